Source: an optimization exercise on an open RTL-to-GDS flow (aim: small area, a short achievable clock period and few clock cycles). Production flows keep margins and buffers that such runs may drop. Where RTL was checked, it was by simulation tests only, not by an equivalence proof against the original. The runs stand in the order in which they began. Some may have run side by side, so a run need not build on the results above it, and the first need not be the original design. Some runs may be left out. An edit can pass the tests and still lose a function that they never use. For runs 1, 3 to 7, 11, 12, 24 and 25, only the layout was checked, not whether the RTL still works. The clock cells of runs 42 to 61 come from the design's own scripts or RTL, not from TritonCTS. The clock port is modelled as an ideal driver, which makes a skipped or thinned clock tree look cheaper than it is; a real chip needs a root buffer or a tree.

**flow/config.mk**
```make
export PLATFORM = sky130hd
export DESIGN_NAME = qr_decode
export DESIGN_NICKNAME = qr_decode
export VERILOG_FILES = /design/flow/design.v
export SDC_FILE = /design/flow/constraint.sdc
export NUM_CORES = 4
export LEC_CHECK = 0
export CAP_MARGIN = 20
export CORE_MARGIN = 2
export CORE_UTILIZATION = 40
export SLEW_MARGIN = 20
```
**flow/constraint.sdc**
```tcl
create_clock -name core_clock -period 9.0 [get_ports {clk}]
set_input_delay 1.8000 -clock core_clock [delete_from_list [all_inputs] [get_ports {clk}]]
set_output_delay 1.8000 -clock core_clock [all_outputs]
set_load 0.01 [all_outputs]
```
**flow/design.v**
```verilog
module poro(
    input clk,
    input srstn,
    input poro_valid,
    input sram_rdata,
    output reg [11:0] sram_raddr,
    output reg SRAM_done,
    output reg [624:0]qr_array
  );
  localparam IDLE = 0,
             PO_RO = 1,  
             DE_MASK = 2,  
             DE_CODEWORD = 3,
             DE_TEXT = 4;
  reg [6:0]height, width;
  reg [6:0]nheight, nwidth;
  reg [11:0] nsram_raddr;
  always@*
  begin
    if(poro_valid==1 && width!=24)
      nwidth = width + 1;
    else
      nwidth = 0;
    if(width==24)
      nheight = height + 1;
    else
      nheight = height;
    nsram_raddr = 64*nheight + nwidth;
    if(nheight==25)
      SRAM_done = 1;
    else
      SRAM_done = 0;
  end
  always@(posedge clk)
    if(~srstn)
    begin
      height <= 0;
      width <= 0;
      sram_raddr <= 0;
    end
    else
    begin
      height <= nheight;
      width <= nwidth;
      sram_raddr <= nsram_raddr;
      if(poro_valid)
        qr_array[25*height + width] <= sram_rdata;
    end
endmodule
module de_mask(
    input clk,
    input srstn,
    input [624:0]qr_array,
    input de_mask_valid,
    output reg [624:0]de_array,
    output reg MASK_done
);
reg [2:0] pat_ID;
reg [624:0] mask;
reg [624:0] nde_array;
integer i,j;  
always@* begin
    pat_ID = {qr_array[25*8+2], qr_array[25*8+3], qr_array[25*8 +4]} ^ 3'b101;
    case(pat_ID)
    3'b000: 
    for(i=0; i<25; i=i+1)
        for(j=0; j<25; j=j+1)begin
            if( (i+j)%2==0 )
                mask[i*25+j] = 1;
            else
                mask[i*25+j] = 0;
        end
    3'b001: 
    for(i=0; i<25; i=i+1)
        for(j=0; j<25; j=j+1)begin
            if( i%2==0 )
                mask[i*25+j] = 1;
            else
                mask[i*25+j] = 0;
        end
    3'b010: 
    for(i=0; i<25; i=i+1)
        for(j=0; j<25; j=j+1)begin
            if( j%3==0 )
                mask[i*25+j] = 1;
            else
                mask[i*25+j] = 0;
        end
    3'b011: 
    for(i=0; i<25; i=i+1)
        for(j=0; j<25; j=j+1)begin
            if( (i+j)%3==0 )
                mask[i*25+j] = 1;
            else
                mask[i*25+j] = 0;
        end
    3'b100: 
    for(i=0; i<25; i=i+1)
        for(j=0; j<25; j=j+1)begin
            if( ((i/2)+(j/3))%2==0 )
                mask[i*25+j] = 1;
            else
                mask[i*25+j] = 0;
        end
    3'b101: 
    for(i=0; i<25; i=i+1)
        for(j=0; j<25; j=j+1)begin
            if( ((i*j)%2+(i*j)%3)==0 )
                mask[i*25+j] = 1;
            else
                mask[i*25+j] = 0;
        end
    3'b110: 
    for(i=0; i<25; i=i+1)
        for(j=0; j<25; j=j+1)begin
            if( ((i*j)%2+(i*j)%3)%2==0  )
                mask[i*25+j] = 1;
            else
                mask[i*25+j] = 0;
        end
    default: 
    for(i=0; i<25; i=i+1)
        for(j=0; j<25; j=j+1)begin
            if( ((i*j)%3+(i+j)%2)%2==0 )
                mask[i*25+j] = 1;
            else
                mask[i*25+j] = 0;
        end
    endcase  
    if(de_mask_valid)begin
        nde_array = qr_array ^ mask;
        MASK_done = 1;
    end
    else begin
        nde_array = 625'b0;
        MASK_done = 0;
    end    
end
always@(posedge clk)
    if(MASK_done)
        de_array <= nde_array;
endmodule
module de_codeword(
    input clk,
    input srstn,
    input [624:0]de_array,
    input de_codeword_valid,
    output reg CODE_done,
    output [351:0] codeword
);
always@(posedge clk)
    if(~srstn)
        CODE_done <= 0;
    else if(de_codeword_valid)
        CODE_done <= 1;
assign codeword[0] = de_array[21*25+23];
assign codeword[1] = de_array[21*25+24];
assign codeword[2] = de_array[22*25+23];
assign codeword[3] = de_array[22*25+24];
assign codeword[4] = de_array[23*25+23];
assign codeword[5] = de_array[23*25+24];
assign codeword[6] = de_array[24*25+23];
assign codeword[7] = de_array[24*25+24];
assign codeword[8] = de_array[17*25+23];
assign codeword[9] = de_array[17*25+24];
assign codeword[10] = de_array[18*25+23];
assign codeword[11] = de_array[18*25+24];
assign codeword[12] = de_array[19*25+23];
assign codeword[13] = de_array[19*25+24];
assign codeword[14] = de_array[20*25+23];
assign codeword[15] = de_array[20*25+24];
assign codeword[16] = de_array[13*25+23];
assign codeword[17] = de_array[13*25+24];
assign codeword[18] = de_array[14*25+23];
assign codeword[19] = de_array[14*25+24];
assign codeword[20] = de_array[15*25+23];
assign codeword[21] = de_array[15*25+24];
assign codeword[22] = de_array[16*25+23];
assign codeword[23] = de_array[16*25+24];
assign codeword[24] = de_array[9*25+23];
assign codeword[25] = de_array[9*25+24];
assign codeword[26] = de_array[10*25+23];
assign codeword[27] = de_array[10*25+24];
assign codeword[28] = de_array[11*25+23];
assign codeword[29] = de_array[11*25+24];
assign codeword[30] = de_array[12*25+23];
assign codeword[31] = de_array[12*25+24];
assign codeword[32] = de_array[12*25+21];
assign codeword[33] = de_array[12*25+22];
assign codeword[34] = de_array[11*25+21];
assign codeword[35] = de_array[11*25+22];
assign codeword[36] = de_array[10*25+21];
assign codeword[37] = de_array[10*25+22];
assign codeword[38] = de_array[9*25+21];
assign codeword[39] = de_array[9*25+22];
assign codeword[40] = de_array[16*25+21];
assign codeword[41] = de_array[16*25+22];
assign codeword[42] = de_array[15*25+21];
assign codeword[43] = de_array[15*25+22];
assign codeword[44] = de_array[14*25+21];
assign codeword[45] = de_array[14*25+22];
assign codeword[46] = de_array[13*25+21];
assign codeword[47] = de_array[13*25+22];
assign codeword[48] = de_array[20*25+21];
assign codeword[49] = de_array[20*25+22];
assign codeword[50] = de_array[19*25+21];
assign codeword[51] = de_array[19*25+22];
assign codeword[52] = de_array[18*25+21];
assign codeword[53] = de_array[18*25+22];
assign codeword[54] = de_array[17*25+21];
assign codeword[55] = de_array[17*25+22];
assign codeword[56] = de_array[24*25+21];
assign codeword[57] = de_array[24*25+22];
assign codeword[58] = de_array[23*25+21];
assign codeword[59] = de_array[23*25+22];
assign codeword[60] = de_array[22*25+21];
assign codeword[61] = de_array[22*25+22];
assign codeword[62] = de_array[21*25+21];
assign codeword[63] = de_array[21*25+22];
assign codeword[64] = de_array[21*25+19];
assign codeword[65] = de_array[21*25+20];
assign codeword[66] = de_array[22*25+19];
assign codeword[67] = de_array[22*25+20];
assign codeword[68] = de_array[23*25+19];
assign codeword[69] = de_array[23*25+20];
assign codeword[70] = de_array[24*25+19];
assign codeword[71] = de_array[24*25+20];
assign codeword[72] = de_array[12*25+19];
assign codeword[73] = de_array[12*25+20];
assign codeword[74] = de_array[13*25+19];
assign codeword[75] = de_array[13*25+20];
assign codeword[76] = de_array[14*25+19];
assign codeword[77] = de_array[14*25+20];
assign codeword[78] = de_array[15*25+19];
assign codeword[79] = de_array[15*25+20];
assign codeword[80] = de_array[9*25+17];
assign codeword[81] = de_array[9*25+18];
assign codeword[82] = de_array[9*25+19];
assign codeword[83] = de_array[9*25+20];
assign codeword[84] = de_array[10*25+19];
assign codeword[85] = de_array[10*25+20];
assign codeword[86] = de_array[11*25+19];
assign codeword[87] = de_array[11*25+20];
assign codeword[88] = de_array[13*25+17];
assign codeword[89] = de_array[13*25+18];
assign codeword[90] = de_array[12*25+17];
assign codeword[91] = de_array[12*25+18];
assign codeword[92] = de_array[11*25+17];
assign codeword[93] = de_array[11*25+18];
assign codeword[94] = de_array[10*25+17];
assign codeword[95] = de_array[10*25+18];
assign codeword[96] = de_array[22*25+17];
assign codeword[97] = de_array[22*25+18];
assign codeword[98] = de_array[21*25+17];
assign codeword[99] = de_array[21*25+18];
assign codeword[100] = de_array[15*25+17];
assign codeword[101] = de_array[15*25+18];
assign codeword[102] = de_array[14*25+17];
assign codeword[103] = de_array[14*25+18];
assign codeword[104] = de_array[23*25+15];
assign codeword[105] = de_array[23*25+16];
assign codeword[106] = de_array[24*25+15];
assign codeword[107] = de_array[24*25+16];
assign codeword[108] = de_array[24*25+17];
assign codeword[109] = de_array[24*25+18];
assign codeword[110] = de_array[23*25+17];
assign codeword[111] = de_array[23*25+18];
assign codeword[112] = de_array[17*25+15];
assign codeword[113] = de_array[18*25+15];
assign codeword[114] = de_array[19*25+15];
assign codeword[115] = de_array[20*25+15];
assign codeword[116] = de_array[21*25+15];
assign codeword[117] = de_array[21*25+16];
assign codeword[118] = de_array[22*25+15];
assign codeword[119] = de_array[22*25+16];
assign codeword[120] = de_array[12*25+16];
assign codeword[121] = de_array[13*25+15];
assign codeword[122] = de_array[13*25+16];
assign codeword[123] = de_array[14*25+15];
assign codeword[124] = de_array[14*25+16];
assign codeword[125] = de_array[15*25+15];
assign codeword[126] = de_array[15*25+16];
assign codeword[127] = de_array[16*25+15];
assign codeword[128] = de_array[8*25+16];
assign codeword[129] = de_array[9*25+15];
assign codeword[130] = de_array[9*25+16];
assign codeword[131] = de_array[10*25+15];
assign codeword[132] = de_array[10*25+16];
assign codeword[133] = de_array[11*25+15];
assign codeword[134] = de_array[11*25+16];
assign codeword[135] = de_array[12*25+15];
assign codeword[136] = de_array[3*25+16];
assign codeword[137] = de_array[4*25+15];
assign codeword[138] = de_array[4*25+16];
assign codeword[139] = de_array[5*25+15];
assign codeword[140] = de_array[5*25+16];
assign codeword[141] = de_array[7*25+15];
assign codeword[142] = de_array[7*25+16];
assign codeword[143] = de_array[8*25+15];
assign codeword[144] = de_array[0*25+14];
assign codeword[145] = de_array[0*25+15];
assign codeword[146] = de_array[0*25+16];
assign codeword[147] = de_array[1*25+15];
assign codeword[148] = de_array[1*25+16];
assign codeword[149] = de_array[2*25+15];
assign codeword[150] = de_array[2*25+16];
assign codeword[151] = de_array[3*25+15];
assign codeword[152] = de_array[4*25+14];
assign codeword[153] = de_array[3*25+13];
assign codeword[154] = de_array[3*25+14];
assign codeword[155] = de_array[2*25+13];
assign codeword[156] = de_array[2*25+14];
assign codeword[157] = de_array[1*25+13];
assign codeword[158] = de_array[1*25+14];
assign codeword[159] = de_array[0*25+13];
assign codeword[160] = de_array[9*25+14];
assign codeword[161] = de_array[8*25+13];
assign codeword[162] = de_array[8*25+14];
assign codeword[163] = de_array[7*25+13];
assign codeword[164] = de_array[7*25+14];
assign codeword[165] = de_array[5*25+13];
assign codeword[166] = de_array[5*25+14];
assign codeword[167] = de_array[4*25+13];
assign codeword[168] = de_array[13*25+14];
assign codeword[169] = de_array[12*25+13];
assign codeword[170] = de_array[12*25+14];
assign codeword[171] = de_array[11*25+13];
assign codeword[172] = de_array[11*25+14];
assign codeword[173] = de_array[10*25+13];
assign codeword[174] = de_array[10*25+14];
assign codeword[175] = de_array[9*25+13];
assign codeword[176] = de_array[17*25+14];
assign codeword[177] = de_array[16*25+13];
assign codeword[178] = de_array[16*25+14];
assign codeword[179] = de_array[15*25+13];
assign codeword[180] = de_array[15*25+14];
assign codeword[181] = de_array[14*25+13];
assign codeword[182] = de_array[14*25+14];
assign codeword[183] = de_array[13*25+13];
assign codeword[184] = de_array[21*25+14];
assign codeword[185] = de_array[20*25+13];
assign codeword[186] = de_array[20*25+14];
assign codeword[187] = de_array[19*25+13];
assign codeword[188] = de_array[19*25+14];
assign codeword[189] = de_array[18*25+13];
assign codeword[190] = de_array[18*25+14];
assign codeword[191] = de_array[17*25+13];
assign codeword[192] = de_array[24*25+12];
assign codeword[193] = de_array[24*25+13];
assign codeword[194] = de_array[24*25+14];
assign codeword[195] = de_array[23*25+13];
assign codeword[196] = de_array[23*25+14];
assign codeword[197] = de_array[22*25+13];
assign codeword[198] = de_array[22*25+14];
assign codeword[199] = de_array[21*25+13];
assign codeword[200] = de_array[20*25+12];
assign codeword[201] = de_array[21*25+11];
assign codeword[202] = de_array[21*25+12];
assign codeword[203] = de_array[22*25+11];
assign codeword[204] = de_array[22*25+12];
assign codeword[205] = de_array[23*25+11];
assign codeword[206] = de_array[23*25+12];
assign codeword[207] = de_array[24*25+11];
assign codeword[208] = de_array[16*25+12];
assign codeword[209] = de_array[17*25+11];
assign codeword[210] = de_array[17*25+12];
assign codeword[211] = de_array[18*25+11];
assign codeword[212] = de_array[18*25+12];
assign codeword[213] = de_array[19*25+11];
assign codeword[214] = de_array[19*25+12];
assign codeword[215] = de_array[20*25+11];
assign codeword[216] = de_array[12*25+12];
assign codeword[217] = de_array[13*25+11];
assign codeword[218] = de_array[13*25+12];
assign codeword[219] = de_array[14*25+11];
assign codeword[220] = de_array[14*25+12];
assign codeword[221] = de_array[15*25+11];
assign codeword[222] = de_array[15*25+12];
assign codeword[223] = de_array[16*25+11];
assign codeword[224] = de_array[8*25+12];
assign codeword[225] = de_array[9*25+11];
assign codeword[226] = de_array[9*25+12];
assign codeword[227] = de_array[10*25+11];
assign codeword[228] = de_array[10*25+12];
assign codeword[229] = de_array[11*25+11];
assign codeword[230] = de_array[11*25+12];
assign codeword[231] = de_array[12*25+11];
assign codeword[232] = de_array[3*25+12];
assign codeword[233] = de_array[4*25+11];
assign codeword[234] = de_array[4*25+12];
assign codeword[235] = de_array[5*25+11];
assign codeword[236] = de_array[5*25+12];
assign codeword[237] = de_array[7*25+11];
assign codeword[238] = de_array[7*25+12];
assign codeword[239] = de_array[8*25+11];
assign codeword[240] = de_array[0*25+10];
assign codeword[241] = de_array[0*25+11];
assign codeword[242] = de_array[0*25+12];
assign codeword[243] = de_array[1*25+11];
assign codeword[244] = de_array[1*25+12];
assign codeword[245] = de_array[2*25+11];
assign codeword[246] = de_array[2*25+12];
assign codeword[247] = de_array[3*25+11];
assign codeword[248] = de_array[4*25+10];
assign codeword[249] = de_array[3*25+9];
assign codeword[250] = de_array[3*25+10];
assign codeword[251] = de_array[2*25+9];
assign codeword[252] = de_array[2*25+10];
assign codeword[253] = de_array[1*25+9];
assign codeword[254] = de_array[1*25+10];
assign codeword[255] = de_array[0*25+9];
assign codeword[256] = de_array[9*25+10];
assign codeword[257] = de_array[8*25+9];
assign codeword[258] = de_array[8*25+10];
assign codeword[259] = de_array[7*25+9];
assign codeword[260] = de_array[7*25+10];
assign codeword[261] = de_array[5*25+9];
assign codeword[262] = de_array[5*25+10];
assign codeword[263] = de_array[4*25+9];
assign codeword[264] = de_array[13*25+10];
assign codeword[265] = de_array[12*25+9];
assign codeword[266] = de_array[12*25+10];
assign codeword[267] = de_array[11*25+9];
assign codeword[268] = de_array[11*25+10];
assign codeword[269] = de_array[10*25+9];
assign codeword[270] = de_array[10*25+10];
assign codeword[271] = de_array[9*25+9];
assign codeword[272] = de_array[17*25+10];
assign codeword[273] = de_array[16*25+9];
assign codeword[274] = de_array[16*25+10];
assign codeword[275] = de_array[15*25+9];
assign codeword[276] = de_array[15*25+10];
assign codeword[277] = de_array[14*25+9];
assign codeword[278] = de_array[14*25+10];
assign codeword[279] = de_array[13*25+9];
assign codeword[280] = de_array[21*25+10];
assign codeword[281] = de_array[20*25+9];
assign codeword[282] = de_array[20*25+10];
assign codeword[283] = de_array[19*25+9];
assign codeword[284] = de_array[19*25+10];
assign codeword[285] = de_array[18*25+9];
assign codeword[286] = de_array[18*25+10];
assign codeword[287] = de_array[17*25+9];
assign codeword[288] = de_array[16*25+8];
assign codeword[289] = de_array[24*25+9];
assign codeword[290] = de_array[24*25+10];
assign codeword[291] = de_array[23*25+9];
assign codeword[292] = de_array[23*25+10];
assign codeword[293] = de_array[22*25+9];
assign codeword[294] = de_array[22*25+10];
assign codeword[295] = de_array[21*25+9];
assign codeword[296] = de_array[12*25+8];
assign codeword[297] = de_array[13*25+7];
assign codeword[298] = de_array[13*25+8];
assign codeword[299] = de_array[14*25+7];
assign codeword[300] = de_array[14*25+8];
assign codeword[301] = de_array[15*25+7];
assign codeword[302] = de_array[15*25+8];
assign codeword[303] = de_array[16*25+7];
assign codeword[304] = de_array[9*25+5];
assign codeword[305] = de_array[9*25+7];
assign codeword[306] = de_array[9*25+8];
assign codeword[307] = de_array[10*25+7];
assign codeword[308] = de_array[10*25+8];
assign codeword[309] = de_array[11*25+7];
assign codeword[310] = de_array[11*25+8];
assign codeword[311] = de_array[12*25+7];
assign codeword[312] = de_array[13*25+5];
assign codeword[313] = de_array[12*25+4];
assign codeword[314] = de_array[12*25+5];
assign codeword[315] = de_array[11*25+4];
assign codeword[316] = de_array[11*25+5];
assign codeword[317] = de_array[10*25+4];
assign codeword[318] = de_array[10*25+5];
assign codeword[319] = de_array[9*25+4];
assign codeword[320] = de_array[16*25+3];
assign codeword[321] = de_array[16*25+4];
assign codeword[322] = de_array[16*25+5];
assign codeword[323] = de_array[15*25+4];
assign codeword[324] = de_array[15*25+5];
assign codeword[325] = de_array[14*25+4];
assign codeword[326] = de_array[14*25+5];
assign codeword[327] = de_array[13*25+4];
assign codeword[328] = de_array[12*25+3];
assign codeword[329] = de_array[13*25+2];
assign codeword[330] = de_array[13*25+3];
assign codeword[331] = de_array[14*25+2];
assign codeword[332] = de_array[14*25+3];
assign codeword[333] = de_array[15*25+2];
assign codeword[334] = de_array[15*25+3];
assign codeword[335] = de_array[16*25+2];
assign codeword[336] = de_array[9*25+1];
assign codeword[337] = de_array[9*25+2];
assign codeword[338] = de_array[9*25+3];
assign codeword[339] = de_array[10*25+2];
assign codeword[340] = de_array[10*25+3];
assign codeword[341] = de_array[11*25+2];
assign codeword[342] = de_array[11*25+3];
assign codeword[343] = de_array[12*25+2];
assign codeword[344] = de_array[13*25+1];
assign codeword[345] = de_array[12*25+0];
assign codeword[346] = de_array[12*25+1];
assign codeword[347] = de_array[11*25+0];
assign codeword[348] = de_array[11*25+1];
assign codeword[349] = de_array[10*25+0];
assign codeword[350] = de_array[10*25+1];
assign codeword[351] = de_array[9*25+0];
endmodule
module de_text(
    input clk,
    input srstn,
    input [351:0]codeword,
    input de_text_valid,
    output reg decode_valid,                  
    output reg [7:0] decode_jis8_code,        
    output reg qr_decode_finish 
);
reg [7:0] text_len;
reg [7:0] cnt, ncnt;
reg [7:0] ndecode_jis8_code;
reg ndecode_valid;
always@*begin
    if(de_text_valid) begin
        text_len = {codeword[3], codeword[2], codeword[1], codeword[0], codeword[15], codeword[14], codeword[13], codeword[12]};
        ndecode_valid = 1;
    end
    else begin
        text_len = 8'b0; 
        ndecode_valid = 0;
    end
end
always@* begin
    if(de_text_valid)
        ncnt = cnt + 1;
    else
        ncnt = cnt;
    if(de_text_valid && cnt==text_len)
        qr_decode_finish = 1;
    else
        qr_decode_finish = 0;
end
always@* begin
    ndecode_jis8_code = {codeword[11+cnt*8], codeword[10+cnt*8], codeword[9+cnt*8], codeword[8+cnt*8], codeword[23+cnt*8], codeword[22+cnt*8], codeword[21+cnt*8], codeword[20+cnt*8]};
end
always@(posedge clk)begin
    if(~srstn) begin
        cnt <= 0;
        decode_valid <= 0;
    end
    else begin
        cnt <= ncnt;
        decode_valid <= ndecode_valid;
        decode_jis8_code <= ndecode_jis8_code;
    end
end
endmodule
module qr_decode(
    input clk,                            
    input srstn,                          
    input qr_decode_start,                
    input sram_rdata,                     
    output [11:0] sram_raddr,         
    output decode_valid,                  
    output [7:0] decode_jis8_code,        
    output qr_decode_finish               
  );
  localparam IDLE = 0,
             PO_RO = 1,  
             DE_MASK = 2,  
             DE_CODEWORD = 3,
             ECC = 4,
						 DE_TEXT = 5;
  integer i;
  reg [2:0] state, nstate;
  wire SRAM_done;  
  wire MASK_done;
  wire CODE_done;
	wire ECC_done;
  wire [624:0]qr_array;
  wire [624:0]de_array;
  reg poro_valid;
  reg de_mask_valid;
  reg de_codeword_valid;
  reg de_text_valid;
	reg ecc_valid;
  wire [351:0] codeword;
	wire [351:0] correct_codeword;
  always@*
  begin
    nstate = IDLE;
    poro_valid = 0;
    de_mask_valid = 0;
    de_codeword_valid = 0;
    de_text_valid = 0;
		ecc_valid = 0;
    case(state)
      IDLE:
      begin
        poro_valid = 0;
        de_mask_valid = 0;
        de_codeword_valid = 0;
        de_text_valid = 0;
				ecc_valid = 0;
        if(qr_decode_start)
        begin
          nstate = PO_RO;
        end
        else
        begin
          nstate = IDLE;
        end
      end
      PO_RO:
      begin
        poro_valid = 1;
        de_mask_valid = 0;
        de_codeword_valid = 0;
        de_text_valid = 0;
				ecc_valid = 0;
        if(SRAM_done)
        begin
          nstate = DE_MASK;
        end
        else
        begin
          nstate = PO_RO;
        end
      end
      DE_MASK:
      begin
        poro_valid = 0;
        de_mask_valid = 1;
        de_codeword_valid = 0;
        de_text_valid = 0;
				ecc_valid = 0;
        if(MASK_done)
        begin
          nstate = DE_CODEWORD;
        end
        else
        begin
          nstate = DE_MASK;
        end
      end
      DE_CODEWORD:
      begin
        poro_valid = 0;
        de_mask_valid = 0;
        de_codeword_valid = 1;
        de_text_valid = 0;
				ecc_valid = 0;
        if(CODE_done)
        begin
          nstate = ECC;
        end
        else
          nstate = DE_CODEWORD;
      end
      ECC:
      begin
        poro_valid = 0;
        de_mask_valid = 0;
        de_codeword_valid = 0;
        de_text_valid = 0;
				ecc_valid = 1;
        if(ECC_done)
        begin
          nstate = DE_TEXT;
        end
        else
        begin
          nstate = ECC;
        end
      end
      DE_TEXT:
      begin
        poro_valid = 0;
        de_mask_valid = 0;
        de_codeword_valid = 0;
        de_text_valid = 1;
				ecc_valid = 0;
        if(qr_decode_finish)
        begin
          nstate = IDLE;
        end
        else
        begin
          nstate = DE_TEXT;
        end
      end
    endcase
  end
  always@(posedge clk)
    if(~srstn)
      state <= IDLE;
    else
      state <= nstate;
  poro 
		poro(
       .clk(clk),
       .srstn(srstn),
       .poro_valid(poro_valid),
       .sram_rdata(sram_rdata),
       .sram_raddr(sram_raddr),
       .SRAM_done(SRAM_done),
       .qr_array(qr_array)
     );
  de_mask
    de_mask(
      .clk(clk),
      .srstn(srstn),
      .qr_array(qr_array),
      .de_mask_valid(de_mask_valid),
      .de_array(de_array),
      .MASK_done(MASK_done)
    );
  de_codeword
    de_codeword(
      .clk(clk),
      .srstn(srstn),
      .de_array(de_array),
      .de_codeword_valid(de_codeword_valid),
      .CODE_done(CODE_done),
      .codeword(codeword)
    );
  de_text
    de_text(
      .clk(clk),
      .srstn(srstn),
      .codeword(correct_codeword),
      .de_text_valid(de_text_valid),
      .decode_valid(decode_valid),                  
      .decode_jis8_code(decode_jis8_code),        
      .qr_decode_finish(qr_decode_finish)
    );
  assign correct_codeword = codeword;
  assign ECC_done = 1'b1;
endmodule
```
**flow/run.sh**
```bash
#!/bin/bash
# synth_recipe.tcl (not shown) runs the flow's synth.tcl, then flattens the netlist and writes it again
# the make line also repeats each setting of config.mk as NAME=value (left out here)
make -C /OpenROAD-flow-scripts/flow DESIGN_CONFIG=/design/flow/config.mk WORK_HOME=/design/flow/orfs CLKGATE_MAP_FILE= SYNTH_SCRIPT=/design/flow/synth_recipe.tcl finish
```
==> summary.txt, run 1 <==
met1 Resource Use GR 0.350; gr usage total 0.254; Tmin final 7.11 ns; Synth Instances 3098; Worst Setup Start Kind register; Slew headroom 0.137; clk buf depth 3; First-pass DRT Iterations 6; core area 0.0983 mm²; synthesis-stage register bit count 740; Max Slew Vio Count 0; DRC Markers 0; CP Data Required Time 9.42 ns; layout cell share with drive strength beyond 1 0.198; most frequent cells in the layout edfxtp_1, nor2_1, xnor2_1, nand4_1, mux2_2; GRT met2 Usage 0.389; starting density of the core 0.403; chip width 318 µm; Post-synth EDFFs around 710; Syn Area/Cell 12.8 µm²; Die H 318 µm; WL final about 130000 µm; Top FF cell, synth edfxtp_1; crit path kind register to register; post-route setup slack 1.89 ns; pin count of the biggest net entering global routing 184; vias in the first global route 25789; post-route setup TNS 0 ns; # port buffers 25; Worst Tran Pin Value roughly 1.3 ns; Hold Path Class register to register; fillers 8912; DR vias 26863; crit share post-route 0.790; Wirelength per Cell 29.9 µm; Hold-fix buffers, CTS 0; CP Data Arrival Time 7.53 ns; pre-CTS WS 2.09 ns; Distinct cells, synth a little under 90; antenna violations before repair 4; worst skew pair latency 0.67 ns; CTS buffer count 82; critical path fanouts, max 19; most common cell after layout, fill and taps aside edfxtp_1; Max-Cap Viols 0; Final #Nets 3082; routability cong. 0.916; Post-Syn Area ~0.040 mm²; Syn. warnings 5; Via density roughly 6; post-route ant nets 0; setup violators final 0; clk_skew about 0.05 ns; register area share after synthesis 0.553; Post-CTS Resized 0; Rows roughly 120; GR peak layer met2; postcts setup bufs 0; global-route wire length before repair 189000 µm; # H-tree levels 3; met3 Track Usage GR 0.0550; CTS sink count 740; FF+latch area 0.0219 mm²; Ports 26; status finished clean; Fin. Hold Viols 0; FMAX 141 MHz; CTS tree yes; CTS root buffer clkbuf_16; 1st-iter DRT viols 3697; gr ovfl total 0; ys async rst share 0; HPWL Detailed 80000 µm; Die ar. just over 0.1 mm²; Layout Area Growth over Synthesis 11.1%; RSZ-0062 raised after global routing no; CP endpoint kind register; clk slew on worst S/H paths around 0.070 ns; Multi-input gate area 0.0167 mm²
==> final timing paths <==
| path | start | to | slack (ns) | cells past startpoint |
|---|---|---|---|---|
| max | poro.height[2]$_SDFF_PN0_ | poro.qr_array[246]$_DFFE_PP_ | 1.89 | 19 |
| min | de_codeword.CODE_done$_SDFFE_PN0N_ | state[2]$_SDFF_PN0_ | 0.52 | 2 |
| max reg2reg | poro.height[2]$_SDFF_PN0_ | poro.qr_array[246]$_DFFE_PP_ | 1.89 | 19 |
| min reg2reg | de_codeword.CODE_done$_SDFFE_PN0N_ | state[2]$_SDFF_PN0_ | 0.52 | 2 |
==> sequential cells by signal, summed over array words and instances, names as in the netlist <==
signal,cells
de_text.decode_valid,1
de_codeword.CODE_done,1
state,3
poro.height,7
poro.width,1
de_mask.de_array,348
de_text.cnt,8
de_text.decode_jis8_code,8
poro.qr_array,351
poro.sram_raddr,12
==> cell usage after synthesis, types with 34 or more instances <==
cell      number  area [µm²]
buf_1         34         128
buf_2         65         325
xor2_1       139        1220
nand2_1       63         236
nand3_1       79         395
xnor2_1      245        2150
ha_1          42         526
nor3_1        46         230
nor2_1       456        1710
a21oi_1       46         230
mux2_2       218        2450
mux4_2        96        2160
mux2_1       132        1490
clkbuf_1     148         556
edfxtp_1     707       21200
nand4_1      240        1500
==> worst max-delay path, cell delays in order, from the launching register on <==
cell and delay (ns):
dfxtp_1 0.42, ha_1 0.27, ha_1 0.29, fa_1 0.46
ha_1 0.38, xnor2_1 0.16, ha_1 0.39, o21ai_0 0.15
a32o_1 0.25, nor2_2 0.21, nand3_2 0.13, or4_1 0.64
o2111a_1 0.19, ha_1 0.28, nand2b_1 0.12, nor2_1 0.14
nand2_1 0.56, nor3_1 1.25, nand3_1 0.21, mux2_1 0.37
==> final cells by class <==
cell class / instances / area share
inverters: 29 / 0.00265
repair buffers: 111 / 0.0225
clock buffers: 104 / 0.0504
well taps: 1287 / 0.0366
clock inverters: 47 / 0.00957
multi-input cells: 2069 / 0.380
diodes: 2 / 0.000114
flip-flops and latches: 740 / 0.498
==> per-stage QoR <==
| stage | area [µm²] | util | hold slack (ns) | instances |
|---|---|---|---|---|
| after floorplan | 39600 | - | 0.456 | 3098 |
| after global placement | 41300 | 0.420 | 0.514 | 4236 |
| after detailed placement | 41300 | 0.420 | 0.519 | 4236 |
| after CTS | 43900 | 0.447 | 0.530 | 4387 |
| after global routing | 43900 | 0.447 | 0.548 | 4387 |
| final | 43900 | 0.447 | 0.522 | 4389 |
==> cells by family (layout without fill, tap and decap cells) <==
| kind of cell | Yosys count | count (layout) | synth area share |
|---|---|---|---|
| adders and majority gates | 45 | 45 | 0.0148 |
| other | 0 | 2 | 0 |
| xor gates and xnor gates | 388 | 388 | 0.0868 |
| muxes | 450 | 450 | 0.155 |
| and+or+nand+nor | 1032 | 1032 | 0.130 |
| DFF | 740 | 740 | 0.553 |
| AOI/OAI and AO/OA | 154 | 154 | 0.0285 |
| buffers and inverters | 289 | 291 | 0.0310 |
==> metal layers <==
metal | wire length (µm) | up-vias
li1 | - | 11420
met1 | 52400 | 13701
met2 | 59200 | 1497
met3 | 14000 | 241
met4 | 5530 | 4
met5 | 22 | -
Power of run 1 is not shown: the default activity estimate is doubtful for this run.
==> run 2: changes to the inputs <==
==> flow/design.v (replaced) <==
module qr_decode(
    input clk,
    input srstn,
    input qr_decode_start,
    input sram_rdata,
    output [11:0] sram_raddr,
    output reg decode_valid,
    output reg [7:0] decode_jis8_code,
    output reg qr_decode_finish
  );
  reg [4:0] r, c;       
  reg [2:0] m;          
  reg [2:0] b;          
  reg [4:0] nb;         
  reg hdr;              
  assign sram_raddr = {1'b0, r, 1'b0, c};
  wire fmt = ~c[4] & ~c[3];
  function [1:0] mod3;
    input [4:0] x;
    mod3 = x % 3;
  endfunction
  wire [1:0] rm = mod3(r);
  wire [1:0] cm = mod3(c);
  wire c3odd = ((c / 3) % 2) == 1;
  wire [2:0] pat = m ^ 3'b101;
  wire a  = r[0] & c[0];                         
  wire s  = r[0] ^ c[0];                         
  wire q0 = (rm == 2'd0) | (cm == 2'd0);         
  wire q1 = (rm == cm) & (rm != 2'd0);           
  reg mk;
  always @* begin
    case (pat)
      3'd0: mk = ~s;
      3'd1: mk = ~r[0];
      3'd2: mk = (cm == 2'd0);
      3'd3: mk = (rm == 2'd0 && cm == 2'd0) || (rm == 2'd1 && cm == 2'd2) || (rm == 2'd2 && cm == 2'd1);
      3'd4: mk = ~(r[1] ^ c3odd);
      3'd5: mk = ~a & q0;
      3'd6: mk = ~(a ^ q1);
      default: mk = ~(s ^ q1);
    endcase
  end
  wire bit_in = sram_rdata ^ mk;
  reg [4:0] nr, nc;
  always @* begin
    nr = r;
    nc = c;
    if (fmt) begin
      if (c[2]) begin nr = 5'd22; nc = 5'd24; end       
      else if (c[0]) nc = 5'd4;                          
      else if (qr_decode_start) nc = 5'd3;               
    end else if (~c[0]) begin
      nc = c - 5'd1;                                     
    end else if (c[1]) begin                             
      if (r == (c[4] ? 5'd9 : 5'd0))
        nc = c - 5'd1;                                   
      else begin
        nr = r - 5'd1;
        if (r == 5'd7) nr = 5'd5;                        
        if (r == 5'd21 && c == 5'd19) nr = 5'd15;        
        nc = c + 5'd1;
        if (c == 5'd15 && r >= 5'd17 && r <= 5'd21) nc = c;    
      end
    end else begin                                       
      if (r == 5'd24)
        nc = c - 5'd1;                                   
      else begin
        nr = r + 5'd1;
        if (r == 5'd5) nr = 5'd7;
        if (r == 5'd15 && c == 5'd17) nr = 5'd21;
        nc = c + 5'd1;
      end
    end
  end
  wire last_bit = (b == 3'd7);
  always @(posedge clk) begin
    if (~srstn) begin
      r <= 5'd8;
      c <= 5'd2;
      hdr <= 1'b1;
      decode_valid <= 1'b0;
      qr_decode_finish <= 1'b0;
    end else begin
      r <= nr;
      c <= nc;
      if (~fmt && last_bit) hdr <= 1'b0;
      decode_valid <= ~hdr & last_bit;
      qr_decode_finish <= ~hdr & ((last_bit & (nb == 5'd1)) | (nb == 5'd0));
    end
    if (fmt) m <= {m[1:0], sram_rdata};
    b <= fmt ? 3'd0 : b + 3'd1;
    if (hdr) nb <= {decode_jis8_code[3:0], bit_in};
    else if (last_bit) nb <= nb - 5'd1;
    decode_jis8_code <= {decode_jis8_code[6:0], bit_in};
  end
endmodule
==> summary.txt, run 2 <==
Layout Cells excl Fill 491; placed inst area between 0.003 and 0.004 mm²; WL final between 7000 and 8000 µm; Synth Area in Adders 0.107; max reg flops 8; crit share post-route 0.635; synth cell count leaders nand2_1, nor2_1, ha_1; R2R Setup Slk 3.29 ns; Synth Area in Compound Gates 0.262; Worst Tran Pin Value 0.905 ns; Reg with most FFs decode_jis8_code; antenna violations before repair 0; Layout Area Growth over Synthesis 11.5%; 1st-iter DRT viols about 120; vias in the first global route approximately 2500; Via density between 5 and 6; routability cong. 0.860; critical path fanouts, max 19; Post-Synth XOR/XNOR Area 0.0590; max incr delay on CP about 0.74 ns; DR vias 2821; Wirelength per Cell roughly 15 µm; postcts setup bufs 0; Die H 91.4 µm; Tmin final 5.71 ns; Fin. Hold Viols 0; synthesis-stage register bit count 32; fin area between 0.003 and 0.004 mm²; met2 routed WL 3270 µm; ys async rst share 0; Final #Nets 421; worst r2r src r[3]$_SDFFE_PN1P_; cell type with the largest total area after synthesis dfxtp_1; DRC Markers 0; # diodes 0; main combinational cell family by area after synthesis compound AO/OA/AOI/OAI gates; post-route ant nets 0; CP endpoint kind register; most common cell after layout, fill and taps aside nand2_1; Syn. warnings 1; Slew headroom 0.396; register area share after synthesis 0.236; worst min-delay path endpoint decode_jis8_code[6]$_DFF_P_; Max Slew Vio Count 0; crit path kind register to register; WHS Path Cells 0; CP Data Required Time between 9 and 10 ns; CP Data Arrival Time about 5.8 ns; ranking of synthesized cells by area dfxtp_1, ha_1, edfxtp_1, nand2_1, a21oi_1; mux cell area share after synthesis 0.0201; highest routed layer met4; CTS tree yes; Top FF cell, synth dfxtp_1; cell depth of the worst flop-to-flop path 21; Ports 26; # H-tree levels 2; Post-CTS Resized 0; # port buffers 23; clk slew on worst S/H paths 0.07 ns; Worst Setup Start Kind register; gr ovfl total 0; gr usage total 0.171; clk buf depth 2; status finished clean; layout cell share with drive strength beyond 1 0.0689; chip width roughly 91 µm; Distinct cells, synth 75; CP Cell Sequence ha_1 > nor3_1 > a41oi_1 > o21ai_0 > ha_1 > inv_1 > o211ai_1 > a221o_1 > xnor2_1 > inv_1 > ha_1 > inv_1 > o211ai_1 > or3b_1 > nor3_1 > nor3_1 > or2_1 > xor2_1 > a311o_1 > a211o_1 > and3_1; capture point of the worst path nb[0]$_DFFE_PP_; most numerous cell in the Yosys netlist nand2_1; setup violators final 0; pre-CTS WS 3.35 ns; crit path max-delay cell type dfxtp_1; post-route setup TNS 0 ns; Hold-fix buffers, CTS 0; routed length on met1 3530 µm; Hold Path Class register to register; Yosys top cell area share 0.157; Post-Synth Simple-Gate Area 0.249; Post-Syn Area 0.00305 mm²; post-route setup slack between 3 and 4 ns; most frequent cells in the layout nand2_1, nor2_1, ha_1, dfxtp_1; HPWL Detailed approximately 5200 µm; critical path startpoint r[3]$_SDFFE_PN1P_; fillers 735; RSZ-0062 raised after global routing no; Die ar. 0.00835 mm²; worst skew pair latency 0.28 ns; Placed Cells 483; core area 0.00733 mm²; pin count of the biggest net entering global routing 26; CTS root buffer clkbuf_8; Rows 31; CTS buffer count 5; hold_sp decode_jis8_code[5]$_DFF_P_; First-pass DRT Iterations 4; FMAX between 150 and 200 MHz; routed wl met3 ~330 µm; global-route wire length before repair 11900 µm; reg2reg end nb[0]$_DFFE_PP_; Synth Instances 382; Max-Cap Viols 0; CTS sink count 32; Post-synth EDFFs 8; starting density of the core 0.416; Syn Area/Cell 7.99 µm²; clk_skew between 0.004 and 0.005 ns
==> run 2: cell types whose count changed after synthesis, sizes merged, moves of 96 or more <==
cell    change
nand4     -237
mux4       -96
xnor2     -236
xor2      -133
mux2      -349
clkbuf    -136
edfxtp    -699
buf       -101
nor2      -429
==> run 2: layout make-up <==
| type | count | area, µm² | share of cell area |
|---|---|---|---|
| Inverter | 21 | 78.8 | 0.0232 |
| Clock inverter | 2 | 35.0 | 0.0103 |
| Sequential cell | 32 | 721 | 0.212 |
| Clock buffer | 6 | 72.6 | 0.0213 |
| Tap cell | 99 | 124 | 0.0364 |
| Timing Repair Buffer | 24 | 238 | 0.0698 |
| Multi-Input combinational cell | 307 | 2140 | 0.627 |
==> run 2: cells by family (layout without fill, tap and decap cells) <==
| logic type | after synthesis | in the layout |
|---|---|---|
| mux | 6 | 6 |
| fa+ha+maj | 26 | 26 |
| xor+xnor | 19 | 19 |
| other cells | 1 | 2 |
| flops | 32 | 32 |
| simple gates | 144 | 144 |
| buf+inv | 44 | 53 |
| compound gates | 110 | 110 |
==> run 2: stage by stage <==
step	util	hold slack, ns
6_report	0.464	0.351
5_1_grt	0.464	0.361
4_1_cts	0.464	0.353
3_5_place_dp	0.450	0.340
3_3_place_gp	0.450	0.333
2_1_floorplan	-	0.382
==> run 2: layer usage <==
layer / GRT usage / vias to the layer above
li1: - / 1422
met3: 0.0332 / 4
met5: 0 / -
met1: 0.236 / 1323
met2: 0.278 / 72
met4: 0.0316 / 0
==> run 2: worst max-delay path, delay by kind of cell (launching register included) <==
family / cells / cell delay, ns
AO/OA/AOI/OAI: 7 / 1.43
XOR/XNOR: 2 / 0.55
adder cells (fa/ha/maj): 3 / 1.04
buffers and inverters: 3 / 0.24
flip-flops: 1 / 0.74
AND/OR/NAND/NOR: 6 / 1.47
Testbench counts for the RTL of run 2, summed over its fixed seeds: cycles 16,184.
Power of run 2 is not shown: the default activity estimate is doubtful for this run.
==> run 3: changes to the inputs <==
==> flow/design.v (replaced) <==
module qr_decode(
    input clk,
    input srstn,
    input qr_decode_start,
    input sram_rdata,
    output [11:0] sram_raddr,
    output reg decode_valid,
    output reg [7:0] decode_jis8_code,
    output reg qr_decode_finish
  );
  reg [4:0] r, c;       
  reg R1, R2;           
  reg [2:0] m;          
  reg [2:0] b;          
  reg [4:0] nb;         
  reg hdr;              
  assign sram_raddr = {1'b0, r, 1'b0, c};
  wire fmt = ~c[4] & ~c[3];
  wire up = c[1];
  wire at_top = c[4] ? (~r[4] & ~r[2] & ~r[1]) : (r == 5'd0);    
  wire at_bot = r[4] & r[3];                                      
  wire turn = up ? at_top : at_bot;
  wire sk6 = ~r[4] & ~r[3] & r[2] & r[0] & (r[1] == up);         
  wire al  = c[4] & ~c[2] & (up ? (r == 5'd21) : (r == 5'd15));  
  wire [4:0] d = r ^ {5{up}};
  wire [4:0] tr = {d[3] & d[2] & d[1] & d[0], d[2] & d[1] & d[0], d[1] & d[0], d[0], 1'b1};
  wire [4:0] rt = al ? 5'b11010 : sk6 ? 5'b00010 : tr;            
  wire [4:0] e = c ^ {5{~c[0]}};
  wire [4:0] tc = {e[3] & e[2] & e[1], e[2] & e[1], e[1], 1'b1, 1'b1};  
  wire alc = ~c[4] & c[3] & c[2] & c[1] & c[0] & r[4] & ~r[3] & ~(r[2] & r[1]) & (r[2] | r[1] | r[0]);
  wire rowmove = ~fmt & c[0] & ~turn;
  reg [4:0] tcol, frow;
  always @* begin
    frow = 5'd0;
    if (fmt) begin
      if (c[2]) begin frow = 5'b11110; tcol = 5'b11100; end      
      else if (c[0]) tcol = 5'b00111;                             
      else tcol = {4'b0, qr_decode_start};                        
    end else if (~c[0]) tcol = tc;
    else if (turn) tcol = 5'b00001;
    else if (alc) tcol = 5'b00000;
    else tcol = tc;
  end
  wire [4:0] nr = r ^ (rowmove ? rt : frow);
  wire [4:0] nc = c ^ tcol;
  wire R0 = ~R1 & ~R2;
  wire rdn = up ^ sk6;
  wire nR1 = fmt ? (R1 | c[2]) : (rowmove & ~al) ? (rdn ? R2 : R0) : R1;
  wire nR2 = fmt ? R2 & ~c[2] : (rowmove & ~al) ? (rdn ? R0 : R1) : R2;
  wire C0 = (~c[0] & ~c[1] & c[3]) | (~c[0] & c[1] & ~c[2]) | (c[0] & c[1] & c[2] & ~c[4]) | (c[0] & ~c[1] & c[2] & ~c[3]);
  wire C1 = (c[0] & ~c[1] & c[3]) | (~c[0] & c[1] & c[2] & c[4]) | (c[0] & c[1] & ~c[2] & c[4]) | (~c[0] & ~c[1] & ~c[2] & ~c[3]);
  wire C2 = ~C0 & ~C1;
  wire C3o = (c[1] & c[2] & ~c[3]) | (~c[1] & ~c[2] & ~c[3]) | (c[0] & c[1] & c[3]) | (c[0] & ~c[1] & ~c[3]);   
  wire a = r[0] & c[0];
  wire s = r[0] ^ c[0];
  wire q0 = R0 | C0;
  wire q1 = (R1 & C1) | (R2 & C2);
  wire z3 = (R0 & C0) | (R1 & C2) | (R2 & C1);
  reg mk;
  always @* begin
    case (m ^ 3'b101)
      3'd0: mk = ~s;
      3'd1: mk = ~r[0];
      3'd2: mk = C0;
      3'd3: mk = z3;
      3'd4: mk = ~(r[1] ^ C3o);
      3'd5: mk = ~a & q0;
      3'd6: mk = ~(a ^ q1);
      default: mk = ~(s ^ q1);
    endcase
  end
  wire bit_in = sram_rdata ^ mk;
  wire last_bit = (b == 3'd7);
  always @(posedge clk) begin
    if (~srstn) begin
      r <= 5'd8;
      c <= 5'd2;
      R1 <= 1'b0;
      R2 <= 1'b1;
      hdr <= 1'b1;
      decode_valid <= 1'b0;
      qr_decode_finish <= 1'b0;
    end else begin
      r <= nr;
      c <= nc;
      R1 <= nR1;
      R2 <= nR2;
      if (~fmt && last_bit) hdr <= 1'b0;
      decode_valid <= ~hdr & last_bit;
      qr_decode_finish <= ~hdr & ((last_bit & (nb == 5'd1)) | (nb == 5'd0));
    end
    if (fmt) m <= {m[1:0], sram_rdata};
    b <= fmt ? 3'd0 : b + 3'd1;
    if (hdr) nb <= {decode_jis8_code[3:0], bit_in};
    else if (last_bit) nb <= nb - 5'd1;
    decode_jis8_code <= {decode_jis8_code[6:0], bit_in};
  end
endmodule
==> summary.txt, run 3 <==
Layout Area Growth over Synthesis 17.4%; Die ar. 0.00568 mm²; Fin. Hold Viols 0; gr usage total 0.153; most common cell after layout, fill and taps aside dfxtp_1; Post-CTS Resized 0; # diodes 0; Critical path buffers and inverters 1; CP Data Arrival Time 1.60 ns; critical path fanouts, max 14; crit share post-route 0.378; family with the most delay on the worst path flip-flops; 1st-iter DRT viols 73; # H-tree levels 2; # port buffers 23; Syn. warnings 1; register area share after synthesis 0.373; post-route setup TNS 0 ns; layout cell share with drive strength beyond 1 0.0750; max incr delay on CP 0.66 ns; routability cong. 0.842; FMAX 294 MHz; Synth Instances 223; DRC Markers 0; Final #Nets 255; vias in the first global route ~1400; Max Slew Vio Count 0; Rows 25; crit path max-delay cell type dfxtp_1; Wirelength per Cell 13.2 µm; Yosys top cell area share 0.255; CTS sink count 34; max reg flops 8; synthesis-stage register bit count 34; synth cell count leaders dfxtp_1, nand2_1, ha_1; clk buf depth 2; postcts setup bufs 0; Ports 26; Via density 5.17; Worst Setup Start Kind register; ranking of synthesized cells by area dfxtp_1, edfxtp_1, ha_1, nand2_1, xor2_1; DR vias 1587; WL final 4070 µm; gr ovfl total 0; Layout Cells excl Fill about 310; starting density of the core 0.423; Post-synth EDFFs 8; CP Cell Sequence clkdlybuf4s50_1; Die H ~75 µm; cell type with the largest total area after synthesis dfxtp_1; ys async rst share 0; Syn Area/Cell 9.14 µm²; Distinct cells, synth between 50 and 60; antenna violations before repair 0; CTS root buffer clkbuf_8; most frequent cells in the layout dfxtp_1, nand2_1, clkdlybuf4s50_1, ha_1, inv_1; GR peak layer met2; core area 0.00482 mm²; clk_skew 0.00848 ns; pre-CTS WS 5.84 ns; Slew headroom 0.643; GRT met2 Usage 0.237; Placed Cells between 200 and 300; Tmin final between 3 and 4 ns; CTS buffer count 5; CTS tree yes; status finished clean; setup violators final 0; Max-Cap Viols 0; post-route ant nets 0; Top FF cell, synth dfxtp_1; First-pass DRT Iterations 4; met3 Track Usage GR 0.0370; Hold-fix buffers, CTS 0; HPWL Detailed 2880 µm; post-route setup slack around 5.6 ns; clk slew on worst S/H paths around 0.080 ns; pin count of the biggest net entering global routing 18; CP endpoint kind primary output; chip width between 70 and 80 µm; worst skew pair latency 0.29 ns; Reg with most FFs decode_jis8_code; global-route wire length before repair 6640 µm; CP Data Required Time 7.20 ns; Post-Syn Area 0.00204 mm²; crit path kind register to primary output; RSZ-0062 raised after global routing no; most numerous cell in the Yosys netlist dfxtp_1; met1 Resource Use GR 0.212; Hold Path Class register to register; Worst Tran Pin Value 0.535 ns
run 3: changes by cell type after synthesis, sizes merged, moves of 10 or more:
cell / delta
nand2: -11
o21ai: -16
inv: -10
ha: -14
nor2: -19
a21oi: -17
run 3: cell families after synthesis:
logic type                 after synthesis  share of synthesized area
adders and majority gates               12                     0.0737
muxes                                    5                     0.0276
other                                    1                    0.00184
xor gates and xnor gates                13                     0.0559
and+or+nand+nor                         88                      0.244
DFF                                     34                      0.373
buffers and inverters                   26                     0.0583
AOI/OAI and AO/OA                       44                      0.165
run 3: worst paths after layout:
check	startpoint	to	slack [ns]	depth (start not counted)
worst min-delay path	decode_jis8_code[4]$_DFF_P_	decode_jis8_code[5]$_DFF_P_	0.35	0
worst max-delay path	c[3]$_SDFF_PN0_	sram_raddr[3]	5.60	1
worst min register to register	decode_jis8_code[4]$_DFF_P_	decode_jis8_code[5]$_DFF_P_	0.35	0
worst max register to register	c[0]$_SDFF_PN0_	nb[0]$_DFFE_PP_	6.01	9
run 3: stage by stage:
step	instance area, µm²	hold WS [ns]	utilization
2_1_floorplan	2040	0.382	-
4_1_cts	2390	0.357	0.497
3_5_place_dp	2280	0.343	0.473
3_3_place_gp	2280	0.340	0.473
5_1_grt	2390	0.366	0.497
6_report	2390	0.353	0.497
run 3: per-layer routing:
layer,vias to the layer above,part of all wire
met4,0,0.010
met5,-,0
met1,741,0.52
met3,4,0.032
met2,26,0.44
li1,816,-
run 3: cell type report:
class / count / area, µm²
well taps: 67 / 83.8
repair buffers: 23 / 230
fillers: 476 / 2420
inverters: 11 / 41.3
multi-input cells: 164 / 1160
clock buffers: 5 / 68.8
flip-flops and latches: 34 / 761
clock inverters: 3 / 45.0
Power of run 3 is not shown: the default activity estimate is doubtful for this run.
==> run 4: changes to the inputs <==
--- a/flow/config.mk
+++ b/flow/config.mk
@@ -8,4 +8,5 @@
 export CAP_MARGIN = 20
 export CORE_MARGIN = 2
 export CORE_UTILIZATION = 40
+export SETUP_SLACK_MARGIN = 5
 export SLEW_MARGIN = 20
==> summary.txt, run 4 <==
WHS Path Cells 0; # port buffers 23; DR vias 1587; worst r2r src c[0]$_SDFF_PN0_; Distinct cells, synth 57; synth cell count leaders dfxtp_1, nand2_1, ha_1; Syn. warnings 1; # diodes 0; R2R Setup Slk 6.01 ns; postcts setup bufs 0; Syn Area/Cell a little over 9 µm²; WP depth 1; FMAX 294 MHz; register area share after synthesis 0.373; post-route setup TNS 0 ns; post-route ant nets 0; chip width 75.4 µm; crit path max-delay cell type dfxtp_1; pre-CTS WS just under 6 ns; Die H 75.4 µm; core area just under 0.005 mm²; Ports 26; Worst Tran Pin Value 0.535 ns; most common cell after layout, fill and taps aside dfxtp_1; CTS root buffer clkbuf_8; CP Data Required Time approximately 7.2 ns; clk_skew 0.00848 ns; global-route wire length before repair 6640 µm; routability cong. between 0.8 and 0.9; Synth Instances 223; synthesis-stage register bit count 34; Rows 25; Top FF cell, synth dfxtp_1; Yosys top cell area share 0.255; Fin. Hold Viols 0; fillers ~480; Final #Nets 255; antenna violations before repair 0; WL final 4070 µm; crit path kind register to primary output; crit share post-route 0.378; most numerous cell in the Yosys netlist dfxtp_1; RSZ-0062 raised after global routing no; pin count of the biggest net entering global routing 18; hold_sp decode_jis8_code[4]$_DFF_P_; DRC Markers 0; Die ar. 0.00568 mm²; 1st-iter DRT viols 73; vias in the first global route 1432; placed inst area between 0.002 and 0.0025 mm²; cell type with the largest total area after synthesis dfxtp_1; starting density of the core 0.423; ys async rst share 0; setup violators final 0; Max-Cap Viols 0; FF+latch area 761 µm²; Worst Setup Start Kind register; Post-synth EDFFs 8; First-pass DRT Iterations 4; layout cell share with drive strength beyond 1 0.0750; max incr delay on CP 0.66 ns; Layout Area Growth over Synthesis 17.4%; critical path startpoint c[3]$_SDFF_PN0_; Wirelength per Cell between 10 and 15 µm; Post-Syn Area approximately 0.002 mm²; max reg flops 8; cell depth of the worst flop-to-flop path 9; clk buf depth 2; Critical path buffers and inverters 1; ranking of synthesized cells by area dfxtp_1, edfxtp_1, ha_1, nand2_1, xor2_1; CP endpoint kind primary output; worst skew pair latency 0.29 ns; # H-tree levels 2; CP Cell Sequence clkdlybuf4s50_1; fin area 0.00239 mm²; CTS buffer count 5; gr usage total 0.153; Reg with most FFs decode_jis8_code; Hold-fix buffers, CTS 0; CTS sink count 34; Tmin final 3.40 ns; Slew headroom 0.643; Max Slew Vio Count 0; CTS tree yes; Post-CTS Resized 0; Multi-input gate area about 0.0012 mm²; HPWL Detailed 2880 µm; Hold Path Class register to register; critical path fanouts, max 14; family with the most delay on the worst path flip-flops; status finished clean; clk slew on worst S/H paths 0.08 ns; Via density 5.17; post-route setup slack 5.60 ns; gr ovfl total 0; CP Data Arrival Time 1.60 ns; most frequent cells in the layout dfxtp_1, nand2_1, clkdlybuf4s50_1, ha_1, inv_1
[run 4: cell counts after synthesis]
Identical to the previous run, type by type.
[run 4: cell type report]
class	count	share of cell area
clock buffer	5	0.0288
clock inverter	3	0.0188
inverter	11	0.0173
multi-input combinational	164	0.486
sequential	34	0.318
tap	67	0.0350
timing repair buffer	23	0.0962
[run 4: final timing paths]
kind	end
setup / recovery	sram_raddr[3]
setup reg to reg	nb[0]$_DFFE_PP_
hold reg to reg	decode_jis8_code[5]$_DFF_P_
hold / removal	decode_jis8_code[5]$_DFF_P_
[run 4: logic make-up (layout without fill, tap and decap cells)]
group           Yosys count  count (layout)  synth area share
fa+ha+maj                12              12            0.0737
buf+inv                  26              42            0.0583
mux                       5               5            0.0276
xor+xnor                 13              13            0.0559
simple gates             88              88             0.244
other cells               1               2           0.00184
compound gates           44              44             0.165
flops                    34              34             0.373
[run 4: metal layers]
layer,track usage,wire length [µm]
met4,0.0468,41
met1,0.212,2110
met2,0.237,1780
met3,0.0370,132
met5,0,0
[run 4: worst reg2reg max path, delay by kind of cell, from the launching register on]
kind	cells	cell delay, ns
buffers and inverters	1	0.18
muxes	1	0.27
AOI/OAI and AO/OA	2	0.72
and+or+nand+nor	4	0.64
DFF	1	0.66
adders and majority gates	1	0.26
[run 4: per-stage QoR]
step / hold slack (ns) / std cells / utilization
after floorplan: 0.382 / 224 / -
final: 0.353 / 307 / 0.497
after global routing: 0.366 / 307 / 0.497
after detailed placement: 0.343 / 299 / 0.473
after CTS: 0.357 / 307 / 0.497
after global placement: 0.340 / 299 / 0.473
Power of run 4 is not shown: the default activity estimate is doubtful for this run.
==> run 5: changes to the inputs <==
==> flow/flow/run.sh (new file) <==
#!/bin/bash
# Standard ORFS layout, with faster port buffers and timing repair aimed
# past the clock period (the constraints themselves are unchanged).
set -euo pipefail
export BUFFER_PORTS_ARGS="-buffer_cell sky130_fd_sc_hd__buf_4"
export SETUP_SLACK_MARGIN=6.5
bash standard.sh > standard.log 2>&1
==> flow/standard.sh (new file) <==
#!/bin/bash
# synth_recipe.tcl (not shown) runs the flow's synth.tcl, then flattens the netlist and writes it again
# the make line also repeats each setting of config.mk as NAME=value (left out here)
make -C /OpenROAD-flow-scripts/flow DESIGN_CONFIG=/design/flow/config.mk WORK_HOME=/design/flow/orfs CLKGATE_MAP_FILE= SYNTH_SCRIPT=/design/flow/synth_recipe.tcl "${@:-finish}"
--- a/flow/config.mk
+++ b/flow/config.mk
@@ -8,5 +8,4 @@
 export CAP_MARGIN = 20
 export CORE_MARGIN = 2
 export CORE_UTILIZATION = 40
-export SETUP_SLACK_MARGIN = 5
 export SLEW_MARGIN = 20
removed: flow/run.sh
==> summary.txt, run 5 <==
met1 Resource Use GR 0.244; clk buf depth 2; crit path kind register to primary output; Synth Area in Adders 0.0737; Post-Syn Area about 0.0020 mm²; ranking of synthesized cells by area dfxtp_1, edfxtp_1, ha_1, nand2_1, xor2_1; Synth Instances 223; most common cell after layout, fill and taps aside buf_4; Hold Path Class register to register; starting density of the core 0.423; WP depth 1; post-route setup slack 6.44 ns; CP Cell Sequence buf_6; cell depth of the worst flop-to-flop path 9; critical path fanouts, max 5; clk_skew 0.00309 ns; Post-Synth XOR/XNOR Area 0.0559; gr usage total 0.174; RSZ-0062 raised after global routing yes; setup violators final 0; WL final 4370 µm; met3 Track Usage GR 0.0397; CTS sink count 34; layout cell share with drive strength beyond 1 0.330; gr ovfl total 0; Die ar. 0.00568 mm²; First-pass DRT Iterations 4; placed inst area 0.00222 mm²; Reg with most FFs decode_jis8_code; Layout Area Growth over Synthesis 30.5%; Max Slew Vio Count 0; chip width 75.4 µm; Synth Area in Compound Gates 0.165; HPWL Detailed approximately 2900 µm; GR peak layer met2; Final #Nets 276; CTS tree yes; max reg flops 8; CTS buffer count 5; routability cong. roughly 0.84; synth cell count leaders dfxtp_1, nand2_1, ha_1; cell type with the largest total area after synthesis dfxtp_1; max incr delay on CP 0.36 ns; Worst Setup Start Kind register; family with the most delay on the worst path flip-flops; antenna violations before repair 0; ys async rst share 0; # port buffers 23; vias in the first global route 1588; Fin. Hold Viols 0; Rows 25; status finished clean; GRT met2 Usage 0.263; # diodes 0; Wirelength per Cell 13.3 µm; fin area 0.00266 mm²; DRC Markers 0; most frequent cells in the layout buf_4, nand2_1, buf_6, inv_1; Distinct cells, synth 57; crit path max-delay cell type dfxtp_4; core area 0.00482 mm²; Via density 5.16; pre-CTS WS 6.15 ns; clk slew on worst S/H paths around 0.07 ns; mux cell area share after synthesis 0.0276; worst skew pair latency 0.29 ns; fillers 461; WHS Path Cells 0; FF+latch area between 800 and 900 µm²; Post-Synth Simple-Gate Area 0.244; most numerous cell in the Yosys netlist dfxtp_1; Tmin final 2.56 ns; Multi-input gate area 0.00119 mm²; post-route ant nets 0; Post-synth EDFFs 8; DR vias 1691; post-route setup TNS 0 ns; register area share after synthesis 0.373; Max-Cap Viols 0; Top FF cell, synth dfxtp_1; main combinational cell family by area after synthesis simple AND/OR/NAND/NOR gates; CP Data Arrival Time about 0.76 ns; FMAX 390 MHz; CTS root buffer clkbuf_8; pin count of the biggest net entering global routing 16; Ports 26; Die H 75.4 µm; # H-tree levels 2; Syn Area/Cell a little over 9 µm²; 1st-iter DRT viols 116; Yosys top cell area share 0.255; Critical path buffers and inverters 1; global-route wire length before repair 7510 µm; CP Data Required Time 7.20 ns; Syn. warnings 1; crit share post-route 0.285; CP endpoint kind primary output; synthesis-stage register bit count 34
==> run 5: cell counts after synthesis <==
No cell type changed its count.
==> run 5: cell type report <==
| type | instances | area share |
|---|---|---|
| Inverter | 11 | 0.0155 |
| Clock inverter | 2 | 0.0146 |
| Timing Repair Buffer | 44 | 0.152 |
| Clock buffer | 6 | 0.0353 |
| Multi-Input combinational cell | 164 | 0.446 |
| Sequential cell | 34 | 0.305 |
| Tap cell | 67 | 0.0315 |
==> run 5: metrics by stage <==
stage / hold WS [ns] / util / std cells
detailed placement: 0.341 / 0.462 / 299
finish: 0.359 / 0.552 / 328
global route: 0.362 / 0.552 / 328
global placement: 0.343 / 0.462 / 299
floorplan: 0.382 / - / 224
CTS: 0.363 / 0.547 / 326
==> run 5: timing repair <==
item,4_1_cts,5_1_grt
setup endpoints to repair,22,22
pin swaps,3,2
hold buffers,0,0
resized for setup,49,4
setup buffers,19,2
==> run 5: final timing paths <==
kind | start | to | slack [ns]
worst max-delay path | c[1]$_SDFF_PN1_ | sram_raddr[1] | 6.44
worst min-delay path | decode_jis8_code[6]$_DFF_P_ | decode_jis8_code[7]$_DFF_P_ | 0.36
worst max register to register | c[0]$_SDFF_PN0_ | nb[0]$_DFFE_PP_ | 6.51
worst min register to register | decode_jis8_code[6]$_DFF_P_ | decode_jis8_code[7]$_DFF_P_ | 0.36
==> run 5: kinds of logic (layout without fill, tap and decap cells) <==
group / after synthesis / count (layout)
and+or+nand+nor: 88 / 88
AOI/OAI and AO/OA: 44 / 44
DFF: 34 / 34
buffers and inverters: 26 / 63
xor gates and xnor gates: 13 / 13
adders and majority gates: 12 / 12
muxes: 5 / 5
other: 1 / 2
==> run 5: layer usage <==
metal / part of all wire / wire (µm)
met2: 0.45 / 1980
met5: 0 / 0
met3: 0.029 / 129
met1: 0.51 / 2220
met4: 0.011 / 46
Power of run 5 is not shown: the default activity estimate is doubtful for this run.
==> run 6: changes to the inputs <==
--- a/flow/config.mk
+++ b/flow/config.mk
@@ -8,4 +8,7 @@
 export CAP_MARGIN = 20
 export CORE_MARGIN = 2
 export CORE_UTILIZATION = 40
+export CTS_BUF_LIST = sky130_fd_sc_hd__clkbuf_16
+export CTS_CLUSTER_DIAMETER = 200
+export CTS_CLUSTER_SIZE = 60
 export SLEW_MARGIN = 20
==> summary.txt, run 6 <==
status finished clean; CTS sink count 34; Final #Nets 276; CP Data Required Time 7.20 ns; CP endpoint kind primary output; Syn Area/Cell 9.14 µm²; GR peak layer met2; met3 Track Usage GR 0.0397; Rows 25; pre-CTS WS 6.15 ns; pin count of the biggest net entering global routing 16; clk slew on worst S/H paths 0.05 ns; ys async rst share 0; GRT met2 Usage 0.273; clk_skew 0.00193 ns; CTS tree yes; post-route setup slack 6.45 ns; hold_sp decode_jis8_code[6]$_DFF_P_; WL final between 4000 and 5000 µm; Placed Cells 299; CP Data Arrival Time 0.75 ns; gr usage total 0.174; most frequent cells in the layout buf_4, nand2_1, buf_6, inv_1; antenna violations before repair 0; critical path fanouts, max 5; WP depth 1; Syn. warnings 1; met1 Resource Use GR 0.243; global-route wire length before repair 7590 µm; DRC Markers 0; register area share after synthesis 0.373; post-route setup TNS 0 ns; critical path startpoint c[1]$_SDFF_PN1_; max reg flops 8; synthesis-stage register bit count 34; CTS root buffer clkbuf_16; core area about 0.0048 mm²; clk buf depth 2; HPWL Detailed roughly 2900 µm; family with the most delay on the worst path flip-flops; CTS buffer count 5; Yosys top cell area share 0.255; Distinct cells, synth 57; # H-tree levels 2; Fin. Hold Viols 0; post-route ant nets 0; Die H 75.4 µm; capture point of the worst path sram_raddr[1]; Critical path buffers and inverters 1; synth cell count leaders dfxtp_1, nand2_1, ha_1; reg2reg end nb[0]$_DFFE_PP_; Tmin final 2.55 ns; Synth Instances ~220; cell type with the largest total area after synthesis dfxtp_1; fin area 0.00272 mm²; layout cell share with drive strength beyond 1 0.330; Hold Path Class register to register; gr ovfl total 0; most numerous cell in the Yosys netlist dfxtp_1; starting density of the core 0.423; chip width 75.4 µm; DR vias 1694; Max-Cap Viols 0; Layout Cells excl Fill 328; most common cell after layout, fill and taps aside buf_4; Max Slew Vio Count 0; Wirelength per Cell 13.6 µm; ranking of synthesized cells by area dfxtp_1, edfxtp_1, ha_1, nand2_1, xor2_1; Top FF cell, synth dfxtp_1; worst skew pair latency between 0.2 and 0.3 ns; 1st-iter DRT viols 92; Reg with most FFs decode_jis8_code; FMAX roughly 400 MHz; fillers between 400 and 500; worst r2r src c[0]$_SDFF_PN0_; Die ar. 0.00568 mm²; First-pass DRT Iterations 4; R2R Setup Slk ~6.5 ns; setup violators final 0; cell depth of the worst flop-to-flop path 9; Post-Syn Area 0.00204 mm²; Post-synth EDFFs 8; Hold-fix buffers, CTS 0; Ports 26; # port buffers 23; routability cong. roughly 0.84; # diodes 0; vias in the first global route between 1500 and 2000; crit share post-route 0.283; placed inst area around 0.0022 mm²; CP Cell Sequence buf_6; crit path kind register to primary output; Layout Area Growth over Synthesis 33.3%; Via density slightly above 5; Worst Setup Start Kind register; max incr delay on CP 0.36 ns; RSZ-0062 raised after global routing yes; crit path max-delay cell type dfxtp_4
[run 6: cell count changes in the layout (fill, tap and decap cells not counted)]
cell / previous run / this run
clkbuf_16: 1 / 6
clkbuf_8: 5 / 0
[run 6: metrics by stage]
step	hold slack, ns	utilization
final	0.356	0.564
after global routing	0.359	0.564
after CTS	0.359	0.559
after detailed placement	0.341	0.462
after global placement	0.343	0.462
after floorplan	0.382	-
[run 6: worst min-delay path by stage]
stage | endpoint | slack (ns) | depth (start not counted)
2_1_floorplan | decode_jis8_code[5]$_DFF_P_ | 0.38 | 0
3_3_place_gp | decode_jis8_code[7]$_DFF_P_ | 0.34 | 0
3_5_place_dp | decode_jis8_code[7]$_DFF_P_ | 0.34 | 0
4_1_cts | decode_jis8_code[7]$_DFF_P_ | 0.36 | 0
5_1_grt | decode_jis8_code[7]$_DFF_P_ | 0.36 | 0
6_report | decode_jis8_code[7]$_DFF_P_ | 0.36 | 0
[run 6: final cells by class]
cell class                 instances  area [µm²]  share of cell area
tap                               67        83.8              0.0309
multi-input combinational        164        1190               0.437
clock inverter                     2        38.8              0.0143
clock buffer                       6         150              0.0553
sequential                        34         811               0.298
timing repair buffer              44         405               0.149
inverter                          11        41.3              0.0152
[run 6: per-layer routing]
layer / up-vias / routed length, µm
li1: 866 / -
met1: 796 / 2220
met2: 25 / 2040
met3: 7 / 140
met4: 0 / 47
met5: - / 0
[run 6: kinds of logic after synthesis]
family                     count (synthesis)  synth area share
other                                      1           0.00184
muxes                                      5            0.0276
xor gates and xnor gates                  13            0.0559
adders and majority gates                 12            0.0737
and+or+nand+nor                           88             0.244
AOI/OAI and AO/OA                         44             0.165
buffers and inverters                     26            0.0583
DFF                                       34             0.373
[run 6: timing repair]
action / CTS / global route
setup endpoints to repair: 22 / 22
gates resized for setup: 49 / 4
pin swaps: 3 / 2
buffers inserted: 19 / 2
Power of run 6 is not shown: the default activity estimate is doubtful for this run.
==> run 7: changes to the inputs <==
==> flow/flow/run.sh (replaced) <==
#!/bin/bash
# Standard ORFS layout, with faster port buffers and timing repair aimed
# past the clock period (the constraints themselves are unchanged).
set -euo pipefail
export BUFFER_PORTS_ARGS="-buffer_cell sky130_fd_sc_hd__buf_2"
export SETUP_SLACK_MARGIN=6.5
bash standard.sh > standard.log 2>&1
--- a/flow/config.mk
+++ b/flow/config.mk
@@ -8,7 +8,4 @@
 export CAP_MARGIN = 20
 export CORE_MARGIN = 2
 export CORE_UTILIZATION = 40
-export CTS_BUF_LIST = sky130_fd_sc_hd__clkbuf_16
-export CTS_CLUSTER_DIAMETER = 200
-export CTS_CLUSTER_SIZE = 60
 export SLEW_MARGIN = 20
==> summary.txt, run 7 <==
status finished clean; family with the most delay on the worst path flip-flops; routability cong. around 0.85; RSZ-0062 raised after global routing yes; global-route wire length before repair 7420 µm; Synth Instances 223; FF+latch area 808 µm²; synth cell count leaders dfxtp_1, nand2_1, ha_1; met3 Track Usage GR 0.0437; Ports 26; Rows 25; clk buf depth 2; CTS sink count 34; max incr delay on CP 0.39 ns; 1st-iter DRT viols 68; pre-CTS WS 6.17 ns; synthesis-stage register bit count 34; gr usage total 0.172; GRT met2 Usage 0.268; post-route setup TNS 0 ns; fin area 0.00261 mm²; Top FF cell, synth dfxtp_1; Max Slew Vio Count 0; DRC Markers 0; HPWL Detailed 2860 µm; most common cell after layout, fill and taps aside nand2_1; register area share after synthesis 0.373; Tmin final between 2 and 3 ns; # diodes 0; pin count of the biggest net entering global routing 16; # port buffers 23; Final #Nets around 270; placed inst area between 0.002 and 0.0025 mm²; CP endpoint kind primary output; Reg with most FFs decode_jis8_code; gr ovfl total 0; crit path max-delay cell type dfxtp_4; Placed Cells 299; Syn Area/Cell 9.14 µm²; ranking of synthesized cells by area dfxtp_1, edfxtp_1, ha_1, nand2_1, xor2_1; CTS tree yes; First-pass DRT Iterations 4; clk_skew 0.00756 ns; cell type with the largest total area after synthesis dfxtp_1; Multi-input gate area 0.00118 mm²; Distinct cells, synth 57; worst skew pair latency 0.29 ns; FMAX 387 MHz; CP Data Required Time 7.20 ns; setup violators final 0; starting density of the core 0.423; CTS buffer count 5; GR peak layer met2; Layout Area Growth over Synthesis 27.8%; met1 Resource Use GR 0.235; Yosys top cell area share 0.255; Max-Cap Viols 0; most numerous cell in the Yosys netlist dfxtp_1; CP Data Arrival Time 0.78 ns; Fin. Hold Viols 0; clk slew on worst S/H paths ~0.08 ns; post-route ant nets 0; Die ar. 0.00568 mm²; CTS root buffer clkbuf_8; # H-tree levels 2; fin util 0.541; Post-Syn Area roughly 0.0020 mm²; antenna violations before repair 0; Post-synth EDFFs 8; vias in the first global route 1582; Critical path buffers and inverters 1; Hold Slack 0.361 ns; core area 0.00482 mm²; crit path kind register to primary output; critical path fanouts, max 6; chip width 75.4 µm; Wirelength per Cell 13.6 µm; CP Cell Sequence buf_6; crit share post-route 0.287; post-route setup slack 6.42 ns; Die H 75.4 µm; Hold Path Class register to register; most frequent cells in the layout nand2_1, buf_6, buf_4, inv_1; layout cell share with drive strength beyond 1 0.318; Layout Cells excl Fill 325; max reg flops 8; Syn. warnings 1; DR vias 1689; ys async rst share 0; Via density about 5.2; WL final 4410 µm; Worst Setup Start Kind register; fillers 448
-- run 7: area by class of cell --
| type | instances | share of cell area |
|---|---|---|
| multi-input combinational | 164 | 0.453 |
| inverter | 11 | 0.0159 |
| tap | 67 | 0.0322 |
| timing repair buffer | 41 | 0.139 |
| clock inverter | 1 | 0.00336 |
| sequential | 34 | 0.310 |
| clock buffer | 7 | 0.0456 |
-- run 7: final timing paths --
| check | slack [ns] | startpoint | cells after the start | to |
|---|---|---|---|---|
| hold / removal | 0.36 | decode_jis8_code[5]$_DFF_P_ | 0 | decode_jis8_code[6]$_DFF_P_ |
| setup / recovery | 6.42 | c[0]$_SDFF_PN0_ | 1 | sram_raddr[0] |
| setup reg to reg | 6.56 | c[0]$_SDFF_PN0_ | 9 | nb[0]$_DFFE_PP_ |
| hold reg to reg | 0.36 | decode_jis8_code[5]$_DFF_P_ | 0 | decode_jis8_code[6]$_DFF_P_ |
-- run 7: cells by family (layout without fill, tap and decap cells) --
kind of cell / Yosys count / count (layout) / synth area share
other: 1 / 2 / 0.00184
adder cells (fa/ha/maj): 12 / 12 / 0.0737
buffers and inverters: 26 / 60 / 0.0583
flip-flops: 34 / 34 / 0.373
AO/OA/AOI/OAI: 44 / 44 / 0.165
AND/OR/NAND/NOR: 88 / 88 / 0.244
multiplexers: 5 / 5 / 0.0276
XOR/XNOR: 13 / 13 / 0.0559
-- run 7: timing repair --
action / CTS / global route
pin swaps: 5 / 5
setup buffers: 18 / 0
resized for setup: 44 / 5
hold buffers: 0 / 0
setup endpoints to repair: 22 / 22
-- run 7: metal layers --
metal | part of all wire | wire length [µm]
met5 | 0 | 0
met4 | 0.013 | 59
met3 | 0.042 | 187
met2 | 0.48 | 2100
met1 | 0.47 | 2060
Power of run 7 is not shown: the default activity estimate is doubtful for this run.
==> run 8: changes to the inputs <==
--- a/flow/design.v
+++ b/flow/design.v
@@ -17,31 +17,26 @@
   assign sram_raddr = {1'b0, r, 1'b0, c};
   wire fmt = ~c[4] & ~c[3];
   wire up = c[1];
-  wire at_top = c[4] ? (~r[4] & ~r[2] & ~r[1]) : (r == 5'd0);    
-  wire at_bot = r[4] & r[3];                                      
-  wire turn = up ? at_top : at_bot;
-  wire sk6 = ~r[4] & ~r[3] & r[2] & r[0] & (r[1] == up);         
-  wire al  = c[4] & ~c[2] & (up ? (r == 5'd21) : (r == 5'd15));  
-  wire [4:0] d = r ^ {5{up}};
-  wire [4:0] tr = {d[3] & d[2] & d[1] & d[0], d[2] & d[1] & d[0], d[1] & d[0], d[0], 1'b1};
-  wire [4:0] rt = al ? 5'b11010 : sk6 ? 5'b00010 : tr;            
-  wire [4:0] e = c ^ {5{~c[0]}};
-  wire [4:0] tc = {e[3] & e[2] & e[1], e[2] & e[1], e[1], 1'b1, 1'b1};  
+  wire at_top = c[4] ? (~r[4] & ~r[2] & ~r[1]) : ~(r[4] | r[3] | r[2] | r[1] | r[0]);   
+  wire at_bot = r[4] & r[3];                                                           
+  wire turn = c[0] & (up ? at_top : at_bot);
+  wire sk6 = ~r[4] & ~r[3] & r[2] & r[0] & ~(r[1] ^ up);                  
+  wire al_up = c[4] & ~c[2] & up & r[4] & ~r[3] & r[2] & ~r[1] & r[0];     
+  wire al_dn = c[4] & ~c[2] & ~up & ~r[4] & r[3] & r[2] & r[1] & r[0];    
+  wire al = al_up | al_dn;
+  wire x = sk6 | al;
+  wire [3:0] d = r[3:0] ^ {4{up}};
+  wire t1 = d[0], t2 = d[1] & d[0], t3 = d[2] & t2, t4 = d[3] & t3;      
+  wire [4:0] rt = {t4 | al, t3 | al, t2 & ~x, t1 | x, ~x};                
+  wire rowmove = ~fmt & c[0] & ~turn;
+  wire [4:0] frow = {{4{fmt & c[2]}}, 1'b0};                                
+  wire [4:0] nr = r ^ (rowmove ? rt : frow);
   wire alc = ~c[4] & c[3] & c[2] & c[1] & c[0] & r[4] & ~r[3] & ~(r[2] & r[1]) & (r[2] | r[1] | r[0]);
-  wire rowmove = ~fmt & c[0] & ~turn;
-  reg [4:0] tcol, frow;
-  always @* begin
-    frow = 5'd0;
-    if (fmt) begin
-      if (c[2]) begin frow = 5'b11110; tcol = 5'b11100; end      
-      else if (c[0]) tcol = 5'b00111;                             
-      else tcol = {4'b0, qr_decode_start};                        
-    end else if (~c[0]) tcol = tc;
-    else if (turn) tcol = 5'b00001;
-    else if (alc) tcol = 5'b00000;
-    else tcol = tc;
-  end
-  wire [4:0] nr = r ^ (rowmove ? rt : frow);
+  wire hold = c[0] & (turn | alc);
+  wire [3:1] e = c[3:1] ^ {3{~c[0]}};
+  wire [4:0] tc = {e[3] & e[2] & e[1], e[2] & e[1], e[1], 1'b1, 1'b1};   
+  wire [4:0] tf = c[2] ? 5'b11100 : c[0] ? 5'b00111 : {4'b0, qr_decode_start};
+  wire [4:0] tcol = fmt ? tf : hold ? {4'b0, ~alc} : tc;
   wire [4:0] nc = c ^ tcol;
   wire R0 = ~R1 & ~R2;
   wire rdn = up ^ sk6;
==> summary.txt, run 8 <==
CTS root buffer clkbuf_8; clk_skew 0.00366 ns; critical path startpoint c[0]$_SDFF_PN0_; CTS buffer count 5; pin count of the biggest net entering global routing 15; global-route wire length before repair 7180 µm; worst skew pair latency a little under 0.3 ns; fillers 421; clk slew on worst S/H paths 0.07 ns; post-route setup TNS 0 ns; crit share post-route 0.290; vias in the first global route 1557; synth cell count leaders dfxtp_1, nor2_1, nand2_1; Max-Cap Viols 0; Die H 74.1 µm; Via density 5.12; Synth Instances between 200 and 250; ranking of synthesized cells by area dfxtp_1, edfxtp_1, ha_1, nor2_1, xor2_1; fin area 0.00258 mm²; Final #Nets 274; antenna violations before repair 0; Slew headroom 0.583; Worst Setup Start Kind register; hold_sp decode_jis8_code[5]$_DFF_P_; cell type with the largest total area after synthesis dfxtp_1; CP Data Arrival Time 0.81 ns; First-pass DRT Iterations 4; max incr delay on CP 0.41 ns; Placed Cells 295; most frequent cells in the layout buf_4, buf_6, nor2_1, nand2_1, inv_1; HPWL Detailed approximately 2900 µm; CTS sink count 34; Layout Area Growth over Synthesis 31.5%; Post-synth EDFFs 8; Yosys top cell area share 0.265; fin util 0.547; Distinct cells, synth 53; setup violators final 0; placed inst area 0.00214 mm²; WHS Path Cells 0; max reg flops 8; status finished clean; DR vias roughly 1700; Hold Slack 0.358 ns; CP Cell Sequence buf_6; cell depth of the worst flop-to-flop path 10; worst r2r src c[0]$_SDFF_PN0_; CP Data Required Time approximately 7 ns; crit path kind register to primary output; crit path max-delay cell type dfxtp_4; chip width 74.1 µm; Tmin final roughly 2.6 ns; WP depth 1; ys async rst share 0; Multi-input gate area approximately 0.0011 mm²; Post-Syn Area 0.00196 mm²; most common cell after layout, fill and taps aside buf_4; register area share after synthesis 0.387; DRC Markers 0; starting density of the core 0.416; CP endpoint kind primary output; Hold Path Class register to register; WL final 4420 µm; synthesis-stage register bit count 34; clk buf depth 2; FF+latch area 807 µm²; gr ovfl total 0; Ports 26; Layout Cells excl Fill 326; RSZ-0062 raised after global routing yes; core area 0.00472 mm²; Rows 25; layout cell share with drive strength beyond 1 0.324; # diodes 0; routability cong. just over 0.8; Syn Area/Cell 9.18 µm²; Hold-fix buffers, CTS 0; FMAX approximately 380 MHz; Critical path buffers and inverters 1; Wirelength per Cell 13.6 µm; pre-CTS WS 6.23 ns; gr usage total 0.171; Reg with most FFs decode_jis8_code; Die ar. around 0.0055 mm²; most numerous cell in the Yosys netlist dfxtp_1; Syn. warnings 1; 1st-iter DRT viols slightly below 90; # port buffers 23; Worst Tran Pin Value 0.618 ns; post-route setup slack approximately 6.4 ns; family with the most delay on the worst path flip-flops; critical path fanouts, max 6; # H-tree levels 2; Fin. Hold Viols 0; post-route ant nets 0; Max Slew Vio Count 0; CTS tree yes; Top FF cell, synth dfxtp_1
run 8: changes by cell type after synthesis, sizes merged, moves of 3 or more:
| cell | previous run | this run |
|---|---|---|
| nor2 | 9 | 18 |
| o31ai | 2 | 5 |
| nand2 | 23 | 15 |
| nor3 | 6 | 10 |
| and2 | 9 | 2 |
| mux2i | 3 | 6 |
| clkbuf | 8 | 5 |
run 8: repair_timing:
action / 4_1_cts / 5_1_grt
setup buffers: 18 / 5
pin swaps: 2 / 6
endpoints found under the setup margin: 22 / 27
gates resized for setup: 41 / 7
run 8: cell families (layout without fill, tap and decap cells):
logic type                 after synthesis  count (layout)  share of synthesized area
DFF                                     34              34                      0.387
buffers and inverters                   23              67                     0.0541
xor gates and xnor gates                13              13                     0.0580
AOI/OAI and AO/OA                       47              47                      0.171
other                                    1               2                    0.00191
adders and majority gates               12              12                     0.0764
and+or+nand+nor                         75              75                      0.201
muxes                                    9               9                     0.0497
run 8: cell type report:
class | count | area share
Clock buffer | 7 | 0.0373
Clock inverter | 1 | 0.00145
Tap cell | 67 | 0.0325
Sequential cell | 34 | 0.312
Inverter | 13 | 0.0208
Timing Repair Buffer | 46 | 0.154
Multi-Input combinational cell | 158 | 0.441
run 8: per-layer routing:
| layer | routed length [µm] | track usage |
|---|---|---|
| met5 | 0 | 0 |
| met4 | 79 | 0.0687 |
| met3 | 140 | 0.0407 |
| met2 | 2060 | 0.268 |
| met1 | 2140 | 0.228 |
run 8: final timing paths:
check                                endpoint  slack [ns]
hold reg to reg   decode_jis8_code[6]$_DFF_P_        0.36
setup reg to reg              nb[0]$_DFFE_PP_        6.51
hold / removal    decode_jis8_code[6]$_DFF_P_        0.36
setup / recovery                sram_raddr[0]        6.39
Testbench counts for the RTL of run 8, summed over its fixed seeds: cycles 16,184.
Power of run 8 is not shown: the default activity estimate is doubtful for this run.
==> run 9: changes to the inputs <==
==> flow/flow/run.sh (replaced) <==
#!/bin/bash
# ORFS layout of the design with three changes to how it is made (the
# constraints are unchanged):
#  - synthesis maps the logic with an area-oriented ABC script and without
#    half/full-adder extraction (registers are mapped exactly as before);
#  - ports are buffered with buf_2 instead of the slow delay buffer;
#  - timing repair aims for more setup slack than the clock period needs.
set -euo pipefail
rm -rf myscripts
cp -r "$FLOW_HOME/scripts" myscripts
printf 'strash\ndch -f\namap\ntopo\n' > myscripts/abc_speed.script
export SCRIPTS_DIR="$PWD/myscripts"
export ADDER_MAP_FILE=
export BUFFER_PORTS_ARGS="-buffer_cell sky130_fd_sc_hd__buf_2"
export SETUP_SLACK_MARGIN=6.5
bash standard.sh > standard.log 2>&1
==> summary.txt, run 9 <==
post-route setup slack 6.35 ns; Hold Path Class register to register; routability cong. 0.918; Ports 26; Worst Tran Pin Value 0.514 ns; Distinct cells, synth 34; DRC Markers 0; Slew headroom 0.653; CP endpoint kind primary output; core area 0.00400 mm²; pin count of the biggest net entering global routing 15; chip width between 60 and 70 µm; cell type with the largest total area after synthesis dfxtp_1; First-pass DRT Iterations 4; setup violators final 0; Post-synth EDFFs 8; pre-CTS WS 5.97 ns; fin area 0.00248 mm²; Top FF cell, synth dfxtp_1; clk buf depth 2; status finished clean; Fin. Hold Viols 0; ranking of synthesized cells by area dfxtp_1, edfxtp_1, clkinv_1, nor2_1, o21ai_0; Tmin final 2.65 ns; crit path kind register to primary output; 1st-iter DRT viols a little over 80; synthesis-stage register bit count 34; crit share post-route 0.294; HPWL Detailed just under 3000 µm; vias in the first global route ~1400; Reg with most FFs decode_jis8_code; placed inst area 0.00184 mm²; Max Slew Vio Count 0; Placed Cells 281; Layout Area Growth over Synthesis 48.4%; CTS buffer count 5; Rows 23; worst skew pair latency 0.29 ns; CTS tree yes; Final #Nets 267; global-route wire length before repair 7040 µm; layout cell share with drive strength beyond 1 0.409; Post-Syn Area 0.00167 mm²; antenna violations before repair 0; max incr delay on CP 0.44 ns; gr usage total 0.205; Die H 68.6 µm; # diodes 0; post-route setup TNS 0 ns; fillers about 330; CTS sink count 34; max reg flops 8; clk slew on worst S/H paths 0.07 ns; starting density of the core 0.418; CTS root buffer clkbuf_8; WL final 4740 µm; gr ovfl total 0; Worst Setup Start Kind register; synth cell count leaders clkinv_1, nor2_1, dfxtp_1; Die ar. 0.00471 mm²; Syn Area/Cell 7.96 µm²; RSZ-0062 raised after global routing yes; ys async rst share 0; Layout Cells excl Fill 314; clk_skew 0.00620 ns; crit path max-delay cell type dfxtp_4; register area share after synthesis 0.455; # port buffers 23; Max-Cap Viols 0; family with the most delay on the worst path flip-flops; DR vias roughly 1700; critical path fanouts, max 6; Wirelength per Cell 15.1 µm; CP Data Arrival Time approximately 0.85 ns; FMAX 378 MHz; Syn. warnings 1; Yosys top cell area share 0.311; CP Data Required Time 7.20 ns; CP Cell Sequence buf_6; # H-tree levels 2; Synth Instances 210; Hold-fix buffers, CTS 0; Via density 5.56; most numerous cell in the Yosys netlist clkinv_1; most frequent cells in the layout nor2_1, buf_4, clkinv_1, buf_6, nand2_1; Critical path buffers and inverters 1; post-route ant nets 0
## run 9: path summary, 6_finish.rpt
path | start | endpoint | slack (ns) | cells after the start
worst max-delay path | c[0]$_SDFF_PN0_ | sram_raddr[0] | 6.35 | 1
worst min register to register | decode_jis8_code[4]$_DFF_P_ | decode_jis8_code[5]$_DFF_P_ | 0.36 | 0
worst min-delay path | decode_jis8_code[4]$_DFF_P_ | decode_jis8_code[5]$_DFF_P_ | 0.36 | 0
worst max register to register | r[2]$_SDFF_PN0_ | r[1]$_SDFF_PN0_ | 6.46 | 13
## run 9: timing repair
action,in CTS,in global routing
endpoints found under the setup margin,28,29
gates resized for setup,50,41
setup buffers,18,7
gates cloned,0,0
endpoints found under the hold margin,0,0
pin swaps,2,9
## run 9: cell type report
| type | instances | area [µm²] | area share |
|---|---|---|---|
| multi-input cells | 141 | 911 | 0.367 |
| flip-flops and latches | 34 | 803 | 0.324 |
| repair buffers | 48 | 415 | 0.167 |
| inverters | 33 | 151 | 0.0610 |
| clock buffers | 5 | 68.8 | 0.0277 |
| clock inverters | 3 | 68.8 | 0.0277 |
| well taps | 50 | 62.6 | 0.0252 |
## run 9: through the flow
stage	util	hold WS [ns]
after floorplan	-	0.382
after global placement	0.460	0.329
after detailed placement	0.460	0.335
after CTS	0.571	0.360
after global routing	0.620	0.365
final	0.620	0.358
## run 9: logic make-up (layout without fill, tap and decap cells)
family,Yosys count,in the layout,share of synthesized area
AO/OA/AOI/OAI,70,70,0.276
buffers and inverters,36,89,0.0876
other,1,2,0.00224
AND/OR/NAND/NOR,69,69,0.179
flip-flops,34,34,0.455
## run 9: metal layers
metal	share of wire	global-route usage	up-vias	wire length, µm
met2	0.47	0.297	64	2220
met4	0.023	0.0750	0	108
met1	0.45	0.296	796	2140
li1	-	-	877	-
met3	0.057	0.0438	10	271
met5	0	0	-	0
Power of run 9 is not shown: the default activity estimate is doubtful for this run.
==> run 10: changes to the inputs <==
--- a/flow/flow/run.sh
+++ b/flow/flow/run.sh
@@ -12,5 +12,5 @@
 export SCRIPTS_DIR="$PWD/myscripts"
 export ADDER_MAP_FILE=
 export BUFFER_PORTS_ARGS="-buffer_cell sky130_fd_sc_hd__buf_2"
-export SETUP_SLACK_MARGIN=6.5
+export SETUP_SLACK_MARGIN=6.0
 bash standard.sh > standard.log 2>&1
==> summary.txt, run 10 <==
clk_skew 0.00637 ns; CP Data Required Time 7.20 ns; worst skew pair latency between 0.2 and 0.3 ns; FMAX roughly 360 MHz; Top FF cell, synth dfxtp_1; RSZ-0062 raised after global routing no; # diodes 0; cell type with the largest total area after synthesis dfxtp_1; Syn Area/Cell 7.96 µm²; Wirelength per Cell 13.6 µm; Die ar. ~0.0047 mm²; most numerous cell in the Yosys netlist clkinv_1; core area 0.00400 mm²; family with the most delay on the worst path flip-flops; most frequent cells in the layout clkinv_1, nor2_1, dfxtp_1, buf_2; ys async rst share 0; Rows 23; global-route wire length before repair 6670 µm; Placed Cells 281; vias in the first global route 1445; Via density 5.44; starting density of the core 0.418; clk slew on worst S/H paths 0.07 ns; Yosys top cell area share 0.311; crit share post-route 0.307; Distinct cells, synth 34; Multi-input gate area 805 µm²; Critical path buffers and inverters 1; post-route ant nets 0; synth cell count leaders clkinv_1, nor2_1, dfxtp_1; max reg flops 8; layout cell share with drive strength beyond 1 0.183; Ports 26; Worst Setup Start Kind register; Fin. Hold Viols 0; setup violators final 0; Tmin final 2.76 ns; Die H 68.6 µm; CP endpoint kind primary output; Post-synth EDFFs 8; pin count of the biggest net entering global routing 15; Slew headroom 0.564; Hold Path Class register to register; crit path kind register to primary output; DR vias 1579; Worst Tran Pin Value 0.654 ns; FF+latch area roughly 770 µm²; CTS buffer count 5; fillers 416; Reg with most FFs decode_jis8_code; WL final 3960 µm; gr usage total 0.191; chip width slightly below 70 µm; status finished clean; Final #Nets 243; CTS tree yes; CTS root buffer clkbuf_8; DRC Markers 0; clk buf depth 2; crit path max-delay cell type dfxtp_1; register area share after synthesis 0.455; max incr delay on CP roughly 0.49 ns; Synth Instances 210; Hold-fix buffers, CTS 0; Syn. warnings 1; routability cong. 0.869; Max-Cap Viols 0; First-pass DRT Iterations 4; gr ovfl total 0; Post-Syn Area 0.00167 mm²; Max Slew Vio Count 0; CP Cell Sequence buf_2; critical path fanouts, max 7; synthesis-stage register bit count 34; Layout Cells excl Fill 290; CP Data Arrival Time around 0.96 ns; # H-tree levels 2; ranking of synthesized cells by area dfxtp_1, edfxtp_1, clkinv_1, nor2_1, o21ai_0; Layout Area Growth over Synthesis 17.8%; antenna violations before repair 0; post-route setup TNS 0 ns; # port buffers 23; CTS sink count 34; 1st-iter DRT viols 86; HPWL Detailed about 2900 µm
## run 10: cell count changes in the layout (fill, tap and decap cells not counted), sizes merged
cell | previous run | this run
buf | 48 | 24
clkinv | 23 | 34
inv | 8 | 0
bufinv | 2 | 0
clkinvlp | 3 | 1
clkbuf | 5 | 6
## run 10: final timing paths
check	startpoint	endpoint	slack [ns]	depth (start not counted)
worst max-delay path	c[3]$_SDFF_PN0_	sram_raddr[3]	6.24	1
worst min-delay path	decode_jis8_code[4]$_DFF_P_	decode_jis8_code[5]$_DFF_P_	0.35	0
worst max register to register	c[1]$_SDFF_PN1_	nb[0]$_DFFE_PP_	6.30	13
worst min register to register	decode_jis8_code[4]$_DFF_P_	decode_jis8_code[5]$_DFF_P_	0.35	0
## run 10: kinds of logic after synthesis
logic type | share of synthesized area
simple gates | 0.179
flops | 0.455
compound gates | 0.276
other cells | 0.00224
buf+inv | 0.0876
## run 10: area by class of cell
cell class,instances,area share
multi-input combinational,141,0.409
sequential,34,0.389
inverter,33,0.0661
timing repair buffer,24,0.0623
clock buffer,6,0.0368
tap,50,0.0318
clock inverter,2,0.00508
## run 10: repair_timing
action	CTS	global route
pin swaps	0	1
endpoints found under the setup margin	3	4
setup buffers	0	1
resized for setup	3	13
## run 10: metrics by stage
step / setup WS, ns / cell area, µm² / utilization / hold WS [ns]
after floorplan: 6.39 / 1680 / - / 0.382
after CTS: 6.02 / 1920 / 0.479 / 0.350
after global placement: 5.96 / 1830 / 0.458 / 0.333
after global routing: 6.01 / 1970 / 0.492 / 0.359
after detailed placement: 5.98 / 1830 / 0.458 / 0.333
final: 6.24 / 1970 / 0.492 / 0.348
## run 10: routing by layer
metal / vias to the layer above / share of wire / track usage
li1: 823 / - / -
met3: 4 / 0.048 / 0.0503
met1: 712 / 0.51 / 0.282
met5: - / 0 / 0
met4: 0 / 0.011 / 0.0700
met2: 40 / 0.43 / 0.264
Power of run 10 is not shown: the default activity estimate is doubtful for this run.
==> run 11: changes to the inputs <==
--- a/flow/design.v
+++ b/flow/design.v
@@ -40,8 +40,8 @@
   wire [4:0] nc = c ^ tcol;
   wire R0 = ~R1 & ~R2;
   wire rdn = up ^ sk6;
-  wire nR1 = fmt ? (R1 | c[2]) : (rowmove & ~al) ? (rdn ? R2 : R0) : R1;
-  wire nR2 = fmt ? R2 & ~c[2] : (rowmove & ~al) ? (rdn ? R0 : R1) : R2;
+  wire nR1 = fmt ? 1'b1 : (rowmove & ~al) ? (rdn ? R2 : R0) : R1;
+  wire nR2 = fmt ? 1'b0 : (rowmove & ~al) ? (rdn ? R0 : R1) : R2;
   wire C0 = (~c[0] & ~c[1] & c[3]) | (~c[0] & c[1] & ~c[2]) | (c[0] & c[1] & c[2] & ~c[4]) | (c[0] & ~c[1] & c[2] & ~c[3]);
   wire C1 = (c[0] & ~c[1] & c[3]) | (~c[0] & c[1] & c[2] & c[4]) | (c[0] & c[1] & ~c[2] & c[4]) | (~c[0] & ~c[1] & ~c[2] & ~c[3]);
   wire C2 = ~C0 & ~C1;
@@ -70,20 +70,18 @@
     if (~srstn) begin
       r <= 5'd8;
       c <= 5'd2;
-      R1 <= 1'b0;
-      R2 <= 1'b1;
       hdr <= 1'b1;
       decode_valid <= 1'b0;
       qr_decode_finish <= 1'b0;
     end else begin
       r <= nr;
       c <= nc;
-      R1 <= nR1;
-      R2 <= nR2;
       if (~fmt && last_bit) hdr <= 1'b0;
       decode_valid <= ~hdr & last_bit;
       qr_decode_finish <= ~hdr & ((last_bit & (nb == 5'd1)) | (nb == 5'd0));
     end
+    R1 <= nR1;
+    R2 <= nR2;
     if (fmt) m <= {m[1:0], sram_rdata};
     b <= fmt ? 3'd0 : b + 3'd1;
     if (hdr) nb <= {decode_jis8_code[3:0], bit_in};
--- a/flow/flow/run.sh
+++ b/flow/flow/run.sh
@@ -12,5 +12,5 @@
 export SCRIPTS_DIR="$PWD/myscripts"
 export ADDER_MAP_FILE=
 export BUFFER_PORTS_ARGS="-buffer_cell sky130_fd_sc_hd__buf_2"
-export SETUP_SLACK_MARGIN=6.0
+export SETUP_SLACK_MARGIN=6.3
 bash standard.sh > standard.log 2>&1
==> summary.txt, run 11 <==
status finished clean; Yosys top cell area share 0.317; post-route setup slack 6.30 ns; starting density of the core 0.414; gr usage total 0.181; antenna violations before repair 0; RSZ-0062 raised after global routing yes; Synth Area in Adders 0; crit share post-route 0.300; Post-Synth XOR/XNOR Area 0; synth cell count leaders clkinv_1, nor2_1, dfxtp_1; Reg with most FFs decode_jis8_code; Syn. warnings 1; Distinct cells, synth 35; post-route ant nets 0; Die ar. between 0.004 and 0.005 mm²; CP most frequent cell buf_6; First-pass DRT Iterations 4; Post-synth EDFFs 8; met3 Track Usage GR 0.0493; gr ovfl total 0; clk buf depth 2; Slew headroom 0.571; Hold Path Class register to register; CP Cell Sequence buf_6 > buf_6; Wirelength per Cell 13.0 µm; chip width 68.1 µm; crit path kind register to primary output; max incr delay on CP 0.41 ns; crit path max-delay cell type dfxtp_4; FMAX 370 MHz; setup violators final 0; CTS sink count 34; Post-Synth Simple-Gate Area 0.173; DRC Markers 0; pin count of the biggest net entering global routing 13; Top FF cell, synth dfxtp_1; Post-Syn Area roughly 0.0016 mm²; clk_skew roughly 0.0028 ns; CTS tree yes; worst skew pair latency 0.28 ns; critical path fanouts, max 7; Final #Nets 244; synthesis-stage register bit count 34; Tmin final 2.70 ns; Worst Tran Pin Value 0.637 ns; post-route setup TNS 0 ns; ys async rst share 0; Max Slew Vio Count 0; CTS buffer count 5; cell type with the largest total area after synthesis dfxtp_1; mux cell area share after synthesis 0; Synth Instances 203; Ports 26; pre-CTS WS 5.99 ns; CP endpoint kind primary output; clk slew on worst S/H paths 0.07 ns; DR vias 1582; Syn Area/Cell 8.10 µm²; vias in the first global route 1372; max reg flops 8; most common cell after layout, fill and taps aside nor2_1; core area 0.00397 mm²; Synth Area in Compound Gates 0.280; Max-Cap Viols 0; Hold-fix buffers, CTS 0; layout cell share with drive strength beyond 1 0.257; Die H 68.1 µm; # H-tree levels 2; GRT met2 Usage 0.244; routability cong. 0.918; family with the most delay on the worst path flip-flops; Layout Area Growth over Synthesis 25.7%; CP Data Arrival Time 0.90 ns; ranking of synthesized cells by area dfxtp_1, edfxtp_1, clkinv_1, nor2_1, o21ai_0; 1st-iter DRT viols 147; Fin. Hold Viols 0; Critical path buffers and inverters 2; Worst Setup Start Kind register; main combinational cell family by area after synthesis compound AO/OA/AOI/OAI gates; met1 Resource Use GR 0.262; register area share after synthesis 0.463; HPWL Detailed 2660 µm; CTS root buffer clkbuf_8; Via density 5.44; most frequent cells in the layout nor2_1, clkinv_1, buf_2, nand2_1, dfxtp_1; global-route wire length before repair 6240 µm; # port buffers 23; GR peak layer met1; WL final ~3800 µm; # diodes 0; CP Data Required Time 7.20 ns; Rows 23
## run 11: routing by layer
| layer | up-vias | share of wire |
|---|---|---|
| li1 | 833 | - |
| met1 | 694 | 0.48 |
| met2 | 45 | 0.44 |
| met3 | 10 | 0.058 |
| met4 | 0 | 0.023 |
| met5 | - | 0 |
## run 11: cells by family after synthesis
| group | count (synthesis) |
|---|---|
| DFF | 34 |
| and+or+nand+nor | 66 |
| buffers and inverters | 33 |
| other | 1 |
| AOI/OAI and AO/OA | 69 |
## run 11: final cells by class
type,instances,area (µm²)
Fill cell,375,1900
Multi-Input combinational cell,137,805
Sequential cell,34,779
Timing Repair Buffer,32,193
Inverter,30,121
Clock buffer,7,76.3
Tap cell,50,62.6
Clock inverter,1,30.0
## run 11: what timing repair did
action / CTS / global route
pin swaps: 1 / 2
resized for setup: 10 / 19
endpoints found under the setup margin: 7 / 8
endpoints found under the hold margin: 0 / 0
setup buffers: 0 / 8
## run 11: metrics by stage
stage | area (µm²) | hold slack, ns | util | cells
2_1_floorplan | 1650 | 0.382 | - | 204
3_3_place_gp | 1820 | 0.328 | 0.457 | 275
3_5_place_dp | 1820 | 0.333 | 0.457 | 275
4_1_cts | 1950 | 0.350 | 0.490 | 283
5_1_grt | 2070 | 0.360 | 0.520 | 291
6_report | 2070 | 0.349 | 0.520 | 291
## run 11: path summary, 6_finish.rpt
| check | to | slack [ns] | startpoint | cells after the start |
|---|---|---|---|---|
| hold reg to reg | decode_jis8_code[6]$_DFF_P_ | 0.35 | decode_jis8_code[5]$_DFF_P_ | 0 |
| hold / removal | decode_jis8_code[6]$_DFF_P_ | 0.35 | decode_jis8_code[5]$_DFF_P_ | 0 |
| setup / recovery | sram_raddr[1] | 6.30 | c[1]$_SDFF_PN1_ | 2 |
| setup reg to reg | nb[0]$_DFFE_PP_ | 6.32 | c[1]$_SDFF_PN1_ | 15 |
Power of run 11 is not shown: the default activity estimate is doubtful for this run.
==> run 12: changes to the inputs <==
--- a/flow/flow/run.sh
+++ b/flow/flow/run.sh
@@ -12,5 +12,5 @@
 export SCRIPTS_DIR="$PWD/myscripts"
 export ADDER_MAP_FILE=
 export BUFFER_PORTS_ARGS="-buffer_cell sky130_fd_sc_hd__buf_2"
-export SETUP_SLACK_MARGIN=6.3
+export SETUP_SLACK_MARGIN=6.4
 bash standard.sh > standard.log 2>&1
==> summary.txt, run 12 <==
max incr delay on CP 0.42 ns; Fin. Hold Viols 0; Rows 23; # port buffers 23; crit path max-delay cell type dfxtp_4; worst skew pair latency around 0.29 ns; gr usage total 0.200; most common cell after layout, fill and taps aside buf_4; Yosys top cell area share 0.317; DR vias 1741; ys async rst share 0; Slew headroom 0.556; cell type with the largest total area after synthesis dfxtp_1; DRC Markers 0; Ports 26; WL final 4660 µm; CP Cell Sequence buf_6; max reg flops 8; synth cell count leaders clkinv_1, nor2_1, dfxtp_1; Reg with most FFs decode_jis8_code; HPWL Detailed 2810 µm; Distinct cells, synth 35; CTS tree yes; layout cell share with drive strength beyond 1 0.385; Die ar. 0.00464 mm²; starting density of the core 0.414; # diodes 0; core area 0.00397 mm²; synthesis-stage register bit count 34; global-route wire length before repair 7070 µm; Hold-fix buffers, CTS 0; Tmin final between 2 and 3 ns; post-route setup TNS 0 ns; Via density 5.62; First-pass DRT Iterations 4; chip width 68.1 µm; CP Data Required Time slightly above 7 ns; critical path fanouts, max 6; antenna violations before repair 0; most frequent cells in the layout buf_4, nor2_1, clkinv_1, buf_2, nand2_1; family with the most delay on the worst path flip-flops; RSZ-0062 raised after global routing yes; Top FF cell, synth dfxtp_1; register area share after synthesis 0.463; CP endpoint kind primary output; clk buf depth 2; Max Slew Vio Count 0; 1st-iter DRT viols 194; ranking of synthesized cells by area dfxtp_1, edfxtp_1, clkinv_1, nor2_1, o21ai_0; setup violators final 0; status finished clean; vias in the first global route between 1500 and 2000; Die H 68.1 µm; clk slew on worst S/H paths 0.08 ns; gr ovfl total 0; Post-Syn Area between 0.0015 and 0.002 mm²; fillers ~350; pin count of the biggest net entering global routing 13; Max-Cap Viols 0; Wirelength per Cell about 15 µm; Final #Nets about 260; Syn Area/Cell 8.10 µm²; Synth Instances 203; Hold Path Class register to register; FMAX 380 MHz; post-route ant nets 0; Worst Setup Start Kind register; Worst Tran Pin Value 0.659 ns; crit path kind register to primary output; CTS sink count 34; routability cong. approximately 0.92; CTS root buffer clkbuf_8; clk_skew 0.0102 ns; CP Data Arrival Time 0.83 ns; Layout Area Growth over Synthesis 43.5%; Syn. warnings 1; crit share post-route 0.292; # H-tree levels 2; Post-CTS Resized 30; CTS buffer count 5; Critical path buffers and inverters 1; Post-synth EDFFs 8; postcts setup bufs 11
[run 12: cell counts after synthesis]
No cell type changed its count.
[run 12: layout make-up]
cell class | count | area [µm²] | share of cell area
clock buffer | 6 | 93.8 | 0.0398
tap | 50 | 62.6 | 0.0265
multi-input combinational | 137 | 870 | 0.369
timing repair buffer | 51 | 350 | 0.148
sequential | 34 | 801 | 0.339
inverter | 30 | 144 | 0.0610
clock inverter | 2 | 38.8 | 0.0164
[run 12: layer usage]
| metal | global-route usage | share of wire | vias to the layer above |
|---|---|---|---|
| li1 | - | - | 860 |
| met1 | 0.272 | 0.44 | 800 |
| met2 | 0.297 | 0.48 | 65 |
| met3 | 0.0526 | 0.053 | 16 |
| met4 | 0.0875 | 0.026 | 0 |
| met5 | 0 | 0 | - |
[run 12: stage by stage]
stage	hold WS (ns)	utilization	instance area (µm²)	worst slack, ns	cells
after floorplan	0.382	-	1660	6.43	204
after global placement	0.330	0.457	1810	6.08	274
after detailed placement	0.336	0.457	1810	6.10	274
after CTS	0.351	0.531	2110	6.35	293
after global routing	0.355	0.594	2360	6.29	310
final	0.350	0.594	2360	6.37	310
[run 12: logic make-up after synthesis]
| logic type | after synthesis | share of synthesized area |
|---|---|---|
| DFF | 34 | 0.463 |
| and+or+nand+nor | 66 | 0.173 |
| buffers and inverters | 33 | 0.0822 |
| other | 1 | 0.00228 |
| AOI/OAI and AO/OA | 69 | 0.280 |
[run 12: worst paths after layout]
kind                                      end  slack [ns]  cells after the start                   startpoint
hold reg to reg   decode_jis8_code[7]$_DFF_P_        0.35                      0  decode_jis8_code[6]$_DFF_P_
setup reg to reg              nb[0]$_DFFE_PP_        6.42                     14              c[0]$_SDFF_PN0_
hold / removal    decode_jis8_code[7]$_DFF_P_        0.35                      0  decode_jis8_code[6]$_DFF_P_
setup / recovery                sram_raddr[0]        6.37                      1              c[0]$_SDFF_PN0_
Power of run 12 is not shown: the default activity estimate is doubtful for this run.
==> run 13: changes to the inputs <==
--- a/flow/design.v
+++ b/flow/design.v
@@ -40,8 +40,8 @@
   wire [4:0] nc = c ^ tcol;
   wire R0 = ~R1 & ~R2;
   wire rdn = up ^ sk6;
-  wire nR1 = fmt ? 1'b1 : (rowmove & ~al) ? (rdn ? R2 : R0) : R1;
-  wire nR2 = fmt ? 1'b0 : (rowmove & ~al) ? (rdn ? R0 : R1) : R2;
+  wire nR1 = fmt ? (R1 | c[2]) : (rowmove & ~al) ? (rdn ? R2 : R0) : R1;
+  wire nR2 = fmt ? R2 & ~c[2] : (rowmove & ~al) ? (rdn ? R0 : R1) : R2;
   wire C0 = (~c[0] & ~c[1] & c[3]) | (~c[0] & c[1] & ~c[2]) | (c[0] & c[1] & c[2] & ~c[4]) | (c[0] & ~c[1] & c[2] & ~c[3]);
   wire C1 = (c[0] & ~c[1] & c[3]) | (~c[0] & c[1] & c[2] & c[4]) | (c[0] & c[1] & ~c[2] & c[4]) | (~c[0] & ~c[1] & ~c[2] & ~c[3]);
   wire C2 = ~C0 & ~C1;
@@ -70,18 +70,20 @@
     if (~srstn) begin
       r <= 5'd8;
       c <= 5'd2;
+      R1 <= 1'b0;
+      R2 <= 1'b1;
       hdr <= 1'b1;
       decode_valid <= 1'b0;
       qr_decode_finish <= 1'b0;
     end else begin
       r <= nr;
       c <= nc;
+      R1 <= nR1;
+      R2 <= nR2;
       if (~fmt && last_bit) hdr <= 1'b0;
       decode_valid <= ~hdr & last_bit;
       qr_decode_finish <= ~hdr & ((last_bit & (nb == 5'd1)) | (nb == 5'd0));
     end
-    R1 <= nR1;
-    R2 <= nR2;
     if (fmt) m <= {m[1:0], sram_rdata};
     b <= fmt ? 3'd0 : b + 3'd1;
     if (hdr) nb <= {decode_jis8_code[3:0], bit_in};
--- a/flow/flow/run.sh
+++ b/flow/flow/run.sh
@@ -12,5 +12,5 @@
 export SCRIPTS_DIR="$PWD/myscripts"
 export ADDER_MAP_FILE=
 export BUFFER_PORTS_ARGS="-buffer_cell sky130_fd_sc_hd__buf_2"
-export SETUP_SLACK_MARGIN=6.4
+export SETUP_SLACK_MARGIN=6.3
 bash standard.sh > standard.log 2>&1
==> summary.txt, run 13 <==
Yosys top cell area share 0.311; Distinct cells, synth 34; max incr delay on CP 0.42 ns; DR vias approximately 1600; Rows 23; Final #Nets 244; DRC Markers 0; Post-synth EDFFs 8; vias in the first global route 1448; Worst Setup Start Kind register; max reg flops 8; crit path max-delay cell type dfxtp_2; Syn. warnings 1; First-pass DRT Iterations 4; routability cong. 0.869; # diodes 0; WL final approximately 4000 µm; CP Data Arrival Time 0.86 ns; CTS root buffer clkbuf_8; starting density of the core 0.418; postcts setup bufs 0; CP Data Required Time 7.20 ns; synthesis-stage register bit count 34; chip width 68.6 µm; Post-CTS Resized 14; HPWL Detailed 2860 µm; Worst Tran Pin Value 0.637 ns; # H-tree levels 2; clk_skew 0.00636 ns; Top FF cell, synth dfxtp_1; Via density 5.48; core area 0.00400 mm²; ys async rst share 0; worst skew pair latency around 0.28 ns; Slew headroom 0.575; global-route wire length before repair 6700 µm; Post-Syn Area 0.00167 mm²; layout cell share with drive strength beyond 1 0.249; clk buf depth 2; crit share post-route 0.296; CP Cell Sequence buf_2; 1st-iter DRT viols 99; most numerous cell in the Yosys netlist clkinv_1; Die ar. ~0.0047 mm²; most common cell after layout, fill and taps aside nor2_1; Reg with most FFs decode_jis8_code; Layout Area Growth over Synthesis 21.0%; Synth Instances 210; Syn Area/Cell 7.96 µm²; family with the most delay on the worst path flip-flops; Max Slew Vio Count 0; pin count of the biggest net entering global routing 15; synth cell count leaders clkinv_1, nor2_1, dfxtp_1; # port buffers 23; ranking of synthesized cells by area dfxtp_1, edfxtp_1, clkinv_1, nor2_1, o21ai_0; clk slew on worst S/H paths 0.07 ns; CTS buffer count 5; Fin. Hold Viols 0; cell type with the largest total area after synthesis dfxtp_1; fillers between 400 and 500; Wirelength per Cell 13.6 µm; gr ovfl total 0; Tmin final 2.66 ns; post-route setup TNS 0 ns; Max-Cap Viols 0; most frequent cells in the layout nor2_1, clkinv_1, buf_2, dfxtp_1, nand2_1; status finished clean; Critical path buffers and inverters 1; RSZ-0062 raised after global routing yes; CTS sink count 34; Hold Path Class register to register; register area share after synthesis 0.455; setup violators final 0; CTS tree yes; crit path kind register to primary output; antenna violations before repair 0; critical path fanouts, max 7; Ports 26; Die H 68.6 µm; FMAX ~380 MHz; CP endpoint kind primary output; gr usage total 0.192; Hold-fix buffers, CTS 0; post-route ant nets 0
## run 13: changes by cell type after synthesis, sizes merged, moves of 2 or more
cell    previous run  this run
nand3              1         3
clkinv            30        33
o22ai              9         7
o21ai             15        18
or2                2         0
a22oi              3         1
## run 13: final timing paths
kind | from | to | slack (ns) | cells after the start
worst max-delay path | r[0]$_SDFF_PN0_ | sram_raddr[6] | 6.34 | 1
worst min-delay path | decode_jis8_code[4]$_DFF_P_ | decode_jis8_code[5]$_DFF_P_ | 0.35 | 0
worst max register to register | c[0]$_SDFF_PN0_ | nb[0]$_DFFE_PP_ | 6.47 | 13
worst min register to register | decode_jis8_code[4]$_DFF_P_ | decode_jis8_code[5]$_DFF_P_ | 0.35 | 0
## run 13: stage by stage
| stage | area (µm²) | std cells | hold WS [ns] | util | worst slack [ns] |
|---|---|---|---|---|---|
| after detailed placement | 1830 | 281 | 0.333 | 0.458 | 5.98 |
| final | 2020 | 291 | 0.348 | 0.505 | 6.34 |
| after global placement | 1830 | 281 | 0.333 | 0.458 | 5.96 |
| after floorplan | 1680 | 211 | 0.382 | - | 6.39 |
| after CTS | 1940 | 289 | 0.350 | 0.484 | 6.24 |
| after global routing | 2020 | 291 | 0.359 | 0.505 | 6.24 |
## run 13: metal layers
layer / routed length [µm] / share of wire / track usage
met1: 2010 / 0.51 / 0.285
met2: 1720 / 0.43 / 0.264
met3: 194 / 0.049 / 0.0503
met4: 46 / 0.012 / 0.0700
met5: 0 / 0 / 0
## run 13: kinds of logic after synthesis
family | count (synthesis) | synth area share
simple gates | 69 | 0.179
flops | 34 | 0.455
compound gates | 70 | 0.276
other cells | 1 | 0.00224
buf+inv | 36 | 0.0876
## run 13: area by class of cell
cell class	instances	area, µm²	area share
well taps	50	62.6	0.0309
inverters	33	133	0.0656
repair buffers	25	130	0.0644
clock inverters	2	10.0	0.00495
flip-flops and latches	34	778	0.385
clock buffers	6	72.6	0.0359
multi-input cells	141	836	0.413
Testbench counts for the RTL of run 13, summed over its fixed seeds: cycles 16,184.
Power of run 13 is not shown: the default activity estimate is doubtful for this run.
==> run 14: changes to the inputs <==
--- a/flow/flow/run.sh
+++ b/flow/flow/run.sh
@@ -12,5 +12,5 @@
 export SCRIPTS_DIR="$PWD/myscripts"
 export ADDER_MAP_FILE=
 export BUFFER_PORTS_ARGS="-buffer_cell sky130_fd_sc_hd__buf_2"
-export SETUP_SLACK_MARGIN=6.3
+export SETUP_SLACK_MARGIN=6.25
 bash standard.sh > standard.log 2>&1
==> summary.txt, run 14 <==
# diodes 0; Top FF cell, synth dfxtp_1; Placed Cells 281; TAP cells 50; family with the most delay on the worst path flip-flops; DRC Markers 0; most numerous cell in the Yosys netlist clkinv_1; most frequent cells in the layout nor2_1, clkinv_1, buf_2, dfxtp_1, nand2_1; max reg flops 8; Worst Setup Start Kind register; chip width 68.6 µm; Die H 68.6 µm; # H-tree levels 2; ys async rst share 0; clk slew on worst S/H paths 0.07 ns; max incr delay on CP ~0.43 ns; RSZ-0062 raised after global routing yes; fillers 414; Via density 5.57; CP Cell Sequence buf_2; vias in the first global route 1450; placed inst area between 0.0015 and 0.002 mm²; WP depth 1; FMAX 375 MHz; CP endpoint kind primary output; Distinct cells, synth 34; synth cell count leaders clkinv_1, nor2_1, dfxtp_1; Clock buf/inv share 0.0414; 1st-iter DRT viols 98; FF+latch area 777 µm²; Fin. Hold Viols 0; Ports 26; Layout Cells excl Fill 290; worst skew pair latency roughly 0.28 ns; crit share post-route 0.296; ranking of synthesized cells by area dfxtp_1, edfxtp_1, clkinv_1, nor2_1, o21ai_0; Reg with most FFs decode_jis8_code; post-route ant nets 0; synthesis-stage register bit count 34; post-route setup slack 6.34 ns; core area 0.00400 mm²; inverter count 33; Critical path buffers and inverters 1; CP Data Arrival Time 0.86 ns; CTS buffer count 5; Seq area share 0.389; antenna violations before repair 0; FF+latch count 34; CTS tree yes; crit path max-delay cell type dfxtp_4; Hold Path Class register to register; layout cell share with drive strength beyond 1 0.233; HPWL Detailed 2860 µm; worst r2r src c[0]$_SDFF_PN0_; CTS sink count 34; critical path fanouts, max 13; crit path kind register to primary output; fraction of area in multi-input gates 0.411; Syn Area/Cell 7.96 µm²; starting density of the core 0.418; Post-synth EDFFs 8; Slew headroom 0.582; gr ovfl total 0; Die ar. about 0.0047 mm²; fin area 0.00200 mm²; pre-CTS WS 5.98 ns; Wirelength per Cell approximately 14 µm; Final #Nets 243; Max-Cap Viols 0; R2R Setup Slk 6.37 ns; CTS root buffer clkbuf_8; DR vias between 1500 and 2000; Yosys top cell area share 0.311; pin count of the biggest net entering global routing 15; setup violators final 0; Multi-input gate area 820 µm²; Layout Area Growth over Synthesis 19.4%; clock buffers 6; Tmin final 2.66 ns; Rows 23; Signal buffers 24; # port buffers 23; post-route setup TNS 0 ns; CP Data Required Time 7.20 ns; clk buf depth 2; Hold-fix buffers, CTS 0; clk_skew 0.00765 ns; WL final 3990 µm; most common cell after layout, fill and taps aside nor2_1; Max Slew Vio Count 0; Worst Tran Pin Value 0.627 ns; fraction of area in non-clock buffers 0.0614; Biggest Area Class multi-input gates; register area share after synthesis 0.455; gr usage total 0.192; routability cong. 0.869; cell depth of the worst flop-to-flop path 14; Post-Syn Area 0.00167 mm²; multi-input combinational gate total roughly 140; First-pass DRT Iterations 4; Synth Instances 210; status finished clean; Syn. warnings 1; critical path startpoint c[1]$_SDFF_PN1_; reg2reg end nb[0]$_DFFE_PP_; capture point of the worst path sram_raddr[1]; global-route wire length before repair 6690 µm; cell type with the largest total area after synthesis dfxtp_1
==> run 14: cell counts after synthesis <==
No cell type changed its count.
==> run 14: worst min path at each step <==
| stage | startpoint | to | slack (ns) | cells past startpoint |
|---|---|---|---|---|
| floorplan | decode_jis8_code[4]$_DFF_P_ | decode_jis8_code[5]$_DFF_P_ | 0.38 | 0 |
| global placement | decode_jis8_code[4]$_DFF_P_ | decode_jis8_code[5]$_DFF_P_ | 0.33 | 0 |
| detailed placement | decode_jis8_code[4]$_DFF_P_ | decode_jis8_code[5]$_DFF_P_ | 0.33 | 0 |
| CTS | decode_jis8_code[4]$_DFF_P_ | decode_jis8_code[5]$_DFF_P_ | 0.35 | 0 |
| global route | decode_jis8_code[4]$_DFF_P_ | decode_jis8_code[5]$_DFF_P_ | 0.36 | 0 |
| finish | decode_jis8_code[4]$_DFF_P_ | decode_jis8_code[5]$_DFF_P_ | 0.35 | 0 |
==> run 14: per-layer routing <==
metal	global-route usage	wire length [µm]	vias to the layer above
met3	0.0503	234	2
met4	0.0700	26	0
met1	0.282	1990	741
met5	0	0	-
met2	0.266	1740	47
li1	-	-	824
==> run 14: stage by stage <==
step | utilization | hold slack [ns]
6_report | 0.499 | 0.348
5_1_grt | 0.499 | 0.359
4_1_cts | 0.482 | 0.350
3_5_place_dp | 0.458 | 0.333
3_3_place_gp | 0.458 | 0.333
2_1_floorplan | - | 0.382
==> run 14: cell families (layout without fill, tap and decap cells) <==
group                  Yosys count  after routing  share of synthesized area
other                            1              2                    0.00224
AND/OR/NAND/NOR                 69             69                      0.179
AO/OA/AOI/OAI                   70             70                      0.276
buffers and inverters           36             65                     0.0876
flip-flops                      34             34                      0.455
==> run 14: repair_timing <==
action                                  4_1_cts  5_1_grt
buffers inserted                              0        1
gates cloned                                  0        0
resized for setup                             9       22
endpoints found under the setup margin        7       12
pin swaps                                     0        3
Power of run 14 is not shown: the default activity estimate is doubtful for this run.
==> run 15: changes to the inputs <==
--- a/flow/flow/run.sh
+++ b/flow/flow/run.sh
@@ -12,5 +12,5 @@
 export SCRIPTS_DIR="$PWD/myscripts"
 export ADDER_MAP_FILE=
 export BUFFER_PORTS_ARGS="-buffer_cell sky130_fd_sc_hd__buf_2"
-export SETUP_SLACK_MARGIN=6.25
+export SETUP_SLACK_MARGIN=6.35
 bash standard.sh > standard.log 2>&1
==> summary.txt, run 15 <==
gr usage total 0.202; cell depth of the worst flop-to-flop path 14; Synth Instances 210; Top FF cell, synth dfxtp_1; worst skew pair latency 0.28 ns; chip width 68.6 µm; Hold Path Class register to register; CTS tree yes; Wirelength per Cell 14.3 µm; WP depth 1; antenna violations before repair 0; Worst Setup Start Kind register; critical path fanouts, max 6; ys async rst share 0; Syn. warnings 1; CP Data Required Time 7.20 ns; Via density 5.56; critical path startpoint c[0]$_SDFF_PN0_; pin count of the biggest net entering global routing 15; status finished clean; Layout Area Growth over Synthesis 25.4%; setup violators final 0; Rows 23; post-route setup TNS 0 ns; layout cell share with drive strength beyond 1 0.285; post-route setup slack between 6 and 7 ns; Fin. Hold Viols 0; clk_skew between 0.007 and 0.008 ns; CTS root buffer clkbuf_8; Slew headroom 0.580; most common cell after layout, fill and taps aside nor2_1; core area 0.00400 mm²; most frequent cells in the layout nor2_1, clkinv_1, buf_2, nand2_1; gr ovfl total 0; # diodes 0; Distinct cells, synth 34; cell type with the largest total area after synthesis dfxtp_1; fin area 0.00210 mm²; DR vias 1645; family with the most delay on the worst path flip-flops; WL final 4230 µm; CP Data Arrival Time 0.85 ns; 1st-iter DRT viols 119; Max-Cap Viols 0; # H-tree levels 2; Hold-fix buffers, CTS 0; CP endpoint kind primary output; Post-Syn Area 0.00167 mm²; placed inst area 0.00183 mm²; Ports 26; Critical path buffers and inverters 1; vias in the first global route 1484; Post-synth EDFFs 8; clk slew on worst S/H paths 0.07 ns; reg2reg end nb[0]$_DFFE_PP_; Reg with most FFs decode_jis8_code; FMAX between 300 and 400 MHz; crit path kind register to primary output; max reg flops 8; post-route ant nets 0; max incr delay on CP ~0.42 ns; CTS buffer count 5; Die ar. 0.00471 mm²; FF+latch area around 790 µm²; capture point of the worst path sram_raddr[0]; starting density of the core 0.418; Tmin final 2.65 ns; First-pass DRT Iterations 4; global-route wire length before repair 6980 µm; Placed Cells roughly 280; pre-CTS WS 5.98 ns; CTS sink count 34; fillers ~400; clk buf depth 2; Die H 68.6 µm; synth cell count leaders clkinv_1, nor2_1, dfxtp_1; CP Cell Sequence buf_2; Syn Area/Cell 7.96 µm²; crit share post-route 0.295; Layout Cells excl Fill 296; HPWL Detailed 2860 µm; routability cong. approximately 0.87; crit path max-delay cell type dfxtp_4; Multi-input gate area 843 µm²; RSZ-0062 raised after global routing yes; worst r2r src c[0]$_SDFF_PN0_; R2R Setup Slk between 6 and 7 ns; DRC Markers 0; Final #Nets 249; Max Slew Vio Count 0; # port buffers 23; register area share after synthesis 0.455; Worst Tran Pin Value 0.621 ns; ranking of synthesized cells by area dfxtp_1, edfxtp_1, clkinv_1, nor2_1, o21ai_0; Yosys top cell area share 0.311; synthesis-stage register bit count 34; most numerous cell in the Yosys netlist clkinv_1
## run 15: cell counts after synthesis
No cell type changed its count.
## run 15: per-layer routing
layer / vias up / share of wire / global-route usage
met5: - / 0 / 0
met4: 0 / 0.0095 / 0.0700
met3: 4 / 0.057 / 0.0519
met2: 55 / 0.45 / 0.297
met1: 750 / 0.48 / 0.285
li1: 836 / - / -
## run 15: per-stage QoR
| stage | hold WS, ns | utilization |
|---|---|---|
| finish | 0.348 | 0.524 |
| CTS | 0.350 | 0.496 |
| global route | 0.359 | 0.524 |
| global placement | 0.333 | 0.458 |
| detailed placement | 0.333 | 0.458 |
| floorplan | 0.382 | - |
## run 15: worst min path at each step
stage	cells past startpoint	from	to
after global routing	0	decode_jis8_code[4]$_DFF_P_	decode_jis8_code[5]$_DFF_P_
after floorplan	0	decode_jis8_code[4]$_DFF_P_	decode_jis8_code[5]$_DFF_P_
final	0	decode_jis8_code[4]$_DFF_P_	decode_jis8_code[5]$_DFF_P_
after detailed placement	0	decode_jis8_code[4]$_DFF_P_	decode_jis8_code[5]$_DFF_P_
after CTS	0	decode_jis8_code[4]$_DFF_P_	decode_jis8_code[5]$_DFF_P_
after global placement	0	decode_jis8_code[4]$_DFF_P_	decode_jis8_code[5]$_DFF_P_
## run 15: what timing repair did
action | in CTS | in global routing
resized for setup | 22 | 29
cloned | 0 | 0
buffers inserted | 3 | 4
pin swaps | 1 | 4
endpoints found under the setup margin | 15 | 17
## run 15: logic make-up (layout without fill, tap and decap cells)
family / Yosys count / after routing / synth area share
AOI/OAI and AO/OA: 70 / 70 / 0.276
and+or+nand+nor: 69 / 69 / 0.179
buffers and inverters: 36 / 71 / 0.0876
DFF: 34 / 34 / 0.455
other: 1 / 2 / 0.00224
## run 15: cell type report
cell class | instances | area share
timing repair buffer | 30 | 0.0854
tap | 50 | 0.0299
clock inverter | 2 | 0.00478
inverter | 33 | 0.0657
clock buffer | 6 | 0.0346
sequential | 34 | 0.377
multi-input combinational | 141 | 0.402
Power of run 15 is not shown: the default activity estimate is doubtful for this run.
==> run 16: changes to the inputs <==
--- a/flow/flow/run.sh
+++ b/flow/flow/run.sh
@@ -12,5 +12,5 @@
 export SCRIPTS_DIR="$PWD/myscripts"
 export ADDER_MAP_FILE=
 export BUFFER_PORTS_ARGS="-buffer_cell sky130_fd_sc_hd__buf_2"
-export SETUP_SLACK_MARGIN=6.35
+export SETUP_SLACK_MARGIN=6.3
 bash standard.sh > standard.log 2>&1
--- a/flow/config.mk
+++ b/flow/config.mk
@@ -7,5 +7,5 @@
 export LEC_CHECK = 0
 export CAP_MARGIN = 20
 export CORE_MARGIN = 2
-export CORE_UTILIZATION = 40
+export CORE_UTILIZATION = 75
 export SLEW_MARGIN = 20
==> summary.txt, run 16 <==
Synth Instances 210; pre-CTS WS 5.89 ns; cell type with the largest total area after synthesis dfxtp_1; worst ep type register input; Syn. warnings 1; # H-tree levels 2; Post-Syn Area roughly 0.0017 mm²; Rows 17; starting density of the core 0.778; CTS buffer count 5; chip width 51.2 µm; register area share after synthesis 0.455; CTS root buffer clkbuf_4; Syn Area/Cell 7.96 µm²; ranking of synthesized cells by area dfxtp_1, edfxtp_1, clkinv_1, nor2_1, o21ai_0; Placed Cells roughly 260; placed inst area ~0.0018 mm²; GR repair worst EP nb[0]$_DFFE_PP_/D; Yosys top cell area share 0.311; CTS sink count 34; HPWL Detailed about 3100 µm; synthesis-stage register bit count 34; status stopped before the end; Distinct cells, synth 34; Ports 26; Top FF cell, synth dfxtp_1; Run Error [ERROR DPL-0038] Utilization greater than 100%, impossible to legalize; synth cell count leaders clkinv_1, nor2_1, dfxtp_1; failing step global routing (5_1_grt); Hold-fix buffers, CTS 0; most numerous cell in the Yosys netlist clkinv_1; # port buffers 23; pin count of the biggest net entering global routing 15; ys async rst share 0; Die H 51.2 µm; routability cong. 0.948; Post-synth EDFFs 8; clk buf depth 2
run 16: cell counts after synthesis:
Identical to the previous run, type by type.
run 16: worst min path at each step:
stage	cells after the start	slack, ns	from	end
4_1_cts	0	0.36	decode_jis8_code[6]$_DFF_P_	decode_jis8_code[7]$_DFF_P_
3_5_place_dp	0	0.34	decode_jis8_code[6]$_DFF_P_	decode_jis8_code[7]$_DFF_P_
3_3_place_gp	0	0.34	decode_jis8_code[6]$_DFF_P_	decode_jis8_code[7]$_DFF_P_
2_1_floorplan	0	0.38	decode_jis8_code[4]$_DFF_P_	decode_jis8_code[5]$_DFF_P_
run 16: kinds of logic after synthesis:
group,Yosys count,synth area share
AO/OA/AOI/OAI,70,0.276
buffers and inverters,36,0.0876
flip-flops,34,0.455
other,1,0.00224
AND/OR/NAND/NOR,69,0.179
run 16: metrics by stage:
| step | hold slack (ns) | util |
|---|---|---|
| 3_5_place_dp | 0.336 | 0.839 |
| 4_1_cts | 0.355 | 0.911 |
| 3_3_place_gp | 0.338 | 0.839 |
| 2_1_floorplan | 0.382 | - |
run 16: what timing repair did:
action / in CTS
gates resized for setup: 21
pin swaps: 0
setup buffers: 7
setup endpoints to repair: 11
==> run 17: changes to the inputs <==
--- a/flow/config.mk
+++ b/flow/config.mk
@@ -7,5 +7,5 @@
 export LEC_CHECK = 0
 export CAP_MARGIN = 20
 export CORE_MARGIN = 2
-export CORE_UTILIZATION = 75
+export CORE_UTILIZATION = 60
 export SLEW_MARGIN = 20
==> summary.txt, run 17 <==
status finished clean; cell depth of the worst flop-to-flop path 14; max reg flops 8; fillers 198; Ports 26; post-route ant nets 0; CTS tree yes; crit share post-route 0.302; Hold Path Class register to register; met2 routed WL 2220 µm; DRC Markers 0; # port buffers 23; CP Cell Sequence nor2_2 > inv_2 > o32ai_2 > a31o_1 > nor2_2 > buf_4 > a222oi_1 > nor2_1 > a311oi_1 > o21ai_1 > o31ai_1 > nor2_1 > a21oi_2 > o22ai_1; synth cell count leaders clkinv_1, nor2_1, dfxtp_1; Max Slew Vio Count 0; Worst Setup Start Kind register; core area 0.00271 mm²; setup violators final 0; Worst Tran Pin Value around 0.66 ns; Syn. warnings 1; Multi-input gate area 812 µm²; CTS sink count 34; starting density of the core 0.617; CP Data Arrival Time 2.81 ns; highest routed layer met4; post-route setup slack around 6.3 ns; synthesis-stage register bit count 34; CTS root buffer clkbuf_4; gr ovfl total 0; RSZ-0062 raised after global routing yes; Distinct cells, synth 34; WHS Path Cells 0; register area share after synthesis 0.455; First-pass DRT Iterations 5; clk_skew around 0.014 ns; Layout Area Growth over Synthesis 25.4%; clk buf depth 2; clk slew on worst S/H paths approximately 0.11 ns; Top FF cell, synth dfxtp_1; gr usage total 0.290; CTS buffer count 5; most frequent cells in the layout nor2_1, clkinv_1, buf_2, nand2_1, o21ai_0; chip width 56.8 µm; routed wl met3 448 µm; FMAX 368 MHz; crit path max-delay cell type dfxtp_4; DR vias 1833; Rows 19; FF+latch area slightly below 800 µm²; postcts setup bufs 5; # H-tree levels 2; pin count of the biggest net entering global routing 15; Via density 6.43; Max-Cap Viols 0; Hold-fix buffers, CTS 0; Synth Instances 210; Yosys top cell area share 0.311; Post-Syn Area 0.00167 mm²; ranking of synthesized cells by area dfxtp_1, edfxtp_1, clkinv_1, nor2_1, o21ai_0; Fin. Hold Viols 0; routed length on met1 1790 µm; Post-synth EDFFs 8; post-route setup TNS 0 ns; # diodes 0; Final #Nets 257; worst min-delay path endpoint decode_jis8_code[5]$_DFF_P_; reg2reg end nb[0]$_DFFE_PP_; global-route wire length before repair approximately 7300 µm; Die H 56.8 µm; layout cell share with drive strength beyond 1 0.295; cell type with the largest total area after synthesis dfxtp_1; crit path kind register to register; ys async rst share 0; CP Data Required Time 9.10 ns; Wirelength per Cell 16.4 µm; worst r2r src c[0]$_SDFF_PN0_; antenna violations before repair 0; Reg with most FFs decode_jis8_code; routability cong. between 0.9 and 1; worst skew pair latency 0.34 ns; R2R Setup Slk 6.29 ns; WL final 4660 µm; HPWL Detailed 2970 µm; most common cell after layout, fill and taps aside nor2_1; Syn Area/Cell 7.96 µm²; Die ar. 0.00322 mm²; CP endpoint kind register; vias in the first global route 1613; Slew headroom 0.557; pre-CTS WS 6.01 ns; max incr delay on CP between 0.3 and 0.4 ns; Post-CTS Resized 21; hold_sp decode_jis8_code[4]$_DFF_P_; 1st-iter DRT viols 127; Tmin final 2.71 ns; most numerous cell in the Yosys netlist clkinv_1; critical path fanouts, max 6
## run 17: cell counts after synthesis
Identical to the previous run, type by type.
## run 17: how the worst max path moves through the flow
stage,end,from
global route,nb[0]$_DFFE_PP_,c[0]$_SDFF_PN0_
floorplan,nb[0]$_DFFE_PP_,c[0]$_SDFF_PN0_
CTS,nb[0]$_DFFE_PP_,c[0]$_SDFF_PN0_
detailed placement,qr_decode_finish$_SDFF_PN0_,srstn
finish,nb[0]$_DFFE_PP_,c[0]$_SDFF_PN0_
global placement,qr_decode_finish$_SDFF_PN0_,srstn
## run 17: cells by family after synthesis
| group | Yosys count | share of synthesized area |
|---|---|---|
| simple gates | 69 | 0.179 |
| buf+inv | 36 | 0.0876 |
| compound gates | 70 | 0.276 |
| flops | 34 | 0.455 |
| other cells | 1 | 0.00224 |
## run 17: area by class of cell
type | count | area share
Clock buffer | 7 | 0.0263
Clock inverter | 1 | 0.0143
Inverter | 33 | 0.0639
Multi-Input combinational cell | 141 | 0.387
Sequential cell | 34 | 0.379
Tap cell | 31 | 0.0185
Timing Repair Buffer | 38 | 0.110
## run 17: per-layer routing
metal  vias up  global-route usage
li1        850                   -
met1       816               0.366
met2       139               0.463
met3        28              0.0737
met4         0               0.136
met5         -                   0
## run 17: worst max-delay path: cells and delay by family, from the launching register on
kind	cells	cell delay (ns)
AO/OA/AOI/OAI	8	1.45
AND/OR/NAND/NOR	4	0.41
buffers and inverters	2	0.22
flip-flops	1	0.39
## run 17: through the flow
step / std cells / util / hold slack, ns / instance area (µm²)
after floorplan: 211 / - / 0.382 / 1680
after global placement: 262 / 0.667 / 0.335 / 1810
after detailed placement: 262 / 0.667 / 0.338 / 1810
after CTS: 275 / 0.728 / 0.344 / 1970
after global routing: 285 / 0.773 / 0.349 / 2100
final: 285 / 0.773 / 0.335 / 2100
Power of run 17 is not shown: the default activity estimate is doubtful for this run.
==> run 18: changes to the inputs <==
--- a/flow/config.mk
+++ b/flow/config.mk
@@ -7,5 +7,5 @@
 export LEC_CHECK = 0
 export CAP_MARGIN = 20
 export CORE_MARGIN = 2
-export CORE_UTILIZATION = 60
+export CORE_UTILIZATION = 30
 export SLEW_MARGIN = 20
==> summary.txt, run 18 <==
gr ovfl total 0; Max-Cap Viols 0; Fin. Hold Viols 0; most common cell after layout, fill and taps aside nor2_1; global-route wire length before repair 6590 µm; Slew headroom 0.571; Worst Tran Pin Value between 0.6 and 0.7 ns; Syn Area/Cell 7.96 µm²; Post-synth EDFFs 8; Final #Nets about 240; FMAX 372 MHz; Hold Path Class register to register; CP endpoint kind primary output; # H-tree levels 2; Tmin final 2.69 ns; Distinct cells, synth 34; vias in the first global route around 1400; Synth Instances 210; worst r2r src c[0]$_SDFF_PN0_; CP Data Required Time between 7 and 8 ns; Wirelength per Cell 12.6 µm; max reg flops 8; most numerous cell in the Yosys netlist clkinv_1; Worst Setup Start Kind register; register area share after synthesis 0.455; family with the most delay on the worst path flip-flops; status finished clean; CP Data Arrival Time 0.89 ns; max incr delay on CP 0.45 ns; setup violators final 0; crit path max-delay cell type dfxtp_4; worst skew pair latency 0.28 ns; Critical path buffers and inverters 1; ys async rst share 0; CTS buffer count 5; 1st-iter DRT viols 101; core area 0.00544 mm²; Layout Area Growth over Synthesis 21.9%; Post-Syn Area 0.00167 mm²; # port buffers 23; critical path fanouts, max 13; critical path startpoint c[1]$_SDFF_PN1_; CTS sink count 34; pin count of the biggest net entering global routing 15; crit share post-route 0.299; CP Cell Sequence buf_2; crit path kind register to primary output; synthesis-stage register bit count 34; DR vias 1602; gr usage total 0.131; chip width about 79 µm; ranking of synthesized cells by area dfxtp_1, edfxtp_1, clkinv_1, nor2_1, o21ai_0; DRC Markers 0; synth cell count leaders clkinv_1, nor2_1, dfxtp_1; Reg with most FFs decode_jis8_code; post-route ant nets 0; cell type with the largest total area after synthesis dfxtp_1; Yosys top cell area share 0.311; routability cong. 0.925; Rows 27; # diodes 0; HPWL Detailed 2840 µm; CTS tree yes; RSZ-0062 raised after global routing yes; clk_skew 0.00868 ns; Die H a little under 80 µm; Syn. warnings 1; hold_sp decode_jis8_code[5]$_DFF_P_; CTS root buffer clkbuf_8; WL final 3940 µm; Die ar. 0.00619 mm²; clk buf depth 2; Via density 5.12; Top FF cell, synth dfxtp_1; Max Slew Vio Count 0; most frequent cells in the layout nor2_1, clkinv_1, buf_2, dfxtp_1, nand2_1; post-route setup TNS 0 ns; clk slew on worst S/H paths around 0.080 ns; First-pass DRT Iterations 4; layout cell share with drive strength beyond 1 0.232; Hold Slack ~0.35 ns; starting density of the core 0.307; Ports 26; antenna violations before repair 0
run 18: final timing paths:
check / cells past startpoint / end / slack [ns]
worst max-delay path: 1 / sram_raddr[1] / 6.31
worst min-delay path: 0 / decode_jis8_code[6]$_DFF_P_ / 0.35
worst max register to register: 14 / nb[0]$_DFFE_PP_ / 6.48
worst min register to register: 0 / decode_jis8_code[6]$_DFF_P_ / 0.35
run 18: cells by family after synthesis:
logic type | synth area share
AO/OA/AOI/OAI | 0.276
AND/OR/NAND/NOR | 0.179
buffers and inverters | 0.0876
flip-flops | 0.455
other | 0.00224
run 18: what timing repair did:
| item | CTS | global route |
|---|---|---|
| setup endpoints to repair | 11 | 8 |
| hold buffers | 0 | 0 |
| cloned | 0 | 0 |
| pin swaps | 0 | 5 |
| gates resized for setup | 10 | 21 |
| buffers inserted | 0 | 2 |
run 18: layout make-up:
class,count,area (µm²)
Tap cell,72,90.1
Clock buffer,6,82.6
Multi-Input combinational cell,141,806
Clock inverter,2,12.5
Fill cell,562,3400
Sequential cell,34,777
Inverter,33,139
Timing Repair Buffer,25,130
run 18: per-stage QoR:
step                area [µm²]  utilization  instances  setup slack (ns)
floorplan                 1680            -        211              6.39
detailed placement        1860        0.342        303              6.00
finish                    2040        0.375        313              6.31
CTS                       1970        0.362        311              6.25
global placement          1860        0.342        303              5.99
global route              2040        0.375        313              6.26
run 18: metal layers:
metal  global-route usage  up-vias  part of all wire
li1                     -      836                 -
met1                0.184      722              0.48
met2                0.196       37              0.46
met3               0.0184        7             0.042
met4               0.0632        0             0.019
met5                    0        -                 0
Power of run 18 is not shown: the default activity estimate is doubtful for this run.
==> run 19: changes to the inputs <==
--- a/flow/config.mk
+++ b/flow/config.mk
@@ -7,5 +7,6 @@
 export LEC_CHECK = 0
 export CAP_MARGIN = 20
 export CORE_MARGIN = 2
-export CORE_UTILIZATION = 30
+export CORE_UTILIZATION = 40
+export CTS_BUF_LIST = sky130_fd_sc_hd__clkbuf_4
 export SLEW_MARGIN = 20
==> summary.txt, run 19 <==
fillers 396; Post-synth EDFFs 8; clk_skew 0.0132 ns; Critical path buffers and inverters 1; ranking of synthesized cells by area dfxtp_1, edfxtp_1, clkinv_1, nor2_1, o21ai_0; clk slew on worst S/H paths 0.11 ns; most numerous cell in the Yosys netlist clkinv_1; register area share after synthesis 0.455; WL final 4170 µm; CP Data Arrival Time 0.90 ns; Hold Path Class register to register; post-route setup TNS 0 ns; Post-Synth Simple-Gate Area 0.179; chip width 68.6 µm; Reg with most FFs decode_jis8_code; gr ovfl total 0; vias in the first global route 1492; ys async rst share 0; most frequent cells in the layout nor2_1, clkinv_1, buf_2, dfxtp_1, o21ai_0; Post-Synth XOR/XNOR Area 0; Synth Instances 210; clk buf depth 2; CTS tree yes; First-pass DRT Iterations 4; Post-Syn Area about 0.0017 mm²; Final #Nets 254; CP Cell Sequence buf_2; main combinational cell family by area after synthesis compound AO/OA/AOI/OAI gates; Top FF cell, synth dfxtp_1; FMAX 370 MHz; Die ar. between 0.004 and 0.005 mm²; routed length on met1 2060 µm; met2 routed WL roughly 1900 µm; cell type with the largest total area after synthesis dfxtp_1; HPWL Detailed between 2000 and 3000 µm; worst skew pair latency 0.34 ns; CP endpoint kind primary output; max incr delay on CP between 0.4 and 0.5 ns; Synth Area in Compound Gates 0.276; antenna violations before repair 0; layout cell share with drive strength beyond 1 0.303; post-route ant nets 0; global-route wire length before repair 6840 µm; Worst Tran Pin Value 0.639 ns; pin count of the biggest net entering global routing 15; Rows 23; Syn Area/Cell 7.96 µm²; # diodes 0; gr usage total 0.197; Die H 68.6 µm; RSZ-0062 raised after global routing yes; Slew headroom 0.574; routability cong. around 0.87; max reg flops 8; Max Slew Vio Count 0; Syn. warnings 1; synth cell count leaders clkinv_1, nor2_1, dfxtp_1; Synth Area in Adders 0; Distinct cells, synth 34; FF+latch area 793 µm²; # H-tree levels 2; crit share post-route 0.300; 1st-iter DRT viols a little under 100; most common cell after layout, fill and taps aside nor2_1; DR vias about 1700; family with the most delay on the worst path flip-flops; routed wl met3 roughly 180 µm; core area between 0.004 and 0.005 mm²; # port buffers 23; Worst Setup Start Kind register; status finished clean; Multi-input gate area 851 µm²; highest routed layer met4; CTS sink count 34; CTS buffer count 5; Via density 5.50; Wirelength per Cell 13.8 µm; CTS root buffer clkbuf_4; crit path kind register to primary output; Layout Area Growth over Synthesis 26.2%; critical path fanouts, max 8; DRC Markers 0; Fin. Hold Viols 0; Tmin final 2.70 ns; CP Data Required Time roughly 7.2 ns; starting density of the core 0.418; setup violators final 0; Max-Cap Viols 0; mux cell area share after synthesis 0; synthesis-stage register bit count 34; crit path max-delay cell type dfxtp_4; R2R Setup Slk 6.40 ns; Ports 26; Yosys top cell area share 0.311
[run 19: cell counts after synthesis]
Identical to the previous run, type by type.
[run 19: timing repair]
| action | 4_1_cts | 5_1_grt |
|---|---|---|
| gates resized for setup | 17 | 33 |
| endpoints found under the setup margin | 13 | 18 |
| buffers inserted | 5 | 7 |
| pin swaps | 0 | 6 |
| hold buffers | 0 | 0 |
| endpoints found under the hold margin | 0 | 0 |
[run 19: final cells by class]
| cell class | count | area share |
|---|---|---|
| well taps | 50 | 0.0297 |
| flip-flops and latches | 34 | 0.376 |
| inverters | 33 | 0.0647 |
| clock buffers | 6 | 0.0214 |
| clock inverters | 2 | 0.00474 |
| repair buffers | 35 | 0.100 |
| multi-input cells | 141 | 0.403 |
[run 19: stage by stage]
stage          setup WS, ns  hold WS, ns  area, µm²  utilization  cells
2_1_floorplan          6.39        0.382       1680            -    211
4_1_cts                6.22        0.356       1950        0.488    294
3_5_place_dp           5.98        0.333       1830        0.458    281
6_report               6.30        0.354       2110        0.527    301
5_1_grt                6.22        0.365       2110        0.527    301
3_3_place_gp           5.96        0.333       1830        0.458    281
[run 19: layer usage]
metal	GRT usage	up-vias
met2	0.274	38
met1	0.285	756
met4	0.0800	0
li1	-	854
met3	0.0519	7
met5	0	-
[run 19: path summary, 6_finish.rpt]
check | start | to | cells past startpoint
hold reg to reg | decode_jis8_code[4]$_DFF_P_ | decode_jis8_code[5]$_DFF_P_ | 0
setup reg to reg | c[0]$_SDFF_PN0_ | nb[0]$_DFFE_PP_ | 13
hold / removal | decode_jis8_code[4]$_DFF_P_ | decode_jis8_code[5]$_DFF_P_ | 0
setup / recovery | c[0]$_SDFF_PN0_ | sram_raddr[0] | 1
Power of run 19 is not shown: the default activity estimate is doubtful for this run.
==> run 20: changes to the inputs <==
--- a/flow/flow/run.sh
+++ b/flow/flow/run.sh
@@ -12,5 +12,6 @@
 export SCRIPTS_DIR="$PWD/myscripts"
 export ADDER_MAP_FILE=
 export BUFFER_PORTS_ARGS="-buffer_cell sky130_fd_sc_hd__buf_2"
-export SETUP_SLACK_MARGIN=6.3
+export SETUP_SLACK_MARGIN=6.5
+export CTS_ARGS="-sink_clustering_enable -repair_clock_nets -sink_clustering_size 50 -sink_clustering_max_diameter 1000 -root_buf sky130_fd_sc_hd__clkbuf_16 -buf_list sky130_fd_sc_hd__clkbuf_16"
 bash standard.sh > standard.log 2>&1
--- a/flow/config.mk
+++ b/flow/config.mk
@@ -8,5 +8,4 @@
 export CAP_MARGIN = 20
 export CORE_MARGIN = 2
 export CORE_UTILIZATION = 40
-export CTS_BUF_LIST = sky130_fd_sc_hd__clkbuf_4
 export SLEW_MARGIN = 20
==> summary.txt, run 20 <==
status finished clean; starting density of the core 0.418; Die H 68.6 µm; synthesis-stage register bit count 34; pin count of the biggest net entering global routing 15; Worst Setup Start Kind register; crit path kind register to primary output; 1st-iter DRT viols 90; highest routed layer met4; Tmin final roughly 2.6 ns; Worst Tran Pin Value 0.527 ns; clk buf depth 2; Wirelength per Cell between 15 and 20 µm; CTS tree yes; global-route wire length before repair around 7200 µm; DRC Markers 0; setup violators final 0; cell depth of the worst flop-to-flop path 13; Ports 26; Syn Area/Cell 7.96 µm²; routability cong. ~0.92; most numerous cell in the Yosys netlist clkinv_1; routed length on met1 2210 µm; WP depth 1; CP Cell Sequence buf_6; post-route ant nets 0; WHS Path Cells 0; Post-Syn Area between 0.0015 and 0.002 mm²; Max-Cap Viols 0; most frequent cells in the layout nor2_1, clkinv_1, buf_4, buf_6, nand2_1; critical path fanouts, max 7; register area share after synthesis 0.455; Rows 23; # port buffers 23; crit path max-delay cell type dfxtp_4; WL final approximately 4800 µm; met2 routed WL about 2200 µm; FF+latch area 801 µm²; CP Data Required Time about 7.2 ns; Distinct cells, synth 34; Slew headroom 0.644; Via density 5.58; CTS buffer count 5; Top FF cell, synth dfxtp_1; synth cell count leaders clkinv_1, nor2_1, dfxtp_1; Multi-input gate area about 900 µm²; Syn. warnings 1; fillers around 320; Layout Area Growth over Synthesis 49.9%; Yosys top cell area share 0.311; Synth Instances between 200 and 250; CTS sink count 34; Fin. Hold Viols 0; layout cell share with drive strength beyond 1 0.382; Die ar. about 0.0047 mm²; chip width 68.6 µm; cell type with the largest total area after synthesis dfxtp_1; First-pass DRT Iterations 4; clk_skew 0.00284 ns; gr ovfl total 0; gr usage total 0.210; HPWL Detailed around 2900 µm; Post-synth EDFFs 8; family with the most delay on the worst path flip-flops; Max Slew Vio Count 0; antenna violations before repair 0; crit share post-route 0.293; # diodes 0; vias in the first global route between 1000 and 1500; # H-tree levels 2; worst skew pair latency ~0.28 ns; FMAX 379 MHz; Final #Nets 265; CTS root buffer clkbuf_16; post-route setup TNS 0 ns; Reg with most FFs decode_jis8_code; max reg flops 8; ys async rst share 0; CP Data Arrival Time 0.84 ns; core area around 0.004 mm²; Hold Path Class register to register; routed wl met3 269 µm; most common cell after layout, fill and taps aside nor2_1; DR vias ~1700; Critical path buffers and inverters 1; clk slew on worst S/H paths roughly 0.050 ns; ranking of synthesized cells by area dfxtp_1, edfxtp_1, clkinv_1, nor2_1, o21ai_0; RSZ-0062 raised after global routing yes; max incr delay on CP about 0.44 ns; CP endpoint kind primary output; Hold Slack 0.355 ns
## run 20: cell counts after synthesis
Identical to the previous run, type by type.
## run 20: cell type report
type                            count  share of cell area
Tap cell                           50              0.0250
Clock buffer                        5              0.0500
Timing Repair Buffer               46               0.160
Inverter                           33              0.0589
Multi-Input combinational cell    141               0.359
Sequential cell                    34               0.320
Clock inverter                      3              0.0275
## run 20: stage by stage
stage               cell area [µm²]  worst slack [ns]   util  cells
detailed placement             1840              5.97  0.460    281
finish                         2500              6.36  0.626    312
global route                   2500              6.35  0.626    312
CTS                            2380              6.37  0.595    310
global placement               1840              5.96  0.460    281
floorplan                      1680              6.51      -    211
## run 20: cell families after synthesis
logic type | synth area share
buf+inv | 0.0876
simple gates | 0.179
compound gates | 0.276
other cells | 0.00224
flops | 0.455
## run 20: repair_timing
action | in CTS | in global routing
setup buffers | 21 | 2
gates resized for setup | 54 | 31
pin swaps | 3 | 7
hold buffers | 0 | 0
endpoints found under the setup margin | 27 | 28
## run 20: final timing paths
path         slack, ns                           to                   startpoint
max               6.36                sram_raddr[0]              c[0]$_SDFF_PN0_
min               0.36  decode_jis8_code[5]$_DFF_P_  decode_jis8_code[4]$_DFF_P_
max reg2reg       6.53              nb[0]$_DFFE_PP_              c[0]$_SDFF_PN0_
min reg2reg       0.36  decode_jis8_code[5]$_DFF_P_  decode_jis8_code[4]$_DFF_P_
## run 20: per-layer routing
layer / GRT usage / up-vias
met1: 0.296 / 802
met4: 0.0750 / 0
met3: 0.0471 / 4
li1: - / 876
met5: 0 / -
met2: 0.313 / 58
Power of run 20 is not shown: the default activity estimate is doubtful for this run.
==> run 21: changes to the inputs <==
--- a/flow/flow/run.sh
+++ b/flow/flow/run.sh
@@ -13,5 +13,5 @@
 export ADDER_MAP_FILE=
 export BUFFER_PORTS_ARGS="-buffer_cell sky130_fd_sc_hd__buf_2"
 export SETUP_SLACK_MARGIN=6.5
-export CTS_ARGS="-sink_clustering_enable -repair_clock_nets -sink_clustering_size 50 -sink_clustering_max_diameter 1000 -root_buf sky130_fd_sc_hd__clkbuf_16 -buf_list sky130_fd_sc_hd__clkbuf_16"
+export CTS_ARGS="-repair_clock_nets -root_buf sky130_fd_sc_hd__clkbuf_16 -buf_list sky130_fd_sc_hd__clkbuf_16"
 bash standard.sh > standard.log 2>&1
==> summary.txt, run 21 <==
First-pass DRT Iterations 4; CTS root buffer clkbuf_16; synth cell count leaders clkinv_1, nor2_1, dfxtp_1; Rows 23; Max-Cap Viols 0; Tmin final 2.64 ns; family with the most delay on the worst path flip-flops; Final #Nets between 200 and 300; crit share post-route 0.293; Post-Syn Area 0.00167 mm²; core area 0.00400 mm²; post-route setup slack 6.36 ns; vias in the first global route about 1500; CP Data Arrival Time 0.84 ns; Critical path buffers and inverters 1; Hold Path Class register to register; chip width 68.6 µm; Worst Tran Pin Value 0.527 ns; Worst Setup Start Kind register; post-route setup TNS 0 ns; HPWL Detailed 2940 µm; CTS buffer count 5; register area share after synthesis 0.455; starting density of the core 0.418; RSZ-0062 raised after global routing yes; WL final 4780 µm; antenna violations before repair 0; CTS sink count 34; Max Slew Vio Count 0; Ports 26; setup violators final 0; Slew headroom 0.644; CTS tree yes; worst skew pair latency 0.28 ns; CP Data Required Time 7.20 ns; # H-tree levels 2; Yosys top cell area share 0.311; post-route ant nets 0; Hold Slack 0.355 ns; Placed Cells between 200 and 300; layout cell share with drive strength beyond 1 0.382; Post-synth EDFFs 8; FMAX 379 MHz; ranking of synthesized cells by area dfxtp_1, edfxtp_1, clkinv_1, nor2_1, o21ai_0; most numerous cell in the Yosys netlist clkinv_1; Die H 68.6 µm; gr usage total 0.210; Layout Area Growth over Synthesis 49.9%; placed inst area 0.00184 mm²; Layout Cells excl Fill 312; Top FF cell, synth dfxtp_1; CP Cell Sequence buf_6; clk buf depth 2; # diodes 0; Via density 5.58; fin area 0.00250 mm²; CP endpoint kind primary output; max reg flops 8; most common cell after layout, fill and taps aside nor2_1; most frequent cells in the layout nor2_1, clkinv_1, buf_4, buf_6, nand2_1; Distinct cells, synth 34; clk slew on worst S/H paths 0.05 ns; ys async rst share 0; Synth Instances 210; Fin. Hold Viols 0; critical path fanouts, max 7; fillers 323; crit path max-delay cell type dfxtp_4; DRC Markers 0; cell type with the largest total area after synthesis dfxtp_1; crit path kind register to primary output; # port buffers 23; routability cong. 0.918; status finished clean; pin count of the biggest net entering global routing 15; 1st-iter DRT viols 90; synthesis-stage register bit count 34; FF+latch area 801 µm²; clk_skew 0.00284 ns; fin util 0.626; max incr delay on CP between 0.4 and 0.5 ns; gr ovfl total 0; pre-CTS WS ~6 ns; global-route wire length before repair 7210 µm; Reg with most FFs decode_jis8_code; Wirelength per Cell ~15 µm; Syn. warnings 1; Syn Area/Cell approximately 8 µm²; Multi-input gate area between 800 and 900 µm²; DR vias around 1700; Die ar. approximately 0.0047 mm²
[run 21: cell counts after synthesis]
Identical to the previous run, type by type.
[run 21: routing by layer]
| layer | routed length [µm] | GRT usage | part of all wire |
|---|---|---|---|
| met4 | 57 | 0.0750 | 0.012 |
| met2 | 2240 | 0.313 | 0.47 |
| met3 | 269 | 0.0471 | 0.056 |
| met5 | 0 | 0 | 0 |
| met1 | 2210 | 0.296 | 0.46 |
[run 21: what timing repair did]
| action | CTS | global route |
|---|---|---|
| setup endpoints to repair | 27 | 28 |
| setup buffers | 21 | 2 |
| hold buffers | 0 | 0 |
| gates resized for setup | 54 | 31 |
| pin swaps | 3 | 7 |
[run 21: cell families (layout without fill, tap and decap cells)]
logic type / count (synthesis) / count (layout) / synth area share
flops: 34 / 34 / 0.455
compound gates: 70 / 70 / 0.276
other cells: 1 / 2 / 0.00224
buf+inv: 36 / 87 / 0.0876
simple gates: 69 / 69 / 0.179
[run 21: layout make-up]
class / instances / share of cell area
clock inverters: 3 / 0.0275
clock buffers: 5 / 0.0500
inverters: 33 / 0.0589
flip-flops and latches: 34 / 0.320
well taps: 50 / 0.0250
repair buffers: 46 / 0.160
multi-input cells: 141 / 0.359
[run 21: worst paths after layout]
check / from / endpoint / slack [ns] / depth (start not counted)
worst min register to register: decode_jis8_code[4]$_DFF_P_ / decode_jis8_code[5]$_DFF_P_ / 0.36 / 0
worst max register to register: c[0]$_SDFF_PN0_ / nb[0]$_DFFE_PP_ / 6.53 / 13
worst max-delay path: c[0]$_SDFF_PN0_ / sram_raddr[0] / 6.36 / 1
worst min-delay path: decode_jis8_code[4]$_DFF_P_ / decode_jis8_code[5]$_DFF_P_ / 0.36 / 0
Power of run 21 is not shown: the default activity estimate is doubtful for this run.
==> run 22: changes to the inputs <==
--- a/flow/flow/run.sh
+++ b/flow/flow/run.sh
@@ -12,6 +12,5 @@
 export SCRIPTS_DIR="$PWD/myscripts"
 export ADDER_MAP_FILE=
 export BUFFER_PORTS_ARGS="-buffer_cell sky130_fd_sc_hd__buf_2"
-export SETUP_SLACK_MARGIN=6.5
-export CTS_ARGS="-repair_clock_nets -root_buf sky130_fd_sc_hd__clkbuf_16 -buf_list sky130_fd_sc_hd__clkbuf_16"
+export SETUP_SLACK_MARGIN=5.5
 bash standard.sh > standard.log 2>&1
==> summary.txt, run 22 <==
status finished clean; # H-tree levels 2; clk buf depth 2; ranking of synthesized cells by area dfxtp_1, edfxtp_1, clkinv_1, nor2_1, o21ai_0; Yosys top cell area share 0.311; layout cell share with drive strength beyond 1 0.134; CTS buffer count 5; register area share after synthesis 0.455; Worst Setup Start Kind register; Distinct cells, synth 34; synthesis-stage register bit count 34; CP Data Arrival Time 3.04 ns; reg2reg end nb[0]$_DFFE_PP_; pin count of the biggest net entering global routing 15; Rows 23; CP endpoint kind register; Die ar. between 0.004 and 0.005 mm²; Post-Syn Area 0.00167 mm²; postcts setup bufs 0; WHS Path Cells 0; chip width 68.6 µm; Placed Cells 281; CP most frequent cell nor2_1; FMAX roughly 330 MHz; cell depth of the worst flop-to-flop path 14; cell type with the largest total area after synthesis dfxtp_1; CTS root buffer clkbuf_8; clk_skew ~0.0067 ns; ys async rst share 0; # port buffers 23; CTS sink count 34; pre-CTS WS 5.98 ns; Max Slew Vio Count 0; Tmin final approximately 3 ns; Ports 26; RSZ-0062 raised after global routing no; worst r2r src c[0]$_SDFF_PN0_; Multi-input gate area between 700 and 800 µm²; crit path kind register to register; Post-synth EDFFs 8; max reg flops 8; HPWL Detailed 2860 µm; worst skew pair latency between 0.2 and 0.3 ns; CP Cell Sequence clkinv_1 > nor2_1 > a21oi_1 > clkinv_1 > a31o_1 > nor2_1 > a22oi_1 > a221oi_1 > a2111oi_1 > o21ai_0 > o31ai_1 > nor2_1 > a21oi_1 > o22ai_1; fin util 0.480; Layout Area Growth over Synthesis 14.8%; most numerous cell in the Yosys netlist clkinv_1; Synth Instances 210; CP Data Required Time roughly 9.0 ns; critical path fanouts, max 9; WL final 3880 µm; antenna violations before repair 0; FF+latch area approximately 760 µm²; Reg with most FFs decode_jis8_code; Fin. Hold Viols 0; Die H 68.6 µm; global-route wire length before repair 6630 µm; max incr delay on CP 0.48 ns; Syn Area/Cell 7.96 µm²; capture point of the worst path nb[0]$_DFFE_PP_; core area 0.00400 mm²; most frequent cells in the layout clkinv_1, nor2_1, dfxtp_1, buf_2, o21ai_0; post-route ant nets 0; Wirelength per Cell 13.4 µm; most common cell after layout, fill and taps aside clkinv_1; Top FF cell, synth dfxtp_1; post-route setup TNS 0 ns; worst min-delay path endpoint decode_jis8_code[5]$_DFF_P_; fillers 420; # diodes 0; setup violators final 0; routability cong. about 0.87; 1st-iter DRT viols 71; R2R Setup Slk 5.99 ns; DRC Markers 0; starting density of the core 0.418; Worst Tran Pin Value roughly 1.0 ns; post-route setup slack 5.99 ns; vias in the first global route 1423; Layout Cells excl Fill 289; DR vias 1556; synth cell count leaders clkinv_1, nor2_1, dfxtp_1; Max-Cap Viols 0; Final #Nets between 200 and 250; crit share post-route 0.335; gr usage total 0.190; Via density 5.38; Slew headroom 0.324; Syn. warnings 1; Hold Path Class register to register; First-pass DRT Iterations 4; CTS tree yes; critical path startpoint c[0]$_SDFF_PN0_; gr ovfl total 0; crit path max-delay cell type dfxtp_1; clk slew on worst S/H paths 0.07 ns; hold_sp decode_jis8_code[4]$_DFF_P_
[run 22: changes by cell type in the layout (fill, tap and decap cells not counted), sizes merged]
cell      before  now
buf           46   23
bufinv         2    0
clkbuf         5    6
clkinv        26   34
clkinvlp       2    1
inv            6    0
[run 22: cell type report]
class,instances,share of cell area
clock buffer,6,0.0378
clock inverter,2,0.00522
inverter,33,0.0665
multi-input combinational,141,0.401
sequential,34,0.397
tap,50,0.0326
timing repair buffer,23,0.0600
[run 22: metal layers]
layer  routed length, µm  global-route usage
met1                2030               0.282
met2                1630               0.266
met3                 174              0.0503
met4                  46              0.0600
met5                   0                   0
[run 22: kinds of logic (layout without fill, tap and decap cells)]
logic type | count (synthesis) | in the layout | share of synthesized area
AOI/OAI and AO/OA | 70 | 70 | 0.276
and+or+nand+nor | 69 | 69 | 0.179
buffers and inverters | 36 | 64 | 0.0876
DFF | 34 | 34 | 0.455
other | 1 | 2 | 0.00224
[run 22: per-stage QoR]
stage	hold WS (ns)	cell area (µm²)
floorplan	0.382	1680
global placement	0.333	1830
detailed placement	0.333	1830
CTS	0.350	1910
global route	0.359	1920
finish	0.348	1920
[run 22: repair_timing]
| item | 4_1_cts | 5_1_grt |
|---|---|---|
| endpoints found under the setup margin | 0 | 2 |
| resized for setup | 0 | 3 |
| hold buffers | 0 | 0 |
[run 22: worst max-delay path, delay by kind of cell (launching register included)]
kind                   cells  cell delay, ns
AO/OA/AOI/OAI              9            1.57
AND/OR/NAND/NOR            3            0.35
buffers and inverters      2            0.36
flip-flops                 1            0.48
Power of run 22 is not shown: the default activity estimate is doubtful for this run.
==> run 23: changes to the inputs <==
--- a/flow/flow/run.sh
+++ b/flow/flow/run.sh
@@ -12,5 +12,5 @@
 export SCRIPTS_DIR="$PWD/myscripts"
 export ADDER_MAP_FILE=
 export BUFFER_PORTS_ARGS="-buffer_cell sky130_fd_sc_hd__buf_2"
-export SETUP_SLACK_MARGIN=5.5
+export SETUP_SLACK_MARGIN=0
 bash standard.sh > standard.log 2>&1
==> summary.txt, run 23 <==
status finished clean; CP Data Arrival Time 3.20 ns; R2R Setup Slk 5.83 ns; Yosys top cell area share 0.311; ranking of synthesized cells by area dfxtp_1, edfxtp_1, clkinv_1, nor2_1, o21ai_0; CTS sink count 34; # port buffers 23; worst r2r src c[1]$_SDFF_PN1_; RSZ-0062 raised after global routing no; max incr delay on CP ~0.60 ns; vias in the first global route ~1400; Layout Area Growth over Synthesis 14.4%; clk slew on worst S/H paths 0.07 ns; CP Cell Sequence clkinv_1 > nand2_1 > o32ai_1 > a31o_1 > nor2_1 > a22oi_1 > clkinv_1 > a221oi_1 > a2111oi_0 > o21ai_0 > o31ai_1 > nor2_1 > a21oi_1 > o22ai_1; gr usage total 0.190; family with the most delay on the worst path compound AO/OA/AOI/OAI gates; CP endpoint kind register; Wirelength per Cell between 10 and 15 µm; CP Data Required Time 9.03 ns; Die ar. 0.00471 mm²; Post-synth EDFFs 8; Slew headroom 0.306; FMAX 315 MHz; Rows 23; # diodes 0; Reg with most FFs decode_jis8_code; Via density 5.43; WHS Path Cells 0; HPWL Detailed 2860 µm; Worst Tran Pin Value just over 1 ns; Distinct cells, synth 34; clk buf depth 2; post-route ant nets 0; global-route wire length before repair about 6600 µm; FF+latch area 761 µm²; crit path max-delay cell type dfxtp_1; Final #Nets 242; met2 routed WL 1630 µm; GR peak layer met1; Placed Cells ~280; most frequent cells in the layout clkinv_1, nor2_1, dfxtp_1, buf_2, o21ai_0; Hold Slack around 0.35 ns; highest routed layer met4; Multi-input gate area 768 µm²; critical path startpoint c[1]$_SDFF_PN1_; placed inst area 0.00183 mm²; crit path kind register to register; DRC Markers 0; Max Slew Vio Count 0; antenna violations before repair 0; Critical path buffers and inverters 2; Synth Instances 210; Post-CTS Resized 0; most common cell after layout, fill and taps aside clkinv_1; setup violators final 0; DR vias 1569; CTS tree yes; Layout Cells excl Fill 289; hold_sp decode_jis8_code[4]$_DFF_P_; # H-tree levels 2; postcts setup bufs 0; post-route setup TNS 0 ns; Post-Syn Area 0.00167 mm²; routed length on met1 2020 µm; gr ovfl total 0; reg2reg end nb[0]$_DFFE_PP_; fillers 421; WL final 3890 µm; Max-Cap Viols 0; worst skew pair latency around 0.28 ns; GRT met2 Usage 0.266; synth cell count leaders clkinv_1, nor2_1, dfxtp_1; layout cell share with drive strength beyond 1 0.126; Hold-fix buffers, CTS 0; ys async rst share 0; core area 0.00400 mm²; routability cong. 0.869; CTS buffer count 5; met3 Track Usage GR 0.0503; most numerous cell in the Yosys netlist clkinv_1; First-pass DRT Iterations 4; Fin. Hold Viols 0; cell type with the largest total area after synthesis dfxtp_1; CTS root buffer clkbuf_8; worst min-delay path endpoint decode_jis8_code[5]$_DFF_P_; crit share post-route 0.353; cell depth of the worst flop-to-flop path 14; Top FF cell, synth dfxtp_1; synthesis-stage register bit count 34; Syn. warnings 1; max reg flops 8; Ports 26; chip width 68.6 µm; Tmin final 3.17 ns; 1st-iter DRT viols between 70 and 80; routed wl met3 roughly 200 µm; Die H slightly below 70 µm; Worst Setup Start Kind register; starting density of the core 0.418; pin count of the biggest net entering global routing 15; Hold Path Class register to register; critical path fanouts, max 13; fin area 0.00191 mm²; Syn Area/Cell between 7 and 8 µm²; register area share after synthesis 0.455; met1 Resource Use GR 0.282; clk_skew 0.00663 ns
[run 23: cell counts after synthesis]
No cell type changed its count.
[run 23: per-stage QoR]
| step | utilization | setup WS (ns) |
|---|---|---|
| after CTS | 0.478 | 5.87 |
| after floorplan | - | 6.39 |
| final | 0.478 | 5.83 |
| after global placement | 0.458 | 5.96 |
| after detailed placement | 0.458 | 5.98 |
| after global routing | 0.478 | 5.34 |
[run 23: worst reg2reg max path: stages (launching register included)]
cell       delay (ns)
dfxtp_1          0.60
clkinv_1         0.41
nand2_1          0.20
o32ai_1          0.08
a31o_1           0.23
nor2_1           0.15
a22oi_1          0.14
clkinv_1         0.08
a221oi_1         0.08
a2111oi_0        0.35
o21ai_0          0.15
o31ai_1          0.11
nor2_1           0.07
a21oi_1          0.18
o22ai_1          0.09
[run 23: how the worst max path moves through the flow]
stage / endpoint / slack (ns) / depth (start not counted)
2_1_floorplan: nb[0]$_DFFE_PP_ / 6.39 / 14
3_3_place_gp: r[4]$_SDFF_PN0_ / 5.96 / 11
3_5_place_dp: r[4]$_SDFF_PN0_ / 5.98 / 11
4_1_cts: nb[0]$_DFFE_PP_ / 5.87 / 14
5_1_grt: nb[0]$_DFFE_PP_ / 5.34 / 14
6_report: nb[0]$_DFFE_PP_ / 5.83 / 14
[run 23: layout make-up]
class	instances	area share
multi-input cells	141	0.402
clock inverters	2	0.00523
clock buffers	6	0.0379
well taps	50	0.0327
flip-flops and latches	34	0.398
inverters	33	0.0647
repair buffers	23	0.0602
[run 23: kinds of logic (layout without fill, tap and decap cells)]
kind of cell / count (synthesis) / count (layout) / share of synthesized area
simple gates: 69 / 69 / 0.179
other cells: 1 / 2 / 0.00224
compound gates: 70 / 70 / 0.276
buf+inv: 36 / 64 / 0.0876
flops: 34 / 34 / 0.455
Power of run 23 is not shown: the default activity estimate is doubtful for this run.
==> run 24: changes to the inputs <==
--- a/flow/design.v
+++ b/flow/design.v
@@ -29,19 +29,19 @@
   wire t1 = d[0], t2 = d[1] & d[0], t3 = d[2] & t2, t4 = d[3] & t3;      
   wire [4:0] rt = {t4 | al, t3 | al, t2 & ~x, t1 | x, ~x};                
   wire rowmove = ~fmt & c[0] & ~turn;
-  wire [4:0] frow = {{4{fmt & c[2]}}, 1'b0};                                
+  wire [4:0] frow = {{3{fmt & c[2]}}, 1'b0, fmt & c[2]};                   
   wire [4:0] nr = r ^ (rowmove ? rt : frow);
   wire alc = ~c[4] & c[3] & c[2] & c[1] & c[0] & r[4] & ~r[3] & ~(r[2] & r[1]) & (r[2] | r[1] | r[0]);
   wire hold = c[0] & (turn | alc);
   wire [3:1] e = c[3:1] ^ {3{~c[0]}};
   wire [4:0] tc = {e[3] & e[2] & e[1], e[2] & e[1], e[1], 1'b1, 1'b1};   
-  wire [4:0] tf = c[2] ? 5'b11100 : c[0] ? 5'b00111 : {4'b0, qr_decode_start};
+  wire [4:0] tf = c[2] ? 5'b10011 : c[0] ? 5'b00111 : {4'b0, qr_decode_start};
   wire [4:0] tcol = fmt ? tf : hold ? {4'b0, ~alc} : tc;
   wire [4:0] nc = c ^ tcol;
   wire R0 = ~R1 & ~R2;
   wire rdn = up ^ sk6;
-  wire nR1 = fmt ? (R1 | c[2]) : (rowmove & ~al) ? (rdn ? R2 : R0) : R1;
-  wire nR2 = fmt ? R2 & ~c[2] : (rowmove & ~al) ? (rdn ? R0 : R1) : R2;
+  wire nR1 = fmt ? 1'b0 : (rowmove & ~al) ? (rdn ? R2 : R0) : R1;
+  wire nR2 = fmt ? 1'b0 : (rowmove & ~al) ? (rdn ? R0 : R1) : R2;
   wire C0 = (~c[0] & ~c[1] & c[3]) | (~c[0] & c[1] & ~c[2]) | (c[0] & c[1] & c[2] & ~c[4]) | (c[0] & ~c[1] & c[2] & ~c[3]);
   wire C1 = (c[0] & ~c[1] & c[3]) | (~c[0] & c[1] & c[2] & c[4]) | (c[0] & c[1] & ~c[2] & c[4]) | (~c[0] & ~c[1] & ~c[2] & ~c[3]);
   wire C2 = ~C0 & ~C1;
@@ -70,22 +70,20 @@
     if (~srstn) begin
       r <= 5'd8;
       c <= 5'd2;
-      R1 <= 1'b0;
-      R2 <= 1'b1;
       hdr <= 1'b1;
       decode_valid <= 1'b0;
       qr_decode_finish <= 1'b0;
     end else begin
       r <= nr;
       c <= nc;
-      R1 <= nR1;
-      R2 <= nR2;
       if (~fmt && last_bit) hdr <= 1'b0;
       decode_valid <= ~hdr & last_bit;
       qr_decode_finish <= ~hdr & ((last_bit & (nb == 5'd1)) | (nb == 5'd0));
     end
+    R1 <= nR1;
+    R2 <= nR2;
     if (fmt) m <= {m[1:0], sram_rdata};
-    b <= fmt ? 3'd0 : b + 3'd1;
+    b <= fmt ? 3'd3 : b + 3'd1;           
     if (hdr) nb <= {decode_jis8_code[3:0], bit_in};
     else if (last_bit) nb <= nb - 5'd1;
     decode_jis8_code <= {decode_jis8_code[6:0], bit_in};
--- a/flow/flow/run.sh
+++ b/flow/flow/run.sh
@@ -12,5 +12,5 @@
 export SCRIPTS_DIR="$PWD/myscripts"
 export ADDER_MAP_FILE=
 export BUFFER_PORTS_ARGS="-buffer_cell sky130_fd_sc_hd__buf_2"
-export SETUP_SLACK_MARGIN=0
+export SETUP_SLACK_MARGIN=6.25
 bash standard.sh > standard.log 2>&1
==> summary.txt, run 24 <==
status finished clean; cell depth of the worst flop-to-flop path 16; Syn. warnings 1; fin util 0.539; register area share after synthesis 0.464; Worst Setup Start Kind register; Die ar. 0.00463 mm²; Tmin final 2.74 ns; DR vias 1599; pin count of the biggest net entering global routing 13; Hold Path Class register to register; crit share post-route 0.304; synth cell count leaders clkinv_1, nor2_1, dfxtp_1; clk_skew 0.0114 ns; Layout Area Growth over Synthesis 30.5%; starting density of the core 0.413; CTS buffer count 5; # H-tree levels 2; Via density 5.46; routed length on met1 between 1500 and 2000 µm; CP Data Required Time between 7 and 8 ns; FMAX roughly 370 MHz; Syn Area/Cell 8.00 µm²; CP endpoint kind primary output; most common cell after layout, fill and taps aside nor2_1; RSZ-0062 raised after global routing yes; Fin. Hold Viols 0; crit path kind register to primary output; placed inst area 0.00181 mm²; hold_sp decode_jis8_code[5]$_DFF_P_; post-route ant nets 0; Hold Slack roughly 0.35 ns; chip width 68.0 µm; Die H 68.0 µm; cell type with the largest total area after synthesis dfxtp_1; synthesis-stage register bit count 34; reg2reg end nb[0]$_DFFE_PP_; post-route setup TNS 0 ns; most frequent cells in the layout nor2_1, clkinv_1, buf_2, dfxtp_1; post-route setup slack 6.26 ns; met2 routed WL approximately 1800 µm; setup violators final 0; gr ovfl total 0; Layout Cells excl Fill between 200 and 300; 1st-iter DRT viols 62; critical path fanouts, max 5; Slew headroom 0.606; gr usage total 0.177; max reg flops 8; fin area between 0.002 and 0.0025 mm²; worst r2r src c[1]$_SDFF_PN1_; Yosys top cell area share 0.317; routability cong. 0.858; WHS Path Cells 0; CP Data Arrival Time around 0.94 ns; ys async rst share 0; highest routed layer met4; clk buf depth 2; DRC Markers 0; Post-synth EDFFs 8; CTS tree yes; Final #Nets 246; CTS root buffer clkbuf_8; First-pass DRT Iterations 4; Max-Cap Viols 0; layout cell share with drive strength beyond 1 0.296; WL final 3920 µm; clk slew on worst S/H paths 0.07 ns; global-route wire length before repair 6170 µm; # diodes 0; Worst Tran Pin Value 0.576 ns; Wirelength per Cell 13.4 µm; routed wl met3 185 µm; Distinct cells, synth 33; vias in the first global route 1347; R2R Setup Slk ~6.3 ns; Rows 23; antenna violations before repair 0; CTS sink count 34; worst min-delay path endpoint decode_jis8_code[6]$_DFF_P_; ranking of synthesized cells by area dfxtp_1, edfxtp_1, clkinv_1, nor2_1, o21ai_0; Synth Instances 205; HPWL Detailed between 2000 and 3000 µm; core area 0.00397 mm²; pre-CTS WS just under 6 ns; worst skew pair latency 0.29 ns; Reg with most FFs decode_jis8_code; # port buffers 23; Top FF cell, synth dfxtp_1; Ports 26; fillers 379; Post-Syn Area 0.00164 mm²; Placed Cells around 280; Max Slew Vio Count 0
run 24: changes by cell type after synthesis, sizes merged, moves of 2 or more:
cell    before  now
a21oi       11    7
a22oi        1    4
a311oi       1    3
a31oi        4    2
nand3        3    5
nor2        31   33
o211ai       2    0
o221ai       4    2
run 24: metal layers:
metal,vias to the layer above,global-route usage
met2,42,0.273
met4,0,0.0450
met1,729,0.244
li1,821,-
met3,7,0.0526
met5,-,0
run 24: how the worst max path moves through the flow:
stage	to	cells past startpoint	start
global route	nb[0]$_DFFE_PP_	16	c[1]$_SDFF_PN1_
detailed placement	nb[0]$_DFFE_PP_	15	c[0]$_SDFF_PN0_
finish	sram_raddr[0]	2	c[0]$_SDFF_PN0_
global placement	nb[0]$_DFFE_PP_	15	c[0]$_SDFF_PN0_
CTS	nb[0]$_DFFE_PP_	15	c[0]$_SDFF_PN0_
floorplan	nb[0]$_DFFE_PP_	15	c[0]$_SDFF_PN0_
run 24: cells by family (layout without fill, tap and decap cells):
| group | after synthesis | in the layout | share of synthesized area |
|---|---|---|---|
| other | 1 | 2 | 0.00229 |
| and+or+nand+nor | 70 | 70 | 0.182 |
| AOI/OAI and AO/OA | 64 | 64 | 0.263 |
| DFF | 34 | 34 | 0.464 |
| buffers and inverters | 36 | 73 | 0.0892 |
run 24: area by class of cell:
class,count,area (µm²),area share
Multi-Input combinational cell,136,837,0.391
Clock buffer,5,68.8,0.0321
Tap cell,50,62.6,0.0292
Clock inverter,3,68.8,0.0321
Sequential cell,34,776,0.362
Timing Repair Buffer,32,186,0.0871
Inverter,33,141,0.0660
run 24: worst max-delay path: stages (launching register included):
cell	delay (ns)
dfxtp_4	0.38
buf_4	0.14
buf_2	0.13
run 24: timing repair:
item	CTS	global route
setup buffers	2	6
pin swaps	1	5
setup endpoints to repair	5	7
gates resized for setup	15	32
hold buffers	0	0
Power of run 24 is not shown: the default activity estimate is doubtful for this run.
==> run 25: changes to the inputs <==
--- a/flow/flow/run.sh
+++ b/flow/flow/run.sh
@@ -12,5 +12,5 @@
 export SCRIPTS_DIR="$PWD/myscripts"
 export ADDER_MAP_FILE=
 export BUFFER_PORTS_ARGS="-buffer_cell sky130_fd_sc_hd__buf_2"
-export SETUP_SLACK_MARGIN=6.25
+export SETUP_SLACK_MARGIN=6.3
 bash standard.sh > standard.log 2>&1
==> summary.txt, run 25 <==
status finished clean; Max Slew Vio Count 0; synthesis-stage register bit count 34; post-route setup slack 6.21 ns; HPWL Detailed 2830 µm; CTS tree yes; Layout Area Growth over Synthesis 30.3%; Syn Area/Cell 8.00 µm²; crit path kind register to register; mux cell area share after synthesis 0; R2R Setup Slk 6.21 ns; cell type with the largest total area after synthesis dfxtp_1; main combinational cell family by area after synthesis compound AO/OA/AOI/OAI gates; # diodes 0; GRT met2 Usage 0.279; met1 Resource Use GR 0.274; CTS root buffer clkbuf_8; RSZ-0062 raised after global routing yes; Hold Slack 0.351 ns; Final #Nets 252; routability cong. between 0.8 and 0.9; Die ar. 0.00463 mm²; gr usage total 0.193; Post-synth EDFFs 8; starting density of the core 0.413; CP Data Required Time 9.03 ns; Synth Area in Adders 0; fin util 0.538; clk buf depth 2; highest routed layer met4; crit share post-route 0.310; Synth Instances 205; post-route ant nets 0; Fin. Hold Viols 0; # port buffers 23; vias in the first global route roughly 1400; cell depth of the worst flop-to-flop path 15; pin count of the biggest net entering global routing 12; Wirelength per Cell 14.1 µm; met2 routed WL 1900 µm; 1st-iter DRT viols 95; DR vias roughly 1700; Placed Cells 277; Via density 5.60; gr ovfl total 0; Syn. warnings 1; GR peak layer met2; clk slew on worst S/H paths 0.07 ns; FMAX approximately 360 MHz; Hold-fix buffers, CTS 0; CP Data Arrival Time 2.82 ns; synth cell count leaders clkinv_1, nor2_1, dfxtp_1; Post-Synth Simple-Gate Area 0.182; Post-Synth XOR/XNOR Area 0; Distinct cells, synth 33; Layout Cells excl Fill 299; clk_skew 0.00442 ns; DRC Markers 0; critical path fanouts, max 10; ranking of synthesized cells by area dfxtp_1, edfxtp_1, clkinv_1, nor2_1, o21ai_0; CTS sink count 34; CP endpoint kind register; Die H 68.0 µm; register area share after synthesis 0.464; Max-Cap Viols 0; Top FF cell, synth dfxtp_1; Tmin final ~2.8 ns; reg2reg end nb[0]$_DFFE_PP_; antenna violations before repair 0; most common cell after layout, fill and taps aside nor2_1; chip width 68.0 µm; max reg flops 8; Hold Path Class register to register; worst skew pair latency between 0.2 and 0.3 ns; # H-tree levels 2; Reg with most FFs decode_jis8_code; core area roughly 0.004 mm²; placed inst area between 0.0015 and 0.002 mm²; most frequent cells in the layout nor2_1, clkinv_1, buf_2, dfxtp_1; CTS buffer count 5; pre-CTS WS 5.73 ns; capture point of the worst path nb[0]$_DFFE_PP_; Yosys top cell area share 0.317; routed wl met3 roughly 270 µm; critical path startpoint c[0]$_SDFF_PN0_; post-route setup TNS 0 ns; WL final 4220 µm; setup violators final 0; ys async rst share 0; global-route wire length before repair 6610 µm; Ports 26; Rows 23; layout cell share with drive strength beyond 1 0.297; First-pass DRT Iterations 4; Synth Area in Compound Gates 0.263; worst r2r src c[0]$_SDFF_PN0_; fin area 0.00214 mm²; Post-Syn Area 0.00164 mm²; Worst Setup Start Kind register; routed length on met1 1980 µm; met3 Track Usage GR 0.0510; fillers approximately 400
-- run 25: cell counts after synthesis --
No cell type changed its count.
-- run 25: cell type report --
class,count,area [µm²],area share
well taps,50,62.6,0.0293
clock buffers,5,68.8,0.0322
clock inverters,3,16.3,0.00761
inverters,33,140,0.0656
repair buffers,38,244,0.114
flip-flops and latches,34,783,0.367
multi-input cells,136,822,0.385
-- run 25: cell families (layout without fill, tap and decap cells) --
group,count (synthesis),after routing
flops,34,34
buf+inv,36,79
compound gates,64,64
simple gates,70,70
other cells,1,2
-- run 25: worst min-delay path by stage --
stage / to / cells after the start / start / slack, ns
after global routing: decode_jis8_code[5]$_DFF_P_ / 0 / decode_jis8_code[4]$_DFF_P_ / 0.36
after global placement: decode_jis8_code[6]$_DFF_P_ / 0 / decode_jis8_code[5]$_DFF_P_ / 0.33
after detailed placement: decode_jis8_code[5]$_DFF_P_ / 0 / decode_jis8_code[4]$_DFF_P_ / 0.34
after CTS: decode_jis8_code[5]$_DFF_P_ / 0 / decode_jis8_code[4]$_DFF_P_ / 0.35
after floorplan: b[0]$_SDFF_PP1_ / 1 / b[0]$_SDFF_PP1_ / 0.37
final: decode_jis8_code[7]$_DFF_P_ / 0 / decode_jis8_code[6]$_DFF_P_ / 0.35
-- run 25: timing repair --
item                       4_1_cts  5_1_grt
pin swaps                        0       10
buffers inserted                 5        9
setup endpoints to repair        8        5
gates resized for setup         23       21
-- run 25: worst max-delay path, stage by stage (launching register included) --
cell       delay [ns]
dfxtp_4          0.42
inv_8            0.07
nor2_4           0.14
clkinv_2         0.11
nor3_4           0.16
a311oi_2         0.08
inv_2            0.10
nor2_2           0.04
a22oi_2          0.21
a221oi_1         0.11
a2111oi_0        0.46
o21ai_1          0.17
o31ai_2          0.11
nor2_1           0.09
a21oi_2          0.15
o22ai_1          0.10
Power of run 25 is not shown: the default activity estimate is doubtful for this run.
==> run 26: changes to the inputs <==
--- a/flow/design.v
+++ b/flow/design.v
@@ -76,7 +76,7 @@
     end else begin
       r <= nr;
       c <= nc;
-      if (~fmt && last_bit) hdr <= 1'b0;
+      if (~fmt && b == 3'd0) hdr <= 1'b0;    
       decode_valid <= ~hdr & last_bit;
       qr_decode_finish <= ~hdr & ((last_bit & (nb == 5'd1)) | (nb == 5'd0));
     end
@@ -84,7 +84,7 @@
     R2 <= nR2;
     if (fmt) m <= {m[1:0], sram_rdata};
     b <= fmt ? 3'd3 : b + 3'd1;           
-    if (hdr) nb <= {decode_jis8_code[3:0], bit_in};
+    if (hdr) nb <= decode_jis8_code[4:0];   
     else if (last_bit) nb <= nb - 5'd1;
     decode_jis8_code <= {decode_jis8_code[6:0], bit_in};
   end
--- a/flow/flow/run.sh
+++ b/flow/flow/run.sh
@@ -12,5 +12,5 @@
 export SCRIPTS_DIR="$PWD/myscripts"
 export ADDER_MAP_FILE=
 export BUFFER_PORTS_ARGS="-buffer_cell sky130_fd_sc_hd__buf_2"
-export SETUP_SLACK_MARGIN=6.3
+export SETUP_SLACK_MARGIN=6.2
 bash standard.sh > standard.log 2>&1
==> summary.txt, run 26 <==
CTS root buffer clkbuf_8; fin area roughly 0.0020 mm²; antenna violations before repair 0; reg2reg end decode_jis8_code[0]$_DFF_P_; Rows 23; synthesis-stage register bit count 34; CP Data Arrival Time between 0.9 and 1 ns; pin count of the biggest net entering global routing 13; Hold Slack 0.353 ns; most common cell after layout, fill and taps aside nor2_1; starting density of the core 0.415; FMAX 364 MHz; cell depth of the worst flop-to-flop path 13; setup violators final 0; family with the most delay on the worst path flip-flops; CP Cell Sequence buf_2; postcts setup bufs 0; Final #Nets 240; Critical path buffers and inverters 1; crit path kind register to primary output; CP endpoint kind primary output; WHS Path Cells 0; Die H 68.4 µm; Top FF cell, synth dfxtp_1; Synth Instances 208; synth cell count leaders clkinv_1, nor2_1, dfxtp_1; Distinct cells, synth 33; Max Slew Vio Count 0; CTS tree yes; gr ovfl total 0; core area around 0.004 mm²; hold_sp decode_jis8_code[6]$_DFF_P_; worst r2r src c[2]$_SDFF_PN0_; Layout Area Growth over Synthesis 19.9%; Post-synth EDFFs 8; 1st-iter DRT viols 83; WL final 3700 µm; post-route ant nets 0; Post-CTS Resized 5; cell type with the largest total area after synthesis dfxtp_1; Syn Area/Cell 7.98 µm²; Tmin final 2.75 ns; Hold Path Class register to register; global-route wire length before repair 6330 µm; crit path max-delay cell type dfxtp_1; Fin. Hold Viols 0; Slew headroom 0.448; crit share post-route 0.305; # port buffers 23; clk slew on worst S/H paths 0.07 ns; CTS sink count 34; gr usage total 0.182; R2R Setup Slk 6.48 ns; RSZ-0062 raised after global routing yes; layout cell share with drive strength beyond 1 0.198; First-pass DRT Iterations 4; fin util 0.497; Max-Cap Viols 0; chip width 68.4 µm; clk buf depth 2; worst skew pair latency 0.28 ns; routability cong. 0.964; Layout Cells excl Fill 287; Reg with most FFs decode_jis8_code; critical path fanouts, max 6; ys async rst share 0; HPWL Detailed 2700 µm; Yosys top cell area share 0.314; post-route setup slack roughly 6.3 ns; # H-tree levels 2; placed inst area 0.00182 mm²; max incr delay on CP 0.47 ns; # diodes 0; Post-Syn Area 0.00166 mm²; CP Data Required Time between 7 and 8 ns; Via density 5.62; Placed Cells 279; DR vias 1612; Worst Setup Start Kind register; Die ar. 0.00468 mm²; DRC Markers 0; post-route setup TNS 0 ns; Wirelength per Cell 12.9 µm; CTS buffer count 5; clk_skew 0.00737 ns; status finished clean; register area share after synthesis 0.459; Ports 26; worst min-delay path endpoint decode_jis8_code[7]$_DFF_P_; Hold-fix buffers, CTS 0; most frequent cells in the layout nor2_1, clkinv_1, buf_2, nand2_1, dfxtp_1; max reg flops 8; Syn. warnings 1; ranking of synthesized cells by area dfxtp_1, edfxtp_1, clkinv_1, nor2_1, o21ai_0; pre-CTS WS about 6.1 ns; vias in the first global route 1403; Worst Tran Pin Value around 0.82 ns
-- run 26: layout make-up --
| cell class | instances | area [µm²] |
|---|---|---|
| inverters | 30 | 118 |
| well taps | 50 | 62.6 |
| multi-input cells | 142 | 788 |
| fillers | 399 | 2010 |
| repair buffers | 23 | 115 |
| flip-flops and latches | 34 | 768 |
| clock inverters | 1 | 30.0 |
| clock buffers | 7 | 108 |
-- run 26: worst max path at each step --
stage                    startpoint                          end  slack (ns)  cells past startpoint
floorplan                     srstn  qr_decode_finish$_SDFF_PN0_        6.45                      4
global placement    r[1]$_SDFF_PN0_              r[4]$_SDFF_PN0_        6.06                     14
detailed placement            srstn  qr_decode_finish$_SDFF_PN0_        6.12                      5
CTS                 c[1]$_SDFF_PN1_  decode_jis8_code[0]$_DFF_P_        6.20                     13
global route        c[0]$_SDFF_PN0_                sram_raddr[0]        6.19                      1
finish              c[0]$_SDFF_PN0_                sram_raddr[0]        6.25                      1
-- run 26: routing by layer --
metal  share of wire  track usage  vias up  wire length (µm)
met3           0.061       0.0510       10               225
met1            0.44        0.231      724              1630
li1                -            -      814                 -
met5               0            0        -                 0
met4           0.018       0.0800        0                65
met2            0.48        0.287       64              1780
-- run 26: worst reg2reg max path: stages (launching register included) --
cell      delay (ns)
dfxtp_2         0.45
clkinv_1        0.24
o32ai_1         0.33
nor2_1          0.06
o21ai_1         0.14
nor2_1          0.10
a22oi_1         0.29
clkinv_1        0.13
o22ai_1         0.17
o31ai_1         0.08
a21oi_1         0.11
or2_0           0.15
nor2_1          0.04
nand2b_1        0.12
-- run 26: kinds of logic (layout without fill, tap and decap cells) --
| group | count (synthesis) | count (layout) | synth area share |
|---|---|---|---|
| compound gates | 67 | 67 | 0.265 |
| simple gates | 73 | 73 | 0.193 |
| other cells | 1 | 2 | 0.00226 |
| buf+inv | 33 | 61 | 0.0814 |
| flops | 34 | 34 | 0.459 |
Testbench counts for the RTL of run 26, summed over its fixed seeds: cycles 15,800.
Power of run 26 is not shown: the default activity estimate is doubtful for this run.
==> run 27: changes to the inputs <==
--- a/flow/flow/run.sh
+++ b/flow/flow/run.sh
@@ -12,5 +12,5 @@
 export SCRIPTS_DIR="$PWD/myscripts"
 export ADDER_MAP_FILE=
 export BUFFER_PORTS_ARGS="-buffer_cell sky130_fd_sc_hd__buf_2"
-export SETUP_SLACK_MARGIN=6.2
+export SETUP_SLACK_MARGIN=6.3
 bash standard.sh > standard.log 2>&1
==> summary.txt, run 27 <==
CTS tree yes; reg2reg end decode_jis8_code[0]$_DFF_P_; Via density around 5.4; worst skew pair latency 0.28 ns; CP Cell Sequence buf_2; Fin. Hold Viols 0; Syn. warnings 1; GRT met2 Usage 0.287; crit path kind register to primary output; Syn Area/Cell 7.98 µm²; Critical path buffers and inverters 1; post-route setup TNS 0 ns; register area share after synthesis 0.459; Yosys top cell area share 0.314; gr ovfl total 0; Tmin final between 2 and 3 ns; Distinct cells, synth 33; # diodes 0; setup violators final 0; Hold Path Class register to register; Post-CTS Resized 11; post-route ant nets 0; Hold Slack 0.352 ns; synth cell count leaders clkinv_1, nor2_1, dfxtp_1; met1 Resource Use GR 0.231; met3 Track Usage GR 0.0510; Post-synth EDFFs 8; status finished clean; vias in the first global route ~1400; family with the most delay on the worst path flip-flops; crit path max-delay cell type dfxtp_2; Rows 23; RSZ-0062 raised after global routing yes; Post-Syn Area 0.00166 mm²; hold_sp decode_jis8_code[6]$_DFF_P_; CTS buffer count 5; synthesis-stage register bit count 34; starting density of the core 0.415; layout cell share with drive strength beyond 1 0.226; Max Slew Vio Count 0; Final #Nets 242; max incr delay on CP roughly 0.42 ns; fillers 397; Layout Area Growth over Synthesis 22.3%; postcts setup bufs 0; met2 routed WL 1850 µm; pin count of the biggest net entering global routing 13; Max-Cap Viols 0; gr usage total 0.182; Synth Instances 208; GR peak layer met2; core area 0.00400 mm²; Hold-fix buffers, CTS 0; clk_skew slightly below 0.006 ns; Multi-input gate area 800 µm²; 1st-iter DRT viols 101; global-route wire length before repair 6330 µm; clk slew on worst S/H paths roughly 0.07 ns; Die ar. around 0.0047 mm²; crit share post-route 0.296; Ports 26; Worst Setup Start Kind register; Die H 68.4 µm; FMAX 376 MHz; pre-CTS WS 6.12 ns; highest routed layer met4; Reg with most FFs decode_jis8_code; CP endpoint kind primary output; critical path fanouts, max 8; Placed Cells 279; CTS root buffer clkbuf_8; post-route setup slack 6.34 ns; CP Data Required Time between 7 and 8 ns; max reg flops 8; # port buffers 23; most frequent cells in the layout nor2_1, clkinv_1, buf_2, nand2_1; FF+latch area 778 µm²; cell depth of the worst flop-to-flop path 13; # H-tree levels 2; clk buf depth 2; antenna violations before repair 0; CP Data Arrival Time roughly 0.86 ns; DR vias ~1600; WL final between 3000 and 4000 µm; WHS Path Cells 0; routability cong. 0.964; Top FF cell, synth dfxtp_1; ranking of synthesized cells by area dfxtp_1, edfxtp_1, clkinv_1, nor2_1, o21ai_0; ys async rst share 0; First-pass DRT Iterations 4; routed length on met1 1670 µm; CTS sink count 34; worst r2r src c[0]$_SDFF_PN0_; worst min-delay path endpoint decode_jis8_code[7]$_DFF_P_; DRC Markers 0; most common cell after layout, fill and taps aside nor2_1; HPWL Detailed 2700 µm; R2R Setup Slk 6.56 ns; cell type with the largest total area after synthesis dfxtp_1; Layout Cells excl Fill 289; Wirelength per Cell 13.0 µm; routed wl met3 198 µm; chip width 68.4 µm
## run 27: cell types whose count changed in the layout (fill, tap and decap cells not counted)
cell	change
inv_2	-1
nor3_2	+1
dfxtp_1	-2
o21ai_1	-1
o21ai_2	+1
nor2_1	-1
clkinvlp_4	+1
buf_4	+2
nor3_1	-1
dfxtp_4	+3
nor2_2	+1
dfxtp_2	-1
## run 27: kinds of logic (layout without fill, tap and decap cells)
family | after synthesis | count (layout) | synth area share
compound gates | 67 | 67 | 0.265
simple gates | 73 | 73 | 0.193
other cells | 1 | 2 | 0.00226
flops | 34 | 34 | 0.459
buf+inv | 33 | 63 | 0.0814
## run 27: area by class of cell
cell class / count / area share
clock buffers: 7 / 0.0530
clock inverters: 1 / 0.0148
inverters: 30 / 0.0598
multi-input cells: 142 / 0.394
flip-flops and latches: 34 / 0.383
well taps: 50 / 0.0308
repair buffers: 25 / 0.0641
## run 27: worst register-to-register path, delay by kind of cell, from the launching register on
family | cells | cell delay [ns]
buf+inv | 2 | 0.34
compound gates | 5 | 0.89
simple gates | 6 | 0.70
flops | 1 | 0.41
## run 27: metrics by stage
step | cell area (µm²) | util
after global placement | 1820 | 0.454
after CTS | 1970 | 0.493
after global routing | 2030 | 0.507
after detailed placement | 1820 | 0.454
final | 2030 | 0.507
after floorplan | 1660 | -
## run 27: worst max-delay path by stage
stage                                              to             from  slack (ns)  depth (start not counted)
after floorplan           qr_decode_finish$_SDFF_PN0_            srstn        6.45                          4
after global placement                r[4]$_SDFF_PN0_  r[1]$_SDFF_PN0_        6.06                         14
after detailed placement  qr_decode_finish$_SDFF_PN0_            srstn        6.12                          5
after CTS                 decode_jis8_code[0]$_DFF_P_  c[1]$_SDFF_PN1_        6.30                         13
after global routing                    sram_raddr[1]  c[1]$_SDFF_PN1_        6.28                          1
final                                   sram_raddr[1]  c[1]$_SDFF_PN1_        6.34                          1
Power of run 27 is not shown: the default activity estimate is doubtful for this run.
==> run 28: changes to the inputs <==
--- a/flow/flow/run.sh
+++ b/flow/flow/run.sh
@@ -12,5 +12,5 @@
 export SCRIPTS_DIR="$PWD/myscripts"
 export ADDER_MAP_FILE=
 export BUFFER_PORTS_ARGS="-buffer_cell sky130_fd_sc_hd__buf_2"
-export SETUP_SLACK_MARGIN=6.3
+export SETUP_SLACK_MARGIN=6.35
 bash standard.sh > standard.log 2>&1
==> summary.txt, run 28 <==
synth cell count leaders clkinv_1, nor2_1, dfxtp_1; crit share post-route 0.290; Die H 68.4 µm; clk_skew slightly above 0.007 ns; Post-synth EDFFs 8; post-route setup TNS 0 ns; CP endpoint kind primary output; routability cong. 0.964; clk slew on worst S/H paths 0.07 ns; Hold Path Class register to register; pin count of the biggest net entering global routing 12; Ports 26; Wirelength per Cell approximately 13 µm; most frequent cells in the layout nor2_1, buf_2, clkinv_1, nand2_1, o21ai_0; Distinct cells, synth 33; DRC Markers 0; RSZ-0062 raised after global routing no; Final #Nets 249; CP Data Required Time 7.20 ns; Syn. warnings 1; # H-tree levels 2; Hold-fix buffers, CTS 0; HPWL Detailed 2700 µm; register area share after synthesis 0.459; placed inst area 0.00182 mm²; Post-Syn Area ~0.0017 mm²; worst skew pair latency 0.29 ns; Yosys top cell area share 0.314; Top FF cell, synth dfxtp_1; post-route ant nets 0; FMAX 382 MHz; cell type with the largest total area after synthesis dfxtp_1; CP Data Arrival Time 0.81 ns; Synth Instances 208; status finished clean; CP Cell Sequence buf_2; chip width between 60 and 70 µm; Reg with most FFs decode_jis8_code; Layout Cells excl Fill a little under 300; Via density 5.54; starting density of the core 0.415; Rows 23; Hold Slack between 0.3 and 0.4 ns; CTS root buffer clkbuf_8; setup violators final 0; Max Slew Vio Count 0; CTS sink count 34; synthesis-stage register bit count 34; 1st-iter DRT viols 92; fin area 0.00211 mm²; antenna violations before repair 0; Fin. Hold Viols 0; vias in the first global route 1421; crit path max-delay cell type dfxtp_1; ranking of synthesized cells by area dfxtp_1, edfxtp_1, clkinv_1, nor2_1, o21ai_0; Syn Area/Cell 7.98 µm²; Tmin final 2.61 ns; Worst Setup Start Kind register; max reg flops 8; Die ar. 0.00468 mm²; max incr delay on CP 0.38 ns; global-route wire length before repair ~6500 µm; WL final 3940 µm; DR vias 1641; fillers 387; Slew headroom 0.658; # diodes 0; gr usage total 0.187; post-route setup slack 6.39 ns; ys async rst share 0; CTS buffer count 5; Placed Cells 279; Critical path buffers and inverters 1; core area 0.00400 mm²; pre-CTS WS around 6 ns; critical path fanouts, max 3; First-pass DRT Iterations 4; fin util 0.527; gr ovfl total 0; Worst Tran Pin Value 0.512 ns; family with the most delay on the worst path flip-flops; CTS tree yes; layout cell share with drive strength beyond 1 0.268; # port buffers 23; clk buf depth 2; Layout Area Growth over Synthesis 27.1%; Max-Cap Viols 0; most common cell after layout, fill and taps aside nor2_1; crit path kind register to primary output
==> run 28: final timing paths <==
check / from / to / slack (ns) / cells after the start
worst max-delay path: r[2]$_SDFF_PN0_ / sram_raddr[8] / 6.39 / 1
worst min-delay path: decode_jis8_code[6]$_DFF_P_ / decode_jis8_code[7]$_DFF_P_ / 0.35 / 0
worst max register to register: c[1]$_SDFF_PN1_ / decode_jis8_code[0]$_DFF_P_ / 6.61 / 14
worst min register to register: decode_jis8_code[6]$_DFF_P_ / decode_jis8_code[7]$_DFF_P_ / 0.35 / 0
==> run 28: kinds of logic (layout without fill, tap and decap cells) <==
family / after synthesis / count (layout) / synth area share
buf+inv: 33 / 70 / 0.0814
simple gates: 73 / 73 / 0.193
flops: 34 / 34 / 0.459
compound gates: 67 / 67 / 0.265
other cells: 1 / 2 / 0.00226
==> run 28: routing by layer <==
metal	wire (µm)	up-vias	track usage
met5	0	-	0
met4	55	0	0.0775
met3	225	9	0.0510
met2	1940	44	0.300
met1	1710	763	0.234
li1	-	825	-
==> run 28: cell type report <==
cell class / count / area [µm²] / area share
Clock inverter: 1 / 30.0 / 0.0142
Tap cell: 50 / 62.6 / 0.0297
Multi-Input combinational cell: 142 / 805 / 0.381
Sequential cell: 34 / 792 / 0.375
Clock buffer: 7 / 108 / 0.0510
Timing Repair Buffer: 32 / 189 / 0.0896
Inverter: 30 / 124 / 0.0587
==> run 28: what timing repair did <==
item / in CTS / in global routing
setup buffers: 2 / 7
setup endpoints to repair: 11 / 12
pin swaps: 1 / 0
gates resized for setup: 19 / 19
==> run 28: worst register-to-register path: stages, from the launching register on <==
cell	delay, ns
dfxtp_4	0.38
buf_4	0.12
clkinv_2	0.14
nor2_4	0.17
clkinv_1	0.14
o21ai_2	0.22
nor2_1	0.10
a22oi_2	0.24
clkinv_1	0.11
o22ai_1	0.16
o31ai_1	0.08
a21oi_1	0.11
or2_0	0.15
nor2_1	0.04
nand2b_1	0.12
Power of run 28 is not shown: the default activity estimate is doubtful for this run.
==> run 29: changes to the inputs <==
--- a/flow/flow/run.sh
+++ b/flow/flow/run.sh
@@ -12,5 +12,5 @@
 export SCRIPTS_DIR="$PWD/myscripts"
 export ADDER_MAP_FILE=
 export BUFFER_PORTS_ARGS="-buffer_cell sky130_fd_sc_hd__buf_2"
-export SETUP_SLACK_MARGIN=6.35
+export SETUP_SLACK_MARGIN=6.3
 bash standard.sh > standard.log 2>&1
--- a/flow/config.mk
+++ b/flow/config.mk
@@ -7,5 +7,5 @@
 export LEC_CHECK = 0
 export CAP_MARGIN = 20
 export CORE_MARGIN = 2
-export CORE_UTILIZATION = 40
+export CORE_UTILIZATION = 35
 export SLEW_MARGIN = 20
==> summary.txt, run 29 <==
worst r2r src r[1]$_SDFF_PN0_; GRT met2 Usage 0.239; synth cell count leaders clkinv_1, nor2_1, dfxtp_1; synthesis-stage register bit count 34; CTS root buffer clkbuf_8; FMAX 376 MHz; routability cong. 0.901; WHS Path Cells 0; post-route setup TNS 0 ns; hold_sp decode_jis8_code[6]$_DFF_P_; # diodes 0; layout cell share with drive strength beyond 1 0.219; postcts setup bufs 0; CP Data Arrival Time approximately 0.86 ns; Post-synth EDFFs 8; CP Data Required Time 7.20 ns; crit share post-route 0.295; CP Cell Sequence buf_2; gr ovfl total 0; Hold-fix buffers, CTS 0; antenna violations before repair 0; DRC Markers 0; vias in the first global route 1353; Critical path buffers and inverters 1; Max Slew Vio Count 0; Die ar. 0.00531 mm²; most frequent cells in the layout nor2_1, buf_2, clkinv_1, nand2_1; WL final between 3000 and 4000 µm; pin count of the biggest net entering global routing 13; Worst Tran Pin Value around 0.73 ns; Top FF cell, synth dfxtp_1; CTS sink count 34; fin area 0.00200 mm²; gr usage total 0.147; global-route wire length before repair ~6100 µm; clk slew on worst S/H paths 0.07 ns; fin util 0.429; most common cell after layout, fill and taps aside nor2_1; Multi-input gate area 800 µm²; worst min-delay path endpoint decode_jis8_code[7]$_DFF_P_; ranking of synthesized cells by area dfxtp_1, edfxtp_1, clkinv_1, nor2_1, o21ai_0; register area share after synthesis 0.459; max reg flops 8; max incr delay on CP 0.42 ns; # H-tree levels 2; Yosys top cell area share 0.314; Synth Instances 208; Die H 72.9 µm; First-pass DRT Iterations 4; RSZ-0062 raised after global routing yes; Worst Setup Start Kind register; placed inst area 0.00182 mm²; Hold Path Class register to register; GR peak layer met2; Max-Cap Viols 0; Ports 26; Fin. Hold Viols 0; Layout Area Growth over Synthesis 20.4%; Via density 5.50; crit path max-delay cell type dfxtp_4; 1st-iter DRT viols 98; worst skew pair latency 0.28 ns; FF+latch area 776 µm²; post-route ant nets 0; starting density of the core 0.356; clk_skew 0.00741 ns; # port buffers 23; Rows 25; chip width 72.9 µm; Final #Nets 240; met1 Resource Use GR 0.191; reg2reg end r[4]$_SDFF_PN0_; status finished clean; cell type with the largest total area after synthesis dfxtp_1; Wirelength per Cell 12.8 µm; clk buf depth 2; fillers about 470; Syn Area/Cell 7.98 µm²; critical path startpoint c[2]$_SDFF_PN0_; Reg with most FFs decode_jis8_code; family with the most delay on the worst path flip-flops; Syn. warnings 1; cell depth of the worst flop-to-flop path 14; Slew headroom 0.512; Tmin final 2.66 ns; DR vias 1600; CP endpoint kind primary output; CTS buffer count 5; HPWL Detailed 2720 µm; ys async rst share 0; CTS tree yes; core area 0.00466 mm²; crit path kind register to primary output; R2R Setup Slk roughly 6.6 ns; met3 Track Usage GR 0.0373; Post-Syn Area 0.00166 mm²; setup violators final 0; critical path fanouts, max 12; Distinct cells, synth 33
[run 29: kinds of logic after synthesis]
group	synth area share
simple gates	0.193
compound gates	0.265
flops	0.459
buf+inv	0.0814
other cells	0.00226
[run 29: cell type report]
| type | instances | area share |
|---|---|---|
| multi-input combinational | 142 | 0.400 |
| sequential | 34 | 0.388 |
| inverter | 30 | 0.0620 |
| timing repair buffer | 23 | 0.0576 |
| clock buffer | 7 | 0.0432 |
| tap | 54 | 0.0338 |
| clock inverter | 1 | 0.0150 |
[run 29: worst max path at each step]
stage,slack [ns],depth (start not counted),to
2_1_floorplan,6.45,4,qr_decode_finish$_SDFF_PN0_
3_3_place_gp,6.16,5,qr_decode_finish$_SDFF_PN0_
3_5_place_dp,6.07,13,decode_jis8_code[0]$_DFF_P_
4_1_cts,6.29,1,sram_raddr[6]
5_1_grt,6.27,14,r[4]$_SDFF_PN0_
6_report,6.34,1,sram_raddr[2]
[run 29: per-stage QoR]
stage | hold WS, ns | setup slack (ns) | cells
6_report | 0.345 | 6.34 | 291
5_1_grt | 0.352 | 6.27 | 291
4_1_cts | 0.348 | 6.29 | 291
3_5_place_dp | 0.333 | 6.07 | 283
3_3_place_gp | 0.334 | 6.16 | 283
2_1_floorplan | 0.368 | 6.45 | 209
[run 29: what timing repair did]
action                                  CTS  global route
pin swaps                                 0             1
endpoints found under the setup margin    8             7
resized for setup                        11            16
[run 29: per-layer routing]
metal | vias to the layer above | routed length (µm)
li1 | 814 | -
met1 | 735 | 1720
met2 | 45 | 1790
met3 | 6 | 173
met4 | 0 | 51
met5 | - | 0
Power of run 29 is not shown: the default activity estimate is doubtful for this run.
==> run 30: changes to the inputs <==
--- a/flow/config.mk
+++ b/flow/config.mk
@@ -7,5 +7,6 @@
 export LEC_CHECK = 0
 export CAP_MARGIN = 20
 export CORE_MARGIN = 2
-export CORE_UTILIZATION = 35
+export CORE_UTILIZATION = 40
+export GPL_TIMING_DRIVEN = 1
 export SLEW_MARGIN = 20
==> summary.txt, run 30 <==
status finished clean; # diodes 0; WL final 3750 µm; Die H 68.4 µm; Syn. warnings 1; max incr delay on CP about 0.42 ns; crit path kind register to primary output; critical path fanouts, max 8; synth cell count leaders clkinv_1, nor2_1, dfxtp_1; core area roughly 0.0040 mm²; DR vias roughly 1600; crit path max-delay cell type dfxtp_2; Max-Cap Viols 0; 1st-iter DRT viols 101; antenna violations before repair 0; ys async rst share 0; Top FF cell, synth dfxtp_1; Via density 5.43; Critical path buffers and inverters 1; Post-synth EDFFs 8; pin count of the biggest net entering global routing 13; chip width 68.4 µm; cell type with the largest total area after synthesis dfxtp_1; Tmin final 2.66 ns; Final #Nets 242; global-route wire length before repair 6330 µm; Synth Instances 208; hold_sp decode_jis8_code[6]$_DFF_P_; CP Data Arrival Time 0.86 ns; gr usage total 0.182; DRC Markers 0; CP Cell Sequence buf_2; Die ar. 0.00468 mm²; clk_skew around 0.006 ns; Wirelength per Cell 13.0 µm; Post-Syn Area 0.00166 mm²; most common cell after layout, fill and taps aside nor2_1; post-route ant nets 0; starting density of the core 0.415; critical path startpoint c[1]$_SDFF_PN1_; worst r2r src c[0]$_SDFF_PN0_; Max Slew Vio Count 0; vias in the first global route 1403; clk buf depth 2; Syn Area/Cell 7.98 µm²; First-pass DRT Iterations 4; Rows 23; post-route setup TNS 0 ns; CP endpoint kind primary output; clk slew on worst S/H paths about 0.070 ns; max reg flops 8; CTS buffer count 5; CP Data Required Time 7.20 ns; worst skew pair latency 0.28 ns; Worst Setup Start Kind register; family with the most delay on the worst path flip-flops; fillers a little under 400; CTS root buffer clkbuf_8; crit share post-route 0.296; Fin. Hold Viols 0; Placed Cells 279; Hold-fix buffers, CTS 0; Hold Slack 0.352 ns; # port buffers 23; synthesis-stage register bit count 34; setup violators final 0; CTS sink count 34; Yosys top cell area share 0.314; # H-tree levels 2; HPWL Detailed 2700 µm; Layout Cells excl Fill 289; CTS tree yes; most frequent cells in the layout nor2_1, clkinv_1, buf_2, nand2_1; layout cell share with drive strength beyond 1 0.226; Hold Path Class register to register; ranking of synthesized cells by area dfxtp_1, edfxtp_1, clkinv_1, nor2_1, o21ai_0; routability cong. slightly below 1; Reg with most FFs decode_jis8_code; register area share after synthesis 0.459; RSZ-0062 raised after global routing yes; FMAX 376 MHz; gr ovfl total 0; Ports 26; Layout Area Growth over Synthesis 22.3%; Distinct cells, synth 33
## run 30: area by class of cell
type,count,area [µm²],share of cell area
clock buffers,7,108,0.0530
multi-input cells,142,800,0.394
flip-flops and latches,34,778,0.383
inverters,30,121,0.0598
repair buffers,25,130,0.0641
well taps,50,62.6,0.0308
clock inverters,1,30.0,0.0148
## run 30: final timing paths
kind	to	slack [ns]	cells after the start
setup / recovery	sram_raddr[1]	6.34	1
hold reg to reg	decode_jis8_code[7]$_DFF_P_	0.35	0
setup reg to reg	decode_jis8_code[0]$_DFF_P_	6.56	13
hold / removal	decode_jis8_code[7]$_DFF_P_	0.35	0
## run 30: logic make-up (layout without fill, tap and decap cells)
family,count (synthesis),after routing,synth area share
AND/OR/NAND/NOR,73,73,0.193
flip-flops,34,34,0.459
buffers and inverters,33,63,0.0814
AO/OA/AOI/OAI,67,67,0.265
other,1,2,0.00226
## run 30: through the flow
step | util | worst slack (ns) | instance area, µm²
2_1_floorplan | - | 6.45 | 1660
3_3_place_gp | 0.454 | 6.06 | 1820
3_5_place_dp | 0.454 | 6.12 | 1820
4_1_cts | 0.493 | 6.30 | 1970
5_1_grt | 0.507 | 6.28 | 2030
6_report | 0.507 | 6.34 | 2030
## run 30: routing by layer
metal	vias to the layer above	wire length, µm	global-route usage	part of all wire
met2	44	1850	0.287	0.49
met1	712	1670	0.231	0.45
li1	808	-	-	-
met3	4	198	0.0510	0.053
met4	0	36	0.0800	0.0096
met5	-	0	0	0
## run 30: timing repair
action / 4_1_cts / 5_1_grt
gates resized for setup: 11 / 16
setup endpoints to repair: 9 / 7
setup buffers: 0 / 2
Power of run 30 is not shown: the default activity estimate is doubtful for this run.
==> run 31: changes to the inputs <==
--- a/flow/config.mk
+++ b/flow/config.mk
@@ -7,6 +7,5 @@
 export LEC_CHECK = 0
 export CAP_MARGIN = 20
 export CORE_MARGIN = 2
-export CORE_UTILIZATION = 40
-export GPL_TIMING_DRIVEN = 1
+export CORE_UTILIZATION = 45
 export SLEW_MARGIN = 20
==> summary.txt, run 31 <==
RSZ-0062 raised after global routing yes; crit share post-route 0.297; Via density 5.68; layout cell share with drive strength beyond 1 0.219; postcts setup bufs 0; CTS sink count 34; post-route setup TNS 0 ns; antenna violations before repair 0; global-route wire length before repair 6600 µm; Tmin final about 2.7 ns; pre-CTS WS 6.08 ns; Critical path buffers and inverters 1; First-pass DRT Iterations 4; vias in the first global route between 1500 and 2000; # diodes 0; chip width approximately 65 µm; Distinct cells, synth 33; WL final 3860 µm; Die H 64.7 µm; Syn. warnings 1; synth cell count leaders clkinv_1, nor2_1, dfxtp_1; Rows 22; status finished clean; post-route setup slack 6.33 ns; Post-Syn Area 0.00166 mm²; ys async rst share 0; Final #Nets 240; worst skew pair latency about 0.28 ns; Placed Cells 277; # port buffers 23; cell type with the largest total area after synthesis dfxtp_1; most common cell after layout, fill and taps aside nor2_1; clk slew on worst S/H paths 0.07 ns; # H-tree levels 2; gr usage total 0.203; core area 0.00361 mm²; Reg with most FFs decode_jis8_code; max incr delay on CP between 0.4 and 0.5 ns; crit path max-delay cell type dfxtp_2; Worst Setup Start Kind register; CP Data Required Time between 7 and 8 ns; Hold Slack 0.348 ns; DR vias 1618; DRC Markers 0; Hold Path Class register to register; Layout Cells excl Fill 285; Yosys top cell area share 0.314; CTS buffer count 5; 1st-iter DRT viols 155; placed inst area 0.00182 mm²; most frequent cells in the layout nor2_1, buf_2, clkinv_1, nand2_1; HPWL Detailed roughly 2800 µm; ranking of synthesized cells by area dfxtp_1, edfxtp_1, clkinv_1, nor2_1, o21ai_0; Syn Area/Cell 7.98 µm²; Ports 26; family with the most delay on the worst path flip-flops; setup violators final 0; Max-Cap Viols 0; CP Cell Sequence buf_2; fin util 0.543; Max Slew Vio Count 0; routability cong. 0.937; Wirelength per Cell 13.5 µm; crit path kind register to primary output; clk_skew 0.00574 ns; Layout Area Growth over Synthesis 18.1%; CTS tree yes; starting density of the core 0.460; Die ar. 0.00419 mm²; CTS root buffer clkbuf_8; max reg flops 8; FMAX 374 MHz; post-route ant nets 0; Synth Instances 208; register area share after synthesis 0.459; Top FF cell, synth dfxtp_1; CP Data Arrival Time 0.87 ns; clk buf depth 2; synthesis-stage register bit count 34; CP endpoint kind primary output; critical path fanouts, max 10; fin area 0.00196 mm²; Post-synth EDFFs 8; Fin. Hold Viols 0; gr ovfl total 0; pin count of the biggest net entering global routing 13
## run 31: cell count changes in the layout (fill, tap and decap cells not counted), sizes merged
cell	change
clkinvlp	+1
clkbuf	-1
buf	-2
bufinv	-1
inv	+1
## run 31: per-layer routing
metal / track usage / share of wire / up-vias
li1: - / - / 806
met1: 0.263 / 0.46 / 735
met3: 0.0434 / 0.059 / 11
met4: 0.117 / 0.024 / 0
met2: 0.311 / 0.45 / 66
met5: 0 / 0 / -
## run 31: final timing paths
path	startpoint	end	slack, ns	cells after the start
setup / recovery	c[3]$_SDFF_PN0_	sram_raddr[3]	6.33	1
hold reg to reg	decode_jis8_code[5]$_DFF_P_	decode_jis8_code[6]$_DFF_P_	0.35	0
setup reg to reg	c[1]$_SDFF_PN1_	decode_jis8_code[0]$_DFF_P_	6.42	13
hold / removal	decode_jis8_code[5]$_DFF_P_	decode_jis8_code[6]$_DFF_P_	0.35	0
## run 31: layout make-up
cell class	instances	area [µm²]
fill	335	1650
multi-input combinational	142	791
sequential	34	776
inverter	30	123
timing repair buffer	23	115
clock buffer	6	82.6
tap	48	60.1
clock inverter	2	12.5
## run 31: cells by family (layout without fill, tap and decap cells)
family,count (synthesis),in the layout,share of synthesized area
compound gates,67,67,0.265
buf+inv,33,61,0.0814
flops,34,34,0.459
other cells,1,2,0.00226
simple gates,73,73,0.193
## run 31: timing repair
| item | 4_1_cts | 5_1_grt |
|---|---|---|
| setup endpoints to repair | 11 | 5 |
| hold buffers | 0 | 0 |
| gates resized for setup | 13 | 13 |
| pin swaps | 0 | 1 |
| gates cloned | 0 | 0 |
Power of run 31 is not shown: the default activity estimate is doubtful for this run.
==> run 32: changes to the inputs <==
--- a/flow/design.v
+++ b/flow/design.v
@@ -21,8 +21,8 @@
   wire at_bot = r[4] & r[3];                                                           
   wire turn = c[0] & (up ? at_top : at_bot);
   wire sk6 = ~r[4] & ~r[3] & r[2] & r[0] & ~(r[1] ^ up);                  
-  wire al_up = c[4] & ~c[2] & up & r[4] & ~r[3] & r[2] & ~r[1] & r[0];     
-  wire al_dn = c[4] & ~c[2] & ~up & ~r[4] & r[3] & r[2] & r[1] & r[0];    
+  wire al_up = c[4] & ~c[2] & up & r[4] & ~r[1] & r[0];                   
+  wire al_dn = c[4] & ~c[2] & ~up & ~r[4] & r[2] & r[1] & r[0];           
   wire al = al_up | al_dn;
   wire x = sk6 | al;
   wire [3:0] d = r[3:0] ^ {4{up}};
@@ -31,7 +31,7 @@
   wire rowmove = ~fmt & c[0] & ~turn;
   wire [4:0] frow = {{3{fmt & c[2]}}, 1'b0, fmt & c[2]};                   
   wire [4:0] nr = r ^ (rowmove ? rt : frow);
-  wire alc = ~c[4] & c[3] & c[2] & c[1] & c[0] & r[4] & ~r[3] & ~(r[2] & r[1]) & (r[2] | r[1] | r[0]);
+  wire alc = ~c[4] & c[2] & c[1] & r[4] & ~r[3] & ~(r[2] & r[1]) & (r[2] | r[1] | r[0]);
   wire hold = c[0] & (turn | alc);
   wire [3:1] e = c[3:1] ^ {3{~c[0]}};
   wire [4:0] tc = {e[3] & e[2] & e[1], e[2] & e[1], e[1], 1'b1, 1'b1};   
--- a/flow/config.mk
+++ b/flow/config.mk
@@ -7,5 +7,5 @@
 export LEC_CHECK = 0
 export CAP_MARGIN = 20
 export CORE_MARGIN = 2
-export CORE_UTILIZATION = 45
+export CORE_UTILIZATION = 40
 export SLEW_MARGIN = 20
==> summary.txt, run 32 <==
status finished clean; ys async rst share 0; starting density of the core 0.413; Post-synth EDFFs 8; Ports 26; Critical path buffers and inverters 1; synth cell count leaders clkinv_1, nor2_1, dfxtp_1; most frequent cells in the layout nor2_1, buf_2, clkinv_1, dfxtp_1, o21ai_0; WL final 3760 µm; Layout Area Growth over Synthesis 19.8%; # H-tree levels 2; Distinct cells, synth 32; routability cong. about 0.94; postcts setup bufs 0; Tmin final 2.68 ns; vias in the first global route 1340; Top FF cell, synth dfxtp_1; Die ar. around 0.0046 mm²; gr usage total 0.175; CP Data Required Time 7.20 ns; setup violators final 0; Die H 68.0 µm; most common cell after layout, fill and taps aside nor2_1; CP Data Arrival Time 0.88 ns; chip width 68.0 µm; Yosys top cell area share 0.317; gr ovfl total 0; crit path max-delay cell type dfxtp_4; First-pass DRT Iterations 4; FMAX 373 MHz; Post-Syn Area 0.00164 mm²; RSZ-0062 raised after global routing yes; clk slew on worst S/H paths 0.07 ns; Synth Instances 204; HPWL Detailed 2660 µm; layout cell share with drive strength beyond 1 0.219; CTS root buffer clkbuf_8; Worst Tran Pin Value around 0.55 ns; global-route wire length before repair 6080 µm; Syn Area/Cell ~8.0 µm²; crit path kind register to primary output; core area 0.00397 mm²; synthesis-stage register bit count 34; critical path fanouts, max 13; ranking of synthesized cells by area dfxtp_1, edfxtp_1, clkinv_1, nor2_1, o21ai_0; worst skew pair latency 0.29 ns; Rows 23; post-route setup TNS 0 ns; clk_skew roughly 0.0079 ns; CTS sink count 34; cell type with the largest total area after synthesis dfxtp_1; Wirelength per Cell 13.3 µm; Final #Nets 236; register area share after synthesis 0.464; CTS buffer count 5; fillers 404; Syn. warnings 1; clk buf depth 2; Via density 5.45; max reg flops 8; Worst Setup Start Kind register; Hold-fix buffers, CTS 0; DR vias 1543; Max Slew Vio Count 0; max incr delay on CP 0.44 ns; placed inst area 0.00180 mm²; post-route setup slack 6.32 ns; CP Cell Sequence buf_2; CTS tree yes; Max-Cap Viols 0; family with the most delay on the worst path flip-flops; pin count of the biggest net entering global routing 14; Hold Path Class register to register; Slew headroom 0.631; 1st-iter DRT viols 78; fin area 0.00197 mm²; crit share post-route 0.297; # diodes 0; CP endpoint kind primary output; most numerous cell in the Yosys netlist clkinv_1; # port buffers 23; post-route ant nets 0; Fin. Hold Viols 0; Reg with most FFs decode_jis8_code; DRC Markers 0; antenna violations before repair 0; pre-CTS WS a little under 6 ns
==> run 32: cell count changes in the layout (fill, tap and decap cells not counted), moves of 3 or more <==
cell,before,now
a211oi_1,8,5
a21oi_1,11,15
inv_2,4,7
dfxtp_2,6,3
nand2_1,21,16
or2_0,4,1
dfxtp_1,18,21
nand3_1,1,4
clkinv_2,3,0
==> run 32: final timing paths <==
path                            slack, ns                           to  cells after the start                   startpoint
worst max-delay path                 6.32                sram_raddr[1]                      1              c[1]$_SDFF_PN1_
worst min-delay path                 0.35  decode_jis8_code[7]$_DFF_P_                      0  decode_jis8_code[6]$_DFF_P_
worst max register to register       6.54  decode_jis8_code[0]$_DFF_P_                     13              c[0]$_SDFF_PN0_
worst min register to register       0.35  decode_jis8_code[7]$_DFF_P_                      0  decode_jis8_code[6]$_DFF_P_
==> run 32: cell families after synthesis <==
group,synth area share
compound gates,0.278
simple gates,0.174
flops,0.464
buf+inv,0.0824
other cells,0.00229
==> run 32: timing repair <==
| action | 4_1_cts | 5_1_grt |
|---|---|---|
| endpoints found under the setup margin | 7 | 6 |
| pin swaps | 0 | 1 |
| resized for setup | 8 | 20 |
==> run 32: through the flow <==
stage	util	hold WS (ns)	cells
3_3_place_gp	0.453	0.337	275
6_report	0.495	0.351	283
4_1_cts	0.485	0.356	283
5_1_grt	0.495	0.369	283
2_1_floorplan	-	0.368	205
3_5_place_dp	0.453	0.344	275
==> run 32: layer usage <==
metal / part of all wire / track usage
met1: 0.48 / 0.237
met2: 0.45 / 0.261
met3: 0.052 / 0.0510
met4: 0.015 / 0.0675
met5: 0 / 0
==> run 32: cell type report <==
class	instances	area [µm²]	share of cell area
timing repair buffer	23	115	0.0586
tap	50	62.6	0.0318
inverter	30	119	0.0605
clock inverter	2	33.8	0.0172
clock buffer	6	72.6	0.0369
sequential	34	772	0.393
multi-input combinational	138	791	0.402
Testbench counts for the RTL of run 32, summed over its fixed seeds: cycles 15,800.
Power of run 32 is not shown: the default activity estimate is doubtful for this run.
==> run 33: changes to the inputs <==
--- a/flow/design.v
+++ b/flow/design.v
@@ -21,8 +21,8 @@
   wire at_bot = r[4] & r[3];                                                           
   wire turn = c[0] & (up ? at_top : at_bot);
   wire sk6 = ~r[4] & ~r[3] & r[2] & r[0] & ~(r[1] ^ up);                  
-  wire al_up = c[4] & ~c[2] & up & r[4] & ~r[1] & r[0];                   
-  wire al_dn = c[4] & ~c[2] & ~up & ~r[4] & r[2] & r[1] & r[0];           
+  wire al_up = c[4] & ~c[2] & up & r[4] & ~r[3] & r[2] & ~r[1] & r[0];     
+  wire al_dn = c[4] & ~c[2] & ~up & ~r[4] & r[3] & r[2] & r[1] & r[0];    
   wire al = al_up | al_dn;
   wire x = sk6 | al;
   wire [3:0] d = r[3:0] ^ {4{up}};
@@ -31,7 +31,7 @@
   wire rowmove = ~fmt & c[0] & ~turn;
   wire [4:0] frow = {{3{fmt & c[2]}}, 1'b0, fmt & c[2]};                   
   wire [4:0] nr = r ^ (rowmove ? rt : frow);
-  wire alc = ~c[4] & c[2] & c[1] & r[4] & ~r[3] & ~(r[2] & r[1]) & (r[2] | r[1] | r[0]);
+  wire alc = ~c[4] & c[3] & c[2] & c[1] & c[0] & r[4] & ~r[3] & ~(r[2] & r[1]) & (r[2] | r[1] | r[0]);
   wire hold = c[0] & (turn | alc);
   wire [3:1] e = c[3:1] ^ {3{~c[0]}};
   wire [4:0] tc = {e[3] & e[2] & e[1], e[2] & e[1], e[1], 1'b1, 1'b1};   
--- a/flow/config.mk
+++ b/flow/config.mk
@@ -8,4 +8,5 @@
 export CAP_MARGIN = 20
 export CORE_MARGIN = 2
 export CORE_UTILIZATION = 40
+export PLACE_DENSITY = 0.75
 export SLEW_MARGIN = 20
==> summary.txt, run 33 <==
status finished clean; global-route wire length before repair 6110 µm; Final #Nets roughly 240; Layout Cells excl Fill 288; Worst Tran Pin Value 0.704 ns; fillers about 380; mux cell area share after synthesis 0; Die H 68.4 µm; synth cell count leaders clkinv_1, nor2_1, dfxtp_1; CTS buffer count 5; layout cell share with drive strength beyond 1 0.202; Syn Area/Cell 7.98 µm²; First-pass DRT Iterations 4; Synth Instances 208; Top FF cell, synth dfxtp_1; Slew headroom 0.529; vias in the first global route approximately 1400; critical path fanouts, max 9; setup violators final 0; clk buf depth 2; CP Data Required Time between 7 and 8 ns; Distinct cells, synth 33; Wirelength per Cell 13.0 µm; # H-tree levels 2; CTS root buffer clkbuf_8; Post-synth EDFFs 8; clk slew on worst S/H paths 0.07 ns; CP Data Arrival Time 0.88 ns; placed inst area 0.00182 mm²; Critical path buffers and inverters 1; DR vias 1581; max incr delay on CP around 0.43 ns; Synth Area in Compound Gates 0.265; worst skew pair latency ~0.28 ns; chip width 68.4 µm; max reg flops 8; core area ~0.004 mm²; ranking of synthesized cells by area dfxtp_1, edfxtp_1, clkinv_1, nor2_1, o21ai_0; CTS tree yes; cell type with the largest total area after synthesis dfxtp_1; CTS sink count 34; main combinational cell family by area after synthesis compound AO/OA/AOI/OAI gates; FMAX 373 MHz; Fin. Hold Viols 0; Synth Area in Adders 0; Syn. warnings 1; crit path max-delay cell type dfxtp_2; WHS Path Cells 0; FF+latch area 776 µm²; R2R Setup Slk between 6 and 7 ns; pin count of the biggest net entering global routing 13; family with the most delay on the worst path flip-flops; Hold-fix buffers, CTS 0; ys async rst share 0; Multi-input gate area 788 µm²; HPWL Detailed between 2000 and 3000 µm; worst r2r src c[0]$_SDFF_PN0_; # port buffers 23; WL final 3750 µm; RSZ-0062 raised after global routing yes; Worst Setup Start Kind register; Hold Path Class register to register; Post-Synth XOR/XNOR Area 0; fin area between 0.002 and 0.0025 mm²; crit path kind register to primary output; routability cong. 1.00; reg2reg end decode_jis8_code[0]$_DFF_P_; Layout Area Growth over Synthesis 20.7%; Post-Syn Area roughly 0.0017 mm²; fin util 0.501; Die ar. roughly 0.0047 mm²; Reg with most FFs decode_jis8_code; worst min-delay path endpoint decode_jis8_code[7]$_DFF_P_; cell depth of the worst flop-to-flop path 13; antenna violations before repair 0; Via density 5.49; post-route setup TNS 0 ns; Ports 26; clk_skew 0.00346 ns; Tmin final ~2.7 ns; most common cell after layout, fill and taps aside nor2_1; Post-Synth Simple-Gate Area 0.193; crit share post-route 0.298; CP endpoint kind primary output; Max-Cap Viols 0; Rows 23; post-route ant nets 0; Yosys top cell area share 0.314; most frequent cells in the layout nor2_1, clkinv_1, buf_2, nand2_1; gr ovfl total 0; register area share after synthesis 0.459; # diodes 0; 1st-iter DRT viols 110; Max Slew Vio Count 0; synthesis-stage register bit count 34; DRC Markers 0; hold_sp decode_jis8_code[6]$_DFF_P_; CP Cell Sequence buf_2; Placed Cells 279; gr usage total 0.173; starting density of the core 0.415
-- run 33: cell count changes after synthesis, sizes merged, moves of 2 or more --
cell / change
a211oi: +3
o31ai: +2
a21oi: -4
nand2: +4
nand3: -3
a22o: -2
or2: +3
o22ai: -2
-- run 33: worst max path at each step --
stage | start | endpoint | slack [ns] | cells past startpoint
after floorplan | srstn | qr_decode_finish$_SDFF_PN0_ | 6.45 | 4
after global placement | srstn | qr_decode_finish$_SDFF_PN0_ | 6.16 | 5
after detailed placement | srstn | qr_decode_finish$_SDFF_PN0_ | 6.11 | 5
after CTS | c[2]$_SDFF_PN0_ | sram_raddr[2] | 6.30 | 1
after global routing | c[0]$_SDFF_PN0_ | decode_jis8_code[0]$_DFF_P_ | 6.20 | 13
final | c[4]$_SDFF_PN0_ | sram_raddr[4] | 6.32 | 1
-- run 33: cell families after synthesis --
logic type / count (synthesis)
compound gates: 67
buf+inv: 33
flops: 34
simple gates: 73
other cells: 1
-- run 33: stage by stage --
| step | setup WS [ns] | hold WS, ns |
|---|---|---|
| 5_1_grt | 6.20 | 0.363 |
| 2_1_floorplan | 6.45 | 0.368 |
| 3_5_place_dp | 6.11 | 0.342 |
| 3_3_place_gp | 6.16 | 0.335 |
| 6_report | 6.32 | 0.352 |
| 4_1_cts | 6.30 | 0.356 |
-- run 33: per-layer routing --
metal	global-route usage	share of wire
met5	0	0
met4	0.0650	0.015
met3	0.0444	0.050
met2	0.272	0.47
met1	0.226	0.46
-- run 33: final cells by class --
| class | count | share of cell area |
|---|---|---|
| multi-input combinational | 142 | 0.394 |
| sequential | 34 | 0.387 |
| timing repair buffer | 24 | 0.0612 |
| inverter | 30 | 0.0606 |
| clock buffer | 5 | 0.0344 |
| clock inverter | 3 | 0.0319 |
| tap | 50 | 0.0312 |
-- run 33: repair_timing --
| item | CTS | global route |
|---|---|---|
| buffers inserted | 0 | 1 |
| endpoints found under the setup margin | 8 | 10 |
| resized for setup | 9 | 13 |
| cloned | 0 | 0 |
Testbench counts for the RTL of run 33, summed over its fixed seeds: cycles 15,800.
Power of run 33 is not shown: the default activity estimate is doubtful for this run.
==> run 34: changes to the inputs <==
--- a/flow/design.v
+++ b/flow/design.v
@@ -21,8 +21,8 @@
   wire at_bot = r[4] & r[3];                                                           
   wire turn = c[0] & (up ? at_top : at_bot);
   wire sk6 = ~r[4] & ~r[3] & r[2] & r[0] & ~(r[1] ^ up);                  
-  wire al_up = c[4] & ~c[2] & up & r[4] & ~r[3] & r[2] & ~r[1] & r[0];     
-  wire al_dn = c[4] & ~c[2] & ~up & ~r[4] & r[3] & r[2] & r[1] & r[0];    
+  wire al_up = c[4] & ~c[2] & up & r[4] & ~r[1] & r[0];                   
+  wire al_dn = c[4] & ~c[2] & ~up & ~r[4] & r[2] & r[1] & r[0];           
   wire al = al_up | al_dn;
   wire x = sk6 | al;
   wire [3:0] d = r[3:0] ^ {4{up}};
@@ -31,7 +31,7 @@
   wire rowmove = ~fmt & c[0] & ~turn;
   wire [4:0] frow = {{3{fmt & c[2]}}, 1'b0, fmt & c[2]};                   
   wire [4:0] nr = r ^ (rowmove ? rt : frow);
-  wire alc = ~c[4] & c[3] & c[2] & c[1] & c[0] & r[4] & ~r[3] & ~(r[2] & r[1]) & (r[2] | r[1] | r[0]);
+  wire alc = ~c[4] & c[2] & c[1] & r[4] & ~r[3] & ~(r[2] & r[1]) & (r[2] | r[1] | r[0]);
   wire hold = c[0] & (turn | alc);
   wire [3:1] e = c[3:1] ^ {3{~c[0]}};
   wire [4:0] tc = {e[3] & e[2] & e[1], e[2] & e[1], e[1], 1'b1, 1'b1};   
--- a/flow/config.mk
+++ b/flow/config.mk
@@ -7,6 +7,5 @@
 export LEC_CHECK = 0
 export CAP_MARGIN = 20
 export CORE_MARGIN = 2
-export CORE_UTILIZATION = 40
-export PLACE_DENSITY = 0.75
+export CORE_UTILIZATION = 35
 export SLEW_MARGIN = 20
==> summary.txt, run 34 <==
Die ar. 0.00525 mm²; FMAX ~370 MHz; Rows 24; Critical path buffers and inverters 1; Top FF cell, synth dfxtp_1; CP Cell Sequence buf_2; routability cong. 0.903; Distinct cells, synth 32; post-route setup TNS 0 ns; setup violators final 0; clk_skew between 0.006 and 0.007 ns; crit path max-delay cell type dfxtp_1; core area 0.00444 mm²; CP Data Required Time between 7 and 8 ns; post-route ant nets 0; Syn. warnings 1; chip width 72.5 µm; crit path kind register to primary output; Max Slew Vio Count 0; CP Data Arrival Time 0.88 ns; 1st-iter DRT viols 88; ys async rst share 0; clk buf depth 2; Post-synth EDFFs 8; Post-Syn Area 0.00164 mm²; fin util 0.456; Syn Area/Cell 8.04 µm²; pre-CTS WS 5.89 ns; CP endpoint kind primary output; clk slew on worst S/H paths 0.07 ns; Max-Cap Viols 0; # diodes 0; CTS root buffer clkbuf_8; synthesis-stage register bit count 34; Multi-input gate area just under 800 µm²; Layout Area Growth over Synthesis 23.4%; synth cell count leaders clkinv_1, nor2_1, dfxtp_1; most frequent cells in the layout nor2_1, buf_2, clkinv_1, dfxtp_1, o21ai_0; pin count of the biggest net entering global routing 13; fillers 458; gr usage total 0.157; Worst Tran Pin Value 0.565 ns; worst skew pair latency 0.30 ns; family with the most delay on the worst path flip-flops; Tmin final 2.68 ns; CTS tree yes; layout cell share with drive strength beyond 1 0.234; Slew headroom 0.623; antenna violations before repair 0; most numerous cell in the Yosys netlist clkinv_1; Synth Instances around 200; First-pass DRT Iterations 4; status finished clean; FF+latch area 778 µm²; register area share after synthesis 0.464; Hold-fix buffers, CTS 0; post-route setup slack approximately 6.3 ns; max incr delay on CP 0.42 ns; Fin. Hold Viols 0; RSZ-0062 raised after global routing yes; Yosys top cell area share 0.317; # port buffers 23; crit share post-route 0.298; DRC Markers 0; vias in the first global route 1361; Via density ~5.4; CTS buffer count 5; Worst Setup Start Kind register; CTS sink count 34; starting density of the core 0.369; global-route wire length before repair 6370 µm; most common cell after layout, fill and taps aside nor2_1; ranking of synthesized cells by area dfxtp_1, edfxtp_1, clkinv_1, nor2_1, o21ai_0; Hold Path Class register to register; # H-tree levels 2; DR vias roughly 1600; Wirelength per Cell 13.3 µm; Die H 72.5 µm; Ports 26; Reg with most FFs decode_jis8_code; critical path fanouts, max 5; HPWL Detailed 2740 µm; max reg flops 8; Final #Nets 238; gr ovfl total 0; WL final between 3000 and 4000 µm; cell type with the largest total area after synthesis dfxtp_1
run 34: kinds of logic (layout without fill, tap and decap cells):
| group | after synthesis | after routing | synth area share |
|---|---|---|---|
| compound gates | 70 | 70 | 0.278 |
| other cells | 1 | 2 | 0.00229 |
| simple gates | 66 | 66 | 0.174 |
| buf+inv | 33 | 63 | 0.0824 |
| flops | 34 | 34 | 0.464 |
run 34: per-stage QoR:
stage / hold WS [ns] / area (µm²) / instances
CTS: 0.360 / 1970 / 286
finish: 0.356 / 2020 / 287
global route: 0.365 / 2020 / 287
floorplan: 0.368 / 1650 / 205
detailed placement: 0.347 / 1800 / 277
global placement: 0.332 / 1800 / 277
run 34: final timing paths:
| kind | startpoint | end | slack, ns | depth (start not counted) |
|---|---|---|---|---|
| max | c[2]$_SDFF_PN0_ | sram_raddr[2] | 6.32 | 1 |
| min | decode_jis8_code[6]$_DFF_P_ | decode_jis8_code[7]$_DFF_P_ | 0.36 | 0 |
| max reg2reg | c[0]$_SDFF_PN0_ | decode_jis8_code[0]$_DFF_P_ | 6.52 | 12 |
| min reg2reg | decode_jis8_code[6]$_DFF_P_ | decode_jis8_code[7]$_DFF_P_ | 0.36 | 0 |
run 34: final cells by class:
cell class,count,area share
Multi-Input combinational cell,138,0.391
Sequential cell,34,0.384
Timing Repair Buffer,25,0.0643
Inverter,30,0.0600
Clock buffer,5,0.0340
Clock inverter,3,0.0340
Tap cell,52,0.0321
run 34: what timing repair did:
action / 4_1_cts / 5_1_grt
setup buffers: 1 / 1
pin swaps: 0 / 1
setup endpoints to repair: 7 / 9
resized for setup: 9 / 20
run 34: layer usage:
metal / global-route usage / routed length (µm)
met5: 0 / 0
met4: 0.0802 / 74
met3: 0.0458 / 216
met2: 0.225 / 1720
met1: 0.214 / 1800
Testbench counts for the RTL of run 34, summed over its fixed seeds: cycles 15,800.
Power of run 34 is not shown: the default activity estimate is doubtful for this run.
==> run 35: changes to the inputs <==
--- a/flow/config.mk
+++ b/flow/config.mk
@@ -7,5 +7,5 @@
 export LEC_CHECK = 0
 export CAP_MARGIN = 20
 export CORE_MARGIN = 2
-export CORE_UTILIZATION = 35
+export CORE_UTILIZATION = 45
 export SLEW_MARGIN = 20
==> summary.txt, run 35 <==
Die ar. ~0.0041 mm²; layout cell share with drive strength beyond 1 0.227; Top FF cell, synth dfxtp_1; Tmin final about 2.7 ns; register area share after synthesis 0.464; placed inst area 0.00180 mm²; chip width 64.4 µm; FF+latch area between 700 and 800 µm²; Worst Setup Start Kind register; # port buffers 23; # H-tree levels 2; Multi-input gate area 774 µm²; critical path fanouts, max 9; Yosys top cell area share 0.317; CTS root buffer clkbuf_4; Fin. Hold Viols 0; Reg with most FFs decode_jis8_code; clk slew on worst S/H paths 0.11 ns; Placed Cells 271; Slew headroom 0.649; most frequent cells in the layout clkinv_1, nor2_1, buf_2, o21ai_0, nand2_1; Max Slew Vio Count 0; First-pass DRT Iterations 4; max incr delay on CP 0.43 ns; synth cell count leaders clkinv_1, nor2_1, dfxtp_1; CTS tree yes; global-route wire length before repair 6700 µm; Post-synth EDFFs 8; Critical path buffers and inverters 1; Ports 26; Hold-fix buffers, CTS 0; Layout Area Growth over Synthesis 19.5%; Via density 5.59; cell type with the largest total area after synthesis dfxtp_1; DRC Markers 0; Hold Slack between 0.3 and 0.4 ns; setup violators final 0; worst skew pair latency 0.34 ns; Wirelength per Cell 13.8 µm; family with the most delay on the worst path flip-flops; CTS sink count 34; Final #Nets 241; gr usage total 0.208; clk buf depth 2; core area 0.00342 mm²; WL final 3920 µm; crit path max-delay cell type dfxtp_2; # diodes 0; RSZ-0062 raised after global routing yes; crit share post-route 0.303; max reg flops 8; ys async rst share 0; Hold Path Class register to register; CP endpoint kind primary output; fin util 0.574; routability cong. roughly 0.86; gr ovfl total 0; fillers 338; Distinct cells, synth 32; Post-Syn Area between 0.0015 and 0.002 mm²; pre-CTS WS just under 6 ns; post-route ant nets 0; Max-Cap Viols 0; vias in the first global route 1484; post-route setup TNS 0 ns; ranking of synthesized cells by area dfxtp_1, edfxtp_1, clkinv_1, nor2_1, o21ai_0; FMAX 367 MHz; Syn Area/Cell 8.04 µm²; R2R Setup Slk between 6 and 7 ns; most numerous cell in the Yosys netlist clkinv_1; 1st-iter DRT viols between 100 and 150; antenna violations before repair 0; CP Data Arrival Time 0.92 ns; Layout Cells excl Fill 284; Syn. warnings 1; DR vias 1588; post-route setup slack 6.28 ns; starting density of the core 0.480; Rows 21; status finished clean; fin area approximately 0.0020 mm²; HPWL Detailed 2860 µm; CP Data Required Time 7.20 ns; CP Cell Sequence buf_2; CTS buffer count 5; pin count of the biggest net entering global routing 13; crit path kind register to primary output; clk_skew 0.0114 ns; Worst Tran Pin Value approximately 0.53 ns; Synth Instances 204; Die H ~64 µm; synthesis-stage register bit count 34
-- run 35: changes by cell type in the layout (fill, tap and decap cells not counted), sizes merged --
| cell | previous run | this run |
|---|---|---|
| clkinv | 24 | 29 |
| inv | 6 | 1 |
| buf | 25 | 28 |
| bufinv | 2 | 0 |
| clkbuf | 5 | 7 |
-- run 35: worst paths after layout --
path,end,from,depth (start not counted)
setup reg to reg,decode_jis8_code[0]$_DFF_P_,c[2]$_SDFF_PN0_,13
setup / recovery,sram_raddr[6],r[0]$_SDFF_PN0_,1
hold reg to reg,decode_jis8_code[6]$_DFF_P_,decode_jis8_code[5]$_DFF_P_,0
hold / removal,decode_jis8_code[6]$_DFF_P_,decode_jis8_code[5]$_DFF_P_,0
-- run 35: routing by layer --
layer	track usage	up-vias	routed length [µm]
met5	0	-	0
met4	0.0638	0	37
met3	0.0405	5	227
met2	0.357	49	1910
met1	0.263	721	1750
li1	-	813	-
-- run 35: layout make-up --
| cell class | instances | share of cell area |
|---|---|---|
| clock buffers | 7 | 0.0281 |
| clock inverters | 1 | 0.00255 |
| inverters | 30 | 0.0619 |
| multi-input cells | 138 | 0.395 |
| flip-flops and latches | 34 | 0.401 |
| well taps | 46 | 0.0294 |
| repair buffers | 28 | 0.0823 |
-- run 35: timing repair --
| action | 4_1_cts | 5_1_grt |
|---|---|---|
| endpoints found under the setup margin | 10 | 11 |
| buffers inserted | 3 | 2 |
| gates resized for setup | 16 | 12 |
| hold endpoints to repair | 0 | 0 |
-- run 35: logic make-up (layout without fill, tap and decap cells) --
family	Yosys count	count (layout)	synth area share
AOI/OAI and AO/OA	70	70	0.278
buffers and inverters	33	66	0.0824
DFF	34	34	0.464
other	1	2	0.00229
and+or+nand+nor	66	66	0.174
Power of run 35 is not shown: the default activity estimate is doubtful for this run.
==> run 36: changes to the inputs <==
--- a/flow/config.mk
+++ b/flow/config.mk
@@ -7,5 +7,5 @@
 export LEC_CHECK = 0
 export CAP_MARGIN = 20
 export CORE_MARGIN = 2
-export CORE_UTILIZATION = 45
+export CORE_UTILIZATION = 50
 export SLEW_MARGIN = 20
==> summary.txt, run 36 <==
Layout Area Growth over Synthesis 26.2%; global-route wire length before repair ~6500 µm; gr usage total 0.236; Yosys top cell area share 0.317; CTS tree yes; most common cell after layout, fill and taps aside nor2_1; chip width slightly above 60 µm; synthesis-stage register bit count 34; CP Data Required Time 7.20 ns; R2R Setup Slk 6.37 ns; Fin. Hold Viols 0; Syn Area/Cell 8.04 µm²; # diodes 0; family with the most delay on the worst path flip-flops; Wirelength per Cell approximately 14 µm; RSZ-0062 raised after global routing yes; DR vias around 1700; setup violators final 0; critical path fanouts, max 3; clk slew on worst S/H paths about 0.11 ns; FMAX around 370 MHz; Syn. warnings 1; highest routed layer met4; Worst Tran Pin Value between 0.5 and 0.6 ns; clk_skew 0.0119 ns; worst skew pair latency 0.34 ns; Reg with most FFs decode_jis8_code; routability cong. 1.01; crit path kind register to primary output; Critical path buffers and inverters 1; core area 0.00308 mm²; fillers 262; status finished clean; starting density of the core 0.533; Post-Syn Area 0.00164 mm²; Via density 5.79; Post-synth EDFFs 8; Tmin final roughly 2.7 ns; synth cell count leaders clkinv_1, nor2_1, dfxtp_1; Worst Setup Start Kind register; vias in the first global route 1536; CP Cell Sequence buf_2; Max Slew Vio Count 0; routed wl met3 around 250 µm; CTS root buffer clkbuf_4; met2 routed WL 2020 µm; post-route ant nets 0; DRC Markers 0; pin count of the biggest net entering global routing 13; Die ar. 0.00375 mm²; HPWL Detailed 2870 µm; ys async rst share 0; clk buf depth 2; most frequent cells in the layout nor2_1, clkinv_1, buf_2, o21ai_0, nand2_1; Die H 61.3 µm; Distinct cells, synth 32; layout cell share with drive strength beyond 1 0.257; Synth Instances roughly 200; Top FF cell, synth dfxtp_1; antenna violations before repair 0; ranking of synthesized cells by area dfxtp_1, edfxtp_1, clkinv_1, nor2_1, o21ai_0; crit share post-route 0.299; Final #Nets 244; register area share after synthesis 0.464; Slew headroom 0.603; Rows 20; Max-Cap Viols 0; routed length on met1 1730 µm; post-route setup TNS 0 ns; max incr delay on CP 0.40 ns; gr ovfl total 0; most numerous cell in the Yosys netlist clkinv_1; WL final approximately 4100 µm; CP Data Arrival Time around 0.89 ns; cell type with the largest total area after synthesis dfxtp_1; Hold Path Class register to register; 1st-iter DRT viols 97; CTS buffer count 5; CP endpoint kind primary output; crit path max-delay cell type dfxtp_1; Ports 26; First-pass DRT Iterations 6; CTS sink count 34; # H-tree levels 2; max reg flops 8; # port buffers 23
[run 36: per-layer routing]
layer,track usage,vias to the layer above
met2,0.388,60
met1,0.287,758
met3,0.0546,10
met5,0,-
met4,0.127,0
li1,-,822
[run 36: logic make-up after synthesis]
logic type | Yosys count | share of synthesized area
buffers and inverters | 33 | 0.0824
AOI/OAI and AO/OA | 70 | 0.278
DFF | 34 | 0.464
and+or+nand+nor | 66 | 0.174
other | 1 | 0.00229
[run 36: worst paths after layout]
check / start / to / cells past startpoint
worst max-delay path: r[4]$_SDFF_PN0_ / sram_raddr[10] / 1
worst min-delay path: decode_jis8_code[5]$_DFF_P_ / decode_jis8_code[6]$_DFF_P_ / 0
worst min register to register: decode_jis8_code[5]$_DFF_P_ / decode_jis8_code[6]$_DFF_P_ / 0
worst max register to register: c[2]$_SDFF_PN0_ / decode_jis8_code[0]$_DFF_P_ / 13
[run 36: what timing repair did]
action | 4_1_cts | 5_1_grt
pin swaps | 0 | 1
gates cloned | 0 | 0
buffers inserted | 4 | 4
gates resized for setup | 16 | 18
endpoints found under the setup margin | 10 | 12
hold buffers | 0 | 0
[run 36: metrics by stage]
stage	std cells	hold slack, ns	setup slack, ns	util	area, µm²
after floorplan	205	0.368	6.38	-	1650
after global placement	269	0.334	5.90	0.583	1790
after detailed placement	269	0.332	5.78	0.583	1790
after CTS	281	0.355	6.27	0.639	1970
after global routing	285	0.359	6.10	0.672	2070
final	285	0.353	6.31	0.672	2070
[run 36: final cells by class]
cell class                 count  area, µm²  share of cell area
inverter                      30        126              0.0611
clock inverter                 3       68.8              0.0333
sequential                    34        790               0.382
clock buffer                   5       37.5              0.0181
timing repair buffer          31        194              0.0937
multi-input combinational    138        798               0.386
tap                           44       55.1              0.0266
Power of run 36 is not shown: the default activity estimate is doubtful for this run.
==> run 37: changes to the inputs <==
--- a/flow/flow/run.sh
+++ b/flow/flow/run.sh
@@ -8,7 +8,7 @@
 set -euo pipefail
 rm -rf myscripts
 cp -r "$FLOW_HOME/scripts" myscripts
-printf 'strash\ndch -f\namap\ntopo\n' > myscripts/abc_speed.script
+printf 'strash\n&get -n\n&deepsyn -T 30\n&put\ndch -f\namap\ntopo\n' > myscripts/abc_speed.script
 export SCRIPTS_DIR="$PWD/myscripts"
 export ADDER_MAP_FILE=
 export BUFFER_PORTS_ARGS="-buffer_cell sky130_fd_sc_hd__buf_2"
--- a/flow/config.mk
+++ b/flow/config.mk
@@ -7,5 +7,5 @@
 export LEC_CHECK = 0
 export CAP_MARGIN = 20
 export CORE_MARGIN = 2
-export CORE_UTILIZATION = 50
+export CORE_UTILIZATION = 40
 export SLEW_MARGIN = 20
==> summary.txt, run 37 <==
core area 0.00372 mm²; Slew headroom 0.553; Synth Area in Compound Gates 0.252; CTS sink count 34; Die H 66.5 µm; mux cell area share after synthesis 0; crit path kind register to primary output; Worst Tran Pin Value 0.668 ns; highest routed layer met4; Worst Setup Start Kind register; chip width between 60 and 70 µm; most numerous cell in the Yosys netlist nor2_1; Placed Cells approximately 270; Critical path buffers and inverters 1; Layout Cells excl Fill 282; reg2reg end r[4]$_SDFF_PN0_; 1st-iter DRT viols around 130; worst min-delay path endpoint decode_jis8_code[7]$_DFF_P_; fillers 377; # H-tree levels 2; HPWL Detailed 2460 µm; Die ar. approximately 0.0044 mm²; # diodes 0; crit path max-delay cell type dfxtp_2; hold_sp decode_jis8_code[6]$_DFF_P_; Via density 5.20; most frequent cells in the layout nor2_1, clkinv_1, buf_2, dfxtp_1, o21ai_0; Tmin final about 2.6 ns; WL final 3460 µm; max reg flops 8; Post-Synth Simple-Gate Area 0.170; gr usage total 0.176; Hold Path Class register to register; synthesis-stage register bit count 34; antenna violations before repair 0; CP Data Arrival Time about 0.84 ns; Post-Synth XOR/XNOR Area 0; fin util 0.506; post-route ant nets 0; Yosys top cell area share 0.333; # port buffers 23; worst skew pair latency roughly 0.29 ns; Rows 22; Syn Area/Cell about 7.9 µm²; Distinct cells, synth 25; crit share post-route 0.294; DR vias 1466; FMAX 378 MHz; status finished clean; met2 routed WL ~1500 µm; family with the most delay on the worst path flip-flops; CP Data Required Time 7.20 ns; CP endpoint kind primary output; critical path fanouts, max 8; starting density of the core 0.421; Reg with most FFs decode_jis8_code; Synth Instances a little under 200; gr ovfl total 0; most common cell after layout, fill and taps aside nor2_1; routed length on met1 1730 µm; cell type with the largest total area after synthesis dfxtp_1; post-route setup TNS 0 ns; register area share after synthesis 0.486; pin count of the biggest net entering global routing 15; Max Slew Vio Count 0; R2R Setup Slk 6.66 ns; Post-Syn Area between 0.0015 and 0.002 mm²; Layout Area Growth over Synthesis 20.3%; clk_skew 0.0135 ns; Top FF cell, synth dfxtp_1; routability cong. ~0.85; main combinational cell family by area after synthesis compound AO/OA/AOI/OAI gates; worst r2r src c[1]$_SDFF_PN1_; routed wl met3 163 µm; Ports 26; cell depth of the worst flop-to-flop path 12; synth cell count leaders nor2_1, clkinv_1, dfxtp_1; vias in the first global route between 1000 and 1500; CTS buffer count 5; Final #Nets 237; Fin. Hold Viols 0; ys async rst share 0; Post-synth EDFFs 8; WHS Path Cells 0; global-route wire length before repair ~5900 µm; CP Cell Sequence buf_2; CTS tree yes; max incr delay on CP ~0.40 ns; ranking of synthesized cells by area dfxtp_1, edfxtp_1, nor2_1, clkinv_1, o21ai_0; CTS root buffer clkbuf_8; setup violators final 0; First-pass DRT Iterations 4; RSZ-0062 raised after global routing no; Synth Area in Adders 0; clk buf depth 2; clk slew on worst S/H paths roughly 0.070 ns; Wirelength per Cell 12.3 µm; Max-Cap Viols 0; DRC Markers 0; Syn. warnings 1; layout cell share with drive strength beyond 1 0.192
[run 37: final cells by class]
| cell class | instances | area (µm²) | share of cell area |
|---|---|---|---|
| Inverter | 31 | 120 | 0.0638 |
| Clock inverter | 2 | 10.0 | 0.00532 |
| Clock buffer | 6 | 72.6 | 0.0386 |
| Multi-Input combinational cell | 132 | 673 | 0.358 |
| Timing Repair Buffer | 29 | 173 | 0.0918 |
| Sequential cell | 34 | 773 | 0.411 |
| Tap cell | 48 | 60.1 | 0.0319 |
[run 37: repair_timing]
| action | CTS | global route |
|---|---|---|
| pin swaps | 0 | 1 |
| hold endpoints to repair | 0 | 0 |
| buffers inserted | 0 | 6 |
| hold buffers | 0 | 0 |
| gates resized for setup | 5 | 8 |
| endpoints found under the setup margin | 5 | 10 |
[run 37: worst max-delay path by stage]
stage	start	endpoint	slack [ns]	depth (start not counted)
after global placement	srstn	qr_decode_finish$_SDFF_PN0_	6.20	6
final	c[2]$_SDFF_PN0_	sram_raddr[2]	6.36	1
after global routing	r[1]$_SDFF_PN0_	r[1]$_SDFF_PN0_	6.28	14
after detailed placement	srstn	qr_decode_finish$_SDFF_PN0_	6.12	6
after floorplan	srstn	qr_decode_finish$_SDFF_PN0_	6.46	5
after CTS	c[1]$_SDFF_PN1_	sram_raddr[1]	6.25	1
[run 37: stage by stage]
step                      instance area [µm²]  setup slack, ns  hold WS (ns)
after floorplan                          1570             6.46         0.372
after CTS                                1810             6.25         0.353
after global routing                     1880             6.28         0.358
after detailed placement                 1720             6.12         0.339
final                                    1880             6.36         0.351
after global placement                   1720             6.20         0.335
[run 37: layer usage]
metal,global-route usage,vias up
met5,0,-
met4,0.0689,0
met3,0.0557,7
met2,0.259,34
met1,0.240,658
li1,-,767
Power of run 37 is not shown: the default activity estimate is doubtful for this run.
==> run 38: changes to the inputs <==
--- a/flow/config.mk
+++ b/flow/config.mk
@@ -7,5 +7,5 @@
 export LEC_CHECK = 0
 export CAP_MARGIN = 20
 export CORE_MARGIN = 2
-export CORE_UTILIZATION = 40
+export CORE_UTILIZATION = 45
 export SLEW_MARGIN = 20
==> summary.txt, run 38 <==
status finished clean; Fin. Hold Viols 0; routed length on met1 about 1700 µm; Yosys top cell area share 0.333; DR vias 1504; Worst Setup Start Kind register; crit path kind register to primary output; Max-Cap Viols 0; HPWL Detailed 2620 µm; # port buffers 23; Layout Area Growth over Synthesis 19.1%; CTS sink count 34; cell depth of the worst flop-to-flop path 12; routed wl met3 ~240 µm; crit share post-route 0.296; Multi-input gate area between 600 and 700 µm²; gr ovfl total 0; Die H 63.0 µm; Die ar. between 0.003 and 0.004 mm²; synth cell count leaders nor2_1, clkinv_1, dfxtp_1; Top FF cell, synth dfxtp_1; vias in the first global route between 1000 and 1500; # H-tree levels 2; max incr delay on CP 0.39 ns; CTS root buffer clkbuf_4; GR peak layer met2; met2 routed WL ~1600 µm; ys async rst share 0; global-route wire length before repair roughly 5800 µm; Hold Path Class register to register; Worst Tran Pin Value around 0.65 ns; most frequent cells in the layout nor2_1, clkinv_1, buf_2, o21ai_0, nand2_1; 1st-iter DRT viols 75; routability cong. 0.800; setup violators final 0; hold_sp decode_jis8_code[6]$_DFF_P_; CP Cell Sequence buf_2; Distinct cells, synth 25; critical path fanouts, max 5; synthesis-stage register bit count 34; clk slew on worst S/H paths 0.11 ns; met3 Track Usage GR 0.0631; worst r2r src c[1]$_SDFF_PN1_; First-pass DRT Iterations 4; post-route ant nets 0; register area share after synthesis 0.486; Final #Nets 237; Slew headroom 0.566; worst skew pair latency 0.34 ns; chip width 63.0 µm; Max Slew Vio Count 0; CP Data Required Time 7.20 ns; Wirelength per Cell 12.7 µm; CTS tree yes; family with the most delay on the worst path flip-flops; CTS buffer count 5; most common cell after layout, fill and taps aside nor2_1; highest routed layer met4; max reg flops 8; RSZ-0062 raised after global routing no; Critical path buffers and inverters 1; FMAX 376 MHz; Via density 5.37; layout cell share with drive strength beyond 1 0.231; met1 Resource Use GR 0.257; fillers 337; antenna violations before repair 0; Reg with most FFs decode_jis8_code; WHS Path Cells 0; Ports 26; Synth Instances roughly 200; Syn Area/Cell 7.86 µm²; core area 0.00334 mm²; Tmin final 2.66 ns; CP Data Arrival Time 0.86 ns; clk_skew 0.00764 ns; post-route setup TNS 0 ns; GRT met2 Usage 0.286; clk buf depth 2; DRC Markers 0; R2R Setup Slk 6.52 ns; Syn. warnings 1; starting density of the core 0.469; # diodes 0; crit path max-delay cell type dfxtp_2; Post-synth EDFFs 8; ranking of synthesized cells by area dfxtp_1, edfxtp_1, nor2_1, clkinv_1, o21ai_0; most numerous cell in the Yosys netlist nor2_1; WL final about 3500 µm; Post-Syn Area 0.00156 mm²; CP endpoint kind primary output; gr usage total 0.189; Hold-fix buffers, CTS 0; cell type with the largest total area after synthesis dfxtp_1; FF+latch area 792 µm²; worst min-delay path endpoint decode_jis8_code[7]$_DFF_P_; pin count of the biggest net entering global routing 15; Rows 21; reg2reg end r[4]$_SDFF_PN0_
run 38: cell counts after synthesis:
No cell type changed its count.
run 38: timing repair:
item / 4_1_cts / 5_1_grt
endpoints found under the setup margin: 9 / 18
setup buffers: 0 / 6
pin swaps: 0 / 1
gates resized for setup: 11 / 12
run 38: cell type report:
cell class / count / share of cell area
multi-input cells: 132 / 0.361
inverters: 31 / 0.0625
clock buffers: 6 / 0.0275
flip-flops and latches: 34 / 0.425
repair buffers: 29 / 0.0860
clock inverters: 2 / 0.00672
well taps: 46 / 0.0309
run 38: how the worst max path moves through the flow:
stage / from / to / cells after the start
6_report: c[3]$_SDFF_PN0_ / sram_raddr[3] / 1
5_1_grt: c[1]$_SDFF_PN1_ / r[1]$_SDFF_PN0_ / 14
4_1_cts: c[1]$_SDFF_PN1_ / sram_raddr[1] / 1
3_5_place_dp: srstn / qr_decode_finish$_SDFF_PN0_ / 6
3_3_place_gp: srstn / qr_decode_finish$_SDFF_PN0_ / 6
2_1_floorplan: srstn / qr_decode_finish$_SDFF_PN0_ / 5
run 38: kinds of logic (layout without fill, tap and decap cells):
group | Yosys count | in the layout | synth area share
AOI/OAI and AO/OA | 65 | 65 | 0.252
buffers and inverters | 34 | 68 | 0.0888
DFF | 34 | 34 | 0.486
other | 1 | 2 | 0.00240
and+or+nand+nor | 65 | 65 | 0.170
run 38: per-stage QoR:
stage | setup WS [ns] | util | area, µm² | std cells | hold WS [ns]
floorplan | 6.46 | - | 1570 | 200 | 0.372
global placement | 6.18 | 0.515 | 1720 | 266 | 0.332
detailed placement | 6.16 | 0.515 | 1720 | 266 | 0.345
CTS | 6.26 | 0.540 | 1800 | 274 | 0.363
global route | 6.22 | 0.558 | 1860 | 280 | 0.368
finish | 6.34 | 0.558 | 1860 | 280 | 0.358
Power of run 38 is not shown: the default activity estimate is doubtful for this run.
==> run 39: changes to the inputs <==
--- a/flow/config.mk
+++ b/flow/config.mk
@@ -7,5 +7,5 @@
 export LEC_CHECK = 0
 export CAP_MARGIN = 20
 export CORE_MARGIN = 2
-export CORE_UTILIZATION = 45
+export CORE_UTILIZATION = 50
 export SLEW_MARGIN = 20
==> summary.txt, run 39 <==
status finished clean; gr ovfl total 0; # diodes 0; Max Slew Vio Count 0; WL final approximately 3500 µm; pin count of the biggest net entering global routing 15; CP endpoint kind primary output; max reg flops 8; Tmin final 2.66 ns; Worst Setup Start Kind register; CP Data Required Time around 7.2 ns; Hold Path Class register to register; CP Cell Sequence buf_2; synth cell count leaders nor2_1, clkinv_1, dfxtp_1; Post-synth EDFFs 8; Top FF cell, synth dfxtp_1; Post-Syn Area ~0.0016 mm²; synthesis-stage register bit count 34; Post-Synth Simple-Gate Area 0.170; chip width 59.9 µm; Post-Synth XOR/XNOR Area 0; DRC Markers 0; most numerous cell in the Yosys netlist nor2_1; Rows 20; core area 0.00300 mm²; most common cell after layout, fill and taps aside nor2_1; CP Data Arrival Time 0.86 ns; post-route ant nets 0; Reg with most FFs decode_jis8_code; Yosys top cell area share 0.333; R2R Setup Slk ~6.6 ns; GR peak layer met2; layout cell share with drive strength beyond 1 0.214; GRT met2 Usage 0.318; crit share post-route 0.296; 1st-iter DRT viols approximately 160; # port buffers 23; Syn. warnings 1; Synth Area in Compound Gates 0.252; max incr delay on CP 0.39 ns; setup violators final 0; Max-Cap Viols 0; family with the most delay on the worst path flip-flops; main combinational cell family by area after synthesis compound AO/OA/AOI/OAI gates; worst skew pair latency 0.34 ns; clk buf depth 2; # H-tree levels 2; Wirelength per Cell around 13 µm; Ports 26; Die H 59.9 µm; Slew headroom 0.507; post-route setup TNS 0 ns; critical path fanouts, max 6; routability cong. 0.853; clk slew on worst S/H paths 0.11 ns; Via density between 5 and 6; HPWL Detailed about 2600 µm; global-route wire length before repair between 5000 and 6000 µm; met3 Track Usage GR 0.0411; Die ar. 0.00359 mm²; CTS sink count 34; CTS root buffer clkbuf_4; DR vias 1514; starting density of the core 0.521; First-pass DRT Iterations 5; met1 Resource Use GR 0.306; antenna violations before repair 0; Layout Area Growth over Synthesis 18.5%; FMAX around 380 MHz; ranking of synthesized cells by area dfxtp_1, edfxtp_1, nor2_1, clkinv_1, o21ai_0; register area share after synthesis 0.486; mux cell area share after synthesis 0; most frequent cells in the layout nor2_1, clkinv_1, buf_2, o21ai_0, nand2_1; Final #Nets 237; CTS buffer count 5; cell type with the largest total area after synthesis dfxtp_1; Fin. Hold Viols 0; gr usage total 0.216; crit path max-delay cell type dfxtp_4; Worst Tran Pin Value roughly 0.74 ns; Distinct cells, synth 25; vias in the first global route 1323; CTS tree yes; Synth Instances between 150 and 200; Critical path buffers and inverters 1; clk_skew 0.00546 ns; crit path kind register to primary output; ys async rst share 0; RSZ-0062 raised after global routing no; Synth Area in Adders 0; Syn Area/Cell between 7 and 8 µm²
==> run 39: cell counts after synthesis <==
No cell type changed its count.
==> run 39: path summary, 6_finish.rpt <==
path | depth (start not counted) | to | startpoint
max reg2reg | 14 | r[1]$_SDFF_PN0_ | r[1]$_SDFF_PN0_
min | 0 | decode_jis8_code[7]$_DFF_P_ | decode_jis8_code[6]$_DFF_P_
min reg2reg | 0 | decode_jis8_code[7]$_DFF_P_ | decode_jis8_code[6]$_DFF_P_
max | 1 | sram_raddr[4] | c[4]$_SDFF_PN0_
==> run 39: area by class of cell <==
class                   instances  area [µm²]
clock buffers                   6        51.3
clock inverters                 2        12.5
fillers                       291        1150
inverters                      31         116
multi-input cells             132         679
flip-flops and latches         34         792
well taps                      33        41.3
repair buffers                 29         160
==> run 39: worst reg2reg max path, cell delays in order (launching register included) <==
cell and delay [ns]:
dfxtp_2 0.36, clkinv_1 0.16, nand2_1 0.14, nor2_1 0.06, o21ai_0 0.10, a21oi_1 0.13
nor3_2 0.26, clkinv_1 0.12, a31oi_1 0.23, o21ai_0 0.12, o21ai_0 0.15, clkinv_1 0.15
o21ai_1 0.17, nor2_1 0.05, a211oi_1 0.16
==> run 39: per-stage QoR <==
stage                     instance area [µm²]  worst slack (ns)  cells  utilization  hold slack [ns]
after floorplan                          1570              6.46    200            -            0.372
after global placement                   1700              6.22    253        0.567            0.333
after detailed placement                 1700              6.16    253        0.567            0.343
after CTS                                1790              6.25    262        0.598            0.362
after global routing                     1850              6.29    267        0.617            0.371
final                                    1850              6.34    267        0.617            0.361
==> run 39: repair_timing <==
action	CTS	global route
buffers inserted	1	5
hold buffers	0	0
pin swaps	0	1
gates resized for setup	11	10
endpoints found under the setup margin	8	14
==> run 39: routing by layer <==
layer	routed length, µm	share of wire
met2	1620	0.46
met4	52	0.015
met3	197	0.056
met5	0	0
met1	1660	0.47
Power of run 39 is not shown: the default activity estimate is doubtful for this run.
==> run 40: changes to the inputs <==
--- a/flow/flow/run.sh
+++ b/flow/flow/run.sh
@@ -12,5 +12,5 @@
 export SCRIPTS_DIR="$PWD/myscripts"
 export ADDER_MAP_FILE=
 export BUFFER_PORTS_ARGS="-buffer_cell sky130_fd_sc_hd__buf_2"
-export SETUP_SLACK_MARGIN=6.3
+export SETUP_SLACK_MARGIN=6.35
 bash standard.sh > standard.log 2>&1
--- a/flow/config.mk
+++ b/flow/config.mk
@@ -7,5 +7,5 @@
 export LEC_CHECK = 0
 export CAP_MARGIN = 20
 export CORE_MARGIN = 2
-export CORE_UTILIZATION = 50
+export CORE_UTILIZATION = 45
 export SLEW_MARGIN = 20
==> summary.txt, run 40 <==
Top FF cell, synth dfxtp_1; Post-Syn Area 0.00156 mm²; fin util 0.600; CTS tree yes; critical path fanouts, max 6; Worst Tran Pin Value about 0.68 ns; Reg with most FFs decode_jis8_code; global-route wire length before repair 5890 µm; Wirelength per Cell 12.6 µm; DR vias 1531; Max-Cap Viols 0; starting density of the core 0.469; max incr delay on CP 0.38 ns; post-route ant nets 0; synth cell count leaders nor2_1, clkinv_1, dfxtp_1; Synth Instances 199; most frequent cells in the layout nor2_1, clkinv_1, o21ai_0, nand2_1, buf_4; Ports 26; worst r2r src r[1]$_SDFF_PN0_; 1st-iter DRT viols 82; cell type with the largest total area after synthesis dfxtp_1; crit share post-route 0.293; # port buffers 23; Rows 21; status finished clean; layout cell share with drive strength beyond 1 0.266; setup violators final 0; critical path startpoint c[4]$_SDFF_PN0_; clk buf depth 2; crit path max-delay cell type dfxtp_4; synthesis-stage register bit count 34; CP Cell Sequence buf_6; HPWL Detailed 2620 µm; Max Slew Vio Count 0; Die ar. 0.00396 mm²; Yosys top cell area share 0.333; Hold Slack about 0.36 ns; CTS buffer count 5; crit path kind register to primary output; DRC Markers 0; CP Data Required Time between 7 and 8 ns; core area 0.00334 mm²; clk slew on worst S/H paths between 0.1 and 0.15 ns; Syn Area/Cell 7.86 µm²; routability cong. 0.800; chip width 63.0 µm; Slew headroom 0.545; CTS sink count 34; pin count of the biggest net entering global routing 15; clk_skew 0.00793 ns; CTS root buffer clkbuf_4; family with the most delay on the worst path flip-flops; Post-synth EDFFs 8; antenna violations before repair 0; # diodes 0; Hold Path Class register to register; ys async rst share 0; Fin. Hold Viols 0; ranking of synthesized cells by area dfxtp_1, edfxtp_1, nor2_1, clkinv_1, o21ai_0; Final #Nets 247; worst skew pair latency 0.33 ns; Via density 5.28; Hold-fix buffers, CTS 0; FMAX 379 MHz; Tmin final 2.64 ns; hold_sp decode_jis8_code[6]$_DFF_P_; Distinct cells, synth 25; Critical path buffers and inverters 1; gr ovfl total 0; WL final ~3700 µm; CP Data Arrival Time 0.84 ns; vias in the first global route 1322; post-route setup TNS 0 ns; most numerous cell in the Yosys netlist nor2_1; most common cell after layout, fill and taps aside nor2_1; # H-tree levels 2; Layout Area Growth over Synthesis 28.1%; CP endpoint kind primary output; First-pass DRT Iterations 4; RSZ-0062 raised after global routing yes; max reg flops 8; gr usage total 0.192; Die H 63.0 µm; register area share after synthesis 0.486; Syn. warnings 1; Worst Setup Start Kind register
==> run 40: cell counts after synthesis <==
Identical to the previous run, type by type.
==> run 40: cells by family (layout without fill, tap and decap cells) <==
family,count (synthesis),in the layout,synth area share
flops,34,34,0.486
buf+inv,34,78,0.0888
compound gates,65,65,0.252
simple gates,65,65,0.170
other cells,1,2,0.00240
==> run 40: routing by layer <==
layer / track usage / up-vias / wire length (µm)
met4: 0.0556 / 0 / 31
li1: - / 788 / -
met1: 0.260 / 702 / 1780
met5: 0 / - / 0
met2: 0.291 / 37 / 1670
met3: 0.0631 / 4 / 175
==> run 40: path summary, 6_finish.rpt <==
path,endpoint,slack (ns),cells after the start
max,sram_raddr[4],6.36,1
min,decode_jis8_code[7]$_DFF_P_,0.36,0
max reg2reg,r[1]$_SDFF_PN0_,6.53,14
min reg2reg,decode_jis8_code[7]$_DFF_P_,0.36,0
==> run 40: final cells by class <==
| cell class | count | area (µm²) |
|---|---|---|
| timing repair buffer | 39 | 285 |
| tap | 46 | 57.6 |
| clock buffer | 6 | 51.3 |
| multi-input combinational | 132 | 679 |
| sequential | 34 | 797 |
| inverter | 31 | 120 |
| clock inverter | 2 | 12.5 |
| fill | 320 | 1330 |
==> run 40: through the flow <==
stage	instances	worst slack, ns	area [µm²]
floorplan	200	6.46	1570
global placement	266	6.18	1720
detailed placement	266	6.16	1720
CTS	279	6.26	1860
global route	290	6.21	2000
finish	290	6.36	2000
==> run 40: what timing repair did <==
action                                  CTS  global route
setup buffers                             5            11
resized for setup                        23            13
pin swaps                                 0             1
endpoints found under the setup margin   18            18
Power of run 40 is not shown: the default activity estimate is doubtful for this run.
==> run 41: changes to the inputs <==
==> flow/flow/run.sh (replaced) <==
#!/bin/bash
# ORFS layout of the design with these changes to how it is made (the
# constraints are unchanged):
#  - synthesis maps the logic with an area-oriented ABC script (deepsyn,
#    then amap) and without half/full-adder extraction; the registers are
#    mapped exactly as in the standard synthesis;
#  - ports are buffered with buf_2 instead of the slow delay buffer;
#  - the clock tree is one clkbuf_16 at the registers' centroid
#    (flow/one_buf_cts.tcl) in place of the two-level tree;
#  - timing repair aims for more setup slack than the clock period needs.
set -euo pipefail
rm -rf myscripts
cp -r "$FLOW_HOME/scripts" myscripts
printf 'strash\n&get -n\n&deepsyn -T 30\n&put\ndch -f\namap\ntopo\n' > myscripts/abc_speed.script
python3 - "$PWD/flow/one_buf_cts.tcl" <<'PY'
import sys
p = 'myscripts/cts.tcl'
s = open(p).read()
old = 'log_cmd clock_tree_synthesis {*}$cts_args'
assert old in s
s = s.replace(old, 'source ' + sys.argv[1])
open(p, 'w').write(s)
PY
export SCRIPTS_DIR="$PWD/myscripts"
export ADDER_MAP_FILE=
export BUFFER_PORTS_ARGS="-buffer_cell sky130_fd_sc_hd__buf_2"
export SETUP_SLACK_MARGIN=6.4

bash standard.sh > standard.log 2>&1
==> summary.txt, run 41 <==
status stopped before the end; failing step clock tree synthesis (4_1_cts); Run Error Error: cts.tcl, 36 couldn't read file "/design/flow/flow/one_buf_cts.tcl": no such file or directory; starting density of the core 0.469; Die H 63.0 µm; cell type with the largest total area after synthesis dfxtp_1; Synth Instances 199; most numerous cell in the Yosys netlist nor2_1; Syn. warnings 1; routability cong. between 0.8 and 0.9; Rows 21; Distinct cells, synth 25; synth cell count leaders nor2_1, clkinv_1, dfxtp_1; Ports 26; register area share after synthesis 0.486; Post-Syn Area 0.00156 mm²; Top FF cell, synth dfxtp_1; Placed Cells ~270; Syn Area/Cell 7.86 µm²; # port buffers 23; ys async rst share 0; Post-synth EDFFs 8; ranking of synthesized cells by area dfxtp_1, edfxtp_1, nor2_1, clkinv_1, o21ai_0; chip width around 63 µm; synthesis-stage register bit count 34; HPWL Detailed 2620 µm; Yosys top cell area share 0.333
run 41: cell counts after synthesis:
Identical to the previous run, type by type.
run 41: logic make-up after synthesis:
logic type / share of synthesized area
AO/OA/AOI/OAI: 0.252
buffers and inverters: 0.0888
AND/OR/NAND/NOR: 0.170
other: 0.00240
flip-flops: 0.486
run 41: through the flow:
stage          worst slack, ns  instance area, µm²  utilization  hold WS, ns
3_5_place_dp              6.16                1720        0.515        0.345
2_1_floorplan             6.46                1570            -        0.372
3_3_place_gp              6.18                1720        0.515        0.332
run 41: how the worst max path moves through the flow:
stage               start                          end  slack (ns)  depth (start not counted)
global placement    srstn  qr_decode_finish$_SDFF_PN0_        6.18                          6
detailed placement  srstn  qr_decode_finish$_SDFF_PN0_        6.16                          6
floorplan           srstn  qr_decode_finish$_SDFF_PN0_        6.46                          5
==> run 42: changes to the inputs <==
==> flow/flow/one_buf_cts.tcl (new file) <==
# Clock tree of a single buffer: the design has a few dozen flip-flops close
# together, so one clkbuf_16 at their centroid drives every clock pin.
set block [ord::get_db_block]
set sx 0.0
set sy 0.0
set n 0
foreach inst [$block getInsts] {
  set master [$inst getMaster]
  if {[$master isSequential]} {
    set bb [$inst getBBox]
    set sx [expr {$sx + ([$bb xMin] + [$bb xMax]) / 2.0}]
    set sy [expr {$sy + ([$bb yMin] + [$bb yMax]) / 2.0}]
    incr n
  }
}
set dbu [$block getDbUnitsPerMicron]
set cx [expr {$sx / $n / $dbu}]
set cy [expr {$sy / $n / $dbu}]
puts "one_buf_cts: $n registers, clock buffer at $cx $cy"
log_cmd insert_buffer -buffer_cell sky130_fd_sc_hd__clkbuf_16 -net clk \
  -location [list $cx $cy] -buffer_name clkbuf_root -net_name clknet_root
==> summary.txt, run 42 <==
status finished clean; gr usage total 0.173; Syn Area/Cell between 7 and 8 µm²; Tmin final about 2.6 ns; DR vias 1435; crit path kind register to primary output; Die ar. between 0.003 and 0.004 mm²; Rows 21; reg2reg end r[1]$_SDFF_PN0_; register area share after synthesis 0.486; Final #Nets 232; setup violators final 0; Max-Cap Viols 0; HPWL Detailed around 2600 µm; Die H roughly 63 µm; synthesis-stage register bit count 34; antenna violations before repair 0; chip width roughly 63 µm; Hold Path Class register to register; starting density of the core 0.469; Placed Cells ~270; layout cell share with drive strength beyond 1 0.173; most common cell after layout, fill and taps aside nor2_1; CP Data Required Time around 7.2 ns; Layout Cells excl Fill approximately 270; post-route setup TNS 0 ns; # port buffers 23; clk slew on worst S/H paths 0.12 ns; RSZ-0062 raised after global routing yes; met2 routed WL 1560 µm; Layout Area Growth over Synthesis 15.4%; clk_skew between 0.002 and 0.0025 ns; ranking of synthesized cells by area dfxtp_1, edfxtp_1, nor2_1, clkinv_1, o21ai_0; WL final 3430 µm; CP endpoint kind primary output; routability cong. 0.800; Wirelength per Cell 12.6 µm; post-route ant nets 0; Post-Syn Area 0.00156 mm²; 1st-iter DRT viols 70; highest routed layer met4; Post-synth EDFFs 8; worst skew pair latency 0.18 ns; CP Cell Sequence buf_2; most numerous cell in the Yosys netlist nor2_1; First-pass DRT Iterations 5; Critical path buffers and inverters 1; core area between 0.003 and 0.004 mm²; # diodes 0; most frequent cells in the layout nor2_1, clkinv_1, buf_2, o21ai_0, dfxtp_1; crit path max-delay cell type dfxtp_2; Yosys top cell area share 0.333; ys async rst share 0; crit share post-route 0.284; Top FF cell, synth dfxtp_1; worst r2r src r[1]$_SDFF_PN0_; Fin. Hold Viols 0; family with the most delay on the worst path flip-flops; pin count of the biggest net entering global routing 35; Slew headroom 0.548; FMAX 391 MHz; DRC Markers 0; Worst Tran Pin Value 0.676 ns; cell depth of the worst flop-to-flop path 14; CP Data Arrival Time roughly 0.76 ns; routed length on met1 around 1700 µm; Distinct cells, synth 25; critical path startpoint c[2]$_SDFF_PN0_; Via density 5.28; cell type with the largest total area after synthesis dfxtp_1; global-route wire length before repair approximately 5700 µm; critical path fanouts, max 8; Reg with most FFs decode_jis8_code; gr ovfl total 0; synth cell count leaders nor2_1, clkinv_1, dfxtp_1; WP depth 1; R2R Setup Slk between 6 and 7 ns; Ports 26; vias in the first global route between 1000 and 1500; max reg flops 8; routed wl met3 155 µm; Syn. warnings 1; Worst Setup Start Kind register; capture point of the worst path sram_raddr[2]; Synth Instances a little under 200; Max Slew Vio Count 0; max incr delay on CP between 0.4 and 0.5 ns
[run 42: cell type report, without the clock buffers]
class	instances	area (µm²)
inverters	31	118
repair buffers	28	153
fillers	346	1530
flip-flops and latches	34	773
well taps	46	57.6
multi-input cells	132	679
[run 42: stage by stage]
step,hold WS [ns],instance area [µm²],utilization,setup slack (ns)
after detailed placement,0.345,1720,0.515,6.16
after floorplan,0.372,1570,-,6.46
after global routing,0.370,1810,0.541,6.20
final,0.360,1810,0.541,6.44
after global placement,0.332,1720,0.515,6.18
after CTS,0.345,1750,0.524,6.31
[run 42: kinds of logic after synthesis]
group | count (synthesis) | share of synthesized area
AOI/OAI and AO/OA | 65 | 0.252
buffers and inverters | 34 | 0.0888
DFF | 34 | 0.486
other | 1 | 0.00240
and+or+nand+nor | 65 | 0.170
[run 42: metal layers]
layer,global-route usage,vias to the layer above
met4,0.0111,0
met1,0.259,659
met5,0,-
met3,0.0144,2
li1,-,746
met2,0.283,28
[run 42: timing repair]
action                     4_1_cts  5_1_grt
setup endpoints to repair        7       14
hold buffers                     0        0
pin swaps                        0        1
buffers inserted                 0        5
gates resized for setup          2       11
[run 42: worst min path at each step]
stage               cells past startpoint                           to  slack [ns]                        start
floorplan                               1              b[0]$_SDFF_PP1_        0.37              b[0]$_SDFF_PP1_
global placement                        0  decode_jis8_code[6]$_DFF_P_        0.33  decode_jis8_code[5]$_DFF_P_
detailed placement                      0  decode_jis8_code[7]$_DFF_P_        0.34  decode_jis8_code[6]$_DFF_P_
CTS                                     0  decode_jis8_code[7]$_DFF_P_        0.34  decode_jis8_code[6]$_DFF_P_
global route                            0  decode_jis8_code[7]$_DFF_P_        0.37  decode_jis8_code[6]$_DFF_P_
finish                                  0  decode_jis8_code[7]$_DFF_P_        0.36  decode_jis8_code[6]$_DFF_P_
Power of run 42 is not shown: the default activity estimate is doubtful for this run.
==> run 43: changes to the inputs <==
--- a/flow/flow/run.sh
+++ b/flow/flow/run.sh
@@ -5,14 +5,14 @@
 #    then amap) and without half/full-adder extraction; the registers are
 #    mapped exactly as in the standard synthesis;
 #  - ports are buffered with buf_2 instead of the slow delay buffer;
-#  - the clock tree is one clkbuf_16 at the registers' centroid
-#    (flow/one_buf_cts.tcl) in place of the two-level tree;
+#  - the clock tree is two clkbuf_16 in parallel, one per half of the registers
+#    (flow/two_buf_cts.tcl) in place of the two-level tree;
 #  - timing repair aims for more setup slack than the clock period needs.
 set -euo pipefail
 rm -rf myscripts
 cp -r "$FLOW_HOME/scripts" myscripts
 printf 'strash\n&get -n\n&deepsyn -T 30\n&put\ndch -f\namap\ntopo\n' > myscripts/abc_speed.script
-python3 - "$PWD/flow/one_buf_cts.tcl" <<'PY'
+python3 - "$PWD/flow/two_buf_cts.tcl" <<'PY'
 import sys
 p = 'myscripts/cts.tcl'
 s = open(p).read()
@@ -25,5 +25,5 @@
 export ADDER_MAP_FILE=
 export BUFFER_PORTS_ARGS="-buffer_cell sky130_fd_sc_hd__buf_2"
 export SETUP_SLACK_MARGIN=6.4
-
+export SETUP_SLACK_MARGIN=6.35
 bash standard.sh > standard.log 2>&1
==> flow/flow/two_buf_cts.tcl (new file) <==
# Clock tree of two buffers in parallel: the registers are split into a left
# and a right half, and a clkbuf_16 at each half's centroid drives its clock pins.
set block [ord::get_db_block]
set dbu [$block getDbUnitsPerMicron]
set pins {}
foreach pin [get_pins -of_objects [get_nets clk]] {
  if {[get_property $pin direction] ne "input"} { continue }
  set it [sta::sta_to_db_pin $pin]
  set bb [[$it getInst] getBBox]
  lappend pins [list [expr {([$bb xMin] + [$bb xMax]) / 2.0 / $dbu}] [expr {([$bb yMin] + [$bb yMax]) / 2.0 / $dbu}] $pin]
}
set pins [lsort -real -index 0 $pins]
set half [expr {[llength $pins] / 2}]
foreach {name group} [list left [lrange $pins 0 [expr {$half - 1}]] right [lrange $pins $half end]] {
  set sx 0.0; set sy 0.0; set loads {}
  foreach p $group { set sx [expr {$sx + [lindex $p 0]}]; set sy [expr {$sy + [lindex $p 1]}]; lappend loads [lindex $p 2] }
  set n [llength $group]
  puts "two_buf_cts: $name $n clock pins, buffer at [expr {$sx / $n}] [expr {$sy / $n}]"
  log_cmd insert_buffer -buffer_cell sky130_fd_sc_hd__clkbuf_16 -net clk -load_pins $loads \
    -location [list [expr {$sx / $n}] [expr {$sy / $n}]] -buffer_name clkbuf_$name -net_name clknet_$name
}
removed: flow/flow/one_buf_cts.tcl
==> summary.txt, run 43 <==
Synth Area in Compound Gates 0.252; Hold Slack roughly 0.35 ns; R2R Setup Slk roughly 6.6 ns; most common cell after layout, fill and taps aside nor2_1; DRC Markers 0; Tmin final 2.60 ns; mux cell area share after synthesis 0; CP Cell Sequence buf_2; layout cell share with drive strength beyond 1 0.152; setup violators final 0; Top FF cell, synth dfxtp_1; Max-Cap Viols 0; Critical path buffers and inverters 1; Die ar. 0.00396 mm²; Synth Instances 199; crit path max-delay cell type dfxtp_2; Layout Cells excl Fill 270; gr ovfl total 0; ys async rst share 0; Via density 5.29; clk_skew between 0.002 and 0.003 ns; antenna violations before repair 0; Synth Area in Adders 0; synth cell count leaders nor2_1, clkinv_1, dfxtp_1; CP endpoint kind primary output; global-route wire length before repair 5680 µm; fillers 341; core area 0.00334 mm²; Post-Synth XOR/XNOR Area 0; Hold Path Class register to register; most frequent cells in the layout nor2_1, clkinv_1, dfxtp_1, buf_2, o21ai_0; Post-Syn Area ~0.0016 mm²; CP Data Arrival Time 0.80 ns; chip width 63.0 µm; # diodes 0; register area share after synthesis 0.486; Yosys top cell area share 0.333; synthesis-stage register bit count 34; Die H between 60 and 70 µm; post-route setup slack 6.40 ns; Post-Synth Simple-Gate Area 0.170; Worst Tran Pin Value 0.663 ns; Fin. Hold Viols 0; cell type with the largest total area after synthesis dfxtp_1; WP depth 1; Syn. warnings 1; Syn Area/Cell 7.86 µm²; reg2reg end r[1]$_SDFF_PN0_; Distinct cells, synth 25; most numerous cell in the Yosys netlist nor2_1; max reg flops 8; pre-CTS WS 6.16 ns; placed inst area 0.00172 mm²; Post-synth EDFFs 8; post-route setup TNS 0 ns; Rows 21; fin area ~0.0018 mm²; Slew headroom 0.556; routability cong. 0.800; ranking of synthesized cells by area dfxtp_1, edfxtp_1, nor2_1, clkinv_1, o21ai_0; WL final 3440 µm; DR vias 1429; gr usage total 0.173; fin util 0.540; FMAX between 300 and 400 MHz; Ports 26; capture point of the worst path sram_raddr[1]; First-pass DRT Iterations 5; clk slew on worst S/H paths approximately 0.07 ns; critical path startpoint c[1]$_SDFF_PN1_; critical path fanouts, max 14; Layout Area Growth over Synthesis 15.1%; vias in the first global route 1248; crit path kind register to primary output; # port buffers 23; RSZ-0062 raised after global routing yes; family with the most delay on the worst path flip-flops; Max Slew Vio Count 0; cell depth of the worst flop-to-flop path 14; 1st-iter DRT viols 89; CP Data Required Time between 7 and 8 ns; Reg with most FFs decode_jis8_code; crit share post-route 0.289; HPWL Detailed 2620 µm; Final #Nets 230; Wirelength per Cell 12.7 µm; max incr delay on CP 0.48 ns; worst r2r src r[1]$_SDFF_PN0_; starting density of the core 0.469; Placed Cells approximately 270; pin count of the biggest net entering global routing 18; Worst Setup Start Kind register; main combinational cell family by area after synthesis compound AO/OA/AOI/OAI gates; worst skew pair latency approximately 0.14 ns; post-route ant nets 0; status finished clean
-- run 43: layout make-up, without the clock buffers --
type                            count  area, µm²  area share
Inverter                           31        118      0.0653
Multi-Input combinational cell    132        682       0.379
Sequential cell                    34        763       0.424
Tap cell                           46       57.6      0.0320
Timing Repair Buffer               25        130      0.0723
-- run 43: what timing repair did --
| item | CTS | global route |
|---|---|---|
| gates cloned | 0 | 0 |
| setup buffers | 0 | 2 |
| hold buffers | 0 | 0 |
| pin swaps | 0 | 1 |
| resized for setup | 2 | 6 |
| setup endpoints to repair | 4 | 9 |
-- run 43: cells by family after synthesis --
group / count (synthesis)
buffers and inverters: 34
flip-flops: 34
other: 1
AO/OA/AOI/OAI: 65
AND/OR/NAND/NOR: 65
-- run 43: worst min path at each step --
stage	from	endpoint	slack, ns	depth (start not counted)
3_3_place_gp	decode_jis8_code[5]$_DFF_P_	decode_jis8_code[6]$_DFF_P_	0.33	0
4_1_cts	decode_jis8_code[6]$_DFF_P_	decode_jis8_code[7]$_DFF_P_	0.34	0
6_report	decode_jis8_code[6]$_DFF_P_	decode_jis8_code[7]$_DFF_P_	0.35	0
3_5_place_dp	decode_jis8_code[6]$_DFF_P_	decode_jis8_code[7]$_DFF_P_	0.34	0
5_1_grt	decode_jis8_code[6]$_DFF_P_	decode_jis8_code[7]$_DFF_P_	0.36	0
2_1_floorplan	b[0]$_SDFF_PP1_	b[0]$_SDFF_PP1_	0.37	1
-- run 43: per-layer routing --
metal,part of all wire,wire (µm),vias to the layer above,track usage
li1,-,-,748,-
met1,0.50,1720,653,0.257
met2,0.45,1560,25,0.282
met3,0.038,131,3,0.0198
met4,0.0058,20,0,0.0139
met5,0,0,-,0
Power of run 43 is not shown: the default activity estimate is doubtful for this run.
==> run 44: changes to the inputs <==
--- a/flow/flow/run.sh
+++ b/flow/flow/run.sh
@@ -25,5 +25,5 @@
 export ADDER_MAP_FILE=
 export BUFFER_PORTS_ARGS="-buffer_cell sky130_fd_sc_hd__buf_2"
 export SETUP_SLACK_MARGIN=6.4
-export SETUP_SLACK_MARGIN=6.35
+
 bash standard.sh > standard.log 2>&1
==> summary.txt, run 44 <==
CP Data Required Time between 7 and 8 ns; global-route wire length before repair 5680 µm; most numerous cell in the Yosys netlist nor2_1; status finished clean; Post-Syn Area 0.00156 mm²; ranking of synthesized cells by area dfxtp_1, edfxtp_1, nor2_1, clkinv_1, o21ai_0; # port buffers 23; WHS Path Cells 0; # diodes 0; Wirelength per Cell between 10 and 15 µm; HPWL Detailed between 2000 and 3000 µm; critical path fanouts, max 14; Worst Tran Pin Value 0.669 ns; Fin. Hold Viols 0; Multi-input gate area 682 µm²; Rows 21; Worst Setup Start Kind register; chip width about 63 µm; CP Cell Sequence buf_2; Critical path buffers and inverters 1; starting density of the core 0.469; DRC Markers 0; cell type with the largest total area after synthesis dfxtp_1; gr ovfl total 0; worst r2r src r[1]$_SDFF_PN0_; most common cell after layout, fill and taps aside nor2_1; vias in the first global route 1248; DR vias 1433; max reg flops 8; crit share post-route 0.289; core area 0.00334 mm²; Final #Nets 230; Via density 5.31; family with the most delay on the worst path flip-flops; Max-Cap Viols 0; 1st-iter DRT viols 87; post-route setup TNS 0 ns; routability cong. around 0.8; Slew headroom 0.553; hold_sp decode_jis8_code[6]$_DFF_P_; Synth Instances between 150 and 200; critical path startpoint c[1]$_SDFF_PN1_; Syn. warnings 1; WP depth 1; worst min-delay path endpoint decode_jis8_code[7]$_DFF_P_; layout cell share with drive strength beyond 1 0.152; setup violators final 0; FF+latch area approximately 760 µm²; Max Slew Vio Count 0; Die H roughly 63 µm; pin count of the biggest net entering global routing 18; Post-synth EDFFs 8; Yosys top cell area share 0.333; synthesis-stage register bit count 34; Syn Area/Cell 7.86 µm²; post-route ant nets 0; FMAX 384 MHz; Reg with most FFs decode_jis8_code; WL final 3400 µm; RSZ-0062 raised after global routing yes; Tmin final 2.60 ns; cell depth of the worst flop-to-flop path 14; CP endpoint kind primary output; ys async rst share 0; Hold Path Class register to register; register area share after synthesis 0.486; crit path max-delay cell type dfxtp_2; gr usage total 0.173; Layout Area Growth over Synthesis 15.2%; Die ar. between 0.003 and 0.004 mm²; CP Data Arrival Time about 0.80 ns; synth cell count leaders nor2_1, clkinv_1, dfxtp_1; Ports 26; worst skew pair latency 0.14 ns; most frequent cells in the layout nor2_1, clkinv_1, dfxtp_1, buf_2, o21ai_0; antenna violations before repair 0; max incr delay on CP 0.48 ns; clk slew on worst S/H paths 0.07 ns; First-pass DRT Iterations 5; capture point of the worst path sram_raddr[1]; crit path kind register to primary output; clk_skew 0.00255 ns; fillers 340; Top FF cell, synth dfxtp_1; reg2reg end r[1]$_SDFF_PN0_; Distinct cells, synth 25; R2R Setup Slk 6.58 ns
run 44: cell counts after synthesis:
No cell type changed its count.
run 44: timing repair:
item,in CTS,in global routing
pin swaps,0,1
hold buffers,0,0
setup endpoints to repair,7,10
gates resized for setup,2,7
setup buffers,0,2
run 44: layout make-up, without the clock buffers:
type | instances | share of cell area
sequential | 34 | 0.424
timing repair buffer | 25 | 0.0722
multi-input combinational | 132 | 0.378
inverter | 31 | 0.0660
tap | 46 | 0.0319
run 44: per-stage QoR:
stage | cell area [µm²] | std cells | hold WS (ns) | setup WS [ns] | utilization
5_1_grt | 1800 | 270 | 0.363 | 6.21 | 0.540
3_3_place_gp | 1720 | 266 | 0.332 | 6.18 | 0.515
2_1_floorplan | 1570 | 200 | 0.372 | 6.46 | -
3_5_place_dp | 1720 | 266 | 0.345 | 6.16 | 0.515
4_1_cts | 1770 | 268 | 0.345 | 6.31 | 0.532
6_report | 1800 | 270 | 0.353 | 6.40 | 0.540
run 44: worst reg2reg max path, cell delays in order, from the launching register on:
cell	delay [ns]
dfxtp_1	0.39
inv_2	0.09
nand2_1	0.10
nor2_1	0.06
o21ai_0	0.10
a21oi_1	0.14
nor3_2	0.29
clkinv_1	0.13
a31oi_1	0.22
o21ai_0	0.12
o21ai_0	0.15
clkinv_1	0.15
o21ai_1	0.20
nor2_1	0.06
a211oi_1	0.15
run 44: logic make-up (layout without fill, tap and decap cells):
kind of cell           count (synthesis)  after routing  synth area share
AO/OA/AOI/OAI                         65             65             0.252
buffers and inverters                 34             58            0.0888
flip-flops                            34             34             0.486
other                                  1              2           0.00240
AND/OR/NAND/NOR                       65             65             0.170
run 44: per-layer routing:
metal	routed length (µm)	track usage	vias up
met5	0	0	-
met4	20	0.0139	0
met3	151	0.0198	3
met2	1540	0.282	30
met1	1690	0.257	652
li1	-	-	748
Power of run 44 is not shown: the default activity estimate is doubtful for this run.
==> run 45: changes to the inputs <==
--- a/flow/flow/run.sh
+++ b/flow/flow/run.sh
@@ -5,14 +5,14 @@
 #    then amap) and without half/full-adder extraction; the registers are
 #    mapped exactly as in the standard synthesis;
 #  - ports are buffered with buf_2 instead of the slow delay buffer;
-#  - the clock tree is two clkbuf_16 in parallel, one per half of the registers
-#    (flow/two_buf_cts.tcl) in place of the two-level tree;
+#  - the clock tree is one clkbuf_16 at the registers' centroid
+#    (flow/one_buf_cts.tcl) in place of the two-level tree;
 #  - timing repair aims for more setup slack than the clock period needs.
 set -euo pipefail
 rm -rf myscripts
 cp -r "$FLOW_HOME/scripts" myscripts
 printf 'strash\n&get -n\n&deepsyn -T 30\n&put\ndch -f\namap\ntopo\n' > myscripts/abc_speed.script
-python3 - "$PWD/flow/two_buf_cts.tcl" <<'PY'
+python3 - "$PWD/flow/one_buf_cts.tcl" <<'PY'
 import sys
 p = 'myscripts/cts.tcl'
 s = open(p).read()
@@ -25,5 +25,5 @@
 export ADDER_MAP_FILE=
 export BUFFER_PORTS_ARGS="-buffer_cell sky130_fd_sc_hd__buf_2"
 export SETUP_SLACK_MARGIN=6.4
-
+export SETUP_SLACK_MARGIN=6.3
 bash standard.sh > standard.log 2>&1
==> flow/flow/one_buf_cts.tcl (new file) <==
# Clock tree of a single buffer: the design has a few dozen flip-flops close
# together, so one clkbuf_16 at their centroid drives every clock pin.
set block [ord::get_db_block]
set sx 0.0
set sy 0.0
set n 0
foreach inst [$block getInsts] {
  set master [$inst getMaster]
  if {[$master isSequential]} {
    set bb [$inst getBBox]
    set sx [expr {$sx + ([$bb xMin] + [$bb xMax]) / 2.0}]
    set sy [expr {$sy + ([$bb yMin] + [$bb yMax]) / 2.0}]
    incr n
  }
}
set dbu [$block getDbUnitsPerMicron]
set cx [expr {$sx / $n / $dbu}]
set cy [expr {$sy / $n / $dbu}]
puts "one_buf_cts: $n registers, clock buffer at $cx $cy"
log_cmd insert_buffer -buffer_cell sky130_fd_sc_hd__clkbuf_16 -net clk \
  -location [list $cx $cy] -buffer_name clkbuf_root -net_name clknet_root
removed: flow/flow/two_buf_cts.tcl
==> summary.txt, run 45 <==
cell type with the largest total area after synthesis dfxtp_1; Die ar. about 0.0040 mm²; Die H 63.0 µm; chip width 63.0 µm; fin util 0.531; Yosys top cell area share 0.333; Rows 21; 1st-iter DRT viols 68; Critical path buffers and inverters 1; worst skew pair latency 0.18 ns; Ports 26; Distinct cells, synth 25; routability cong. roughly 0.8; Fin. Hold Viols 0; starting density of the core 0.469; RSZ-0062 raised after global routing no; DR vias 1434; register area share after synthesis 0.486; Final #Nets 229; CP Cell Sequence buf_2; Post-Syn Area 0.00156 mm²; antenna violations before repair 0; # port buffers 23; Reg with most FFs decode_jis8_code; FMAX slightly below 400 MHz; status finished clean; most numerous cell in the Yosys netlist nor2_1; # diodes 0; gr ovfl total 0; Hold Slack 0.359 ns; CP Data Arrival Time 0.79 ns; Layout Area Growth over Synthesis 13.2%; crit path kind register to primary output; Via density 5.33; most common cell after layout, fill and taps aside nor2_1; vias in the first global route 1253; clk slew on worst S/H paths 0.12 ns; critical path fanouts, max 6; Worst Setup Start Kind register; DRC Markers 0; post-route setup TNS 0 ns; max reg flops 8; ranking of synthesized cells by area dfxtp_1, edfxtp_1, nor2_1, clkinv_1, o21ai_0; setup violators final 0; family with the most delay on the worst path flip-flops; crit path max-delay cell type dfxtp_1; CP endpoint kind primary output; WL final 3430 µm; gr usage total 0.173; synthesis-stage register bit count 34; Syn Area/Cell a little under 8 µm²; Synth Instances 199; most frequent cells in the layout nor2_1, clkinv_1, dfxtp_1, buf_2, o21ai_0; ys async rst share 0; Tmin final 2.59 ns; max incr delay on CP 0.45 ns; Post-synth EDFFs 8; global-route wire length before repair 5690 µm; clk_skew 0.00313 ns; Max-Cap Viols 0; layout cell share with drive strength beyond 1 0.143; core area 0.00334 mm²; post-route ant nets 0; First-pass DRT Iterations 4; pin count of the biggest net entering global routing 35; Max Slew Vio Count 0; Hold Path Class register to register; synth cell count leaders nor2_1, clkinv_1, dfxtp_1; Top FF cell, synth dfxtp_1; crit share post-route 0.288; Syn. warnings 1; CP Data Required Time 7.20 ns; Worst Tran Pin Value 0.685 ns; Slew headroom 0.542; Wirelength per Cell between 10 and 15 µm; HPWL Detailed 2620 µm; Hold-fix buffers, CTS 0
run 45: changes by cell type in the layout (fill, tap and decap cells not counted), sizes merged:
cell / change
clkbuf: -1
clkinv: +1
inv: -1
run 45: final timing paths:
kind / cells after the start / slack [ns] / to / start
hold reg to reg: 0 / 0.36 / decode_jis8_code[7]$_DFF_P_ / decode_jis8_code[6]$_DFF_P_
setup / recovery: 1 / 6.41 / sram_raddr[4] / c[4]$_SDFF_PN0_
setup reg to reg: 12 / 6.55 / r[4]$_SDFF_PN0_ / r[1]$_SDFF_PN0_
hold / removal: 0 / 0.36 / decode_jis8_code[7]$_DFF_P_ / decode_jis8_code[6]$_DFF_P_
run 45: through the flow:
stage / setup WS, ns / std cells / instance area, µm²
2_1_floorplan: 6.46 / 200 / 1570
3_3_place_gp: 6.18 / 266 / 1720
3_5_place_dp: 6.16 / 266 / 1720
4_1_cts: 6.31 / 267 / 1750
5_1_grt: 6.20 / 269 / 1770
6_report: 6.41 / 269 / 1770
run 45: layer usage:
metal	share of wire	vias up	wire, µm	GRT usage
met3	0.048	2	166	0.0144
met5	0	-	0	0
li1	-	743	-	-
met2	0.45	29	1560	0.283
met4	0.0038	0	13	0.0111
met1	0.49	660	1690	0.259
run 45: cell type report, without the clock buffers:
class / instances / area (µm²)
fill: 346 / 1570
inverter: 31 / 118
multi-input combinational: 132 / 673
sequential: 34 / 767
tap: 46 / 57.6
timing repair buffer: 25 / 130
run 45: logic make-up (layout without fill, tap and decap cells):
| group | count (synthesis) | after routing | synth area share |
|---|---|---|---|
| and+or+nand+nor | 65 | 65 | 0.170 |
| AOI/OAI and AO/OA | 65 | 65 | 0.252 |
| other | 1 | 2 | 0.00240 |
| buffers and inverters | 34 | 57 | 0.0888 |
| DFF | 34 | 34 | 0.486 |
run 45: timing repair:
action | in CTS | in global routing
resized for setup | 2 | 6
setup buffers | 0 | 2
setup endpoints to repair | 2 | 8
pin swaps | 0 | 1
Power of run 45 is not shown: the default activity estimate is doubtful for this run.
==> run 46: changes to the inputs <==
--- a/flow/flow/run.sh
+++ b/flow/flow/run.sh
@@ -5,14 +5,14 @@
 #    then amap) and without half/full-adder extraction; the registers are
 #    mapped exactly as in the standard synthesis;
 #  - ports are buffered with buf_2 instead of the slow delay buffer;
-#  - the clock tree is one clkbuf_16 at the registers' centroid
-#    (flow/one_buf_cts.tcl) in place of the two-level tree;
+#  - the clock tree is two clkbuf_8 in parallel, one per half of the registers
+#    (flow/two_buf_cts.tcl) in place of the two-level tree;
 #  - timing repair aims for more setup slack than the clock period needs.
 set -euo pipefail
 rm -rf myscripts
 cp -r "$FLOW_HOME/scripts" myscripts
 printf 'strash\n&get -n\n&deepsyn -T 30\n&put\ndch -f\namap\ntopo\n' > myscripts/abc_speed.script
-python3 - "$PWD/flow/one_buf_cts.tcl" <<'PY'
+python3 - "$PWD/flow/two_buf_cts.tcl" <<'PY'
 import sys
 p = 'myscripts/cts.tcl'
 s = open(p).read()
@@ -25,5 +25,5 @@
 export ADDER_MAP_FILE=
 export BUFFER_PORTS_ARGS="-buffer_cell sky130_fd_sc_hd__buf_2"
 export SETUP_SLACK_MARGIN=6.4
-export SETUP_SLACK_MARGIN=6.3
+export SETUP_SLACK_MARGIN=6.35
 bash standard.sh > standard.log 2>&1
==> flow/flow/two_buf_cts.tcl (new file) <==
# Clock tree of two buffers in parallel: the registers are split into a left
# and a right half, and a clkbuf_8 at each half's centroid drives its clock pins.
set block [ord::get_db_block]
set dbu [$block getDbUnitsPerMicron]
set pins {}
foreach pin [get_pins -of_objects [get_nets clk]] {
  if {[get_property $pin direction] ne "input"} { continue }
  set it [sta::sta_to_db_pin $pin]
  set bb [[$it getInst] getBBox]
  lappend pins [list [expr {([$bb xMin] + [$bb xMax]) / 2.0 / $dbu}] [expr {([$bb yMin] + [$bb yMax]) / 2.0 / $dbu}] $pin]
}
set pins [lsort -real -index 0 $pins]
set half [expr {[llength $pins] / 2}]
foreach {name group} [list left [lrange $pins 0 [expr {$half - 1}]] right [lrange $pins $half end]] {
  set sx 0.0; set sy 0.0; set loads {}
  foreach p $group { set sx [expr {$sx + [lindex $p 0]}]; set sy [expr {$sy + [lindex $p 1]}]; lappend loads [lindex $p 2] }
  set n [llength $group]
  puts "two_buf_cts: $name $n clock pins, buffer at [expr {$sx / $n}] [expr {$sy / $n}]"
  log_cmd insert_buffer -buffer_cell sky130_fd_sc_hd__clkbuf_8 -net clk -load_pins $loads \
    -location [list [expr {$sx / $n}] [expr {$sy / $n}]] -buffer_name clkbuf_$name -net_name clknet_$name
}
removed: flow/flow/one_buf_cts.tcl
==> summary.txt, run 46 <==
status finished clean; post-route setup TNS 0 ns; crit share post-route 0.287; Rows 21; Distinct cells, synth 25; global-route wire length before repair ~5600 µm; most numerous cell in the Yosys netlist nor2_1; most frequent cells in the layout nor2_1, clkinv_1, dfxtp_1, buf_2, o21ai_0; Final #Nets 230; Die ar. between 0.003 and 0.004 mm²; crit path kind register to primary output; cell depth of the worst flop-to-flop path 14; R2R Setup Slk between 6 and 7 ns; starting density of the core 0.469; DRC Markers 0; clk_skew 0.00483 ns; # diodes 0; Hold Path Class register to register; setup violators final 0; Post-synth EDFFs 8; gr usage total 0.171; WP depth 1; GR peak layer met2; pin count of the biggest net entering global routing 18; Synth Area in Compound Gates 0.252; RSZ-0062 raised after global routing yes; CP Data Arrival Time 0.78 ns; crit path max-delay cell type dfxtp_1; max reg flops 8; cell type with the largest total area after synthesis dfxtp_1; 1st-iter DRT viols 83; main combinational cell family by area after synthesis compound AO/OA/AOI/OAI gates; Yosys top cell area share 0.333; clk slew on worst S/H paths 0.10 ns; CP endpoint kind primary output; Synth Instances 199; family with the most delay on the worst path flip-flops; worst r2r src r[1]$_SDFF_PN0_; CP Cell Sequence buf_2; Ports 26; Hold Slack 0.356 ns; worst skew pair latency around 0.16 ns; First-pass DRT Iterations 4; pre-CTS WS 6.16 ns; capture point of the worst path sram_raddr[9]; critical path startpoint r[3]$_SDFF_PN1_; Reg with most FFs decode_jis8_code; FMAX 387 MHz; max incr delay on CP 0.45 ns; ranking of synthesized cells by area dfxtp_1, edfxtp_1, nor2_1, clkinv_1, o21ai_0; reg2reg end r[1]$_SDFF_PN0_; antenna violations before repair 0; register area share after synthesis 0.486; CP Data Required Time 7.20 ns; chip width 63.0 µm; Post-Synth Simple-Gate Area 0.170; # port buffers 23; Worst Setup Start Kind register; synthesis-stage register bit count 34; post-route ant nets 0; Max-Cap Viols 0; layout cell share with drive strength beyond 1 0.152; core area 0.00334 mm²; met3 Track Usage GR 0.0180; ys async rst share 0; Layout Area Growth over Synthesis 13.8%; Post-Syn Area 0.00156 mm²; Syn. warnings 1; synth cell count leaders nor2_1, clkinv_1, dfxtp_1; Max Slew Vio Count 0; Via density roughly 5.3; gr ovfl total 0; GRT met2 Usage 0.279; Tmin final 2.58 ns; WL final roughly 3400 µm; Wirelength per Cell between 10 and 15 µm; Die H 63.0 µm; vias in the first global route 1245; Slew headroom 0.548; mux cell area share after synthesis 0; Syn Area/Cell 7.86 µm²; Worst Tran Pin Value 0.675 ns; post-route setup slack ~6.4 ns; met1 Resource Use GR 0.255; Post-Synth XOR/XNOR Area 0; Top FF cell, synth dfxtp_1; Critical path buffers and inverters 1; most common cell after layout, fill and taps aside nor2_1; routability cong. approximately 0.8; DR vias around 1400; HPWL Detailed 2620 µm; Fin. Hold Viols 0; critical path fanouts, max 5; Synth Area in Adders 0
run 46: layout make-up, without the clock buffers:
type	instances	area, µm²
multi-input combinational	132	679
sequential	34	767
fill	346	1560
tap	46	57.6
timing repair buffer	25	130
inverter	31	118
run 46: logic make-up after synthesis:
group / after synthesis
flip-flops: 34
AO/OA/AOI/OAI: 65
other: 1
buffers and inverters: 34
AND/OR/NAND/NOR: 65
run 46: worst min-delay path by stage:
stage	endpoint	depth (start not counted)	slack [ns]	from
floorplan	b[0]$_SDFF_PP1_	1	0.37	b[0]$_SDFF_PP1_
global placement	decode_jis8_code[6]$_DFF_P_	0	0.33	decode_jis8_code[5]$_DFF_P_
detailed placement	decode_jis8_code[7]$_DFF_P_	0	0.34	decode_jis8_code[6]$_DFF_P_
CTS	decode_jis8_code[7]$_DFF_P_	0	0.34	decode_jis8_code[6]$_DFF_P_
global route	decode_jis8_code[7]$_DFF_P_	0	0.37	decode_jis8_code[6]$_DFF_P_
finish	decode_jis8_code[7]$_DFF_P_	0	0.36	decode_jis8_code[6]$_DFF_P_
run 46: routing by layer:
metal	up-vias	part of all wire	routed length, µm
met2	42	0.46	1560
met5	-	0	0
li1	743	-	-
met3	2	0.058	199
met1	640	0.48	1640
met4	0	0.0035	12
run 46: what timing repair did:
item | in CTS | in global routing
buffers inserted | 0 | 2
hold buffers | 0 | 0
setup endpoints to repair | 4 | 9
gates resized for setup | 2 | 7
pin swaps | 0 | 1
run 46: per-stage QoR:
| stage | instance area (µm²) | utilization | cells |
|---|---|---|---|
| after floorplan | 1570 | - | 200 |
| after global placement | 1720 | 0.515 | 266 |
| after detailed placement | 1720 | 0.515 | 266 |
| after CTS | 1750 | 0.525 | 268 |
| after global routing | 1780 | 0.533 | 270 |
| final | 1780 | 0.533 | 270 |
Power of run 46 is not shown: the default activity estimate is doubtful for this run.
==> run 47: changes to the inputs <==
--- a/flow/flow/run.sh
+++ b/flow/flow/run.sh
@@ -25,5 +25,5 @@
 export ADDER_MAP_FILE=
 export BUFFER_PORTS_ARGS="-buffer_cell sky130_fd_sc_hd__buf_2"
 export SETUP_SLACK_MARGIN=6.4
-export SETUP_SLACK_MARGIN=6.35
+export SETUP_SLACK_MARGIN=6.4
 bash standard.sh > standard.log 2>&1
==> summary.txt, run 47 <==
Distinct cells, synth 25; HPWL Detailed 2620 µm; CP Data Required Time between 7 and 8 ns; register area share after synthesis 0.486; layout cell share with drive strength beyond 1 0.165; Max Slew Vio Count 0; Tmin final 2.58 ns; Reg with most FFs decode_jis8_code; cell type with the largest total area after synthesis dfxtp_1; synth cell count leaders nor2_1, clkinv_1, dfxtp_1; starting density of the core 0.469; Ports 26; WP depth 1; post-route setup TNS 0 ns; FMAX 388 MHz; routability cong. 0.800; worst skew pair latency approximately 0.16 ns; Slew headroom 0.547; vias in the first global route 1245; WL final 3410 µm; Yosys top cell area share 0.333; synthesis-stage register bit count 34; max reg flops 8; Worst Setup Start Kind register; DRC Markers 0; crit share post-route 0.286; # port buffers 23; core area 0.00334 mm²; Synth Instances 199; First-pass DRT Iterations 4; status finished clean; gr ovfl total 0; ranking of synthesized cells by area dfxtp_1, edfxtp_1, nor2_1, clkinv_1, o21ai_0; Die ar. 0.00396 mm²; fillers 343; Layout Area Growth over Synthesis 14.3%; setup violators final 0; Worst Tran Pin Value 0.676 ns; Hold Path Class register to register; Post-synth EDFFs 8; RSZ-0062 raised after global routing yes; Syn Area/Cell 7.86 µm²; CP Data Arrival Time 0.78 ns; placed inst area 0.00172 mm²; most numerous cell in the Yosys netlist nor2_1; Final #Nets 230; Rows 21; Syn. warnings 1; most frequent cells in the layout nor2_1, clkinv_1, buf_2, dfxtp_1, o21ai_0; ys async rst share 0; DR vias 1431; family with the most delay on the worst path flip-flops; # diodes 0; CP endpoint kind primary output; Post-Syn Area ~0.0016 mm²; gr usage total 0.171; fin area 0.00179 mm²; Die H 63.0 µm; 1st-iter DRT viols 90; fin util 0.536; WHS Path Cells 0; CP Cell Sequence buf_2; antenna violations before repair 0; Max-Cap Viols 0; crit path max-delay cell type dfxtp_1; Top FF cell, synth dfxtp_1; clk slew on worst S/H paths ~0.10 ns; cell depth of the worst flop-to-flop path 14; crit path kind register to primary output; Critical path buffers and inverters 1; global-route wire length before repair 5620 µm; most common cell after layout, fill and taps aside nor2_1; Via density 5.30; chip width 63.0 µm; post-route ant nets 0; Fin. Hold Viols 0; pin count of the biggest net entering global routing 18; Wirelength per Cell 12.6 µm; max incr delay on CP 0.45 ns; critical path fanouts, max 5; clk_skew 0.00352 ns
## run 47: area by class of cell, without the clock buffers
class,count,area [µm²],share of cell area
sequential,34,772,0.432
tap,46,57.6,0.0322
inverter,31,119,0.0665
timing repair buffer,25,130,0.0728
multi-input combinational,132,682,0.381
## run 47: cells by family (layout without fill, tap and decap cells)
kind of cell    count (synthesis)  in the layout  synth area share
compound gates                 65             65             0.252
simple gates                   65             65             0.170
flops                          34             34             0.486
buf+inv                        34             58            0.0888
other cells                     1              2           0.00240
## run 47: worst paths after layout
check	endpoint	start	slack, ns
setup reg to reg	r[1]$_SDFF_PN0_	r[1]$_SDFF_PN0_	6.58
hold / removal	decode_jis8_code[7]$_DFF_P_	decode_jis8_code[6]$_DFF_P_	0.36
setup / recovery	sram_raddr[9]	r[3]$_SDFF_PN1_	6.42
hold reg to reg	decode_jis8_code[7]$_DFF_P_	decode_jis8_code[6]$_DFF_P_	0.36
## run 47: stage by stage
step	hold WS, ns	std cells	worst slack, ns
after global routing	0.367	270	6.21
final	0.357	270	6.42
after CTS	0.345	268	6.31
after detailed placement	0.345	266	6.16
after global placement	0.332	266	6.18
after floorplan	0.372	200	6.46
## run 47: layer usage
layer	share of wire	track usage
met5	0	0
met1	0.49	0.255
met3	0.050	0.0180
met2	0.45	0.279
met4	0.0035	0.00833
## run 47: timing repair
item,4_1_cts,5_1_grt
buffers inserted,0,2
hold buffers,0,0
endpoints found under the setup margin,7,13
endpoints found under the hold margin,0,0
resized for setup,2,12
pin swaps,0,1
Power of run 47 is not shown: the default activity estimate is doubtful for this run.
==> run 48: changes to the inputs <==
--- a/flow/flow/run.sh
+++ b/flow/flow/run.sh
@@ -25,5 +25,5 @@
 export ADDER_MAP_FILE=
 export BUFFER_PORTS_ARGS="-buffer_cell sky130_fd_sc_hd__buf_2"
 export SETUP_SLACK_MARGIN=6.4
-export SETUP_SLACK_MARGIN=6.4
+export SETUP_SLACK_MARGIN=6.45
 bash standard.sh > standard.log 2>&1
==> summary.txt, run 48 <==
Slew headroom 0.537; Reg with most FFs decode_jis8_code; post-route ant nets 0; Synth Area in Compound Gates 0.252; # port buffers 23; ys async rst share 0; worst skew pair latency 0.16 ns; pin count of the biggest net entering global routing 18; fin area ~0.0018 mm²; layout cell share with drive strength beyond 1 0.197; Post-synth EDFFs 8; core area 0.00334 mm²; Critical path buffers and inverters 1; pre-CTS WS ~6.2 ns; Final #Nets 235; Syn Area/Cell 7.86 µm²; placed inst area 0.00172 mm²; Tmin final 2.52 ns; Synth Instances between 150 and 200; cell type with the largest total area after synthesis dfxtp_1; Worst Tran Pin Value 0.692 ns; routability cong. 0.800; CP Cell Sequence buf_2; Wirelength per Cell 12.5 µm; status finished clean; global-route wire length before repair 5620 µm; Max-Cap Viols 0; most common cell after layout, fill and taps aside nor2_1; family with the most delay on the worst path flip-flops; crit path max-delay cell type dfxtp_4; clk_skew 0.00223 ns; CP Data Arrival Time 0.72 ns; hold_sp decode_jis8_code[6]$_DFF_P_; FMAX 398 MHz; worst min-delay path endpoint decode_jis8_code[7]$_DFF_P_; Fin. Hold Viols 0; crit path kind register to primary output; Max Slew Vio Count 0; WHS Path Cells 0; main combinational cell family by area after synthesis compound AO/OA/AOI/OAI gates; Hold Path Class register to register; synthesis-stage register bit count 34; Syn. warnings 1; post-route setup TNS 0 ns; # diodes 0; Layout Area Growth over Synthesis 17.1%; mux cell area share after synthesis 0; most numerous cell in the Yosys netlist nor2_1; RSZ-0062 raised after global routing yes; antenna violations before repair 0; synth cell count leaders nor2_1, clkinv_1, dfxtp_1; CP endpoint kind primary output; WP depth 1; critical path fanouts, max 10; Worst Setup Start Kind register; Die ar. 0.00396 mm²; Post-Synth Simple-Gate Area 0.170; DR vias 1452; Post-Syn Area 0.00156 mm²; First-pass DRT Iterations 4; 1st-iter DRT viols 76; reg2reg end r[1]$_SDFF_PN0_; Rows 21; fillers between 300 and 400; worst r2r src r[1]$_SDFF_PN0_; most frequent cells in the layout nor2_1, clkinv_1, buf_2, o21ai_0, dfxtp_1; setup violators final 0; cell depth of the worst flop-to-flop path 14; starting density of the core 0.469; crit share post-route 0.279; Die H 63.0 µm; ranking of synthesized cells by area dfxtp_1, edfxtp_1, nor2_1, clkinv_1, o21ai_0; gr usage total 0.171; HPWL Detailed 2620 µm; chip width 63.0 µm; Yosys top cell area share 0.333; Via density 5.28; register area share after synthesis 0.486; Top FF cell, synth dfxtp_1; Post-Synth XOR/XNOR Area 0; CP Data Required Time 7.20 ns; DRC Markers 0; Ports 26; vias in the first global route between 1000 and 1500; max incr delay on CP 0.41 ns; fin util 0.549; max reg flops 8; WL final 3430 µm; gr ovfl total 0; R2R Setup Slk 6.64 ns; Synth Area in Adders 0; clk slew on worst S/H paths 0.10 ns; post-route setup slack 6.48 ns; Distinct cells, synth 25
## run 48: cell counts after synthesis
No cell type changed its count.
## run 48: stage by stage
stage | hold slack (ns) | cells
floorplan | 0.372 | 200
global placement | 0.332 | 266
detailed placement | 0.345 | 266
CTS | 0.345 | 268
global route | 0.367 | 275
finish | 0.357 | 275
## run 48: per-layer routing
metal | global-route usage | share of wire | wire, µm
met1 | 0.255 | 0.50 | 1710
met2 | 0.279 | 0.46 | 1570
met3 | 0.0180 | 0.041 | 141
met4 | 0.00833 | 0.0035 | 12
met5 | 0 | 0 | 0
## run 48: cells by family (layout without fill, tap and decap cells)
logic type | after synthesis | in the layout
compound gates | 65 | 65
simple gates | 65 | 65
flops | 34 | 34
buf+inv | 34 | 63
other cells | 1 | 2
## run 48: cell type report, without the clock buffers
cell class / count / area [µm²] / share of cell area
inverters: 31 / 119 / 0.0649
multi-input cells: 132 / 682 / 0.372
flip-flops and latches: 34 / 778 / 0.425
well taps: 46 / 57.6 / 0.0314
repair buffers: 30 / 168 / 0.0915
## run 48: how the worst max path moves through the flow
stage | from | end
floorplan | srstn | qr_decode_finish$_SDFF_PN0_
global placement | srstn | qr_decode_finish$_SDFF_PN0_
detailed placement | srstn | qr_decode_finish$_SDFF_PN0_
CTS | srstn | qr_decode_finish$_SDFF_PN0_
global route | r[1]$_SDFF_PN0_ | r[1]$_SDFF_PN0_
finish | c[1]$_SDFF_PN1_ | sram_raddr[1]
## run 48: timing repair
action                                  4_1_cts  5_1_grt
hold buffers                                  0        0
endpoints found under the setup margin       10       13
buffers inserted                              0        7
gates resized for setup                       3       16
pin swaps                                     0        1
Power of run 48 is not shown: the default activity estimate is doubtful for this run.
==> run 49: changes to the inputs <==
--- a/flow/flow/run.sh
+++ b/flow/flow/run.sh
@@ -24,6 +24,5 @@
 export SCRIPTS_DIR="$PWD/myscripts"
 export ADDER_MAP_FILE=
 export BUFFER_PORTS_ARGS="-buffer_cell sky130_fd_sc_hd__buf_2"
-export SETUP_SLACK_MARGIN=6.4
-export SETUP_SLACK_MARGIN=6.45
+export SETUP_SLACK_MARGIN=6.35
 bash standard.sh > standard.log 2>&1
==> summary.txt, run 49 <==
Max Slew Vio Count 0; WL final 3410 µm; cell type with the largest total area after synthesis dfxtp_1; Reg with most FFs decode_jis8_code; CP endpoint kind primary output; Hold Slack 0.356 ns; Worst Setup Start Kind register; 1st-iter DRT viols between 80 and 90; Placed Cells approximately 270; antenna violations before repair 0; met1 Resource Use GR 0.255; Synth Area in Adders 0; global-route wire length before repair 5620 µm; family with the most delay on the worst path flip-flops; starting density of the core 0.469; RSZ-0062 raised after global routing yes; Syn Area/Cell 7.86 µm²; Distinct cells, synth 25; synthesis-stage register bit count 34; ys async rst share 0; post-route setup slack 6.42 ns; hold_sp decode_jis8_code[6]$_DFF_P_; Hold Path Class register to register; Tmin final 2.58 ns; Synth Area in Compound Gates 0.252; Syn. warnings 1; Critical path buffers and inverters 1; GRT met2 Usage 0.279; gr ovfl total 0; post-route ant nets 0; Via density 5.29; worst r2r src r[1]$_SDFF_PN0_; core area 0.00334 mm²; chip width 63.0 µm; pre-CTS WS 6.16 ns; reg2reg end r[1]$_SDFF_PN0_; most numerous cell in the Yosys netlist nor2_1; register area share after synthesis 0.486; DRC Markers 0; Top FF cell, synth dfxtp_1; Final #Nets 230; # diodes 0; Layout Area Growth over Synthesis 13.8%; vias in the first global route ~1200; Post-Syn Area 0.00156 mm²; WHS Path Cells 0; clk slew on worst S/H paths 0.10 ns; max incr delay on CP 0.45 ns; max reg flops 8; Ports 26; FMAX 387 MHz; CP Data Required Time 7.20 ns; layout cell share with drive strength beyond 1 0.152; HPWL Detailed 2620 µm; met3 Track Usage GR 0.0180; gr usage total 0.171; cell depth of the worst flop-to-flop path 14; Die H 63.0 µm; Fin. Hold Viols 0; most common cell after layout, fill and taps aside nor2_1; main combinational cell family by area after synthesis compound AO/OA/AOI/OAI gates; synth cell count leaders nor2_1, clkinv_1, dfxtp_1; Wirelength per Cell 12.6 µm; Slew headroom 0.548; ranking of synthesized cells by area dfxtp_1, edfxtp_1, nor2_1, clkinv_1, o21ai_0; status finished clean; R2R Setup Slk 6.58 ns; DR vias 1427; crit path kind register to primary output; Synth Instances approximately 200; most frequent cells in the layout nor2_1, clkinv_1, dfxtp_1, buf_2, o21ai_0; First-pass DRT Iterations 4; Max-Cap Viols 0; worst min-delay path endpoint decode_jis8_code[7]$_DFF_P_; GR peak layer met2; routability cong. 0.800; CP Cell Sequence buf_2; Layout Cells excl Fill between 200 and 300; pin count of the biggest net entering global routing 18; critical path fanouts, max 5; Worst Tran Pin Value 0.675 ns; clk_skew between 0.004 and 0.005 ns; Post-Synth Simple-Gate Area 0.170; mux cell area share after synthesis 0; CP Data Arrival Time 0.78 ns; Hold-fix buffers, CTS 0; crit path max-delay cell type dfxtp_1; Post-Synth XOR/XNOR Area 0; post-route setup TNS 0 ns; Post-synth EDFFs 8; worst skew pair latency 0.16 ns; # port buffers 23; Die ar. 0.00396 mm²; crit share post-route 0.287; setup violators final 0; Rows 21; Yosys top cell area share 0.333
## run 49: final cells by class, without the clock buffers
type | instances | area [µm²]
fill | 346 | 1560
inverter | 31 | 118
multi-input combinational | 132 | 679
tap | 46 | 57.6
sequential | 34 | 767
timing repair buffer | 25 | 130
## run 49: cells by family (layout without fill, tap and decap cells)
kind of cell,count (synthesis),count (layout)
compound gates,65,65
buf+inv,34,58
flops,34,34
other cells,1,2
simple gates,65,65
## run 49: how the worst max path moves through the flow
stage / start / to / slack, ns / cells after the start
finish: r[3]$_SDFF_PN1_ / sram_raddr[9] / 6.42 / 1
floorplan: srstn / qr_decode_finish$_SDFF_PN0_ / 6.46 / 5
detailed placement: srstn / qr_decode_finish$_SDFF_PN0_ / 6.16 / 6
global route: r[1]$_SDFF_PN0_ / r[1]$_SDFF_PN0_ / 6.21 / 14
CTS: srstn / qr_decode_finish$_SDFF_PN0_ / 6.31 / 6
global placement: srstn / qr_decode_finish$_SDFF_PN0_ / 6.18 / 6
## run 49: repair_timing
item,in CTS,in global routing
pin swaps,0,1
hold endpoints to repair,0,0
endpoints found under the setup margin,4,9
setup buffers,0,2
gates resized for setup,2,7
cloned,0,0
## run 49: per-stage QoR
step,utilization,instance area [µm²]
after floorplan,-,1570
after global placement,0.515,1720
after detailed placement,0.515,1720
after CTS,0.525,1750
after global routing,0.533,1780
final,0.533,1780
## run 49: per-layer routing
metal | up-vias | share of wire
li1 | 743 | -
met1 | 640 | 0.48
met2 | 42 | 0.46
met3 | 2 | 0.058
met4 | 0 | 0.0035
met5 | - | 0
Power of run 49 is not shown: the default activity estimate is doubtful for this run.
==> run 50: changes to the inputs <==
--- a/flow/flow/run.sh
+++ b/flow/flow/run.sh
@@ -25,4 +25,5 @@
 export ADDER_MAP_FILE=
 export BUFFER_PORTS_ARGS="-buffer_cell sky130_fd_sc_hd__buf_2"
 export SETUP_SLACK_MARGIN=6.35
+
 bash standard.sh > standard.log 2>&1
--- a/flow/config.mk
+++ b/flow/config.mk
@@ -7,5 +7,5 @@
 export LEC_CHECK = 0
 export CAP_MARGIN = 20
 export CORE_MARGIN = 2
-export CORE_UTILIZATION = 45
+export CORE_UTILIZATION = 40
 export SLEW_MARGIN = 20
==> summary.txt, run 50 <==
clk slew on worst S/H paths 0.11 ns; CP Cell Sequence buf_2; HPWL Detailed 2460 µm; met2 routed WL about 1400 µm; Layout Area Growth over Synthesis 14.0%; Hold Path Class register to register; max incr delay on CP 0.48 ns; status finished clean; synth cell count leaders nor2_1, clkinv_1, dfxtp_1; Distinct cells, synth 25; RSZ-0062 raised after global routing yes; register area share after synthesis 0.486; Fin. Hold Viols 0; First-pass DRT Iterations 4; Die ar. about 0.0044 mm²; Yosys top cell area share 0.333; core area 0.00372 mm²; DRC Markers 0; post-route ant nets 0; most numerous cell in the Yosys netlist nor2_1; Via density 5.15; Final #Nets 230; 1st-iter DRT viols 109; crit share post-route 0.292; ranking of synthesized cells by area dfxtp_1, edfxtp_1, nor2_1, clkinv_1, o21ai_0; WL final 3270 µm; Wirelength per Cell 12.0 µm; Syn. warnings 1; crit path kind register to primary output; Synth Instances 199; max reg flops 8; layout cell share with drive strength beyond 1 0.152; post-route setup TNS 0 ns; cell type with the largest total area after synthesis dfxtp_1; critical path fanouts, max 8; Post-synth EDFFs 8; vias in the first global route 1274; Tmin final 2.63 ns; # diodes 0; CP Data Required Time 7.20 ns; Max Slew Vio Count 0; setup violators final 0; Worst Setup Start Kind register; Layout Cells excl Fill 272; most common cell after layout, fill and taps aside nor2_1; Post-Syn Area ~0.0016 mm²; Max-Cap Viols 0; worst skew pair latency 0.16 ns; highest routed layer met4; routed wl met3 ~180 µm; # port buffers 23; Slew headroom 0.535; fillers 385; Worst Tran Pin Value 0.696 ns; Rows 22; CP Data Arrival Time ~0.83 ns; starting density of the core 0.421; global-route wire length before repair 5730 µm; routability cong. 0.850; chip width 66.5 µm; family with the most delay on the worst path flip-flops; CP endpoint kind primary output; Placed Cells around 270; Syn Area/Cell 7.86 µm²; Top FF cell, synth dfxtp_1; FMAX about 380 MHz; DR vias roughly 1400; gr ovfl total 0; Ports 26; Reg with most FFs decode_jis8_code; ys async rst share 0; Die H 66.5 µm; routed length on met1 about 1700 µm; pin count of the biggest net entering global routing 18; gr usage total 0.157; synthesis-stage register bit count 34; antenna violations before repair 0; clk_skew 0.00739 ns; crit path max-delay cell type dfxtp_1; Critical path buffers and inverters 1; most frequent cells in the layout nor2_1, clkinv_1, dfxtp_1, buf_2, o21ai_0
==> run 50: cell counts after synthesis <==
Identical to the previous run, type by type.
==> run 50: per-stage QoR <==
stage | instance area (µm²) | setup WS [ns] | hold slack [ns] | util
floorplan | 1570 | 6.46 | 0.372 | -
global placement | 1720 | 6.20 | 0.335 | 0.463
detailed placement | 1720 | 6.12 | 0.339 | 0.463
CTS | 1760 | 6.34 | 0.339 | 0.474
global route | 1780 | 6.27 | 0.365 | 0.480
finish | 1780 | 6.37 | 0.358 | 0.480
==> run 50: metal layers <==
metal	global-route usage	up-vias
li1	-	752
met1	0.239	609
met2	0.255	39
met3	0.0118	2
met4	0.0102	0
met5	0	-
==> run 50: final cells by class, without the clock buffers <==
cell class                      count  area, µm²  share of cell area
Multi-Input combinational cell    132        682               0.382
Inverter                           31        118              0.0660
Tap cell                           48       60.1              0.0337
Sequential cell                    34        766               0.429
Timing Repair Buffer               25        130              0.0730
==> run 50: kinds of logic after synthesis <==
logic type             after synthesis  share of synthesized area
AO/OA/AOI/OAI                       65                      0.252
buffers and inverters               34                     0.0888
flip-flops                          34                      0.486
other                                1                    0.00240
AND/OR/NAND/NOR                     65                      0.170
==> run 50: what timing repair did <==
action / 4_1_cts / 5_1_grt
buffers inserted: 0 / 2
gates resized for setup: 4 / 6
setup endpoints to repair: 2 / 9
gates cloned: 0 / 0
pin swaps: 0 / 1
hold buffers: 0 / 0
==> run 50: final timing paths <==
check / endpoint / slack [ns] / start / cells after the start
setup reg to reg: r[1]$_SDFF_PN0_ / 6.67 / r[1]$_SDFF_PN0_ / 14
hold reg to reg: decode_jis8_code[7]$_DFF_P_ / 0.36 / decode_jis8_code[6]$_DFF_P_ / 0
hold / removal: decode_jis8_code[7]$_DFF_P_ / 0.36 / decode_jis8_code[6]$_DFF_P_ / 0
setup / recovery: sram_raddr[2] / 6.37 / c[2]$_SDFF_PN0_ / 1
Power of run 50 is not shown: the default activity estimate is doubtful for this run.
==> run 51: changes to the inputs <==
--- a/flow/flow/run.sh
+++ b/flow/flow/run.sh
@@ -25,5 +25,5 @@
 export ADDER_MAP_FILE=
 export BUFFER_PORTS_ARGS="-buffer_cell sky130_fd_sc_hd__buf_2"
 export SETUP_SLACK_MARGIN=6.35
-
+export RECOVER_POWER=100
 bash standard.sh > standard.log 2>&1
--- a/flow/config.mk
+++ b/flow/config.mk
@@ -7,5 +7,5 @@
 export LEC_CHECK = 0
 export CAP_MARGIN = 20
 export CORE_MARGIN = 2
-export CORE_UTILIZATION = 40
+export CORE_UTILIZATION = 45
 export SLEW_MARGIN = 20
==> summary.txt, run 51 <==
crit share post-route 0.315; First-pass DRT Iterations 4; WL final 3420 µm; Synth Area in Compound Gates 0.252; family with the most delay on the worst path buffers and inverters; Wirelength per Cell 12.7 µm; Syn Area/Cell 7.86 µm²; Max-Cap Viols 0; mux cell area share after synthesis 0; Max Slew Vio Count 0; pin count of the biggest net entering global routing 18; gr usage total 0.171; synthesis-stage register bit count 34; Hold Path Class register to register; most common cell after layout, fill and taps aside nor2_1; CP Cell Sequence clkbuf_1 > clkinvlp_2 > nor2_1 > clkinv_1 > nor4_1 > o21a_1; HPWL Detailed 2620 µm; gr ovfl total 0; ys async rst share 0; Yosys top cell area share 0.333; post-route setup TNS 0 ns; max reg flops 8; Post-synth EDFFs 8; cell depth of the worst flop-to-flop path 12; Syn. warnings 1; Layout Area Growth over Synthesis 11.0%; DRC Markers 0; routability cong. 0.800; Final #Nets 230; Critical path buffers and inverters 3; Post-Syn Area around 0.0016 mm²; # port buffers 23; WHS Path Cells 0; Ports 26; main combinational cell family by area after synthesis compound AO/OA/AOI/OAI gates; FMAX 352 MHz; Reg with most FFs decode_jis8_code; synth cell count leaders nor2_1, clkinv_1, dfxtp_1; Worst Setup Start Kind primary input; starting density of the core 0.469; Worst Tran Pin Value 0.636 ns; crit path max-delay cell type clkinvlp_2; cell type with the largest total area after synthesis dfxtp_1; Die ar. 0.00396 mm²; worst skew pair latency 0.16 ns; Post-Synth XOR/XNOR Area 0; layout cell share with drive strength beyond 1 0.0357; 1st-iter DRT viols 74; crit path kind primary input to register; Hold-fix buffers, CTS 0; Synth Instances 199; max incr delay on CP 0.33 ns; critical path fanouts, max 9; Distinct cells, synth 25; # diodes 0; CP endpoint kind register; core area 0.00334 mm²; clk slew on worst S/H paths 0.10 ns; Tmin final 2.84 ns; vias in the first global route approximately 1200; chip width 63.0 µm; most numerous cell in the Yosys netlist nor2_1; register area share after synthesis 0.486; Fin. Hold Viols 0; CP Data Arrival Time 2.95 ns; Synth Area in Adders 0; antenna violations before repair 0; Slew headroom 0.574; DR vias 1440; CP Data Required Time 9.11 ns; WP depth 6; post-route ant nets 0; Die H roughly 63 µm; RSZ-0062 raised after global routing yes; Via density approximately 5.3; status finished clean; global-route wire length before repair 5620 µm; Top FF cell, synth dfxtp_1; clk_skew 0.00410 ns; setup violators final 0; most frequent cells in the layout nor2_1, clkinv_1, dfxtp_1, o21ai_0, clkbuf_1; ranking of synthesized cells by area dfxtp_1, edfxtp_1, nor2_1, clkinv_1, o21ai_0; Rows 21; Post-Synth Simple-Gate Area 0.170
[run 51: cell types whose count changed in the layout (fill, tap and decap cells not counted), moves of 2 or more]
cell / change
o21ai_1: -2
clkbuf_1: +20
buf_2: -20
dfxtp_1: +2
o21ai_0: +2
[run 51: final cells by class, without the clock buffers]
type / instances / area (µm²)
repair buffers: 25 / 105
flip-flops and latches: 34 / 761
well taps: 46 / 57.6
fillers: 351 / 1600
inverters: 31 / 118
multi-input cells: 132 / 668
[run 51: metal layers]
metal	part of all wire	track usage
met5	0	0
met4	0.0035	0.00833
met1	0.49	0.255
met2	0.46	0.279
met3	0.050	0.0180
[run 51: metrics by stage]
| step | instances | util | worst slack (ns) | area [µm²] | hold WS [ns] |
|---|---|---|---|---|---|
| floorplan | 200 | - | 6.46 | 1570 | 0.372 |
| global placement | 266 | 0.515 | 6.18 | 1720 | 0.332 |
| detailed placement | 266 | 0.515 | 6.16 | 1720 | 0.345 |
| CTS | 268 | 0.525 | 6.31 | 1750 | 0.345 |
| global route | 270 | 0.520 | 5.88 | 1740 | 0.370 |
| finish | 270 | 0.520 | 6.16 | 1740 | 0.358 |
[run 51: what timing repair did]
action	in CTS	in global routing
resized for setup	2	7
setup buffers	0	2
endpoints found under the setup margin	4	9
pin swaps	0	1
endpoints found under the hold margin	0	0
[run 51: worst reg2reg max path, delay by kind of cell (launching register included)]
family / cells / cell delay (ns)
compound gates: 6 / 0.99
buf+inv: 2 / 0.29
flops: 1 / 0.64
simple gates: 4 / 0.74
[run 51: path summary, 6_finish.rpt]
path	start	endpoint	slack [ns]
hold / removal	decode_jis8_code[6]$_DFF_P_	decode_jis8_code[7]$_DFF_P_	0.36
setup / recovery	srstn	qr_decode_finish$_SDFF_PN0_	6.16
setup reg to reg	c[1]$_SDFF_PN1_	r[1]$_SDFF_PN0_	6.26
hold reg to reg	decode_jis8_code[6]$_DFF_P_	decode_jis8_code[7]$_DFF_P_	0.36
Power of run 51 is not shown: the default activity estimate is doubtful for this run.
==> run 52: changes to the inputs <==
--- a/flow/flow/run.sh
+++ b/flow/flow/run.sh
@@ -7,6 +7,8 @@
 #  - ports are buffered with buf_2 instead of the slow delay buffer;
 #  - the clock tree is two clkbuf_8 in parallel, one per half of the registers
 #    (flow/two_buf_cts.tcl) in place of the two-level tree;
+#  - registers that drive output ports hand their other loads to a buffer
+#    (flow/iso_outputs.tcl, run after the clock buffers);
 #  - timing repair aims for more setup slack than the clock period needs.
 set -euo pipefail
 rm -rf myscripts
@@ -24,6 +26,6 @@
 export SCRIPTS_DIR="$PWD/myscripts"
 export ADDER_MAP_FILE=
 export BUFFER_PORTS_ARGS="-buffer_cell sky130_fd_sc_hd__buf_2"
-export SETUP_SLACK_MARGIN=6.35
-export RECOVER_POWER=100
+export SETUP_SLACK_MARGIN=6.5
+
 bash standard.sh > standard.log 2>&1
==> flow/flow/iso_outputs.tcl (new file) <==
# Output ports: the register behind each output port buffer also drives
# logic; move that logic onto a buffer so the register drives the port
# buffer alone.
foreach bufinst [get_cells output*] {
  set inpin [get_pins -of_objects $bufinst -filter "direction == input"]
  set qnet [get_nets -of_objects $inpin]
  set loads {}
  foreach p [get_pins -of_objects $qnet -filter "direction == input"] {
    if {[get_property [get_cells -of_objects $p] full_name] ne [get_property $bufinst full_name]} { lappend loads $p }
  }
  if {[llength $loads] >= 3} {
    puts "iso: [get_property $qnet full_name] [llength $loads] loads"
    insert_buffer -buffer_cell sky130_fd_sc_hd__buf_1 -net [get_property $qnet full_name] -load_pins $loads
  }
}
--- a/flow/flow/two_buf_cts.tcl
+++ b/flow/flow/two_buf_cts.tcl
@@ -19,3 +19,4 @@
   log_cmd insert_buffer -buffer_cell sky130_fd_sc_hd__clkbuf_8 -net clk -load_pins $loads \
     -location [list [expr {$sx / $n}] [expr {$sy / $n}]] -buffer_name clkbuf_$name -net_name clknet_$name
 }
+source [file join [file dirname [info script]] iso_outputs.tcl]
==> summary.txt, run 52 <==
Via density between 5 and 6; family with the most delay on the worst path flip-flops; met1 Resource Use GR 0.268; DR vias roughly 1500; CP Cell Sequence buf_2; Placed Cells around 270; most common cell after layout, fill and taps aside nor2_1; Post-Syn Area 0.00156 mm²; status finished clean; met3 Track Usage GR 0.0180; crit path max-delay cell type dfxtp_1; most frequent cells in the layout nor2_1, clkinv_1, dfxtp_1, buf_2, o21ai_0; fillers 328; antenna violations before repair 0; cell depth of the worst flop-to-flop path 12; Rows 21; Distinct cells, synth 25; ys async rst share 0; reg2reg end decode_jis8_code[0]$_DFF_P_; clk_skew 0.00634 ns; max incr delay on CP about 0.37 ns; 1st-iter DRT viols ~100; crit share post-route 0.275; Final #Nets roughly 240; Worst Setup Start Kind register; Syn. warnings 1; routability cong. 0.872; synthesis-stage register bit count 34; CP endpoint kind primary output; Die H around 63 µm; crit path kind register to primary output; Ports 26; R2R Setup Slk 6.74 ns; CP Data Arrival Time 0.67 ns; critical path startpoint c[1]$_SDFF_PN1_; Reg with most FFs decode_jis8_code; Hold Path Class register to register; clk slew on worst S/H paths 0.10 ns; GR peak layer met2; global-route wire length before repair 6130 µm; post-route setup TNS 0 ns; pin count of the biggest net entering global routing 18; gr usage total 0.184; capture point of the worst path sram_raddr[1]; most numerous cell in the Yosys netlist nor2_1; Yosys top cell area share 0.333; WL final 3540 µm; Die ar. 0.00396 mm²; chip width 63.0 µm; # diodes 0; core area 0.00334 mm²; Syn Area/Cell ~7.9 µm²; Layout Area Growth over Synthesis 21.1%; FMAX 404 MHz; Critical path buffers and inverters 1; ranking of synthesized cells by area dfxtp_1, edfxtp_1, nor2_1, clkinv_1, o21ai_0; critical path fanouts, max 2; GRT met2 Usage 0.305; layout cell share with drive strength beyond 1 0.233; Synth Instances 199; CP Data Required Time 7.20 ns; Max Slew Vio Count 0; post-route ant nets 0; RSZ-0062 raised after global routing yes; DRC Markers 0; HPWL Detailed 2510 µm; cell type with the largest total area after synthesis dfxtp_1; max reg flops 8; setup violators final 0; Multi-input gate area between 700 and 800 µm²; starting density of the core 0.469; worst r2r src c[0]$_SDFF_PN0_; First-pass DRT Iterations 4; register area share after synthesis 0.486; FF+latch area 766 µm²; Wirelength per Cell 12.5 µm; worst skew pair latency 0.16 ns; Tmin final 2.47 ns; Fin. Hold Viols 0; synth cell count leaders nor2_1, clkinv_1, dfxtp_1; Layout Cells excl Fill 282; post-route setup slack 6.53 ns; Top FF cell, synth dfxtp_1; # port buffers 23; pre-CTS WS roughly 6.3 ns; Hold Slack 0.355 ns; Max-Cap Viols 0; gr ovfl total 0; Post-synth EDFFs 8; WP depth 1; Hold-fix buffers, CTS 0; vias in the first global route 1362
[run 52: cell types whose count changed in the layout (fill, tap and decap cells not counted), sizes merged]
cell    change
buf        +30
inv         +4
clkbuf     -18
clkinv      -4
[run 52: worst min-delay path by stage]
stage                                start                           to  slack [ns]  cells after the start
2_1_floorplan              b[0]$_SDFF_PP1_              b[0]$_SDFF_PP1_        0.37                      1
3_3_place_gp   decode_jis8_code[5]$_DFF_P_  decode_jis8_code[6]$_DFF_P_        0.33                      0
3_5_place_dp   decode_jis8_code[5]$_DFF_P_  decode_jis8_code[6]$_DFF_P_        0.34                      0
4_1_cts        decode_jis8_code[5]$_DFF_P_  decode_jis8_code[6]$_DFF_P_        0.34                      0
5_1_grt        decode_jis8_code[6]$_DFF_P_  decode_jis8_code[7]$_DFF_P_        0.37                      0
6_report       decode_jis8_code[5]$_DFF_P_  decode_jis8_code[6]$_DFF_P_        0.35                      0
[run 52: per-stage QoR]
stage | cell area [µm²] | util
finish | 1890 | 0.568
floorplan | 1570 | -
CTS | 1850 | 0.553
global placement | 1720 | 0.516
detailed placement | 1720 | 0.516
global route | 1890 | 0.568
[run 52: timing repair]
| action | CTS | global route |
|---|---|---|
| setup buffers | 4 | 0 |
| pin swaps | 1 | 1 |
| endpoints found under the setup margin | 8 | 15 |
| gates resized for setup | 8 | 25 |
[run 52: logic make-up (layout without fill, tap and decap cells)]
logic type      Yosys count  after routing  share of synthesized area
simple gates             65             65                      0.170
other cells               1              2                    0.00240
buf+inv                  34             70                     0.0888
compound gates           65             65                      0.252
flops                    34             34                      0.486
[run 52: final cells by class, without the clock buffers]
cell class | count | share of cell area
repair buffers | 37 | 0.103
well taps | 46 | 0.0304
inverters | 31 | 0.0667
multi-input cells | 132 | 0.381
flip-flops and latches | 34 | 0.404
[run 52: metal layers]
metal | part of all wire | routed length, µm
met1 | 0.47 | 1660
met2 | 0.46 | 1620
met3 | 0.061 | 214
met4 | 0.012 | 41
met5 | 0 | 0
Power of run 52 is not shown: the default activity estimate is doubtful for this run.
==> run 53: changes to the inputs <==
--- a/flow/flow/run.sh
+++ b/flow/flow/run.sh
@@ -27,5 +27,5 @@
 export ADDER_MAP_FILE=
 export BUFFER_PORTS_ARGS="-buffer_cell sky130_fd_sc_hd__buf_2"
 export SETUP_SLACK_MARGIN=6.5
-
+export SETUP_SLACK_MARGIN=6.4
 bash standard.sh > standard.log 2>&1
==> summary.txt, run 53 <==
starting density of the core 0.469; family with the most delay on the worst path flip-flops; gr ovfl total 0; reg2reg end decode_jis8_code[0]$_DFF_P_; post-route setup TNS 0 ns; worst min-delay path endpoint decode_jis8_code[7]$_DFF_P_; Post-Synth Simple-Gate Area 0.170; # port buffers 23; Hold Path Class register to register; status finished clean; max reg flops 8; synth cell count leaders nor2_1, clkinv_1, dfxtp_1; Reg with most FFs decode_jis8_code; layout cell share with drive strength beyond 1 0.162; mux cell area share after synthesis 0; 1st-iter DRT viols between 70 and 80; worst r2r src c[2]$_SDFF_PN0_; pin count of the biggest net entering global routing 18; Rows 21; # diodes 0; hold_sp decode_jis8_code[6]$_DFF_P_; RSZ-0062 raised after global routing yes; CP endpoint kind primary output; critical path fanouts, max 3; max incr delay on CP around 0.39 ns; Die ar. 0.00396 mm²; Worst Setup Start Kind register; HPWL Detailed approximately 2600 µm; core area 0.00334 mm²; register area share after synthesis 0.486; post-route setup slack around 6.5 ns; chip width 63.0 µm; Critical path buffers and inverters 1; most common cell after layout, fill and taps aside nor2_1; crit path kind register to primary output; Ports 26; setup violators final 0; Post-Syn Area 0.00156 mm²; routability cong. 0.800; Synth Area in Compound Gates 0.252; DR vias approximately 1500; antenna violations before repair 0; CP Data Required Time slightly above 7 ns; FMAX 400 MHz; most frequent cells in the layout nor2_1, clkinv_1, dfxtp_1, buf_2, o21ai_0; Final #Nets 241; most numerous cell in the Yosys netlist nor2_1; Max Slew Vio Count 0; Fin. Hold Viols 0; post-route ant nets 0; main combinational cell family by area after synthesis compound AO/OA/AOI/OAI gates; crit share post-route 0.278; Die H 63.0 µm; Post-synth EDFFs 8; Yosys top cell area share 0.333; Synth Area in Adders 0; Layout Area Growth over Synthesis 17.8%; Distinct cells, synth 25; clk_skew approximately 0.0030 ns; DRC Markers 0; WL final between 3000 and 4000 µm; CP Data Arrival Time 0.70 ns; worst skew pair latency between 0.15 and 0.2 ns; cell type with the largest total area after synthesis dfxtp_1; Wirelength per Cell 12.6 µm; gr usage total 0.179; Syn Area/Cell 7.86 µm²; Via density 5.32; synthesis-stage register bit count 34; Top FF cell, synth dfxtp_1; R2R Setup Slk 6.63 ns; First-pass DRT Iterations 4; cell depth of the worst flop-to-flop path 12; Syn. warnings 1; WHS Path Cells 0; vias in the first global route 1299; Post-Synth XOR/XNOR Area 0; Synth Instances 199; pre-CTS WS between 6 and 7 ns; Max-Cap Viols 0; ranking of synthesized cells by area dfxtp_1, edfxtp_1, nor2_1, clkinv_1, o21ai_0; Tmin final about 2.5 ns; ys async rst share 0; CP Cell Sequence buf_2; crit path max-delay cell type dfxtp_1; global-route wire length before repair roughly 5900 µm; clk slew on worst S/H paths 0.10 ns
[run 53: worst max-delay path by stage]
| stage | endpoint | from | depth (start not counted) | slack (ns) |
|---|---|---|---|---|
| 6_report | decode_jis8_code[4] | decode_jis8_code[4]$_DFF_P_ | 1 | 6.50 |
| 5_1_grt | r[1]$_SDFF_PN0_ | r[1]$_SDFF_PN0_ | 15 | 6.35 |
| 4_1_cts | qr_decode_finish$_SDFF_PN0_ | srstn | 6 | 6.41 |
| 3_5_place_dp | qr_decode_finish$_SDFF_PN0_ | srstn | 6 | 6.16 |
| 3_3_place_gp | qr_decode_finish$_SDFF_PN0_ | srstn | 6 | 6.18 |
| 2_1_floorplan | qr_decode_finish$_SDFF_PN0_ | srstn | 5 | 6.46 |
[run 53: layer usage]
metal	wire length, µm	GRT usage	up-vias
met5	0	0	-
met4	12	0.00833	0
met3	182	0.0180	2
met2	1610	0.290	38
met1	1720	0.269	684
li1	-	-	771
[run 53: cell type report, without the clock buffers]
type                    count  area, µm²
repair buffers             36        178
multi-input cells         132        696
flip-flops and latches     34        761
fillers                   347       1500
well taps                  46       57.6
inverters                  31        123
[run 53: per-stage QoR]
step                      hold WS, ns  cells   util  area, µm²
after floorplan                 0.372    200      -       1570
after global placement          0.332    266  0.515       1720
after detailed placement        0.345    266  0.515       1720
after CTS                       0.345    280  0.547       1820
after global routing            0.367    281  0.552       1840
final                           0.357    281  0.552       1840
[run 53: what timing repair did]
action	4_1_cts	5_1_grt
buffers inserted	2	1
pin swaps	2	0
endpoints found under the hold margin	0	0
resized for setup	8	6
endpoints found under the setup margin	9	7
hold buffers	0	0
[run 53: logic make-up (layout without fill, tap and decap cells)]
logic type | count (synthesis) | count (layout)
and+or+nand+nor | 65 | 65
buffers and inverters | 34 | 69
other | 1 | 2
AOI/OAI and AO/OA | 65 | 65
DFF | 34 | 34
Power of run 53 is not shown: the default activity estimate is doubtful for this run.
==> run 54: changes to the inputs <==
--- a/flow/flow/run.sh
+++ b/flow/flow/run.sh
@@ -27,5 +27,5 @@
 export ADDER_MAP_FILE=
 export BUFFER_PORTS_ARGS="-buffer_cell sky130_fd_sc_hd__buf_2"
 export SETUP_SLACK_MARGIN=6.5
-export SETUP_SLACK_MARGIN=6.4
+export SETUP_SLACK_MARGIN=6.45
 bash standard.sh > standard.log 2>&1
==> summary.txt, run 54 <==
status finished clean; DR vias 1490; Ports 26; CP Data Arrival Time 0.70 ns; Hold-fix buffers, CTS 0; clk_skew ~0.0026 ns; Hold Path Class register to register; max incr delay on CP 0.39 ns; # diodes 0; First-pass DRT Iterations 5; max reg flops 8; routability cong. ~0.8; Worst Setup Start Kind register; clk slew on worst S/H paths around 0.1 ns; Reg with most FFs decode_jis8_code; most frequent cells in the layout nor2_1, clkinv_1, dfxtp_1, buf_2, o21ai_0; FMAX 400 MHz; Post-Synth Simple-Gate Area 0.170; Rows 21; Syn. warnings 1; gr ovfl total 0; Fin. Hold Viols 0; WL final 3500 µm; critical path fanouts, max 3; antenna violations before repair 0; starting density of the core 0.469; Die ar. 0.00396 mm²; Post-synth EDFFs 8; # port buffers 23; synthesis-stage register bit count 34; Synth Area in Adders 0; post-route setup slack 6.50 ns; global-route wire length before repair approximately 5900 µm; synth cell count leaders nor2_1, clkinv_1, dfxtp_1; crit path max-delay cell type dfxtp_1; Layout Area Growth over Synthesis 19.4%; Max Slew Vio Count 0; WP depth 1; Top FF cell, synth dfxtp_1; crit path kind register to primary output; pin count of the biggest net entering global routing 18; 1st-iter DRT viols 90; post-route setup TNS 0 ns; pre-CTS WS between 6 and 7 ns; cell type with the largest total area after synthesis dfxtp_1; core area ~0.0033 mm²; worst skew pair latency ~0.16 ns; HPWL Detailed 2620 µm; CP Cell Sequence buf_2; layout cell share with drive strength beyond 1 0.177; most numerous cell in the Yosys netlist nor2_1; register area share after synthesis 0.486; CP Data Required Time 7.20 ns; Synth Instances 199; Die H approximately 63 µm; Syn Area/Cell 7.86 µm²; cell depth of the worst flop-to-flop path 12; post-route ant nets 0; Post-Syn Area around 0.0016 mm²; Distinct cells, synth 25; mux cell area share after synthesis 0; CP endpoint kind primary output; ranking of synthesized cells by area dfxtp_1, edfxtp_1, nor2_1, clkinv_1, o21ai_0; Critical path buffers and inverters 1; WHS Path Cells 0; Via density 5.27; ys async rst share 0; crit share post-route 0.278; DRC Markers 0; Post-Synth XOR/XNOR Area 0; setup violators final 0; Max-Cap Viols 0; vias in the first global route 1303; chip width 63.0 µm; Synth Area in Compound Gates 0.252; Yosys top cell area share 0.333; family with the most delay on the worst path flip-flops; Wirelength per Cell 12.4 µm; Final #Nets 243; gr usage total 0.179; RSZ-0062 raised after global routing yes; most common cell after layout, fill and taps aside nor2_1; main combinational cell family by area after synthesis compound AO/OA/AOI/OAI gates; Tmin final 2.50 ns
-- run 54: cell count changes in the layout (fill, tap and decap cells not counted), sizes merged --
cell    change
buf         +1
clkbuf      +1
clkinv      -1
inv         +1
-- run 54: worst paths after layout --
path                               start                     endpoint  slack [ns]
max reg2reg              c[1]$_SDFF_PN1_              r[2]$_SDFF_PN0_        6.70
max          decode_jis8_code[4]$_DFF_P_          decode_jis8_code[4]        6.50
min reg2reg  decode_jis8_code[6]$_DFF_P_  decode_jis8_code[7]$_DFF_P_        0.36
min          decode_jis8_code[6]$_DFF_P_  decode_jis8_code[7]$_DFF_P_        0.36
-- run 54: what timing repair did --
| action | CTS | global route |
|---|---|---|
| gates resized for setup | 11 | 9 |
| setup endpoints to repair | 9 | 7 |
| pin swaps | 3 | 0 |
| setup buffers | 4 | 1 |
-- run 54: cell type report, without the clock buffers --
cell class	instances	area (µm²)
Tap cell	46	57.6
Timing Repair Buffer	38	204
Fill cell	342	1470
Multi-Input combinational cell	132	696
Inverter	31	123
Sequential cell	34	761
-- run 54: logic make-up (layout without fill, tap and decap cells) --
group,count (synthesis),in the layout
AOI/OAI and AO/OA,65,65
buffers and inverters,34,71
DFF,34,34
other,1,2
and+or+nand+nor,65,65
-- run 54: routing by layer --
metal	vias to the layer above	wire (µm)	track usage
met2	46	1610	0.291
met3	2	212	0.0180
met1	669	1670	0.270
met5	-	0	0
met4	0	12	0.00833
li1	773	-	-
-- run 54: stage by stage --
step	instances	hold slack (ns)	area, µm²	utilization
2_1_floorplan	200	0.372	1570	-
3_3_place_gp	266	0.332	1720	0.515
3_5_place_dp	266	0.345	1720	0.515
4_1_cts	282	0.345	1850	0.554
5_1_grt	283	0.367	1870	0.560
6_report	283	0.357	1870	0.560
Power of run 54 is not shown: the default activity estimate is doubtful for this run.
==> run 55: changes to the inputs <==
==> flow/flow/run.sh (replaced) <==
#!/bin/bash
# ORFS layout of the design with these changes to how it is made (the
# constraints are unchanged):
#  - synthesis maps the logic with an area-oriented ABC script (deepsyn,
#    then amap) and without half/full-adder extraction; the registers are
#    mapped exactly as in the standard synthesis;
#  - ports are buffered with buf_2 instead of the slow delay buffer;
#  - the clock tree is one clkbuf_16 at the registers' centroid
#    (flow/one_buf_cts.tcl) in place of the two-level tree;
#  - registers that drive output ports hand their other loads to a buffer
#    (flow/iso_outputs.tcl, run after the clock buffers);
#  - timing repair aims for more setup slack than the clock period needs.
set -euo pipefail
rm -rf myscripts
cp -r "$FLOW_HOME/scripts" myscripts
printf 'strash\n&get -n\n&deepsyn -T 30\n&put\ndch -f\namap\ntopo\n' > myscripts/abc_speed.script
python3 - "$PWD/flow/one_buf_cts.tcl" <<'PY'
import sys
p = 'myscripts/cts.tcl'
s = open(p).read()
old = 'log_cmd clock_tree_synthesis {*}$cts_args'
assert old in s
s = s.replace(old, 'source ' + sys.argv[1])
open(p, 'w').write(s)
PY
export SCRIPTS_DIR="$PWD/myscripts"
export ADDER_MAP_FILE=
export BUFFER_PORTS_ARGS="-buffer_cell sky130_fd_sc_hd__buf_2"
export SETUP_SLACK_MARGIN=6.4

bash standard.sh > standard.log 2>&1
==> flow/flow/one_buf_cts.tcl (new file) <==
# Clock tree of a single buffer: the design has a few dozen flip-flops close
# together, so one clkbuf_16 at their centroid drives every clock pin.
set block [ord::get_db_block]
set sx 0.0
set sy 0.0
set n 0
foreach inst [$block getInsts] {
  set master [$inst getMaster]
  if {[$master isSequential]} {
    set bb [$inst getBBox]
    set sx [expr {$sx + ([$bb xMin] + [$bb xMax]) / 2.0}]
    set sy [expr {$sy + ([$bb yMin] + [$bb yMax]) / 2.0}]
    incr n
  }
}
set dbu [$block getDbUnitsPerMicron]
set cx [expr {$sx / $n / $dbu}]
set cy [expr {$sy / $n / $dbu}]
puts "one_buf_cts: $n registers, clock buffer at $cx $cy"
log_cmd insert_buffer -buffer_cell sky130_fd_sc_hd__clkbuf_16 -net clk \
  -location [list $cx $cy] -buffer_name clkbuf_root -net_name clknet_root
source [file join [file dirname [info script]] iso_outputs.tcl]
removed: flow/flow/two_buf_cts.tcl
==> summary.txt, run 55 <==
CP Cell Sequence buf_2; layout cell share with drive strength beyond 1 0.162; cell depth of the worst flop-to-flop path 12; pre-CTS WS 6.16 ns; WHS Path Cells 0; vias in the first global route 1305; Post-Syn Area 0.00156 mm²; Post-synth EDFFs 8; Fin. Hold Viols 0; post-route setup slack 6.47 ns; fin area 0.00184 mm²; Via density 5.38; RSZ-0062 raised after global routing yes; clk slew on worst S/H paths 0.12 ns; # diodes 0; crit share post-route 0.281; First-pass DRT Iterations 4; post-route setup TNS 0 ns; register area share after synthesis 0.486; Tmin final about 2.5 ns; synthesis-stage register bit count 34; max reg flops 8; setup violators final 0; global-route wire length before repair between 5000 and 6000 µm; family with the most delay on the worst path flip-flops; post-route ant nets 0; Wirelength per Cell 12.7 µm; max incr delay on CP 0.40 ns; clk_skew 0.00834 ns; Syn. warnings 1; Die ar. roughly 0.004 mm²; ranking of synthesized cells by area dfxtp_1, edfxtp_1, nor2_1, clkinv_1, o21ai_0; starting density of the core 0.469; ys async rst share 0; Hold Slack 0.360 ns; routability cong. 0.800; Reg with most FFs decode_jis8_code; antenna violations before repair 0; FMAX 395 MHz; crit path kind register to primary output; synth cell count leaders nor2_1, clkinv_1, dfxtp_1; most numerous cell in the Yosys netlist nor2_1; CP endpoint kind primary output; 1st-iter DRT viols 92; fillers 345; Final #Nets 240; Max-Cap Viols 0; WP depth 1; CP Data Required Time 7.20 ns; critical path fanouts, max 3; Worst Setup Start Kind register; WL final approximately 3600 µm; Ports 26; Syn Area/Cell about 8 µm²; FF+latch area 761 µm²; Multi-input gate area 696 µm²; HPWL Detailed about 2600 µm; Max Slew Vio Count 0; most common cell after layout, fill and taps aside nor2_1; pin count of the biggest net entering global routing 35; Layout Area Growth over Synthesis 17.7%; Distinct cells, synth 25; DRC Markers 0; chip width 63.0 µm; crit path max-delay cell type dfxtp_1; Yosys top cell area share 0.333; placed inst area 0.00172 mm²; DR vias 1507; most frequent cells in the layout nor2_1, clkinv_1, dfxtp_1, buf_2, o21ai_0; CP Data Arrival Time 0.73 ns; gr usage total 0.182; Critical path buffers and inverters 1; Hold Path Class register to register; Rows 21; cell type with the largest total area after synthesis dfxtp_1; Synth Instances 199; gr ovfl total 0; worst skew pair latency 0.18 ns; # port buffers 23; Top FF cell, synth dfxtp_1; status finished clean; Die H 63.0 µm; core area 0.00334 mm²
==> run 55: cell counts after synthesis <==
Identical to the previous run, type by type.
==> run 55: area by class of cell, without the clock buffers <==
| cell class | count | area share |
|---|---|---|
| flip-flops and latches | 34 | 0.413 |
| inverters | 31 | 0.0666 |
| repair buffers | 36 | 0.0972 |
| well taps | 46 | 0.0313 |
| multi-input cells | 132 | 0.378 |
==> run 55: final timing paths <==
check / start / endpoint / slack [ns]
worst max-delay path: decode_jis8_code[4]$_DFF_P_ / decode_jis8_code[4] / 6.47
worst min-delay path: decode_jis8_code[6]$_DFF_P_ / decode_jis8_code[7]$_DFF_P_ / 0.36
worst max register to register: r[3]$_SDFF_PN1_ / r[2]$_SDFF_PN0_ / 6.60
worst min register to register: decode_jis8_code[6]$_DFF_P_ / decode_jis8_code[7]$_DFF_P_ / 0.36
==> run 55: cells by family after synthesis <==
group	Yosys count	share of synthesized area
AOI/OAI and AO/OA	65	0.252
other	1	0.00240
and+or+nand+nor	65	0.170
buffers and inverters	34	0.0888
DFF	34	0.486
==> run 55: metrics by stage <==
| step | util | instances |
|---|---|---|
| floorplan | - | 200 |
| global placement | 0.515 | 266 |
| detailed placement | 0.515 | 266 |
| CTS | 0.546 | 279 |
| global route | 0.552 | 280 |
| finish | 0.552 | 280 |
==> run 55: timing repair <==
action | CTS | global route
pin swaps | 2 | 0
gates resized for setup | 8 | 7
setup endpoints to repair | 9 | 7
hold buffers | 0 | 0
buffers inserted | 2 | 1
==> run 55: layer usage <==
| layer | global-route usage | wire, µm |
|---|---|---|
| met4 | 0.0111 | 13 |
| met2 | 0.301 | 1620 |
| met3 | 0.0144 | 223 |
| met1 | 0.271 | 1710 |
| met5 | 0 | 0 |
Power of run 55 is not shown: the default activity estimate is doubtful for this run.
==> run 56: changes to the inputs <==
--- a/flow/flow/run.sh
+++ b/flow/flow/run.sh
@@ -5,8 +5,8 @@
 #    then amap) and without half/full-adder extraction; the registers are
 #    mapped exactly as in the standard synthesis;
 #  - ports are buffered with buf_2 instead of the slow delay buffer;
-#  - the clock tree is one clkbuf_16 at the registers' centroid
-#    (flow/one_buf_cts.tcl) in place of the two-level tree;
+#  - the clock tree is two clkbuf_8 in parallel, one per half of the registers
+#    (flow/two_buf_cts.tcl) in place of the two-level tree;
 #  - registers that drive output ports hand their other loads to a buffer
 #    (flow/iso_outputs.tcl, run after the clock buffers);
 #  - timing repair aims for more setup slack than the clock period needs.
@@ -14,7 +14,7 @@
 rm -rf myscripts
 cp -r "$FLOW_HOME/scripts" myscripts
 printf 'strash\n&get -n\n&deepsyn -T 30\n&put\ndch -f\namap\ntopo\n' > myscripts/abc_speed.script
-python3 - "$PWD/flow/one_buf_cts.tcl" <<'PY'
+python3 - "$PWD/flow/two_buf_cts.tcl" <<'PY'
 import sys
 p = 'myscripts/cts.tcl'
 s = open(p).read()
@@ -26,6 +26,6 @@
 export SCRIPTS_DIR="$PWD/myscripts"
 export ADDER_MAP_FILE=
 export BUFFER_PORTS_ARGS="-buffer_cell sky130_fd_sc_hd__buf_2"
-export SETUP_SLACK_MARGIN=6.4
-
+export SETUP_SLACK_MARGIN=6.5
+export SETUP_SLACK_MARGIN=6.35
 bash standard.sh > standard.log 2>&1
==> flow/flow/two_buf_cts.tcl (new file) <==
# Clock tree of two buffers in parallel: the registers are split into a left
# and a right half, and a clkbuf_8 at each half's centroid drives its clock pins.
set block [ord::get_db_block]
set dbu [$block getDbUnitsPerMicron]
set pins {}
foreach pin [get_pins -of_objects [get_nets clk]] {
  if {[get_property $pin direction] ne "input"} { continue }
  set it [sta::sta_to_db_pin $pin]
  set bb [[$it getInst] getBBox]
  lappend pins [list [expr {([$bb xMin] + [$bb xMax]) / 2.0 / $dbu}] [expr {([$bb yMin] + [$bb yMax]) / 2.0 / $dbu}] $pin]
}
set pins [lsort -real -index 0 $pins]
set half [expr {[llength $pins] / 2}]
foreach {name group} [list left [lrange $pins 0 [expr {$half - 1}]] right [lrange $pins $half end]] {
  set sx 0.0; set sy 0.0; set loads {}
  foreach p $group { set sx [expr {$sx + [lindex $p 0]}]; set sy [expr {$sy + [lindex $p 1]}]; lappend loads [lindex $p 2] }
  set n [llength $group]
  puts "two_buf_cts: $name $n clock pins, buffer at [expr {$sx / $n}] [expr {$sy / $n}]"
  log_cmd insert_buffer -buffer_cell sky130_fd_sc_hd__clkbuf_8 -net clk -load_pins $loads \
    -location [list [expr {$sx / $n}] [expr {$sy / $n}]] -buffer_name clkbuf_$name -net_name clknet_$name
}
source [file join [file dirname [info script]] iso_outputs.tcl]
removed: flow/flow/one_buf_cts.tcl
==> summary.txt, run 56 <==
status finished clean; max incr delay on CP 0.39 ns; crit path max-delay cell type dfxtp_1; Layout Cells excl Fill between 200 and 300; vias in the first global route about 1300; crit share post-route 0.277; First-pass DRT Iterations 4; Die ar. around 0.0040 mm²; Wirelength per Cell 12.4 µm; layout cell share with drive strength beyond 1 0.153; CP endpoint kind primary output; cell depth of the worst flop-to-flop path 11; fillers 347; WP depth 1; Distinct cells, synth 25; Syn Area/Cell 7.86 µm²; Worst Tran Pin Value around 0.67 ns; Rows 21; Post-synth EDFFs 8; Reg with most FFs decode_jis8_code; Critical path buffers and inverters 1; gr usage total 0.176; DR vias 1485; most frequent cells in the layout nor2_1, clkinv_1, dfxtp_1, buf_2, o21ai_0; clk_skew 0.00350 ns; Syn. warnings 1; Hold Path Class register to register; routability cong. 0.800; pre-CTS WS 6.16 ns; Die H 63.0 µm; WL final 3480 µm; Tmin final 2.50 ns; Placed Cells 266; Top FF cell, synth dfxtp_1; CP Data Required Time approximately 7 ns; Final #Nets 241; cell type with the largest total area after synthesis dfxtp_1; worst r2r src c[1]$_SDFF_PN1_; # diodes 0; gr ovfl total 0; HPWL Detailed 2620 µm; synth cell count leaders nor2_1, clkinv_1, dfxtp_1; FMAX 401 MHz; global-route wire length before repair approximately 5800 µm; ys async rst share 0; Slew headroom 0.552; CP Cell Sequence buf_2; critical path fanouts, max 3; pin count of the biggest net entering global routing 18; crit path kind register to primary output; Yosys top cell area share 0.333; # port buffers 23; post-route ant nets 0; capture point of the worst path decode_jis8_code[4]; Worst Setup Start Kind register; Multi-input gate area 682 µm²; Max-Cap Viols 0; Ports 26; family with the most delay on the worst path flip-flops; most numerous cell in the Yosys netlist nor2_1; Fin. Hold Viols 0; Synth Instances between 150 and 200; post-route setup slack 6.50 ns; Via density 5.28; RSZ-0062 raised after global routing no; starting density of the core 0.469; max reg flops 8; Hold-fix buffers, CTS 0; worst skew pair latency approximately 0.16 ns; most common cell after layout, fill and taps aside nor2_1; setup violators final 0; DRC Markers 0; chip width 63.0 µm; R2R Setup Slk 6.56 ns; Layout Area Growth over Synthesis 16.9%; WHS Path Cells 0; core area 0.00334 mm²; critical path startpoint decode_jis8_code[4]$_DFF_P_; synthesis-stage register bit count 34; register area share after synthesis 0.486; post-route setup TNS 0 ns; Max Slew Vio Count 0; FF+latch area 761 µm²; reg2reg end r[4]$_SDFF_PN0_; CP Data Arrival Time roughly 0.7 ns; antenna violations before repair 0; ranking of synthesized cells by area dfxtp_1, edfxtp_1, nor2_1, clkinv_1, o21ai_0; 1st-iter DRT viols 89; Post-Syn Area roughly 0.0016 mm²; clk slew on worst S/H paths 0.10 ns
## run 56: logic make-up (layout without fill, tap and decap cells)
logic type | count (synthesis) | count (layout) | share of synthesized area
other cells | 1 | 2 | 0.00240
buf+inv | 34 | 69 | 0.0888
flops | 34 | 34 | 0.486
compound gates | 65 | 65 | 0.252
simple gates | 65 | 65 | 0.170
## run 56: worst min path at each step
stage / start / endpoint
2_1_floorplan: b[0]$_SDFF_PP1_ / b[0]$_SDFF_PP1_
3_3_place_gp: decode_jis8_code[5]$_DFF_P_ / decode_jis8_code[6]$_DFF_P_
3_5_place_dp: decode_jis8_code[6]$_DFF_P_ / decode_jis8_code[7]$_DFF_P_
4_1_cts: decode_jis8_code[6]$_DFF_P_ / decode_jis8_code[7]$_DFF_P_
5_1_grt: decode_jis8_code[6]$_DFF_P_ / decode_jis8_code[7]$_DFF_P_
6_report: decode_jis8_code[6]$_DFF_P_ / decode_jis8_code[7]$_DFF_P_
## run 56: layout make-up, without the clock buffers
type,instances,area share
multi-input combinational,132,0.373
tap,46,0.0315
timing repair buffer,36,0.0979
sequential,34,0.416
inverter,31,0.0664
## run 56: what timing repair did
| item | 4_1_cts | 5_1_grt |
|---|---|---|
| setup buffers | 0 | 3 |
| gates resized for setup | 5 | 7 |
| endpoints found under the setup margin | 7 | 7 |
| pin swaps | 0 | 1 |
| cloned | 0 | 0 |
## run 56: stage by stage
step / utilization / hold WS (ns) / cell area [µm²]
floorplan: - / 0.372 / 1570
detailed placement: 0.515 / 0.345 / 1720
global route: 0.548 / 0.367 / 1830
finish: 0.548 / 0.356 / 1830
CTS: 0.538 / 0.345 / 1800
global placement: 0.515 / 0.332 / 1720
## run 56: routing by layer
metal | up-vias | wire (µm) | track usage
met5 | - | 0 | 0
met4 | 0 | 12 | 0.00833
met3 | 2 | 178 | 0.0180
met2 | 41 | 1560 | 0.282
met1 | 670 | 1720 | 0.268
li1 | 772 | - | -
Power of run 56 is not shown: the default activity estimate is doubtful for this run.
==> run 57: changes to the inputs <==
--- a/flow/flow/run.sh
+++ b/flow/flow/run.sh
@@ -7,13 +7,11 @@
 #  - ports are buffered with buf_2 instead of the slow delay buffer;
 #  - the clock tree is two clkbuf_8 in parallel, one per half of the registers
 #    (flow/two_buf_cts.tcl) in place of the two-level tree;
-#  - registers that drive output ports hand their other loads to a buffer
-#    (flow/iso_outputs.tcl, run after the clock buffers);
 #  - timing repair aims for more setup slack than the clock period needs.
 set -euo pipefail
 rm -rf myscripts
 cp -r "$FLOW_HOME/scripts" myscripts
-printf 'strash\n&get -n\n&deepsyn -T 30\n&put\ndch -f\namap\ntopo\n' > myscripts/abc_speed.script
+printf 'strash\n&get -n\n&deepsyn -T 30\n&put\namap\ntopo\n' > myscripts/abc_speed.script
 python3 - "$PWD/flow/two_buf_cts.tcl" <<'PY'
 import sys
 p = 'myscripts/cts.tcl'
@@ -26,6 +24,6 @@
 export SCRIPTS_DIR="$PWD/myscripts"
 export ADDER_MAP_FILE=
 export BUFFER_PORTS_ARGS="-buffer_cell sky130_fd_sc_hd__buf_2"
-export SETUP_SLACK_MARGIN=6.5
 export SETUP_SLACK_MARGIN=6.35
+
 bash standard.sh > standard.log 2>&1
--- a/flow/flow/two_buf_cts.tcl
+++ b/flow/flow/two_buf_cts.tcl
@@ -19,4 +19,3 @@
   log_cmd insert_buffer -buffer_cell sky130_fd_sc_hd__clkbuf_8 -net clk -load_pins $loads \
     -location [list [expr {$sx / $n}] [expr {$sy / $n}]] -buffer_name clkbuf_$name -net_name clknet_$name
 }
-source [file join [file dirname [info script]] iso_outputs.tcl]
removed: flow/flow/iso_outputs.tcl
==> summary.txt, run 57 <==
status finished clean; layout cell share with drive strength beyond 1 0.177; Synth Area in Adders 0; fin util 0.532; Die ar. 0.00394 mm²; GRT met2 Usage 0.331; # port buffers 23; crit path max-delay cell type dfxtp_1; chip width roughly 63 µm; most frequent cells in the layout nor2_1, clkinv_1, buf_2, dfxtp_1, a21oi_1; family with the most delay on the worst path flip-flops; DRC Markers 0; post-route ant nets 0; post-route setup slack 6.34 ns; synth cell count leaders nor2_1, clkinv_1, dfxtp_1; main combinational cell family by area after synthesis compound AO/OA/AOI/OAI gates; First-pass DRT Iterations 5; register area share after synthesis 0.490; Syn. warnings 1; Worst Tran Pin Value ~0.6 ns; Post-Synth XOR/XNOR Area 0.00564; Hold Path Class register to register; crit share post-route 0.295; max incr delay on CP 0.51 ns; setup violators final 0; pre-CTS WS slightly above 6 ns; cell type with the largest total area after synthesis dfxtp_1; Rows 21; max reg flops 8; clk slew on worst S/H paths 0.10 ns; post-route setup TNS 0 ns; Die H around 63 µm; mux cell area share after synthesis 0; ranking of synthesized cells by area dfxtp_1, edfxtp_1, nor2_1, clkinv_1, a21oi_1; Hold Slack 0.356 ns; placed inst area 0.00171 mm²; worst skew pair latency 0.16 ns; starting density of the core 0.465; WL final between 3000 and 4000 µm; Ports 26; crit path kind register to primary output; most common cell after layout, fill and taps aside nor2_1; Critical path buffers and inverters 1; Synth Instances 196; Tmin final 2.66 ns; Yosys top cell area share 0.335; clk_skew approximately 0.0065 ns; vias in the first global route 1346; Post-synth EDFFs 8; Slew headroom 0.586; pin count of the biggest net entering global routing 18; global-route wire length before repair 5810 µm; # diodes 0; Wirelength per Cell 13.3 µm; critical path fanouts, max 7; fin area 0.00178 mm²; Max-Cap Viols 0; ys async rst share 0; Synth Area in Compound Gates 0.251; met1 Resource Use GR 0.212; Multi-input gate area roughly 690 µm²; CP Data Required Time 7.20 ns; Top FF cell, synth dfxtp_1; Post-Synth Simple-Gate Area 0.167; Final #Nets 226; most numerous cell in the Yosys netlist nor2_1; Distinct cells, synth 28; Reg with most FFs decode_jis8_code; RSZ-0062 raised after global routing yes; FMAX approximately 380 MHz; Hold-fix buffers, CTS 0; Fin. Hold Viols 0; CP endpoint kind primary output; fillers 336; gr usage total 0.174; GR peak layer met2; Layout Cells excl Fill about 270; Post-Syn Area 0.00155 mm²; Placed Cells 263; routability cong. slightly above 0.9; antenna violations before repair 0; Worst Setup Start Kind register; gr ovfl total 0; met3 Track Usage GR 0.0180; DR vias 1463; CP Cell Sequence buf_2; synthesis-stage register bit count 34; Syn Area/Cell 7.92 µm²; core area 0.00334 mm²; HPWL Detailed 2600 µm; 1st-iter DRT viols 91; Layout Area Growth over Synthesis 14.4%; Via density 5.50; Max Slew Vio Count 0; CP Data Arrival Time 0.86 ns; FF+latch area 768 µm²
[run 57: changes by cell type after synthesis, moves of 2 or more]
cell,change
a31oi_1,+2
a21oi_1,+6
o211ai_1,-2
or2_0,-2
nand2_1,-2
clkinv_1,-2
o21ai_0,-4
nor3_1,+2
[run 57: final timing paths]
kind                            slack [ns]  cells after the start                     endpoint                   startpoint
worst min-delay path                  0.36                      0  decode_jis8_code[6]$_DFF_P_  decode_jis8_code[5]$_DFF_P_
worst min register to register        0.36                      0  decode_jis8_code[6]$_DFF_P_  decode_jis8_code[5]$_DFF_P_
worst max-delay path                  6.34                      1                sram_raddr[7]              r[1]$_SDFF_PN0_
worst max register to register        6.59                     14              r[1]$_SDFF_PN0_              c[1]$_SDFF_PN1_
[run 57: worst reg2reg max path, stage by stage (launching register included)]
cell and delay, ns:
dfxtp_4 0.43, clkinv_2 0.14, nor2_2 0.17, clkinv_1 0.09, nor2_1 0.15, o21ai_0 0.16, a21oi_2 0.21, nor3_2 0.09
o21ai_2 0.15, clkinv_1 0.12, o21ai_0 0.08, o21ai_1 0.13, a21oi_1 0.19, nor2_1 0.06, a211oi_1 0.15
[run 57: kinds of logic after synthesis]
logic type / count (synthesis)
xor gates and xnor gates: 1
other: 1
buffers and inverters: 32
and+or+nand+nor: 63
DFF: 34
AOI/OAI and AO/OA: 65
[run 57: per-layer routing]
layer,part of all wire,routed length (µm)
met1,0.41,1440
met2,0.52,1830
met3,0.061,214
met4,0.016,58
met5,0,0
[run 57: timing repair]
item                                    in CTS  in global routing
resized for setup                            4                 13
buffers inserted                             0                  1
pin swaps                                    0                  3
endpoints found under the setup margin       7                 10
[run 57: cell type report, without the clock buffers]
class | count | share of cell area
multi-input combinational | 131 | 0.388
timing repair buffer | 24 | 0.0690
tap | 46 | 0.0324
inverter | 29 | 0.0627
sequential | 34 | 0.432
Power of run 57 is not shown: the default activity estimate is doubtful for this run.
==> run 58: changes to the inputs <==
--- a/flow/flow/run.sh
+++ b/flow/flow/run.sh
@@ -25,5 +25,5 @@
 export ADDER_MAP_FILE=
 export BUFFER_PORTS_ARGS="-buffer_cell sky130_fd_sc_hd__buf_2"
 export SETUP_SLACK_MARGIN=6.35
-
+export SETUP_SLACK_MARGIN=6.4
 bash standard.sh > standard.log 2>&1
==> summary.txt, run 58 <==
cell depth of the worst flop-to-flop path 14; family with the most delay on the worst path flip-flops; ys async rst share 0; vias in the first global route 1346; synthesis-stage register bit count 34; fillers between 300 and 400; Die ar. 0.00394 mm²; post-route setup TNS 0 ns; Syn Area/Cell 7.92 µm²; # diodes 0; Hold Path Class register to register; Distinct cells, synth 28; Final #Nets 226; R2R Setup Slk between 6 and 7 ns; Ports 26; max reg flops 8; highest routed layer met4; setup violators final 0; Critical path buffers and inverters 1; DR vias 1468; hold_sp decode_jis8_code[5]$_DFF_P_; ranking of synthesized cells by area dfxtp_1, edfxtp_1, nor2_1, clkinv_1, a21oi_1; Layout Area Growth over Synthesis 15.1%; status finished clean; post-route ant nets 0; Syn. warnings 1; routed wl met3 226 µm; Wirelength per Cell 13.5 µm; Worst Tran Pin Value roughly 0.6 ns; worst r2r src c[1]$_SDFF_PN1_; Tmin final about 2.6 ns; DRC Markers 0; Hold Slack 0.356 ns; WHS Path Cells 0; clk slew on worst S/H paths 0.11 ns; most numerous cell in the Yosys netlist nor2_1; Max-Cap Viols 0; Top FF cell, synth dfxtp_1; antenna violations before repair 0; crit path kind register to primary output; layout cell share with drive strength beyond 1 0.200; HPWL Detailed 2600 µm; critical path fanouts, max 6; gr ovfl total 0; most frequent cells in the layout nor2_1, clkinv_1, buf_2, a21oi_1, dfxtp_1; pin count of the biggest net entering global routing 18; chip width 62.7 µm; CP Cell Sequence buf_2; # port buffers 23; Post-Syn Area 0.00155 mm²; routed length on met1 between 1000 and 1500 µm; WL final 3590 µm; FF+latch area 776 µm²; Fin. Hold Viols 0; Die H 62.7 µm; CP Data Arrival Time 0.76 ns; reg2reg end r[1]$_SDFF_PN0_; Via density ~5.5; crit share post-route 0.285; Yosys top cell area share 0.335; 1st-iter DRT viols 104; Reg with most FFs decode_jis8_code; Slew headroom 0.598; fin util 0.536; most common cell after layout, fill and taps aside nor2_1; crit path max-delay cell type dfxtp_1; worst skew pair latency 0.16 ns; First-pass DRT Iterations 4; routability cong. 0.909; Worst Setup Start Kind register; cell type with the largest total area after synthesis dfxtp_1; CP Data Required Time 7.20 ns; met2 routed WL 1830 µm; Multi-input gate area 689 µm²; starting density of the core 0.465; core area ~0.0033 mm²; Rows 21; gr usage total 0.174; CP endpoint kind primary output; register area share after synthesis 0.490; synth cell count leaders nor2_1, clkinv_1, dfxtp_1; max incr delay on CP about 0.43 ns; FMAX a little under 400 MHz; Synth Instances just under 200; clk_skew 0.00632 ns; Post-synth EDFFs 8; global-route wire length before repair 5810 µm; worst min-delay path endpoint decode_jis8_code[6]$_DFF_P_; Max Slew Vio Count 0; RSZ-0062 raised after global routing no
[run 58: what timing repair did]
item | CTS | global route
resized for setup | 4 | 20
setup buffers | 0 | 1
endpoints found under the hold margin | 0 | 0
pin swaps | 0 | 3
gates cloned | 0 | 0
hold buffers | 0 | 0
endpoints found under the setup margin | 8 | 16
[run 58: worst max-delay path by stage]
stage                                from               to  slack (ns)  depth (start not counted)
after floorplan           c[1]$_SDFF_PN1_  r[1]$_SDFF_PN0_        6.54                         14
after global placement              srstn  c[3]$_SDFF_PN0_        6.26                          3
after detailed placement  c[1]$_SDFF_PN1_  r[1]$_SDFF_PN0_        6.09                         14
after CTS                 c[1]$_SDFF_PN1_  r[1]$_SDFF_PN0_        6.39                         14
after global routing      c[1]$_SDFF_PN1_  c[3]$_SDFF_PN0_        6.37                         11
final                     r[3]$_SDFF_PN1_    sram_raddr[9]        6.44                          1
[run 58: kinds of logic after synthesis]
family | count (synthesis) | share of synthesized area
other | 1 | 0.00242
xor gates and xnor gates | 1 | 0.00564
DFF | 34 | 0.490
buffers and inverters | 32 | 0.0846
AOI/OAI and AO/OA | 65 | 0.251
and+or+nand+nor | 63 | 0.167
[run 58: final cells by class, without the clock buffers]
type / instances / share of cell area
inverter: 29 / 0.0644
multi-input combinational: 131 / 0.386
sequential: 34 / 0.434
tap: 46 / 0.0322
timing repair buffer: 24 / 0.0686
[run 58: layer usage]
metal | vias up | GRT usage
met3 | 10 | 0.0180
li1 | 737 | -
met4 | 0 | 0.0333
met1 | 656 | 0.212
met5 | - | 0
met2 | 65 | 0.331
[run 58: per-stage QoR]
step | cell area [µm²] | instances | setup WS [ns]
final | 1790 | 266 | 6.44
after global routing | 1790 | 266 | 6.37
after CTS | 1740 | 265 | 6.39
after detailed placement | 1710 | 263 | 6.09
after global placement | 1710 | 263 | 6.26
after floorplan | 1560 | 197 | 6.54
Power of run 58 is not shown: the default activity estimate is doubtful for this run.
==> run 59: changes to the inputs <==
--- a/flow/design.v
+++ b/flow/design.v
@@ -84,8 +84,7 @@
     R2 <= nR2;
     if (fmt) m <= {m[1:0], sram_rdata};
     b <= fmt ? 3'd3 : b + 3'd1;           
-    if (hdr) nb <= decode_jis8_code[4:0];   
-    else if (last_bit) nb <= nb - 5'd1;
+    nb <= hdr ? decode_jis8_code[4:0] : nb - {4'd0, last_bit};
     decode_jis8_code <= {decode_jis8_code[6:0], bit_in};
   end
 endmodule
--- a/flow/flow/run.sh
+++ b/flow/flow/run.sh
@@ -11,7 +11,7 @@
 set -euo pipefail
 rm -rf myscripts
 cp -r "$FLOW_HOME/scripts" myscripts
-printf 'strash\n&get -n\n&deepsyn -T 30\n&put\namap\ntopo\n' > myscripts/abc_speed.script
+printf 'strash\n&get -n\n&deepsyn -T 30\n&put\ndch -f\namap\ntopo\n' > myscripts/abc_speed.script
 python3 - "$PWD/flow/two_buf_cts.tcl" <<'PY'
 import sys
 p = 'myscripts/cts.tcl'
@@ -25,5 +25,5 @@
 export ADDER_MAP_FILE=
 export BUFFER_PORTS_ARGS="-buffer_cell sky130_fd_sc_hd__buf_2"
 export SETUP_SLACK_MARGIN=6.35
-export SETUP_SLACK_MARGIN=6.4
+
 bash standard.sh > standard.log 2>&1
==> summary.txt, run 59 <==
fillers 329; CP Data Required Time 7.20 ns; CP endpoint kind primary output; capture point of the worst path sram_raddr[7]; clk slew on worst S/H paths 0.11 ns; critical path startpoint r[1]$_SDFF_PN0_; Max Slew Vio Count 0; worst r2r src c[1]$_SDFF_PN1_; layout cell share with drive strength beyond 1 0.183; status finished clean; Final #Nets 224; post-route ant nets 0; Ports 26; main combinational cell family by area after synthesis compound AO/OA/AOI/OAI gates; ys async rst share 0; clk_skew 0.0111 ns; crit path kind register to primary output; WP depth 1; synth cell count leaders nor2_1, dfxtp_1, clkinv_1; HPWL Detailed 2670 µm; vias in the first global route around 1300; ranking of synthesized cells by area dfxtp_1, nor2_1, clkinv_1, edfxtp_1, o21ai_0; Worst Tran Pin Value 0.724 ns; pin count of the biggest net entering global routing 18; Post-Synth XOR/XNOR Area 0; RSZ-0062 raised after global routing no; Tmin final 2.59 ns; Post-Syn Area 0.00153 mm²; Post-synth EDFFs 3; register area share after synthesis 0.466; Wirelength per Cell approximately 14 µm; FMAX 386 MHz; Die H between 60 and 70 µm; Critical path buffers and inverters 1; Post-CTS Resized 3; Reg with most FFs decode_jis8_code; Die ar. 0.00387 mm²; max incr delay on CP 0.45 ns; Rows 21; Hold Path Class register to register; family with the most delay on the worst path flip-flops; setup violators final 0; Distinct cells, synth 32; max reg flops 8; critical path fanouts, max 6; CP Cell Sequence buf_2; First-pass DRT Iterations 4; antenna violations before repair 0; # port buffers 23; DR vias 1468; Syn Area/Cell 7.94 µm²; Layout Area Growth over Synthesis 15.5%; Slew headroom 0.515; worst skew pair latency 0.16 ns; Post-Synth Simple-Gate Area 0.205; most numerous cell in the Yosys netlist nor2_1; routability cong. between 0.9 and 1; # diodes 0; cell depth of the worst flop-to-flop path 13; Worst Setup Start Kind register; fin util 0.536; postcts setup bufs 0; Synth Area in Compound Gates 0.248; mux cell area share after synthesis 0; post-route setup TNS 0 ns; starting density of the core 0.464; global-route wire length before repair 5860 µm; gr usage total 0.177; Yosys top cell area share 0.407; cell type with the largest total area after synthesis dfxtp_1; Synth Instances 192; placed inst area 0.00168 mm²; crit share post-route 0.288; most frequent cells in the layout nor2_1, dfxtp_1, buf_2, clkinv_1, nand2_1; core area 0.00328 mm²; most common cell after layout, fill and taps aside nor2_1; Top FF cell, synth dfxtp_1; Via density ~5.6; gr ovfl total 0; DRC Markers 0; Synth Area in Adders 0; fin area 0.00176 mm²; CP Data Arrival Time roughly 0.79 ns; chip width 62.2 µm; Max-Cap Viols 0; 1st-iter DRT viols 106; synthesis-stage register bit count 34; R2R Setup Slk between 6 and 7 ns; Fin. Hold Viols 0; crit path max-delay cell type dfxtp_1; reg2reg end decode_jis8_code[0]$_DFF_P_; Hold-fix buffers, CTS 0; WL final between 3000 and 4000 µm; Syn. warnings 1
[run 59: cell count changes in the layout (fill, tap and decap cells not counted), sizes merged, moves of 3 or more]
| cell | before | now |
|---|---|---|
| clkinv | 27 | 24 |
| o21ai | 18 | 12 |
| dfxtp | 26 | 31 |
| a21oi | 20 | 8 |
| nor2 | 35 | 38 |
| o32a | 0 | 3 |
| edfxtp | 8 | 3 |
[run 59: layer usage]
metal  routed length, µm  track usage  share of wire  vias to the layer above
met4                  15       0.0167         0.0042                        0
met3                 230       0.0163          0.065                        4
li1                    -            -              -                      741
met1                1760        0.270           0.49                      665
met5                   0            0              0                        -
met2                1560        0.284           0.44                       58
[run 59: cells by family after synthesis]
family                 after synthesis
AOI/OAI and AO/OA                   56
buffers and inverters               29
DFF                                 34
other                                1
and+or+nand+nor                     72
[run 59: metrics by stage]
stage	hold WS [ns]	instances	setup slack (ns)
global route	0.363	264	6.35
global placement	0.331	259	6.29
CTS	0.341	261	6.38
floorplan	0.372	193	6.62
finish	0.355	264	6.41
detailed placement	0.341	259	6.25
[run 59: how the worst min path moves through the flow]
stage                                      from                          end  depth (start not counted)
detailed placement  decode_jis8_code[5]$_DFF_P_  decode_jis8_code[6]$_DFF_P_                          0
global route        decode_jis8_code[5]$_DFF_P_  decode_jis8_code[6]$_DFF_P_                          0
CTS                 decode_jis8_code[5]$_DFF_P_  decode_jis8_code[6]$_DFF_P_                          0
floorplan                       b[0]$_SDFF_PP1_              b[0]$_SDFF_PP1_                          1
global placement    decode_jis8_code[5]$_DFF_P_  decode_jis8_code[6]$_DFF_P_                          0
finish              decode_jis8_code[5]$_DFF_P_  decode_jis8_code[6]$_DFF_P_                          0
[run 59: cell type report, without the clock buffers]
type | instances | area [µm²] | share of cell area
tap | 46 | 57.6 | 0.0327
sequential | 34 | 719 | 0.408
timing repair buffer | 26 | 138 | 0.0781
multi-input combinational | 130 | 711 | 0.403
inverter | 26 | 109 | 0.0618
Testbench counts for the RTL of run 59, summed over its fixed seeds: cycles 15,800.
Power of run 59 is not shown: the default activity estimate is doubtful for this run.
==> run 60: changes to the inputs <==
--- a/flow/flow/run.sh
+++ b/flow/flow/run.sh
@@ -25,5 +25,5 @@
 export ADDER_MAP_FILE=
 export BUFFER_PORTS_ARGS="-buffer_cell sky130_fd_sc_hd__buf_2"
 export SETUP_SLACK_MARGIN=6.35
-
+export SETUP_SLACK_MARGIN=6.4
 bash standard.sh > standard.log 2>&1
==> summary.txt, run 60 <==
synth cell count leaders nor2_1, dfxtp_1, clkinv_1; cell depth of the worst flop-to-flop path 13; Syn. warnings 1; FMAX 391 MHz; critical path fanouts, max 6; clk slew on worst S/H paths between 0.1 and 0.15 ns; Distinct cells, synth 32; gr usage total 0.178; crit path kind register to primary output; worst min-delay path endpoint decode_jis8_code[6]$_DFF_P_; pin count of the biggest net entering global routing 18; DRC Markers 0; Worst Tran Pin Value 0.719 ns; Synth Instances 192; family with the most delay on the worst path flip-flops; Critical path buffers and inverters 1; Via density between 5 and 6; # diodes 0; HPWL Detailed 2670 µm; WL final roughly 3600 µm; CP Cell Sequence buf_2; chip width 62.2 µm; reg2reg end decode_jis8_code[0]$_DFF_P_; core area 0.00328 mm²; CP endpoint kind primary output; Ports 26; starting density of the core 0.464; Max Slew Vio Count 0; Post-synth EDFFs 3; CP Data Arrival Time 0.76 ns; FF+latch area 724 µm²; vias in the first global route around 1300; Final #Nets approximately 220; ys async rst share 0; Wirelength per Cell around 14 µm; Reg with most FFs decode_jis8_code; Fin. Hold Viols 0; DR vias approximately 1500; most frequent cells in the layout nor2_1, dfxtp_1, buf_2, clkinv_1, nand2_1; Syn Area/Cell 7.94 µm²; most numerous cell in the Yosys netlist nor2_1; met3 Track Usage GR 0.0163; Hold-fix buffers, CTS 0; worst r2r src c[0]$_SDFF_PN0_; met1 Resource Use GR 0.269; GR peak layer met2; Layout Area Growth over Synthesis 15.6%; ranking of synthesized cells by area dfxtp_1, nor2_1, clkinv_1, edfxtp_1, o21ai_0; Max-Cap Viols 0; Top FF cell, synth dfxtp_1; crit path max-delay cell type dfxtp_1; WP depth 1; Die ar. roughly 0.0039 mm²; Yosys top cell area share 0.407; # port buffers 23; gr ovfl total 0; hold_sp decode_jis8_code[5]$_DFF_P_; synthesis-stage register bit count 34; Post-Syn Area 0.00153 mm²; Multi-input gate area 709 µm²; RSZ-0062 raised after global routing yes; First-pass DRT Iterations 4; global-route wire length before repair 5860 µm; post-route ant nets 0; max incr delay on CP 0.43 ns; cell type with the largest total area after synthesis dfxtp_1; post-route setup TNS 0 ns; Hold Path Class register to register; GRT met2 Usage 0.284; antenna violations before repair 0; Worst Setup Start Kind register; crit share post-route 0.284; setup violators final 0; status finished clean; max reg flops 8; register area share after synthesis 0.466; Rows 21; R2R Setup Slk ~6.5 ns; layout cell share with drive strength beyond 1 0.193; Tmin final 2.56 ns; Die H about 62 µm; WHS Path Cells 0; CP Data Required Time 7.20 ns; most common cell after layout, fill and taps aside nor2_1; Slew headroom 0.519; clk_skew 0.0110 ns; worst skew pair latency between 0.15 and 0.2 ns; 1st-iter DRT viols 108; fillers about 330; fin util 0.537; routability cong. between 0.9 and 1
## run 60: kinds of logic after synthesis
| logic type | after synthesis | synth area share |
|---|---|---|
| compound gates | 56 | 0.248 |
| buf+inv | 29 | 0.0787 |
| flops | 34 | 0.466 |
| other cells | 1 | 0.00246 |
| simple gates | 72 | 0.205 |
## run 60: stage by stage
stage / hold slack (ns) / setup WS (ns) / area [µm²] / cells
2_1_floorplan: 0.372 / 6.62 / 1530 / 193
3_3_place_gp: 0.331 / 6.29 / 1680 / 259
3_5_place_dp: 0.341 / 6.25 / 1680 / 259
4_1_cts: 0.341 / 6.38 / 1710 / 261
5_1_grt: 0.363 / 6.37 / 1760 / 264
6_report: 0.355 / 6.44 / 1760 / 264
## run 60: final cells by class, without the clock buffers
class	count	area share
Inverter	26	0.0603
Multi-Input combinational cell	130	0.402
Sequential cell	34	0.411
Tap cell	46	0.0326
Timing Repair Buffer	26	0.0781
## run 60: routing by layer
metal / vias up / share of wire
li1: 736 / -
met1: 680 / 0.49
met2: 52 / 0.45
met3: 0 / 0.063
met4: 0 / 0
met5: - / 0
## run 60: how the worst max path moves through the flow
stage / from / to / slack [ns]
5_1_grt: c[0]$_SDFF_PN0_ / decode_jis8_code[0]$_DFF_P_ / 6.37
4_1_cts: srstn / qr_decode_finish$_SDFF_PN0_ / 6.38
2_1_floorplan: srstn / qr_decode_finish$_SDFF_PN0_ / 6.62
3_3_place_gp: srstn / qr_decode_finish$_SDFF_PN0_ / 6.29
3_5_place_dp: srstn / qr_decode_finish$_SDFF_PN0_ / 6.25
6_report: r[4]$_SDFF_PN0_ / sram_raddr[10] / 6.44
## run 60: repair_timing
| item | in CTS | in global routing |
|---|---|---|
| setup endpoints to repair | 5 | 12 |
| buffers inserted | 0 | 3 |
| pin swaps | 0 | 0 |
| resized for setup | 4 | 12 |
Power of run 60 is not shown: the default activity estimate is doubtful for this run.
==> run 61: changes to the inputs <==
--- a/flow/flow/run.sh
+++ b/flow/flow/run.sh
@@ -24,6 +24,5 @@
 export SCRIPTS_DIR="$PWD/myscripts"
 export ADDER_MAP_FILE=
 export BUFFER_PORTS_ARGS="-buffer_cell sky130_fd_sc_hd__buf_2"
-export SETUP_SLACK_MARGIN=6.35
 export SETUP_SLACK_MARGIN=6.4
 bash standard.sh > standard.log 2>&1
==> summary.txt, run 61 <==
status finished clean; CP endpoint kind primary output; cell type with the largest total area after synthesis dfxtp_1; crit path max-delay cell type dfxtp_1; GR peak layer met2; Post-synth EDFFs 3; Max-Cap Viols 0; # diodes 0; RSZ-0062 raised after global routing yes; post-route setup TNS 0 ns; Layout Area Growth over Synthesis 15.6%; Die H 62.2 µm; Fin. Hold Viols 0; Syn. warnings 1; CP Cell Sequence buf_2; FMAX 391 MHz; max reg flops 8; gr ovfl total 0; CP Data Arrival Time 0.76 ns; most numerous cell in the Yosys netlist nor2_1; Hold Slack 0.355 ns; Via density 5.56; Distinct cells, synth 32; GRT met2 Usage 0.284; core area 0.00328 mm²; Top FF cell, synth dfxtp_1; Max Slew Vio Count 0; layout cell share with drive strength beyond 1 0.193; Critical path buffers and inverters 1; Multi-input gate area just over 700 µm²; met1 Resource Use GR 0.269; Hold-fix buffers, CTS 0; Rows 21; max incr delay on CP 0.43 ns; DRC Markers 0; cell depth of the worst flop-to-flop path 13; Slew headroom 0.519; Worst Tran Pin Value 0.719 ns; gr usage total 0.178; HPWL Detailed 2670 µm; antenna violations before repair 0; Layout Cells excl Fill 264; register area share after synthesis 0.466; clk slew on worst S/H paths 0.11 ns; Yosys top cell area share 0.407; DR vias 1468; Final #Nets 224; WL final 3560 µm; WHS Path Cells 0; Ports 26; # port buffers 23; Syn Area/Cell 7.94 µm²; Tmin final approximately 2.6 ns; WP depth 1; First-pass DRT Iterations 4; crit path kind register to primary output; most common cell after layout, fill and taps aside nor2_1; clk_skew 0.0110 ns; Post-Syn Area 0.00153 mm²; Synth Instances 192; synthesis-stage register bit count 34; worst skew pair latency 0.16 ns; Reg with most FFs decode_jis8_code; CP Data Required Time between 7 and 8 ns; post-route ant nets 0; setup violators final 0; critical path fanouts, max 6; Wirelength per Cell 13.5 µm; chip width 62.2 µm; synth cell count leaders nor2_1, dfxtp_1, clkinv_1; crit share post-route 0.284; most frequent cells in the layout nor2_1, dfxtp_1, buf_2, clkinv_1, nand2_1; Worst Setup Start Kind register; Die ar. 0.00387 mm²; FF+latch area between 700 and 800 µm²; 1st-iter DRT viols between 100 and 150; ranking of synthesized cells by area dfxtp_1, nor2_1, clkinv_1, edfxtp_1, o21ai_0; vias in the first global route roughly 1300; starting density of the core 0.464; Placed Cells 259; global-route wire length before repair between 5000 and 6000 µm; family with the most delay on the worst path flip-flops; Hold Path Class register to register; met3 Track Usage GR 0.0163; pin count of the biggest net entering global routing 18; routability cong. approximately 0.92; ys async rst share 0; fillers 328
run 61: cell counts after synthesis:
Identical to the previous run, type by type.
run 61: area by class of cell, without the clock buffers:
class | instances | area share
multi-input combinational | 130 | 0.402
timing repair buffer | 26 | 0.0781
sequential | 34 | 0.411
tap | 46 | 0.0326
inverter | 26 | 0.0603
run 61: per-stage QoR:
stage                util  setup slack (ns)  instance area (µm²)
detailed placement  0.511              6.25                 1680
CTS                 0.521              6.38                 1710
global placement    0.511              6.29                 1680
finish              0.537              6.44                 1760
global route        0.537              6.37                 1760
floorplan               -              6.62                 1530
run 61: worst paths after layout:
| check | slack, ns | endpoint | from |
|---|---|---|---|
| max | 6.44 | sram_raddr[10] | r[4]$_SDFF_PN0_ |
| min | 0.36 | decode_jis8_code[6]$_DFF_P_ | decode_jis8_code[5]$_DFF_P_ |
| max reg2reg | 6.49 | decode_jis8_code[0]$_DFF_P_ | c[0]$_SDFF_PN0_ |
| min reg2reg | 0.36 | decode_jis8_code[6]$_DFF_P_ | decode_jis8_code[5]$_DFF_P_ |
run 61: per-layer routing:
| metal | up-vias | routed length [µm] |
|---|---|---|
| met5 | - | 0 |
| met4 | 0 | 0 |
| met3 | 0 | 226 |
| met2 | 52 | 1600 |
| met1 | 680 | 1740 |
| li1 | 736 | - |
run 61: repair_timing:
action,CTS,global route
resized for setup,4,12
setup buffers,0,3
gates cloned,0,0
setup endpoints to repair,5,12
run 61: cells by family after synthesis:
| group | after synthesis | share of synthesized area |
|---|---|---|
| simple gates | 72 | 0.205 |
| compound gates | 56 | 0.248 |
| other cells | 1 | 0.00246 |
| flops | 34 | 0.466 |
| buf+inv | 29 | 0.0787 |
Power of run 61 is not shown: the default activity estimate is doubtful for this run.

==> static timing again, ports no longer ideal <==
The results above use ideal ports. As a check the final layouts listed here were re-extracted and re-timed, cells and wires unchanged. Step 1 assumes that a clkbuf_16 drives the clock port and a buf_2 every other input. Step 2, shift: input delay + t, output delay - t, t = (earliest + latest rising clock arrival at the registers) / 2. This alone moves slack from input paths to output paths. a / b / c = ideal / step 1 / step 2; a / b = the first two.
run | t (ns) | slack for setup (ns) | worst hold slack (ns) | worst setup path at the end
run 1 | 0.717 | 1.894 / 1.894 / 1.894 | 0.522 / 0.522 / 0.522 | register to register
run 2 | 0.303 | 3.288 / 3.288 / 3.288 | 0.351 / 0.351 / 0.351 | register to register
run 3 | 0.314 | 5.595 / 5.568 / 5.828 | 0.353 / 0.353 / 0.353 | input to register
run 4 | 0.314 | 5.595 / 5.568 / 5.828 | 0.353 / 0.353 / 0.353 | input to register
run 5 | 0.310 | 6.437 / 6.411 / 6.220 | 0.359 / 0.359 / 0.359 | input to register
run 6 | 0.304 | 6.452 / 6.421 / 6.216 | 0.356 / 0.356 / 0.356 | input to register
run 7 | 0.312 | 6.417 / 6.390 / 6.238 | 0.361 / 0.361 / 0.361 | input to register
run 8 | 0.317 | 6.386 / 6.358 / 6.232 | 0.358 / 0.358 / 0.358 | input to register
run 9 | 0.317 | 6.352 / 6.322 / 6.346 | 0.358 / 0.358 / 0.358 | input to register
run 10 | 0.306 | 6.237 / 6.210 / 6.033 | 0.348 / 0.348 / 0.348 | input to register
run 11 | 0.306 | 6.300 / 6.276 / 6.179 | 0.349 / 0.349 / 0.349 | input to register
run 12 | 0.306 | 6.368 / 6.343 / 6.188 | 0.350 / 0.350 / 0.350 | input to register
run 13 | 0.307 | 6.340 / 6.313 / 6.108 | 0.348 / 0.348 / 0.348 | input to register
run 14 | 0.306 | 6.335 / 6.308 / 6.104 | 0.348 / 0.348 / 0.348 | input to register
run 15 | 0.306 | 6.349 / 6.322 / 6.190 | 0.348 / 0.348 / 0.348 | input to register
run 17 | 0.358 | 6.286 / 6.286 / 6.054 | 0.335 / 0.335 / 0.335 | input to register
run 18 | 0.308 | 6.311 / 6.282 / 6.260 | 0.351 / 0.351 / 0.351 | input to register
run 19 | 0.353 | 6.296 / 6.272 / 6.150 | 0.354 / 0.354 / 0.354 | input to register
run 20 | 0.311 | 6.360 / 6.325 / 6.329 | 0.355 / 0.355 / 0.355 | input to register
run 21 | 0.311 | 6.360 / 6.325 / 6.329 | 0.355 / 0.355 / 0.355 | input to register
run 22 | 0.307 | 5.989 / 5.989 / 5.989 | 0.348 / 0.348 / 0.348 | register to register
run 23 | 0.307 | 5.827 / 5.827 / 5.827 | 0.348 / 0.348 / 0.348 | register to register
run 24 | 0.309 | 6.263 / 6.238 / 6.127 | 0.346 / 0.346 / 0.346 | input to register
run 25 | 0.311 | 6.208 / 6.208 / 6.124 | 0.351 / 0.351 / 0.351 | input to register
run 26 | 0.306 | 6.255 / 6.228 / 6.122 | 0.353 / 0.353 / 0.353 | input to register
run 27 | 0.306 | 6.339 / 6.313 / 6.125 | 0.352 / 0.352 / 0.352 | input to register
run 28 | 0.308 | 6.386 / 6.360 / 6.219 | 0.353 / 0.353 / 0.353 | input to register
run 29 | 0.305 | 6.342 / 6.315 / 6.193 | 0.345 / 0.345 / 0.345 | input to register
run 30 | 0.306 | 6.339 / 6.313 / 6.125 | 0.352 / 0.352 / 0.352 | input to register
run 31 | 0.308 | 6.326 / 6.299 / 6.107 | 0.348 / 0.348 / 0.348 | input to register
run 32 | 0.309 | 6.323 / 6.297 / 6.207 | 0.351 / 0.351 / 0.351 | input to register
run 33 | 0.308 | 6.317 / 6.289 / 6.196 | 0.352 / 0.352 / 0.352 | input to register
run 34 | 0.319 | 6.319 / 6.294 / 6.158 | 0.356 / 0.356 / 0.356 | input to register
run 35 | 0.355 | 6.277 / 6.254 / 6.218 | 0.354 / 0.354 / 0.354 | input to register
run 36 | 0.356 | 6.310 / 6.289 / 6.182 | 0.353 / 0.353 / 0.353 | input to register
run 37 | 0.311 | 6.358 / 6.330 / 6.183 | 0.351 / 0.351 / 0.351 | input to register
run 38 | 0.354 | 6.337 / 6.315 / 6.151 | 0.358 / 0.358 / 0.358 | input to register
run 39 | 0.357 | 6.340 / 6.317 / 6.165 | 0.361 / 0.361 / 0.361 | input to register
run 40 | 0.352 | 6.363 / 6.341 / 6.131 | 0.358 / 0.358 / 0.358 | input to register
run 42 | 0.205 | 6.441 / 6.411 / 6.299 | 0.360 / 0.360 / 0.360 | input to register
run 43 | 0.181 | 6.395 / 6.349 / 6.317 | 0.353 / 0.353 / 0.353 | input to register
run 44 | 0.182 | 6.397 / 6.351 / 6.417 | 0.353 / 0.353 / 0.353 | input to register
run 45 | 0.203 | 6.406 / 6.376 / 6.295 | 0.359 / 0.359 / 0.359 | input to register
run 46 | 0.188 | 6.418 / 6.385 / 6.288 | 0.356 / 0.356 / 0.356 | input to register
run 47 | 0.188 | 6.422 / 6.389 / 6.427 | 0.357 / 0.357 / 0.357 | input to register
run 48 | 0.188 | 6.485 / 6.452 / 6.428 | 0.357 / 0.357 / 0.357 | input to register
run 49 | 0.188 | 6.418 / 6.385 / 6.288 | 0.356 / 0.356 / 0.356 | input to register
run 50 | 0.196 | 6.369 / 6.332 / 6.366 | 0.358 / 0.358 / 0.358 | input to register
run 51 | 0.188 | 6.162 / 6.171 / 5.984 | 0.358 / 0.358 / 0.358 | input to register
run 52 | 0.195 | 6.527 / 6.489 / 6.493 | 0.355 / 0.355 / 0.355 | input to register
run 53 | 0.188 | 6.502 / 6.469 / 6.381 | 0.357 / 0.357 / 0.357 | input to register
run 54 | 0.188 | 6.502 / 6.469 / 6.399 | 0.357 / 0.357 / 0.357 | input to register
run 55 | 0.209 | 6.470 / 6.441 / 6.384 | 0.360 / 0.360 / 0.360 | input to register
run 56 | 0.187 | 6.503 / 6.471 / 6.383 | 0.356 / 0.356 / 0.356 | input to register
run 57 | 0.194 | 6.344 / 6.308 / 6.432 | 0.356 / 0.356 / 0.356 | input to register
run 58 | 0.193 | 6.438 / 6.402 / 6.420 | 0.356 / 0.356 / 0.356 | input to register
run 59 | 0.193 | 6.408 / 6.374 / 6.410 | 0.355 / 0.355 / 0.355 | input to register
run 60 | 0.193 | 6.443 / 6.409 / 6.407 | 0.355 / 0.355 / 0.355 | input to register
run 61 | 0.193 | 6.443 / 6.409 / 6.407 | 0.355 / 0.355 / 0.355 | input to register
After both steps every run listed still meets setup and hold. For run 6, which loses most, drivers alone change the setup slack by -0.031 ns; drivers and shift together by -0.236 ns.
